Source: an optimization exercise on an open RTL-to-GDS flow (aim: small area and a short achievable clock period). Production flows keep margins and buffers that such runs may drop. At most, simulation tests tie the RTL to the original design; equivalence was not proved. Order is by start time. A run may have started before the one above it ended, and the first run may already hold edits. Some runs may be left out. An edit can pass the tests and still lose a function that they never use. The RTL of runs 3 to 7, 9, 11 and 13 to 19 was laid out without a check of its function. The clock port is modelled as an ideal driver; clocking choices that lean on that would not hold on a real chip.

==> design/flow/config.mk <==
export PLATFORM = sky130hd
export DESIGN_NAME = fir_filter
export DESIGN_NICKNAME = fir_filter
export VERILOG_FILES = /design/flow/design.v
export SDC_FILE = /design/flow/constraint.sdc
export NUM_CORES = 4
export LEC_CHECK = 0
export CAP_MARGIN = 20
export CORE_MARGIN = 2
export CORE_UTILIZATION = 40
export SETUP_SLACK_MARGIN = 0.2
export SLEW_MARGIN = 20
export SYNTH_MEMORY_MAX_BITS = 65536
==> design/flow/filters_coeffs.mem <==
1111111111110110111111111110000111111111110010111111111110111000111111111010100111111111101001111111111110110111111111111110000100000000001001100000000010000011000000001110101100000001010010100000000110000111000000011000011100000001001100100000000001111101111111110110111111111110001000011111110011000101111110111001100111111010111010111111101100000101111111000010001111111110011010110000000111011101000001100101010100001011100001010001000011111111000101100100001000011010110010010001111000011011000111111101110000011111110111000001111000011011000110101100100100010110010000100001000011111111000010111000010100000110010101010000000111011101111111100110101111111100001000111111101100000101111110101110101111111011100110011111110011000101111111100010000111111111011011110000000001111101000000010011001000000001100001110000000110000111000000010100101000000000111010110000000010000011000000000010011011111111111000011111111110110111111111111010011111111111101010011111111110111000111111111100101111111111111000011111111111110110
1111111111110110111111111110101111111111111110100000000000101100000000000111100000000000101111000000000011000010000000000101110011111111100100001111111010100101111111100001000111111110001101101111111100010010000000000010101100000000110010100000000001111000111111110111010111111110110001001111111110100100000000101010110100000111000011000000101001111101000010100100001100000100101011011111101001111110111011110010111111100111110000001110100001101111111100100111011000000010111110000001001111101000000111101000111000011110100011100001001111101000000000101111100011110010011101101110100001101111111001111100000011101111001011111111101001111110000001001010110100001010010000110000101001111101000001110000110000000010101011011111111110100100111111101100010011111111011101010000000001111000000000001100101000000000001010111111111100010010111111100011011011111110000100011111111010100101111111111001000000000000010111000000000011000010000000001011110000000000011110000000000000101100111111111111101011111111111010111111111111110110
1111111111110111111111111111110100000000001011100000000001011001000000000010100011111111100010001111111100000111111111110110101000000000101101100000000110111111000000010011101111111111011010011111111000011101111111101010101100000000000111110000000001101111111111111000000011111111110011110000001011010011000001010110111100000010010100101111100101010000111100101100101011111000011010000000100011110001000101011010011000001111011101101111100000111110111001001000010011101000100101010000001100010011000111000010100100011100001010010000001100010011111010001001010111100100100001001111100000111110000011110111011000010101101001100000100011110001111110000110100011110010110010101111100101010000000000100101001000000101011011110000001011010011111111111100111111111111100000000000000001101111000000000001111111111110101010111111111000011101111111110110100100000001001110110000000110111111000000001011011011111111011010101111111100000111111111111000100000000000001010000000000001011001000000000010111011111111111111011111111111110111
1111111111111000000000000000111100000000001110011111111111110111111111110111100011111111110010010000000011011101000000001100101011111111000010111111111001110100000000001001000000000010000001010000000000110001111111100101100111111111011010100000000001100001111111111001000000000000111010110000001110000000111111110111001011111000000011011111110011110001000010111011010100001010001110011111001111110111111011001101000000000111000100110001101010011000000000101101000111100011000000111111000100110101000110001010111100011000101011111111000100110101111000110000001100000010110100010001101010011000000001110001001111101100110100001111001111110111000010100011100100001011101101011111110011110001111110000000110111111111011100100000001110000000000000001110101111111111100100000000000001100001111111110110101011111110010110010000000000110001000000100000010100000000100100001111111001110100111111110000101100000000110010100000000011011101111111111100100111111111011110001111111111110111000000000011100100000000000011111111111111111000
1111111111111001000000000001110100000000000100011111111110100011000000000000110100000000101101011111111110001010111111110000101000000001001010110000000011010100111111100010010011111111110011010000000111110110111111111000000011111110111001110000000001001111111111111010010000000001101110000000000100010000111110100101100100000000110010000000101000010110111110011011111011110011100011000000111010101010000010100100000111101000101011101111110101100010000111001001010111110111001101011110010001010100000101000100001000010100010000101110010001010100111101110011010100011100100101011111110101100010111010001010111000001010010000010000111010101010111100111000110011111001101111100000101000010110000000001100100011111010010110010000000100010000000000011011100011111111101001000000000001001111111111101110011111111111100000000000000111110110111111111100110111111110001001000000000011010100000000010010101111111111000010101111111110001010000000001011010100000000000011011111111110100011000000000001000100000000000111011111111111111001
1111111111111011000000000010000111111111110110101111111111100101000000001000001011111111011011101111111111100111000000010001100011111110101010110000000000101100000000011000000011111110000011110000000010010011000000010001100011111110110000110000000000111011111111111011101100000001111100001111110110101110111111100101101000000111101001011111011111011010111111101011001100001110001101101110111101000101000000100010001000010010110101101110011001101110000010000101011000010011001110001110000011000110000011110000110100001111000011011110000011000110000100110011100000001000010101101110011001101110000100101101011000000010001000101110111101000101000011100011011011111110101100111111011111011010000001111010010111111110010110101111110110101110000000011111000011111111101110110000000000111011111111101100001100000001000110000000000010010011111111100000111100000001100000000000000000101100111111101010101100000001000110001111111111100111111111110110111000000000100000101111111111100101111111111101101000000000001000011111111111111011
1111111111111101000000000001100111111111110001010000000001010010111111111100000011111111111011010000000010011111111111101101000000000001011100101111111011100011000000000011000100000000111101011111111001000011000000011011100011111111000010100000000000100100111111111101011000000001100000101111110001011101000001010000001011111100001111001111111011111000000010000110110011110000100101010001001000100111111100100011001100000010011000110000110010011001111001101010110000011110001001101110011110111111000010010100010100001001010001011110011110111111000111100010011011100110101011000000110010011001000000100110001111110010001100110001001000100111111100001001010100001000011011001111111011111000111111000011110000000101000000101111110001011101000000011000001011111111110101100000000000100100111111110000101000000001101110001111111001000011000000001111010100000000001100011111111011100011000000010111001011111110110100000000000010011111111111111110110111111111110000000000000001010010111111111100010100000000000110011111111111111101
1111111111110110000000000001111111111111110011000000000001001000111111111010101000000000010110011111111110110111000000000001111100000000001001101111111101111110000000001110101011111110101101110000000110000110111111100111101100000001001100011111111110000011111111110110111100000001110111011111110011000111000001000110010011111010111011110000010011111000111111000010011000000001100101000000000111011100111110011010111100001011011111011110111100001100000101100011010011100101010010010001111000000111111000000011100100011111110001111110000111111001000110101011011111101001110011000001000011110100111101001000001100000110010100011111111000100100111111100110110000000011110110101111101100001000000001010001000111111011100111000000001100111001111111100010001100000000100100010000000001111101111111101100111100000001100001011111111001111010000000010100100111111111000101100000000010000010111111111101101011111111111000010000000001001001111111111010011100000000010101101111111110111000000000000011010011111111111000010000000000001010
==> design/flow/design.v <==
module counter #(
    parameter NUMBER_OF_TAPS = 64
) (
    input clk,
    input rst,
    input clk_enable,   
    output reg [$clog2(NUMBER_OF_TAPS)-1:0] current_count,   
    output phase_min
);
  localparam COUNTER_BITS = $clog2(NUMBER_OF_TAPS);
  localparam COUNTER_MIN = 0;
  localparam COUNTER_MAX = NUMBER_OF_TAPS - 1;
  always @(posedge clk, posedge rst) begin : count_process
    if (rst) begin
      current_count <= COUNTER_MIN;
    end else begin
      if (clk_enable) begin
        if (current_count == COUNTER_MAX) begin
          current_count <= COUNTER_MIN;
        end else begin
          current_count <= current_count + 1;
        end
      end
    end
  end
  assign phase_min = (clk_enable && (current_count == COUNTER_MIN));
endmodule
module coeff_rom #(
    parameter NUMBER_OF_TAPS = 64,
    parameter COEFF_BITS     = 16,
    parameter NUMBER_OF_FILTERS = 8
) (
    input  [$clog2(NUMBER_OF_FILTERS)-1:0]  filter_sel,
    output [COEFF_BITS*NUMBER_OF_TAPS-1:0]  coeffs_all
);
  reg [COEFF_BITS*NUMBER_OF_TAPS-1:0] rom[0:NUMBER_OF_FILTERS-1];
  initial $readmemb("filters_coeffs.mem", rom);
  assign coeffs_all = rom[filter_sel];
endmodule
module coeffs #(
    parameter NUMBER_OF_TAPS = 64,   
    parameter COEFF_BITS     = 16    
) (
    input [$clog2(NUMBER_OF_TAPS)-1:0] current_count,   
    input [COEFF_BITS*NUMBER_OF_TAPS-1:0] coeffs_in,         
    output signed [COEFF_BITS-1:0] coeff   
);
  localparam COUNTER_BITS = $clog2(NUMBER_OF_TAPS);
  wire signed [COEFF_BITS-1:0] r_coeffs[0:NUMBER_OF_TAPS-1];
  genvar r_coeffs_index;
  generate
    for (
        r_coeffs_index = 0;  
        r_coeffs_index < NUMBER_OF_TAPS;  
        r_coeffs_index = r_coeffs_index + 1
    ) begin : gen_r_coeffs
      assign r_coeffs[r_coeffs_index] = coeffs_in[(r_coeffs_index+1)*COEFF_BITS-1:r_coeffs_index*COEFF_BITS];
    end
  endgenerate
  assign coeff = r_coeffs[current_count];
endmodule
module delay_pipeline #(
    parameter FILTER_IN_BITS  = 16,
    parameter FILTER_OUT_BITS = 16,
    parameter NUMBER_OF_TAPS  = 64
) (
    input clk,
    input rst,
    input phase_min,
    input [$clog2(NUMBER_OF_TAPS)-1:0] current_count,
    input  signed [ FILTER_IN_BITS-1:0] filter_in,
    output signed [FILTER_OUT_BITS-1:0] delay_filter_in
);
  localparam COUNTER_BITS = $clog2(NUMBER_OF_TAPS);
  integer pipe_index;
  reg signed [FILTER_IN_BITS-1:0] delay_line[0:NUMBER_OF_TAPS-1];
  always @(posedge clk, posedge rst) begin : delay_process
    if (rst) begin
      for (pipe_index = 0; pipe_index < NUMBER_OF_TAPS; pipe_index = pipe_index + 1) begin
        delay_line[pipe_index] <= 0;
      end
    end else begin
      if (phase_min) begin
        delay_line[0] <= filter_in;
        for (pipe_index = 1; pipe_index < NUMBER_OF_TAPS; pipe_index = pipe_index + 1) begin
          delay_line[pipe_index] <= delay_line[pipe_index-1];
        end
      end
    end
  end
  assign delay_filter_in = delay_line[current_count];
endmodule
module compute #(
    parameter FILTER_IN_BITS = 16,
    parameter FILTER_OUT_BITS = 16,
    parameter NUMBER_OF_TAPS = 64,
    parameter COEFF_BITS = 16,
    parameter COEFF_FRAC_BITS = 16
) (
    input clk,
    input rst,
    input clk_enable,
    input signed [FILTER_IN_BITS-1:0] delay_filter_in,   
    input signed [COEFF_BITS-1:0] coeff,   
    input phase_min,   
    output reg signed [FILTER_OUT_BITS-1:0] filter_out   
);
  localparam PRODUCT_BITS = FILTER_IN_BITS + FILTER_OUT_BITS;
  wire signed [PRODUCT_BITS-1:0] product = delay_filter_in * coeff;
  wire signed [PRODUCT_BITS-1+2:0] sign_extended_product = $signed(
      {
        {2{product[PRODUCT_BITS-1]}},   
        product
      }
  );
  reg signed [PRODUCT_BITS-1+2:0] acc_out;
  wire signed [PRODUCT_BITS-1+2:0] next_value_to_add = acc_out;
  wire signed [PRODUCT_BITS-1+3:0] add_temp = sign_extended_product + next_value_to_add;
  wire signed [PRODUCT_BITS-1+2:0] acc_sum = add_temp[PRODUCT_BITS-1+2:0];   
  wire signed [PRODUCT_BITS-1+2:0] acc_in = phase_min ? sign_extended_product : acc_sum;
  reg signed [PRODUCT_BITS-1+2:0] acc_final;
  always @(posedge clk, posedge rst) begin : update_acc_out
    if (rst) acc_out <= 0;
    else if (clk_enable) acc_out <= acc_in;
  end
  always @(posedge clk, posedge rst) begin
    if (rst) acc_final <= 0;
    else if (phase_min) acc_final <= acc_out;
  end
  localparam ACC_FINAL_BITS = PRODUCT_BITS + 2;   
  localparam ACC_FINAL_SIGN_BIT = ACC_FINAL_BITS - 1;   
  localparam ACC_FINAL_CHECK_BIT_HIGH = ACC_FINAL_SIGN_BIT - 1;  
  localparam ACC_FINAL_CHECK_BIT_LOW = COEFF_FRAC_BITS + FILTER_OUT_BITS;  
  localparam ACC_FINAL_CHECK_BITS = ACC_FINAL_CHECK_BIT_HIGH - ACC_FINAL_CHECK_BIT_LOW + 1;  
  localparam ACC_FINAL_CONVERTED_HIGH_BIT = COEFF_FRAC_BITS + FILTER_OUT_BITS - 1;
  localparam ACC_FINAL_CONVERTED_LOW_BIT = COEFF_FRAC_BITS;
  wire acc_final_sign_bit = acc_final[ACC_FINAL_SIGN_BIT];
  wire is_positive_overflow = (  
  (acc_final_sign_bit == 0) &&  
  (acc_final[ACC_FINAL_CHECK_BIT_HIGH:ACC_FINAL_CHECK_BIT_LOW] != {ACC_FINAL_CHECK_BITS{1'b0}})  
  );
  wire is_negative_overflow = (  
  (acc_final_sign_bit == 1) &&  
  (acc_final[ACC_FINAL_CHECK_BIT_HIGH:ACC_FINAL_CHECK_BIT_LOW] != {ACC_FINAL_CHECK_BITS{1'b1}})  
  );
  wire [FILTER_OUT_BITS-1:0] positive_overflow_filter_out = {1'b0, {(FILTER_OUT_BITS - 1) {1'b1}}};
  wire [FILTER_OUT_BITS-1:0] negative_overflow_filter_out = {1'b1, {(FILTER_OUT_BITS - 1) {1'b0}}};
  wire [FILTER_OUT_BITS-1:0] rounded_filter_out = acc_final[ACC_FINAL_CONVERTED_HIGH_BIT:ACC_FINAL_CONVERTED_LOW_BIT];
  always_comb begin : rounding_and_overflow_handling
    if (is_positive_overflow) filter_out = positive_overflow_filter_out;
    else if (is_negative_overflow) filter_out = negative_overflow_filter_out;
    else filter_out = rounded_filter_out;
  end
endmodule
module fir_filter (
    input clk,
    input rst,
    input clk_enable,
    input [2:0] filter_sel,
    input  signed [15:0] filter_in,
    output signed [15:0] filter_out
);
  localparam FILTER_IN_BITS  = 16;
  localparam FILTER_OUT_BITS = 16;
  localparam NUMBER_OF_TAPS  = 64;
  localparam COEFF_BITS      = 16;
  localparam COEFF_FRAC_BITS = 16;
  localparam COUNTER_BITS    = $clog2(NUMBER_OF_TAPS);
  wire [COUNTER_BITS-1:0] current_count;
  wire phase_min;
  wire [COEFF_BITS*NUMBER_OF_TAPS-1:0] coeffs_all;
  wire signed [COEFF_BITS-1:0] coeff;
  wire signed [FILTER_IN_BITS-1:0] delay_filter_in;
  counter #(
      .NUMBER_OF_TAPS(NUMBER_OF_TAPS)
  ) u_counter (
      .clk(clk),
      .rst(rst),
      .clk_enable(clk_enable),
      .current_count(current_count),
      .phase_min(phase_min)
  );
  coeff_rom #(
      .NUMBER_OF_TAPS(NUMBER_OF_TAPS),
      .COEFF_BITS(COEFF_BITS)
  ) u_coeff_rom (
      .filter_sel(filter_sel),
      .coeffs_all(coeffs_all)
  );
  coeffs #(
      .NUMBER_OF_TAPS(NUMBER_OF_TAPS),
      .COEFF_BITS(COEFF_BITS)
  ) u_coeffs (
      .current_count(current_count),
      .coeffs_in(coeffs_all),
      .coeff(coeff)
  );
  delay_pipeline #(
      .FILTER_IN_BITS(FILTER_IN_BITS),
      .FILTER_OUT_BITS(FILTER_OUT_BITS),
      .NUMBER_OF_TAPS(NUMBER_OF_TAPS)
  ) u_delay_pipeline (
      .clk(clk),
      .rst(rst),
      .phase_min(phase_min),
      .current_count(current_count),
      .filter_in(filter_in),
      .delay_filter_in(delay_filter_in)
  );
  compute #(
      .FILTER_IN_BITS(FILTER_IN_BITS),
      .FILTER_OUT_BITS(FILTER_OUT_BITS),
      .NUMBER_OF_TAPS(NUMBER_OF_TAPS),
      .COEFF_BITS(COEFF_BITS),
      .COEFF_FRAC_BITS(COEFF_FRAC_BITS)
  ) u_compute (
      .clk(clk),
      .rst(rst),
      .clk_enable(clk_enable),
      .delay_filter_in(delay_filter_in),
      .coeff(coeff),
      .phase_min(phase_min),
      .filter_out(filter_out)
  );
endmodule
==> design/flow/run.sh <==
#!/bin/bash
# synth_recipe.tcl (not shown) runs the flow's synth.tcl, then flattens the netlist and writes it again
# the make line also repeats each setting of config.mk as NAME=value (left out here)
make -C /OpenROAD-flow-scripts/flow DESIGN_CONFIG=/design/flow/config.mk WORK_HOME=/design/flow/orfs CLKGATE_MAP_FILE= SYNTH_SCRIPT=/design/flow/synth_recipe.tcl finish
==> design/flow/constraint.sdc <==
create_clock -name core_clock -period 13.5 [get_ports {clk}]
set_input_delay 2.7000 -clock core_clock [delete_from_list [all_inputs] [get_ports {clk}]]
set_output_delay 2.7000 -clock core_clock [all_outputs]
set_load 0.01 [all_outputs]
==> results of run 1 <==
-- sequential cells by signal, indices dropped and copies added, names as in the netlist --
signal,flops
u_delay_pipeline.delay_line,1024
u_compute.acc_out,34
u_compute.acc_final,18
u_counter.current_count,6
-- area by class of cell --
class | count | area [um2]
Fill cell | 15700 | 85000
Multi-Input combinational cell | 6075 | 34600
Sequential cell | 1082 | 27100
Timing Repair Buffer | 690 | 5590
Clock buffer | 164 | 3370
Tap cell | 2160 | 2700
Inverter | 315 | 1190
Clock inverter | 54 | 641
Antenna cell | 9 | 22.5
-- synthesized netlist by cell type, types with 15 or more instances --
cell type / instances
ha_1: 134
nor2_1: 369
xnor2_1: 39
or2_2: 109
nand2b_1: 23
o2111ai_1: 23
a221oi_1: 73
nand2_1: 3403
nor2b_1: 21
a21oi_1: 188
clkbuf_1: 466
fa_1: 261
o22ai_1: 78
buf_1: 34
buf_2: 21
and2_1: 16
o211ai_1: 28
nor3_1: 53
nor4_1: 47
a22oi_1: 444
a31oi_1: 25
xor2_1: 23
inv_1: 312
o221ai_1: 26
dfrtp_1: 1082
maj3_1: 15
a222oi_1: 17
nand4_1: 93
a21o_1: 23
o21ai_0: 198
a22o_1: 40
a211oi_1: 17
nand3_1: 87
and3_1: 18
-- per-layer routing --
layer	GRT usage [%]	share of wire, %
met1	52.4	41
met4	20.5	6.4
met3	10.2	11
met2	54.5	42
met5	0	0.095
-- worst paths after layout --
check	slack (ns)	start	depth (start not counted)	endpoint
setup / recovery	0.68	filter_sel[0]	49	u_compute.acc_out[33]
hold / removal	0.45	u_delay_pipeline.delay_line[6][11]	2	u_delay_pipeline.delay_line[7][11]
setup reg to reg	1.29	u_counter.current_count[0]	39	u_compute.acc_out[33]
hold reg to reg	0.45	u_delay_pipeline.delay_line[6][11]	2	u_delay_pipeline.delay_line[7][11]
max in group asynchronous	8.42	rst	5	u_delay_pipeline.delay_line[24][4]
min in group asynchronous	2.36	rst	2	u_delay_pipeline.delay_line[27][11]
-- through the flow --
| step | area (um2) | setup WS, ns | hold WS, ns | TNS, ns |
|---|---|---|---|---|
| floorplan | 64400 | -4.13 | 0.445 | -4463.48 |
| global placement | 71100 | -0.379 | 0.458 | -0.573 |
| detailed placement | 71100 | -0.405 | 0.466 | -0.705 |
| CTS | 75100 | 0.417 | 0.446 | 0 |
| global route | 75200 | 0.218 | 0.488 | 0 |
| finish | 75200 | 0.678 | 0.452 | 0 |
-- cell usage in the layout, fill, tap and decap left out, types with 17 or more instances in the layout --
cell type / count
o211ai_1: 28
a22oi_1: 444
clkbuf_1: 20
nand3_1: 86
ha_1: 134
xor2_1: 23
clkinv_2: 28
nand4_1: 93
a21o_1: 23
and3_1: 17
a31oi_1: 24
o21ai_0: 179
clkbuf_8: 27
o221ai_1: 26
nor4_1: 46
nor3_1: 48
nand2_1: 3403
nand2b_1: 23
xnor2_1: 39
nor2_4: 59
inv_1: 311
a221oi_1: 73
o21ai_1: 22
nor2_1: 310
dfrtp_1: 1082
fa_1: 261
or2_2: 109
buf_12: 25
nor2b_1: 21
o22ai_1: 77
clkbuf_16: 117
a222oi_1: 17
a21oi_1: 187
o2111ai_1: 23
a22o_1: 40
clkdlybuf4s50_1: 33
buf_4: 627
-- worst max-delay path: cells and delay by family --
family          cells  cell delay, ns
compound gates     18            3.98
fa+ha+maj           9            3.36
simple gates       10            1.76
buf+inv            11            1.48
xor+xnor            1            0.18
-- kinds of logic after synthesis --
| family | after synthesis | synth area share, % |
|---|---|---|
| muxes | 8 | 0.128 |
| adders and majority gates | 410 | 10.9 |
| DFF | 1082 | 42.0 |
| xor gates and xnor gates | 63 | 0.885 |
| AOI/OAI and AO/OA | 1297 | 14.0 |
| and+or+nand+nor | 4297 | 27.0 |
| buffers and inverters | 846 | 5.06 |
==> flow_summary.ini, run 1 <==
[clock_tree]
cts_tree = yes
clk_latency_ns = 0.81
clk_path_buf_depth = 3
clkSlewWorstSetupHoldPaths_ns = 0.06
cts.repair.resized = 0
post-cts-setup-buffers = 0
clock_sinks = 1082
h-tree-depth = 3
root_buffer = clkbuf_16
cts_buffers = 117
postCtsHoldBufs = 0

[setup_path]
path_max_fanout = 6
cp_slowest_stage_delay_ns = 0.51
critical_path_arrival_ns = 13.51
required_ns = 14.18
cp_slowest_cell = fa_1
startpoint_type = input pin
setup.worst_path.class = input pin to flip-flop
end_kind = flip-flop

[synth]
ys_ff_latch = 1082
yosysSeqAreaShare_pct = 42.0
yosys_warnings = 6
yosys.area.top_type = dfrtp_1
syn-mean-instance-area_um2 = 8.05
synth_top_area_share_pct = 42.0
netlist_area_um2 = 64400
synth.area.top_cells = dfrtp_1 42%, nand2_1 20%, fa_1 8.1%
synth_edf_count = 0
ys_types = 90
netlist_instances = 8003
syn-num-nets = 8420
synthFlopType = dfrtp_1
postSynth.asyncResetShare_pct = 100

[drt]
drtPass1Iterations = 7
wl_per_cell_um = 29.9
drc = 0
viasPerCell = 6.03
wl_um = 316000
drtIter0Drc = 9831
vias = 63600
drtAntennaViolNets = 0

[global_route]
grt_max_degree = 216
grt_pass1_vias = 60300
grt.total_usage_pct = 38.1
overflow = 0
antenna_found_initial = 43
grt_pass1_wl_um = 449000

[floorplan]
die_height_um = 405
rows = 147
core_um2 = 160000
die_x_um = 405
die_area_um2 = 164000
io_pins = 38
initial_core_util_pct = 40.2

[run]
cap_violations = 0

[layout]
drive_gt1_share_pct = 12.6
final-instance-count-excl-fill = 10500
area_growth_pct = 16.8
final_core_util_pct = 47.0
finalNetCount = 8698

[timing]
fin_crit_ns = 12.82
worst_pin_slew_ns = 1.31
relSlewSlack_pct = 12.7
max_freq_mhz = 78.0
setup_violations = 0
hold_violations = 0
fin_crit_sh_pct = 95.0
drv_slew = 0
rsz0062_at_grt = false
skew_ns = 0.0616

[place]
placedCellCount = 10300
io_buffers = 37
hpwl_um = 215000
place.gp.congestion = 1.10

[worst_hold_path]
hp-class = flip-flop to flip-flop

[outcome]
status = finished clean
Power of run 1 is left out: the tool's default activity adds up to more than one toggle a clock period on the data nets, which glitch-free logic cannot reach.
==> run 2: changes to the inputs <==
==> design/flow/design.v (replaced) <==
module counter (
    input clk,
    input rst,
    input clk_enable,
    output phase,
    output reg [5:0] age,
    output reg [6:0] since,
    output reg [5:0] filled
);
  reg [5:0] tap_count;
  assign phase = clk_enable && (tap_count == 6'd0);
  always @(posedge clk, posedge rst) begin
    if (rst) begin
      tap_count <= 6'd0;
      since     <= 7'd127;
      filled    <= 6'd0;
    end else begin
      if (clk_enable) tap_count <= tap_count + 6'd1;
      if (phase) since <= 7'd1;
      else if (since != 7'd127) since <= since + 7'd1;
      if (phase && filled != 6'd63) filled <= filled + 6'd1;
    end
  end
  always @(posedge clk) begin
    age <= phase ? age : age - 6'd1;
  end
endmodule
module coeff_rom (
    input  [2:0] filter_sel,
    input  [5:0] age,
    output reg signed [13:0] coeff
);
  always @(*) begin
    case ({filter_sel, age})
      9'd0: coeff = 14'sd0;
      9'd1: coeff = -14'sd41;
      9'd2: coeff = -14'sd53;
      9'd3: coeff = -14'sd72;
      9'd4: coeff = -14'sd87;
      9'd5: coeff = -14'sd89;
      9'd6: coeff = -14'sd73;
      9'd7: coeff = -14'sd31;
      9'd8: coeff = 14'sd38;
      9'd9: coeff = 14'sd131;
      9'd10: coeff = 14'sd235;
      9'd11: coeff = 14'sd330;
      9'd12: coeff = 14'sd391;
      9'd13: coeff = 14'sd391;
      9'd14: coeff = 14'sd306;
      9'd15: coeff = 14'sd125;
      9'd16: coeff = -14'sd145;
      9'd17: coeff = -14'sd479;
      9'd18: coeff = -14'sd827;
      9'd19: coeff = -14'sd1127;
      9'd20: coeff = -14'sd1301;
      9'd21: coeff = -14'sd1275;
      9'd22: coeff = -14'sd989;
      9'd23: coeff = -14'sd405;
      9'd24: coeff = 14'sd477;
      9'd25: coeff = 14'sd1621;
      9'd26: coeff = 14'sd2949;
      9'd27: coeff = 14'sd4351;
      9'd28: coeff = 14'sd5698;
      9'd29: coeff = 14'sd6857;
      9'd30: coeff = 14'sd7707;
      9'd31: coeff = 14'sd8156;
      9'd32: coeff = 14'sd8156;
      9'd33: coeff = 14'sd7707;
      9'd34: coeff = 14'sd6857;
      9'd35: coeff = 14'sd5698;
      9'd36: coeff = 14'sd4351;
      9'd37: coeff = 14'sd2949;
      9'd38: coeff = 14'sd1621;
      9'd39: coeff = 14'sd477;
      9'd40: coeff = -14'sd405;
      9'd41: coeff = -14'sd989;
      9'd42: coeff = -14'sd1275;
      9'd43: coeff = -14'sd1301;
      9'd44: coeff = -14'sd1127;
      9'd45: coeff = -14'sd827;
      9'd46: coeff = -14'sd479;
      9'd47: coeff = -14'sd145;
      9'd48: coeff = 14'sd125;
      9'd49: coeff = 14'sd306;
      9'd50: coeff = 14'sd391;
      9'd51: coeff = 14'sd391;
      9'd52: coeff = 14'sd330;
      9'd53: coeff = 14'sd235;
      9'd54: coeff = 14'sd131;
      9'd55: coeff = 14'sd38;
      9'd56: coeff = -14'sd31;
      9'd57: coeff = -14'sd73;
      9'd58: coeff = -14'sd89;
      9'd59: coeff = -14'sd87;
      9'd60: coeff = -14'sd72;
      9'd61: coeff = -14'sd53;
      9'd62: coeff = -14'sd31;
      9'd63: coeff = -14'sd10;
      9'd64: coeff = 14'sd0;
      9'd65: coeff = -14'sd31;
      9'd66: coeff = -14'sd6;
      9'd67: coeff = 14'sd44;
      9'd68: coeff = 14'sd120;
      9'd69: coeff = 14'sd188;
      9'd70: coeff = 14'sd194;
      9'd71: coeff = 14'sd92;
      9'd72: coeff = -14'sd112;
      9'd73: coeff = -14'sd347;
      9'd74: coeff = -14'sd495;
      9'd75: coeff = -14'sd458;
      9'd76: coeff = -14'sd238;
      9'd77: coeff = 14'sd43;
      9'd78: coeff = 14'sd202;
      9'd79: coeff = 14'sd120;
      9'd80: coeff = -14'sd139;
      9'd81: coeff = -14'sd316;
      9'd82: coeff = -14'sd92;
      9'd83: coeff = 14'sd685;
      9'd84: coeff = 14'sd1804;
      9'd85: coeff = 14'sd2685;
      9'd86: coeff = 14'sd2627;
      9'd87: coeff = 14'sd1197;
      9'd88: coeff = -14'sd1410;
      9'd89: coeff = -14'sd4305;
      9'd90: coeff = -14'sd6208;
      9'd91: coeff = -14'sd6033;
      9'd92: coeff = -14'sd3466;
      9'd93: coeff = 14'sd760;
      9'd94: coeff = 14'sd5096;
      9'd95: coeff = 14'sd7822;
      9'd96: coeff = 14'sd7822;
      9'd97: coeff = 14'sd5096;
      9'd98: coeff = 14'sd760;
      9'd99: coeff = -14'sd3466;
      9'd100: coeff = -14'sd6033;
      9'd101: coeff = -14'sd6208;
      9'd102: coeff = -14'sd4305;
      9'd103: coeff = -14'sd1410;
      9'd104: coeff = 14'sd1197;
      9'd105: coeff = 14'sd2627;
      9'd106: coeff = 14'sd2685;
      9'd107: coeff = 14'sd1804;
      9'd108: coeff = 14'sd685;
      9'd109: coeff = -14'sd92;
      9'd110: coeff = -14'sd316;
      9'd111: coeff = -14'sd139;
      9'd112: coeff = 14'sd120;
      9'd113: coeff = 14'sd202;
      9'd114: coeff = 14'sd43;
      9'd115: coeff = -14'sd238;
      9'd116: coeff = -14'sd458;
      9'd117: coeff = -14'sd495;
      9'd118: coeff = -14'sd347;
      9'd119: coeff = -14'sd112;
      9'd120: coeff = 14'sd92;
      9'd121: coeff = 14'sd194;
      9'd122: coeff = 14'sd188;
      9'd123: coeff = 14'sd120;
      9'd124: coeff = 14'sd44;
      9'd125: coeff = -14'sd6;
      9'd126: coeff = -14'sd21;
      9'd127: coeff = -14'sd10;
      9'd128: coeff = 14'sd0;
      9'd129: coeff = -14'sd12;
      9'd130: coeff = 14'sd46;
      9'd131: coeff = 14'sd89;
      9'd132: coeff = 14'sd40;
      9'd133: coeff = -14'sd120;
      9'd134: coeff = -14'sd249;
      9'd135: coeff = -14'sd150;
      9'd136: coeff = 14'sd182;
      9'd137: coeff = 14'sd447;
      9'd138: coeff = 14'sd315;
      9'd139: coeff = -14'sd151;
      9'd140: coeff = -14'sd483;
      9'd141: coeff = -14'sd341;
      9'd142: coeff = 14'sd31;
      9'd143: coeff = 14'sd111;
      9'd144: coeff = -14'sd128;
      9'd145: coeff = -14'sd49;
      9'd146: coeff = 14'sd723;
      9'd147: coeff = 14'sd1391;
      9'd148: coeff = 14'sd594;
      9'd149: coeff = -14'sd1712;
      9'd150: coeff = -14'sd3382;
      9'd151: coeff = -14'sd1944;
      9'd152: coeff = 14'sd2289;
      9'd153: coeff = 14'sd5542;
      9'd154: coeff = 14'sd3958;
      9'd155: coeff = -14'sd1986;
      9'd156: coeff = -14'sd7036;
      9'd157: coeff = -14'sd5995;
      9'd158: coeff = 14'sd787;
      9'd159: coeff = 14'sd7209;
      9'd160: coeff = 14'sd7209;
      9'd161: coeff = 14'sd787;
      9'd162: coeff = -14'sd5995;
      9'd163: coeff = -14'sd7036;
      9'd164: coeff = -14'sd1986;
      9'd165: coeff = 14'sd3958;
      9'd166: coeff = 14'sd5542;
      9'd167: coeff = 14'sd2289;
      9'd168: coeff = -14'sd1944;
      9'd169: coeff = -14'sd3382;
      9'd170: coeff = -14'sd1712;
      9'd171: coeff = 14'sd594;
      9'd172: coeff = 14'sd1391;
      9'd173: coeff = 14'sd723;
      9'd174: coeff = -14'sd49;
      9'd175: coeff = -14'sd128;
      9'd176: coeff = 14'sd111;
      9'd177: coeff = 14'sd31;
      9'd178: coeff = -14'sd341;
      9'd179: coeff = -14'sd483;
      9'd180: coeff = -14'sd151;
      9'd181: coeff = 14'sd315;
      9'd182: coeff = 14'sd447;
      9'd183: coeff = 14'sd182;
      9'd184: coeff = -14'sd150;
      9'd185: coeff = -14'sd249;
      9'd186: coeff = -14'sd120;
      9'd187: coeff = 14'sd40;
      9'd188: coeff = 14'sd89;
      9'd189: coeff = 14'sd46;
      9'd190: coeff = -14'sd3;
      9'd191: coeff = -14'sd9;
      9'd192: coeff = 14'sd0;
      9'd193: coeff = 14'sd7;
      9'd194: coeff = 14'sd57;
      9'd195: coeff = -14'sd9;
      9'd196: coeff = -14'sd136;
      9'd197: coeff = -14'sd55;
      9'd198: coeff = 14'sd221;
      9'd199: coeff = 14'sd202;
      9'd200: coeff = -14'sd245;
      9'd201: coeff = -14'sd396;
      9'd202: coeff = 14'sd144;
      9'd203: coeff = 14'sd517;
      9'd204: coeff = 14'sd49;
      9'd205: coeff = -14'sd423;
      9'd206: coeff = -14'sd150;
      9'd207: coeff = 14'sd97;
      9'd208: coeff = -14'sd112;
      9'd209: coeff = 14'sd235;
      9'd210: coeff = 14'sd896;
      9'd211: coeff = -14'sd142;
      9'd212: coeff = -14'sd2035;
      9'd213: coeff = -14'sd783;
      9'd214: coeff = 14'sd2997;
      9'd215: coeff = 14'sd2617;
      9'd216: coeff = -14'sd3081;
      9'd217: coeff = -14'sd4912;
      9'd218: coeff = 14'sd1811;
      9'd219: coeff = 14'sd6808;
      9'd220: coeff = 14'sd721;
      9'd221: coeff = -14'sd7421;
      9'd222: coeff = -14'sd3787;
      9'd223: coeff = 14'sd6319;
      9'd224: coeff = 14'sd6319;
      9'd225: coeff = -14'sd3787;
      9'd226: coeff = -14'sd7421;
      9'd227: coeff = 14'sd721;
      9'd228: coeff = 14'sd6808;
      9'd229: coeff = 14'sd1811;
      9'd230: coeff = -14'sd4912;
      9'd231: coeff = -14'sd3081;
      9'd232: coeff = 14'sd2617;
      9'd233: coeff = 14'sd2997;
      9'd234: coeff = -14'sd783;
      9'd235: coeff = -14'sd2035;
      9'd236: coeff = -14'sd142;
      9'd237: coeff = 14'sd896;
      9'd238: coeff = 14'sd235;
      9'd239: coeff = -14'sd112;
      9'd240: coeff = 14'sd97;
      9'd241: coeff = -14'sd150;
      9'd242: coeff = -14'sd423;
      9'd243: coeff = 14'sd49;
      9'd244: coeff = 14'sd517;
      9'd245: coeff = 14'sd144;
      9'd246: coeff = -14'sd396;
      9'd247: coeff = -14'sd245;
      9'd248: coeff = 14'sd202;
      9'd249: coeff = 14'sd221;
      9'd250: coeff = -14'sd55;
      9'd251: coeff = -14'sd136;
      9'd252: coeff = -14'sd9;
      9'd253: coeff = 14'sd57;
      9'd254: coeff = 14'sd15;
      9'd255: coeff = -14'sd8;
      9'd256: coeff = 14'sd0;
      9'd257: coeff = 14'sd22;
      9'd258: coeff = 14'sd17;
      9'd259: coeff = -14'sd93;
      9'd260: coeff = 14'sd13;
      9'd261: coeff = 14'sd181;
      9'd262: coeff = -14'sd118;
      9'd263: coeff = -14'sd246;
      9'd264: coeff = 14'sd299;
      9'd265: coeff = 14'sd212;
      9'd266: coeff = -14'sd476;
      9'd267: coeff = -14'sd51;
      9'd268: coeff = 14'sd502;
      9'd269: coeff = -14'sd128;
      9'd270: coeff = -14'sd281;
      9'd271: coeff = 14'sd79;
      9'd272: coeff = -14'sd92;
      9'd273: coeff = 14'sd440;
      9'd274: coeff = 14'sd272;
      9'd275: coeff = -14'sd1447;
      9'd276: coeff = 14'sd200;
      9'd277: coeff = 14'sd2582;
      9'd278: coeff = -14'sd1602;
      9'd279: coeff = -14'sd3188;
      9'd280: coeff = 14'sd3754;
      9'd281: coeff = 14'sd2625;
      9'd282: coeff = -14'sd5970;
      9'd283: coeff = -14'sd670;
      9'd284: coeff = 14'sd7317;
      9'd285: coeff = -14'sd2251;
      9'd286: coeff = -14'sd7084;
      9'd287: coeff = 14'sd5186;
      9'd288: coeff = 14'sd5186;
      9'd289: coeff = -14'sd7084;
      9'd290: coeff = -14'sd2251;
      9'd291: coeff = 14'sd7317;
      9'd292: coeff = -14'sd670;
      9'd293: coeff = -14'sd5970;
      9'd294: coeff = 14'sd2625;
      9'd295: coeff = 14'sd3754;
      9'd296: coeff = -14'sd3188;
      9'd297: coeff = -14'sd1602;
      9'd298: coeff = 14'sd2582;
      9'd299: coeff = 14'sd200;
      9'd300: coeff = -14'sd1447;
      9'd301: coeff = 14'sd272;
      9'd302: coeff = 14'sd440;
      9'd303: coeff = -14'sd92;
      9'd304: coeff = 14'sd79;
      9'd305: coeff = -14'sd281;
      9'd306: coeff = -14'sd128;
      9'd307: coeff = 14'sd502;
      9'd308: coeff = -14'sd51;
      9'd309: coeff = -14'sd476;
      9'd310: coeff = 14'sd212;
      9'd311: coeff = 14'sd299;
      9'd312: coeff = -14'sd246;
      9'd313: coeff = -14'sd118;
      9'd314: coeff = 14'sd181;
      9'd315: coeff = 14'sd13;
      9'd316: coeff = -14'sd93;
      9'd317: coeff = 14'sd17;
      9'd318: coeff = 14'sd29;
      9'd319: coeff = -14'sd7;
      9'd320: coeff = 14'sd0;
      9'd321: coeff = 14'sd28;
      9'd322: coeff = -14'sd38;
      9'd323: coeff = -14'sd27;
      9'd324: coeff = 14'sd130;
      9'd325: coeff = -14'sd146;
      9'd326: coeff = -14'sd25;
      9'd327: coeff = 14'sd280;
      9'd328: coeff = -14'sd341;
      9'd329: coeff = 14'sd44;
      9'd330: coeff = 14'sd384;
      9'd331: coeff = -14'sd497;
      9'd332: coeff = 14'sd147;
      9'd333: coeff = 14'sd280;
      9'd334: coeff = -14'sd317;
      9'd335: coeff = 14'sd59;
      9'd336: coeff = -14'sd69;
      9'd337: coeff = 14'sd496;
      9'd338: coeff = -14'sd594;
      9'd339: coeff = -14'sd422;
      9'd340: coeff = 14'sd1957;
      9'd341: coeff = -14'sd2086;
      9'd342: coeff = -14'sd333;
      9'd343: coeff = 14'sd3638;
      9'd344: coeff = -14'sd4283;
      9'd345: coeff = 14'sd546;
      9'd346: coeff = 14'sd4822;
      9'd347: coeff = -14'sd6546;
      9'd348: coeff = 14'sd2134;
      9'd349: coeff = 14'sd4920;
      9'd350: coeff = -14'sd7994;
      9'd351: coeff = 14'sd3853;
      9'd352: coeff = 14'sd3853;
      9'd353: coeff = -14'sd7994;
      9'd354: coeff = 14'sd4920;
      9'd355: coeff = 14'sd2134;
      9'd356: coeff = -14'sd6546;
      9'd357: coeff = 14'sd4822;
      9'd358: coeff = 14'sd546;
      9'd359: coeff = -14'sd4283;
      9'd360: coeff = 14'sd3638;
      9'd361: coeff = -14'sd333;
      9'd362: coeff = -14'sd2086;
      9'd363: coeff = 14'sd1957;
      9'd364: coeff = -14'sd422;
      9'd365: coeff = -14'sd594;
      9'd366: coeff = 14'sd496;
      9'd367: coeff = -14'sd69;
      9'd368: coeff = 14'sd59;
      9'd369: coeff = -14'sd317;
      9'd370: coeff = 14'sd280;
      9'd371: coeff = 14'sd147;
      9'd372: coeff = -14'sd497;
      9'd373: coeff = 14'sd384;
      9'd374: coeff = 14'sd44;
      9'd375: coeff = -14'sd341;
      9'd376: coeff = 14'sd280;
      9'd377: coeff = -14'sd25;
      9'd378: coeff = -14'sd146;
      9'd379: coeff = 14'sd130;
      9'd380: coeff = -14'sd27;
      9'd381: coeff = -14'sd38;
      9'd382: coeff = 14'sd33;
      9'd383: coeff = -14'sd5;
      9'd384: coeff = 14'sd0;
      9'd385: coeff = 14'sd22;
      9'd386: coeff = -14'sd59;
      9'd387: coeff = 14'sd82;
      9'd388: coeff = -14'sd64;
      9'd389: coeff = -14'sd19;
      9'd390: coeff = 14'sd159;
      9'd391: coeff = -14'sd304;
      9'd392: coeff = 14'sd370;
      9'd393: coeff = -14'sd285;
      9'd394: coeff = 14'sd49;
      9'd395: coeff = 14'sd245;
      9'd396: coeff = -14'sd445;
      9'd397: coeff = 14'sd440;
      9'd398: coeff = -14'sd246;
      9'd399: coeff = 14'sd36;
      9'd400: coeff = -14'sd42;
      9'd401: coeff = 14'sd386;
      9'd402: coeff = -14'sd931;
      9'd403: coeff = 14'sd1282;
      9'd404: coeff = -14'sd964;
      9'd405: coeff = -14'sd264;
      9'd406: coeff = 14'sd2156;
      9'd407: coeff = -14'sd3947;
      9'd408: coeff = 14'sd4647;
      9'd409: coeff = -14'sd3533;
      9'd410: coeff = 14'sd611;
      9'd411: coeff = 14'sd3225;
      9'd412: coeff = -14'sd6484;
      9'd413: coeff = 14'sd7718;
      9'd414: coeff = -14'sd6209;
      9'd415: coeff = 14'sd2373;
      9'd416: coeff = 14'sd2373;
      9'd417: coeff = -14'sd6209;
      9'd418: coeff = 14'sd7718;
      9'd419: coeff = -14'sd6484;
      9'd420: coeff = 14'sd3225;
      9'd421: coeff = 14'sd611;
      9'd422: coeff = -14'sd3533;
      9'd423: coeff = 14'sd4647;
      9'd424: coeff = -14'sd3947;
      9'd425: coeff = 14'sd2156;
      9'd426: coeff = -14'sd264;
      9'd427: coeff = -14'sd964;
      9'd428: coeff = 14'sd1282;
      9'd429: coeff = -14'sd931;
      9'd430: coeff = 14'sd386;
      9'd431: coeff = -14'sd42;
      9'd432: coeff = 14'sd36;
      9'd433: coeff = -14'sd246;
      9'd434: coeff = 14'sd440;
      9'd435: coeff = -14'sd445;
      9'd436: coeff = 14'sd245;
      9'd437: coeff = 14'sd49;
      9'd438: coeff = -14'sd285;
      9'd439: coeff = 14'sd370;
      9'd440: coeff = -14'sd304;
      9'd441: coeff = 14'sd159;
      9'd442: coeff = -14'sd19;
      9'd443: coeff = -14'sd64;
      9'd444: coeff = 14'sd82;
      9'd445: coeff = -14'sd59;
      9'd446: coeff = 14'sd25;
      9'd447: coeff = -14'sd3;
      9'd448: coeff = 14'sd0;
      9'd449: coeff = -14'sd21;
      9'd450: coeff = 14'sd52;
      9'd451: coeff = -14'sd72;
      9'd452: coeff = 14'sd86;
      9'd453: coeff = -14'sd89;
      9'd454: coeff = 14'sd73;
      9'd455: coeff = -14'sd31;
      9'd456: coeff = -14'sd38;
      9'd457: coeff = 14'sd130;
      9'd458: coeff = -14'sd234;
      9'd459: coeff = 14'sd329;
      9'd460: coeff = -14'sd390;
      9'd461: coeff = 14'sd389;
      9'd462: coeff = -14'sd305;
      9'd463: coeff = 14'sd125;
      9'd464: coeff = 14'sd145;
      9'd465: coeff = -14'sd477;
      9'd466: coeff = 14'sd825;
      9'd467: coeff = -14'sd1124;
      9'd468: coeff = 14'sd1297;
      9'd469: coeff = -14'sd1272;
      9'd470: coeff = 14'sd986;
      9'd471: coeff = -14'sd404;
      9'd472: coeff = -14'sd476;
      9'd473: coeff = 14'sd1617;
      9'd474: coeff = -14'sd2941;
      9'd475: coeff = 14'sd4340;
      9'd476: coeff = -14'sd5684;
      9'd477: coeff = 14'sd6839;
      9'd478: coeff = -14'sd7687;
      9'd479: coeff = 14'sd8135;
      9'd480: coeff = -14'sd8135;
      9'd481: coeff = 14'sd7687;
      9'd482: coeff = -14'sd6839;
      9'd483: coeff = 14'sd5684;
      9'd484: coeff = -14'sd4340;
      9'd485: coeff = 14'sd2941;
      9'd486: coeff = -14'sd1617;
      9'd487: coeff = 14'sd476;
      9'd488: coeff = 14'sd404;
      9'd489: coeff = -14'sd986;
      9'd490: coeff = 14'sd1272;
      9'd491: coeff = -14'sd1297;
      9'd492: coeff = 14'sd1124;
      9'd493: coeff = -14'sd825;
      9'd494: coeff = 14'sd477;
      9'd495: coeff = -14'sd145;
      9'd496: coeff = -14'sd125;
      9'd497: coeff = 14'sd305;
      9'd498: coeff = -14'sd389;
      9'd499: coeff = 14'sd390;
      9'd500: coeff = -14'sd329;
      9'd501: coeff = 14'sd234;
      9'd502: coeff = -14'sd130;
      9'd503: coeff = 14'sd38;
      9'd504: coeff = 14'sd31;
      9'd505: coeff = -14'sd73;
      9'd506: coeff = 14'sd89;
      9'd507: coeff = -14'sd86;
      9'd508: coeff = 14'sd72;
      9'd509: coeff = -14'sd52;
      9'd510: coeff = 14'sd31;
      9'd511: coeff = -14'sd10;
      default: coeff = 14'sd0;
    endcase
  end
endmodule
module coeffs (
    input clk,
    input rst,
    input [2:0] filter_sel,
    input [5:0] age,
    input [6:0] since,
    input [5:0] filled,
    output reg signed [13:0] coeff_q
);
  wire signed [13:0] rom_coeff;
  coeff_rom u_coeff_rom (
      .filter_sel(filter_sel),
      .age(age),
      .coeff(rom_coeff)
  );
  wire use_slot = (age <= filled) && (since != 7'd0) && (since <= 7'd64);
  always @(posedge clk, posedge rst) begin
    if (rst) coeff_q <= 14'sd0;
    else coeff_q <= use_slot ? rom_coeff : 14'sd0;
  end
endmodule
module delay_pipeline (
    input clk,
    input phase,
    input [5:0] age,
    input signed [15:0] filter_in,
    output signed [15:0] sample,
    output signed [15:0] sample_q    
);
  reg signed [15:0] newest;
  reg signed [15:0] ring[0:63];
  integer i;
  assign sample = (age == 6'd1) ? newest : ring[0];
  assign sample_q = ring[63];
  always @(posedge clk) begin
    if (phase) newest <= filter_in;
    for (i = 0; i < 63; i = i + 1) ring[i] <= ring[i+1];
    ring[63] <= sample;
  end
endmodule
module compute (
    input clk,
    input rst,
    input phase,
    input [6:0] since,
    input signed [15:0] sample_q,
    input signed [13:0] coeff_q,
    output reg signed [15:0] filter_out
);
  reg signed [29:0] product;
  reg signed [33:0] acc;
  reg signed [15:0] result;
  wire first = (since == 7'd3);
  wire sat_pos = ~acc[33] & acc[32];
  wire sat_neg = acc[33] & ~acc[32];
  wire [15:0] acc_sat = sat_pos ? 16'h7fff : sat_neg ? 16'h8000 : acc[31:16];
  always @(posedge clk, posedge rst) begin
    if (rst) begin
      product <= 30'sd0;
      acc <= 34'sd0;
      result <= 16'sd0;
      filter_out <= 16'sd0;
    end else begin
      product <= sample_q * coeff_q;
      acc <= (first ? 34'sd0 : acc) + {{4{product[29]}}, product};
      if (first) result <= acc_sat;
      if (phase) filter_out <= result;
    end
  end
endmodule
module fir_filter (
    input clk,
    input rst,
    input clk_enable,
    input [2:0] filter_sel,
    input  signed [15:0] filter_in,
    output signed [15:0] filter_out
);
  wire phase;
  wire [5:0] age;
  wire [6:0] since;
  wire [5:0] filled;
  wire signed [15:0] sample, sample_q;
  wire signed [13:0] coeff_q;
  counter u_counter (
      .clk(clk),
      .rst(rst),
      .clk_enable(clk_enable),
      .phase(phase),
      .age(age),
      .since(since),
      .filled(filled)
  );
  delay_pipeline u_delay_pipeline (
      .clk(clk),
      .phase(phase),
      .age(age),
      .filter_in(filter_in),
      .sample(sample),
      .sample_q(sample_q)
  );
  coeffs u_coeffs (
      .clk(clk),
      .rst(rst),
      .filter_sel(filter_sel),
      .age(age),
      .since(since),
      .filled(filled),
      .coeff_q(coeff_q)
  );
  compute u_compute (
      .clk(clk),
      .rst(rst),
      .phase(phase),
      .since(since),
      .sample_q(sample_q),
      .coeff_q(coeff_q),
      .filter_out(filter_out)
  );
endmodule
removed: design/flow/filters_coeffs.mem
==> run 2 against run 1 <==
  * Register-to-register slack improved by 5.8 ns
  * Die area fell by 30%
  * Via count fell by 52%
  * Design area fell by 34%
  * Wire length fell by 59%
  * Sequential cell count rose by 93
  * Setup slack improved by 6.4 ns
  * Critical path type is now flip-flop to flip-flop
  * Largest cell class is now flip-flops and latches
  * Highest routed layer unchanged
==> flow_summary.ini, run 2 <==
[outcome]
status = finished clean

[timing]
max_freq_mhz = 155
relSlewSlack_pct = 14.9
rsz0062_at_grt = false
skew_ns = 0.0453
worst_pin_slew_ns = 1.27
setup_tns_ns = 0
setup_slack_ns = 7.06
setup_violations = 0
fin_crit_sh_pct = 47.7
fin_crit_ns = 6.44
drv_slew = 0
hold_violations = 0

[drt]
drtPass1Iterations = 6
vias = 30700
wl_um = 128000
wl_per_cell_um = 22.9
viasPerCell = 5.47
drtAntennaViolNets = 0
drc = 0
drtIter0Drc = 3510

[synth]
yosysSeqAreaShare_pct = 54.5
syn-num-nets = 4452
postSynth.asyncResetShare_pct = 11.0
synth_most_common_cell = dfxtp_1
synthFlopType = dfxtp_1
synth_common_cells = 1024 x dfxtp_1, 362 x nand2_1, 285 x inv_1, 223 x o21ai_0, 220 x fa_1
yosys_warnings = 6
ys_types = 93
ys_ff_latch = 1175
synth_top_area_share_pct = 45.8
yosys.area.top_type = dfxtp_1
syn-mean-instance-area_um2 = 11.0
synth_edf_count = 22
synth.area.top_cells = dfxtp_1 46%, fa_1 9.8%, dfrtp_1 6.8%
netlist_instances = 4070
netlist_area_um2 = 44800

[global_route]
antenna_found_initial = 11
grt.total_usage_pct = 22.3
grt_pass1_vias = 30300
grt_max_degree = 150
grt_pass1_wl_um = 194000
overflow = 0

[layout]
largest-register = u_delay_pipeline.ring
layout_commonest_cell = dfxtp_1
largestRegisters = u_delay_pipeline.ring (1024), u_compute.acc (34), u_compute.product (30)
register_area_um2 = 24400
area_growth_pct = 11.3
drive_gt1_share_pct = 7.58
finalNetCount = 4410
layout.filler_cells = 10300
largest_reg_flops = 1024
mostFrequentLayoutCells = 1024 x dfxtp_1, 362 x nand2_1, 283 x inv_1
final-instance-count-excl-fill = 5608
multi_input_area_um2 = 18100

[clock_tree]
h-tree-depth = 3
cts.repair.resized = 0
cts_tree = yes
clkSlewWorstSetupHoldPaths_ns = 0.06
clk_path_buf_depth = 3
root_buffer = clkbuf_16
clk_latency_ns = 0.69
postCtsHoldBufs = 0
clock_sinks = 1175
post-cts-setup-buffers = 0
cts_buffers = 103

[setup_path]
crit_end = u_compute.product[26]
critical_path_arrival_ns = 7.03
required_ns = 14.09
end_kind = flip-flop
reg2regPathDepth = 22
cp_slowest_cell = dfrtp_1
reg2reg_slack_ns = 7.06
crit_path_start = u_coeffs.coeff_q[2]
rr_endpoint = u_compute.product[26]
path_buf_inv = 6
path_max_fanout = 16
r2r-start = u_coeffs.coeff_q[2]
path_delay_family = adder cells
cp_cell_sequence = and2_1 > fa_1 > inv_1 > fa_1 > inv_1 > fa_1 > inv_1 > fa_1 > inv_1 > fa_1 > inv_1 > fa_1 > inv_1 > ha_1 > a21o_1 > a21o_1 > o31a_1 > o21ai_1 > o21ai_0 > a41oi_1 > nor2b_1 > xnor2_1
cp_slowest_stage_delay_ns = 0.59
cp.depth = 22
setup.worst_path.class = flip-flop to flip-flop
startpoint_type = flip-flop

[floorplan]
die_height_um = 339
core_um2 = 111000
rows = 122
die_area_um2 = 115000
io_pins = 38
die_x_um = 339
initial_core_util_pct = 40.4

[place]
place.gp.congestion = 1.06
pre_cts_ws_ns = 7.10
io_buffers = 37
placedCellCount = 5411
hpwl_um = 86400

[run]
cap_violations = 0

[worst_hold_path]
hp-class = flip-flop to flip-flop
min-delay-start = u_delay_pipeline.ring[51][14]
## run 2: cell type report
class | instances | share of cell area (%)
multi-input cells | 2366 | 36.3
clock inverters | 47 | 1.25
well taps | 1488 | 3.74
diodes | 5 | 0.0251
inverters | 292 | 2.21
clock buffers | 145 | 5.91
repair buffers | 90 | 1.57
flip-flops and latches | 1175 | 49.0
## run 2: cell families (layout without fill, tap and decap cells)
logic type / Yosys count / in the layout / synth area share [%]
AOI/OAI and AO/OA: 887 / 887 / 13.0
xor gates and xnor gates: 77 / 77 / 1.51
adders and majority gates: 361 / 361 / 13.8
buffers and inverters: 529 / 574 / 5.07
DFF: 1175 / 1175 / 54.5
muxes: 43 / 43 / 1.52
other: 0 / 5 / 0
and+or+nand+nor: 998 / 998 / 10.7
## run 2: worst min-delay path by stage
stage / end / slack, ns / cells after the start
after detailed placement: u_delay_pipeline.ring[25][4] / 0.31 / 0
final: u_delay_pipeline.ring[50][14] / 0.28 / 0
after global placement: u_delay_pipeline.ring[26][14] / 0.31 / 0
after global routing: u_delay_pipeline.ring[50][14] / 0.30 / 0
after CTS: u_delay_pipeline.ring[50][14] / 0.28 / 0
after floorplan: u_delay_pipeline.ring[0][0] / 0.31 / 0
## run 2: per-layer routing
metal / share of wire [%] / up-vias / global-route usage, %
li1: - / 13700 / -
met1: 41 / 14800 / 29.1
met2: 42 / 1667 / 32.9
met3: 10 / 536 / 6.49
met4: 6.6 / 8 / 13.0
met5: 0.037 / - / 0
## run 2: through the flow
stage / utilization (%) / hold WS [ns] / instance area, um2
6_report: 45.0 / 0.282 / 49800
5_1_grt: 45.0 / 0.299 / 49800
4_1_cts: 45.0 / 0.284 / 49800
3_5_place_dp: 41.7 / 0.312 / 46300
3_3_place_gp: 41.7 / 0.310 / 46300
2_1_floorplan: - / 0.310 / 44800
## run 2: worst reg2reg max path, stage by stage (launching register included)
cell and delay [ns]:
dfrtp_1 0.59, and2_1 0.27, fa_1 0.53, inv_1 0.05
fa_1 0.47, inv_1 0.05, fa_1 0.50, inv_1 0.05
fa_1 0.53, inv_1 0.05, fa_1 0.47, inv_1 0.06
fa_1 0.47, inv_1 0.04, ha_1 0.37, a21o_1 0.21
a21o_1 0.17, o31a_1 0.26, o21ai_1 0.24, o21ai_0 0.29
a41oi_1 0.34, nor2b_1 0.21, xnor2_1 0.14
Power of run 2 is not shown: the default activity estimate is doubtful for this run.
==> run 3: changes to the inputs <==
==> design/flow/design.v (replaced) <==
module counter (
    input clk,
    input rst,
    input clk_enable,
    output phase,
    output reg [5:0] age,
    output reg [6:0] since,
    output reg [5:0] filled
);
  reg [5:0] tap_count;
  assign phase = clk_enable && (tap_count == 6'd0);
  always @(posedge clk, posedge rst) begin
    if (rst) begin
      tap_count <= 6'd0;
      since     <= 7'd127;
      filled    <= 6'd0;
    end else begin
      if (clk_enable) tap_count <= tap_count + 6'd1;
      if (phase) since <= 7'd1;
      else if (since != 7'd127) since <= since + 7'd1;
      if (phase && filled != 6'd63) filled <= filled + 6'd1;
    end
  end
  always @(posedge clk) begin
    age <= phase ? age : age - 6'd1;
  end
endmodule
module coeff_rom (
    input  [2:0] filter_sel,
    input  [4:0] tap,
    output reg signed [13:0] coeff
);
  always @(*) begin
    case ({filter_sel, tap})
      8'd0: coeff = -14'sd10;
      8'd1: coeff = -14'sd31;
      8'd2: coeff = -14'sd53;
      8'd3: coeff = -14'sd72;
      8'd4: coeff = -14'sd87;
      8'd5: coeff = -14'sd89;
      8'd6: coeff = -14'sd73;
      8'd7: coeff = -14'sd31;
      8'd8: coeff = 14'sd38;
      8'd9: coeff = 14'sd131;
      8'd10: coeff = 14'sd235;
      8'd11: coeff = 14'sd330;
      8'd12: coeff = 14'sd391;
      8'd13: coeff = 14'sd391;
      8'd14: coeff = 14'sd306;
      8'd15: coeff = 14'sd125;
      8'd16: coeff = -14'sd145;
      8'd17: coeff = -14'sd479;
      8'd18: coeff = -14'sd827;
      8'd19: coeff = -14'sd1127;
      8'd20: coeff = -14'sd1301;
      8'd21: coeff = -14'sd1275;
      8'd22: coeff = -14'sd989;
      8'd23: coeff = -14'sd405;
      8'd24: coeff = 14'sd477;
      8'd25: coeff = 14'sd1621;
      8'd26: coeff = 14'sd2949;
      8'd27: coeff = 14'sd4351;
      8'd28: coeff = 14'sd5698;
      8'd29: coeff = 14'sd6857;
      8'd30: coeff = 14'sd7707;
      8'd31: coeff = 14'sd8156;
      8'd32: coeff = -14'sd10;
      8'd33: coeff = -14'sd21;
      8'd34: coeff = -14'sd6;
      8'd35: coeff = 14'sd44;
      8'd36: coeff = 14'sd120;
      8'd37: coeff = 14'sd188;
      8'd38: coeff = 14'sd194;
      8'd39: coeff = 14'sd92;
      8'd40: coeff = -14'sd112;
      8'd41: coeff = -14'sd347;
      8'd42: coeff = -14'sd495;
      8'd43: coeff = -14'sd458;
      8'd44: coeff = -14'sd238;
      8'd45: coeff = 14'sd43;
      8'd46: coeff = 14'sd202;
      8'd47: coeff = 14'sd120;
      8'd48: coeff = -14'sd139;
      8'd49: coeff = -14'sd316;
      8'd50: coeff = -14'sd92;
      8'd51: coeff = 14'sd685;
      8'd52: coeff = 14'sd1804;
      8'd53: coeff = 14'sd2685;
      8'd54: coeff = 14'sd2627;
      8'd55: coeff = 14'sd1197;
      8'd56: coeff = -14'sd1410;
      8'd57: coeff = -14'sd4305;
      8'd58: coeff = -14'sd6208;
      8'd59: coeff = -14'sd6033;
      8'd60: coeff = -14'sd3466;
      8'd61: coeff = 14'sd760;
      8'd62: coeff = 14'sd5096;
      8'd63: coeff = 14'sd7822;
      8'd64: coeff = -14'sd9;
      8'd65: coeff = -14'sd3;
      8'd66: coeff = 14'sd46;
      8'd67: coeff = 14'sd89;
      8'd68: coeff = 14'sd40;
      8'd69: coeff = -14'sd120;
      8'd70: coeff = -14'sd249;
      8'd71: coeff = -14'sd150;
      8'd72: coeff = 14'sd182;
      8'd73: coeff = 14'sd447;
      8'd74: coeff = 14'sd315;
      8'd75: coeff = -14'sd151;
      8'd76: coeff = -14'sd483;
      8'd77: coeff = -14'sd341;
      8'd78: coeff = 14'sd31;
      8'd79: coeff = 14'sd111;
      8'd80: coeff = -14'sd128;
      8'd81: coeff = -14'sd49;
      8'd82: coeff = 14'sd723;
      8'd83: coeff = 14'sd1391;
      8'd84: coeff = 14'sd594;
      8'd85: coeff = -14'sd1712;
      8'd86: coeff = -14'sd3382;
      8'd87: coeff = -14'sd1944;
      8'd88: coeff = 14'sd2289;
      8'd89: coeff = 14'sd5542;
      8'd90: coeff = 14'sd3958;
      8'd91: coeff = -14'sd1986;
      8'd92: coeff = -14'sd7036;
      8'd93: coeff = -14'sd5995;
      8'd94: coeff = 14'sd787;
      8'd95: coeff = 14'sd7209;
      8'd96: coeff = -14'sd8;
      8'd97: coeff = 14'sd15;
      8'd98: coeff = 14'sd57;
      8'd99: coeff = -14'sd9;
      8'd100: coeff = -14'sd136;
      8'd101: coeff = -14'sd55;
      8'd102: coeff = 14'sd221;
      8'd103: coeff = 14'sd202;
      8'd104: coeff = -14'sd245;
      8'd105: coeff = -14'sd396;
      8'd106: coeff = 14'sd144;
      8'd107: coeff = 14'sd517;
      8'd108: coeff = 14'sd49;
      8'd109: coeff = -14'sd423;
      8'd110: coeff = -14'sd150;
      8'd111: coeff = 14'sd97;
      8'd112: coeff = -14'sd112;
      8'd113: coeff = 14'sd235;
      8'd114: coeff = 14'sd896;
      8'd115: coeff = -14'sd142;
      8'd116: coeff = -14'sd2035;
      8'd117: coeff = -14'sd783;
      8'd118: coeff = 14'sd2997;
      8'd119: coeff = 14'sd2617;
      8'd120: coeff = -14'sd3081;
      8'd121: coeff = -14'sd4912;
      8'd122: coeff = 14'sd1811;
      8'd123: coeff = 14'sd6808;
      8'd124: coeff = 14'sd721;
      8'd125: coeff = -14'sd7421;
      8'd126: coeff = -14'sd3787;
      8'd127: coeff = 14'sd6319;
      8'd128: coeff = -14'sd7;
      8'd129: coeff = 14'sd29;
      8'd130: coeff = 14'sd17;
      8'd131: coeff = -14'sd93;
      8'd132: coeff = 14'sd13;
      8'd133: coeff = 14'sd181;
      8'd134: coeff = -14'sd118;
      8'd135: coeff = -14'sd246;
      8'd136: coeff = 14'sd299;
      8'd137: coeff = 14'sd212;
      8'd138: coeff = -14'sd476;
      8'd139: coeff = -14'sd51;
      8'd140: coeff = 14'sd502;
      8'd141: coeff = -14'sd128;
      8'd142: coeff = -14'sd281;
      8'd143: coeff = 14'sd79;
      8'd144: coeff = -14'sd92;
      8'd145: coeff = 14'sd440;
      8'd146: coeff = 14'sd272;
      8'd147: coeff = -14'sd1447;
      8'd148: coeff = 14'sd200;
      8'd149: coeff = 14'sd2582;
      8'd150: coeff = -14'sd1602;
      8'd151: coeff = -14'sd3188;
      8'd152: coeff = 14'sd3754;
      8'd153: coeff = 14'sd2625;
      8'd154: coeff = -14'sd5970;
      8'd155: coeff = -14'sd670;
      8'd156: coeff = 14'sd7317;
      8'd157: coeff = -14'sd2251;
      8'd158: coeff = -14'sd7084;
      8'd159: coeff = 14'sd5186;
      8'd160: coeff = -14'sd5;
      8'd161: coeff = 14'sd33;
      8'd162: coeff = -14'sd38;
      8'd163: coeff = -14'sd27;
      8'd164: coeff = 14'sd130;
      8'd165: coeff = -14'sd146;
      8'd166: coeff = -14'sd25;
      8'd167: coeff = 14'sd280;
      8'd168: coeff = -14'sd341;
      8'd169: coeff = 14'sd44;
      8'd170: coeff = 14'sd384;
      8'd171: coeff = -14'sd497;
      8'd172: coeff = 14'sd147;
      8'd173: coeff = 14'sd280;
      8'd174: coeff = -14'sd317;
      8'd175: coeff = 14'sd59;
      8'd176: coeff = -14'sd69;
      8'd177: coeff = 14'sd496;
      8'd178: coeff = -14'sd594;
      8'd179: coeff = -14'sd422;
      8'd180: coeff = 14'sd1957;
      8'd181: coeff = -14'sd2086;
      8'd182: coeff = -14'sd333;
      8'd183: coeff = 14'sd3638;
      8'd184: coeff = -14'sd4283;
      8'd185: coeff = 14'sd546;
      8'd186: coeff = 14'sd4822;
      8'd187: coeff = -14'sd6546;
      8'd188: coeff = 14'sd2134;
      8'd189: coeff = 14'sd4920;
      8'd190: coeff = -14'sd7994;
      8'd191: coeff = 14'sd3853;
      8'd192: coeff = -14'sd3;
      8'd193: coeff = 14'sd25;
      8'd194: coeff = -14'sd59;
      8'd195: coeff = 14'sd82;
      8'd196: coeff = -14'sd64;
      8'd197: coeff = -14'sd19;
      8'd198: coeff = 14'sd159;
      8'd199: coeff = -14'sd304;
      8'd200: coeff = 14'sd370;
      8'd201: coeff = -14'sd285;
      8'd202: coeff = 14'sd49;
      8'd203: coeff = 14'sd245;
      8'd204: coeff = -14'sd445;
      8'd205: coeff = 14'sd440;
      8'd206: coeff = -14'sd246;
      8'd207: coeff = 14'sd36;
      8'd208: coeff = -14'sd42;
      8'd209: coeff = 14'sd386;
      8'd210: coeff = -14'sd931;
      8'd211: coeff = 14'sd1282;
      8'd212: coeff = -14'sd964;
      8'd213: coeff = -14'sd264;
      8'd214: coeff = 14'sd2156;
      8'd215: coeff = -14'sd3947;
      8'd216: coeff = 14'sd4647;
      8'd217: coeff = -14'sd3533;
      8'd218: coeff = 14'sd611;
      8'd219: coeff = 14'sd3225;
      8'd220: coeff = -14'sd6484;
      8'd221: coeff = 14'sd7718;
      8'd222: coeff = -14'sd6209;
      8'd223: coeff = 14'sd2373;
      8'd224: coeff = 14'sd10;
      8'd225: coeff = -14'sd31;
      8'd226: coeff = 14'sd52;
      8'd227: coeff = -14'sd72;
      8'd228: coeff = 14'sd86;
      8'd229: coeff = -14'sd89;
      8'd230: coeff = 14'sd73;
      8'd231: coeff = -14'sd31;
      8'd232: coeff = -14'sd38;
      8'd233: coeff = 14'sd130;
      8'd234: coeff = -14'sd234;
      8'd235: coeff = 14'sd329;
      8'd236: coeff = -14'sd390;
      8'd237: coeff = 14'sd389;
      8'd238: coeff = -14'sd305;
      8'd239: coeff = 14'sd125;
      8'd240: coeff = 14'sd145;
      8'd241: coeff = -14'sd477;
      8'd242: coeff = 14'sd825;
      8'd243: coeff = -14'sd1124;
      8'd244: coeff = 14'sd1297;
      8'd245: coeff = -14'sd1272;
      8'd246: coeff = 14'sd986;
      8'd247: coeff = -14'sd404;
      8'd248: coeff = -14'sd476;
      8'd249: coeff = 14'sd1617;
      8'd250: coeff = -14'sd2941;
      8'd251: coeff = 14'sd4340;
      8'd252: coeff = -14'sd5684;
      8'd253: coeff = 14'sd6839;
      8'd254: coeff = -14'sd7687;
      8'd255: coeff = 14'sd8135;
      default: coeff = 14'sd0;
    endcase
  end
endmodule
module coeffs (
    input clk,
    input [2:0] filter_sel,
    input [5:0] age,
    input [6:0] since,
    input [5:0] filled,
    output reg signed [13:0] coeff_q,
    output reg negate_q
);
  wire signed [13:0] rom_coeff;
  coeff_rom u_coeff_rom (
      .filter_sel(filter_sel),
      .tap(age[5] ? ~age[4:0] : age[4:0]),
      .coeff(rom_coeff)
  );
  wire use_slot = (age <= filled) && (filled != 6'd0) && (since <= 7'd64);
  always @(posedge clk) begin
    coeff_q  <= use_slot ? rom_coeff : 14'sd0;
    negate_q <= (filter_sel == 3'd7) && age[5];
  end
endmodule
module delay_pipeline (
    input clk,
    input phase,
    input [5:0] age,
    input signed [15:0] filter_in,
    output signed [15:0] sample_q
);
  reg signed [15:0] newest;
  reg signed [15:0] ring[0:63];
  integer i;
  wire signed [15:0] sample = (age[5:1] == 5'd0) ? newest : ring[0];
  assign sample_q = ring[63];
  always @(posedge clk) begin
    if (phase) newest <= filter_in;
    for (i = 0; i < 63; i = i + 1) ring[i] <= ring[i+1];
    ring[63] <= sample;
  end
endmodule
module compute (
    input clk,
    input rst,
    input phase,
    input [6:0] since,
    input [5:0] filled,
    input signed [15:0] sample_q,
    input signed [13:0] coeff_q,
    input negate_q,
    output reg signed [15:0] filter_out
);
  localparam W = 34;
  function automatic [2*W-1:0] csa(input [W-1:0] a, input [W-1:0] b, input [W-1:0] c);
    csa = {(a & b | a & c | b & c) << 1, a ^ b ^ c};
  endfunction
  wire [15:0] cx = {coeff_q[13], coeff_q, 1'b0};
  reg [W-1:0] rows[0:6];
  reg [W-1:0] negs;
  integer j;
  reg neg, one, two;
  reg [16:0] y;
  reg [17:0] r;
  always @(*) begin
    negs = {W{1'b0}};
    for (j = 0; j < 7; j = j + 1) begin
      neg = cx[2*j+2] ^ negate_q;
      one = cx[2*j+1] ^ cx[2*j];
      two = (cx[2*j+2] & ~cx[2*j+1] & ~cx[2*j]) | (~cx[2*j+2] & cx[2*j+1] & cx[2*j]);
      y = one ? {sample_q[15], sample_q} : two ? {sample_q, 1'b0} : 17'd0;
      r = {y[16], y} ^ {18{neg}};
      rows[j] = {{(W - 18) {1'b0}}, ~r[17], r[16:0]} << (2 * j);
      negs[2*j] = neg;
    end
  end
  localparam [W-1:0] CONST = -((34'd1 << 17) + (34'd1 << 19) + (34'd1 << 21) + (34'd1 << 23) +
                               (34'd1 << 25) + (34'd1 << 27) + (34'd1 << 29));
  reg [W-1:0] acc;
  reg signed [15:0] result;
  wire first = (since == 7'd2);
  wire [W-1:0] acc_in = first ? {W{1'b0}} : acc;
  wire [W-1:0] s1, c1, s2, c2, s3, c3, s4, c4, s5, c5, s6, c6, s7, c7;
  assign {c1, s1} = csa(rows[0], rows[1], rows[2]);
  assign {c2, s2} = csa(rows[3], rows[4], rows[5]);
  assign {c3, s3} = csa(rows[6], negs | CONST, acc_in);
  assign {c4, s4} = csa(s1, c1, s2);
  assign {c5, s5} = csa(c2, s3, c3);
  assign {c6, s6} = csa(s4, c4, s5);
  assign {c7, s7} = csa(s6, c6, c5);
  wire sat_pos = ~acc[33] & acc[32];
  wire sat_neg = acc[33] & ~acc[32];
  wire [15:0] acc_sat = sat_pos ? 16'h7fff : sat_neg ? 16'h8000 : acc[31:16];
  always @(posedge clk) begin
    acc <= s7 + c7;
  end
  always @(posedge clk, posedge rst) begin
    if (rst) begin
      result <= 16'sd0;
      filter_out <= 16'sd0;
    end else begin
      if (first) result <= (filled[5:1] != 5'd0) ? acc_sat : 16'd0;
      if (phase) filter_out <= result;
    end
  end
endmodule
module fir_filter (
    input clk,
    input rst,
    input clk_enable,
    input [2:0] filter_sel,
    input  signed [15:0] filter_in,
    output signed [15:0] filter_out
);
  wire phase;
  wire [5:0] age;
  wire [6:0] since;
  wire [5:0] filled;
  wire signed [15:0] sample_q;
  wire negate_q;
  wire signed [13:0] coeff_q;
  counter u_counter (
      .clk(clk),
      .rst(rst),
      .clk_enable(clk_enable),
      .phase(phase),
      .age(age),
      .since(since),
      .filled(filled)
  );
  delay_pipeline u_delay_pipeline (
      .clk(clk),
      .phase(phase),
      .age(age),
      .filter_in(filter_in),
      .sample_q(sample_q)
  );
  coeffs u_coeffs (
      .clk(clk),
      .filter_sel(filter_sel),
      .age(age),
      .since(since),
      .filled(filled),
      .coeff_q(coeff_q),
      .negate_q(negate_q)
  );
  compute u_compute (
      .clk(clk),
      .rst(rst),
      .phase(phase),
      .since(since),
      .filled(filled),
      .sample_q(sample_q),
      .coeff_q(coeff_q),
      .negate_q(negate_q),
      .filter_out(filter_out)
  );
endmodule
--- a/design/flow/config.mk
+++ b/design/flow/config.mk
@@ -5,6 +5,7 @@
 export SDC_FILE = /design/flow/constraint.sdc
 export NUM_CORES = 4
 export LEC_CHECK = 0
+export ABC_AREA = 1
 export CAP_MARGIN = 20
 export CORE_MARGIN = 2
 export CORE_UTILIZATION = 40
==> run 3 against run 2 <==
  * Still clean
  * Final cell count decreased by 14%
  * Setup slack improved by 0.81 ns
  * Critical path depth increased by 2
  * Global-route usage decreased by 3.8 points
  * Sequential cell count decreased by 29
  * Die area decreased by 17%
  * Wire length decreased by 32%
  * Critical path type unchanged
  * Highest routed layer is now met4
==> flow_summary.ini, run 3 <==
[clock_tree]
cts_tree = yes
cts.repair.resized = 0
cts_buffers = 103
root_buffer = clkbuf_16
post-cts-setup-buffers = 0
h-tree-depth = 3
clk_path_buf_depth = 3
clk_latency_ns = 0.68
clkSlewWorstSetupHoldPaths_ns = 0.06
postCtsHoldBufs = 0
clock_sinks = 1146

[global_route]
grt_pass1_vias = 23100
overflow = 0
grt_max_degree = 84
antenna_found_initial = 1
grt.total_usage_pct = 18.5
grt_pass1_wl_um = 135000

[setup_path]
required_ns = 14.05
r2r-start = u_coeffs.coeff_q[3]
path_delay_family = adder cells
crit_path_start = u_coeffs.coeff_q[3]
cp_slowest_cell = fa_1
setup.worst_path.class = flip-flop to flip-flop
cp_slowest_stage_delay_ns = 0.54
cp_cell_sequence = xor2_1 > nor2_1 > inv_1 > o22ai_1 > xor2_1 > fa_1 > inv_1 > fa_1 > inv_1 > fa_1 > inv_1 > fa_1 > inv_1 > ha_1 > nand2_1 > inv_1 > a21oi_1 > nand2_1 > a21oi_1 > o21ai_0 > nand3b_1 > nand2_1 > nand2_1 > nand2_1
startpoint_type = flip-flop
cp_common_cell = inv_1
path_max_fanout = 15
end_kind = flip-flop
critical_path_arrival_ns = 6.18
path_buf_inv = 6

[synth]
synth_edf_count = 22
synthFlopType = dfxtp_1
synth_common_cells = 1073 x dfxtp_1, 609 x nand2_1, 349 x inv_1, 231 x nand3_1, 156 x xor2_1
yosys.area.top_type = dfxtp_1
ys_types = 50
yosys_warnings = 7
synth_most_common_cell = dfxtp_1
synth.area.top_cells = dfxtp_1 58%, nand2_1 6.2%, fa_1 5.5%
synth_top_area_share_pct = 57.9
postSynth.asyncResetShare_pct = 4.45
synthAdderAreaFrac_pct = 9.69
yosysSeqAreaShare_pct = 63.2
netlist_instances = 3434
yosys.area_share.simple_pct = 11.8
syn-num-nets = 3682
ys_ff_latch = 1146
synth_compound_area_share_pct = 5.38
synth_top_family_by_area = simple AND/OR/NAND/NOR gates
netlist_area_um2 = 37100
synthMuxAreaShare_pct = 0.513
synth_xor_area_share_pct = 4.18
syn-mean-instance-area_um2 = 10.8

[drt]
vias = 23000
drtIter0Drc = 1797
drtAntennaViolNets = 0
drtPass1Iterations = 7
wl_per_cell_um = 18.1
drc = 0
viasPerCell = 4.78
wl_um = 87200

[timing]
max_freq_mhz = 178
fin_crit_ns = 5.63
skew_ns = 0.0662
relSlewSlack_pct = 31.9
setup_tns_ns = 0
fin_crit_sh_pct = 41.7
setup_violations = 0
drv_slew = 0
rsz0062_at_grt = false
worst_pin_slew_ns = 1.02
hold_violations = 0

[layout]
mostFrequentLayoutCells = 1073 x dfxtp_1, 608 x nand2_1, 348 x inv_1
antennaDiodeCount = 0
layout_commonest_cell = dfxtp_1
largest_reg_flops = 1024
area_growth_pct = 13.5
largest-register = u_delay_pipeline.ring
drive_gt1_share_pct = 7.04
layout.filler_cells = 8537
finalNetCount = 3734
largestRegisters = u_delay_pipeline.ring (1024), u_compute.acc (34)

[outcome]
status = finished clean

[worst_hold_path]
hp-class = flip-flop to flip-flop
min-delay-start = u_delay_pipeline.ring[49][8]

[floorplan]
die_x_um = 308
core_um2 = 91800
io_pins = 38
initial_core_util_pct = 40.4
die_height_um = 308
rows = 111
die_area_um2 = 95100

[place]
place.gp.congestion = 1.01
io_buffers = 37
hpwl_um = 59600

[run]
cap_violations = 0
## run 3: cell types whose count changed after synthesis, sizes merged, moves of 106 or more
| cell | previous run | this run |
|---|---|---|
| xor2 | 16 | 156 |
| nand2 | 364 | 633 |
| nand3 | 69 | 232 |
| and2 | 172 | 1 |
| fa | 220 | 102 |
| o21ai | 232 | 126 |
## run 3: area by class of cell
type	count	area [um2]	share of cell area (%)
clock inverters	39	581	1.38
flip-flops and latches	1146	23400	55.6
inverters	362	1360	3.23
clock buffers	147	2920	6.95
well taps	1243	1560	3.69
multi-input cells	1815	11700	27.9
repair buffers	58	523	1.24
## run 3: per-layer routing
layer | up-vias | global-route usage [%] | wire, um
li1 | 11000 | - | -
met1 | 10900 | 25.3 | 40100
met2 | 851 | 28.0 | 37100
met3 | 251 | 3.53 | 5550
met4 | 0 | 9.52 | 4450
met5 | - | 0 | 0
## run 3: per-stage QoR
| step | util [%] | worst slack (ns) | hold slack (ns) | cells | cell area [um2] |
|---|---|---|---|---|---|
| CTS | 45.9 | 7.93 | 0.258 | 4810 | 42100 |
| detailed placement | 42.0 | 7.93 | 0.312 | 4624 | 38600 |
| finish | 45.9 | 7.87 | 0.267 | 4810 | 42100 |
| floorplan | - | 8.64 | 0.310 | 3434 | 37100 |
| global route | 45.9 | 7.44 | 0.266 | 4810 | 42100 |
| global placement | 42.0 | 7.91 | 0.310 | 4624 | 38600 |
## run 3: cell families after synthesis
logic type      count (synthesis)
flops                        1146
simple gates                 1038
buf+inv                       473
compound gates                358
fa+ha+maj                     226
xor+xnor                      176
mux                            17
## run 3: path summary, 6_finish.rpt
check,endpoint,slack [ns],cells after the start
min reg2reg,u_delay_pipeline.ring[48][8],0.27,0
min,u_delay_pipeline.ring[48][8],0.27,0
max reg2reg,u_compute.acc[33],7.87,24
max,u_compute.acc[33],7.87,24
max in group asynchronous,u_compute.result[5],10.42,3
min in group asynchronous,u_counter.tap_count[3],2.57,3
Power of run 3 is not shown: default switching activity piles up to over one toggle a cycle in this logic, so the estimate is an artifact.
==> run 4: changes to the inputs <==
==> design/flow/design.v (replaced) <==
module counter (
    input clk,
    input rst,
    input clk_enable,
    output phase,
    output reg [5:0] age,
    output reg [6:0] since,
    output reg [5:0] filled
);
  reg [5:0] tap_count;
  assign phase = clk_enable && (tap_count == 6'd0);
  always @(posedge clk, posedge rst) begin
    if (rst) begin
      tap_count <= 6'd0;
      since     <= 7'd127;
      filled    <= 6'd0;
    end else begin
      if (clk_enable) tap_count <= tap_count + 6'd1;
      if (phase) since <= 7'd1;
      else if (since != 7'd127) since <= since + 7'd1;
      if (phase && filled != 6'd63) filled <= filled + 6'd1;
    end
  end
  always @(posedge clk) begin
    age <= phase ? age : age - 6'd1;
  end
endmodule
module coeff_rom (
    input  [2:0] filter_sel,
    input  [4:0] tap,
    output reg sign,
    output reg [12:0] magnitude
);
  always @(*) begin
    case ({filter_sel, tap})
      8'd0: {sign, magnitude} = {1'b1, 13'd10};
      8'd1: {sign, magnitude} = {1'b1, 13'd31};
      8'd2: {sign, magnitude} = {1'b1, 13'd53};
      8'd3: {sign, magnitude} = {1'b1, 13'd72};
      8'd4: {sign, magnitude} = {1'b1, 13'd87};
      8'd5: {sign, magnitude} = {1'b1, 13'd89};
      8'd6: {sign, magnitude} = {1'b1, 13'd73};
      8'd7: {sign, magnitude} = {1'b1, 13'd31};
      8'd8: {sign, magnitude} = {1'b0, 13'd38};
      8'd9: {sign, magnitude} = {1'b0, 13'd131};
      8'd10: {sign, magnitude} = {1'b0, 13'd235};
      8'd11: {sign, magnitude} = {1'b0, 13'd330};
      8'd12: {sign, magnitude} = {1'b0, 13'd391};
      8'd13: {sign, magnitude} = {1'b0, 13'd391};
      8'd14: {sign, magnitude} = {1'b0, 13'd306};
      8'd15: {sign, magnitude} = {1'b0, 13'd125};
      8'd16: {sign, magnitude} = {1'b1, 13'd145};
      8'd17: {sign, magnitude} = {1'b1, 13'd479};
      8'd18: {sign, magnitude} = {1'b1, 13'd827};
      8'd19: {sign, magnitude} = {1'b1, 13'd1127};
      8'd20: {sign, magnitude} = {1'b1, 13'd1301};
      8'd21: {sign, magnitude} = {1'b1, 13'd1275};
      8'd22: {sign, magnitude} = {1'b1, 13'd989};
      8'd23: {sign, magnitude} = {1'b1, 13'd405};
      8'd24: {sign, magnitude} = {1'b0, 13'd477};
      8'd25: {sign, magnitude} = {1'b0, 13'd1621};
      8'd26: {sign, magnitude} = {1'b0, 13'd2949};
      8'd27: {sign, magnitude} = {1'b0, 13'd4351};
      8'd28: {sign, magnitude} = {1'b0, 13'd5698};
      8'd29: {sign, magnitude} = {1'b0, 13'd6857};
      8'd30: {sign, magnitude} = {1'b0, 13'd7707};
      8'd31: {sign, magnitude} = {1'b0, 13'd8156};
      8'd32: {sign, magnitude} = {1'b1, 13'd10};
      8'd33: {sign, magnitude} = {1'b1, 13'd21};
      8'd34: {sign, magnitude} = {1'b1, 13'd6};
      8'd35: {sign, magnitude} = {1'b0, 13'd44};
      8'd36: {sign, magnitude} = {1'b0, 13'd120};
      8'd37: {sign, magnitude} = {1'b0, 13'd188};
      8'd38: {sign, magnitude} = {1'b0, 13'd194};
      8'd39: {sign, magnitude} = {1'b0, 13'd92};
      8'd40: {sign, magnitude} = {1'b1, 13'd112};
      8'd41: {sign, magnitude} = {1'b1, 13'd347};
      8'd42: {sign, magnitude} = {1'b1, 13'd495};
      8'd43: {sign, magnitude} = {1'b1, 13'd458};
      8'd44: {sign, magnitude} = {1'b1, 13'd238};
      8'd45: {sign, magnitude} = {1'b0, 13'd43};
      8'd46: {sign, magnitude} = {1'b0, 13'd202};
      8'd47: {sign, magnitude} = {1'b0, 13'd120};
      8'd48: {sign, magnitude} = {1'b1, 13'd139};
      8'd49: {sign, magnitude} = {1'b1, 13'd316};
      8'd50: {sign, magnitude} = {1'b1, 13'd92};
      8'd51: {sign, magnitude} = {1'b0, 13'd685};
      8'd52: {sign, magnitude} = {1'b0, 13'd1804};
      8'd53: {sign, magnitude} = {1'b0, 13'd2685};
      8'd54: {sign, magnitude} = {1'b0, 13'd2627};
      8'd55: {sign, magnitude} = {1'b0, 13'd1197};
      8'd56: {sign, magnitude} = {1'b1, 13'd1410};
      8'd57: {sign, magnitude} = {1'b1, 13'd4305};
      8'd58: {sign, magnitude} = {1'b1, 13'd6208};
      8'd59: {sign, magnitude} = {1'b1, 13'd6033};
      8'd60: {sign, magnitude} = {1'b1, 13'd3466};
      8'd61: {sign, magnitude} = {1'b0, 13'd760};
      8'd62: {sign, magnitude} = {1'b0, 13'd5096};
      8'd63: {sign, magnitude} = {1'b0, 13'd7822};
      8'd64: {sign, magnitude} = {1'b1, 13'd9};
      8'd65: {sign, magnitude} = {1'b1, 13'd3};
      8'd66: {sign, magnitude} = {1'b0, 13'd46};
      8'd67: {sign, magnitude} = {1'b0, 13'd89};
      8'd68: {sign, magnitude} = {1'b0, 13'd40};
      8'd69: {sign, magnitude} = {1'b1, 13'd120};
      8'd70: {sign, magnitude} = {1'b1, 13'd249};
      8'd71: {sign, magnitude} = {1'b1, 13'd150};
      8'd72: {sign, magnitude} = {1'b0, 13'd182};
      8'd73: {sign, magnitude} = {1'b0, 13'd447};
      8'd74: {sign, magnitude} = {1'b0, 13'd315};
      8'd75: {sign, magnitude} = {1'b1, 13'd151};
      8'd76: {sign, magnitude} = {1'b1, 13'd483};
      8'd77: {sign, magnitude} = {1'b1, 13'd341};
      8'd78: {sign, magnitude} = {1'b0, 13'd31};
      8'd79: {sign, magnitude} = {1'b0, 13'd111};
      8'd80: {sign, magnitude} = {1'b1, 13'd128};
      8'd81: {sign, magnitude} = {1'b1, 13'd49};
      8'd82: {sign, magnitude} = {1'b0, 13'd723};
      8'd83: {sign, magnitude} = {1'b0, 13'd1391};
      8'd84: {sign, magnitude} = {1'b0, 13'd594};
      8'd85: {sign, magnitude} = {1'b1, 13'd1712};
      8'd86: {sign, magnitude} = {1'b1, 13'd3382};
      8'd87: {sign, magnitude} = {1'b1, 13'd1944};
      8'd88: {sign, magnitude} = {1'b0, 13'd2289};
      8'd89: {sign, magnitude} = {1'b0, 13'd5542};
      8'd90: {sign, magnitude} = {1'b0, 13'd3958};
      8'd91: {sign, magnitude} = {1'b1, 13'd1986};
      8'd92: {sign, magnitude} = {1'b1, 13'd7036};
      8'd93: {sign, magnitude} = {1'b1, 13'd5995};
      8'd94: {sign, magnitude} = {1'b0, 13'd787};
      8'd95: {sign, magnitude} = {1'b0, 13'd7209};
      8'd96: {sign, magnitude} = {1'b1, 13'd8};
      8'd97: {sign, magnitude} = {1'b0, 13'd15};
      8'd98: {sign, magnitude} = {1'b0, 13'd57};
      8'd99: {sign, magnitude} = {1'b1, 13'd9};
      8'd100: {sign, magnitude} = {1'b1, 13'd136};
      8'd101: {sign, magnitude} = {1'b1, 13'd55};
      8'd102: {sign, magnitude} = {1'b0, 13'd221};
      8'd103: {sign, magnitude} = {1'b0, 13'd202};
      8'd104: {sign, magnitude} = {1'b1, 13'd245};
      8'd105: {sign, magnitude} = {1'b1, 13'd396};
      8'd106: {sign, magnitude} = {1'b0, 13'd144};
      8'd107: {sign, magnitude} = {1'b0, 13'd517};
      8'd108: {sign, magnitude} = {1'b0, 13'd49};
      8'd109: {sign, magnitude} = {1'b1, 13'd423};
      8'd110: {sign, magnitude} = {1'b1, 13'd150};
      8'd111: {sign, magnitude} = {1'b0, 13'd97};
      8'd112: {sign, magnitude} = {1'b1, 13'd112};
      8'd113: {sign, magnitude} = {1'b0, 13'd235};
      8'd114: {sign, magnitude} = {1'b0, 13'd896};
      8'd115: {sign, magnitude} = {1'b1, 13'd142};
      8'd116: {sign, magnitude} = {1'b1, 13'd2035};
      8'd117: {sign, magnitude} = {1'b1, 13'd783};
      8'd118: {sign, magnitude} = {1'b0, 13'd2997};
      8'd119: {sign, magnitude} = {1'b0, 13'd2617};
      8'd120: {sign, magnitude} = {1'b1, 13'd3081};
      8'd121: {sign, magnitude} = {1'b1, 13'd4912};
      8'd122: {sign, magnitude} = {1'b0, 13'd1811};
      8'd123: {sign, magnitude} = {1'b0, 13'd6808};
      8'd124: {sign, magnitude} = {1'b0, 13'd721};
      8'd125: {sign, magnitude} = {1'b1, 13'd7421};
      8'd126: {sign, magnitude} = {1'b1, 13'd3787};
      8'd127: {sign, magnitude} = {1'b0, 13'd6319};
      8'd128: {sign, magnitude} = {1'b1, 13'd7};
      8'd129: {sign, magnitude} = {1'b0, 13'd29};
      8'd130: {sign, magnitude} = {1'b0, 13'd17};
      8'd131: {sign, magnitude} = {1'b1, 13'd93};
      8'd132: {sign, magnitude} = {1'b0, 13'd13};
      8'd133: {sign, magnitude} = {1'b0, 13'd181};
      8'd134: {sign, magnitude} = {1'b1, 13'd118};
      8'd135: {sign, magnitude} = {1'b1, 13'd246};
      8'd136: {sign, magnitude} = {1'b0, 13'd299};
      8'd137: {sign, magnitude} = {1'b0, 13'd212};
      8'd138: {sign, magnitude} = {1'b1, 13'd476};
      8'd139: {sign, magnitude} = {1'b1, 13'd51};
      8'd140: {sign, magnitude} = {1'b0, 13'd502};
      8'd141: {sign, magnitude} = {1'b1, 13'd128};
      8'd142: {sign, magnitude} = {1'b1, 13'd281};
      8'd143: {sign, magnitude} = {1'b0, 13'd79};
      8'd144: {sign, magnitude} = {1'b1, 13'd92};
      8'd145: {sign, magnitude} = {1'b0, 13'd440};
      8'd146: {sign, magnitude} = {1'b0, 13'd272};
      8'd147: {sign, magnitude} = {1'b1, 13'd1447};
      8'd148: {sign, magnitude} = {1'b0, 13'd200};
      8'd149: {sign, magnitude} = {1'b0, 13'd2582};
      8'd150: {sign, magnitude} = {1'b1, 13'd1602};
      8'd151: {sign, magnitude} = {1'b1, 13'd3188};
      8'd152: {sign, magnitude} = {1'b0, 13'd3754};
      8'd153: {sign, magnitude} = {1'b0, 13'd2625};
      8'd154: {sign, magnitude} = {1'b1, 13'd5970};
      8'd155: {sign, magnitude} = {1'b1, 13'd670};
      8'd156: {sign, magnitude} = {1'b0, 13'd7317};
      8'd157: {sign, magnitude} = {1'b1, 13'd2251};
      8'd158: {sign, magnitude} = {1'b1, 13'd7084};
      8'd159: {sign, magnitude} = {1'b0, 13'd5186};
      8'd160: {sign, magnitude} = {1'b1, 13'd5};
      8'd161: {sign, magnitude} = {1'b0, 13'd33};
      8'd162: {sign, magnitude} = {1'b1, 13'd38};
      8'd163: {sign, magnitude} = {1'b1, 13'd27};
      8'd164: {sign, magnitude} = {1'b0, 13'd130};
      8'd165: {sign, magnitude} = {1'b1, 13'd146};
      8'd166: {sign, magnitude} = {1'b1, 13'd25};
      8'd167: {sign, magnitude} = {1'b0, 13'd280};
      8'd168: {sign, magnitude} = {1'b1, 13'd341};
      8'd169: {sign, magnitude} = {1'b0, 13'd44};
      8'd170: {sign, magnitude} = {1'b0, 13'd384};
      8'd171: {sign, magnitude} = {1'b1, 13'd497};
      8'd172: {sign, magnitude} = {1'b0, 13'd147};
      8'd173: {sign, magnitude} = {1'b0, 13'd280};
      8'd174: {sign, magnitude} = {1'b1, 13'd317};
      8'd175: {sign, magnitude} = {1'b0, 13'd59};
      8'd176: {sign, magnitude} = {1'b1, 13'd69};
      8'd177: {sign, magnitude} = {1'b0, 13'd496};
      8'd178: {sign, magnitude} = {1'b1, 13'd594};
      8'd179: {sign, magnitude} = {1'b1, 13'd422};
      8'd180: {sign, magnitude} = {1'b0, 13'd1957};
      8'd181: {sign, magnitude} = {1'b1, 13'd2086};
      8'd182: {sign, magnitude} = {1'b1, 13'd333};
      8'd183: {sign, magnitude} = {1'b0, 13'd3638};
      8'd184: {sign, magnitude} = {1'b1, 13'd4283};
      8'd185: {sign, magnitude} = {1'b0, 13'd546};
      8'd186: {sign, magnitude} = {1'b0, 13'd4822};
      8'd187: {sign, magnitude} = {1'b1, 13'd6546};
      8'd188: {sign, magnitude} = {1'b0, 13'd2134};
      8'd189: {sign, magnitude} = {1'b0, 13'd4920};
      8'd190: {sign, magnitude} = {1'b1, 13'd7994};
      8'd191: {sign, magnitude} = {1'b0, 13'd3853};
      8'd192: {sign, magnitude} = {1'b1, 13'd3};
      8'd193: {sign, magnitude} = {1'b0, 13'd25};
      8'd194: {sign, magnitude} = {1'b1, 13'd59};
      8'd195: {sign, magnitude} = {1'b0, 13'd82};
      8'd196: {sign, magnitude} = {1'b1, 13'd64};
      8'd197: {sign, magnitude} = {1'b1, 13'd19};
      8'd198: {sign, magnitude} = {1'b0, 13'd159};
      8'd199: {sign, magnitude} = {1'b1, 13'd304};
      8'd200: {sign, magnitude} = {1'b0, 13'd370};
      8'd201: {sign, magnitude} = {1'b1, 13'd285};
      8'd202: {sign, magnitude} = {1'b0, 13'd49};
      8'd203: {sign, magnitude} = {1'b0, 13'd245};
      8'd204: {sign, magnitude} = {1'b1, 13'd445};
      8'd205: {sign, magnitude} = {1'b0, 13'd440};
      8'd206: {sign, magnitude} = {1'b1, 13'd246};
      8'd207: {sign, magnitude} = {1'b0, 13'd36};
      8'd208: {sign, magnitude} = {1'b1, 13'd42};
      8'd209: {sign, magnitude} = {1'b0, 13'd386};
      8'd210: {sign, magnitude} = {1'b1, 13'd931};
      8'd211: {sign, magnitude} = {1'b0, 13'd1282};
      8'd212: {sign, magnitude} = {1'b1, 13'd964};
      8'd213: {sign, magnitude} = {1'b1, 13'd264};
      8'd214: {sign, magnitude} = {1'b0, 13'd2156};
      8'd215: {sign, magnitude} = {1'b1, 13'd3947};
      8'd216: {sign, magnitude} = {1'b0, 13'd4647};
      8'd217: {sign, magnitude} = {1'b1, 13'd3533};
      8'd218: {sign, magnitude} = {1'b0, 13'd611};
      8'd219: {sign, magnitude} = {1'b0, 13'd3225};
      8'd220: {sign, magnitude} = {1'b1, 13'd6484};
      8'd221: {sign, magnitude} = {1'b0, 13'd7718};
      8'd222: {sign, magnitude} = {1'b1, 13'd6209};
      8'd223: {sign, magnitude} = {1'b0, 13'd2373};
      8'd224: {sign, magnitude} = {1'b0, 13'd10};
      8'd225: {sign, magnitude} = {1'b1, 13'd31};
      8'd226: {sign, magnitude} = {1'b0, 13'd52};
      8'd227: {sign, magnitude} = {1'b1, 13'd72};
      8'd228: {sign, magnitude} = {1'b0, 13'd86};
      8'd229: {sign, magnitude} = {1'b1, 13'd89};
      8'd230: {sign, magnitude} = {1'b0, 13'd73};
      8'd231: {sign, magnitude} = {1'b1, 13'd31};
      8'd232: {sign, magnitude} = {1'b1, 13'd38};
      8'd233: {sign, magnitude} = {1'b0, 13'd130};
      8'd234: {sign, magnitude} = {1'b1, 13'd234};
      8'd235: {sign, magnitude} = {1'b0, 13'd329};
      8'd236: {sign, magnitude} = {1'b1, 13'd390};
      8'd237: {sign, magnitude} = {1'b0, 13'd389};
      8'd238: {sign, magnitude} = {1'b1, 13'd305};
      8'd239: {sign, magnitude} = {1'b0, 13'd125};
      8'd240: {sign, magnitude} = {1'b0, 13'd145};
      8'd241: {sign, magnitude} = {1'b1, 13'd477};
      8'd242: {sign, magnitude} = {1'b0, 13'd825};
      8'd243: {sign, magnitude} = {1'b1, 13'd1124};
      8'd244: {sign, magnitude} = {1'b0, 13'd1297};
      8'd245: {sign, magnitude} = {1'b1, 13'd1272};
      8'd246: {sign, magnitude} = {1'b0, 13'd986};
      8'd247: {sign, magnitude} = {1'b1, 13'd404};
      8'd248: {sign, magnitude} = {1'b1, 13'd476};
      8'd249: {sign, magnitude} = {1'b0, 13'd1617};
      8'd250: {sign, magnitude} = {1'b1, 13'd2941};
      8'd251: {sign, magnitude} = {1'b0, 13'd4340};
      8'd252: {sign, magnitude} = {1'b1, 13'd5684};
      8'd253: {sign, magnitude} = {1'b0, 13'd6839};
      8'd254: {sign, magnitude} = {1'b1, 13'd7687};
      8'd255: {sign, magnitude} = {1'b0, 13'd8135};
      default: {sign, magnitude} = 14'd0;
    endcase
  end
endmodule
module coeffs (
    input clk,
    input [2:0] filter_sel,
    input [5:0] age,
    input [6:0] since,
    input [5:0] filled,
    output reg [12:0] magnitude_q,
    output reg negative_q
);
  reg [2:0] sel_q;
  wire rom_sign;
  wire [12:0] rom_magnitude;
  coeff_rom u_coeff_rom (
      .filter_sel(sel_q),
      .tap(age[5] ? ~age[4:0] : age[4:0]),
      .sign(rom_sign),
      .magnitude(rom_magnitude)
  );
  wire use_slot = (age <= filled) && (filled != 6'd0) && (since <= 7'd64);
  always @(posedge clk) begin
    sel_q <= filter_sel;
    magnitude_q <= use_slot ? rom_magnitude : 13'd0;
    negative_q <= rom_sign ^ ((sel_q == 3'd7) && age[5]);
  end
endmodule
module delay_pipeline (
    input clk,
    input phase,
    input [5:0] age,
    input signed [15:0] filter_in,
    output signed [15:0] sample_q
);
  reg signed [15:0] newest;
  reg signed [15:0] ring[0:63];
  integer i;
  wire signed [15:0] sample = (age[5:1] == 5'd0) ? newest : ring[0];
  assign sample_q = ring[63];
  always @(posedge clk) begin
    if (phase) newest <= filter_in;
    for (i = 0; i < 63; i = i + 1) ring[i] <= ring[i+1];
    ring[63] <= sample;
  end
endmodule
module compute (
    input clk,
    input rst,
    input phase,
    input [6:0] since,
    input [5:0] filled,
    input signed [15:0] sample_q,
    input [12:0] magnitude_q,
    input negative_q,
    output reg signed [15:0] filter_out
);
  localparam W = 34;
  function automatic [2*W-1:0] csa(input [W-1:0] a, input [W-1:0] b, input [W-1:0] c);
    csa = {(a & b | a & c | b & c) << 1, a ^ b ^ c};
  endfunction
  wire [14:0] mx = {1'b0, magnitude_q, 1'b0};
  reg [W-1:0] rows[0:6];
  reg [W-1:0] negs;
  integer j;
  reg neg, one, two;
  reg [16:0] y;
  reg [17:0] r;
  always @(*) begin
    negs = {W{1'b0}};
    for (j = 0; j < 7; j = j + 1) begin
      neg = mx[2*j+2] ^ negative_q;
      one = mx[2*j+1] ^ mx[2*j];
      two = (mx[2*j+2] & ~mx[2*j+1] & ~mx[2*j]) | (~mx[2*j+2] & mx[2*j+1] & mx[2*j]);
      y = one ? {sample_q[15], sample_q} : two ? {sample_q, 1'b0} : 17'd0;
      r = {y[16], y} ^ {18{neg}};
      rows[j] = {{(W - 18) {1'b0}}, ~r[17], r[16:0]} << (2 * j);
      negs[2*j] = neg;
    end
  end
  localparam [W-1:0] CONST = -((34'd1 << 17) + (34'd1 << 19) + (34'd1 << 21) + (34'd1 << 23) +
                               (34'd1 << 25) + (34'd1 << 27) + (34'd1 << 29));
  reg [W-1:0] acc_s, acc_c;
  reg signed [15:0] result;
  wire first = (since == 7'd2);
  wire [W-1:0] s_in = first ? {W{1'b0}} : acc_s;
  wire [W-1:0] c_in = first ? {W{1'b0}} : acc_c;
  wire [W-1:0] s1, c1, s2, c2, s3, c3, s4, c4, s5, c5, s6, c6, s7, c7, s8, c8;
  assign {c1, s1} = csa(rows[0], rows[1], rows[2]);
  assign {c2, s2} = csa(rows[3], rows[4], rows[5]);
  assign {c3, s3} = csa(rows[6], negs | CONST, s_in);
  assign {c4, s4} = csa(s1, c1, s2);
  assign {c5, s5} = csa(c2, s3, c3);
  assign {c6, s6} = csa(s4, c4, s5);
  assign {c7, s7} = csa(s6, c6, c5);
  assign {c8, s8} = csa(s7, c7, c_in);
  wire [W-1:0] acc = acc_s + acc_c;
  wire sat_pos = ~acc[33] & acc[32];
  wire sat_neg = acc[33] & ~acc[32];
  wire [15:0] acc_sat = sat_pos ? 16'h7fff : sat_neg ? 16'h8000 : acc[31:16];
  always @(posedge clk) begin
    acc_s <= s8;
    acc_c <= c8;
  end
  always @(posedge clk, posedge rst) begin
    if (rst) begin
      result <= 16'sd0;
      filter_out <= 16'sd0;
    end else begin
      if (first) result <= (filled[5:1] != 5'd0) ? acc_sat : 16'd0;
      if (phase) filter_out <= result;
    end
  end
endmodule
module fir_filter (
    input clk,
    input rst,
    input clk_enable,
    input [2:0] filter_sel,
    input  signed [15:0] filter_in,
    output signed [15:0] filter_out
);
  wire phase;
  wire [5:0] age;
  wire [6:0] since;
  wire [5:0] filled;
  wire signed [15:0] sample_q;
  wire negative_q;
  wire [12:0] magnitude_q;
  counter u_counter (
      .clk(clk),
      .rst(rst),
      .clk_enable(clk_enable),
      .phase(phase),
      .age(age),
      .since(since),
      .filled(filled)
  );
  delay_pipeline u_delay_pipeline (
      .clk(clk),
      .phase(phase),
      .age(age),
      .filter_in(filter_in),
      .sample_q(sample_q)
  );
  coeffs u_coeffs (
      .clk(clk),
      .filter_sel(filter_sel),
      .age(age),
      .since(since),
      .filled(filled),
      .magnitude_q(magnitude_q),
      .negative_q(negative_q)
  );
  compute u_compute (
      .clk(clk),
      .rst(rst),
      .phase(phase),
      .since(since),
      .filled(filled),
      .sample_q(sample_q),
      .magnitude_q(magnitude_q),
      .negative_q(negative_q),
      .filter_out(filter_out)
  );
endmodule
--- a/design/flow/config.mk
+++ b/design/flow/config.mk
@@ -8,7 +8,9 @@
 export ABC_AREA = 1
 export CAP_MARGIN = 20
 export CORE_MARGIN = 2
-export CORE_UTILIZATION = 40
+export CORE_UTILIZATION = 60
+export CTS_BUF_LIST = sky130_fd_sc_hd__clkbuf_8
+export CTS_CLUSTER_SIZE = 30
 export SETUP_SLACK_MARGIN = 0.2
 export SLEW_MARGIN = 20
 export SYNTH_MEMORY_MAX_BITS = 65536
==> run 4 against run 3 <==
  * Register-to-register slack better by 0.75 ns
  * Highest routed layer is now met5
  * Final cell count down 5.2%
  * Clock skew up 0.014 ns
  * Die area down 31%
  * Via count up 4.6%
  * Worst hold slack better by 0.014 ns
==> flow_summary.ini, run 4 <==
[synth]
synth_common_cells = 1106 x dfxtp_1, 661 x nand2_1, 386 x inv_1, 143 x xor2_1, 139 x nand3_1
syn-num-nets = 3743
syn-mean-instance-area_um2 = 11.0
synth_top_family_by_area = adder cells
synth_most_common_cell = dfxtp_1
ys_ff_latch = 1179
yosys.area.top_type = dfxtp_1
postSynth.asyncResetShare_pct = 4.33
synth_edf_count = 22
synthAdderAreaFrac_pct = 11.1
netlist_area_um2 = 38000
yosys_warnings = 7
ys_types = 45
synthFlopType = dfxtp_1
netlist_instances = 3461
yosys.area_share.simple_pct = 10.4
synth_xor_area_share_pct = 3.86
yosysSeqAreaShare_pct = 63.5
synthMuxAreaShare_pct = 0.475
synth.area.top_cells = dfxtp_1 58%, fa_1 6.8%, nand2_1 6.5%
synth_top_area_share_pct = 58.3
synth_compound_area_share_pct = 5.53

[layout]
largestRegisters = u_delay_pipeline.ring (1024), u_compute.acc_s (34), u_compute.acc_c (31)
drive_gt1_share_pct = 8.40
largest-register = u_delay_pipeline.ring
multi_input_area_um2 = 12000
largest_reg_flops = 1024
finalNetCount = 3868
mostFrequentLayoutCells = 1106 x dfxtp_1, 661 x nand2_1, 438 x inv_1
register_area_um2 = 24100
layout_commonest_cell = dfxtp_1
layout.filler_cells = 4295
area_growth_pct = 12.2

[place]
place.gp.congestion = 0.947
pre_cts_ws_ns = 8.01
hpwl_um = 66100
io_buffers = 37

[timing]
drv_slew = 0
worst_pin_slew_ns = 0.961
fin_crit_sh_pct = 36.2
hold_violations = 0
fin_crit_ns = 4.88
skew_ns = 0.0804
relSlewSlack_pct = 35.8
setup_violations = 0
setup_slack_ns = 8.62
max_freq_mhz = 205
setup_tns_ns = 0
rsz0062_at_grt = false

[floorplan]
die_height_um = 256
core_um2 = 62900
io_pins = 38
rows = 92
initial_core_util_pct = 60.4
die_area_um2 = 65300
die_x_um = 256

[drt]
drtAntennaViolNets = 0
wl_um = 98600
drtPass1Iterations = 8
viasPerCell = 5.27
drtIter0Drc = 2134
wl_per_cell_um = 21.6
vias = 24000
drc = 0

[global_route]
grt.total_usage_pct = 30.6
antenna_found_initial = 5
grt_pass1_wl_um = 152000
busiest_layer = met2
grt.met1_usage_pct = 40.1
grt_max_degree = 58
overflow = 0
use_met2_pct = 50.0
use_met3_pct = 7.42
grt_pass1_vias = 25400

[clock_tree]
postCtsHoldBufs = 0
cts.repair.resized = 0
clk_latency_ns = 0.84
h-tree-depth = 4
clkSlewWorstSetupHoldPaths_ns = 0.07
clk_path_buf_depth = 3
root_buffer = clkbuf_8
post-cts-setup-buffers = 0
cts_tree = yes
cts_buffers = 160
clock_sinks = 1179

[setup_path]
end_kind = flip-flop
required_ns = 14.18
setup.worst_path.class = flip-flop to flip-flop
critical_path_arrival_ns = 5.56
path_max_fanout = 18
startpoint_type = flip-flop

[outcome]
status = finished clean

[run]
cap_violations = 0

[worst_hold_path]
hp-class = flip-flop to flip-flop
-- run 4: cell count changes after synthesis, sizes merged, moves of 27 or more --
cell   delta
inv      +35
fa       +27
dfxtp    +33
nand3    -93
nand2    +35
-- run 4: routing by layer --
metal	share of wire (%)	up-vias
met5	0.023	-
met4	2.8	2
met3	7.6	209
met2	47	990
met1	42	11700
li1	-	11200
-- run 4: layout make-up --
cell class / instances / share of cell area [%]
diodes: 2 / 0.0118
clock buffers: 203 / 6.56
clock inverters: 87 / 1.43
inverters: 395 / 3.49
multi-input cells: 1786 / 28.1
flip-flops and latches: 1179 / 56.6
well taps: 846 / 2.49
repair buffers: 64 / 1.35
-- run 4: logic make-up (layout without fill, tap and decap cells) --
logic type                 Yosys count  after routing
DFF                               1179           1179
and+or+nand+nor                    979            979
buffers and inverters              496            749
AOI/OAI and AO/OA                  367            367
adders and majority gates          260            260
xor gates and xnor gates           164            164
muxes                               16             16
other                                0              2
-- run 4: worst max-delay path, stage by stage, from the launching register on --
cell and delay (ns):
dfxtp_1 0.40, xnor2_2 0.75, nand2_1 0.54, o22ai_1 0.30, xor2_1 0.24, fa_1 0.44
inv_1 0.08, fa_1 0.42, fa_1 0.49, inv_1 0.05, fa_1 0.48, inv_1 0.05
fa_1 0.47, inv_1 0.04
-- run 4: final timing paths --
check | slack [ns] | depth (start not counted) | startpoint | to
min in group asynchronous | 2.37 | 2 | rst | u_counter.tap_count[1]
worst min-delay path | 0.28 | 0 | u_delay_pipeline.ring[24][2] | u_delay_pipeline.ring[23][2]
worst max-delay path | 8.62 | 13 | u_coeffs.magnitude_q[1] | u_compute.acc_s[13]
max in group asynchronous | 10.62 | 2 | rst | u_counter.filled[1]
worst min register to register | 0.28 | 0 | u_delay_pipeline.ring[24][2] | u_delay_pipeline.ring[23][2]
worst max register to register | 8.62 | 13 | u_coeffs.magnitude_q[1] | u_compute.acc_s[13]
-- run 4: metrics by stage --
stage | instances | instance area, um2 | hold slack [ns] | util (%)
after floorplan | 3461 | 38000 | 0.310 | -
after global placement | 4270 | 39200 | 0.310 | 62.3
after detailed placement | 4270 | 39200 | 0.312 | 62.3
after CTS | 4560 | 42600 | 0.279 | 67.7
after global routing | 4561 | 42600 | 0.282 | 67.7
final | 4562 | 42600 | 0.282 | 67.7
Power of run 4 is left out for the same reason.
==> run 5: changes to the inputs <==
--- a/design/flow/config.mk
+++ b/design/flow/config.mk
@@ -8,9 +8,7 @@
 export ABC_AREA = 1
 export CAP_MARGIN = 20
 export CORE_MARGIN = 2
-export CORE_UTILIZATION = 60
-export CTS_BUF_LIST = sky130_fd_sc_hd__clkbuf_8
-export CTS_CLUSTER_SIZE = 30
+export CORE_UTILIZATION = 40
 export SETUP_SLACK_MARGIN = 0.2
 export SLEW_MARGIN = 20
 export SYNTH_MEMORY_MAX_BITS = 65536
==> run 5 against run 4 <==
  * Critical path depth is the same
  * Register-to-register slack gained 0.09 ns
  * Utilization decreased by 21 points
  * Critical endpoint unchanged
  * Clock skew fell by 0.018 ns
  * First-iteration DRC count fell by 15%
  * Wire length shrank 14%
==> flow_summary.ini, run 5 <==
[outcome]
status = finished clean

[floorplan]
core_um2 = 93600
die_height_um = 312
io_pins = 38
rows = 112
die_x_um = 312
initial_core_util_pct = 40.5
die_area_um2 = 97400

[drt]
wl_um = 84800
drtIter0Drc = 1810
drc = 0
vias = 22800
drtAntennaViolNets = 0
drtPass1Iterations = 7
wl_per_cell_um = 17.4
viasPerCell = 4.67

[synth]
yosysSeqAreaShare_pct = 63.5
syn-mean-instance-area_um2 = 11.0
synth_top_area_share_pct = 58.3
synthFlopType = dfxtp_1
ys_types = 45
synth_edf_count = 22
postSynth.asyncResetShare_pct = 4.33
netlist_instances = 3461
synth_most_common_cell = dfxtp_1
ys_ff_latch = 1179
netlist_area_um2 = 38000
yosys_warnings = 7
synth_common_cells = 1106 x dfxtp_1, 661 x nand2_1, 386 x inv_1, 143 x xor2_1, 139 x nand3_1
yosys.area.top_type = dfxtp_1
synth.area.top_cells = dfxtp_1 58%, fa_1 6.8%, nand2_1 6.5%
syn-num-nets = 3743

[setup_path]
startpoint_type = flip-flop
cp_common_cell = fa_1
cp_slowest_cell = xnor2_2
setup.worst_path.class = flip-flop to flip-flop
cp_slowest_stage_delay_ns = 0.72
path_max_fanout = 18
required_ns = 14.03
critical_path_arrival_ns = 5.32
cp_cell_sequence = xnor2_2 > nand2_1 > o22ai_1 > xor2_1 > fa_1 > inv_1 > fa_1 > fa_1 > inv_1 > fa_1 > inv_1 > fa_1 > inv_1
end_kind = flip-flop

[global_route]
grt_pass1_vias = 22600
grt_max_degree = 58
use_met3_pct = 2.99
grt.met1_usage_pct = 24.8
antenna_found_initial = 1
use_met2_pct = 26.5
grt.total_usage_pct = 17.5
overflow = 0
grt_pass1_wl_um = 133000
busiest_layer = met2

[timing]
setup_tns_ns = 0
hold_violations = 0
relSlewSlack_pct = 18.0
drv_slew = 0
rsz0062_at_grt = false
skew_ns = 0.0623
fin_crit_ns = 4.79
worst_pin_slew_ns = 1.23
setup_violations = 0
max_freq_mhz = 209
fin_crit_sh_pct = 35.5

[clock_tree]
postCtsHoldBufs = 0
root_buffer = clkbuf_16
cts.repair.resized = 0
cts_tree = yes
clk_latency_ns = 0.68
h-tree-depth = 3
clk_path_buf_depth = 3
cts_buffers = 106
post-cts-setup-buffers = 0
clock_sinks = 1179
clkSlewWorstSetupHoldPaths_ns = 0.06

[layout]
mostFrequentLayoutCells = 1106 x dfxtp_1, 661 x nand2_1, 385 x inv_1
layout_commonest_cell = dfxtp_1
largestRegisters = u_delay_pipeline.ring (1024), u_compute.acc_s (34), u_compute.acc_c (31)
area_growth_pct = 14.5
final-instance-count-excl-fill = 4875
multi_input_area_um2 = 12000
register_area_um2 = 24100
drive_gt1_share_pct = 7.04
antennaDiodeCount = 0
finalNetCount = 3814
largest_reg_flops = 1024
layout.filler_cells = 8718
largest-register = u_delay_pipeline.ring

[place]
hpwl_um = 58000
placedCellCount = 4678
io_buffers = 37
place.gp.congestion = 0.986

[worst_hold_path]
hp-class = flip-flop to flip-flop

[run]
cap_violations = 0
[run 5: cell counts after synthesis]
No cell type changed its count.
[run 5: logic make-up after synthesis]
group           after synthesis  synth area share [%]
buf+inv                     496                  5.12
flops                      1179                  63.5
fa+ha+maj                   260                  11.1
mux                          16                 0.475
simple gates                979                  10.4
xor+xnor                    164                  3.86
compound gates              367                  5.53
[run 5: metal layers]
layer | up-vias | routed length, um
met5 | - | 0
met4 | 0 | 3380
met3 | 190 | 5320
met2 | 655 | 36500
met1 | 10900 | 39600
li1 | 11000 | -
[run 5: worst max-delay path: cells and delay by family, from the launching register on]
family / cells / cell delay [ns]
adder cells (fa/ha/maj): 5 / 2.28
XOR/XNOR: 2 / 0.94
AND/OR/NAND/NOR: 1 / 0.56
flip-flops: 1 / 0.37
AO/OA/AOI/OAI: 1 / 0.30
buffers and inverters: 4 / 0.21
[run 5: worst paths after layout]
path | from | endpoint | slack, ns | depth (start not counted)
max | u_coeffs.magnitude_q[1] | u_compute.acc_s[13] | 8.71 | 13
min | u_delay_pipeline.ring[5][0] | u_delay_pipeline.ring[4][0] | 0.29 | 0
max reg2reg | u_coeffs.magnitude_q[1] | u_compute.acc_s[13] | 8.71 | 13
min in group asynchronous | rst | u_counter.tap_count[5] | 2.51 | 3
min reg2reg | u_delay_pipeline.ring[5][0] | u_delay_pipeline.ring[4][0] | 0.29 | 0
max in group asynchronous | rst | u_counter.filled[0] | 10.53 | 3
[run 5: metrics by stage]
| step | worst slack (ns) | hold WS [ns] | utilization (%) | area, um2 |
|---|---|---|---|---|
| 2_1_floorplan | 9.28 | 0.310 | - | 38000 |
| 6_report | 8.71 | 0.290 | 46.4 | 43500 |
| 5_1_grt | 8.52 | 0.309 | 46.4 | 43500 |
| 3_3_place_gp | 8.60 | 0.310 | 42.4 | 39700 |
| 4_1_cts | 8.78 | 0.283 | 46.4 | 43500 |
| 3_5_place_dp | 8.58 | 0.312 | 42.4 | 39700 |
[run 5: final cells by class]
class | count | share of cell area, %
clock inverter | 46 | 1.57
sequential | 1179 | 55.4
clock buffer | 151 | 7.17
timing repair buffer | 64 | 1.32
tap | 1254 | 3.61
inverter | 395 | 3.41
multi-input combinational | 1786 | 27.5
Power of run 5 is left out for the same reason.
==> run 6: changes to the inputs <==
--- a/design/flow/design.v
+++ b/design/flow/design.v
@@ -299,8 +299,9 @@
     input [5:0] age,
     input [6:0] since,
     input [5:0] filled,
-    output reg [12:0] magnitude_q,
-    output reg negative_q
+    output reg [6:0] neg_q,
+    output reg [6:0] one_q,
+    output reg [6:0] two_q
 );
   reg [2:0] sel_q;
   wire rom_sign;
@@ -312,10 +313,16 @@
       .magnitude(rom_magnitude)
   );
   wire use_slot = (age <= filled) && (filled != 6'd0) && (since <= 7'd64);
+  wire negative = rom_sign ^ ((sel_q == 3'd7) && age[5]);
+  wire [14:0] mx = {1'b0, use_slot ? rom_magnitude : 13'd0, 1'b0};
+  integer j;
   always @(posedge clk) begin
     sel_q <= filter_sel;
-    magnitude_q <= use_slot ? rom_magnitude : 13'd0;
-    negative_q <= rom_sign ^ ((sel_q == 3'd7) && age[5]);
+    for (j = 0; j < 7; j = j + 1) begin
+      neg_q[j] <= mx[2*j+2] ^ negative;
+      one_q[j] <= mx[2*j+1] ^ mx[2*j];
+      two_q[j] <= (mx[2*j+2] & ~mx[2*j+1] & ~mx[2*j]) | (~mx[2*j+2] & mx[2*j+1] & mx[2*j]);
+    end
   end
 endmodule
 module delay_pipeline (
@@ -343,49 +350,44 @@
     input [6:0] since,
     input [5:0] filled,
     input signed [15:0] sample_q,
-    input [12:0] magnitude_q,
-    input negative_q,
+    input [6:0] neg_q,
+    input [6:0] one_q,
+    input [6:0] two_q,
     output reg signed [15:0] filter_out
 );
   localparam W = 34;
   function automatic [2*W-1:0] csa(input [W-1:0] a, input [W-1:0] b, input [W-1:0] c);
     csa = {(a & b | a & c | b & c) << 1, a ^ b ^ c};
   endfunction
-  wire [14:0] mx = {1'b0, magnitude_q, 1'b0};
   reg [W-1:0] rows[0:6];
-  reg [W-1:0] negs;
   integer j;
-  reg neg, one, two;
   reg [16:0] y;
   reg [17:0] r;
   always @(*) begin
-    negs = {W{1'b0}};
     for (j = 0; j < 7; j = j + 1) begin
-      neg = mx[2*j+2] ^ negative_q;
-      one = mx[2*j+1] ^ mx[2*j];
-      two = (mx[2*j+2] & ~mx[2*j+1] & ~mx[2*j]) | (~mx[2*j+2] & mx[2*j+1] & mx[2*j]);
-      y = one ? {sample_q[15], sample_q} : two ? {sample_q, 1'b0} : 17'd0;
-      r = {y[16], y} ^ {18{neg}};
+      y = one_q[j] ? {sample_q[15], sample_q} : two_q[j] ? {sample_q, 1'b0} : 17'd0;
+      r = {y[16], y} ^ {18{neg_q[j]}};
       rows[j] = {{(W - 18) {1'b0}}, ~r[17], r[16:0]} << (2 * j);
-      negs[2*j] = neg;
     end
   end
   localparam [W-1:0] CONST = -((34'd1 << 17) + (34'd1 << 19) + (34'd1 << 21) + (34'd1 << 23) +
                                (34'd1 << 25) + (34'd1 << 27) + (34'd1 << 29));
+  wire [W-1:0] negs = {{(W - 13) {1'b0}}, neg_q[6], 1'b0, neg_q[5], 1'b0, neg_q[4], 1'b0,
+                       neg_q[3], 1'b0, neg_q[2], 1'b0, neg_q[1], 1'b0, neg_q[0]};
   reg [W-1:0] acc_s, acc_c;
+  reg first;   
   reg signed [15:0] result;
-  wire first = (since == 7'd2);
   wire [W-1:0] s_in = first ? {W{1'b0}} : acc_s;
   wire [W-1:0] c_in = first ? {W{1'b0}} : acc_c;
   wire [W-1:0] s1, c1, s2, c2, s3, c3, s4, c4, s5, c5, s6, c6, s7, c7, s8, c8;
-  assign {c1, s1} = csa(rows[0], rows[1], rows[2]);
-  assign {c2, s2} = csa(rows[3], rows[4], rows[5]);
-  assign {c3, s3} = csa(rows[6], negs | CONST, s_in);
-  assign {c4, s4} = csa(s1, c1, s2);
-  assign {c5, s5} = csa(c2, s3, c3);
-  assign {c6, s6} = csa(s4, c4, s5);
-  assign {c7, s7} = csa(s6, c6, c5);
-  assign {c8, s8} = csa(s7, c7, c_in);
+  assign {c1, s1} = csa(s_in, c_in, negs | CONST);
+  assign {c2, s2} = csa(rows[0], rows[1], rows[2]);
+  assign {c3, s3} = csa(rows[3], rows[4], rows[5]);
+  assign {c4, s4} = csa(rows[6], s1, c1);
+  assign {c5, s5} = csa(s2, c2, s3);
+  assign {c6, s6} = csa(c3, s4, c4);
+  assign {c7, s7} = csa(s5, c5, s6);
+  assign {c8, s8} = csa(s7, c7, c6);
   wire [W-1:0] acc = acc_s + acc_c;
   wire sat_pos = ~acc[33] & acc[32];
   wire sat_neg = acc[33] & ~acc[32];
@@ -393,6 +395,7 @@
   always @(posedge clk) begin
     acc_s <= s8;
     acc_c <= c8;
+    first <= (since == 7'd1);
   end
   always @(posedge clk, posedge rst) begin
     if (rst) begin
@@ -417,8 +420,7 @@
   wire [6:0] since;
   wire [5:0] filled;
   wire signed [15:0] sample_q;
-  wire negative_q;
-  wire [12:0] magnitude_q;
+  wire [6:0] neg_q, one_q, two_q;
   counter u_counter (
       .clk(clk),
       .rst(rst),
@@ -441,8 +443,9 @@
       .age(age),
       .since(since),
       .filled(filled),
-      .magnitude_q(magnitude_q),
-      .negative_q(negative_q)
+      .neg_q(neg_q),
+      .one_q(one_q),
+      .two_q(two_q)
   );
   compute u_compute (
       .clk(clk),
@@ -451,8 +454,9 @@
       .since(since),
       .filled(filled),
       .sample_q(sample_q),
-      .magnitude_q(magnitude_q),
-      .negative_q(negative_q),
+      .neg_q(neg_q),
+      .one_q(one_q),
+      .two_q(two_q),
       .filter_out(filter_out)
   );
 endmodule
--- a/design/flow/config.mk
+++ b/design/flow/config.mk
@@ -8,7 +8,8 @@
 export ABC_AREA = 1
 export CAP_MARGIN = 20
 export CORE_MARGIN = 2
-export CORE_UTILIZATION = 40
+export CORE_UTILIZATION = 65
+export CTS_BUF_LIST = sky130_fd_sc_hd__clkbuf_4
 export SETUP_SLACK_MARGIN = 0.2
 export SLEW_MARGIN = 20
 export SYNTH_MEMORY_MAX_BITS = 65536
==> run 6 against run 5 <==
  * Register-to-register slack worse by 0.14 ns
  * Synthesized area rose by 3.1%
  * Design area hardly changed
  * Global-route usage rose by 20 points
  * Final cell count unchanged
  * Sequential cell count rose by 9
  * Critical path type unchanged
  * Highest routed layer is now met5
==> flow_summary.ini, run 6 <==
[timing]
drv_slew = 0
setup_violations = 0
hold_violations = 0
fin_crit_ns = 4.93
setup_tns_ns = 0
worst_pin_slew_ns = 1.24
rsz0062_at_grt = false
relSlewSlack_pct = 17.5
setup_slack_ns = 8.57
skew_ns = 0.115
max_freq_mhz = 203
fin_crit_sh_pct = 36.5

[clock_tree]
clock_sinks = 1188
cts_buffers = 285
clk_path_buf_depth = 4
post-cts-setup-buffers = 0
cts_tree = yes
h-tree-depth = 5
postCtsHoldBufs = 0
cts.repair.resized = 0
clk_latency_ns = 1.09
clkSlewWorstSetupHoldPaths_ns = 0.08
root_buffer = clkbuf_4

[layout]
final_core_util_pct = 73.4
finalNetCount = 4202
drive_gt1_share_pct = 12.9
mostFrequentLayoutCells = 1115 x dfxtp_1, 637 x nand2_1, 414 x clkbuf_4
largest_reg_flops = 1024
largest-register = u_delay_pipeline.ring
largestRegisters = u_delay_pipeline.ring (1024), u_compute.acc_s (34), u_compute.acc_c (32)
area_growth_pct = 11.2
layout_commonest_cell = dfxtp_1
final-instance-count-excl-fill = 4875

[setup_path]
r2r-start = u_delay_pipeline.ring[63][7]
reg2reg_slack_ns = 8.57
setup.worst_path.class = flip-flop to flip-flop
rr_endpoint = u_compute.acc_s[8]
crit_end = u_compute.acc_s[8]
startpoint_type = flip-flop
critical_path_arrival_ns = 5.83
crit_path_start = u_delay_pipeline.ring[63][7]
path_max_fanout = 9
end_kind = flip-flop
required_ns = 14.41
reg2regPathDepth = 10

[global_route]
overflow = 0
grt_pass1_vias = 29900
use_met2_pct = 60.3
grt.met1_usage_pct = 39.9
busiest_layer = met2
grt_max_degree = 75
grt.total_usage_pct = 37.2
use_met3_pct = 13.3
antenna_found_initial = 12
grt_pass1_wl_um = 173000

[place]
pre_cts_ws_ns = 8.10
hpwl_um = 69300
placedCellCount = 4396
place.gp.congestion = 0.987
io_buffers = 37

[synth]
postSynth.asyncResetShare_pct = 4.29
synthFlopType = dfxtp_1
netlist_instances = 3681
synth_edf_count = 22
yosys.area.top_type = dfxtp_1
ys_ff_latch = 1188
yosys_warnings = 7
synth_most_common_cell = dfxtp_1
synth_top_area_share_pct = 57.1
syn-num-nets = 3972
syn-mean-instance-area_um2 = 10.6
ys_types = 52
yosysSeqAreaShare_pct = 62.0
synth.area.top_cells = dfxtp_1 57%, fa_1 6.5%, nand2_1 6.1%
netlist_area_um2 = 39100
synth_common_cells = 1115 x dfxtp_1, 638 x nand2_1, 403 x inv_1, 273 x o21ai_0, 268 x nand3_1

[drt]
wl_um = 114000
drtPass1Iterations = 12
drtIter0Drc = 3148
viasPerCell = 5.70
drtAntennaViolNets = 0
wl_per_cell_um = 23.4
vias = 27800
drc = 0

[floorplan]
die_height_um = 249
io_pins = 38
initial_core_util_pct = 66.0
core_um2 = 59200
die_x_um = 249
rows = 89
die_area_um2 = 62200

[run]
cap_violations = 0

[outcome]
status = finished clean

[worst_hold_path]
hp-class = flip-flop to flip-flop
min-delay-start = u_delay_pipeline.ring[7][4]
run 6: cell types whose count changed after synthesis, moves of 13 or more:
cell	before	now
o211ai_1	18	4
inv_1	386	403
nand2_1	661	638
xnor2_1	17	4
nand3_1	139	268
clkbuf_1	51	64
nor2_1	129	168
a21oi_1	96	79
o21ai_0	110	273
o22ai_1	95	1
run 6: final cells by class:
cell class                      count  area, um2
Tap cell                          773        967
Inverter                          412       1550
Timing Repair Buffer               55        505
Multi-Input combinational cell   1969      12800
Clock inverter                     56        304
Fill cell                        3768      15700
Sequential cell                  1188      24300
Antenna cell                        8       20.0
Clock buffer                      414       3110
run 6: metrics by stage:
stage / hold slack (ns) / cell area, um2
6_report: 0.227 / 43500
5_1_grt: 0.234 / 43500
4_1_cts: 0.250 / 43500
3_5_place_dp: 0.312 / 40100
3_3_place_gp: 0.309 / 40100
2_1_floorplan: 0.310 / 39100
run 6: metal layers:
metal	share of wire, %	wire (um)
met3	9.9	11300
met1	35	39700
met4	8.0	9170
met2	47	53700
met5	0.17	198
run 6: worst min-delay path by stage:
stage,end,slack (ns),cells past startpoint
CTS,u_delay_pipeline.ring[54][14],0.25,0
floorplan,u_delay_pipeline.ring[0][0],0.31,0
detailed placement,u_delay_pipeline.ring[19][10],0.31,0
global placement,u_delay_pipeline.ring[18][2],0.31,0
global route,u_delay_pipeline.ring[6][4],0.23,0
finish,u_delay_pipeline.ring[6][4],0.23,0
run 6: cells by family after synthesis:
group	count (synthesis)	share of synthesized area [%]
multiplexers	16	0.460
AND/OR/NAND/NOR	1144	12.6
AO/OA/AOI/OAI	387	5.11
flip-flops	1188	62.0
adder cells (fa/ha/maj)	269	11.0
buffers and inverters	524	5.37
XOR/XNOR	153	3.42
run 6: critical path, stage by stage, from the launching register on:
cell and delay [ns]:
dfxtp_1 0.82, inv_1 0.34, o21ai_0 0.27, o21ai_0 0.17
xor2_1 0.84, fa_1 0.59, inv_1 0.20, fa_1 0.51
inv_1 0.12, fa_1 0.45, fa_1 0.46
Power of run 6 is left out for the same reason.
==> run 7: changes to the inputs <==
==> design/flow/flow/run.sh (new file) <==
#!/bin/bash
# Own layout flow: the standard layout (standard.sh: ORFS synthesis and
# place-and-route, same config and constraints), with these changes:
#  - ABC maps the logic with flow/abc.script in place of ORFS's script
#    (registers and their names are untouched: ABC sees only the
#    combinational logic),
#  - the port buffers that ORFS inserts are sky130_fd_sc_hd__buf_4,
#  - clock tree synthesis uses clkbuf_8 for the leaf (sink cluster) buffers and
#    clkbuf_16 above them.
# ORFS's scripts are copied into this folder and only the ABC scripts replaced.
# Every tool's output is in orfs/logs/ (one log per step) and flow_make.log.
set -euo pipefail
W="$(pwd)"
rm -rf "$W/scripts_own"
cp -r "$FLOW_HOME/scripts" "$W/scripts_own"
cp "$W/flow/abc.script" "$W/scripts_own/abc_area.script"
cp "$W/flow/abc.script" "$W/scripts_own/abc_speed.script"
export SCRIPTS_DIR="$W/scripts_own"
export BUFFER_PORTS_ARGS="-buffer_cell sky130_fd_sc_hd__buf_4"
export CTS_ARGS="-sink_clustering_enable -repair_clock_nets -root_buf sky130_fd_sc_hd__clkbuf_16 -tree_buf sky130_fd_sc_hd__clkbuf_16 -sink_clustering_buffer sky130_fd_sc_hd__clkbuf_8"
bash "$W/standard.sh" > "$W/flow_make.log" 2>&1
==> design/flow/flow/abc.script (new file) <==
strash
dc2
dch -f
map
topo
stime -c
buffer -c
upsize -c
dnsize -c
==> design/flow/standard.sh (new file) <==
#!/bin/bash
# synth_recipe.tcl (not shown) runs the flow's synth.tcl, then flattens the netlist and writes it again
# the make line also repeats each setting of config.mk as NAME=value (left out here)
make -C /OpenROAD-flow-scripts/flow DESIGN_CONFIG=/design/flow/config.mk WORK_HOME=/design/flow/orfs CLKGATE_MAP_FILE= SYNTH_SCRIPT=/design/flow/synth_recipe.tcl "${@:-finish}"
--- a/design/flow/config.mk
+++ b/design/flow/config.mk
@@ -8,8 +8,7 @@
 export ABC_AREA = 1
 export CAP_MARGIN = 20
 export CORE_MARGIN = 2
-export CORE_UTILIZATION = 65
-export CTS_BUF_LIST = sky130_fd_sc_hd__clkbuf_4
+export CORE_UTILIZATION = 60
 export SETUP_SLACK_MARGIN = 0.2
 export SLEW_MARGIN = 20
 export SYNTH_MEMORY_MAX_BITS = 65536
removed: design/flow/run.sh
==> run 7 against run 6 <==
  * Synthesized area down 4.5%
  * Design area down 3.4%
  * Still clean on timing, DRC and antenna
  * First-iteration DRC count down 29%
  * Critical path type is now input pin to flip-flop
  * Synthesized cell count down 14%
  * Die area up 3.4%
  * Sequential share of layout area up 2.0 points
  * Critical path depth up 1
  * Utilization down 5.2 points
  * Wire length down 23%
==> flow_summary.ini, run 7 <==
[clock_tree]
clk_latency_ns = 0.69
h-tree-depth = 4
clkSlewWorstSetupHoldPaths_ns = 0.07
cts_buffers = 163
cts.repair.resized = 0
root_buffer = clkbuf_16
clk_path_buf_depth = 3
postCtsHoldBufs = 0
cts_tree = yes
post-cts-setup-buffers = 0
clock_sinks = 1188

[layout]
layout.filler_cells = 4208
final-instance-count-excl-fill = 4244
area_growth_pct = 12.5
register_area_um2 = 24300
multi_input_area_um2 = 11300
largest_reg_flops = 1024
layout_commonest_cell = dfxtp_1
mostFrequentLayoutCells = 1110 x dfxtp_1, 346 x inv_1, 262 x a21oi_1
drive_gt1_share_pct = 10.7
largest-register = u_delay_pipeline.ring
finalNetCount = 3567
largestRegisters = u_delay_pipeline.ring (1024), u_compute.acc_s (34), u_compute.acc_c (32)

[synth]
synth_compound_area_share_pct = 8.47
postSynth.asyncResetShare_pct = 4.29
yosys.area_share.simple_pct = 5.96
synth_edf_count = 22
synthMuxAreaShare_pct = 0.509
synth_common_cells = 1115 x dfxtp_1, 348 x inv_1, 262 x a21oi_1, 227 x nand2_1, 199 x nor2_1
syn-num-nets = 3456
synthAdderAreaFrac_pct = 11.6
syn-mean-instance-area_um2 = 11.8
yosys.area.top_type = dfxtp_1
netlist_instances = 3165
synth_top_family_by_area = adder cells
yosysSeqAreaShare_pct = 64.9
synth_top_area_share_pct = 59.7
ys_ff_latch = 1188
yosys_warnings = 7
ys_types = 58
synthFlopType = dfxtp_1
netlist_area_um2 = 37400
synth_xor_area_share_pct = 3.77
synth.area.top_cells = dfxtp_1 60%, fa_1 6.8%, ha_1 4.8%
synth_most_common_cell = dfxtp_1

[floorplan]
die_height_um = 254
core_um2 = 61600
rows = 91
io_pins = 38
die_area_um2 = 64300
die_x_um = 254
initial_core_util_pct = 60.7

[drt]
drtPass1Iterations = 6
drtAntennaViolNets = 0
drtIter0Drc = 2239
wl_um = 87800
viasPerCell = 5.29
vias = 22500
drc = 0
wl_per_cell_um = 20.7

[timing]
worst_pin_slew_ns = 1.16
hold_violations = 0
drv_slew = 0
rsz0062_at_grt = false
relSlewSlack_pct = 22.6
skew_ns = 0.0379
setup_tns_ns = 0
fin_crit_ns = 4.72
fin_crit_sh_pct = 35.0
setup_violations = 0
max_freq_mhz = 212

[setup_path]
end_kind = flip-flop
startpoint_type = input pin
reg2reg_slack_ns = 8.84
rr_endpoint = u_coeffs.two_q[5]
critical_path_arrival_ns = 5.32
setup.worst_path.class = input pin to flip-flop
required_ns = 14.09
r2r-start = u_counter.age[5]
reg2regPathDepth = 17
path_max_fanout = 47

[worst_hold_path]
hold_depth = 0
hp-class = flip-flop to flip-flop
min-delay-start = u_delay_pipeline.ring[12][5]
hold_end = u_delay_pipeline.ring[11][5]

[place]
placedCellCount = 3948
hpwl_um = 57100
io_buffers = 37
place.gp.congestion = 0.988

[global_route]
grt_pass1_wl_um = 135000
overflow = 0
grt_pass1_vias = 23700
antenna_found_initial = 0
grt.total_usage_pct = 28.1
grt_max_degree = 70

[run]
cap_violations = 0

[outcome]
status = finished clean
## run 7: cell count changes after synthesis, sizes merged, moves of 26 or more
cell | previous run | this run
o211ai | 4 | 41
o21ai | 285 | 82
nor2 | 173 | 199
inv | 410 | 352
nand2 | 660 | 228
a21oi | 80 | 268
nand3 | 276 | 52
a31oi | 4 | 32
## run 7: worst max path at each step
| stage | start | endpoint | slack, ns | depth (start not counted) |
|---|---|---|---|---|
| floorplan | clk_enable | u_counter.filled[5] | 9.49 | 9 |
| CTS | clk_enable | u_counter.filled[5] | 8.86 | 11 |
| detailed placement | clk_enable | u_counter.filled[5] | 8.16 | 11 |
| finish | clk_enable | u_counter.filled[5] | 8.78 | 11 |
| global route | clk_enable | u_counter.filled[5] | 8.50 | 11 |
| global placement | clk_enable | u_counter.filled[5] | 8.23 | 11 |
## run 7: per-stage QoR
step / util (%) / hold WS, ns / worst slack [ns] / area [um2]
6_report: 68.2 / 0.302 / 8.78 / 42000
5_1_grt: 68.2 / 0.310 / 8.50 / 42000
4_1_cts: 68.2 / 0.303 / 8.86 / 42000
3_5_place_dp: 62.4 / 0.312 / 8.16 / 38500
3_3_place_gp: 62.4 / 0.310 / 8.23 / 38400
2_1_floorplan: - / 0.310 / 9.49 / 37400
## run 7: layer usage
metal / up-vias / global-route usage, % / routed length (um) / share of wire, %
li1: 10500 / - / - / -
met3: 258 / 6.94 / 6590 / 7.5
met1: 10800 / 34.5 / 35100 / 40
met5: - / 0 / 0 / 0
met2: 971 / 46.2 / 41900 / 48
met4: 0 / 14.3 / 4210 / 4.8
## run 7: final cells by class
cell class / instances / area share (%)
inverters: 360 / 3.22
well taps: 837 / 2.49
multi-input cells: 1505 / 27.0
flip-flops and latches: 1188 / 57.8
clock inverters: 39 / 0.968
diodes: 1 / 0.00595
repair buffers: 58 / 1.05
clock buffers: 256 / 7.51
## run 7: logic make-up (layout without fill, tap and decap cells)
family,after synthesis,count (layout)
AOI/OAI and AO/OA,523,523
DFF,1188,1188
buffers and inverters,472,713
adders and majority gates,269,269
xor gates and xnor gates,160,160
muxes,17,17
and+or+nand+nor,536,536
other,0,1
## run 7: worst max-delay path, cell delays in order
cell and delay, ns:
buf_4 0.11, nand2_1 0.10, nor2_4 0.12, buf_4 0.51, inv_1 0.49, a31oi_1 0.52, inv_1 0.10, nor2_1 0.15
nand3_1 0.12, nor3_1 0.22, xor2_1 0.16
Power of run 7 is left out for the same reason.
==> run 8: changes to the inputs <==
--- a/design/flow/design.v
+++ b/design/flow/design.v
@@ -8,21 +8,26 @@
     output reg [5:0] filled
 );
   reg [5:0] tap_count;
-  assign phase = clk_enable && (tap_count == 6'd0);
+  reg tap_zero;
+  assign phase = clk_enable && tap_zero;
   always @(posedge clk, posedge rst) begin
     if (rst) begin
       tap_count <= 6'd0;
+      tap_zero  <= 1'b1;
       since     <= 7'd127;
       filled    <= 6'd0;
     end else begin
-      if (clk_enable) tap_count <= tap_count + 6'd1;
+      if (clk_enable) begin
+        tap_count <= tap_count + 6'd1;
+        tap_zero  <= (tap_count == 6'd63);
+      end
       if (phase) since <= 7'd1;
       else if (since != 7'd127) since <= since + 7'd1;
       if (phase && filled != 6'd63) filled <= filled + 6'd1;
     end
   end
   always @(posedge clk) begin
-    age <= phase ? age : age - 6'd1;
+    age <= age + {6{~phase}};
   end
 endmodule
 module coeff_rom (
@@ -301,9 +306,10 @@
     input [5:0] filled,
     output reg [6:0] neg_q,
     output reg [6:0] one_q,
-    output reg [6:0] two_q
+    output reg [6:0] two_q,
+    output reg win_q,
+    output reg [2:0] sel_q
 );
-  reg [2:0] sel_q;
   wire rom_sign;
   wire [12:0] rom_magnitude;
   coeff_rom u_coeff_rom (
@@ -312,14 +318,21 @@
       .sign(rom_sign),
       .magnitude(rom_magnitude)
   );
-  wire use_slot = (age <= filled) && (filled != 6'd0) && (since <= 7'd64);
-  wire negative = rom_sign ^ ((sel_q == 3'd7) && age[5]);
-  wire [14:0] mx = {1'b0, use_slot ? rom_magnitude : 13'd0, 1'b0};
-  integer j;
+  reg [12:0] magnitude_q;
+  reg negative_q, use_q, win1;
   always @(posedge clk) begin
     sel_q <= filter_sel;
+    magnitude_q <= rom_magnitude;
+    negative_q <= rom_sign ^ ((sel_q == 3'd7) && age[5]);
+    use_q <= (age <= filled) && (filled != 6'd0) && (since <= 7'd64);
+    win1 <= (since <= 7'd64);
+  end
+  wire [14:0] mx = {1'b0, use_q ? magnitude_q : 13'd0, 1'b0};
+  integer j;
+  always @(posedge clk) begin
+    win_q <= win1;
     for (j = 0; j < 7; j = j + 1) begin
-      neg_q[j] <= mx[2*j+2] ^ negative;
+      neg_q[j] <= (mx[2*j+2] ^ negative_q) & win1;
       one_q[j] <= mx[2*j+1] ^ mx[2*j];
       two_q[j] <= (mx[2*j+2] & ~mx[2*j+1] & ~mx[2*j]) | (~mx[2*j+2] & mx[2*j+1] & mx[2*j]);
     end
@@ -336,7 +349,7 @@
   reg signed [15:0] ring[0:63];
   integer i;
   wire signed [15:0] sample = (age[5:1] == 5'd0) ? newest : ring[0];
-  assign sample_q = ring[63];
+  assign sample_q = ring[62];
   always @(posedge clk) begin
     if (phase) newest <= filter_in;
     for (i = 0; i < 63; i = i + 1) ring[i] <= ring[i+1];
@@ -349,53 +362,220 @@
     input phase,
     input [6:0] since,
     input [5:0] filled,
+    input [2:0] sel_q,
     input signed [15:0] sample_q,
     input [6:0] neg_q,
     input [6:0] one_q,
     input [6:0] two_q,
+    input win_q,
     output reg signed [15:0] filter_out
 );
-  localparam W = 34;
-  function automatic [2*W-1:0] csa(input [W-1:0] a, input [W-1:0] b, input [W-1:0] c);
-    csa = {(a & b | a & c | b & c) << 1, a ^ b ^ c};
-  endfunction
-  reg [W-1:0] rows[0:6];
-  integer j;
-  reg [16:0] y;
-  reg [17:0] r;
-  always @(*) begin
-    for (j = 0; j < 7; j = j + 1) begin
-      y = one_q[j] ? {sample_q[15], sample_q} : two_q[j] ? {sample_q, 1'b0} : 17'd0;
-      r = {y[16], y} ^ {18{neg_q[j]}};
-      rows[j] = {{(W - 18) {1'b0}}, ~r[17], r[16:0]} << (2 * j);
+  wire [15:0] x = sample_q;
+  wire [17:0] pp0;
+  wire [17:0] pp1;
+  wire [17:0] pp2;
+  wire [17:0] pp3;
+  wire [17:0] pp4;
+  wire [17:0] pp5;
+  wire [17:0] pp6;
+  genvar g;
+  generate
+    for (g = 0; g < 7; g = g + 1) begin : g_pp
+      wire [16:0] y = ({17{one_q[g]}} & {x[15], x}) | ({17{two_q[g]}} & {x, 1'b0});
+      wire [17:0] r = {~(y[16] ^ neg_q[g]) & win_q, y ^ {17{neg_q[g]}}};
     end
-  end
-  localparam [W-1:0] CONST = -((34'd1 << 17) + (34'd1 << 19) + (34'd1 << 21) + (34'd1 << 23) +
-                               (34'd1 << 25) + (34'd1 << 27) + (34'd1 << 29));
-  wire [W-1:0] negs = {{(W - 13) {1'b0}}, neg_q[6], 1'b0, neg_q[5], 1'b0, neg_q[4], 1'b0,
-                       neg_q[3], 1'b0, neg_q[2], 1'b0, neg_q[1], 1'b0, neg_q[0]};
-  reg [W-1:0] acc_s, acc_c;
+  endgenerate
+  assign pp0 = g_pp[0].r;
+  assign pp1 = g_pp[1].r;
+  assign pp2 = g_pp[2].r;
+  assign pp3 = g_pp[3].r;
+  assign pp4 = g_pp[4].r;
+  assign pp5 = g_pp[5].r;
+  assign pp6 = g_pp[6].r;
+  reg [33:0] acc_s, acc_c;
   reg first;   
   reg signed [15:0] result;
-  wire [W-1:0] s_in = first ? {W{1'b0}} : acc_s;
-  wire [W-1:0] c_in = first ? {W{1'b0}} : acc_c;
-  wire [W-1:0] s1, c1, s2, c2, s3, c3, s4, c4, s5, c5, s6, c6, s7, c7, s8, c8;
-  assign {c1, s1} = csa(s_in, c_in, negs | CONST);
-  assign {c2, s2} = csa(rows[0], rows[1], rows[2]);
-  assign {c3, s3} = csa(rows[3], rows[4], rows[5]);
-  assign {c4, s4} = csa(rows[6], s1, c1);
-  assign {c5, s5} = csa(s2, c2, s3);
-  assign {c6, s6} = csa(c3, s4, c4);
-  assign {c7, s7} = csa(s5, c5, s6);
-  assign {c8, s8} = csa(s7, c7, c6);
-  wire [W-1:0] acc = acc_s + acc_c;
+  reg [33:0] init;
+  always @(*) begin
+    case (sel_q)
+      3'd0: init = 34'd5729550336;
+      3'd1: init = 34'd5729550336;
+      3'd2: init = 34'd5729550336;
+      3'd3: init = 34'd5729550336;
+      3'd4: init = 34'd5729550336;
+      3'd5: init = 34'd5729550336;
+      3'd6: init = 34'd5729550336;
+      3'd7: init = 34'd5729550336;
+      default: init = 34'd0;
+    endcase
+  end
+  wire [33:0] s_in = first ? init : acc_s;
+  wire [33:0] c_in = first ? 34'd0 : acc_c;
+  wire [307:0] t;
+  csa_ha u0 (neg_q[3], c_in[6], t[0], t[1]);
+  csa_ha u1 (c_in[7], s_in[7], t[2], t[3]);
+  csa_fa u2 (neg_q[4], c_in[8], s_in[8], t[4], t[5]);
+  csa_ha u3 (pp0[8], pp1[6], t[6], t[7]);
+  csa_fa u4 (c_in[9], s_in[9], pp0[9], t[8], t[9]);
+  csa_ha u5 (pp1[7], pp2[5], t[10], t[11]);
+  csa_fa u6 (neg_q[5], c_in[10], s_in[10], t[12], t[13]);
+  csa_fa u7 (pp0[10], pp1[8], pp2[6], t[14], t[15]);
+  csa_ha u8 (pp3[4], pp4[2], t[16], t[17]);
+  csa_fa u9 (c_in[11], s_in[11], pp0[11], t[18], t[19]);
+  csa_fa u10 (pp1[9], pp2[7], pp3[5], t[20], t[21]);
+  csa_ha u11 (pp4[3], pp5[1], t[22], t[23]);
+  csa_fa u12 (c_in[12], s_in[12], pp0[12], t[24], t[25]);
+  csa_fa u13 (pp1[10], pp2[8], pp3[6], t[26], t[27]);
+  csa_fa u14 (pp4[4], pp5[2], pp6[0], t[28], t[29]);
+  csa_fa u15 (c_in[13], s_in[13], pp0[13], t[30], t[31]);
+  csa_fa u16 (pp1[11], pp2[9], pp3[7], t[32], t[33]);
+  csa_fa u17 (pp4[5], pp5[3], pp6[1], t[34], t[35]);
+  csa_fa u18 (c_in[14], s_in[14], pp0[14], t[36], t[37]);
+  csa_fa u19 (pp1[12], pp2[10], pp3[8], t[38], t[39]);
+  csa_fa u20 (pp4[6], pp5[4], pp6[2], t[40], t[41]);
+  csa_fa u21 (c_in[15], s_in[15], pp0[15], t[42], t[43]);
+  csa_fa u22 (pp1[13], pp2[11], pp3[9], t[44], t[45]);
+  csa_fa u23 (pp4[7], pp5[5], pp6[3], t[46], t[47]);
+  csa_fa u24 (c_in[16], s_in[16], pp0[16], t[48], t[49]);
+  csa_fa u25 (pp1[14], pp2[12], pp3[10], t[50], t[51]);
+  csa_fa u26 (pp4[8], pp5[6], pp6[4], t[52], t[53]);
+  csa_fa u27 (c_in[17], s_in[17], pp0[17], t[54], t[55]);
+  csa_fa u28 (pp1[15], pp2[13], pp3[11], t[56], t[57]);
+  csa_fa u29 (pp4[9], pp5[7], pp6[5], t[58], t[59]);
+  csa_fa u30 (c_in[18], s_in[18], pp1[16], t[60], t[61]);
+  csa_fa u31 (pp2[14], pp3[12], pp4[10], t[62], t[63]);
+  csa_ha u32 (pp5[8], pp6[6], t[64], t[65]);
+  csa_fa u33 (c_in[19], s_in[19], pp1[17], t[66], t[67]);
+  csa_fa u34 (pp2[15], pp3[13], pp4[11], t[68], t[69]);
+  csa_ha u35 (pp5[9], pp6[7], t[70], t[71]);
+  csa_fa u36 (c_in[20], s_in[20], pp2[16], t[72], t[73]);
+  csa_fa u37 (pp3[14], pp4[12], pp5[10], t[74], t[75]);
+  csa_fa u38 (c_in[21], s_in[21], pp2[17], t[76], t[77]);
+  csa_ha u39 (pp3[15], pp4[13], t[78], t[79]);
+  csa_fa u40 (c_in[22], s_in[22], pp3[16], t[80], t[81]);
+  csa_ha u41 (c_in[23], s_in[23], t[82], t[83]);
+  csa_ha u42 (neg_q[1], c_in[2], t[84], t[85]);
+  csa_ha u43 (c_in[3], s_in[3], t[86], t[87]);
+  csa_fa u44 (neg_q[2], c_in[4], s_in[4], t[88], t[89]);
+  csa_ha u45 (pp0[4], pp1[2], t[90], t[91]);
+  csa_fa u46 (c_in[5], s_in[5], pp0[5], t[92], t[93]);
+  csa_ha u47 (pp1[3], pp2[1], t[94], t[95]);
+  csa_fa u48 (s_in[6], t[0], pp0[6], t[96], t[97]);
+  csa_fa u49 (pp1[4], pp2[2], pp3[0], t[98], t[99]);
+  csa_fa u50 (t[1], t[2], pp0[7], t[100], t[101]);
+  csa_fa u51 (pp1[5], pp2[3], pp3[1], t[102], t[103]);
+  csa_fa u52 (t[3], pp2[4], pp3[2], t[104], t[105]);
+  csa_fa u53 (pp4[0], t[4], t[6], t[106], t[107]);
+  csa_fa u54 (pp3[3], pp4[1], t[5], t[108], t[109]);
+  csa_fa u55 (t[10], t[7], t[8], t[110], t[111]);
+  csa_fa u56 (pp5[0], t[12], t[11], t[112], t[113]);
+  csa_fa u57 (t[16], t[14], t[9], t[114], t[115]);
+  csa_fa u58 (t[13], t[17], t[22], t[116], t[117]);
+  csa_fa u59 (t[15], t[18], t[20], t[118], t[119]);
+  csa_fa u60 (t[23], t[19], t[21], t[120], t[121]);
+  csa_fa u61 (t[24], t[26], t[28], t[122], t[123]);
+  csa_fa u62 (t[25], t[27], t[29], t[124], t[125]);
+  csa_fa u63 (t[30], t[32], t[34], t[126], t[127]);
+  csa_fa u64 (t[31], t[33], t[35], t[128], t[129]);
+  csa_fa u65 (t[36], t[38], t[40], t[130], t[131]);
+  csa_fa u66 (t[37], t[39], t[41], t[132], t[133]);
+  csa_fa u67 (t[42], t[44], t[46], t[134], t[135]);
+  csa_fa u68 (t[43], t[45], t[47], t[136], t[137]);
+  csa_fa u69 (t[48], t[50], t[52], t[138], t[139]);
+  csa_fa u70 (t[49], t[51], t[53], t[140], t[141]);
+  csa_fa u71 (t[54], t[56], t[58], t[142], t[143]);
+  csa_fa u72 (t[64], t[55], t[57], t[144], t[145]);
+  csa_fa u73 (t[59], t[60], t[62], t[146], t[147]);
+  csa_fa u74 (t[65], t[70], t[61], t[148], t[149]);
+  csa_fa u75 (t[63], t[66], t[68], t[150], t[151]);
+  csa_fa u76 (pp6[8], t[71], t[67], t[152], t[153]);
+  csa_fa u77 (t[69], t[72], t[74], t[154], t[155]);
+  csa_fa u78 (pp5[11], pp6[9], t[78], t[156], t[157]);
+  csa_fa u79 (t[73], t[75], t[76], t[158], t[159]);
+  csa_fa u80 (pp4[14], pp5[12], pp6[10], t[160], t[161]);
+  csa_fa u81 (t[79], t[77], t[80], t[162], t[163]);
+  csa_fa u82 (t[82], pp3[17], pp4[15], t[164], t[165]);
+  csa_fa u83 (pp5[13], pp6[11], t[81], t[166], t[167]);
+  csa_fa u84 (c_in[24], s_in[24], t[83], t[168], t[169]);
+  csa_fa u85 (pp4[16], pp5[14], pp6[12], t[170], t[171]);
+  csa_fa u86 (c_in[25], s_in[25], pp4[17], t[172], t[173]);
+  csa_ha u87 (pp5[15], pp6[13], t[174], t[175]);
+  csa_fa u88 (c_in[26], s_in[26], pp5[16], t[176], t[177]);
+  csa_ha u89 (c_in[27], s_in[27], t[178], t[179]);
+  csa_ha u90 (neg_q[0], c_in[0], t[180], t[181]);
+  csa_ha u91 (c_in[1], s_in[1], t[182], t[183]);
+  csa_fa u92 (s_in[2], t[84], pp0[2], t[184], t[185]);
+  csa_fa u93 (t[85], t[86], pp0[3], t[186], t[187]);
+  csa_fa u94 (t[87], pp2[0], t[88], t[188], t[189]);
+  csa_fa u95 (t[89], t[91], t[94], t[190], t[191]);
+  csa_fa u96 (t[95], t[93], t[96], t[192], t[193]);
+  csa_fa u97 (t[100], t[102], t[97], t[194], t[195]);
+  csa_fa u98 (t[101], t[103], t[104], t[196], t[197]);
+  csa_fa u99 (t[105], t[108], t[107], t[198], t[199]);
+  csa_fa u100 (t[109], t[112], t[111], t[200], t[201]);
+  csa_fa u101 (t[113], t[116], t[115], t[202], t[203]);
+  csa_fa u102 (t[117], t[119], t[120], t[204], t[205]);
+  csa_fa u103 (t[121], t[123], t[124], t[206], t[207]);
+  csa_fa u104 (t[125], t[127], t[128], t[208], t[209]);
+  csa_fa u105 (t[129], t[131], t[132], t[210], t[211]);
+  csa_fa u106 (t[133], t[135], t[136], t[212], t[213]);
+  csa_fa u107 (t[137], t[139], t[140], t[214], t[215]);
+  csa_fa u108 (t[141], t[143], t[144], t[216], t[217]);
+  csa_fa u109 (t[145], t[147], t[148], t[218], t[219]);
+  csa_fa u110 (t[149], t[151], t[152], t[220], t[221]);
+  csa_fa u111 (t[156], t[153], t[155], t[222], t[223]);
+  csa_fa u112 (t[160], t[157], t[159], t[224], t[225]);
+  csa_fa u113 (t[161], t[164], t[163], t[226], t[227]);
+  csa_fa u114 (t[168], t[165], t[170], t[228], t[229]);
+  csa_fa u115 (t[169], t[174], t[171], t[230], t[231]);
+  csa_fa u116 (pp6[14], t[175], t[173], t[232], t[233]);
+  csa_fa u117 (t[178], pp5[17], pp6[15], t[234], t[235]);
+  csa_fa u118 (c_in[28], s_in[28], t[179], t[236], t[237]);
+  csa_ha u119 (c_in[29], s_in[29], t[238], t[239]);
+  csa_ha u120 (s_in[0], t[180], t[240], t[241]);
+  csa_fa u121 (t[181], t[182], pp0[1], t[242], t[243]);
+  csa_fa u122 (t[183], pp1[0], t[184], t[244], t[245]);
+  csa_fa u123 (pp1[1], t[185], t[186], t[246], t[247]);
+  csa_fa u124 (t[90], t[187], t[188], t[248], t[249]);
+  csa_fa u125 (t[189], t[92], t[190], t[250], t[251]);
+  csa_fa u126 (t[98], t[191], t[192], t[252], t[253]);
+  csa_fa u127 (t[99], t[193], t[194], t[254], t[255]);
+  csa_fa u128 (t[106], t[195], t[196], t[256], t[257]);
+  csa_fa u129 (t[110], t[197], t[198], t[258], t[259]);
+  csa_fa u130 (t[114], t[199], t[200], t[260], t[261]);
+  csa_fa u131 (t[118], t[201], t[202], t[262], t[263]);
+  csa_fa u132 (t[122], t[203], t[204], t[264], t[265]);
+  csa_fa u133 (t[126], t[205], t[206], t[266], t[267]);
+  csa_fa u134 (t[130], t[207], t[208], t[268], t[269]);
+  csa_fa u135 (t[134], t[209], t[210], t[270], t[271]);
+  csa_fa u136 (t[138], t[211], t[212], t[272], t[273]);
+  csa_fa u137 (t[142], t[213], t[214], t[274], t[275]);
+  csa_fa u138 (t[146], t[215], t[216], t[276], t[277]);
+  csa_fa u139 (t[150], t[217], t[218], t[278], t[279]);
+  csa_fa u140 (t[154], t[219], t[220], t[280], t[281]);
+  csa_fa u141 (t[158], t[221], t[222], t[282], t[283]);
+  csa_fa u142 (t[162], t[223], t[224], t[284], t[285]);
+  csa_fa u143 (t[166], t[225], t[226], t[286], t[287]);
+  csa_fa u144 (t[167], t[228], t[227], t[288], t[289]);
+  csa_fa u145 (t[172], t[229], t[230], t[290], t[291]);
+  csa_fa u146 (t[176], t[231], t[232], t[292], t[293]);
+  csa_fa u147 (t[177], t[234], t[233], t[294], t[295]);
+  csa_fa u148 (pp6[16], t[236], t[235], t[296], t[297]);
+  csa_fa u149 (t[238], pp6[17], t[237], t[298], t[299]);
+  csa_fa u150 (c_in[30], s_in[30], t[239], t[300], t[301]);
+  csa_ha u151 (c_in[31], s_in[31], t[302], t[303]);
+  csa_ha u152 (c_in[32], s_in[32], t[304], t[305]);
+  csa_ha u153 (c_in[33], s_in[33], t[306], t[307]);
+  wire [33:0] s_next = {t[306], t[304], t[302], t[300], t[298], t[296], t[294], t[292], t[290], t[288], t[286], t[284], t[282], t[280], t[278], t[276], t[274], t[272], t[270], t[268], t[266], t[264], t[262], t[260], t[258], t[256], t[254], t[252], t[250], t[248], t[246], t[244], t[242], t[240]};
+  wire [33:0] c_next = {t[305], t[303], t[301], t[299], t[297], t[295], t[293], t[291], t[289], t[287], t[285], t[283], t[281], t[279], t[277], t[275], t[273], t[271], t[269], t[267], t[265], t[263], t[261], t[259], t[257], t[255], t[253], t[251], t[249], t[247], t[245], t[243], t[241], pp0[0]};
+  wire [33:0] acc = acc_s + acc_c;
   wire sat_pos = ~acc[33] & acc[32];
   wire sat_neg = acc[33] & ~acc[32];
   wire [15:0] acc_sat = sat_pos ? 16'h7fff : sat_neg ? 16'h8000 : acc[31:16];
   always @(posedge clk) begin
-    acc_s <= s8;
-    acc_c <= c8;
-    first <= (since == 7'd1);
+    acc_s <= s_next;
+    acc_c <= c_next;
+    first <= (since == 7'd2);
   end
   always @(posedge clk, posedge rst) begin
     if (rst) begin
@@ -407,6 +587,23 @@
     end
   end
 endmodule
+module csa_fa (
+    input a,
+    input b,
+    input c,
+    output s,
+    output co
+);
+  assign {co, s} = {1'b0, a} + {1'b0, b} + {1'b0, c};
+endmodule
+module csa_ha (
+    input a,
+    input b,
+    output s,
+    output co
+);
+  assign {co, s} = {1'b0, a} + {1'b0, b};
+endmodule
 module fir_filter (
     input clk,
     input rst,
@@ -421,6 +618,8 @@
   wire [5:0] filled;
   wire signed [15:0] sample_q;
   wire [6:0] neg_q, one_q, two_q;
+  wire win_q;
+  wire [2:0] sel_q;
   counter u_counter (
       .clk(clk),
       .rst(rst),
@@ -445,7 +644,9 @@
       .filled(filled),
       .neg_q(neg_q),
       .one_q(one_q),
-      .two_q(two_q)
+      .two_q(two_q),
+      .win_q(win_q),
+      .sel_q(sel_q)
   );
   compute u_compute (
       .clk(clk),
@@ -453,10 +654,12 @@
       .phase(phase),
       .since(since),
       .filled(filled),
+      .sel_q(sel_q),
       .sample_q(sample_q),
       .neg_q(neg_q),
       .one_q(one_q),
       .two_q(two_q),
+      .win_q(win_q),
       .filter_out(filter_out)
   );
 endmodule
==> design/flow/flow/run.sh (replaced) <==
#!/bin/bash
# Own layout flow: the standard layout (standard.sh: ORFS synthesis and
# place-and-route with the standard flow's config and constraints), with these changes:
#  - synthesis: synth_recipe.tcl with Yosys's quick ABC pass inside 'synth'
#    skipped (-noabc), so the adders reach extract_fa as written; registers and
#    their names are the same as the standard synthesis's,
#  - ABC maps the logic with flow/abc.script in place of ORFS's script,
#  - the port buffers that ORFS inserts are sky130_fd_sc_hd__buf_4,
#  - clock tree synthesis: clusters of up to 26 sinks within 70 um, clkbuf_16
#    buffers, no dummy loads.
# ORFS's scripts are copied into this folder and only the ABC scripts replaced.
# Every tool's output is in orfs/logs/ (one log per step) and flow_make.log.
set -euo pipefail
W="$(pwd)"
rm -rf "$W/scripts_own"
cp -r "$FLOW_HOME/scripts" "$W/scripts_own"
cp "$W/flow/abc.script" "$W/scripts_own/abc_area.script"
cp "$W/flow/abc.script" "$W/scripts_own/abc_speed.script"
sed 's/yosys synth -nofsm -noshare {\*}\$args/yosys synth -nofsm -noshare -noabc {*}$args/' \
  "$W/synth_recipe.tcl" > "$W/own_synth.tcl"
grep -q -- '-noabc' "$W/own_synth.tcl"
sed "s#synth_recipe\.tcl#own_synth.tcl#g" "$W/standard.sh" > "$W/own_standard.sh"
grep -q own_synth.tcl "$W/own_standard.sh"
export SCRIPTS_DIR="$W/scripts_own"
export BUFFER_PORTS_ARGS="-buffer_cell sky130_fd_sc_hd__buf_4"
export CTS_ARGS="-sink_clustering_enable -repair_clock_nets -dont_use_dummy_load -sink_clustering_size 26 -sink_clustering_max_diameter 70 -buf_list sky130_fd_sc_hd__clkbuf_16"
bash "$W/own_standard.sh" > "$W/flow_make.log" 2>&1
==> run 8 against run 7 <==
  * Utilization down 3.1 points
  * Via count down 8.8%
  * Wire length down 0.35%
  * Synthesized area down 3.5%
  * Sequential cell count up 20
  * Final cell count down 13%
  * Largest cell class unchanged
  * Critical path depth up 14
  * Worst hold slack worse by 0.029 ns
  * Critical path type is now flip-flop to flip-flop
==> flow_summary.ini, run 8 <==
[outcome]
status = finished clean

[global_route]
use_met3_pct = 4.17
grt_max_degree = 85
grt_pass1_wl_um = 133000
grt_pass1_vias = 21700
antenna_found_initial = 4
grt.met1_usage_pct = 36.0
overflow = 0
use_met2_pct = 48.8
grt.total_usage_pct = 28.4
busiest_layer = met2

[setup_path]
cp_common_cell = a21oi_1
critical_path_arrival_ns = 4.98
cp_slowest_cell = o21bai_1
cp_slowest_stage_delay_ns = 0.60
path_buf_inv = 0
path_delay_family = compound AO/OA/AOI/OAI gates
required_ns = 13.93
end_kind = flip-flop
setup.worst_path.class = flip-flop to flip-flop
path_max_fanout = 12
startpoint_type = flip-flop

[clock_tree]
postCtsHoldBufs = 0
cts_tree = yes
clk_path_buf_depth = 3
cts.repair.resized = 0
root_buffer = clkbuf_16
clock_sinks = 1208
cts_buffers = 57
post-cts-setup-buffers = 0
clkSlewWorstSetupHoldPaths_ns = 0.10
clk_latency_ns = 0.66
h-tree-depth = 2

[floorplan]
die_area_um2 = 62100
core_um2 = 59200
die_x_um = 249
initial_core_util_pct = 60.9
die_height_um = 249
rows = 89
io_pins = 38

[timing]
skew_ns = 0.135
hold_violations = 0
fin_crit_ns = 4.56
setup_tns_ns = 0
relSlewSlack_pct = 24.0
worst_pin_slew_ns = 1.14
setup_violations = 0
rsz0062_at_grt = false
fin_crit_sh_pct = 33.8
drv_slew = 0
max_freq_mhz = 219

[drt]
drc = 0
vias = 20500
viasPerCell = 5.56
wl_um = 87500
drtPass1Iterations = 8
wl_per_cell_um = 23.8
drtAntennaViolNets = 0
drtIter0Drc = 2051

[synth]
synth_common_cells = 1140 x dfxtp_1, 264 x nor2_1, 256 x inv_1, 132 x fa_1, 128 x xor2_1
syn-mean-instance-area_um2 = 12.5
yosys.area_share.simple_pct = 5.42
synth_xor_area_share_pct = 3.64
synth_top_area_share_pct = 63.3
netlist_instances = 2882
yosys.area.top_type = dfxtp_1
synth_edf_count = 16
yosysSeqAreaShare_pct = 68.3
postSynth.asyncResetShare_pct = 4.30
netlist_area_um2 = 36100
synth_most_common_cell = dfxtp_1
synth_top_family_by_area = adder cells
synth_compound_area_share_pct = 8.48
synthMuxAreaShare_pct = 0.500
synthFlopType = dfxtp_1
yosys_warnings = 6
ys_types = 63
synthAdderAreaFrac_pct = 9.93
syn-num-nets = 3111
synth.area.top_cells = dfxtp_1 63%, fa_1 7.3%, xor2_1 3.1%
ys_ff_latch = 1208

[layout]
largest-register = u_delay_pipeline.ring
largest_reg_flops = 1024
multi_input_area_um2 = 10100
area_growth_pct = 7.04
mostFrequentLayoutCells = 1138 x dfxtp_1, 259 x nor2_1, 254 x inv_1
finalNetCount = 3140
layout_commonest_cell = dfxtp_1
register_area_um2 = 24600
drive_gt1_share_pct = 6.74
largestRegisters = u_delay_pipeline.ring (1024), u_compute.acc_c (34), u_compute.acc_s (34)
layout.filler_cells = 4195
antennaDiodeCount = 0

[run]
cap_violations = 0

[place]
io_buffers = 37
hpwl_um = 58500
place.gp.congestion = 0.986

[worst_hold_path]
hp-class = flip-flop to flip-flop
## run 8: cell types whose count changed in the layout (fill, tap and decap cells not counted), moves of 64 or more
cell / before / now
o22ai_1: 19 / 116
nor2_1: 195 / 259
inv_1: 346 / 254
nand2_1: 227 / 105
ha_1: 142 / 75
a21oi_1: 262 / 113
clkbuf_8: 181 / 0
## run 8: cells by family (layout without fill, tap and decap cells)
kind of cell,Yosys count,after routing
xor+xnor,150,150
flops,1208,1208
simple gates,473,473
fa+ha+maj,207,207
mux,16,16
compound gates,472,472
buf+inv,356,383
## run 8: path summary, 6_finish.rpt
| path | slack, ns | cells past startpoint | endpoint | from |
|---|---|---|---|---|
| max in group asynchronous | 10.64 | 2 | u_compute.result[1] | rst |
| setup reg to reg | 8.94 | 25 | u_compute.result[15] | u_compute.acc_c[1] |
| min in group asynchronous | 2.23 | 2 | u_counter.filled[1] | rst |
| setup / recovery | 8.94 | 25 | u_compute.result[15] | u_compute.acc_c[1] |
| hold / removal | 0.27 | 0 | u_delay_pipeline.ring[56][3] | u_delay_pipeline.ring[57][3] |
| hold reg to reg | 0.27 | 0 | u_delay_pipeline.ring[56][3] | u_delay_pipeline.ring[57][3] |
## run 8: metal layers
layer	share of wire, %	vias up
met2	49	858
met5	0.027	-
met4	4.9	4
li1	-	9373
met1	40	9989
met3	6.1	259
## run 8: final cells by class
type	instances	area share [%]
sequential	1208	63.8
timing repair buffer	64	1.24
tap	773	2.51
inverter	262	2.55
clock buffer	57	3.70
multi-input combinational	1318	26.2
## run 8: stage by stage
step / instance area (um2) / hold WS [ns] / util, % / setup WS [ns] / cells
after CTS: 38600 / 0.261 / 65.1 / 8.92 / 3682
after global routing: 38600 / 0.268 / 65.1 / 8.56 / 3682
after detailed placement: 37200 / 0.312 / 62.7 / 8.40 / 3625
final: 38600 / 0.273 / 65.1 / 8.94 / 3682
after floorplan: 36100 / 0.310 / - / 8.41 / 2882
after global placement: 37200 / 0.310 / 62.7 / 8.48 / 3625
## run 8: worst register-to-register path: cells and delay by family, from the launching register on
family / cells / cell delay [ns]
AND/OR/NAND/NOR: 5 / 0.71
flip-flops: 1 / 0.32
AO/OA/AOI/OAI: 19 / 3.06
adder cells (fa/ha/maj): 1 / 0.30
Power of run 8 is not shown: the default activity estimate is doubtful for this run.
==> run 9: changes to the inputs <==
--- a/design/flow/design.v
+++ b/design/flow/design.v
@@ -26,8 +26,16 @@
       if (phase && filled != 6'd63) filled <= filled + 6'd1;
     end
   end
+  wire [5:0] age_flip;
+  assign age_flip[0] = 1'b1;
+  genvar i;
+  generate
+    for (i = 1; i < 6; i = i + 1) begin : g_age
+      assign age_flip[i] = age_flip[i-1] & ~age[i-1];
+    end
+  endgenerate
   always @(posedge clk) begin
-    age <= age + {6{~phase}};
+    age <= age ^ (age_flip & {6{~phase}});
   end
 endmodule
 module coeff_rom (
@@ -394,7 +402,7 @@
   assign pp6 = g_pp[6].r;
   reg [33:0] acc_s, acc_c;
   reg first;   
-  reg signed [15:0] result;
+  reg [17:0] result;
   reg [33:0] init;
   always @(*) begin
     case (sel_q)
@@ -569,9 +577,10 @@
   wire [33:0] s_next = {t[306], t[304], t[302], t[300], t[298], t[296], t[294], t[292], t[290], t[288], t[286], t[284], t[282], t[280], t[278], t[276], t[274], t[272], t[270], t[268], t[266], t[264], t[262], t[260], t[258], t[256], t[254], t[252], t[250], t[248], t[246], t[244], t[242], t[240]};
   wire [33:0] c_next = {t[305], t[303], t[301], t[299], t[297], t[295], t[293], t[291], t[289], t[287], t[285], t[283], t[281], t[279], t[277], t[275], t[273], t[271], t[269], t[267], t[265], t[263], t[261], t[259], t[257], t[255], t[253], t[251], t[249], t[247], t[245], t[243], t[241], pp0[0]};
   wire [33:0] acc = acc_s + acc_c;
-  wire sat_pos = ~acc[33] & acc[32];
-  wire sat_neg = acc[33] & ~acc[32];
-  wire [15:0] acc_sat = sat_pos ? 16'h7fff : sat_neg ? 16'h8000 : acc[31:16];
+  wire [17:0] acc_hi = acc[33:16];
+  wire sat_pos = ~result[17] & result[16];
+  wire sat_neg = result[17] & ~result[16];
+  wire [15:0] result_sat = sat_pos ? 16'h7fff : sat_neg ? 16'h8000 : result[15:0];
   always @(posedge clk) begin
     acc_s <= s_next;
     acc_c <= c_next;
@@ -579,11 +588,11 @@
   end
   always @(posedge clk, posedge rst) begin
     if (rst) begin
-      result <= 16'sd0;
+      result <= 18'd0;
       filter_out <= 16'sd0;
     end else begin
-      if (first) result <= (filled[5:1] != 5'd0) ? acc_sat : 16'd0;
-      if (phase) filter_out <= result;
+      if (first) result <= (filled[5:1] != 5'd0) ? acc_hi : 18'd0;
+      if (phase) filter_out <= result_sat;
     end
   end
 endmodule
==> run 9 against run 8 <==
  * Still clean
  * Critical path depth decreased by 18
  * Clock skew decreased by 0.042 ns
  * Setup slack got worse by 0.12 ns
  * Final cell count increased by 0.22%
  * Sequential cell count increased by 2
  * Wire length decreased by 2.7%
  * Via count decreased by 0.40%
  * Worst hold slack improved by 0.0077 ns
  * Sequential share of layout area increased by 0.45 points
  * Register-to-register slack improved by 0.05 ns
  * Non-clock buffer count decreased by 1
  * Critical path type is now input pin to flip-flop
==> flow_summary.ini, run 9 <==
[worst_hold_path]
hp-class = flip-flop to flip-flop

[setup_path]
path_max_fanout = 36
cp_cell_sequence = buf_4 > inv_1 > nor2_4 > inv_1 > a21oi_2 > o21ai_0 > nand2_1
path_delay_family = simple AND/OR/NAND/NOR gates
path_buf_inv = 3
crit_path_start = clk_enable
rr_endpoint = u_coeffs.magnitude_q[4]
reg2reg_slack_ns = 8.99
cp.depth = 7
cp_common_cell = inv_1
cp_slowest_cell = nor2_4
required_ns = 14.06
cp_slowest_stage_delay_ns = 0.82
setup.worst_path.class = input pin to flip-flop
end_kind = flip-flop
startpoint_type = input pin
crit_end = u_compute.filter_out[15]
reg2regPathDepth = 13
r2r-start = u_counter.age[5]
critical_path_arrival_ns = 5.24

[run]
cap_violations = 0

[global_route]
grt.met1_usage_pct = 36.0
use_met3_pct = 3.84
grt_pass1_wl_um = 129000
grt.total_usage_pct = 28.1
use_met2_pct = 48.0
grt_max_degree = 70
busiest_layer = met2
grt_pass1_vias = 21500
antenna_found_initial = 1
overflow = 0

[synth]
postSynth.asyncResetShare_pct = 4.46
yosys.area.top_type = dfxtp_1
ys_ff_latch = 1210
synth.area.top_cells = dfxtp_1 64%, fa_1 7.3%, dfrtp_1 3.2%
synth_edf_count = 16
syn-num-nets = 3114
netlist_area_um2 = 35800
netlist_instances = 2890
synth_most_common_cell = dfxtp_1
yosys_warnings = 6
syn-mean-instance-area_um2 = 12.4
synth_top_area_share_pct = 63.7
ys_types = 54
synth_common_cells = 1140 x dfxtp_1, 272 x nor2_1, 250 x inv_1, 140 x nand2_1, 131 x fa_1
yosysSeqAreaShare_pct = 68.9
synthFlopType = dfxtp_1

[clock_tree]
cts_buffers = 58
clk_latency_ns = 0.63
post-cts-setup-buffers = 0
clock_sinks = 1210
postCtsHoldBufs = 0
cts.repair.resized = 0
root_buffer = clkbuf_16
cts_tree = yes
h-tree-depth = 2
clk_path_buf_depth = 3
clkSlewWorstSetupHoldPaths_ns = 0.10

[floorplan]
die_height_um = 248
die_area_um2 = 61700
initial_core_util_pct = 60.7
core_um2 = 59000
io_pins = 38
die_x_um = 248
rows = 89

[timing]
worst_pin_slew_ns = 1.22
max_freq_mhz = 214
relSlewSlack_pct = 18.4
rsz0062_at_grt = false
fin_crit_sh_pct = 34.6
hold_slack_ns = 0.281
fin_crit_ns = 4.68
skew_ns = 0.0924
hold_violations = 0
setup_violations = 0
setup_tns_ns = 0
drv_slew = 0

[drt]
wl_um = 85100
wl_per_cell_um = 23.1
vias = 20400
viasPerCell = 5.53
drtAntennaViolNets = 0
drtPass1Iterations = 6
drc = 0
drtIter0Drc = 1562

[place]
placed_cell_area_um2 = 36900
io_buffers = 37
hpwl_um = 56500
place.gp.congestion = 0.960

[layout]
postLayoutCellArea_um2 = 38400
largest-register = u_delay_pipeline.ring
antennaDiodeCount = 0
drive_gt1_share_pct = 6.24
register_area_um2 = 24700
layout.filler_cells = 4183
finalNetCount = 3143
mostFrequentLayoutCells = 1138 x dfxtp_1, 266 x nor2_1, 248 x inv_1
layout_commonest_cell = dfxtp_1
largestRegisters = u_delay_pipeline.ring (1024), u_compute.acc_c (34), u_compute.acc_s (34)
area_growth_pct = 7.23
largest_reg_flops = 1024
multi_input_area_um2 = 9870

[outcome]
status = finished clean
==> run 9: through the flow <==
stage	utilization, %	instances	worst slack, ns
finish	65.1	3690	8.82
global route	65.1	3690	8.65
CTS	65.0	3690	8.45
detailed placement	62.6	3632	7.88
global placement	62.6	3632	8.06
floorplan	-	2890	8.96
==> run 9: worst min-delay path by stage <==
stage                             startpoint                             to  cells after the start
2_1_floorplan    u_delay_pipeline.ring[1][0]    u_delay_pipeline.ring[0][0]                      0
3_5_place_dp   u_delay_pipeline.ring[40][15]  u_delay_pipeline.ring[39][15]                      0
4_1_cts          u_delay_pipeline.ring[8][1]    u_delay_pipeline.ring[7][1]                      0
5_1_grt         u_delay_pipeline.ring[38][1]   u_delay_pipeline.ring[37][1]                      0
6_report         u_delay_pipeline.ring[2][1]    u_delay_pipeline.ring[1][1]                      0
3_3_place_gp   u_delay_pipeline.ring[35][11]  u_delay_pipeline.ring[34][11]                      0
==> run 9: logic make-up (layout without fill, tap and decap cells) <==
logic type                 after synthesis  in the layout  synth area share [%]
AOI/OAI and AO/OA                      459            459                  7.88
xor gates and xnor gates               137            137                  3.37
adders and majority gates              202            202                  9.80
buffers and inverters                  351            378                  3.69
DFF                                   1210           1210                  68.9
muxes                                   16             16                 0.503
and+or+nand+nor                        515            515                  5.89
==> run 9: routing by layer <==
layer  routed length [um]  share of wire, %
met4                 3710               4.4
met2                41500                49
met3                 4870               5.7
met5                   10             0.012
met1                35000                41
==> run 9: layout make-up <==
cell class | instances | share of cell area [%]
Tap cell | 773 | 2.52
Timing Repair Buffer | 63 | 1.23
Sequential cell | 1210 | 64.2
Inverter | 257 | 2.52
Multi-Input combinational cell | 1329 | 25.7
Clock buffer | 58 | 3.78
Power of run 9 is not shown: the default activity estimate is doubtful for this run.
==> run 10: changes to the inputs <==
--- a/design/flow/design.v
+++ b/design/flow/design.v
@@ -26,16 +26,8 @@
       if (phase && filled != 6'd63) filled <= filled + 6'd1;
     end
   end
-  wire [5:0] age_flip;
-  assign age_flip[0] = 1'b1;
-  genvar i;
-  generate
-    for (i = 1; i < 6; i = i + 1) begin : g_age
-      assign age_flip[i] = age_flip[i-1] & ~age[i-1];
-    end
-  endgenerate
   always @(posedge clk) begin
-    age <= age ^ (age_flip & {6{~phase}});
+    age <= age + {6{~phase}};
   end
 endmodule
 module coeff_rom (
@@ -402,7 +394,7 @@
   assign pp6 = g_pp[6].r;
   reg [33:0] acc_s, acc_c;
   reg first;   
-  reg [17:0] result;
+  reg signed [15:0] result;
   reg [33:0] init;
   always @(*) begin
     case (sel_q)
@@ -577,10 +569,9 @@
   wire [33:0] s_next = {t[306], t[304], t[302], t[300], t[298], t[296], t[294], t[292], t[290], t[288], t[286], t[284], t[282], t[280], t[278], t[276], t[274], t[272], t[270], t[268], t[266], t[264], t[262], t[260], t[258], t[256], t[254], t[252], t[250], t[248], t[246], t[244], t[242], t[240]};
   wire [33:0] c_next = {t[305], t[303], t[301], t[299], t[297], t[295], t[293], t[291], t[289], t[287], t[285], t[283], t[281], t[279], t[277], t[275], t[273], t[271], t[269], t[267], t[265], t[263], t[261], t[259], t[257], t[255], t[253], t[251], t[249], t[247], t[245], t[243], t[241], pp0[0]};
   wire [33:0] acc = acc_s + acc_c;
-  wire [17:0] acc_hi = acc[33:16];
-  wire sat_pos = ~result[17] & result[16];
-  wire sat_neg = result[17] & ~result[16];
-  wire [15:0] result_sat = sat_pos ? 16'h7fff : sat_neg ? 16'h8000 : result[15:0];
+  wire sat_pos = ~acc[33] & acc[32];
+  wire sat_neg = acc[33] & ~acc[32];
+  wire [15:0] acc_sat = sat_pos ? 16'h7fff : sat_neg ? 16'h8000 : acc[31:16];
   always @(posedge clk) begin
     acc_s <= s_next;
     acc_c <= c_next;
@@ -588,11 +579,11 @@
   end
   always @(posedge clk, posedge rst) begin
     if (rst) begin
-      result <= 18'd0;
+      result <= 16'sd0;
       filter_out <= 16'sd0;
     end else begin
-      if (first) result <= (filled[5:1] != 5'd0) ? acc_hi : 18'd0;
-      if (phase) filter_out <= result_sat;
+      if (first) result <= (filled[5:1] != 5'd0) ? acc_sat : 16'd0;
+      if (phase) filter_out <= result;
     end
   end
 endmodule
==> design/flow/run.sh (new file) <==
#!/bin/bash
# synth_recipe.tcl (not shown) runs the flow's synth.tcl, then flattens the netlist and writes it again
# the make line also repeats each setting of config.mk as NAME=value (left out here)
make -C /OpenROAD-flow-scripts/flow DESIGN_CONFIG=/design/flow/config.mk WORK_HOME=/design/flow/orfs CLKGATE_MAP_FILE= SYNTH_SCRIPT=/design/flow/synth_recipe.tcl finish
--- a/design/flow/config.mk
+++ b/design/flow/config.mk
@@ -9,6 +9,9 @@
 export CAP_MARGIN = 20
 export CORE_MARGIN = 2
 export CORE_UTILIZATION = 60
+export CTS_BUF_LIST = sky130_fd_sc_hd__clkbuf_16
+export CTS_CLUSTER_DIAMETER = 70
+export CTS_CLUSTER_SIZE = 26
 export SETUP_SLACK_MARGIN = 0.2
 export SLEW_MARGIN = 20
 export SYNTH_MEMORY_MAX_BITS = 65536
removed: design/flow/flow/run.sh
removed: design/flow/flow/abc.script
removed: design/flow/standard.sh
==> run 10 against run 9 <==
  * Maximum frequency up 8.5%
  * Count of clock-buffer cells in the layout unchanged
  * Die area up 5.9%
  * Design area rose by 6.4%
  * Critical path depth up 4
  * Utilization hardly changed
  * Wire length increased by 6.3%
  * Sequential cell count down 2
  * Clock skew fell by 0.021 ns
  * Largest cell class unchanged
  * First-iteration DRC count grew 45%
==> flow_summary.ini, run 10 <==
[setup_path]
crit_path_start = clk_enable
end_kind = flip-flop
path_max_fanout = 30
cp_common_cell = nand2_1
setup.worst_path.class = input pin to flip-flop
path_buf_inv = 3
required_ns = 14.03
cp_cell_sequence = clkdlybuf4s50_1 > nand2_1 > buf_4 > ha_1 > a21oi_1 > inv_1 > a31oi_1 > nor2_1 > o21ai_0 > nand2_1 > xnor2_1
cp_slowest_cell = clkdlybuf4s50_1
r2r-start = u_compute.first
startpoint_type = input pin
path_delay_family = buffers and inverters
cp_slowest_stage_delay_ns = 0.58
critical_path_arrival_ns = 4.84

[floorplan]
core_um2 = 62900
die_x_um = 256
rows = 92
initial_core_util_pct = 60.4
die_area_um2 = 65300
io_pins = 38
die_height_um = 256

[synth]
yosys.area.top_type = dfxtp_1
netlist_area_um2 = 38000
synth_top_area_share_pct = 60.1
yosys_warnings = 6
syn-mean-instance-area_um2 = 11.2
synth_common_cells = 1140 x dfxtp_1, 499 x nand2_1, 359 x inv_1, 192 x nor2_1, 132 x fa_1
synthFlopType = dfxtp_1
yosysSeqAreaShare_pct = 64.8
syn-num-nets = 3640
synth_most_common_cell = dfxtp_1
postSynth.asyncResetShare_pct = 4.30
synth_edf_count = 16
netlist_instances = 3393
ys_types = 55
ys_ff_latch = 1208
synth.area.top_cells = dfxtp_1 60%, fa_1 7.0%, nand2_1 4.9%

[timing]
skew_ns = 0.0712
drv_slew = 0
max_freq_mhz = 232
worst_pin_slew_ns = 1.01
hold_violations = 0
relSlewSlack_pct = 32.6
fin_crit_sh_pct = 31.9
fin_crit_ns = 4.31
rsz0062_at_grt = false
setup_violations = 0
setup_tns_ns = 0

[clock_tree]
root_buffer = clkbuf_16
postCtsHoldBufs = 0
h-tree-depth = 2
clock_sinks = 1208
clkSlewWorstSetupHoldPaths_ns = 0.10
clk_path_buf_depth = 3
post-cts-setup-buffers = 0
cts_tree = yes
clk_latency_ns = 0.68
cts.repair.resized = 0
cts_buffers = 58

[worst_hold_path]
min-delay-start = u_delay_pipeline.ring[40][11]
hp-class = flip-flop to flip-flop

[place]
hpwl_um = 59500
io_buffers = 37
place.gp.congestion = 0.998

[drt]
viasPerCell = 5.45
drc = 0
wl_um = 90600
wl_per_cell_um = 21.2
drtPass1Iterations = 6
drtIter0Drc = 2271
drtAntennaViolNets = 0
vias = 23300

[layout]
mostFrequentLayoutCells = 1140 x dfxtp_1, 499 x nand2_1, 368 x inv_1
final_core_util_pct = 65.0
largestRegisters = u_delay_pipeline.ring (1024), u_compute.acc_c (34), u_compute.acc_s (34)
drive_gt1_share_pct = 4.38
largest_reg_flops = 1024
layout_commonest_cell = dfxtp_1
area_growth_pct = 7.65
antennaDiodeCount = 0
finalNetCount = 3651
largest-register = u_delay_pipeline.ring

[global_route]
grt_pass1_wl_um = 141000
overflow = 0
grt.total_usage_pct = 27.9
grt_max_degree = 67
grt_pass1_vias = 24000
antenna_found_initial = 0

[run]
cap_violations = 0

[outcome]
status = finished clean
run 10: final cells by class:
cell class | instances | area (um2)
Clock inverter | 26 | 335
Inverter | 372 | 1400
Tap cell | 846 | 1060
Clock buffer | 58 | 1450
Timing Repair Buffer | 58 | 528
Fill cell | 4641 | 22000
Sequential cell | 1208 | 24600
Multi-Input combinational cell | 1706 | 11500
run 10: cells by family (layout without fill, tap and decap cells):
| kind of cell | Yosys count | after routing | synth area share [%] |
|---|---|---|---|
| fa+ha+maj | 225 | 225 | 10.0 |
| simple gates | 879 | 879 | 9.49 |
| flops | 1208 | 1208 | 64.8 |
| mux | 16 | 16 | 0.475 |
| xor+xnor | 141 | 141 | 3.29 |
| buf+inv | 479 | 514 | 4.97 |
| compound gates | 445 | 445 | 6.92 |
run 10: path summary, 6_finish.rpt:
check,endpoint,slack [ns],cells past startpoint
worst max-delay path,u_counter.age[5],9.19,11
worst min-delay path,u_delay_pipeline.ring[39][11],0.29,0
worst max register to register,u_compute.acc_s[23],9.21,8
worst min register to register,u_delay_pipeline.ring[39][11],0.29,0
max in group asynchronous,u_compute.result[4],10.45,2
min in group asynchronous,u_counter.filled[2],2.53,2
run 10: stage by stage:
| stage | std cells | worst slack, ns | hold WS (ns) | area (um2) |
|---|---|---|---|---|
| after floorplan | 3393 | 8.86 | 0.310 | 38000 |
| after global placement | 4190 | 8.49 | 0.309 | 39100 |
| after detailed placement | 4190 | 8.52 | 0.312 | 39100 |
| after CTS | 4274 | 9.19 | 0.287 | 40900 |
| after global routing | 4274 | 8.95 | 0.290 | 40900 |
| final | 4274 | 9.19 | 0.285 | 40900 |
run 10: layer usage:
layer  vias up  GRT usage, %  wire, um
li1      10800             -         -
met1     11200          38.5     38800
met2      1037          44.2     41200
met3       276          3.90      6200
met4         0          12.6      4370
met5         -             0         0
Power of run 10 is not shown: the default activity estimate is doubtful for this run.
==> run 11: changes to the inputs <==
--- a/design/flow/design.v
+++ b/design/flow/design.v
@@ -26,8 +26,16 @@
       if (phase && filled != 6'd63) filled <= filled + 6'd1;
     end
   end
+  wire [5:0] age_flip;
+  assign age_flip[0] = 1'b1;
+  genvar i;
+  generate
+    for (i = 1; i < 6; i = i + 1) begin : g_age
+      assign age_flip[i] = age_flip[i-1] & ~age[i-1];
+    end
+  endgenerate
   always @(posedge clk) begin
-    age <= age + {6{~phase}};
+    age <= age ^ (age_flip & {6{~phase}});
   end
 endmodule
 module coeff_rom (
@@ -318,21 +326,16 @@
       .sign(rom_sign),
       .magnitude(rom_magnitude)
   );
-  reg [12:0] magnitude_q;
-  reg negative_q, use_q, win1;
-  always @(posedge clk) begin
-    sel_q <= filter_sel;
-    magnitude_q <= rom_magnitude;
-    negative_q <= rom_sign ^ ((sel_q == 3'd7) && age[5]);
-    use_q <= (age <= filled) && (filled != 6'd0) && (since <= 7'd64);
-    win1 <= (since <= 7'd64);
-  end
-  wire [14:0] mx = {1'b0, use_q ? magnitude_q : 13'd0, 1'b0};
+  wire win = (since <= 7'd64);
+  wire use_slot = (age <= filled) && (filled != 6'd0) && win;
+  wire negative = rom_sign ^ ((sel_q == 3'd7) && age[5]);
+  wire [14:0] mx = {1'b0, use_slot ? rom_magnitude : 13'd0, 1'b0};
   integer j;
   always @(posedge clk) begin
-    win_q <= win1;
+    sel_q <= filter_sel;
+    win_q <= win;
     for (j = 0; j < 7; j = j + 1) begin
-      neg_q[j] <= (mx[2*j+2] ^ negative_q) & win1;
+      neg_q[j] <= (mx[2*j+2] ^ negative) & win;
       one_q[j] <= mx[2*j+1] ^ mx[2*j];
       two_q[j] <= (mx[2*j+2] & ~mx[2*j+1] & ~mx[2*j]) | (~mx[2*j+2] & mx[2*j+1] & mx[2*j]);
     end
@@ -349,7 +352,7 @@
   reg signed [15:0] ring[0:63];
   integer i;
   wire signed [15:0] sample = (age[5:1] == 5'd0) ? newest : ring[0];
-  assign sample_q = ring[62];
+  assign sample_q = ring[63];
   always @(posedge clk) begin
     if (phase) newest <= filter_in;
     for (i = 0; i < 63; i = i + 1) ring[i] <= ring[i+1];
@@ -569,13 +572,14 @@
   wire [33:0] s_next = {t[306], t[304], t[302], t[300], t[298], t[296], t[294], t[292], t[290], t[288], t[286], t[284], t[282], t[280], t[278], t[276], t[274], t[272], t[270], t[268], t[266], t[264], t[262], t[260], t[258], t[256], t[254], t[252], t[250], t[248], t[246], t[244], t[242], t[240]};
   wire [33:0] c_next = {t[305], t[303], t[301], t[299], t[297], t[295], t[293], t[291], t[289], t[287], t[285], t[283], t[281], t[279], t[277], t[275], t[273], t[271], t[269], t[267], t[265], t[263], t[261], t[259], t[257], t[255], t[253], t[251], t[249], t[247], t[245], t[243], t[241], pp0[0]};
   wire [33:0] acc = acc_s + acc_c;
-  wire sat_pos = ~acc[33] & acc[32];
-  wire sat_neg = acc[33] & ~acc[32];
-  wire [15:0] acc_sat = sat_pos ? 16'h7fff : sat_neg ? 16'h8000 : acc[31:16];
+  wire [17:0] acc_hi = acc[33:16];
+  wire sat_pos = ~acc_hi[17] & acc_hi[16];
+  wire sat_neg = acc_hi[17] & ~acc_hi[16];
+  wire [15:0] acc_sat = sat_pos ? 16'h7fff : sat_neg ? 16'h8000 : acc_hi[15:0];
   always @(posedge clk) begin
     acc_s <= s_next;
     acc_c <= c_next;
-    first <= (since == 7'd2);
+    first <= (since == 7'd1);
   end
   always @(posedge clk, posedge rst) begin
     if (rst) begin
==> design/flow/flow/run.sh (new file) <==
#!/bin/bash
# Own layout flow: the standard layout (standard.sh: ORFS synthesis and
# place-and-route with the standard flow's config and constraints), with these changes:
#  - synthesis: synth_recipe.tcl with Yosys's quick ABC pass inside 'synth'
#    skipped (-noabc), so the adders reach extract_fa as written; registers and
#    their names are the same as the standard synthesis's,
#  - ABC maps the logic with flow/abc.script in place of ORFS's script,
#  - the port buffers that ORFS inserts are sky130_fd_sc_hd__buf_4,
#  - clock tree synthesis: clusters of up to 26 sinks within 70 um, clkbuf_16
#    buffers, no dummy loads.
# ORFS's scripts are copied into this folder and only the ABC scripts replaced.
# Every tool's output is in orfs/logs/ (one log per step) and flow_make.log.
set -euo pipefail
W="$(pwd)"
rm -rf "$W/scripts_own"
cp -r "$FLOW_HOME/scripts" "$W/scripts_own"
cp "$W/flow/abc.script" "$W/scripts_own/abc_area.script"
cp "$W/flow/abc.script" "$W/scripts_own/abc_speed.script"
sed 's/yosys synth -nofsm -noshare {\*}\$args/yosys synth -nofsm -noshare -noabc {*}$args/' \
  "$W/synth_recipe.tcl" > "$W/own_synth.tcl"
grep -q -- '-noabc' "$W/own_synth.tcl"
sed "s#synth_recipe\.tcl#own_synth.tcl#g" "$W/standard.sh" > "$W/own_standard.sh"
grep -q own_synth.tcl "$W/own_standard.sh"
export SCRIPTS_DIR="$W/scripts_own"
export BUFFER_PORTS_ARGS="-buffer_cell sky130_fd_sc_hd__buf_4"
export CTS_ARGS="-sink_clustering_enable -repair_clock_nets -dont_use_dummy_load -sink_clustering_size 26 -sink_clustering_max_diameter 70 -buf_list sky130_fd_sc_hd__clkbuf_16"
bash "$W/own_standard.sh" > "$W/flow_make.log" 2>&1
==> design/flow/flow/abc.script (new file) <==
strash
dc2
dch -f
map
topo
stime -c
buffer -c
upsize -c
dnsize -c
==> design/flow/standard.sh (new file) <==
#!/bin/bash
# synth_recipe.tcl (not shown) runs the flow's synth.tcl, then flattens the netlist and writes it again
# the make line also repeats each setting of config.mk as NAME=value (left out here)
make -C /OpenROAD-flow-scripts/flow DESIGN_CONFIG=/design/flow/config.mk WORK_HOME=/design/flow/orfs CLKGATE_MAP_FILE= SYNTH_SCRIPT=/design/flow/synth_recipe.tcl "${@:-finish}"
--- a/design/flow/config.mk
+++ b/design/flow/config.mk
@@ -9,9 +9,6 @@
 export CAP_MARGIN = 20
 export CORE_MARGIN = 2
 export CORE_UTILIZATION = 60
-export CTS_BUF_LIST = sky130_fd_sc_hd__clkbuf_16
-export CTS_CLUSTER_DIAMETER = 70
-export CTS_CLUSTER_SIZE = 26
 export SETUP_SLACK_MARGIN = 0.2
 export SLEW_MARGIN = 20
 export SYNTH_MEMORY_MAX_BITS = 65536
removed: design/flow/run.sh
==> run 11 against run 10 <==
  * Clock skew up 0.054 ns
  * Global-route usage down 1.2 points
  * Sequential share of layout area up 3.5 points
  * Die area down 6.3%
==> flow_summary.ini, run 11 <==
[outcome]
status = finished clean

[timing]
fin_crit_sh_pct = 32.2
setup_tns_ns = 0
worst_pin_slew_ns = 1.14
drv_slew = 0
max_freq_mhz = 230
relSlewSlack_pct = 23.8
fin_crit_ns = 4.35
skew_ns = 0.125
setup_slack_ns = 9.15
rsz0062_at_grt = false
hold_violations = 0
setup_violations = 0

[global_route]
antenna_found_initial = 1
overflow = 0
grt.total_usage_pct = 26.7
grt_pass1_vias = 20700
use_met2_pct = 44.5
grt.met1_usage_pct = 34.8
grt_max_degree = 85
busiest_layer = met2
use_met3_pct = 4.60
grt_pass1_wl_um = 123000

[floorplan]
die_height_um = 247
initial_core_util_pct = 60.4
core_um2 = 58800
rows = 89
die_x_um = 247
die_area_um2 = 61200
io_pins = 38

[synth]
synth_most_common_cell = dfxtp_1
yosysSeqAreaShare_pct = 68.4
netlist_instances = 2833
synth.area.top_cells = dfxtp_1 63%, fa_1 7.4%, xor2_1 3.1%
syn-mean-instance-area_um2 = 12.5
synth_common_cells = 1124 x dfxtp_1, 270 x nor2_1, 243 x inv_1, 131 x fa_1, 127 x xor2_1
yosys_warnings = 6
yosys.area.top_type = dfxtp_1
ys_types = 60
syn-num-nets = 3057
postSynth.asyncResetShare_pct = 4.36
synth_top_area_share_pct = 63.3
synthFlopType = dfxtp_1
ys_ff_latch = 1192
netlist_area_um2 = 35500
synth_edf_count = 16

[drt]
vias = 19700
wl_um = 80200
drtPass1Iterations = 7
drtIter0Drc = 1506
viasPerCell = 5.42
drtAntennaViolNets = 0
drc = 0
wl_per_cell_um = 22.0

[layout]
layout_commonest_cell = dfxtp_1
largestRegisters = u_delay_pipeline.ring (1024), u_compute.acc_c (34), u_compute.acc_s (34)
layout.filler_cells = 4179
largest-register = u_delay_pipeline.ring
area_growth_pct = 7.34
largest_reg_flops = 1024
final_core_util_pct = 64.8
finalNetCount = 3091
mostFrequentLayoutCells = 1123 x dfxtp_1, 266 x nor2_1, 242 x inv_1
final-instance-count-excl-fill = 3640
drive_gt1_share_pct = 6.63

[worst_hold_path]
hold_depth = 0
hp-class = flip-flop to flip-flop

[clock_tree]
cts.repair.resized = 0
cts_buffers = 58
clkSlewWorstSetupHoldPaths_ns = 0.09
post-cts-setup-buffers = 0
clk_path_buf_depth = 3
clock_sinks = 1192
clk_latency_ns = 0.65
cts_tree = yes
root_buffer = clkbuf_16
postCtsHoldBufs = 0
h-tree-depth = 2

[setup_path]
setup.worst_path.class = flip-flop to flip-flop
required_ns = 13.96
startpoint_type = flip-flop
critical_path_arrival_ns = 4.81
path_max_fanout = 47
reg2regPathDepth = 15
end_kind = flip-flop

[place]
pre_cts_ws_ns = 8.70
io_buffers = 37
place.gp.congestion = 0.956
placedCellCount = 3580
hpwl_um = 53700

[run]
cap_violations = 0
==> run 11: per-layer routing <==
| metal | wire (um) | part of all wire (%) |
|---|---|---|
| met1 | 34100 | 43 |
| met2 | 38100 | 48 |
| met3 | 4770 | 5.9 |
| met4 | 3220 | 4.0 |
| met5 | 0 | 0 |
==> run 11: critical path, cell delays in order (launching register included) <==
cell,delay (ns)
dfxtp_1,0.55
nor2_1,0.11
nor2_2,0.12
buf_4,0.54
clkinv_1,0.15
buf_4,0.32
nor2_1,0.42
inv_1,0.25
nor2_1,0.24
inv_1,0.09
a31oi_1,0.24
nand4_1,0.19
o21ai_0,0.59
nor2_1,0.16
nor2_1,0.15
a21oi_1,0.07
==> run 11: final timing paths <==
check | startpoint | to | slack, ns
worst max-delay path | u_counter.age[5] | u_coeffs.neg_q[1] | 9.15
worst min-delay path | u_delay_pipeline.ring[61][1] | u_delay_pipeline.ring[60][1] | 0.19
worst max register to register | u_counter.age[5] | u_coeffs.neg_q[1] | 9.15
worst min register to register | u_delay_pipeline.ring[61][1] | u_delay_pipeline.ring[60][1] | 0.19
max in group asynchronous | rst | u_counter.tap_count[0] | 10.76
min in group asynchronous | rst | u_compute.filter_out[4] | 2.26
==> run 11: logic make-up (layout without fill, tap and decap cells) <==
kind of cell | count (synthesis) | count (layout) | share of synthesized area, %
adder cells (fa/ha/maj) | 202 | 202 | 9.88
buffers and inverters | 345 | 377 | 3.65
other | 0 | 2 | 0
AO/OA/AOI/OAI | 435 | 435 | 8.00
flip-flops | 1192 | 1192 | 68.4
AND/OR/NAND/NOR | 489 | 489 | 5.77
XOR/XNOR | 154 | 154 | 3.80
multiplexers | 16 | 16 | 0.507
==> run 11: cell type report <==
| cell class | count | area, um2 | area share [%] |
|---|---|---|---|
| inverter | 253 | 950 | 2.49 |
| multi-input combinational | 1296 | 9960 | 26.1 |
| clock buffer | 58 | 1450 | 3.81 |
| tap | 773 | 967 | 2.54 |
| sequential | 1192 | 24300 | 63.7 |
| timing repair buffer | 66 | 495 | 1.30 |
| antenna | 2 | 5.00 | 0.0131 |
==> run 11: stage by stage <==
step           hold WS (ns)  area (um2)
4_1_cts               0.187       38100
3_5_place_dp          0.312       36700
5_1_grt               0.190       38100
6_report              0.192       38100
3_3_place_gp          0.310       36700
2_1_floorplan         0.310       35500
Power of run 11 is not shown: the default activity estimate is doubtful for this run.
==> run 12: changes to the inputs <==
--- a/design/flow/design.v
+++ b/design/flow/design.v
@@ -397,7 +397,9 @@
   assign pp6 = g_pp[6].r;
   reg [33:0] acc_s, acc_c;
   reg first;   
-  reg signed [15:0] result;
+  reg [17:0] result;
+  reg first2;   
+  reg signed [15:0] result_sat_q;
   reg [33:0] init;
   always @(*) begin
     case (sel_q)
@@ -573,21 +575,23 @@
   wire [33:0] c_next = {t[305], t[303], t[301], t[299], t[297], t[295], t[293], t[291], t[289], t[287], t[285], t[283], t[281], t[279], t[277], t[275], t[273], t[271], t[269], t[267], t[265], t[263], t[261], t[259], t[257], t[255], t[253], t[251], t[249], t[247], t[245], t[243], t[241], pp0[0]};
   wire [33:0] acc = acc_s + acc_c;
   wire [17:0] acc_hi = acc[33:16];
-  wire sat_pos = ~acc_hi[17] & acc_hi[16];
-  wire sat_neg = acc_hi[17] & ~acc_hi[16];
-  wire [15:0] acc_sat = sat_pos ? 16'h7fff : sat_neg ? 16'h8000 : acc_hi[15:0];
+  wire sat_pos = ~result[17] & result[16];
+  wire sat_neg = result[17] & ~result[16];
+  wire [15:0] result_sat = sat_pos ? 16'h7fff : sat_neg ? 16'h8000 : result[15:0];
   always @(posedge clk) begin
     acc_s <= s_next;
     acc_c <= c_next;
     first <= (since == 7'd1);
+    first2 <= first;
+    if (first) result <= acc_hi;
   end
   always @(posedge clk, posedge rst) begin
     if (rst) begin
-      result <= 16'sd0;
+      result_sat_q <= 16'sd0;
       filter_out <= 16'sd0;
     end else begin
-      if (first) result <= (filled[5:1] != 5'd0) ? acc_sat : 16'd0;
-      if (phase) filter_out <= result;
+      if (first2) result_sat_q <= (filled[5:1] != 5'd0) ? result_sat : 16'd0;
+      if (phase) filter_out <= result_sat_q;
     end
   end
 endmodule
==> run 12 against run 11 <==
  * Critical path type unchanged
  * Largest cell class unchanged
  * Maximum frequency rose by 10%
  * Count of clock-buffer cells in the layout down 1
  * Final cell count grew 1.3%
  * Sequential cell count rose by 19
  * Synthesized cell count grew 1.8%
  * Critical endpoint is now u_coeffs.two_q[4]
==> flow_summary.ini, run 12 <==
[floorplan]
die_x_um = 250
core_um2 = 60000
rows = 90
die_area_um2 = 62300
initial_core_util_pct = 60.3
die_height_um = 250
io_pins = 38

[drt]
vias = 19800
drtPass1Iterations = 6
viasPerCell = 5.38
wl_per_cell_um = 21.1
drtAntennaViolNets = 0
wl_um = 77900
drtIter0Drc = 1526
drc = 0

[setup_path]
startpoint_type = flip-flop
path_max_fanout = 13
r2r-start = u_counter.age[5]
reg2regPathDepth = 13
end_kind = flip-flop
setup.worst_path.class = flip-flop to flip-flop
required_ns = 14.01
cp_slowest_cell = dfxtp_1
cp_slowest_stage_delay_ns = 0.71
reg2reg_slack_ns = 9.56
rr_endpoint = u_coeffs.two_q[4]
critical_path_arrival_ns = 4.45
cp_cell_sequence = xnor2_2 > buf_4 > inv_2 > nor2_4 > nor2_2 > nor2_2 > nor2_1 > nand2_1 > nand2_1 > o22ai_1 > a32oi_1 > o2111ai_1 > a211oi_1

[global_route]
antenna_found_initial = 2
grt_pass1_wl_um = 122000
busiest_layer = met2
grt.total_usage_pct = 25.4
grt_max_degree = 63
grt_pass1_vias = 20800
use_met2_pct = 41.5
use_met3_pct = 3.99
grt.met1_usage_pct = 34.6
overflow = 0

[synth]
synth_common_cells = 1125 x dfxtp_1, 255 x nor2_1, 231 x inv_1, 132 x xor2_1, 131 x fa_1
synth.area.top_cells = dfxtp_1 62%, fa_1 7.2%, xor2_1 3.2%
synth_most_common_cell = dfxtp_1
yosys.area.top_type = dfxtp_1
synth_edf_count = 34
netlist_area_um2 = 36200
ys_ff_latch = 1211
syn-num-nets = 3108
synthFlopType = dfxtp_1
netlist_instances = 2884
ys_types = 64
postSynth.asyncResetShare_pct = 4.29
yosysSeqAreaShare_pct = 68.6
synth_top_area_share_pct = 62.2
yosys_warnings = 6
syn-mean-instance-area_um2 = 12.6

[run]
cap_violations = 0

[timing]
fin_crit_ns = 3.94
setup_violations = 0
skew_ns = 0.126
relSlewSlack_pct = 29.3
setup_slack_ns = 9.56
worst_pin_slew_ns = 1.06
drv_slew = 0
max_freq_mhz = 254
rsz0062_at_grt = false
hold_violations = 0
setup_tns_ns = 0
fin_crit_sh_pct = 29.2

[clock_tree]
cts_tree = yes
clock_sinks = 1211
clkSlewWorstSetupHoldPaths_ns = 0.10
h-tree-depth = 2
clk_path_buf_depth = 3
clk_latency_ns = 0.66
post-cts-setup-buffers = 0
cts.repair.resized = 0
cts_buffers = 57
postCtsHoldBufs = 0
root_buffer = clkbuf_16

[layout]
final-instance-count-excl-fill = 3687
layout_commonest_cell = dfxtp_1
layout.filler_cells = 4358
drive_gt1_share_pct = 7.20
finalNetCount = 3130
mostFrequentLayoutCells = 1124 x dfxtp_1, 252 x nor2_1, 230 x inv_1
largest_reg_flops = 1024
final_core_util_pct = 64.5
area_growth_pct = 6.84
largest-register = u_delay_pipeline.ring
largestRegisters = u_delay_pipeline.ring (1024), u_compute.acc_c (34), u_compute.acc_s (34)

[place]
hpwl_um = 52300
pre_cts_ws_ns = 9.01
io_buffers = 37
place.gp.congestion = 0.988
placedCellCount = 3629

[worst_hold_path]
hold_depth = 0
hold_end = u_delay_pipeline.ring[60][7]
min-delay-start = u_delay_pipeline.ring[61][7]
hp-class = flip-flop to flip-flop

[outcome]
status = finished clean
## run 12: logic make-up (layout without fill, tap and decap cells)
logic type	after synthesis	count (layout)	synth area share, %
buffers and inverters	348	368	3.72
AOI/OAI and AO/OA	449	449	7.46
and+or+nand+nor	504	504	6.15
muxes	16	16	0.498
DFF	1211	1211	68.6
xor gates and xnor gates	154	154	3.83
adders and majority gates	202	202	9.70
other	0	1	0
## run 12: worst max path at each step
stage | from | endpoint | slack, ns | cells after the start
after global routing | u_counter.age[5] | u_coeffs.two_q[2] | 9.30 | 16
final | u_counter.age[5] | u_coeffs.two_q[4] | 9.56 | 13
after CTS | u_compute.filter_out[0] | filter_out[0] | 9.57 | 1
after detailed placement | clk_enable | u_counter.age[5] | 9.01 | 9
after floorplan | clk_enable | u_delay_pipeline.newest[0] | 9.02 | 4
after global placement | clk_enable | u_counter.age[5] | 9.07 | 10
## run 12: area by class of cell
| cell class | instances | area [um2] | share of cell area, % |
|---|---|---|---|
| sequential | 1211 | 24900 | 64.3 |
| tap | 782 | 978 | 2.53 |
| timing repair buffer | 59 | 443 | 1.14 |
| inverter | 252 | 952 | 2.46 |
| multi-input combinational | 1325 | 10000 | 25.9 |
| antenna | 1 | 2.50 | 0.00647 |
| clock buffer | 57 | 1430 | 3.69 |
## run 12: worst max-delay path: cells and delay by family (launching register included)
kind | cells | cell delay [ns]
flip-flops | 1 | 0.71
AND/OR/NAND/NOR | 6 | 1.45
AO/OA/AOI/OAI | 4 | 0.97
XOR/XNOR | 1 | 0.12
buffers and inverters | 2 | 0.64
## run 12: metal layers
layer / vias up / wire (um)
li1: 9360 / -
met2: 566 / 36400
met4: 4 / 2860
met1: 9729 / 34700
met3: 163 / 3960
met5: - / 26
## run 12: through the flow
step	cell area [um2]	hold WS [ns]
after floorplan	36200	0.310
after global placement	37300	0.310
after detailed placement	37300	0.312
after CTS	38700	0.259
after global routing	38700	0.262
final	38700	0.260
Power of run 12 is not shown: the default activity estimate is doubtful for this run.
==> run 13: changes to the inputs <==
==> design/flow/design.v (replaced) <==
module counter (
    input clk,
    input rst,
    input clk_enable,
    output phase,
    output reg [4:0] tap,
    output reg upper,
    output [5:0] age,
    output reg [6:0] since,
    output reg [5:0] filled
);
  reg [5:0] tap_count;
  reg tap_zero;
  assign phase = clk_enable && tap_zero;
  assign age = upper ? ~{1'b0, tap} : {1'b0, tap};
  wire [5:0] tap_count_inc = tap_count + 6'd1;
  wire [6:0] since_inc = (since == 7'd127) ? since : since + 7'd1;
  wire [5:0] filled_inc = (filled == 6'd63) ? filled : filled + 6'd1;
  always @(posedge clk, posedge rst) begin
    if (rst) begin
      tap_count <= 6'd0;
      tap_zero  <= 1'b1;
      since     <= 7'd127;
      filled    <= 6'd0;
    end else begin
      tap_count <= tap_count ^ ((tap_count ^ tap_count_inc) & {6{clk_enable}});
      tap_zero  <= tap_zero ^ ((tap_zero ^ (tap_count == 6'd63)) & clk_enable);
      since     <= (since_inc & {7{~phase}}) | {6'd0, phase};
      filled    <= filled ^ ((filled ^ filled_inc) & {6{phase}});
    end
  end
  wire [4:0] tap_dec = upper ? ((tap == 5'd31) ? tap : tap + 5'd1) : ((tap == 5'd0) ? tap : tap - 5'd1);
  wire upper_dec = upper ? (tap != 5'd31) : (tap == 5'd0);
  always @(posedge clk) begin
    tap   <= tap ^ ((tap ^ tap_dec) & {5{~phase}});
    upper <= upper ^ ((upper ^ upper_dec) & ~phase);
  end
endmodule
module coeff_rom (
    input  [2:0] filter_sel,
    input  mirror,
    input  [4:0] tap,
    output reg sign,
    output reg [12:0] magnitude
);
  always @(*) begin
    case ({filter_sel, mirror, tap})
      9'd0: {sign, magnitude} = {1'b1, 13'd10};
      9'd1: {sign, magnitude} = {1'b1, 13'd31};
      9'd2: {sign, magnitude} = {1'b1, 13'd53};
      9'd3: {sign, magnitude} = {1'b1, 13'd72};
      9'd4: {sign, magnitude} = {1'b1, 13'd87};
      9'd5: {sign, magnitude} = {1'b1, 13'd89};
      9'd6: {sign, magnitude} = {1'b1, 13'd73};
      9'd7: {sign, magnitude} = {1'b1, 13'd31};
      9'd8: {sign, magnitude} = {1'b0, 13'd38};
      9'd9: {sign, magnitude} = {1'b0, 13'd131};
      9'd10: {sign, magnitude} = {1'b0, 13'd235};
      9'd11: {sign, magnitude} = {1'b0, 13'd330};
      9'd12: {sign, magnitude} = {1'b0, 13'd391};
      9'd13: {sign, magnitude} = {1'b0, 13'd391};
      9'd14: {sign, magnitude} = {1'b0, 13'd306};
      9'd15: {sign, magnitude} = {1'b0, 13'd125};
      9'd16: {sign, magnitude} = {1'b1, 13'd145};
      9'd17: {sign, magnitude} = {1'b1, 13'd479};
      9'd18: {sign, magnitude} = {1'b1, 13'd827};
      9'd19: {sign, magnitude} = {1'b1, 13'd1127};
      9'd20: {sign, magnitude} = {1'b1, 13'd1301};
      9'd21: {sign, magnitude} = {1'b1, 13'd1275};
      9'd22: {sign, magnitude} = {1'b1, 13'd989};
      9'd23: {sign, magnitude} = {1'b1, 13'd405};
      9'd24: {sign, magnitude} = {1'b0, 13'd477};
      9'd25: {sign, magnitude} = {1'b0, 13'd1621};
      9'd26: {sign, magnitude} = {1'b0, 13'd2949};
      9'd27: {sign, magnitude} = {1'b0, 13'd4351};
      9'd28: {sign, magnitude} = {1'b0, 13'd5698};
      9'd29: {sign, magnitude} = {1'b0, 13'd6857};
      9'd30: {sign, magnitude} = {1'b0, 13'd7707};
      9'd31: {sign, magnitude} = {1'b0, 13'd8156};
      9'd32: {sign, magnitude} = {1'b1, 13'd10};
      9'd33: {sign, magnitude} = {1'b1, 13'd31};
      9'd34: {sign, magnitude} = {1'b1, 13'd53};
      9'd35: {sign, magnitude} = {1'b1, 13'd72};
      9'd36: {sign, magnitude} = {1'b1, 13'd87};
      9'd37: {sign, magnitude} = {1'b1, 13'd89};
      9'd38: {sign, magnitude} = {1'b1, 13'd73};
      9'd39: {sign, magnitude} = {1'b1, 13'd31};
      9'd40: {sign, magnitude} = {1'b0, 13'd38};
      9'd41: {sign, magnitude} = {1'b0, 13'd131};
      9'd42: {sign, magnitude} = {1'b0, 13'd235};
      9'd43: {sign, magnitude} = {1'b0, 13'd330};
      9'd44: {sign, magnitude} = {1'b0, 13'd391};
      9'd45: {sign, magnitude} = {1'b0, 13'd391};
      9'd46: {sign, magnitude} = {1'b0, 13'd306};
      9'd47: {sign, magnitude} = {1'b0, 13'd125};
      9'd48: {sign, magnitude} = {1'b1, 13'd145};
      9'd49: {sign, magnitude} = {1'b1, 13'd479};
      9'd50: {sign, magnitude} = {1'b1, 13'd827};
      9'd51: {sign, magnitude} = {1'b1, 13'd1127};
      9'd52: {sign, magnitude} = {1'b1, 13'd1301};
      9'd53: {sign, magnitude} = {1'b1, 13'd1275};
      9'd54: {sign, magnitude} = {1'b1, 13'd989};
      9'd55: {sign, magnitude} = {1'b1, 13'd405};
      9'd56: {sign, magnitude} = {1'b0, 13'd477};
      9'd57: {sign, magnitude} = {1'b0, 13'd1621};
      9'd58: {sign, magnitude} = {1'b0, 13'd2949};
      9'd59: {sign, magnitude} = {1'b0, 13'd4351};
      9'd60: {sign, magnitude} = {1'b0, 13'd5698};
      9'd61: {sign, magnitude} = {1'b0, 13'd6857};
      9'd62: {sign, magnitude} = {1'b0, 13'd7707};
      9'd63: {sign, magnitude} = {1'b0, 13'd8156};
      9'd64: {sign, magnitude} = {1'b1, 13'd10};
      9'd65: {sign, magnitude} = {1'b1, 13'd21};
      9'd66: {sign, magnitude} = {1'b1, 13'd6};
      9'd67: {sign, magnitude} = {1'b0, 13'd44};
      9'd68: {sign, magnitude} = {1'b0, 13'd120};
      9'd69: {sign, magnitude} = {1'b0, 13'd188};
      9'd70: {sign, magnitude} = {1'b0, 13'd194};
      9'd71: {sign, magnitude} = {1'b0, 13'd92};
      9'd72: {sign, magnitude} = {1'b1, 13'd112};
      9'd73: {sign, magnitude} = {1'b1, 13'd347};
      9'd74: {sign, magnitude} = {1'b1, 13'd495};
      9'd75: {sign, magnitude} = {1'b1, 13'd458};
      9'd76: {sign, magnitude} = {1'b1, 13'd238};
      9'd77: {sign, magnitude} = {1'b0, 13'd43};
      9'd78: {sign, magnitude} = {1'b0, 13'd202};
      9'd79: {sign, magnitude} = {1'b0, 13'd120};
      9'd80: {sign, magnitude} = {1'b1, 13'd139};
      9'd81: {sign, magnitude} = {1'b1, 13'd316};
      9'd82: {sign, magnitude} = {1'b1, 13'd92};
      9'd83: {sign, magnitude} = {1'b0, 13'd685};
      9'd84: {sign, magnitude} = {1'b0, 13'd1804};
      9'd85: {sign, magnitude} = {1'b0, 13'd2685};
      9'd86: {sign, magnitude} = {1'b0, 13'd2627};
      9'd87: {sign, magnitude} = {1'b0, 13'd1197};
      9'd88: {sign, magnitude} = {1'b1, 13'd1410};
      9'd89: {sign, magnitude} = {1'b1, 13'd4305};
      9'd90: {sign, magnitude} = {1'b1, 13'd6208};
      9'd91: {sign, magnitude} = {1'b1, 13'd6033};
      9'd92: {sign, magnitude} = {1'b1, 13'd3466};
      9'd93: {sign, magnitude} = {1'b0, 13'd760};
      9'd94: {sign, magnitude} = {1'b0, 13'd5096};
      9'd95: {sign, magnitude} = {1'b0, 13'd7822};
      9'd96: {sign, magnitude} = {1'b1, 13'd10};
      9'd97: {sign, magnitude} = {1'b1, 13'd21};
      9'd98: {sign, magnitude} = {1'b1, 13'd6};
      9'd99: {sign, magnitude} = {1'b0, 13'd44};
      9'd100: {sign, magnitude} = {1'b0, 13'd120};
      9'd101: {sign, magnitude} = {1'b0, 13'd188};
      9'd102: {sign, magnitude} = {1'b0, 13'd194};
      9'd103: {sign, magnitude} = {1'b0, 13'd92};
      9'd104: {sign, magnitude} = {1'b1, 13'd112};
      9'd105: {sign, magnitude} = {1'b1, 13'd347};
      9'd106: {sign, magnitude} = {1'b1, 13'd495};
      9'd107: {sign, magnitude} = {1'b1, 13'd458};
      9'd108: {sign, magnitude} = {1'b1, 13'd238};
      9'd109: {sign, magnitude} = {1'b0, 13'd43};
      9'd110: {sign, magnitude} = {1'b0, 13'd202};
      9'd111: {sign, magnitude} = {1'b0, 13'd120};
      9'd112: {sign, magnitude} = {1'b1, 13'd139};
      9'd113: {sign, magnitude} = {1'b1, 13'd316};
      9'd114: {sign, magnitude} = {1'b1, 13'd92};
      9'd115: {sign, magnitude} = {1'b0, 13'd685};
      9'd116: {sign, magnitude} = {1'b0, 13'd1804};
      9'd117: {sign, magnitude} = {1'b0, 13'd2685};
      9'd118: {sign, magnitude} = {1'b0, 13'd2627};
      9'd119: {sign, magnitude} = {1'b0, 13'd1197};
      9'd120: {sign, magnitude} = {1'b1, 13'd1410};
      9'd121: {sign, magnitude} = {1'b1, 13'd4305};
      9'd122: {sign, magnitude} = {1'b1, 13'd6208};
      9'd123: {sign, magnitude} = {1'b1, 13'd6033};
      9'd124: {sign, magnitude} = {1'b1, 13'd3466};
      9'd125: {sign, magnitude} = {1'b0, 13'd760};
      9'd126: {sign, magnitude} = {1'b0, 13'd5096};
      9'd127: {sign, magnitude} = {1'b0, 13'd7822};
      9'd128: {sign, magnitude} = {1'b1, 13'd9};
      9'd129: {sign, magnitude} = {1'b1, 13'd3};
      9'd130: {sign, magnitude} = {1'b0, 13'd46};
      9'd131: {sign, magnitude} = {1'b0, 13'd89};
      9'd132: {sign, magnitude} = {1'b0, 13'd40};
      9'd133: {sign, magnitude} = {1'b1, 13'd120};
      9'd134: {sign, magnitude} = {1'b1, 13'd249};
      9'd135: {sign, magnitude} = {1'b1, 13'd150};
      9'd136: {sign, magnitude} = {1'b0, 13'd182};
      9'd137: {sign, magnitude} = {1'b0, 13'd447};
      9'd138: {sign, magnitude} = {1'b0, 13'd315};
      9'd139: {sign, magnitude} = {1'b1, 13'd151};
      9'd140: {sign, magnitude} = {1'b1, 13'd483};
      9'd141: {sign, magnitude} = {1'b1, 13'd341};
      9'd142: {sign, magnitude} = {1'b0, 13'd31};
      9'd143: {sign, magnitude} = {1'b0, 13'd111};
      9'd144: {sign, magnitude} = {1'b1, 13'd128};
      9'd145: {sign, magnitude} = {1'b1, 13'd49};
      9'd146: {sign, magnitude} = {1'b0, 13'd723};
      9'd147: {sign, magnitude} = {1'b0, 13'd1391};
      9'd148: {sign, magnitude} = {1'b0, 13'd594};
      9'd149: {sign, magnitude} = {1'b1, 13'd1712};
      9'd150: {sign, magnitude} = {1'b1, 13'd3382};
      9'd151: {sign, magnitude} = {1'b1, 13'd1944};
      9'd152: {sign, magnitude} = {1'b0, 13'd2289};
      9'd153: {sign, magnitude} = {1'b0, 13'd5542};
      9'd154: {sign, magnitude} = {1'b0, 13'd3958};
      9'd155: {sign, magnitude} = {1'b1, 13'd1986};
      9'd156: {sign, magnitude} = {1'b1, 13'd7036};
      9'd157: {sign, magnitude} = {1'b1, 13'd5995};
      9'd158: {sign, magnitude} = {1'b0, 13'd787};
      9'd159: {sign, magnitude} = {1'b0, 13'd7209};
      9'd160: {sign, magnitude} = {1'b1, 13'd9};
      9'd161: {sign, magnitude} = {1'b1, 13'd3};
      9'd162: {sign, magnitude} = {1'b0, 13'd46};
      9'd163: {sign, magnitude} = {1'b0, 13'd89};
      9'd164: {sign, magnitude} = {1'b0, 13'd40};
      9'd165: {sign, magnitude} = {1'b1, 13'd120};
      9'd166: {sign, magnitude} = {1'b1, 13'd249};
      9'd167: {sign, magnitude} = {1'b1, 13'd150};
      9'd168: {sign, magnitude} = {1'b0, 13'd182};
      9'd169: {sign, magnitude} = {1'b0, 13'd447};
      9'd170: {sign, magnitude} = {1'b0, 13'd315};
      9'd171: {sign, magnitude} = {1'b1, 13'd151};
      9'd172: {sign, magnitude} = {1'b1, 13'd483};
      9'd173: {sign, magnitude} = {1'b1, 13'd341};
      9'd174: {sign, magnitude} = {1'b0, 13'd31};
      9'd175: {sign, magnitude} = {1'b0, 13'd111};
      9'd176: {sign, magnitude} = {1'b1, 13'd128};
      9'd177: {sign, magnitude} = {1'b1, 13'd49};
      9'd178: {sign, magnitude} = {1'b0, 13'd723};
      9'd179: {sign, magnitude} = {1'b0, 13'd1391};
      9'd180: {sign, magnitude} = {1'b0, 13'd594};
      9'd181: {sign, magnitude} = {1'b1, 13'd1712};
      9'd182: {sign, magnitude} = {1'b1, 13'd3382};
      9'd183: {sign, magnitude} = {1'b1, 13'd1944};
      9'd184: {sign, magnitude} = {1'b0, 13'd2289};
      9'd185: {sign, magnitude} = {1'b0, 13'd5542};
      9'd186: {sign, magnitude} = {1'b0, 13'd3958};
      9'd187: {sign, magnitude} = {1'b1, 13'd1986};
      9'd188: {sign, magnitude} = {1'b1, 13'd7036};
      9'd189: {sign, magnitude} = {1'b1, 13'd5995};
      9'd190: {sign, magnitude} = {1'b0, 13'd787};
      9'd191: {sign, magnitude} = {1'b0, 13'd7209};
      9'd192: {sign, magnitude} = {1'b1, 13'd8};
      9'd193: {sign, magnitude} = {1'b0, 13'd15};
      9'd194: {sign, magnitude} = {1'b0, 13'd57};
      9'd195: {sign, magnitude} = {1'b1, 13'd9};
      9'd196: {sign, magnitude} = {1'b1, 13'd136};
      9'd197: {sign, magnitude} = {1'b1, 13'd55};
      9'd198: {sign, magnitude} = {1'b0, 13'd221};
      9'd199: {sign, magnitude} = {1'b0, 13'd202};
      9'd200: {sign, magnitude} = {1'b1, 13'd245};
      9'd201: {sign, magnitude} = {1'b1, 13'd396};
      9'd202: {sign, magnitude} = {1'b0, 13'd144};
      9'd203: {sign, magnitude} = {1'b0, 13'd517};
      9'd204: {sign, magnitude} = {1'b0, 13'd49};
      9'd205: {sign, magnitude} = {1'b1, 13'd423};
      9'd206: {sign, magnitude} = {1'b1, 13'd150};
      9'd207: {sign, magnitude} = {1'b0, 13'd97};
      9'd208: {sign, magnitude} = {1'b1, 13'd112};
      9'd209: {sign, magnitude} = {1'b0, 13'd235};
      9'd210: {sign, magnitude} = {1'b0, 13'd896};
      9'd211: {sign, magnitude} = {1'b1, 13'd142};
      9'd212: {sign, magnitude} = {1'b1, 13'd2035};
      9'd213: {sign, magnitude} = {1'b1, 13'd783};
      9'd214: {sign, magnitude} = {1'b0, 13'd2997};
      9'd215: {sign, magnitude} = {1'b0, 13'd2617};
      9'd216: {sign, magnitude} = {1'b1, 13'd3081};
      9'd217: {sign, magnitude} = {1'b1, 13'd4912};
      9'd218: {sign, magnitude} = {1'b0, 13'd1811};
      9'd219: {sign, magnitude} = {1'b0, 13'd6808};
      9'd220: {sign, magnitude} = {1'b0, 13'd721};
      9'd221: {sign, magnitude} = {1'b1, 13'd7421};
      9'd222: {sign, magnitude} = {1'b1, 13'd3787};
      9'd223: {sign, magnitude} = {1'b0, 13'd6319};
      9'd224: {sign, magnitude} = {1'b1, 13'd8};
      9'd225: {sign, magnitude} = {1'b0, 13'd15};
      9'd226: {sign, magnitude} = {1'b0, 13'd57};
      9'd227: {sign, magnitude} = {1'b1, 13'd9};
      9'd228: {sign, magnitude} = {1'b1, 13'd136};
      9'd229: {sign, magnitude} = {1'b1, 13'd55};
      9'd230: {sign, magnitude} = {1'b0, 13'd221};
      9'd231: {sign, magnitude} = {1'b0, 13'd202};
      9'd232: {sign, magnitude} = {1'b1, 13'd245};
      9'd233: {sign, magnitude} = {1'b1, 13'd396};
      9'd234: {sign, magnitude} = {1'b0, 13'd144};
      9'd235: {sign, magnitude} = {1'b0, 13'd517};
      9'd236: {sign, magnitude} = {1'b0, 13'd49};
      9'd237: {sign, magnitude} = {1'b1, 13'd423};
      9'd238: {sign, magnitude} = {1'b1, 13'd150};
      9'd239: {sign, magnitude} = {1'b0, 13'd97};
      9'd240: {sign, magnitude} = {1'b1, 13'd112};
      9'd241: {sign, magnitude} = {1'b0, 13'd235};
      9'd242: {sign, magnitude} = {1'b0, 13'd896};
      9'd243: {sign, magnitude} = {1'b1, 13'd142};
      9'd244: {sign, magnitude} = {1'b1, 13'd2035};
      9'd245: {sign, magnitude} = {1'b1, 13'd783};
      9'd246: {sign, magnitude} = {1'b0, 13'd2997};
      9'd247: {sign, magnitude} = {1'b0, 13'd2617};
      9'd248: {sign, magnitude} = {1'b1, 13'd3081};
      9'd249: {sign, magnitude} = {1'b1, 13'd4912};
      9'd250: {sign, magnitude} = {1'b0, 13'd1811};
      9'd251: {sign, magnitude} = {1'b0, 13'd6808};
      9'd252: {sign, magnitude} = {1'b0, 13'd721};
      9'd253: {sign, magnitude} = {1'b1, 13'd7421};
      9'd254: {sign, magnitude} = {1'b1, 13'd3787};
      9'd255: {sign, magnitude} = {1'b0, 13'd6319};
      9'd256: {sign, magnitude} = {1'b1, 13'd7};
      9'd257: {sign, magnitude} = {1'b0, 13'd29};
      9'd258: {sign, magnitude} = {1'b0, 13'd17};
      9'd259: {sign, magnitude} = {1'b1, 13'd93};
      9'd260: {sign, magnitude} = {1'b0, 13'd13};
      9'd261: {sign, magnitude} = {1'b0, 13'd181};
      9'd262: {sign, magnitude} = {1'b1, 13'd118};
      9'd263: {sign, magnitude} = {1'b1, 13'd246};
      9'd264: {sign, magnitude} = {1'b0, 13'd299};
      9'd265: {sign, magnitude} = {1'b0, 13'd212};
      9'd266: {sign, magnitude} = {1'b1, 13'd476};
      9'd267: {sign, magnitude} = {1'b1, 13'd51};
      9'd268: {sign, magnitude} = {1'b0, 13'd502};
      9'd269: {sign, magnitude} = {1'b1, 13'd128};
      9'd270: {sign, magnitude} = {1'b1, 13'd281};
      9'd271: {sign, magnitude} = {1'b0, 13'd79};
      9'd272: {sign, magnitude} = {1'b1, 13'd92};
      9'd273: {sign, magnitude} = {1'b0, 13'd440};
      9'd274: {sign, magnitude} = {1'b0, 13'd272};
      9'd275: {sign, magnitude} = {1'b1, 13'd1447};
      9'd276: {sign, magnitude} = {1'b0, 13'd200};
      9'd277: {sign, magnitude} = {1'b0, 13'd2582};
      9'd278: {sign, magnitude} = {1'b1, 13'd1602};
      9'd279: {sign, magnitude} = {1'b1, 13'd3188};
      9'd280: {sign, magnitude} = {1'b0, 13'd3754};
      9'd281: {sign, magnitude} = {1'b0, 13'd2625};
      9'd282: {sign, magnitude} = {1'b1, 13'd5970};
      9'd283: {sign, magnitude} = {1'b1, 13'd670};
      9'd284: {sign, magnitude} = {1'b0, 13'd7317};
      9'd285: {sign, magnitude} = {1'b1, 13'd2251};
      9'd286: {sign, magnitude} = {1'b1, 13'd7084};
      9'd287: {sign, magnitude} = {1'b0, 13'd5186};
      9'd288: {sign, magnitude} = {1'b1, 13'd7};
      9'd289: {sign, magnitude} = {1'b0, 13'd29};
      9'd290: {sign, magnitude} = {1'b0, 13'd17};
      9'd291: {sign, magnitude} = {1'b1, 13'd93};
      9'd292: {sign, magnitude} = {1'b0, 13'd13};
      9'd293: {sign, magnitude} = {1'b0, 13'd181};
      9'd294: {sign, magnitude} = {1'b1, 13'd118};
      9'd295: {sign, magnitude} = {1'b1, 13'd246};
      9'd296: {sign, magnitude} = {1'b0, 13'd299};
      9'd297: {sign, magnitude} = {1'b0, 13'd212};
      9'd298: {sign, magnitude} = {1'b1, 13'd476};
      9'd299: {sign, magnitude} = {1'b1, 13'd51};
      9'd300: {sign, magnitude} = {1'b0, 13'd502};
      9'd301: {sign, magnitude} = {1'b1, 13'd128};
      9'd302: {sign, magnitude} = {1'b1, 13'd281};
      9'd303: {sign, magnitude} = {1'b0, 13'd79};
      9'd304: {sign, magnitude} = {1'b1, 13'd92};
      9'd305: {sign, magnitude} = {1'b0, 13'd440};
      9'd306: {sign, magnitude} = {1'b0, 13'd272};
      9'd307: {sign, magnitude} = {1'b1, 13'd1447};
      9'd308: {sign, magnitude} = {1'b0, 13'd200};
      9'd309: {sign, magnitude} = {1'b0, 13'd2582};
      9'd310: {sign, magnitude} = {1'b1, 13'd1602};
      9'd311: {sign, magnitude} = {1'b1, 13'd3188};
      9'd312: {sign, magnitude} = {1'b0, 13'd3754};
      9'd313: {sign, magnitude} = {1'b0, 13'd2625};
      9'd314: {sign, magnitude} = {1'b1, 13'd5970};
      9'd315: {sign, magnitude} = {1'b1, 13'd670};
      9'd316: {sign, magnitude} = {1'b0, 13'd7317};
      9'd317: {sign, magnitude} = {1'b1, 13'd2251};
      9'd318: {sign, magnitude} = {1'b1, 13'd7084};
      9'd319: {sign, magnitude} = {1'b0, 13'd5186};
      9'd320: {sign, magnitude} = {1'b1, 13'd5};
      9'd321: {sign, magnitude} = {1'b0, 13'd33};
      9'd322: {sign, magnitude} = {1'b1, 13'd38};
      9'd323: {sign, magnitude} = {1'b1, 13'd27};
      9'd324: {sign, magnitude} = {1'b0, 13'd130};
      9'd325: {sign, magnitude} = {1'b1, 13'd146};
      9'd326: {sign, magnitude} = {1'b1, 13'd25};
      9'd327: {sign, magnitude} = {1'b0, 13'd280};
      9'd328: {sign, magnitude} = {1'b1, 13'd341};
      9'd329: {sign, magnitude} = {1'b0, 13'd44};
      9'd330: {sign, magnitude} = {1'b0, 13'd384};
      9'd331: {sign, magnitude} = {1'b1, 13'd497};
      9'd332: {sign, magnitude} = {1'b0, 13'd147};
      9'd333: {sign, magnitude} = {1'b0, 13'd280};
      9'd334: {sign, magnitude} = {1'b1, 13'd317};
      9'd335: {sign, magnitude} = {1'b0, 13'd59};
      9'd336: {sign, magnitude} = {1'b1, 13'd69};
      9'd337: {sign, magnitude} = {1'b0, 13'd496};
      9'd338: {sign, magnitude} = {1'b1, 13'd594};
      9'd339: {sign, magnitude} = {1'b1, 13'd422};
      9'd340: {sign, magnitude} = {1'b0, 13'd1957};
      9'd341: {sign, magnitude} = {1'b1, 13'd2086};
      9'd342: {sign, magnitude} = {1'b1, 13'd333};
      9'd343: {sign, magnitude} = {1'b0, 13'd3638};
      9'd344: {sign, magnitude} = {1'b1, 13'd4283};
      9'd345: {sign, magnitude} = {1'b0, 13'd546};
      9'd346: {sign, magnitude} = {1'b0, 13'd4822};
      9'd347: {sign, magnitude} = {1'b1, 13'd6546};
      9'd348: {sign, magnitude} = {1'b0, 13'd2134};
      9'd349: {sign, magnitude} = {1'b0, 13'd4920};
      9'd350: {sign, magnitude} = {1'b1, 13'd7994};
      9'd351: {sign, magnitude} = {1'b0, 13'd3853};
      9'd352: {sign, magnitude} = {1'b1, 13'd5};
      9'd353: {sign, magnitude} = {1'b0, 13'd33};
      9'd354: {sign, magnitude} = {1'b1, 13'd38};
      9'd355: {sign, magnitude} = {1'b1, 13'd27};
      9'd356: {sign, magnitude} = {1'b0, 13'd130};
      9'd357: {sign, magnitude} = {1'b1, 13'd146};
      9'd358: {sign, magnitude} = {1'b1, 13'd25};
      9'd359: {sign, magnitude} = {1'b0, 13'd280};
      9'd360: {sign, magnitude} = {1'b1, 13'd341};
      9'd361: {sign, magnitude} = {1'b0, 13'd44};
      9'd362: {sign, magnitude} = {1'b0, 13'd384};
      9'd363: {sign, magnitude} = {1'b1, 13'd497};
      9'd364: {sign, magnitude} = {1'b0, 13'd147};
      9'd365: {sign, magnitude} = {1'b0, 13'd280};
      9'd366: {sign, magnitude} = {1'b1, 13'd317};
      9'd367: {sign, magnitude} = {1'b0, 13'd59};
      9'd368: {sign, magnitude} = {1'b1, 13'd69};
      9'd369: {sign, magnitude} = {1'b0, 13'd496};
      9'd370: {sign, magnitude} = {1'b1, 13'd594};
      9'd371: {sign, magnitude} = {1'b1, 13'd422};
      9'd372: {sign, magnitude} = {1'b0, 13'd1957};
      9'd373: {sign, magnitude} = {1'b1, 13'd2086};
      9'd374: {sign, magnitude} = {1'b1, 13'd333};
      9'd375: {sign, magnitude} = {1'b0, 13'd3638};
      9'd376: {sign, magnitude} = {1'b1, 13'd4283};
      9'd377: {sign, magnitude} = {1'b0, 13'd546};
      9'd378: {sign, magnitude} = {1'b0, 13'd4822};
      9'd379: {sign, magnitude} = {1'b1, 13'd6546};
      9'd380: {sign, magnitude} = {1'b0, 13'd2134};
      9'd381: {sign, magnitude} = {1'b0, 13'd4920};
      9'd382: {sign, magnitude} = {1'b1, 13'd7994};
      9'd383: {sign, magnitude} = {1'b0, 13'd3853};
      9'd384: {sign, magnitude} = {1'b1, 13'd3};
      9'd385: {sign, magnitude} = {1'b0, 13'd25};
      9'd386: {sign, magnitude} = {1'b1, 13'd59};
      9'd387: {sign, magnitude} = {1'b0, 13'd82};
      9'd388: {sign, magnitude} = {1'b1, 13'd64};
      9'd389: {sign, magnitude} = {1'b1, 13'd19};
      9'd390: {sign, magnitude} = {1'b0, 13'd159};
      9'd391: {sign, magnitude} = {1'b1, 13'd304};
      9'd392: {sign, magnitude} = {1'b0, 13'd370};
      9'd393: {sign, magnitude} = {1'b1, 13'd285};
      9'd394: {sign, magnitude} = {1'b0, 13'd49};
      9'd395: {sign, magnitude} = {1'b0, 13'd245};
      9'd396: {sign, magnitude} = {1'b1, 13'd445};
      9'd397: {sign, magnitude} = {1'b0, 13'd440};
      9'd398: {sign, magnitude} = {1'b1, 13'd246};
      9'd399: {sign, magnitude} = {1'b0, 13'd36};
      9'd400: {sign, magnitude} = {1'b1, 13'd42};
      9'd401: {sign, magnitude} = {1'b0, 13'd386};
      9'd402: {sign, magnitude} = {1'b1, 13'd931};
      9'd403: {sign, magnitude} = {1'b0, 13'd1282};
      9'd404: {sign, magnitude} = {1'b1, 13'd964};
      9'd405: {sign, magnitude} = {1'b1, 13'd264};
      9'd406: {sign, magnitude} = {1'b0, 13'd2156};
      9'd407: {sign, magnitude} = {1'b1, 13'd3947};
      9'd408: {sign, magnitude} = {1'b0, 13'd4647};
      9'd409: {sign, magnitude} = {1'b1, 13'd3533};
      9'd410: {sign, magnitude} = {1'b0, 13'd611};
      9'd411: {sign, magnitude} = {1'b0, 13'd3225};
      9'd412: {sign, magnitude} = {1'b1, 13'd6484};
      9'd413: {sign, magnitude} = {1'b0, 13'd7718};
      9'd414: {sign, magnitude} = {1'b1, 13'd6209};
      9'd415: {sign, magnitude} = {1'b0, 13'd2373};
      9'd416: {sign, magnitude} = {1'b1, 13'd3};
      9'd417: {sign, magnitude} = {1'b0, 13'd25};
      9'd418: {sign, magnitude} = {1'b1, 13'd59};
      9'd419: {sign, magnitude} = {1'b0, 13'd82};
      9'd420: {sign, magnitude} = {1'b1, 13'd64};
      9'd421: {sign, magnitude} = {1'b1, 13'd19};
      9'd422: {sign, magnitude} = {1'b0, 13'd159};
      9'd423: {sign, magnitude} = {1'b1, 13'd304};
      9'd424: {sign, magnitude} = {1'b0, 13'd370};
      9'd425: {sign, magnitude} = {1'b1, 13'd285};
      9'd426: {sign, magnitude} = {1'b0, 13'd49};
      9'd427: {sign, magnitude} = {1'b0, 13'd245};
      9'd428: {sign, magnitude} = {1'b1, 13'd445};
      9'd429: {sign, magnitude} = {1'b0, 13'd440};
      9'd430: {sign, magnitude} = {1'b1, 13'd246};
      9'd431: {sign, magnitude} = {1'b0, 13'd36};
      9'd432: {sign, magnitude} = {1'b1, 13'd42};
      9'd433: {sign, magnitude} = {1'b0, 13'd386};
      9'd434: {sign, magnitude} = {1'b1, 13'd931};
      9'd435: {sign, magnitude} = {1'b0, 13'd1282};
      9'd436: {sign, magnitude} = {1'b1, 13'd964};
      9'd437: {sign, magnitude} = {1'b1, 13'd264};
      9'd438: {sign, magnitude} = {1'b0, 13'd2156};
      9'd439: {sign, magnitude} = {1'b1, 13'd3947};
      9'd440: {sign, magnitude} = {1'b0, 13'd4647};
      9'd441: {sign, magnitude} = {1'b1, 13'd3533};
      9'd442: {sign, magnitude} = {1'b0, 13'd611};
      9'd443: {sign, magnitude} = {1'b0, 13'd3225};
      9'd444: {sign, magnitude} = {1'b1, 13'd6484};
      9'd445: {sign, magnitude} = {1'b0, 13'd7718};
      9'd446: {sign, magnitude} = {1'b1, 13'd6209};
      9'd447: {sign, magnitude} = {1'b0, 13'd2373};
      9'd448: {sign, magnitude} = {1'b0, 13'd10};
      9'd449: {sign, magnitude} = {1'b1, 13'd31};
      9'd450: {sign, magnitude} = {1'b0, 13'd52};
      9'd451: {sign, magnitude} = {1'b1, 13'd72};
      9'd452: {sign, magnitude} = {1'b0, 13'd86};
      9'd453: {sign, magnitude} = {1'b1, 13'd89};
      9'd454: {sign, magnitude} = {1'b0, 13'd73};
      9'd455: {sign, magnitude} = {1'b1, 13'd31};
      9'd456: {sign, magnitude} = {1'b1, 13'd38};
      9'd457: {sign, magnitude} = {1'b0, 13'd130};
      9'd458: {sign, magnitude} = {1'b1, 13'd234};
      9'd459: {sign, magnitude} = {1'b0, 13'd329};
      9'd460: {sign, magnitude} = {1'b1, 13'd390};
      9'd461: {sign, magnitude} = {1'b0, 13'd389};
      9'd462: {sign, magnitude} = {1'b1, 13'd305};
      9'd463: {sign, magnitude} = {1'b0, 13'd125};
      9'd464: {sign, magnitude} = {1'b0, 13'd145};
      9'd465: {sign, magnitude} = {1'b1, 13'd477};
      9'd466: {sign, magnitude} = {1'b0, 13'd825};
      9'd467: {sign, magnitude} = {1'b1, 13'd1124};
      9'd468: {sign, magnitude} = {1'b0, 13'd1297};
      9'd469: {sign, magnitude} = {1'b1, 13'd1272};
      9'd470: {sign, magnitude} = {1'b0, 13'd986};
      9'd471: {sign, magnitude} = {1'b1, 13'd404};
      9'd472: {sign, magnitude} = {1'b1, 13'd476};
      9'd473: {sign, magnitude} = {1'b0, 13'd1617};
      9'd474: {sign, magnitude} = {1'b1, 13'd2941};
      9'd475: {sign, magnitude} = {1'b0, 13'd4340};
      9'd476: {sign, magnitude} = {1'b1, 13'd5684};
      9'd477: {sign, magnitude} = {1'b0, 13'd6839};
      9'd478: {sign, magnitude} = {1'b1, 13'd7687};
      9'd479: {sign, magnitude} = {1'b0, 13'd8135};
      9'd480: {sign, magnitude} = {1'b1, 13'd10};
      9'd481: {sign, magnitude} = {1'b0, 13'd31};
      9'd482: {sign, magnitude} = {1'b1, 13'd52};
      9'd483: {sign, magnitude} = {1'b0, 13'd72};
      9'd484: {sign, magnitude} = {1'b1, 13'd86};
      9'd485: {sign, magnitude} = {1'b0, 13'd89};
      9'd486: {sign, magnitude} = {1'b1, 13'd73};
      9'd487: {sign, magnitude} = {1'b0, 13'd31};
      9'd488: {sign, magnitude} = {1'b0, 13'd38};
      9'd489: {sign, magnitude} = {1'b1, 13'd130};
      9'd490: {sign, magnitude} = {1'b0, 13'd234};
      9'd491: {sign, magnitude} = {1'b1, 13'd329};
      9'd492: {sign, magnitude} = {1'b0, 13'd390};
      9'd493: {sign, magnitude} = {1'b1, 13'd389};
      9'd494: {sign, magnitude} = {1'b0, 13'd305};
      9'd495: {sign, magnitude} = {1'b1, 13'd125};
      9'd496: {sign, magnitude} = {1'b1, 13'd145};
      9'd497: {sign, magnitude} = {1'b0, 13'd477};
      9'd498: {sign, magnitude} = {1'b1, 13'd825};
      9'd499: {sign, magnitude} = {1'b0, 13'd1124};
      9'd500: {sign, magnitude} = {1'b1, 13'd1297};
      9'd501: {sign, magnitude} = {1'b0, 13'd1272};
      9'd502: {sign, magnitude} = {1'b1, 13'd986};
      9'd503: {sign, magnitude} = {1'b0, 13'd404};
      9'd504: {sign, magnitude} = {1'b0, 13'd476};
      9'd505: {sign, magnitude} = {1'b1, 13'd1617};
      9'd506: {sign, magnitude} = {1'b0, 13'd2941};
      9'd507: {sign, magnitude} = {1'b1, 13'd4340};
      9'd508: {sign, magnitude} = {1'b0, 13'd5684};
      9'd509: {sign, magnitude} = {1'b1, 13'd6839};
      9'd510: {sign, magnitude} = {1'b0, 13'd7687};
      9'd511: {sign, magnitude} = {1'b1, 13'd8135};
      default: {sign, magnitude} = 14'd0;
    endcase
  end
endmodule
module coeffs (
    input clk,
    input [2:0] filter_sel,
    input [5:0] age,
    input [4:0] tap,
    input upper,
    input [6:0] since,
    input [5:0] filled,
    output reg [6:0] neg_q,
    output reg [6:0] one_q,
    output reg [6:0] two_q,
    output reg win_q,
    output reg [2:0] sel_q
);
  wire rom_sign;
  wire [12:0] rom_magnitude;
  coeff_rom u_coeff_rom (
      .filter_sel(sel_q),
      .mirror(upper && (sel_q == 3'd7)),
      .tap(tap),
      .sign(rom_sign),
      .magnitude(rom_magnitude)
  );
  reg [12:0] magnitude_q;
  reg negative_q, use_q, win1;
  always @(posedge clk) begin
    sel_q <= filter_sel;
    magnitude_q <= rom_magnitude;
    negative_q <= rom_sign;
    win1 <= (since <= 7'd64);
    use_q <= (age <= filled) && (filled != 6'd0) && (since <= 7'd64);
  end
  wire [14:0] mx = {1'b0, use_q ? magnitude_q : 13'd0, 1'b0};
  integer j;
  always @(posedge clk) begin
    win_q <= win1;
    for (j = 0; j < 7; j = j + 1) begin
      neg_q[j] <= (mx[2*j+2] ^ negative_q) & win1;
      one_q[j] <= mx[2*j+1] ^ mx[2*j];
      two_q[j] <= (mx[2*j+2] & ~mx[2*j+1] & ~mx[2*j]) | (~mx[2*j+2] & mx[2*j+1] & mx[2*j]);
    end
  end
endmodule
module delay_pipeline (
    input clk,
    input phase,
    input [5:0] age,
    input signed [15:0] filter_in,
    output signed [15:0] sample_q
);
  reg signed [15:0] newest;
  reg signed [15:0] ring[0:63];
  integer i;
  wire signed [15:0] sample = (age[5:1] == 5'd0) ? newest : ring[0];
  assign sample_q = ring[62];
  always @(posedge clk) begin
    if (phase) newest <= filter_in;
    for (i = 0; i < 63; i = i + 1) ring[i] <= ring[i+1];
    ring[63] <= sample;
  end
endmodule
module compute (
    input clk,
    input rst,
    input phase,
    input [6:0] since,
    input [5:0] filled,
    input [2:0] sel_q,
    input signed [15:0] sample_q,
    input [6:0] neg_q,
    input [6:0] one_q,
    input [6:0] two_q,
    input win_q,
    output reg signed [15:0] filter_out
);
  wire [15:0] x = sample_q;
  wire [17:0] pp0;
  wire [17:0] pp1;
  wire [17:0] pp2;
  wire [17:0] pp3;
  wire [17:0] pp4;
  wire [17:0] pp5;
  wire [17:0] pp6;
  genvar g;
  generate
    for (g = 0; g < 7; g = g + 1) begin : g_pp
      wire [16:0] y = ({17{one_q[g]}} & {x[15], x}) | ({17{two_q[g]}} & {x, 1'b0});
      wire [17:0] r = {~(y[16] ^ neg_q[g]) & win_q, y ^ {17{neg_q[g]}}};
    end
  endgenerate
  assign pp0 = g_pp[0].r;
  assign pp1 = g_pp[1].r;
  assign pp2 = g_pp[2].r;
  assign pp3 = g_pp[3].r;
  assign pp4 = g_pp[4].r;
  assign pp5 = g_pp[5].r;
  assign pp6 = g_pp[6].r;
  reg [33:0] acc_s, acc_c;
  reg first;   
  reg signed [15:0] result;
  reg [33:0] init;
  always @(*) begin
    case (sel_q)
      3'd0: init = 34'd5729550336;
      3'd1: init = 34'd5729550336;
      3'd2: init = 34'd5729550336;
      3'd3: init = 34'd5729550336;
      3'd4: init = 34'd5729550336;
      3'd5: init = 34'd5729550336;
      3'd6: init = 34'd5729550336;
      3'd7: init = 34'd5729550336;
      default: init = 34'd0;
    endcase
  end
  wire [33:0] s_in = first ? init : acc_s;
  wire [33:0] c_in = first ? 34'd0 : acc_c;
  wire [307:0] t;
  csa_ha u0 (neg_q[3], c_in[6], t[0], t[1]);
  csa_ha u1 (c_in[7], s_in[7], t[2], t[3]);
  csa_fa u2 (neg_q[4], c_in[8], s_in[8], t[4], t[5]);
  csa_ha u3 (pp0[8], pp1[6], t[6], t[7]);
  csa_fa u4 (c_in[9], s_in[9], pp0[9], t[8], t[9]);
  csa_ha u5 (pp1[7], pp2[5], t[10], t[11]);
  csa_fa u6 (neg_q[5], c_in[10], s_in[10], t[12], t[13]);
  csa_fa u7 (pp0[10], pp1[8], pp2[6], t[14], t[15]);
  csa_ha u8 (pp3[4], pp4[2], t[16], t[17]);
  csa_fa u9 (c_in[11], s_in[11], pp0[11], t[18], t[19]);
  csa_fa u10 (pp1[9], pp2[7], pp3[5], t[20], t[21]);
  csa_ha u11 (pp4[3], pp5[1], t[22], t[23]);
  csa_fa u12 (c_in[12], s_in[12], pp0[12], t[24], t[25]);
  csa_fa u13 (pp1[10], pp2[8], pp3[6], t[26], t[27]);
  csa_fa u14 (pp4[4], pp5[2], pp6[0], t[28], t[29]);
  csa_fa u15 (c_in[13], s_in[13], pp0[13], t[30], t[31]);
  csa_fa u16 (pp1[11], pp2[9], pp3[7], t[32], t[33]);
  csa_fa u17 (pp4[5], pp5[3], pp6[1], t[34], t[35]);
  csa_fa u18 (c_in[14], s_in[14], pp0[14], t[36], t[37]);
  csa_fa u19 (pp1[12], pp2[10], pp3[8], t[38], t[39]);
  csa_fa u20 (pp4[6], pp5[4], pp6[2], t[40], t[41]);
  csa_fa u21 (c_in[15], s_in[15], pp0[15], t[42], t[43]);
  csa_fa u22 (pp1[13], pp2[11], pp3[9], t[44], t[45]);
  csa_fa u23 (pp4[7], pp5[5], pp6[3], t[46], t[47]);
  csa_fa u24 (c_in[16], s_in[16], pp0[16], t[48], t[49]);
  csa_fa u25 (pp1[14], pp2[12], pp3[10], t[50], t[51]);
  csa_fa u26 (pp4[8], pp5[6], pp6[4], t[52], t[53]);
  csa_fa u27 (c_in[17], s_in[17], pp0[17], t[54], t[55]);
  csa_fa u28 (pp1[15], pp2[13], pp3[11], t[56], t[57]);
  csa_fa u29 (pp4[9], pp5[7], pp6[5], t[58], t[59]);
  csa_fa u30 (c_in[18], s_in[18], pp1[16], t[60], t[61]);
  csa_fa u31 (pp2[14], pp3[12], pp4[10], t[62], t[63]);
  csa_ha u32 (pp5[8], pp6[6], t[64], t[65]);
  csa_fa u33 (c_in[19], s_in[19], pp1[17], t[66], t[67]);
  csa_fa u34 (pp2[15], pp3[13], pp4[11], t[68], t[69]);
  csa_ha u35 (pp5[9], pp6[7], t[70], t[71]);
  csa_fa u36 (c_in[20], s_in[20], pp2[16], t[72], t[73]);
  csa_fa u37 (pp3[14], pp4[12], pp5[10], t[74], t[75]);
  csa_fa u38 (c_in[21], s_in[21], pp2[17], t[76], t[77]);
  csa_ha u39 (pp3[15], pp4[13], t[78], t[79]);
  csa_fa u40 (c_in[22], s_in[22], pp3[16], t[80], t[81]);
  csa_ha u41 (c_in[23], s_in[23], t[82], t[83]);
  csa_ha u42 (neg_q[1], c_in[2], t[84], t[85]);
  csa_ha u43 (c_in[3], s_in[3], t[86], t[87]);
  csa_fa u44 (neg_q[2], c_in[4], s_in[4], t[88], t[89]);
  csa_ha u45 (pp0[4], pp1[2], t[90], t[91]);
  csa_fa u46 (c_in[5], s_in[5], pp0[5], t[92], t[93]);
  csa_ha u47 (pp1[3], pp2[1], t[94], t[95]);
  csa_fa u48 (s_in[6], t[0], pp0[6], t[96], t[97]);
  csa_fa u49 (pp1[4], pp2[2], pp3[0], t[98], t[99]);
  csa_fa u50 (t[1], t[2], pp0[7], t[100], t[101]);
  csa_fa u51 (pp1[5], pp2[3], pp3[1], t[102], t[103]);
  csa_fa u52 (t[3], pp2[4], pp3[2], t[104], t[105]);
  csa_fa u53 (pp4[0], t[4], t[6], t[106], t[107]);
  csa_fa u54 (pp3[3], pp4[1], t[5], t[108], t[109]);
  csa_fa u55 (t[10], t[7], t[8], t[110], t[111]);
  csa_fa u56 (pp5[0], t[12], t[11], t[112], t[113]);
  csa_fa u57 (t[16], t[14], t[9], t[114], t[115]);
  csa_fa u58 (t[13], t[17], t[22], t[116], t[117]);
  csa_fa u59 (t[15], t[18], t[20], t[118], t[119]);
  csa_fa u60 (t[23], t[19], t[21], t[120], t[121]);
  csa_fa u61 (t[24], t[26], t[28], t[122], t[123]);
  csa_fa u62 (t[25], t[27], t[29], t[124], t[125]);
  csa_fa u63 (t[30], t[32], t[34], t[126], t[127]);
  csa_fa u64 (t[31], t[33], t[35], t[128], t[129]);
  csa_fa u65 (t[36], t[38], t[40], t[130], t[131]);
  csa_fa u66 (t[37], t[39], t[41], t[132], t[133]);
  csa_fa u67 (t[42], t[44], t[46], t[134], t[135]);
  csa_fa u68 (t[43], t[45], t[47], t[136], t[137]);
  csa_fa u69 (t[48], t[50], t[52], t[138], t[139]);
  csa_fa u70 (t[49], t[51], t[53], t[140], t[141]);
  csa_fa u71 (t[54], t[56], t[58], t[142], t[143]);
  csa_fa u72 (t[64], t[55], t[57], t[144], t[145]);
  csa_fa u73 (t[59], t[60], t[62], t[146], t[147]);
  csa_fa u74 (t[65], t[70], t[61], t[148], t[149]);
  csa_fa u75 (t[63], t[66], t[68], t[150], t[151]);
  csa_fa u76 (pp6[8], t[71], t[67], t[152], t[153]);
  csa_fa u77 (t[69], t[72], t[74], t[154], t[155]);
  csa_fa u78 (pp5[11], pp6[9], t[78], t[156], t[157]);
  csa_fa u79 (t[73], t[75], t[76], t[158], t[159]);
  csa_fa u80 (pp4[14], pp5[12], pp6[10], t[160], t[161]);
  csa_fa u81 (t[79], t[77], t[80], t[162], t[163]);
  csa_fa u82 (t[82], pp3[17], pp4[15], t[164], t[165]);
  csa_fa u83 (pp5[13], pp6[11], t[81], t[166], t[167]);
  csa_fa u84 (c_in[24], s_in[24], t[83], t[168], t[169]);
  csa_fa u85 (pp4[16], pp5[14], pp6[12], t[170], t[171]);
  csa_fa u86 (c_in[25], s_in[25], pp4[17], t[172], t[173]);
  csa_ha u87 (pp5[15], pp6[13], t[174], t[175]);
  csa_fa u88 (c_in[26], s_in[26], pp5[16], t[176], t[177]);
  csa_ha u89 (c_in[27], s_in[27], t[178], t[179]);
  csa_ha u90 (neg_q[0], c_in[0], t[180], t[181]);
  csa_ha u91 (c_in[1], s_in[1], t[182], t[183]);
  csa_fa u92 (s_in[2], t[84], pp0[2], t[184], t[185]);
  csa_fa u93 (t[85], t[86], pp0[3], t[186], t[187]);
  csa_fa u94 (t[87], pp2[0], t[88], t[188], t[189]);
  csa_fa u95 (t[89], t[91], t[94], t[190], t[191]);
  csa_fa u96 (t[95], t[93], t[96], t[192], t[193]);
  csa_fa u97 (t[100], t[102], t[97], t[194], t[195]);
  csa_fa u98 (t[101], t[103], t[104], t[196], t[197]);
  csa_fa u99 (t[105], t[108], t[107], t[198], t[199]);
  csa_fa u100 (t[109], t[112], t[111], t[200], t[201]);
  csa_fa u101 (t[113], t[116], t[115], t[202], t[203]);
  csa_fa u102 (t[117], t[119], t[120], t[204], t[205]);
  csa_fa u103 (t[121], t[123], t[124], t[206], t[207]);
  csa_fa u104 (t[125], t[127], t[128], t[208], t[209]);
  csa_fa u105 (t[129], t[131], t[132], t[210], t[211]);
  csa_fa u106 (t[133], t[135], t[136], t[212], t[213]);
  csa_fa u107 (t[137], t[139], t[140], t[214], t[215]);
  csa_fa u108 (t[141], t[143], t[144], t[216], t[217]);
  csa_fa u109 (t[145], t[147], t[148], t[218], t[219]);
  csa_fa u110 (t[149], t[151], t[152], t[220], t[221]);
  csa_fa u111 (t[156], t[153], t[155], t[222], t[223]);
  csa_fa u112 (t[160], t[157], t[159], t[224], t[225]);
  csa_fa u113 (t[161], t[164], t[163], t[226], t[227]);
  csa_fa u114 (t[168], t[165], t[170], t[228], t[229]);
  csa_fa u115 (t[169], t[174], t[171], t[230], t[231]);
  csa_fa u116 (pp6[14], t[175], t[173], t[232], t[233]);
  csa_fa u117 (t[178], pp5[17], pp6[15], t[234], t[235]);
  csa_fa u118 (c_in[28], s_in[28], t[179], t[236], t[237]);
  csa_ha u119 (c_in[29], s_in[29], t[238], t[239]);
  csa_ha u120 (s_in[0], t[180], t[240], t[241]);
  csa_fa u121 (t[181], t[182], pp0[1], t[242], t[243]);
  csa_fa u122 (t[183], pp1[0], t[184], t[244], t[245]);
  csa_fa u123 (pp1[1], t[185], t[186], t[246], t[247]);
  csa_fa u124 (t[90], t[187], t[188], t[248], t[249]);
  csa_fa u125 (t[189], t[92], t[190], t[250], t[251]);
  csa_fa u126 (t[98], t[191], t[192], t[252], t[253]);
  csa_fa u127 (t[99], t[193], t[194], t[254], t[255]);
  csa_fa u128 (t[106], t[195], t[196], t[256], t[257]);
  csa_fa u129 (t[110], t[197], t[198], t[258], t[259]);
  csa_fa u130 (t[114], t[199], t[200], t[260], t[261]);
  csa_fa u131 (t[118], t[201], t[202], t[262], t[263]);
  csa_fa u132 (t[122], t[203], t[204], t[264], t[265]);
  csa_fa u133 (t[126], t[205], t[206], t[266], t[267]);
  csa_fa u134 (t[130], t[207], t[208], t[268], t[269]);
  csa_fa u135 (t[134], t[209], t[210], t[270], t[271]);
  csa_fa u136 (t[138], t[211], t[212], t[272], t[273]);
  csa_fa u137 (t[142], t[213], t[214], t[274], t[275]);
  csa_fa u138 (t[146], t[215], t[216], t[276], t[277]);
  csa_fa u139 (t[150], t[217], t[218], t[278], t[279]);
  csa_fa u140 (t[154], t[219], t[220], t[280], t[281]);
  csa_fa u141 (t[158], t[221], t[222], t[282], t[283]);
  csa_fa u142 (t[162], t[223], t[224], t[284], t[285]);
  csa_fa u143 (t[166], t[225], t[226], t[286], t[287]);
  csa_fa u144 (t[167], t[228], t[227], t[288], t[289]);
  csa_fa u145 (t[172], t[229], t[230], t[290], t[291]);
  csa_fa u146 (t[176], t[231], t[232], t[292], t[293]);
  csa_fa u147 (t[177], t[234], t[233], t[294], t[295]);
  csa_fa u148 (pp6[16], t[236], t[235], t[296], t[297]);
  csa_fa u149 (t[238], pp6[17], t[237], t[298], t[299]);
  csa_fa u150 (c_in[30], s_in[30], t[239], t[300], t[301]);
  csa_ha u151 (c_in[31], s_in[31], t[302], t[303]);
  csa_ha u152 (c_in[32], s_in[32], t[304], t[305]);
  csa_ha u153 (c_in[33], s_in[33], t[306], t[307]);
  wire [33:0] s_next = {t[306], t[304], t[302], t[300], t[298], t[296], t[294], t[292], t[290], t[288], t[286], t[284], t[282], t[280], t[278], t[276], t[274], t[272], t[270], t[268], t[266], t[264], t[262], t[260], t[258], t[256], t[254], t[252], t[250], t[248], t[246], t[244], t[242], t[240]};
  wire [33:0] c_next = {t[305], t[303], t[301], t[299], t[297], t[295], t[293], t[291], t[289], t[287], t[285], t[283], t[281], t[279], t[277], t[275], t[273], t[271], t[269], t[267], t[265], t[263], t[261], t[259], t[257], t[255], t[253], t[251], t[249], t[247], t[245], t[243], t[241], pp0[0]};
  wire [33:0] acc = acc_s + acc_c;
  wire [17:0] acc_hi = acc[33:16];
  wire sat_pos = ~acc_hi[17] & acc_hi[16];
  wire sat_neg = acc_hi[17] & ~acc_hi[16];
  wire [15:0] acc_sat = sat_pos ? 16'h7fff : sat_neg ? 16'h8000 : acc_hi[15:0];
  always @(posedge clk) begin
    acc_s <= s_next;
    acc_c <= c_next;
    first <= (since == 7'd2);
  end
  always @(posedge clk, posedge rst) begin
    if (rst) begin
      result <= 16'sd0;
      filter_out <= 16'sd0;
    end else begin
      if (first) result <= (filled[5:1] != 5'd0) ? acc_sat : 16'd0;
      if (phase) filter_out <= result;
    end
  end
endmodule
module csa_fa (
    input a,
    input b,
    input c,
    output s,
    output co
);
  assign {co, s} = {1'b0, a} + {1'b0, b} + {1'b0, c};
endmodule
module csa_ha (
    input a,
    input b,
    output s,
    output co
);
  assign {co, s} = {1'b0, a} + {1'b0, b};
endmodule
module fir_filter (
    input clk,
    input rst,
    input clk_enable,
    input [2:0] filter_sel,
    input  signed [15:0] filter_in,
    output signed [15:0] filter_out
);
  wire phase;
  wire [5:0] age;
  wire [4:0] tap;
  wire upper;
  wire [6:0] since;
  wire [5:0] filled;
  wire signed [15:0] sample_q;
  wire [6:0] neg_q, one_q, two_q;
  wire win_q;
  wire [2:0] sel_q;
  counter u_counter (
      .clk(clk),
      .rst(rst),
      .clk_enable(clk_enable),
      .phase(phase),
      .tap(tap),
      .upper(upper),
      .age(age),
      .since(since),
      .filled(filled)
  );
  delay_pipeline u_delay_pipeline (
      .clk(clk),
      .phase(phase),
      .age(age),
      .filter_in(filter_in),
      .sample_q(sample_q)
  );
  coeffs u_coeffs (
      .clk(clk),
      .filter_sel(filter_sel),
      .age(age),
      .tap(tap),
      .upper(upper),
      .since(since),
      .filled(filled),
      .neg_q(neg_q),
      .one_q(one_q),
      .two_q(two_q),
      .win_q(win_q),
      .sel_q(sel_q)
  );
  compute u_compute (
      .clk(clk),
      .rst(rst),
      .phase(phase),
      .since(since),
      .filled(filled),
      .sel_q(sel_q),
      .sample_q(sample_q),
      .neg_q(neg_q),
      .one_q(one_q),
      .two_q(two_q),
      .win_q(win_q),
      .filter_out(filter_out)
  );
endmodule
==> run 13 against run 12 <==
  * Highest routed layer is now met4
  * Die area increased by 0.59%
  * Critical path type is now input pin to flip-flop
  * Synthesized area rose by 0.59%
  * Wire length is 10% higher
  * Design area rose by 0.86%
  * Global-route usage is 2.4 points higher
  * Final cell count increased by 1.8%
  * Via count grew 4.8%
  * Clock skew decreased by 0.030 ns
  * Non-clock buffer count up 10
  * Critical endpoint is now u_counter.filled[4]
  * First-iteration DRC count rose by 11%
  * Setup slack lost 0.26 ns
==> flow_summary.ini, run 13 <==
[global_route]
grt_max_degree = 85
grt.total_usage_pct = 27.8
grt_pass1_vias = 21900
antenna_found_initial = 0
grt_pass1_wl_um = 133000
overflow = 0

[setup_path]
cp_slowest_stage_delay_ns = 0.64
setup.worst_path.class = input pin to flip-flop
cp_common_cell = inv_1
cp_cell_sequence = buf_4 > inv_1 > nor2_4 > buf_4 > inv_1 > nor2_1 > inv_1 > nor2_1 > nand3_1 > xor2_1
path_delay_family = buffers and inverters
critical_path_arrival_ns = 4.73
cp_slowest_cell = buf_4
path_max_fanout = 65
path_buf_inv = 5
required_ns = 14.03
end_kind = flip-flop
cp.depth = 10
startpoint_type = input pin
reg2regPathDepth = 25

[synth]
netlist_instances = 2941
synth_top_area_share_pct = 62.7
ys_types = 67
syn-num-nets = 3167
synth.area.top_cells = dfxtp_1 63%, fa_1 7.2%, xor2_1 3.2%
synth_common_cells = 1140 x dfxtp_1, 291 x nor2_1, 261 x inv_1, 131 x fa_1, 131 x xor2_1
synth_most_common_cell = dfxtp_1
netlist_area_um2 = 36400
synthFlopType = dfxtp_1
postSynth.asyncResetShare_pct = 4.30
synth_edf_count = 16
ys_ff_latch = 1208
yosys_warnings = 6
yosys.area.top_type = dfxtp_1
syn-mean-instance-area_um2 = 12.4
yosysSeqAreaShare_pct = 67.6

[timing]
setup_tns_ns = 0
hold_violations = 0
fin_crit_ns = 4.20
max_freq_mhz = 238
setup_violations = 0
skew_ns = 0.0956
relSlewSlack_pct = 24.8
rsz0062_at_grt = false
worst_pin_slew_ns = 1.13
fin_crit_sh_pct = 31.1
drv_slew = 0

[clock_tree]
root_buffer = clkbuf_16
post-cts-setup-buffers = 0
h-tree-depth = 2
cts_buffers = 59
clkSlewWorstSetupHoldPaths_ns = 0.10
clk_latency_ns = 0.65
clk_path_buf_depth = 3
cts_tree = yes
postCtsHoldBufs = 0
cts.repair.resized = 0
clock_sinks = 1208

[layout]
largestRegisters = u_delay_pipeline.ring (1024), u_compute.acc_c (34), u_compute.acc_s (34)
mostFrequentLayoutCells = 1139 x dfxtp_1, 288 x nor2_1, 260 x inv_1
drive_gt1_share_pct = 7.34
layout_commonest_cell = dfxtp_1
largest-register = u_delay_pipeline.ring
antennaDiodeCount = 0
largest_reg_flops = 1024
layout.filler_cells = 4387
area_growth_pct = 7.12
finalNetCount = 3199

[place]
hpwl_um = 57000
io_buffers = 37
place.gp.congestion = 0.990

[worst_hold_path]
hp-class = flip-flop to flip-flop
hold_depth = 0

[run]
cap_violations = 0

[drt]
drtPass1Iterations = 6
drc = 0
vias = 20800
wl_um = 86000
wl_per_cell_um = 22.9
drtAntennaViolNets = 0
drtIter0Drc = 1700
viasPerCell = 5.54

[floorplan]
core_um2 = 60100
rows = 90
io_pins = 38
initial_core_util_pct = 60.6
die_area_um2 = 62700
die_height_um = 250
die_x_um = 250

[outcome]
status = finished clean
-- run 13: final timing paths --
check / from / slack, ns / end
max reg2reg: u_compute.acc_c[1] / 9.56 / u_compute.result[2]
min reg2reg: u_delay_pipeline.ring[2][13] / 0.26 / u_delay_pipeline.ring[1][13]
min: u_delay_pipeline.ring[2][13] / 0.26 / u_delay_pipeline.ring[1][13]
max: clk_enable / 9.30 / u_counter.filled[4]
max in group asynchronous: rst / 10.67 / u_counter.filled[0]
min in group asynchronous: rst / 2.23 / u_compute.filter_out[10]
-- run 13: metal layers --
| metal | vias up | wire, um | global-route usage [%] |
|---|---|---|---|
| met2 | 761 | 41300 | 46.6 |
| met3 | 219 | 4700 | 3.86 |
| met5 | - | 0 | 0 |
| li1 | 9616 | - | - |
| met4 | 0 | 3900 | 11.5 |
| met1 | 10200 | 36100 | 36.6 |
-- run 13: cells by family after synthesis --
| kind of cell | after synthesis | synth area share [%] |
|---|---|---|
| AOI/OAI and AO/OA | 468 | 8.51 |
| xor gates and xnor gates | 148 | 3.56 |
| adders and majority gates | 204 | 9.71 |
| buffers and inverters | 366 | 3.85 |
| DFF | 1208 | 67.6 |
| muxes | 16 | 0.495 |
| and+or+nand+nor | 531 | 6.31 |
-- run 13: final cells by class --
class | instances | area, um2 | share of cell area, %
repair buffers | 69 | 518 | 1.33
inverters | 268 | 1010 | 2.59
flip-flops and latches | 1208 | 24600 | 63.1
well taps | 782 | 978 | 2.51
multi-input cells | 1367 | 10400 | 26.7
clock buffers | 59 | 1480 | 3.78
-- run 13: metrics by stage --
| step | setup WS [ns] | instance area (um2) | utilization [%] | instances | hold slack, ns |
|---|---|---|---|---|---|
| 6_report | 9.30 | 39000 | 64.9 | 3753 | 0.265 |
| 5_1_grt | 9.07 | 39000 | 64.9 | 3753 | 0.257 |
| 4_1_cts | 9.31 | 39000 | 64.9 | 3753 | 0.250 |
| 3_5_place_dp | 8.63 | 37500 | 62.4 | 3694 | 0.312 |
| 3_3_place_gp | 8.71 | 37500 | 62.4 | 3694 | 0.310 |
| 2_1_floorplan | 9.21 | 36400 | - | 2941 | 0.310 |
Power of run 13 is not shown: the default activity estimate is doubtful for this run.
==> run 14: changes to the inputs <==
--- a/design/flow/design.v
+++ b/design/flow/design.v
@@ -6,6 +6,7 @@
     output reg [4:0] tap,
     output reg upper,
     output [5:0] age,
+    output reg phase_q,
     output reg [6:0] since,
     output reg [5:0] filled
 );
@@ -20,13 +21,15 @@
     if (rst) begin
       tap_count <= 6'd0;
       tap_zero  <= 1'b1;
+      phase_q   <= 1'b0;
       since     <= 7'd127;
       filled    <= 6'd0;
     end else begin
       tap_count <= tap_count ^ ((tap_count ^ tap_count_inc) & {6{clk_enable}});
       tap_zero  <= tap_zero ^ ((tap_zero ^ (tap_count == 6'd63)) & clk_enable);
-      since     <= (since_inc & {7{~phase}}) | {6'd0, phase};
-      filled    <= filled ^ ((filled ^ filled_inc) & {6{phase}});
+      phase_q   <= phase;
+      since     <= phase_q ? 7'd1 : since_inc;
+      if (phase_q) filled <= filled_inc;
     end
   end
   wire [4:0] tap_dec = upper ? ((tap == 5'd31) ? tap : tap + 5'd1) : ((tap == 5'd0) ? tap : tap - 5'd1);
@@ -567,6 +570,7 @@
     input [5:0] age,
     input [4:0] tap,
     input upper,
+    input phase_q,
     input [6:0] since,
     input [5:0] filled,
     output reg [6:0] neg_q,
@@ -584,14 +588,16 @@
       .sign(rom_sign),
       .magnitude(rom_magnitude)
   );
+  wire win = phase_q || (since != 7'd0 && since <= 7'd63);
+  wire age_ok = (age <= filled) && (filled != 6'd0 || phase_q);
   reg [12:0] magnitude_q;
   reg negative_q, use_q, win1;
   always @(posedge clk) begin
     sel_q <= filter_sel;
     magnitude_q <= rom_magnitude;
     negative_q <= rom_sign;
-    win1 <= (since <= 7'd64);
-    use_q <= (age <= filled) && (filled != 6'd0) && (since <= 7'd64);
+    win1 <= win;
+    use_q <= (age_ok || phase_q && age == filled + 6'd1) && win;
   end
   wire [14:0] mx = {1'b0, use_q ? magnitude_q : 13'd0, 1'b0};
   integer j;
@@ -842,7 +848,7 @@
   always @(posedge clk) begin
     acc_s <= s_next;
     acc_c <= c_next;
-    first <= (since == 7'd2);
+    first <= (since == 7'd1);
   end
   always @(posedge clk, posedge rst) begin
     if (rst) begin
@@ -883,6 +889,7 @@
   wire [5:0] age;
   wire [4:0] tap;
   wire upper;
+  wire phase_q;
   wire [6:0] since;
   wire [5:0] filled;
   wire signed [15:0] sample_q;
@@ -897,6 +904,7 @@
       .tap(tap),
       .upper(upper),
       .age(age),
+      .phase_q(phase_q),
       .since(since),
       .filled(filled)
   );
@@ -913,6 +921,7 @@
       .age(age),
       .tap(tap),
       .upper(upper),
+      .phase_q(phase_q),
       .since(since),
       .filled(filled),
       .neg_q(neg_q),
==> run 14 against run 13 <==
  * Still clean
  * Critical path depth rose by 13
  * Final cell count up 0.27%
  * Non-clock buffer count grew 4
  * Die area down 0.33%
  * Sequential cell count is 1 higher
  * Synthesized area is 0.33% lower
  * First-iteration DRC count rose by 2.8%
  * Highest routed layer is now met5
==> flow_summary.ini, run 14 <==
[outcome]
status = finished clean

[setup_path]
crit_end = u_compute.result[6]
cp.depth = 23
end_kind = flip-flop
critical_path_arrival_ns = 4.36
path_delay_family = compound AO/OA/AOI/OAI gates
setup.worst_path.class = flip-flop to flip-flop
cp_slowest_stage_delay_ns = 0.33
path_buf_inv = 0
r2r-start = u_compute.acc_c[1]
crit_path_start = u_compute.acc_c[1]
cp_slowest_cell = dfxtp_1
reg2reg_slack_ns = 9.57
cp_common_cell = o21bai_1
required_ns = 13.93
reg2regPathDepth = 23
startpoint_type = flip-flop
rr_endpoint = u_compute.result[6]
cp_cell_sequence = ha_1 > a31oi_1 > o21bai_1 > a21oi_1 > o21bai_1 > a21oi_1 > o21bai_1 > a21oi_1 > o21bai_1 > a31oi_1 > o21bai_2 > nand3_2 > nand2_2 > nand3_2 > nand2_4 > a31oi_4 > o21ai_4 > a21boi_4 > nand2_1 > nand2_1 > nand3_4 > nand2_4 > o22ai_2
path_max_fanout = 8

[drt]
drtAntennaViolNets = 0
drtPass1Iterations = 6
wl_um = 85700
viasPerCell = 5.53
vias = 20800
drtIter0Drc = 1747
drc = 0
wl_per_cell_um = 22.8

[global_route]
antenna_found_initial = 2
grt_pass1_wl_um = 132000
overflow = 0
grt_pass1_vias = 21900
grt.total_usage_pct = 27.8
grt_max_degree = 84

[timing]
max_freq_mhz = 254
setup_tns_ns = 0
rsz0062_at_grt = false
hold_violations = 0
relSlewSlack_pct = 24.8
fin_crit_sh_pct = 29.1
fin_crit_ns = 3.93
setup_violations = 0
skew_ns = 0.113
worst_pin_slew_ns = 1.13
drv_slew = 0

[layout]
drive_gt1_share_pct = 6.57
area_growth_pct = 7.38
largestRegisters = u_delay_pipeline.ring (1024), u_compute.acc_c (34), u_compute.acc_s (34)
layout_commonest_cell = dfxtp_1
largest-register = u_delay_pipeline.ring
layout.filler_cells = 4298
multi_input_area_um2 = 10300
antennaDiodeCount = 0
largest_reg_flops = 1024
finalNetCount = 3209
mostFrequentLayoutCells = 1139 x dfxtp_1, 275 x nor2_1, 269 x inv_1
register_area_um2 = 24600

[clock_tree]
root_buffer = clkbuf_16
cts.repair.resized = 0
clk_latency_ns = 0.66
cts_tree = yes
h-tree-depth = 2
post-cts-setup-buffers = 0
clkSlewWorstSetupHoldPaths_ns = 0.09
postCtsHoldBufs = 0
cts_buffers = 60
clk_path_buf_depth = 3
clock_sinks = 1209

[floorplan]
die_area_um2 = 62500
die_x_um = 250
core_um2 = 60100
rows = 90
initial_core_util_pct = 60.4
die_height_um = 250
io_pins = 38

[synth]
postSynth.asyncResetShare_pct = 4.38
synth_edf_count = 16
syn-mean-instance-area_um2 = 12.3
syn-num-nets = 3174
synth.area.top_cells = dfxtp_1 63%, fa_1 7.2%, dfrtp_1 3.1%
synth_top_area_share_pct = 62.9
netlist_area_um2 = 36300
yosys.area.top_type = dfxtp_1
yosys_warnings = 6
ys_types = 59
synth_most_common_cell = dfxtp_1
synth_common_cells = 1140 x dfxtp_1, 278 x nor2_1, 271 x inv_1, 131 x fa_1, 129 x nand2_1
ys_ff_latch = 1209
synthFlopType = dfxtp_1
netlist_instances = 2948
yosysSeqAreaShare_pct = 67.9

[place]
io_buffers = 37
place.gp.congestion = 0.986
hpwl_um = 55000

[run]
cap_violations = 0

[worst_hold_path]
hp-class = flip-flop to flip-flop
## run 14: cell type report
| type | count | share of cell area (%) |
|---|---|---|
| Clock buffer | 60 | 3.85 |
| Tap cell | 782 | 2.51 |
| Sequential cell | 1209 | 63.2 |
| Multi-Input combinational cell | 1367 | 26.4 |
| Inverter | 272 | 2.62 |
| Timing Repair Buffer | 73 | 1.43 |
## run 14: worst reg2reg max path, cell delays in order, from the launching register on
cell and delay (ns):
dfxtp_1 0.33, ha_1 0.30, a31oi_1 0.19, o21bai_1 0.09, a21oi_1 0.17, o21bai_1 0.10, a21oi_1 0.19, o21bai_1 0.11
a21oi_1 0.18, o21bai_1 0.11, a31oi_1 0.22, o21bai_2 0.16, nand3_2 0.09, nand2_2 0.09, nand3_2 0.10, nand2_4 0.08
a31oi_4 0.23, o21ai_4 0.11, a21boi_4 0.24, nand2_1 0.09, nand2_1 0.13, nand3_4 0.15, nand2_4 0.19, o22ai_2 0.09
## run 14: how the worst min path moves through the flow
stage                                   from                            end  slack (ns)  depth (start not counted)
5_1_grt        u_delay_pipeline.ring[59][11]  u_delay_pipeline.ring[58][11]        0.26                          0
4_1_cts        u_delay_pipeline.ring[63][10]  u_delay_pipeline.ring[62][10]        0.25                          0
2_1_floorplan    u_delay_pipeline.ring[1][0]    u_delay_pipeline.ring[0][0]        0.31                          0
3_3_place_gp    u_delay_pipeline.ring[32][0]   u_delay_pipeline.ring[31][0]        0.31                          0
3_5_place_dp    u_delay_pipeline.ring[25][3]   u_delay_pipeline.ring[24][3]        0.31                          0
6_report       u_delay_pipeline.ring[63][10]  u_delay_pipeline.ring[62][10]        0.26                          0
## run 14: through the flow
step | util (%) | worst slack (ns) | cells | area, um2 | hold WS (ns)
after floorplan | - | 9.18 | 2948 | 36300 | 0.310
after global placement | 62.3 | 9.29 | 3702 | 37500 | 0.310
after detailed placement | 62.3 | 9.22 | 3702 | 37500 | 0.312
after CTS | 64.8 | 9.59 | 3762 | 39000 | 0.254
after global routing | 64.8 | 9.30 | 3763 | 39000 | 0.265
final | 64.8 | 9.57 | 3763 | 39000 | 0.263
## run 14: cell families after synthesis
kind of cell / share of synthesized area [%]
DFF: 67.9
muxes: 0.496
and+or+nand+nor: 6.00
buffers and inverters: 3.85
xor gates and xnor gates: 3.57
adders and majority gates: 9.74
AOI/OAI and AO/OA: 8.47
## run 14: routing by layer
| metal | GRT usage (%) | vias to the layer above | wire (um) | share of wire, % |
|---|---|---|---|---|
| li1 | - | 9608 | - | - |
| met1 | 37.9 | 10200 | 37100 | 43 |
| met2 | 44.8 | 777 | 39500 | 46 |
| met3 | 4.33 | 203 | 5260 | 6.1 |
| met4 | 11.0 | 2 | 3780 | 4.4 |
| met5 | 0 | - | 11 | 0.013 |
Power of run 14 is not shown: the default activity estimate is doubtful for this run.
==> run 15: changes to the inputs <==
--- a/design/flow/design.v
+++ b/design/flow/design.v
@@ -589,22 +589,15 @@
       .magnitude(rom_magnitude)
   );
   wire win = phase_q || (since != 7'd0 && since <= 7'd63);
-  wire age_ok = (age <= filled) && (filled != 6'd0 || phase_q);
-  reg [12:0] magnitude_q;
-  reg negative_q, use_q, win1;
-  always @(posedge clk) begin
-    sel_q <= filter_sel;
-    magnitude_q <= rom_magnitude;
-    negative_q <= rom_sign;
-    win1 <= win;
-    use_q <= (age_ok || phase_q && age == filled + 6'd1) && win;
-  end
-  wire [14:0] mx = {1'b0, use_q ? magnitude_q : 13'd0, 1'b0};
+  wire use_slot = ((age <= filled) || phase_q && age == filled + 6'd1) && (filled != 6'd0 || phase_q) && win;
+  wire negative = rom_sign;
+  wire [14:0] mx = {1'b0, use_slot ? rom_magnitude : 13'd0, 1'b0};
   integer j;
   always @(posedge clk) begin
-    win_q <= win1;
+    sel_q <= filter_sel;
+    win_q <= win;
     for (j = 0; j < 7; j = j + 1) begin
-      neg_q[j] <= (mx[2*j+2] ^ negative_q) & win1;
+      neg_q[j] <= (mx[2*j+2] ^ negative) & win;
       one_q[j] <= mx[2*j+1] ^ mx[2*j];
       two_q[j] <= (mx[2*j+2] & ~mx[2*j+1] & ~mx[2*j]) | (~mx[2*j+2] & mx[2*j+1] & mx[2*j]);
     end
@@ -621,7 +614,7 @@
   reg signed [15:0] ring[0:63];
   integer i;
   wire signed [15:0] sample = (age[5:1] == 5'd0) ? newest : ring[0];
-  assign sample_q = ring[62];
+  assign sample_q = ring[63];
   always @(posedge clk) begin
     if (phase) newest <= filter_in;
     for (i = 0; i < 63; i = i + 1) ring[i] <= ring[i+1];
@@ -632,7 +625,7 @@
     input clk,
     input rst,
     input phase,
-    input [6:0] since,
+    input phase_q,
     input [5:0] filled,
     input [2:0] sel_q,
     input signed [15:0] sample_q,
@@ -848,7 +841,7 @@
   always @(posedge clk) begin
     acc_s <= s_next;
     acc_c <= c_next;
-    first <= (since == 7'd1);
+    first <= phase_q;
   end
   always @(posedge clk, posedge rst) begin
     if (rst) begin
@@ -934,7 +927,7 @@
       .clk(clk),
       .rst(rst),
       .phase(phase),
-      .since(since),
+      .phase_q(phase_q),
       .filled(filled),
       .sel_q(sel_q),
       .sample_q(sample_q),
==> run 15 against run 14 <==
  * Utilization rose by 0.29 points
  * Maximum frequency decreased by 15%
  * Critical path depth fell by 12
  * Sequential share of layout area hardly changed
==> flow_summary.ini, run 15 <==
[synth]
yosys_warnings = 6
synthFlopType = dfxtp_1
yosysSeqAreaShare_pct = 67.7
ys_ff_latch = 1193
postSynth.asyncResetShare_pct = 4.44
synth_edf_count = 16
synth_most_common_cell = dfxtp_1
netlist_area_um2 = 35900
netlist_instances = 2938
synth.area.top_cells = dfxtp_1 63%, fa_1 7.3%, xor2_1 3.2%
synth_common_cells = 1124 x dfxtp_1, 283 x nor2_1, 260 x inv_1, 137 x nand2_1, 132 x xor2_1
ys_types = 56
syn-mean-instance-area_um2 = 12.2
syn-num-nets = 3163
yosys.area.top_type = dfxtp_1
synth_top_area_share_pct = 62.7

[timing]
worst_pin_slew_ns = 1.23
relSlewSlack_pct = 17.1
setup_tns_ns = 0
setup_violations = 0
fin_crit_ns = 4.65
hold_violations = 0
fin_crit_sh_pct = 34.4
skew_ns = 0.119
rsz0062_at_grt = false
max_freq_mhz = 215
drv_slew = 0

[global_route]
grt_pass1_vias = 22000
grt_max_degree = 85
grt_pass1_wl_um = 139000
overflow = 0
grt.total_usage_pct = 29.9
antenna_found_initial = 2

[layout]
largestRegisters = u_delay_pipeline.ring (1024), u_compute.acc_c (34), u_compute.acc_s (34)
layout.filler_cells = 4143
mostFrequentLayoutCells = 1119 x dfxtp_1, 281 x nor2_1, 259 x inv_1
antennaDiodeCount = 0
drive_gt1_share_pct = 6.33
finalNetCount = 3195
largest_reg_flops = 1024
multi_input_area_um2 = 10200
register_area_um2 = 24300
area_growth_pct = 7.24
layout_commonest_cell = dfxtp_1
largest-register = u_delay_pipeline.ring

[drt]
drtPass1Iterations = 16
drtAntennaViolNets = 0
drc = 0
drtIter0Drc = 1899
wl_um = 91800
vias = 21100
viasPerCell = 5.64
wl_per_cell_um = 24.6

[floorplan]
rows = 89
die_height_um = 249
die_x_um = 249
initial_core_util_pct = 60.7
core_um2 = 59100
die_area_um2 = 61800
io_pins = 38

[place]
hpwl_um = 63000
place.gp.congestion = 1.01
io_buffers = 37

[setup_path]
cp_cell_sequence = buf_4 > clkinv_1 > nor2_1 > clkinv_1 > nor2_1 > nor3_1 > o31ai_1 > a21oi_1 > o21ai_0 > nor3_1 > o22a_1
critical_path_arrival_ns = 5.09
r2r-start = u_counter.tap[3]
startpoint_type = flip-flop
end_kind = flip-flop
cp_slowest_cell = nor2_1
setup.worst_path.class = flip-flop to flip-flop
cp_slowest_stage_delay_ns = 0.66
path_max_fanout = 24
required_ns = 13.95
crit_path_start = u_counter.tap[3]
path_delay_family = simple AND/OR/NAND/NOR gates
path_buf_inv = 3

[worst_hold_path]
hp-class = flip-flop to flip-flop
min-delay-start = u_delay_pipeline.ring[19][0]

[clock_tree]
clk_path_buf_depth = 3
cts_buffers = 58
cts.repair.resized = 0
clk_latency_ns = 0.67
cts_tree = yes
clock_sinks = 1193
clkSlewWorstSetupHoldPaths_ns = 0.09
root_buffer = clkbuf_16
postCtsHoldBufs = 0
h-tree-depth = 2
post-cts-setup-buffers = 0

[run]
cap_violations = 0

[outcome]
status = finished clean
==> run 15: routing by layer <==
layer | vias up | share of wire [%] | track usage, %
li1 | 9556 | - | -
met5 | - | 0.032 | 0
met1 | 10500 | 42 | 39.8
met3 | 215 | 6.0 | 4.17
met4 | 4 | 4.2 | 11.3
met2 | 841 | 48 | 50.1
==> run 15: final cells by class <==
class / instances / area share, %
Multi-Input combinational cell: 1380 / 26.6
Sequential cell: 1193 / 63.2
Clock buffer: 58 / 3.77
Tap cell: 773 / 2.51
Inverter: 265 / 2.58
Timing Repair Buffer: 72 / 1.40
==> run 15: metrics by stage <==
stage	cells	utilization, %	hold WS (ns)	cell area, um2	setup slack, ns
after global routing	3741	65.1	0.275	38500	8.66
final	3741	65.1	0.269	38500	8.85
after global placement	3683	62.7	0.310	37100	9.12
after floorplan	2938	-	0.310	35900	8.89
after CTS	3741	65.1	0.274	38500	9.06
after detailed placement	3683	62.7	0.312	37100	9.14
==> run 15: cell families (layout without fill, tap and decap cells) <==
family,count (synthesis),after routing,synth area share (%)
compound gates,457,457,7.97
xor+xnor,151,151,3.68
fa+ha+maj,203,203,9.81
buf+inv,365,395,3.82
flops,1193,1193,67.7
mux,16,16,0.502
simple gates,553,553,6.49
==> run 15: final timing paths <==
| path | to | slack, ns | cells after the start |
|---|---|---|---|
| setup / recovery | u_coeffs.two_q[1] | 8.85 | 11 |
| hold / removal | u_delay_pipeline.ring[18][0] | 0.27 | 0 |
| setup reg to reg | u_coeffs.two_q[1] | 8.85 | 11 |
| hold reg to reg | u_delay_pipeline.ring[18][0] | 0.27 | 0 |
| max in group asynchronous | u_counter.phase_q | 10.59 | 3 |
| min in group asynchronous | u_counter.tap_count[5] | 2.29 | 3 |
Power of run 15 is not shown: the default activity estimate is doubtful for this run.
==> run 16: changes to the inputs <==
--- a/design/flow/design.v
+++ b/design/flow/design.v
@@ -32,8 +32,8 @@
       if (phase_q) filled <= filled_inc;
     end
   end
-  wire [4:0] tap_dec = upper ? ((tap == 5'd31) ? tap : tap + 5'd1) : ((tap == 5'd0) ? tap : tap - 5'd1);
-  wire upper_dec = upper ? (tap != 5'd31) : (tap == 5'd0);
+  wire [4:0] tap_dec = upper ? ((tap == 5'd31) ? tap : tap + 5'd1) : ((tap == 5'd1) ? 5'd0 : tap - 5'd1);
+  wire upper_dec = upper ? (tap != 5'd31) : (tap == 5'd1);
   always @(posedge clk) begin
     tap   <= tap ^ ((tap ^ tap_dec) & {5{~phase}});
     upper <= upper ^ ((upper ^ upper_dec) & ~phase);
@@ -49,7 +49,7 @@
   always @(*) begin
     case ({filter_sel, mirror, tap})
       9'd0: {sign, magnitude} = {1'b1, 13'd10};
-      9'd1: {sign, magnitude} = {1'b1, 13'd31};
+      9'd1: {sign, magnitude} = {1'b1, 13'd41};
       9'd2: {sign, magnitude} = {1'b1, 13'd53};
       9'd3: {sign, magnitude} = {1'b1, 13'd72};
       9'd4: {sign, magnitude} = {1'b1, 13'd87};
@@ -113,7 +113,7 @@
       9'd62: {sign, magnitude} = {1'b0, 13'd7707};
       9'd63: {sign, magnitude} = {1'b0, 13'd8156};
       9'd64: {sign, magnitude} = {1'b1, 13'd10};
-      9'd65: {sign, magnitude} = {1'b1, 13'd21};
+      9'd65: {sign, magnitude} = {1'b1, 13'd31};
       9'd66: {sign, magnitude} = {1'b1, 13'd6};
       9'd67: {sign, magnitude} = {1'b0, 13'd44};
       9'd68: {sign, magnitude} = {1'b0, 13'd120};
@@ -177,7 +177,7 @@
       9'd126: {sign, magnitude} = {1'b0, 13'd5096};
       9'd127: {sign, magnitude} = {1'b0, 13'd7822};
       9'd128: {sign, magnitude} = {1'b1, 13'd9};
-      9'd129: {sign, magnitude} = {1'b1, 13'd3};
+      9'd129: {sign, magnitude} = {1'b1, 13'd12};
       9'd130: {sign, magnitude} = {1'b0, 13'd46};
       9'd131: {sign, magnitude} = {1'b0, 13'd89};
       9'd132: {sign, magnitude} = {1'b0, 13'd40};
@@ -241,7 +241,7 @@
       9'd190: {sign, magnitude} = {1'b0, 13'd787};
       9'd191: {sign, magnitude} = {1'b0, 13'd7209};
       9'd192: {sign, magnitude} = {1'b1, 13'd8};
-      9'd193: {sign, magnitude} = {1'b0, 13'd15};
+      9'd193: {sign, magnitude} = {1'b0, 13'd7};
       9'd194: {sign, magnitude} = {1'b0, 13'd57};
       9'd195: {sign, magnitude} = {1'b1, 13'd9};
       9'd196: {sign, magnitude} = {1'b1, 13'd136};
@@ -305,7 +305,7 @@
       9'd254: {sign, magnitude} = {1'b1, 13'd3787};
       9'd255: {sign, magnitude} = {1'b0, 13'd6319};
       9'd256: {sign, magnitude} = {1'b1, 13'd7};
-      9'd257: {sign, magnitude} = {1'b0, 13'd29};
+      9'd257: {sign, magnitude} = {1'b0, 13'd22};
       9'd258: {sign, magnitude} = {1'b0, 13'd17};
       9'd259: {sign, magnitude} = {1'b1, 13'd93};
       9'd260: {sign, magnitude} = {1'b0, 13'd13};
@@ -369,7 +369,7 @@
       9'd318: {sign, magnitude} = {1'b1, 13'd7084};
       9'd319: {sign, magnitude} = {1'b0, 13'd5186};
       9'd320: {sign, magnitude} = {1'b1, 13'd5};
-      9'd321: {sign, magnitude} = {1'b0, 13'd33};
+      9'd321: {sign, magnitude} = {1'b0, 13'd28};
       9'd322: {sign, magnitude} = {1'b1, 13'd38};
       9'd323: {sign, magnitude} = {1'b1, 13'd27};
       9'd324: {sign, magnitude} = {1'b0, 13'd130};
@@ -433,7 +433,7 @@
       9'd382: {sign, magnitude} = {1'b1, 13'd7994};
       9'd383: {sign, magnitude} = {1'b0, 13'd3853};
       9'd384: {sign, magnitude} = {1'b1, 13'd3};
-      9'd385: {sign, magnitude} = {1'b0, 13'd25};
+      9'd385: {sign, magnitude} = {1'b0, 13'd22};
       9'd386: {sign, magnitude} = {1'b1, 13'd59};
       9'd387: {sign, magnitude} = {1'b0, 13'd82};
       9'd388: {sign, magnitude} = {1'b1, 13'd64};
@@ -496,8 +496,8 @@
       9'd445: {sign, magnitude} = {1'b0, 13'd7718};
       9'd446: {sign, magnitude} = {1'b1, 13'd6209};
       9'd447: {sign, magnitude} = {1'b0, 13'd2373};
-      9'd448: {sign, magnitude} = {1'b0, 13'd10};
-      9'd449: {sign, magnitude} = {1'b1, 13'd31};
+      9'd448: {sign, magnitude} = {1'b1, 13'd10};
+      9'd449: {sign, magnitude} = {1'b1, 13'd21};
       9'd450: {sign, magnitude} = {1'b0, 13'd52};
       9'd451: {sign, magnitude} = {1'b1, 13'd72};
       9'd452: {sign, magnitude} = {1'b0, 13'd86};
@@ -583,21 +583,28 @@
   wire [12:0] rom_magnitude;
   coeff_rom u_coeff_rom (
       .filter_sel(sel_q),
-      .mirror(upper && (sel_q == 3'd7)),
+      .mirror(upper),
       .tap(tap),
       .sign(rom_sign),
       .magnitude(rom_magnitude)
   );
-  wire win = phase_q || (since != 7'd0 && since <= 7'd63);
-  wire use_slot = ((age <= filled) || phase_q && age == filled + 6'd1) && (filled != 6'd0 || phase_q) && win;
-  wire negative = rom_sign;
-  wire [14:0] mx = {1'b0, use_slot ? rom_magnitude : 13'd0, 1'b0};
-  integer j;
+  wire win = phase_q || (since != 7'd0 && since <= 7'd62);
+  wire age_ok = (age <= filled);
+  reg [12:0] magnitude_q;
+  reg negative_q, use_q, win1;
   always @(posedge clk) begin
     sel_q <= filter_sel;
-    win_q <= win;
+    magnitude_q <= rom_magnitude;
+    negative_q <= rom_sign;
+    win1 <= win;
+    use_q <= (age_ok || phase_q && age == filled + 6'd1) && win;
+  end
+  wire [14:0] mx = {1'b0, use_q ? magnitude_q : 13'd0, 1'b0};
+  integer j;
+  always @(posedge clk) begin
+    win_q <= win1;
     for (j = 0; j < 7; j = j + 1) begin
-      neg_q[j] <= (mx[2*j+2] ^ negative) & win;
+      neg_q[j] <= (mx[2*j+2] ^ negative_q) & win1;
       one_q[j] <= mx[2*j+1] ^ mx[2*j];
       two_q[j] <= (mx[2*j+2] & ~mx[2*j+1] & ~mx[2*j]) | (~mx[2*j+2] & mx[2*j+1] & mx[2*j]);
     end
@@ -611,21 +618,21 @@
     output signed [15:0] sample_q
 );
   reg signed [15:0] newest;
-  reg signed [15:0] ring[0:63];
+  reg signed [15:0] ring[0:62];
   integer i;
-  wire signed [15:0] sample = (age[5:1] == 5'd0) ? newest : ring[0];
-  assign sample_q = ring[63];
+  wire signed [15:0] sample = (age == 6'd1) ? newest : ring[0];
+  assign sample_q = ring[61];
   always @(posedge clk) begin
     if (phase) newest <= filter_in;
-    for (i = 0; i < 63; i = i + 1) ring[i] <= ring[i+1];
-    ring[63] <= sample;
+    for (i = 0; i < 62; i = i + 1) ring[i] <= ring[i+1];
+    ring[62] <= sample;
   end
 endmodule
 module compute (
     input clk,
     input rst,
     input phase,
-    input phase_q,
+    input [6:0] since,
     input [5:0] filled,
     input [2:0] sel_q,
     input signed [15:0] sample_q,
@@ -663,14 +670,14 @@
   reg [33:0] init;
   always @(*) begin
     case (sel_q)
-      3'd0: init = 34'd5729550336;
-      3'd1: init = 34'd5729550336;
-      3'd2: init = 34'd5729550336;
-      3'd3: init = 34'd5729550336;
-      3'd4: init = 34'd5729550336;
-      3'd5: init = 34'd5729550336;
-      3'd6: init = 34'd5729550336;
-      3'd7: init = 34'd5729550336;
+      3'd0: init = 34'd6445330432;
+      3'd1: init = 34'd6445330432;
+      3'd2: init = 34'd6445330432;
+      3'd3: init = 34'd6445330432;
+      3'd4: init = 34'd6445330432;
+      3'd5: init = 34'd6445330432;
+      3'd6: init = 34'd6445330432;
+      3'd7: init = 34'd6445334528;
       default: init = 34'd0;
     endcase
   end
@@ -841,7 +848,7 @@
   always @(posedge clk) begin
     acc_s <= s_next;
     acc_c <= c_next;
-    first <= phase_q;
+    first <= (since == 7'd1);
   end
   always @(posedge clk, posedge rst) begin
     if (rst) begin
@@ -927,7 +934,7 @@
       .clk(clk),
       .rst(rst),
       .phase(phase),
-      .phase_q(phase_q),
+      .since(since),
       .filled(filled),
       .sel_q(sel_q),
       .sample_q(sample_q),
==> run 16 against run 15 <==
  * Still clean on timing, DRC and antenna
  * Die area grew 1.1%
  * Maximum frequency rose by 11%
  * Wire length grew 1.7%
==> flow_summary.ini, run 16 <==
[setup_path]
path_delay_family = compound AO/OA/AOI/OAI gates
path_max_fanout = 9
r2r-start = u_compute.acc_c[1]
cp_common_cell = o21bai_1
path_buf_inv = 0
startpoint_type = flip-flop
cp_slowest_cell = dfxtp_1
critical_path_arrival_ns = 4.63
cp_slowest_stage_delay_ns = 0.32
end_kind = flip-flop
cp_cell_sequence = ha_1 > a31oi_1 > o21bai_1 > a21oi_1 > o21bai_1 > a21oi_1 > o21bai_1 > a21oi_2 > o211ai_2 > nand3_2 > a21oi_1 > o21ai_0 > a211oi_1 > o21bai_1 > a21oi_1 > o21bai_1 > a21oi_1 > o21bai_1 > nand2_4 > a31oi_1 > o22ai_2
required_ns = 13.96
crit_path_start = u_compute.acc_c[1]
setup.worst_path.class = flip-flop to flip-flop

[drt]
drtAntennaViolNets = 0
vias = 21900
drtIter0Drc = 2224
viasPerCell = 5.69
wl_per_cell_um = 24.3
drtPass1Iterations = 7
drc = 0
wl_um = 93400

[layout]
mostFrequentLayoutCells = 1124 x dfxtp_1, 297 x nor2_1, 257 x inv_1
area_growth_pct = 7.16
largest_reg_flops = 1008
largestRegisters = u_delay_pipeline.ring (1008), u_compute.acc_c (34), u_compute.acc_s (34)
antennaDiodeCount = 0
largest-register = u_delay_pipeline.ring
finalNetCount = 3287
layout_commonest_cell = dfxtp_1
drive_gt1_share_pct = 5.76

[synth]
syn-mean-instance-area_um2 = 12.0
syn-num-nets = 3258
yosys.area.top_type = dfxtp_1
yosysSeqAreaShare_pct = 67.1
synth.area.top_cells = dfxtp_1 62%, fa_1 7.2%, dfrtp_1 3.1%
netlist_instances = 3031
ys_ff_latch = 1195
synth_edf_count = 16
ys_types = 57
synthFlopType = dfxtp_1
synth_most_common_cell = dfxtp_1
synth_common_cells = 1126 x dfxtp_1, 300 x nor2_1, 258 x inv_1, 193 x nand2_1, 131 x fa_1
netlist_area_um2 = 36300
yosys_warnings = 6
synth_top_area_share_pct = 62.1
postSynth.asyncResetShare_pct = 4.44

[global_route]
antenna_found_initial = 3
grt_max_degree = 79
grt.total_usage_pct = 30.0
grt_pass1_wl_um = 141000
overflow = 0
grt_pass1_vias = 22800

[floorplan]
die_area_um2 = 62500
io_pins = 38
die_x_um = 250
rows = 90
initial_core_util_pct = 60.4
core_um2 = 60100
die_height_um = 250

[timing]
setup_violations = 0
relSlewSlack_pct = 24.6
worst_pin_slew_ns = 1.13
hold_violations = 0
fin_crit_sh_pct = 30.9
fin_crit_ns = 4.17
max_freq_mhz = 240
setup_tns_ns = 0
drv_slew = 0
rsz0062_at_grt = false
skew_ns = 0.0695

[worst_hold_path]
min-delay-start = u_delay_pipeline.ring[58][5]
hp-class = flip-flop to flip-flop

[run]
cap_violations = 0

[clock_tree]
clock_sinks = 1195
root_buffer = clkbuf_16
post-cts-setup-buffers = 0
clkSlewWorstSetupHoldPaths_ns = 0.09
clk_path_buf_depth = 3
clk_latency_ns = 0.64
cts_tree = yes
cts.repair.resized = 0
postCtsHoldBufs = 0
cts_buffers = 58
h-tree-depth = 2

[outcome]
status = finished clean

[place]
place.gp.congestion = 1.02
io_buffers = 37
hpwl_um = 60700
-- run 16: worst register-to-register path: cells and delay by family (launching register included) --
kind,cells,cell delay (ns)
AOI/OAI and AO/OA,18,3.17
DFF,1,0.32
adders and majority gates,1,0.28
and+or+nand+nor,2,0.26
-- run 16: path summary, 6_finish.rpt --
path                       slack, ns  cells after the start                            to
max                             9.33                     21           u_compute.result[5]
min                             0.29                      0  u_delay_pipeline.ring[57][5]
max reg2reg                     9.33                     21           u_compute.result[5]
min reg2reg                     0.29                      0  u_delay_pipeline.ring[57][5]
max in group asynchronous      10.65                      2       u_compute.filter_out[9]
min in group asynchronous       2.26                      2           u_counter.filled[3]
-- run 16: layout make-up --
class / instances / area, um2
clock buffers: 58 / 1450
repair buffers: 70 / 533
flip-flops and latches: 1195 / 24400
fillers: 4295 / 21200
multi-input cells: 1471 / 10600
well taps: 782 / 978
inverters: 264 / 992
-- run 16: metal layers --
layer | part of all wire [%] | track usage, %
met1 | 42 | 39.6
met2 | 46 | 47.8
met3 | 6.8 | 5.51
met4 | 5.7 | 15.3
met5 | 0.012 | 0
-- run 16: through the flow --
| stage | area [um2] | instances | setup slack (ns) | hold WS [ns] | util, % |
|---|---|---|---|---|---|
| finish | 38900 | 3840 | 9.33 | 0.286 | 64.7 |
| global route | 38900 | 3840 | 9.08 | 0.287 | 64.7 |
| CTS | 38900 | 3839 | 9.42 | 0.285 | 64.7 |
| detailed placement | 37500 | 3781 | 9.15 | 0.312 | 62.3 |
| global placement | 37500 | 3781 | 9.18 | 0.310 | 62.3 |
| floorplan | 36300 | 3031 | 8.99 | 0.310 | - |
-- run 16: cells by family after synthesis --
logic type / Yosys count / share of synthesized area, %
DFF: 1195 / 67.1
and+or+nand+nor: 618 / 7.07
AOI/OAI and AO/OA: 505 / 8.88
buffers and inverters: 365 / 3.77
adders and majority gates: 205 / 9.77
xor gates and xnor gates: 143 / 3.45
Power of run 16 is not shown: the default activity estimate is doubtful for this run.
==> run 17: changes to the inputs <==
--- a/design/flow/design.v
+++ b/design/flow/design.v
@@ -25,18 +25,22 @@
       since     <= 7'd127;
       filled    <= 6'd0;
     end else begin
-      tap_count <= tap_count ^ ((tap_count ^ tap_count_inc) & {6{clk_enable}});
-      tap_zero  <= tap_zero ^ ((tap_zero ^ (tap_count == 6'd63)) & clk_enable);
+      if (clk_enable) begin
+        tap_count <= tap_count_inc;
+        tap_zero  <= (tap_count == 6'd63);
+      end
       phase_q   <= phase;
       since     <= phase_q ? 7'd1 : since_inc;
       if (phase_q) filled <= filled_inc;
     end
   end
-  wire [4:0] tap_dec = upper ? ((tap == 5'd31) ? tap : tap + 5'd1) : ((tap == 5'd1) ? 5'd0 : tap - 5'd1);
-  wire upper_dec = upper ? (tap != 5'd31) : (tap == 5'd1);
+  wire [4:0] tap_dec = upper ? ((tap == 5'd31) ? tap : tap + 5'd1) : ((tap == 5'd0) ? tap : tap - 5'd1);
+  wire upper_dec = upper ? (tap != 5'd31) : (tap == 5'd0);
   always @(posedge clk) begin
-    tap   <= tap ^ ((tap ^ tap_dec) & {5{~phase}});
-    upper <= upper ^ ((upper ^ upper_dec) & ~phase);
+    if (!phase) begin
+      tap   <= tap_dec;
+      upper <= upper_dec;
+    end
   end
 endmodule
 module coeff_rom (
@@ -49,7 +53,7 @@
   always @(*) begin
     case ({filter_sel, mirror, tap})
       9'd0: {sign, magnitude} = {1'b1, 13'd10};
-      9'd1: {sign, magnitude} = {1'b1, 13'd41};
+      9'd1: {sign, magnitude} = {1'b1, 13'd31};
       9'd2: {sign, magnitude} = {1'b1, 13'd53};
       9'd3: {sign, magnitude} = {1'b1, 13'd72};
       9'd4: {sign, magnitude} = {1'b1, 13'd87};
@@ -113,7 +117,7 @@
       9'd62: {sign, magnitude} = {1'b0, 13'd7707};
       9'd63: {sign, magnitude} = {1'b0, 13'd8156};
       9'd64: {sign, magnitude} = {1'b1, 13'd10};
-      9'd65: {sign, magnitude} = {1'b1, 13'd31};
+      9'd65: {sign, magnitude} = {1'b1, 13'd21};
       9'd66: {sign, magnitude} = {1'b1, 13'd6};
       9'd67: {sign, magnitude} = {1'b0, 13'd44};
       9'd68: {sign, magnitude} = {1'b0, 13'd120};
@@ -177,7 +181,7 @@
       9'd126: {sign, magnitude} = {1'b0, 13'd5096};
       9'd127: {sign, magnitude} = {1'b0, 13'd7822};
       9'd128: {sign, magnitude} = {1'b1, 13'd9};
-      9'd129: {sign, magnitude} = {1'b1, 13'd12};
+      9'd129: {sign, magnitude} = {1'b1, 13'd3};
       9'd130: {sign, magnitude} = {1'b0, 13'd46};
       9'd131: {sign, magnitude} = {1'b0, 13'd89};
       9'd132: {sign, magnitude} = {1'b0, 13'd40};
@@ -241,7 +245,7 @@
       9'd190: {sign, magnitude} = {1'b0, 13'd787};
       9'd191: {sign, magnitude} = {1'b0, 13'd7209};
       9'd192: {sign, magnitude} = {1'b1, 13'd8};
-      9'd193: {sign, magnitude} = {1'b0, 13'd7};
+      9'd193: {sign, magnitude} = {1'b0, 13'd15};
       9'd194: {sign, magnitude} = {1'b0, 13'd57};
       9'd195: {sign, magnitude} = {1'b1, 13'd9};
       9'd196: {sign, magnitude} = {1'b1, 13'd136};
@@ -305,7 +309,7 @@
       9'd254: {sign, magnitude} = {1'b1, 13'd3787};
       9'd255: {sign, magnitude} = {1'b0, 13'd6319};
       9'd256: {sign, magnitude} = {1'b1, 13'd7};
-      9'd257: {sign, magnitude} = {1'b0, 13'd22};
+      9'd257: {sign, magnitude} = {1'b0, 13'd29};
       9'd258: {sign, magnitude} = {1'b0, 13'd17};
       9'd259: {sign, magnitude} = {1'b1, 13'd93};
       9'd260: {sign, magnitude} = {1'b0, 13'd13};
@@ -369,7 +373,7 @@
       9'd318: {sign, magnitude} = {1'b1, 13'd7084};
       9'd319: {sign, magnitude} = {1'b0, 13'd5186};
       9'd320: {sign, magnitude} = {1'b1, 13'd5};
-      9'd321: {sign, magnitude} = {1'b0, 13'd28};
+      9'd321: {sign, magnitude} = {1'b0, 13'd33};
       9'd322: {sign, magnitude} = {1'b1, 13'd38};
       9'd323: {sign, magnitude} = {1'b1, 13'd27};
       9'd324: {sign, magnitude} = {1'b0, 13'd130};
@@ -433,7 +437,7 @@
       9'd382: {sign, magnitude} = {1'b1, 13'd7994};
       9'd383: {sign, magnitude} = {1'b0, 13'd3853};
       9'd384: {sign, magnitude} = {1'b1, 13'd3};
-      9'd385: {sign, magnitude} = {1'b0, 13'd22};
+      9'd385: {sign, magnitude} = {1'b0, 13'd25};
       9'd386: {sign, magnitude} = {1'b1, 13'd59};
       9'd387: {sign, magnitude} = {1'b0, 13'd82};
       9'd388: {sign, magnitude} = {1'b1, 13'd64};
@@ -496,8 +500,8 @@
       9'd445: {sign, magnitude} = {1'b0, 13'd7718};
       9'd446: {sign, magnitude} = {1'b1, 13'd6209};
       9'd447: {sign, magnitude} = {1'b0, 13'd2373};
-      9'd448: {sign, magnitude} = {1'b1, 13'd10};
-      9'd449: {sign, magnitude} = {1'b1, 13'd21};
+      9'd448: {sign, magnitude} = {1'b0, 13'd10};
+      9'd449: {sign, magnitude} = {1'b1, 13'd31};
       9'd450: {sign, magnitude} = {1'b0, 13'd52};
       9'd451: {sign, magnitude} = {1'b1, 13'd72};
       9'd452: {sign, magnitude} = {1'b0, 13'd86};
@@ -583,13 +587,13 @@
   wire [12:0] rom_magnitude;
   coeff_rom u_coeff_rom (
       .filter_sel(sel_q),
-      .mirror(upper),
+      .mirror(upper && (sel_q == 3'd7)),
       .tap(tap),
       .sign(rom_sign),
       .magnitude(rom_magnitude)
   );
-  wire win = phase_q || (since != 7'd0 && since <= 7'd62);
-  wire age_ok = (age <= filled);
+  wire win = phase_q || (since != 7'd0 && since <= 7'd63);
+  wire age_ok = (age <= filled) && (filled != 6'd0 || phase_q);
   reg [12:0] magnitude_q;
   reg negative_q, use_q, win1;
   always @(posedge clk) begin
@@ -618,14 +622,14 @@
     output signed [15:0] sample_q
 );
   reg signed [15:0] newest;
-  reg signed [15:0] ring[0:62];
+  reg signed [15:0] ring[0:63];
   integer i;
-  wire signed [15:0] sample = (age == 6'd1) ? newest : ring[0];
-  assign sample_q = ring[61];
+  wire signed [15:0] sample = (age[5:1] == 5'd0) ? newest : ring[0];
+  assign sample_q = ring[62];
   always @(posedge clk) begin
     if (phase) newest <= filter_in;
-    for (i = 0; i < 62; i = i + 1) ring[i] <= ring[i+1];
-    ring[62] <= sample;
+    for (i = 0; i < 63; i = i + 1) ring[i] <= ring[i+1];
+    ring[63] <= sample;
   end
 endmodule
 module compute (
@@ -670,14 +674,14 @@
   reg [33:0] init;
   always @(*) begin
     case (sel_q)
-      3'd0: init = 34'd6445330432;
-      3'd1: init = 34'd6445330432;
-      3'd2: init = 34'd6445330432;
-      3'd3: init = 34'd6445330432;
-      3'd4: init = 34'd6445330432;
-      3'd5: init = 34'd6445330432;
-      3'd6: init = 34'd6445330432;
-      3'd7: init = 34'd6445334528;
+      3'd0: init = 34'd5729550336;
+      3'd1: init = 34'd5729550336;
+      3'd2: init = 34'd5729550336;
+      3'd3: init = 34'd5729550336;
+      3'd4: init = 34'd5729550336;
+      3'd5: init = 34'd5729550336;
+      3'd6: init = 34'd5729550336;
+      3'd7: init = 34'd5729550336;
       default: init = 34'd0;
     endcase
   end
@@ -855,7 +859,7 @@
       result <= 16'sd0;
       filter_out <= 16'sd0;
     end else begin
-      if (first) result <= (filled[5:1] != 5'd0) ? acc_sat : 16'd0;
+      if (first && filled[5:1] != 5'd0) result <= acc_sat;
       if (phase) filter_out <= result;
     end
   end
--- a/design/flow/flow/run.sh
+++ b/design/flow/flow/run.sh
@@ -7,7 +7,10 @@
 #  - ABC maps the logic with flow/abc.script in place of ORFS's script,
 #  - the port buffers that ORFS inserts are sky130_fd_sc_hd__buf_4,
 #  - clock tree synthesis: clusters of up to 26 sinks within 70 um, clkbuf_16
-#    buffers, no dummy loads.
+#    buffers, no dummy loads,
+#  - timing repair (ORFS's repair_timing after CTS and global routing) aims for
+#    a setup slack of 9.5 ns against the design's 13.5 ns clock (the SDC is
+#    unchanged), so it also mends paths slower than 4 ns.
 # ORFS's scripts are copied into this folder and only the ABC scripts replaced.
 # Every tool's output is in orfs/logs/ (one log per step) and flow_make.log.
 set -euo pipefail
@@ -22,6 +25,7 @@
 sed "s#synth_recipe\.tcl#own_synth.tcl#g" "$W/standard.sh" > "$W/own_standard.sh"
 grep -q own_synth.tcl "$W/own_standard.sh"
 export SCRIPTS_DIR="$W/scripts_own"
+export SETUP_SLACK_MARGIN=9.5
 export BUFFER_PORTS_ARGS="-buffer_cell sky130_fd_sc_hd__buf_4"
 export CTS_ARGS="-sink_clustering_enable -repair_clock_nets -dont_use_dummy_load -sink_clustering_size 26 -sink_clustering_max_diameter 70 -buf_list sky130_fd_sc_hd__clkbuf_16"
 bash "$W/own_standard.sh" > "$W/flow_make.log" 2>&1
--- a/design/flow/config.mk
+++ b/design/flow/config.mk
@@ -9,6 +9,5 @@
 export CAP_MARGIN = 20
 export CORE_MARGIN = 2
 export CORE_UTILIZATION = 60
-export SETUP_SLACK_MARGIN = 0.2
 export SLEW_MARGIN = 20
 export SYNTH_MEMORY_MAX_BITS = 65536
==> run 17 against run 16 <==
  * Still clean on timing, DRC and antenna
  * Count of clock-buffer cells in the layout increased by 2
  * Maximum frequency increased by 3.3%
  * Synthesized cell count decreased by 3.4%
  * Design area decreased by 0.21%
  * Critical path type unchanged
==> flow_summary.ini, run 17 <==
[layout]
largest_reg_flops = 1024
layout_commonest_cell = dfxtp_1
register_area_um2 = 24700
postLayoutCellArea_um2 = 38800
largest-register = u_delay_pipeline.ring
multi_input_area_um2 = 10200
finalNetCount = 3189
drive_gt1_share_pct = 6.52
area_growth_pct = 7.33
layout.filler_cells = 4279
mostFrequentLayoutCells = 1132 x dfxtp_1, 277 x nor2_1, 239 x inv_1
largestRegisters = u_delay_pipeline.ring (1024), u_compute.acc_c (34), u_compute.acc_s (34)

[global_route]
grt_pass1_vias = 21400
grt.met1_usage_pct = 36.7
grt.total_usage_pct = 26.9
use_met2_pct = 43.7
antenna_found_initial = 3
use_met3_pct = 4.09
grt_max_degree = 69
overflow = 0
grt_pass1_wl_um = 129000
busiest_layer = met2

[place]
placed_cell_area_um2 = 37300
place.gp.congestion = 0.964
io_buffers = 37
hpwl_um = 54000

[synth]
yosys.area.top_type = dfxtp_1
yosys.area_share.simple_pct = 6.30
synth_top_area_share_pct = 62.7
ys_types = 58
yosys_warnings = 6
postSynth.asyncResetShare_pct = 4.38
synthFlopType = dfxtp_1
ys_ff_latch = 1209
synth_most_common_cell = dfxtp_1
synth.area.top_cells = dfxtp_1 63%, fa_1 7.3%, dfrtp_1 3.1%
synthMuxAreaShare_pct = 0.498
synth_edf_count = 22
netlist_area_um2 = 36200
synth_common_cells = 1134 x dfxtp_1, 279 x nor2_1, 241 x inv_1, 176 x nand2_1, 132 x fa_1
synth_xor_area_share_pct = 3.73
synth_top_family_by_area = adder cells
synth_compound_area_share_pct = 7.82
synthAdderAreaFrac_pct = 9.83
netlist_instances = 2927
syn-mean-instance-area_um2 = 12.4
yosysSeqAreaShare_pct = 68.3
syn-num-nets = 3154

[setup_path]
path_delay_family = simple AND/OR/NAND/NOR gates
cp_cell_sequence = nor2_1 > inv_1 > nand2_1 > inv_1 > nor2_1 > nor2_1 > o32ai_1 > nand2_1 > a21oi_1
reg2regPathDepth = 9
critical_path_arrival_ns = 4.55
path_max_fanout = 15
required_ns = 14.01
cp.depth = 9
end_kind = flip-flop
cp_slowest_stage_delay_ns = 0.83
startpoint_type = flip-flop
setup.worst_path.class = flip-flop to flip-flop
cp_slowest_cell = nor2_1
path_buf_inv = 2
cp_common_cell = nor2_1

[drt]
drtIter0Drc = 1811
viasPerCell = 5.45
drtPass1Iterations = 8
vias = 20400
wl_per_cell_um = 21.9
drtAntennaViolNets = 0
drc = 0
wl_um = 82100

[worst_hold_path]
hold_depth = 0
hp-class = flip-flop to flip-flop

[outcome]
status = finished clean

[floorplan]
io_pins = 38
die_area_um2 = 62300
rows = 90
die_height_um = 250
die_x_um = 250
core_um2 = 60000
initial_core_util_pct = 60.3

[timing]
hold_violations = 0
skew_ns = 0.101
relSlewSlack_pct = 25.3
drv_slew = 0
setup_tns_ns = 0
fin_crit_sh_pct = 29.9
worst_pin_slew_ns = 1.12
rsz0062_at_grt = false
fin_crit_ns = 4.04
setup_violations = 0
max_freq_mhz = 248

[clock_tree]
h-tree-depth = 2
cts_tree = yes
cts_buffers = 60
clock_sinks = 1209
clkSlewWorstSetupHoldPaths_ns = 0.09
clk_path_buf_depth = 3
postCtsHoldBufs = 0
root_buffer = clkbuf_16
clk_latency_ns = 0.69

[run]
cap_violations = 0
[run 17: cell count changes after synthesis, moves of 8 or more]
cell      before   now
nor2_1       300   279
a31oi_1       37    19
nand3_1       54    36
inv_1        258   241
nand2_1      193   176
o21ai_0      115    98
mux2_2         0    16
a21oi_2        1    10
a211oi_1       9    17
dfxtp_1     1126  1134
[run 17: worst reg2reg max path: stages, from the launching register on]
cell and delay (ns):
edfxtp_1 0.69, nor2_1 0.84, inv_1 0.36, nand2_1 0.40
inv_1 0.11, nor2_1 0.50, nor2_1 0.23, o32ai_1 0.55
nand2_1 0.10, a21oi_1 0.18
[run 17: layout make-up]
cell class | instances | area share [%]
antenna | 1 | 0.00644
clock buffer | 60 | 3.87
tap | 782 | 2.52
inverter | 244 | 2.36
timing repair buffer | 67 | 1.33
multi-input combinational | 1380 | 26.3
sequential | 1209 | 63.6
[run 17: worst paths after layout]
kind,start,slack [ns],to
max,u_counter.tap[2],9.46,u_coeffs.negative_q
min,u_delay_pipeline.ring[17][2],0.23,u_delay_pipeline.ring[16][2]
max reg2reg,u_counter.tap[2],9.46,u_coeffs.negative_q
min reg2reg,u_delay_pipeline.ring[17][2],0.23,u_delay_pipeline.ring[16][2]
max in group asynchronous,rst,10.67,u_counter.filled[0]
min in group asynchronous,rst,2.24,u_compute.filter_out[5]
[run 17: what timing repair did]
item	CTS	global route
setup endpoints to repair	0	20
setup buffers	0	2
gates resized for setup	0	4
[run 17: per-stage QoR]
step	instances	hold WS [ns]	worst slack, ns	util (%)
after global placement	3680	0.310	9.04	62.1
after detailed placement	3680	0.312	8.97	62.1
final	3743	0.231	9.46	64.7
after floorplan	2927	0.310	9.50	-
after global routing	3742	0.229	9.50	64.7
after CTS	3740	0.219	9.60	64.6
[run 17: cells by family (layout without fill, tap and decap cells)]
| group | count (synthesis) | count (layout) |
|---|---|---|
| other | 0 | 1 |
| AND/OR/NAND/NOR | 558 | 558 |
| buffers and inverters | 338 | 371 |
| multiplexers | 16 | 16 |
| XOR/XNOR | 154 | 154 |
| adder cells (fa/ha/maj) | 205 | 205 |
| AO/OA/AOI/OAI | 447 | 447 |
| flip-flops | 1209 | 1209 |
[run 17: per-layer routing]
| metal | up-vias | share of wire [%] |
|---|---|---|
| met3 | 224 | 6.0 |
| met1 | 9915 | 43 |
| li1 | 9506 | - |
| met5 | - | 0.016 |
| met4 | 2 | 4.4 |
| met2 | 768 | 46 |
Power of run 17 is not shown: the default activity estimate is doubtful for this run.
==> run 18: changes to the inputs <==
--- a/design/flow/design.v
+++ b/design/flow/design.v
@@ -593,22 +593,15 @@
       .magnitude(rom_magnitude)
   );
   wire win = phase_q || (since != 7'd0 && since <= 7'd63);
-  wire age_ok = (age <= filled) && (filled != 6'd0 || phase_q);
-  reg [12:0] magnitude_q;
-  reg negative_q, use_q, win1;
-  always @(posedge clk) begin
-    sel_q <= filter_sel;
-    magnitude_q <= rom_magnitude;
-    negative_q <= rom_sign;
-    win1 <= win;
-    use_q <= (age_ok || phase_q && age == filled + 6'd1) && win;
-  end
-  wire [14:0] mx = {1'b0, use_q ? magnitude_q : 13'd0, 1'b0};
+  wire use_slot = ((age <= filled) || phase_q && age == filled + 6'd1) && (filled != 6'd0 || phase_q) && win;
+  wire negative = rom_sign;
+  wire [14:0] mx = {1'b0, use_slot ? rom_magnitude : 13'd0, 1'b0};
   integer j;
   always @(posedge clk) begin
-    win_q <= win1;
+    sel_q <= filter_sel;
+    win_q <= win;
     for (j = 0; j < 7; j = j + 1) begin
-      neg_q[j] <= (mx[2*j+2] ^ negative_q) & win1;
+      neg_q[j] <= (mx[2*j+2] ^ negative) & win;
       one_q[j] <= mx[2*j+1] ^ mx[2*j];
       two_q[j] <= (mx[2*j+2] & ~mx[2*j+1] & ~mx[2*j]) | (~mx[2*j+2] & mx[2*j+1] & mx[2*j]);
     end
@@ -625,7 +618,7 @@
   reg signed [15:0] ring[0:63];
   integer i;
   wire signed [15:0] sample = (age[5:1] == 5'd0) ? newest : ring[0];
-  assign sample_q = ring[62];
+  assign sample_q = ring[63];
   always @(posedge clk) begin
     if (phase) newest <= filter_in;
     for (i = 0; i < 63; i = i + 1) ring[i] <= ring[i+1];
@@ -636,7 +629,7 @@
     input clk,
     input rst,
     input phase,
-    input [6:0] since,
+    input phase_q,
     input [5:0] filled,
     input [2:0] sel_q,
     input signed [15:0] sample_q,
@@ -852,7 +845,7 @@
   always @(posedge clk) begin
     acc_s <= s_next;
     acc_c <= c_next;
-    first <= (since == 7'd1);
+    first <= phase_q;
   end
   always @(posedge clk, posedge rst) begin
     if (rst) begin
@@ -938,7 +931,7 @@
       .clk(clk),
       .rst(rst),
       .phase(phase),
-      .since(since),
+      .phase_q(phase_q),
       .filled(filled),
       .sel_q(sel_q),
       .sample_q(sample_q),
==> run 18 against run 17 <==
  * Setup slack better by 0.11 ns
  * Synthesized area down 0.79%
  * Worst hold slack better by 0.021 ns
  * Die area fell by 0.78%
  * Via count increased by 0.90%
  * Still clean on timing, DRC and antenna
  * First-iteration DRC count rose by 1.2%
  * Non-clock buffer count increased by 13
  * Wire length increased by 6.2%
  * Sequential share of layout area decreased by 0.51 points
  * Critical path depth is 7 higher
==> flow_summary.ini, run 18 <==
[outcome]
status = finished clean

[floorplan]
die_x_um = 249
io_pins = 38
initial_core_util_pct = 60.7
die_height_um = 249
core_um2 = 59100
rows = 89
die_area_um2 = 61800

[layout]
drive_gt1_share_pct = 7.85
mostFrequentLayoutCells = 1115 x dfxtp_1, 252 x nor2_1, 234 x inv_1
final-instance-count-excl-fill = 3705
register_area_um2 = 24400
finalNetCount = 3159
layout_commonest_cell = dfxtp_1
largest-register = u_delay_pipeline.ring
area_growth_pct = 7.65
largest_reg_flops = 1024
largestRegisters = u_delay_pipeline.ring (1024), u_compute.acc_c (34), u_compute.acc_s (34)
layout.filler_cells = 4152
multi_input_area_um2 = 10400

[drt]
vias = 20600
drtIter0Drc = 1832
drtPass1Iterations = 27
drtAntennaViolNets = 0
wl_um = 87200
drc = 0
viasPerCell = 5.56
wl_per_cell_um = 23.5

[setup_path]
cp_common_cell = nor2_1
startpoint_type = flip-flop
critical_path_arrival_ns = 4.35
cp_slowest_cell = a311oi_1
required_ns = 13.91
path_max_fanout = 16
cp_slowest_stage_delay_ns = 0.44
setup.worst_path.class = flip-flop to flip-flop
end_kind = flip-flop
cp_cell_sequence = buf_4 > nor2_1 > buf_4 > inv_2 > nand2_1 > inv_1 > nor2_4 > nor2_1 > a21oi_2 > a21oi_1 > a311oi_1 > o2111ai_1 > o21ai_1 > nor2_1 > a22oi_1 > a21oi_1

[worst_hold_path]
hp-class = flip-flop to flip-flop

[timing]
hold_violations = 0
skew_ns = 0.155
relSlewSlack_pct = 25.6
setup_violations = 0
setup_tns_ns = 0
fin_crit_sh_pct = 29.1
rsz0062_at_grt = false
fin_crit_ns = 3.93
max_freq_mhz = 254
drv_slew = 0
setup_slack_ns = 9.57
worst_pin_slew_ns = 1.12

[clock_tree]
cts_buffers = 55
h-tree-depth = 2
clock_sinks = 1193
cts_tree = yes
postCtsHoldBufs = 0
clk_latency_ns = 0.67
clk_path_buf_depth = 3
root_buffer = clkbuf_16
clkSlewWorstSetupHoldPaths_ns = 0.10

[synth]
synthFlopType = dfxtp_1
yosys_warnings = 6
synth_common_cells = 1118 x dfxtp_1, 259 x nor2_1, 236 x inv_1, 158 x nand2_1, 132 x fa_1
netlist_area_um2 = 35900
synth_most_common_cell = dfxtp_1
synth.area.top_cells = dfxtp_1 62%, fa_1 7.4%, xor2_1 3.2%
syn-mean-instance-area_um2 = 12.4
postSynth.asyncResetShare_pct = 4.44
yosys.area.top_type = dfxtp_1
syn-num-nets = 3115
synth_top_area_share_pct = 62.3
netlist_instances = 2889
ys_types = 68
ys_ff_latch = 1193
yosysSeqAreaShare_pct = 67.9
synth_edf_count = 22

[place]
placedCellCount = 3635
hpwl_um = 58100
pre_cts_ws_ns = 8.89
place.gp.congestion = 0.974
io_buffers = 37

[global_route]
grt_pass1_wl_um = 132000
grt_max_degree = 68
overflow = 0
grt.total_usage_pct = 28.2
grt_pass1_vias = 21500
antenna_found_initial = 2

[run]
cap_violations = 0
run 18: cell count changes in the layout (fill, tap and decap cells not counted), sizes merged, moves of 11 or more:
| cell | previous run | this run |
|---|---|---|
| dfxtp | 1134 | 1118 |
| buf | 67 | 79 |
| nand2 | 178 | 158 |
| nand3 | 40 | 51 |
| nor2 | 279 | 259 |
| a2bb2oi | 0 | 15 |
run 18: worst paths after layout:
path | start | endpoint | slack (ns) | depth (start not counted)
setup / recovery | u_counter.tap[0] | u_coeffs.two_q[1] | 9.57 | 16
hold / removal | u_delay_pipeline.ring[61][1] | u_delay_pipeline.ring[60][1] | 0.25 | 0
setup reg to reg | u_counter.tap[0] | u_coeffs.two_q[1] | 9.57 | 16
hold reg to reg | u_delay_pipeline.ring[61][1] | u_delay_pipeline.ring[60][1] | 0.25 | 0
max in group asynchronous | rst | u_counter.phase_q | 10.68 | 2
min in group asynchronous | rst | u_compute.result[6] | 2.27 | 2
run 18: worst max-delay path: cells and delay by family (launching register included):
kind	cells	cell delay, ns
AO/OA/AOI/OAI	7	1.53
AND/OR/NAND/NOR	5	1.00
buffers and inverters	4	0.86
flip-flops	1	0.40
run 18: per-layer routing:
| metal | routed length [um] | vias to the layer above | track usage [%] |
|---|---|---|---|
| met3 | 5460 | 167 | 3.89 |
| met5 | 13 | - | 0 |
| li1 | - | 9456 | - |
| met2 | 42000 | 794 | 47.6 |
| met4 | 2660 | 2 | 8.29 |
| met1 | 37000 | 10200 | 38.1 |
run 18: logic make-up after synthesis:
kind of cell,Yosys count,synth area share [%]
compound gates,465,8.52
xor+xnor,154,3.76
fa+ha+maj,204,9.87
buf+inv,337,3.57
flops,1193,67.9
mux,16,0.502
simple gates,520,5.89
run 18: what timing repair did:
item / CTS / global route
setup endpoints to repair: 19 / 33
pin swaps: 1 / 16
setup buffers: 5 / 7
gates resized for setup: 2 / 32
cloned: 0 / 2
run 18: final cells by class:
cell class	instances	share of cell area, %
inverters	243	2.37
clock buffers	55	3.56
well taps	773	2.50
flip-flops and latches	1193	63.1
multi-input cells	1360	26.8
diodes	1	0.00648
repair buffers	80	1.64
run 18: stage by stage:
| step | utilization [%] | hold WS [ns] | area [um2] |
|---|---|---|---|
| 5_1_grt | 65.4 | 0.265 | 38600 |
| 4_1_cts | 65.0 | 0.244 | 38500 |
| 6_report | 65.4 | 0.252 | 38600 |
| 2_1_floorplan | - | 0.310 | 35900 |
| 3_5_place_dp | 62.6 | 0.312 | 37000 |
| 3_3_place_gp | 62.6 | 0.310 | 37000 |
Power of run 18 is not shown: the default activity estimate is doubtful for this run.
==> run 19: changes to the inputs <==
--- a/design/flow/design.v
+++ b/design/flow/design.v
@@ -583,25 +583,32 @@
     output reg win_q,
     output reg [2:0] sel_q
 );
+  wire win = phase_q || (since != 7'd0 && since <= 7'd63);
+  wire use_slot = ((age <= filled) || phase_q && age == filled + 6'd1) && (filled != 6'd0 || phase_q) && win;
+  reg [4:0] tap_d;
+  reg upper_d, use_d, win_d;
+  always @(posedge clk) begin
+    sel_q <= filter_sel;
+    tap_d <= tap;
+    upper_d <= upper;
+    use_d <= use_slot;
+    win_d <= win;
+  end
   wire rom_sign;
   wire [12:0] rom_magnitude;
   coeff_rom u_coeff_rom (
       .filter_sel(sel_q),
-      .mirror(upper && (sel_q == 3'd7)),
-      .tap(tap),
+      .mirror(upper_d && (sel_q == 3'd7)),
+      .tap(tap_d),
       .sign(rom_sign),
       .magnitude(rom_magnitude)
   );
-  wire win = phase_q || (since != 7'd0 && since <= 7'd63);
-  wire use_slot = ((age <= filled) || phase_q && age == filled + 6'd1) && (filled != 6'd0 || phase_q) && win;
-  wire negative = rom_sign;
-  wire [14:0] mx = {1'b0, use_slot ? rom_magnitude : 13'd0, 1'b0};
+  wire [14:0] mx = {1'b0, use_d ? rom_magnitude : 13'd0, 1'b0};
   integer j;
   always @(posedge clk) begin
-    sel_q <= filter_sel;
-    win_q <= win;
+    win_q <= win_d;
     for (j = 0; j < 7; j = j + 1) begin
-      neg_q[j] <= (mx[2*j+2] ^ negative) & win;
+      neg_q[j] <= (mx[2*j+2] ^ rom_sign) & win_d;
       one_q[j] <= mx[2*j+1] ^ mx[2*j];
       two_q[j] <= (mx[2*j+2] & ~mx[2*j+1] & ~mx[2*j]) | (~mx[2*j+2] & mx[2*j+1] & mx[2*j]);
     end
@@ -618,7 +625,7 @@
   reg signed [15:0] ring[0:63];
   integer i;
   wire signed [15:0] sample = (age[5:1] == 5'd0) ? newest : ring[0];
-  assign sample_q = ring[63];
+  assign sample_q = ring[62];
   always @(posedge clk) begin
     if (phase) newest <= filter_in;
     for (i = 0; i < 63; i = i + 1) ring[i] <= ring[i+1];
@@ -629,7 +636,7 @@
     input clk,
     input rst,
     input phase,
-    input phase_q,
+    input [6:0] since,
     input [5:0] filled,
     input [2:0] sel_q,
     input signed [15:0] sample_q,
@@ -845,7 +852,7 @@
   always @(posedge clk) begin
     acc_s <= s_next;
     acc_c <= c_next;
-    first <= phase_q;
+    first <= (since == 7'd1);
   end
   always @(posedge clk, posedge rst) begin
     if (rst) begin
@@ -931,7 +938,7 @@
       .clk(clk),
       .rst(rst),
       .phase(phase),
-      .phase_q(phase_q),
+      .since(since),
       .filled(filled),
       .sel_q(sel_q),
       .sample_q(sample_q),
==> run 19 against run 18 <==
  * Critical path type unchanged
  * Via count decreased by 1.5%
  * Die area is 0.34% higher
  * First-iteration DRC count down 15%
  * Critical path depth down 4
  * Design area fell by 0.25%
  * Non-clock buffer count is 18 lower
  * Synthesized cell count is 0.31% higher
  * Clock skew fell by 0.052 ns
  * Utilization fell by 0.29 points
==> flow_summary.ini, run 19 <==
[floorplan]
initial_core_util_pct = 60.8
io_pins = 38
core_um2 = 59200
die_height_um = 249
rows = 89
die_area_um2 = 62000
die_x_um = 249

[synth]
postSynth.asyncResetShare_pct = 4.41
syn-mean-instance-area_um2 = 12.4
synth.area.top_cells = dfxtp_1 63%, fa_1 7.3%, xor2_1 3.2%
syn-num-nets = 3125
yosysSeqAreaShare_pct = 68.1
synthFlopType = dfxtp_1
ys_ff_latch = 1201
synth_top_area_share_pct = 62.6
synth_edf_count = 22
synth_most_common_cell = dfxtp_1
yosys.area.top_type = dfxtp_1
netlist_instances = 2898
synth_common_cells = 1126 x dfxtp_1, 235 x nor2_1, 231 x inv_1, 199 x nand2_1, 132 x fa_1
ys_types = 59
netlist_area_um2 = 36000
yosys_warnings = 6

[setup_path]
cp_slowest_cell = nor2_1
cp_cell_sequence = buf_4 > inv_1 > buf_4 > nor2_1 > inv_2 > nor2_2 > a21oi_1 > o2111ai_1 > nand2_1 > inv_1 > o21ai_0 > a21oi_1
startpoint_type = flip-flop
setup.worst_path.class = flip-flop to flip-flop
path_delay_family = simple AND/OR/NAND/NOR gates
required_ns = 13.99
cp.depth = 12
cp_slowest_stage_delay_ns = 0.76
end_kind = flip-flop
path_buf_inv = 5
path_max_fanout = 29
critical_path_arrival_ns = 4.49
reg2regPathDepth = 12

[layout]
layout.filler_cells = 4264
drive_gt1_share_pct = 6.57
area_growth_pct = 7.01
largestRegisters = u_delay_pipeline.ring (1024), u_compute.acc_c (34), u_compute.acc_s (34)
largest_reg_flops = 1024
mostFrequentLayoutCells = 1125 x dfxtp_1, 230 x inv_1, 230 x nor2_1
antennaDiodeCount = 0
finalNetCount = 3152
layout_commonest_cell = dfxtp_1
largest-register = u_delay_pipeline.ring
final_core_util_pct = 65.1

[drt]
routed.top_layer = met5
viasPerCell = 5.49
drt-met1-wl_um = 35400
drtPass1Iterations = 5
drtIter0Drc = 1555
drtAntennaViolNets = 0
met3_length_um = 5380
vias = 20300
wl_um = 82300
wl_met2_um = 38400
drc = 0
wl_per_cell_um = 22.3

[global_route]
overflow = 0
grt_max_degree = 69
grt.total_usage_pct = 26.7
antenna_found_initial = 3
grt_pass1_wl_um = 127000
grt_pass1_vias = 21100

[clock_tree]
clk_path_buf_depth = 3
h-tree-depth = 2
root_buffer = clkbuf_16
clkSlewWorstSetupHoldPaths_ns = 0.10
clk_latency_ns = 0.65
clock_sinks = 1201
cts_buffers = 56
cts_tree = yes
postCtsHoldBufs = 0

[timing]
worst_pin_slew_ns = 1.17
fin_crit_ns = 3.99
skew_ns = 0.103
rsz0062_at_grt = true
hold_violations = 0
drv_slew = 0
max_freq_mhz = 250
setup_tns_ns = 0
fin_crit_sh_pct = 29.6
setup_violations = 0
relSlewSlack_pct = 21.7

[run]
cap_violations = 0

[place]
place.gp.congestion = 0.967
hpwl_um = 55700
io_buffers = 37

[outcome]
status = finished clean

[worst_hold_path]
hold_depth = 0
hp-class = flip-flop to flip-flop
[run 19: cell types whose count changed after synthesis, sizes merged, moves of 6 or more]
cell    before   now
nand2      158   199
nor2       259   236
a21oi      122   105
nor3        31    18
nand4        9    20
dfxtp     1118  1126
inv        239   232
nand3       50    57
o21ai       90    97
a311oi       6     0
[run 19: repair_timing]
| item | in CTS | in global routing |
|---|---|---|
| endpoints found under the setup margin | 0 | 25 |
| setup buffers | 0 | 1 |
| gates resized for setup | 0 | 6 |
[run 19: logic make-up after synthesis]
kind of cell | synth area share [%]
AO/OA/AOI/OAI | 7.96
XOR/XNOR | 3.82
adder cells (fa/ha/maj) | 9.87
buffers and inverters | 3.49
flip-flops | 68.1
multiplexers | 0.500
AND/OR/NAND/NOR | 6.25
[run 19: path summary, 6_finish.rpt]
check,endpoint,slack [ns],start
setup / recovery,u_coeffs.two_q[4],9.51,u_coeffs.tap_d[3]
hold / removal,u_delay_pipeline.ring[62][14],0.27,u_delay_pipeline.ring[63][14]
setup reg to reg,u_coeffs.two_q[4],9.51,u_coeffs.tap_d[3]
hold reg to reg,u_delay_pipeline.ring[62][14],0.27,u_delay_pipeline.ring[63][14]
max in group asynchronous,u_compute.filter_out[9],10.68,rst
min in group asynchronous,u_compute.result[2],2.23,rst
[run 19: per-stage QoR]
step	hold WS, ns	cell area (um2)	setup slack, ns	std cells
finish	0.275	38500	9.51	3696
global route	0.271	38500	9.46	3696
floorplan	0.310	36000	9.53	2898
detailed placement	0.312	37100	9.30	3639
CTS	0.271	38500	9.58	3695
global placement	0.310	37100	9.30	3639
[run 19: final cells by class]
type                       instances  area, um2  share of cell area, %
inverter                         237        895                   2.32
clock buffer                      56       1400                   3.64
multi-input combinational       1367      10300                   26.6
timing repair buffer              62        478                   1.24
tap                              773        967                   2.51
sequential                      1201      24500                   63.7
[run 19: worst reg2reg max path, delay by kind of cell (launching register included)]
family	cells	cell delay [ns]
AOI/OAI and AO/OA	4	0.60
buffers and inverters	5	1.31
DFF	1	0.32
and+or+nand+nor	3	1.69
[run 19: layer usage]
layer / vias up / GRT usage, %
li1: 9438 / -
met5: - / 0
met2: 760 / 44.1
met4: 2 / 9.60
met3: 194 / 4.17
met1: 9890 / 36.1
Power of run 19 is not shown: the default activity estimate is doubtful for this run.
==> run 20: changes to the inputs <==
--- a/design/flow/design.v
+++ b/design/flow/design.v
@@ -583,19 +583,10 @@
     output reg win_q,
     output reg [2:0] sel_q
 );
-  wire win = phase_q || (since != 7'd0 && since <= 7'd63);
-  wire use_slot = ((age <= filled) || phase_q && age == filled + 6'd1) && (filled != 6'd0 || phase_q) && win;
-  reg [4:0] tap_d;
-  reg upper_d, use_d, win_d;
-  always @(posedge clk) begin
-    sel_q <= filter_sel;
-    tap_d <= tap;
-    upper_d <= upper;
-    use_d <= use_slot;
-    win_d <= win;
-  end
   wire rom_sign;
   wire [12:0] rom_magnitude;
+  reg [4:0] tap_d;
+  reg upper_d, use_d, win_d;
   coeff_rom u_coeff_rom (
       .filter_sel(sel_q),
       .mirror(upper_d && (sel_q == 3'd7)),
@@ -603,12 +594,27 @@
       .sign(rom_sign),
       .magnitude(rom_magnitude)
   );
-  wire [14:0] mx = {1'b0, use_d ? rom_magnitude : 13'd0, 1'b0};
+  wire win = phase_q || (since != 7'd0 && since <= 7'd63);
+  wire age_ok = (age <= filled) && (filled != 6'd0 || phase_q);
+  reg [12:0] magnitude_q;
+  reg negative_q, use_q, win1;
+  always @(posedge clk) begin
+    sel_q <= filter_sel;
+    tap_d <= tap;
+    upper_d <= upper;
+    win_d <= win;
+    use_d <= (age_ok || phase_q && age == filled + 6'd1) && win;
+    magnitude_q <= rom_magnitude;
+    negative_q <= rom_sign;
+    win1 <= win_d;
+    use_q <= use_d;
+  end
+  wire [14:0] mx = {1'b0, use_q ? magnitude_q : 13'd0, 1'b0};
   integer j;
   always @(posedge clk) begin
-    win_q <= win_d;
+    win_q <= win1;
     for (j = 0; j < 7; j = j + 1) begin
-      neg_q[j] <= (mx[2*j+2] ^ rom_sign) & win_d;
+      neg_q[j] <= (mx[2*j+2] ^ negative_q) & win1;
       one_q[j] <= mx[2*j+1] ^ mx[2*j];
       two_q[j] <= (mx[2*j+2] & ~mx[2*j+1] & ~mx[2*j]) | (~mx[2*j+2] & mx[2*j+1] & mx[2*j]);
     end
@@ -625,7 +631,7 @@
   reg signed [15:0] ring[0:63];
   integer i;
   wire signed [15:0] sample = (age[5:1] == 5'd0) ? newest : ring[0];
-  assign sample_q = ring[62];
+  assign sample_q = ring[61];
   always @(posedge clk) begin
     if (phase) newest <= filter_in;
     for (i = 0; i < 63; i = i + 1) ring[i] <= ring[i+1];
@@ -852,7 +858,7 @@
   always @(posedge clk) begin
     acc_s <= s_next;
     acc_c <= c_next;
-    first <= (since == 7'd1);
+    first <= (since == 7'd2);
   end
   always @(posedge clk, posedge rst) begin
     if (rst) begin
==> run 20 against run 19 <==
  * Non-clock buffer count increased by 8
  * Utilization is 0.20 points lower
  * Maximum frequency rose by 2.4%
  * Worst hold slack improved by 0.018 ns
  * Sequential cell count rose by 16
  * Count of clock-buffer cells in the layout increased by 1
  * Sequential share of layout area hardly changed
  * Setup slack improved by 0.094 ns
  * Critical path depth fell by 11
  * First-iteration DRC count is 4.2% higher
  * Die area rose by 1.3%
  * Largest cell class unchanged
==> flow_summary.ini, run 20 <==
[outcome]
status = finished clean

[clock_tree]
root_buffer = clkbuf_16
cts.repair.resized = 0
cts_buffers = 57
clock_sinks = 1217
h-tree-depth = 2
postCtsHoldBufs = 0
cts_tree = yes
post-cts-setup-buffers = 0
clk_path_buf_depth = 3
clk_latency_ns = 0.67
clkSlewWorstSetupHoldPaths_ns = 0.09

[drt]
vias = 20800
drtPass1Iterations = 6
drtAntennaViolNets = 0
viasPerCell = 5.48
wl_um = 83500
drtIter0Drc = 1621
wl_per_cell_um = 22.1
drc = 0

[timing]
hold_violations = 0
relSlewSlack_pct = 27.7
setup_violations = 0
max_freq_mhz = 256
skew_ns = 0.140
worst_pin_slew_ns = 1.08
setup_tns_ns = 0
fin_crit_sh_pct = 28.9
rsz0062_at_grt = false
fin_crit_ns = 3.90
drv_slew = 0

[setup_path]
cp_cell_sequence = buf_4
cp_slowest_stage_delay_ns = 0.42
path_buf_inv = 1
path_max_fanout = 2
r2r-start = u_delay_pipeline.ring[61][15]
cp_slowest_cell = dfrtp_1
startpoint_type = flip-flop
setup.worst_path.class = flip-flop to output pin
required_ns = 10.80
reg2regPathDepth = 7
path_delay_family = flip-flops
end_kind = output pin
rr_endpoint = u_compute.acc_s[20]
reg2reg_slack_ns = 9.83
critical_path_arrival_ns = 1.20

[worst_hold_path]
min-delay-start = u_delay_pipeline.ring[59][14]
hp-class = flip-flop to flip-flop
hold_end = u_delay_pipeline.ring[58][14]
hold_depth = 0

[synth]
synth_edf_count = 22
ys_ff_latch = 1217
synth_common_cells = 1142 x dfxtp_1, 284 x nor2_1, 257 x inv_1, 167 x nand2_1, 132 x fa_1
netlist_area_um2 = 36500
synth_most_common_cell = dfxtp_1
yosysSeqAreaShare_pct = 68.1
postSynth.asyncResetShare_pct = 4.35
synth.area.top_cells = dfxtp_1 63%, fa_1 7.2%, dfrtp_1 3.1%
synthFlopType = dfxtp_1
ys_types = 61
syn-num-nets = 3201
yosys.area.top_type = dfxtp_1
netlist_instances = 2974
synth_top_area_share_pct = 62.6
syn-mean-instance-area_um2 = 12.3
yosys_warnings = 6

[layout]
largestRegisters = u_delay_pipeline.ring (1024), u_compute.acc_c (34), u_compute.acc_s (34)
finalNetCount = 3235
layout_commonest_cell = dfxtp_1
layout.filler_cells = 4309
area_growth_pct = 7.10
largest_reg_flops = 1024
drive_gt1_share_pct = 6.45
largest-register = u_delay_pipeline.ring
mostFrequentLayoutCells = 1139 x dfxtp_1, 282 x nor2_1, 256 x inv_1
antennaDiodeCount = 0

[global_route]
overflow = 0
grt_pass1_vias = 21800
grt_max_degree = 69
antenna_found_initial = 2
grt_pass1_wl_um = 129000
grt.total_usage_pct = 26.9

[floorplan]
die_height_um = 251
rows = 90
core_um2 = 60200
die_x_um = 251
initial_core_util_pct = 60.6
io_pins = 38
die_area_um2 = 62800

[place]
hpwl_um = 55100
io_buffers = 37
place.gp.congestion = 1.03

[run]
cap_violations = 0
[run 20: worst max-delay path by stage]
stage / to / start / cells after the start
floorplan: u_compute.filter_out[0] / rst / 1
global placement: u_counter.upper / clk_enable / 5
detailed placement: u_counter.upper / clk_enable / 5
CTS: filter_out[6] / u_compute.filter_out[6] / 1
global route: u_compute.result[14] / u_compute.acc_c[1] / 20
finish: filter_out[6] / u_compute.filter_out[6] / 1
[run 20: layout make-up]
cell class	instances	area, um2	area share, %
Clock buffer	57	1430	3.65
Multi-Input combinational cell	1399	10300	26.3
Inverter	263	988	2.53
Tap cell	782	978	2.50
Sequential cell	1217	24900	63.6
Timing Repair Buffer	70	538	1.38
[run 20: kinds of logic after synthesis]
| family | after synthesis | synth area share, % |
|---|---|---|
| flops | 1217 | 68.1 |
| simple gates | 565 | 6.36 |
| compound gates | 466 | 8.03 |
| buf+inv | 358 | 3.73 |
| fa+ha+maj | 205 | 9.74 |
| xor+xnor | 147 | 3.53 |
| mux | 16 | 0.494 |
[run 20: through the flow]
step | cell area, um2 | setup WS (ns) | hold WS [ns] | cells | utilization [%]
floorplan | 36500 | 9.53 | 0.310 | 2974 | -
global placement | 37600 | 9.37 | 0.310 | 3730 | 62.5
detailed placement | 37600 | 9.30 | 0.312 | 3730 | 62.5
CTS | 39100 | 9.57 | 0.279 | 3787 | 64.8
global route | 39100 | 9.52 | 0.275 | 3788 | 64.9
finish | 39100 | 9.60 | 0.293 | 3788 | 64.9
[run 20: routing by layer]
metal / global-route usage, % / wire length [um] / up-vias / part of all wire [%]
li1: - / - / 9637 / -
met1: 36.2 / 35700 / 10100 / 43
met2: 44.2 / 39100 / 797 / 47
met3: 4.23 / 5430 / 197 / 6.5
met4: 10.3 / 3310 / 2 / 4.0
met5: 0 / 13 / - / 0.016
Power of run 20 is not shown: the default activity estimate is doubtful for this run.
==> run 21: changes to the inputs <==
--- a/design/flow/flow/run.sh
+++ b/design/flow/flow/run.sh
@@ -6,7 +6,7 @@
 #    their names are the same as the standard synthesis's,
 #  - ABC maps the logic with flow/abc.script in place of ORFS's script,
 #  - the port buffers that ORFS inserts are sky130_fd_sc_hd__buf_4,
-#  - clock tree synthesis: clusters of up to 26 sinks within 70 um, clkbuf_16
+#  - clock tree synthesis: clusters of up to 30 sinks within 90 um, clkbuf_16
 #    buffers, no dummy loads,
 #  - timing repair (ORFS's repair_timing after CTS and global routing) aims for
 #    a setup slack of 9.5 ns against the design's 13.5 ns clock (the SDC is
@@ -27,5 +27,5 @@
 export SCRIPTS_DIR="$W/scripts_own"
 export SETUP_SLACK_MARGIN=9.5
 export BUFFER_PORTS_ARGS="-buffer_cell sky130_fd_sc_hd__buf_4"
-export CTS_ARGS="-sink_clustering_enable -repair_clock_nets -dont_use_dummy_load -sink_clustering_size 26 -sink_clustering_max_diameter 70 -buf_list sky130_fd_sc_hd__clkbuf_16"
+export CTS_ARGS="-sink_clustering_enable -repair_clock_nets -dont_use_dummy_load -sink_clustering_size 30 -sink_clustering_max_diameter 90 -buf_list sky130_fd_sc_hd__clkbuf_16"
 bash "$W/own_standard.sh" > "$W/flow_make.log" 2>&1
==> run 21 against run 20 <==
  * Count of clock-buffer cells in the layout is 6 lower
  * Register-to-register slack improved by 0.03 ns
  * Sequential share of layout area increased by 0.24 points
  * Largest cell class unchanged
==> flow_summary.ini, run 21 <==
[outcome]
status = finished clean

[synth]
synth_common_cells = 1142 x dfxtp_1, 284 x nor2_1, 257 x inv_1, 167 x nand2_1, 132 x fa_1
synthFlopType = dfxtp_1
yosys.area.top_type = dfxtp_1
netlist_instances = 2974
postSynth.asyncResetShare_pct = 4.35
ys_ff_latch = 1217
synth_top_area_share_pct = 62.6
netlist_area_um2 = 36500
synth.area.top_cells = dfxtp_1 63%, fa_1 7.2%, dfrtp_1 3.1%
synth_edf_count = 22
yosys_warnings = 6
syn-mean-instance-area_um2 = 12.3
syn-num-nets = 3201
synth_most_common_cell = dfxtp_1
yosysSeqAreaShare_pct = 68.1
ys_types = 61

[place]
io_buffers = 37
hpwl_um = 55100
place.gp.congestion = 1.03
placed_cell_area_um2 = 37600

[clock_tree]
h-tree-depth = 2
clock_sinks = 1217
clkSlewWorstSetupHoldPaths_ns = 0.11
cts_buffers = 51
clk_latency_ns = 0.64
postCtsHoldBufs = 0
root_buffer = clkbuf_16
clk_path_buf_depth = 3
cts_tree = yes

[worst_hold_path]
hp-class = flip-flop to flip-flop
hold_depth = 0

[layout]
postLayoutCellArea_um2 = 38900
layout.filler_cells = 4334
mostFrequentLayoutCells = 1139 x dfxtp_1, 282 x nor2_1, 256 x inv_1
largest-register = u_delay_pipeline.ring
largest_reg_flops = 1024
finalNetCount = 3229
drive_gt1_share_pct = 6.27
area_growth_pct = 6.70
final_core_util_pct = 64.6
register_area_um2 = 24900
layout_commonest_cell = dfxtp_1
multi_input_area_um2 = 10300
largestRegisters = u_delay_pipeline.ring (1024), u_compute.acc_c (34), u_compute.acc_s (34)

[setup_path]
setup.worst_path.class = flip-flop to output pin
end_kind = output pin
cp_slowest_cell = dfrtp_1
cp.depth = 1
path_max_fanout = 2
startpoint_type = flip-flop
required_ns = 10.80
cp_cell_sequence = buf_4
path_buf_inv = 1
path_delay_family = flip-flops
reg2regPathDepth = 7
critical_path_arrival_ns = 1.15
cp_slowest_stage_delay_ns = 0.42

[timing]
hold_violations = 0
skew_ns = 0.112
fin_crit_ns = 3.85
drv_slew = 0
hold_slack_ns = 0.301
setup_tns_ns = 0
rsz0062_at_grt = false
fin_crit_sh_pct = 28.5
worst_pin_slew_ns = 1.09
max_freq_mhz = 260
setup_violations = 0
relSlewSlack_pct = 27.4

[global_route]
grt_pass1_wl_um = 127000
overflow = 0
grt_max_degree = 69
grt.total_usage_pct = 26.4
grt_pass1_vias = 21500
antenna_found_initial = 4

[drt]
wl_um = 82000
wl_per_cell_um = 21.7
drtPass1Iterations = 5
drc = 0
viasPerCell = 5.45
drtAntennaViolNets = 0
vias = 20600
drtIter0Drc = 1665

[floorplan]
io_pins = 38
die_height_um = 251
core_um2 = 60200
initial_core_util_pct = 60.6
die_area_um2 = 62800
die_x_um = 251
rows = 90

[run]
cap_violations = 0
[run 21: cell count changes in the layout (fill, tap and decap cells not counted), sizes merged]
| cell | change |
|---|---|
| clkbuf | -6 |
| diode | +1 |
[run 21: path summary, 6_finish.rpt]
check	startpoint	endpoint	slack, ns
setup / recovery	u_compute.filter_out[6]	filter_out[6]	9.65
hold reg to reg	u_delay_pipeline.ring[51][13]	u_delay_pipeline.ring[50][13]	0.30
setup reg to reg	u_delay_pipeline.ring[61][15]	u_compute.acc_s[20]	9.86
hold / removal	u_delay_pipeline.ring[51][13]	u_delay_pipeline.ring[50][13]	0.30
max in group asynchronous	rst	u_compute.result[3]	10.71
min in group asynchronous	rst	u_counter.filled[3]	2.26
[run 21: timing repair]
item                                    CTS  global route
buffers inserted                          0             1
gates resized for setup                   0             0
endpoints found under the hold margin     0             0
endpoints found under the setup margin    0             7
[run 21: area by class of cell]
class | instances | share of cell area [%]
antenna | 1 | 0.00643
inverter | 263 | 2.54
timing repair buffer | 70 | 1.38
multi-input combinational | 1399 | 26.4
clock buffer | 51 | 3.28
sequential | 1217 | 63.9
tap | 782 | 2.51
[run 21: worst reg2reg max path, cell delays in order (launching register included)]
cell	delay, ns
dfxtp_1	0.72
inv_1	0.32
o22ai_1	0.23
xor2_1	0.28
fa_1	0.49
fa_1	0.47
fa_1	0.54
fa_1	0.41
[run 21: per-stage QoR]
| step | std cells | worst slack, ns |
|---|---|---|
| 3_3_place_gp | 3730 | 9.37 |
| 6_report | 3783 | 9.65 |
| 5_1_grt | 3782 | 9.60 |
| 2_1_floorplan | 2974 | 9.53 |
| 4_1_cts | 3781 | 9.63 |
| 3_5_place_dp | 3730 | 9.30 |
[run 21: cells by family after synthesis]
kind of cell / share of synthesized area [%]
and+or+nand+nor: 6.36
AOI/OAI and AO/OA: 8.03
buffers and inverters: 3.73
muxes: 0.494
adders and majority gates: 9.74
xor gates and xnor gates: 3.53
DFF: 68.1
[run 21: per-layer routing]
| layer | GRT usage [%] | vias to the layer above | share of wire (%) |
|---|---|---|---|
| met3 | 3.75 | 182 | 6.1 |
| li1 | - | 9613 | - |
| met1 | 36.2 | 10000 | 44 |
| met4 | 9.91 | 2 | 4.0 |
| met2 | 43.1 | 777 | 46 |
| met5 | 0 | - | 0.016 |
Power of run 21 is not shown: the default activity estimate is doubtful for this run.
==> run 22: changes to the inputs <==
==> design/flow/flow/abc.script (replaced) <==
strash
dc2
dch -f
map
==> run 22 against run 21 <==
  * Still clean on timing, DRC and antenna
  * Critical endpoint is now u_coeffs.negative_q
  * Global-route usage grew 0.88 points
  * Sequential cell count is the same
  * Synthesized area shrank 1.4%
  * Die area shrank 1.4%
  * Highest routed layer unchanged
  * Wire length grew 2.2%
  * Sequential share of layout area grew 0.30 points
  * Critical path type is now flip-flop to flip-flop
  * Non-clock buffer count shrank 2
  * Setup slack lost 0.13 ns
==> flow_summary.ini, run 22 <==
[layout]
antennaDiodeCount = 0
postLayoutCellArea_um2 = 38800
mostFrequentLayoutCells = 1139 x dfxtp_1, 284 x nor2_1, 260 x clkinv_1
layout_commonest_cell = dfxtp_1
largest_reg_flops = 1024
largestRegisters = u_delay_pipeline.ring (1024), u_compute.acc_c (34), u_compute.acc_s (34)
drive_gt1_share_pct = 5.57
final-instance-count-excl-fill = 3770
finalNetCount = 3226
area_growth_pct = 7.68
layout.filler_cells = 4147
largest-register = u_delay_pipeline.ring

[timing]
fin_crit_sh_pct = 29.5
setup_tns_ns = 0
max_freq_mhz = 251
relSlewSlack_pct = 23.3
setup_violations = 0
drv_slew = 0
fin_crit_ns = 3.98
skew_ns = 0.0702
worst_pin_slew_ns = 1.15
hold_violations = 0
rsz0062_at_grt = false

[synth]
netlist_instances = 2879
synth_most_common_cell = dfxtp_1
yosys.area.top_type = dfxtp_1
ys_ff_latch = 1217
ys_types = 44
postSynth.asyncResetShare_pct = 4.35
yosys_warnings = 6
synth_top_area_share_pct = 63.5
synth_edf_count = 22
yosysSeqAreaShare_pct = 69.1
netlist_area_um2 = 36000
syn-mean-instance-area_um2 = 12.5
synth_common_cells = 1142 x dfxtp_1, 285 x nor2_1, 263 x clkinv_1, 168 x nand2_1, 132 x fa_1
synth.area.top_cells = dfxtp_1 64%, fa_1 7.3%, dfrtp_1 3.1%
synthFlopType = dfxtp_1
syn-num-nets = 3106

[run]
cap_violations = 0

[global_route]
grt_pass1_wl_um = 130000
grt_pass1_vias = 21800
grt.met1_usage_pct = 36.1
use_met2_pct = 45.5
grt.total_usage_pct = 27.3
overflow = 0
grt_max_degree = 69
busiest_layer = met2
use_met3_pct = 4.63
antenna_found_initial = 9

[setup_path]
crit_path_start = u_coeffs.sel_q[1]
cp_cell_sequence = clkinv_1 > nor2_1 > buf_4 > clkinv_1 > nor2_1 > nand2_1 > a21oi_1 > o21ai_0 > nand2_1 > a21oi_1 > o31ai_1
cp_slowest_cell = dfxtp_1
end_kind = flip-flop
cp_slowest_stage_delay_ns = 0.81
setup.worst_path.class = flip-flop to flip-flop
r2r-start = u_coeffs.sel_q[1]
path_max_fanout = 15
required_ns = 13.97
startpoint_type = flip-flop
critical_path_arrival_ns = 4.45

[drt]
vias = 20800
drtIter0Drc = 1771
viasPerCell = 5.52
wl_um = 83700
wl_per_cell_um = 22.2
drtPass1Iterations = 7
drtAntennaViolNets = 0
drc = 0

[place]
io_buffers = 37
hpwl_um = 55800
place.gp.congestion = 1.01
placedCellCount = 3720
placed_cell_area_um2 = 37500

[clock_tree]
clk_path_buf_depth = 3
clock_sinks = 1217
root_buffer = clkbuf_16
clkSlewWorstSetupHoldPaths_ns = 0.10
cts_tree = yes
h-tree-depth = 2
cts_buffers = 50
clk_latency_ns = 0.61

[floorplan]
die_x_um = 249
die_height_um = 249
die_area_um2 = 62000
rows = 89
io_pins = 38
core_um2 = 59100
initial_core_util_pct = 60.9

[outcome]
status = finished clean

[worst_hold_path]
min-delay-start = u_delay_pipeline.ring[36][3]
hp-class = flip-flop to flip-flop
==> run 22: worst max-delay path, delay by kind of cell (launching register included) <==
kind	cells	cell delay [ns]
buf+inv	3	1.44
simple gates	4	0.89
compound gates	4	0.74
flops	1	0.81
==> run 22: logic make-up after synthesis <==
family	synth area share (%)
AOI/OAI and AO/OA	7.80
xor gates and xnor gates	3.58
adders and majority gates	9.88
buffers and inverters	2.74
DFF	69.1
muxes	0.501
and+or+nand+nor	6.42
==> run 22: area by class of cell <==
type / count / area, um2 / share of cell area (%)
clock buffers: 50 / 1250 / 3.23
inverters: 263 / 990 / 2.55
multi-input cells: 1399 / 10200 / 26.2
flip-flops and latches: 1217 / 24900 / 64.2
well taps: 773 / 967 / 2.50
repair buffers: 68 / 510 / 1.32
==> run 22: stage by stage <==
step	utilization [%]	worst slack [ns]	hold slack, ns
global placement	63.4	9.26	0.310
finish	65.5	9.52	0.277
floorplan	-	9.57	0.310
CTS	65.5	9.60	0.284
detailed placement	63.4	9.11	0.312
global route	65.5	9.50	0.279
==> run 22: timing repair <==
action,4_1_cts,5_1_grt
endpoints found under the hold margin,0,0
setup endpoints to repair,15,16
hold buffers,0,0
setup buffers,0,0
pin swaps,0,0
gates resized for setup,1,3
==> run 22: final timing paths <==
path                       slack (ns)                            to  cells past startpoint
min in group asynchronous        2.27       u_compute.filter_out[9]                      2
hold / removal                   0.28  u_delay_pipeline.ring[35][3]                      0
setup reg to reg                 9.52           u_coeffs.negative_q                     11
hold reg to reg                  0.28  u_delay_pipeline.ring[35][3]                      0
setup / recovery                 9.52           u_coeffs.negative_q                     11
max in group asynchronous       10.71        u_counter.tap_count[0]                      2
==> run 22: per-layer routing <==
layer | vias to the layer above | wire length, um
li1 | 9652 | -
met1 | 10100 | 35100
met2 | 830 | 39800
met3 | 222 | 5550
met4 | 10 | 3270
met5 | - | 58
Power of run 22 is not shown: the default activity estimate is doubtful for this run.
==> run 23: changes to the inputs <==
--- a/design/flow/flow/run.sh
+++ b/design/flow/flow/run.sh
@@ -27,5 +27,5 @@
 export SCRIPTS_DIR="$W/scripts_own"
 export SETUP_SLACK_MARGIN=9.5
 export BUFFER_PORTS_ARGS="-buffer_cell sky130_fd_sc_hd__buf_4"
-export CTS_ARGS="-sink_clustering_enable -repair_clock_nets -dont_use_dummy_load -sink_clustering_size 30 -sink_clustering_max_diameter 90 -buf_list sky130_fd_sc_hd__clkbuf_16"
+export CTS_ARGS="-sink_clustering_enable -repair_clock_nets -dont_use_dummy_load -sink_clustering_size 34 -sink_clustering_max_diameter 90 -buf_list sky130_fd_sc_hd__clkbuf_16"
 bash "$W/own_standard.sh" > "$W/flow_make.log" 2>&1
==> design/flow/flow/abc.script (replaced) <==
strash
dc2
dch -f
map
topo
stime -c
buffer -c
upsize -c
dnsize -c
==> run 23 against run 22 <==
  * Maximum frequency grew 2.9%
  * Sequential cell count unchanged
  * Non-clock buffer count up 2
  * First-iteration DRC count down 5.3%
  * Sequential share of layout area fell by 0.097 points
  * Final cell count grew 0.21%
==> flow_summary.ini, run 23 <==
[clock_tree]
cts_buffers = 46
clock_sinks = 1217
clk_latency_ns = 0.64
clkSlewWorstSetupHoldPaths_ns = 0.11
clk_path_buf_depth = 3
root_buffer = clkbuf_16
cts_tree = yes
h-tree-depth = 2
postCtsHoldBufs = 0

[timing]
hold_violations = 0
skew_ns = 0.129
fin_crit_ns = 3.87
setup_tns_ns = 0
rsz0062_at_grt = false
fin_crit_sh_pct = 28.6
worst_pin_slew_ns = 1.11
setup_violations = 0
drv_slew = 0
relSlewSlack_pct = 25.8
max_freq_mhz = 259

[layout]
mostFrequentLayoutCells = 1139 x dfxtp_1, 282 x nor2_1, 256 x inv_1
area_growth_pct = 6.36
drive_gt1_share_pct = 6.11
largest_reg_flops = 1024
finalNetCount = 3224
largestRegisters = u_delay_pipeline.ring (1024), u_compute.acc_c (34), u_compute.acc_s (34)
largest-register = u_delay_pipeline.ring
layout_commonest_cell = dfxtp_1

[synth]
syn-num-nets = 3201
synth_edf_count = 22
netlist_instances = 2974
syn-mean-instance-area_um2 = 12.3
postSynth.asyncResetShare_pct = 4.35
netlist_area_um2 = 36500
synth.area.top_cells = dfxtp_1 63%, fa_1 7.2%, dfrtp_1 3.1%
yosysSeqAreaShare_pct = 68.1
ys_ff_latch = 1217
synthFlopType = dfxtp_1
yosys_warnings = 6
synth_top_area_share_pct = 62.6
ys_types = 61
yosys.area.top_type = dfxtp_1
synth_most_common_cell = dfxtp_1
synth_common_cells = 1142 x dfxtp_1, 284 x nor2_1, 257 x inv_1, 167 x nand2_1, 132 x fa_1

[worst_hold_path]
min-delay-start = u_delay_pipeline.ring[5][0]
hp-class = flip-flop to flip-flop

[drt]
viasPerCell = 5.43
drtIter0Drc = 1677
vias = 20500
wl_per_cell_um = 21.6
drc = 0
wl_um = 81400
drtAntennaViolNets = 0
drtPass1Iterations = 6

[setup_path]
crit_path_start = u_compute.filter_out[6]
end_kind = output pin
setup.worst_path.class = flip-flop to output pin
cp_cell_sequence = buf_4
r2r-start = u_delay_pipeline.ring[61][15]
required_ns = 10.80
path_delay_family = flip-flops
path_buf_inv = 1
reg2reg_slack_ns = 9.86
cp_slowest_stage_delay_ns = 0.42
critical_path_arrival_ns = 1.17
startpoint_type = flip-flop
path_max_fanout = 2
cp_slowest_cell = dfrtp_1

[floorplan]
io_pins = 38
core_um2 = 60200
rows = 90
die_area_um2 = 62800
initial_core_util_pct = 60.6
die_x_um = 251
die_height_um = 251

[outcome]
status = finished clean

[run]
cap_violations = 0

[place]
io_buffers = 37
place.gp.congestion = 1.03
hpwl_um = 55100

[global_route]
grt_pass1_vias = 21300
grt_pass1_wl_um = 126000
grt.total_usage_pct = 26.3
grt_max_degree = 69
antenna_found_initial = 4
overflow = 0
[run 23: changes by cell type after synthesis, sizes merged]
cell	before	now
clkinv	263	5
clkbuf	0	85
inv	0	258
buf	0	10
[run 23: cells by family after synthesis]
family / Yosys count / synth area share [%]
xor gates and xnor gates: 147 / 3.53
muxes: 16 / 0.494
adders and majority gates: 205 / 9.74
DFF: 1217 / 68.1
and+or+nand+nor: 565 / 6.36
AOI/OAI and AO/OA: 466 / 8.03
buffers and inverters: 358 / 3.73
[run 23: final timing paths]
check	endpoint	depth (start not counted)
min in group asynchronous	u_compute.filter_out[9]	2
max in group asynchronous	u_compute.result[3]	2
hold / removal	u_delay_pipeline.ring[4][0]	0
setup reg to reg	u_compute.acc_s[20]	7
hold reg to reg	u_delay_pipeline.ring[4][0]	0
setup / recovery	filter_out[6]	1
[run 23: repair_timing]
action | CTS | global route
setup endpoints to repair | 0 | 8
gates resized for setup | 0 | 0
setup buffers | 0 | 1
[run 23: per-layer routing]
layer	up-vias	global-route usage [%]	wire [um]
li1	9622	-	-
met1	9994	36.2	35600
met2	736	42.8	38000
met3	162	3.46	4800
met4	2	9.72	3080
met5	-	0	13
[run 23: cell type report]
type	instances	area, um2
repair buffers	70	538
diodes	1	2.50
fillers	4359	21400
clock buffers	46	1150
flip-flops and latches	1217	24900
multi-input cells	1399	10300
well taps	782	978
inverters	263	988
[run 23: through the flow]
step,hold WS [ns],setup WS [ns],instance area [um2],util (%),cells
after floorplan,0.310,9.53,36500,-,2974
after global placement,0.310,9.37,37600,62.5,3730
after detailed placement,0.312,9.30,37600,62.5,3730
after CTS,0.288,9.61,38800,64.4,3776
after global routing,0.282,9.58,38800,64.4,3777
final,0.286,9.63,38800,64.4,3778
Power of run 23 is not shown: the default activity estimate is doubtful for this run.
==> run 24: changes to the inputs <==
--- a/design/flow/flow/run.sh
+++ b/design/flow/flow/run.sh
@@ -27,5 +27,5 @@
 export SCRIPTS_DIR="$W/scripts_own"
 export SETUP_SLACK_MARGIN=9.5
 export BUFFER_PORTS_ARGS="-buffer_cell sky130_fd_sc_hd__buf_4"
-export CTS_ARGS="-sink_clustering_enable -repair_clock_nets -dont_use_dummy_load -sink_clustering_size 34 -sink_clustering_max_diameter 90 -buf_list sky130_fd_sc_hd__clkbuf_16"
+export CTS_ARGS="-sink_clustering_enable -repair_clock_nets -dont_use_dummy_load -sink_clustering_size 30 -sink_clustering_max_diameter 90 -buf_list sky130_fd_sc_hd__clkbuf_16"
 bash "$W/own_standard.sh" > "$W/flow_make.log" 2>&1
--- a/design/flow/config.mk
+++ b/design/flow/config.mk
@@ -8,6 +8,6 @@
 export ABC_AREA = 1
 export CAP_MARGIN = 20
 export CORE_MARGIN = 2
-export CORE_UTILIZATION = 60
+export CORE_UTILIZATION = 64
 export SLEW_MARGIN = 20
 export SYNTH_MEMORY_MAX_BITS = 65536
==> run 24 against run 23 <==
  * Still clean on timing, DRC and antenna
  * Non-clock buffer count is the same
  * Sequential share of layout area shrank 0.15 points
  * Count of clock-buffer cells in the layout grew 5
  * Design area grew 0.24%
  * Critical path depth is the same
  * Critical path type unchanged
  * Largest cell class unchanged
==> flow_summary.ini, run 24 <==
[outcome]
status = finished clean

[synth]
postSynth.asyncResetShare_pct = 4.35
synthMuxAreaShare_pct = 0.494
yosys.area_share.simple_pct = 6.36
synth_compound_area_share_pct = 8.03
yosys.area.top_type = dfxtp_1
synth_edf_count = 22
netlist_instances = 2974
synth.area.top_cells = dfxtp_1 63%, fa_1 7.2%, dfrtp_1 3.1%
ys_ff_latch = 1217
syn-mean-instance-area_um2 = 12.3
synthAdderAreaFrac_pct = 9.74
synth_common_cells = 1142 x dfxtp_1, 284 x nor2_1, 257 x inv_1, 167 x nand2_1, 132 x fa_1
synthFlopType = dfxtp_1
syn-num-nets = 3201
netlist_area_um2 = 36500
yosys_warnings = 6
synth_xor_area_share_pct = 3.53
ys_types = 61
synth_most_common_cell = dfxtp_1
synth_top_family_by_area = adder cells
yosysSeqAreaShare_pct = 68.1
synth_top_area_share_pct = 62.6

[clock_tree]
clk_latency_ns = 0.64
h-tree-depth = 2
clkSlewWorstSetupHoldPaths_ns = 0.11
clk_path_buf_depth = 3
cts_tree = yes
clock_sinks = 1217
cts_buffers = 51
root_buffer = clkbuf_16

[global_route]
grt_max_degree = 69
grt_pass1_vias = 22500
grt_pass1_wl_um = 136000
overflow = 0
grt.total_usage_pct = 30.6
antenna_found_initial = 6

[timing]
rsz0062_at_grt = false
setup_violations = 0
drv_slew = 0
setup_tns_ns = 0
fin_crit_sh_pct = 29.0
worst_pin_slew_ns = 1.10
hold_violations = 0
relSlewSlack_pct = 26.7
fin_crit_ns = 3.91
max_freq_mhz = 255
skew_ns = 0.120

[drt]
drtPass1Iterations = 6
wl_per_cell_um = 23.9
drtAntennaViolNets = 0
drtIter0Drc = 1865
vias = 21400
drc = 0
viasPerCell = 5.69
wl_um = 89800

[setup_path]
path_delay_family = flip-flops
startpoint_type = flip-flop
cp_slowest_cell = dfrtp_1
cp_cell_sequence = buf_4
cp_slowest_stage_delay_ns = 0.42
critical_path_arrival_ns = 1.21
setup.worst_path.class = flip-flop to output pin
required_ns = 10.80
path_max_fanout = 2
path_buf_inv = 1
end_kind = output pin

[place]
placed_cell_area_um2 = 37600
hpwl_um = 59600
place.gp.congestion = 1.02
placedCellCount = 3704
io_buffers = 37

[layout]
largest_reg_flops = 1024
drive_gt1_share_pct = 6.27
mostFrequentLayoutCells = 1139 x dfxtp_1, 282 x nor2_1, 256 x inv_1
layout_commonest_cell = dfxtp_1
area_growth_pct = 6.61
largestRegisters = u_delay_pipeline.ring (1024), u_compute.acc_c (34), u_compute.acc_s (34)
postLayoutCellArea_um2 = 38900
finalNetCount = 3229
largest-register = u_delay_pipeline.ring
final-instance-count-excl-fill = 3758
final_core_util_pct = 69.0

[floorplan]
rows = 87
die_x_um = 243
core_um2 = 56400
die_area_um2 = 58900
initial_core_util_pct = 64.7
die_height_um = 243
io_pins = 38

[run]
cap_violations = 0

[worst_hold_path]
hp-class = flip-flop to flip-flop
## run 24: cell counts after synthesis
No cell type changed its count.
## run 24: through the flow
| stage | setup WS [ns] | hold WS [ns] |
|---|---|---|
| 2_1_floorplan | 9.53 | 0.310 |
| 3_3_place_gp | 9.33 | 0.310 |
| 3_5_place_dp | 9.21 | 0.312 |
| 4_1_cts | 9.56 | 0.291 |
| 5_1_grt | 9.51 | 0.294 |
| 6_report | 9.59 | 0.285 |
## run 24: cells by family after synthesis
family,Yosys count
buffers and inverters,358
XOR/XNOR,147
multiplexers,16
AND/OR/NAND/NOR,565
flip-flops,1217
AO/OA/AOI/OAI,466
adder cells (fa/ha/maj),205
## run 24: path summary, 6_finish.rpt
kind | startpoint | to | slack (ns) | cells past startpoint
worst min-delay path | u_delay_pipeline.ring[29][9] | u_delay_pipeline.ring[28][9] | 0.28 | 0
min in group asynchronous | rst | u_compute.filter_out[9] | 2.21 | 2
worst max-delay path | u_compute.filter_out[6] | filter_out[6] | 9.59 | 1
worst min register to register | u_delay_pipeline.ring[29][9] | u_delay_pipeline.ring[28][9] | 0.28 | 0
max in group asynchronous | rst | u_counter.filled[4] | 10.68 | 2
worst max register to register | u_compute.acc_c[1] | u_compute.result[4] | 9.70 | 20
## run 24: layout make-up
| type | count | area, um2 |
|---|---|---|
| tap | 756 | 946 |
| antenna | 2 | 5.00 |
| timing repair buffer | 70 | 538 |
| inverter | 263 | 988 |
| clock buffer | 51 | 1280 |
| multi-input combinational | 1399 | 10300 |
| fill | 3797 | 17500 |
| sequential | 1217 | 24900 |
## run 24: repair_timing
item	CTS	global route
setup endpoints to repair	1	0
buffers inserted	1	0
gates resized for setup	0	0
hold buffers	0	0
## run 24: per-layer routing
layer,global-route usage [%],vias up,share of wire [%]
met1,39.5,10400,40
met3,5.42,309,7.4
li1,-,9627,-
met5,0,-,0.027
met2,50.8,1063,48
met4,13.6,4,5.1
Power of run 24 is not shown: the default activity estimate is doubtful for this run.
==> run 25: changes to the inputs <==
==> design/flow/flow/abc.script (replaced) <==
strash
dc2
drw
dch -f
map
topo
stime -c
buffer -c
upsize -c
dnsize -c
--- a/design/flow/config.mk
+++ b/design/flow/config.mk
@@ -8,6 +8,6 @@
 export ABC_AREA = 1
 export CAP_MARGIN = 20
 export CORE_MARGIN = 2
-export CORE_UTILIZATION = 64
+export CORE_UTILIZATION = 60
 export SLEW_MARGIN = 20
 export SYNTH_MEMORY_MAX_BITS = 65536
==> run 25 against run 24 <==
  * Die area up 6.2%
  * Highest routed layer unchanged
  * Critical path depth is the same
  * First-iteration DRC count decreased by 8.0%
  * Wire length is 9.9% lower
  * Critical path type unchanged
  * Register-to-register slack about the same
  * Global-route usage decreased by 4.6 points
  * Via count is 4.5% lower
  * Count of clock-buffer cells in the layout shrank 2
  * Worst hold slack gained 0.018 ns
  * Maximum frequency rose by 0.76%
  * Still clean
  * Synthesized area is 0.36% lower
  * Final cell count shrank 0.53%
==> flow_summary.ini, run 25 <==
[outcome]
status = finished clean

[clock_tree]
clock_sinks = 1217
cts_buffers = 49
postCtsHoldBufs = 0
root_buffer = clkbuf_16
clk_path_buf_depth = 3
clk_latency_ns = 0.61
cts_tree = yes
clkSlewWorstSetupHoldPaths_ns = 0.11
h-tree-depth = 2

[timing]
setup_violations = 0
drv_slew = 0
worst_pin_slew_ns = 0.894
hold_slack_ns = 0.302
setup_tns_ns = 0
fin_crit_ns = 3.88
hold_violations = 0
max_freq_mhz = 257
fin_crit_sh_pct = 28.8
skew_ns = 0.0657
rsz0062_at_grt = false
relSlewSlack_pct = 39.7

[place]
hpwl_um = 54800
io_buffers = 37
place.gp.congestion = 1.00

[synth]
syn-mean-instance-area_um2 = 12.4
synthFlopType = dfxtp_1
yosys_warnings = 6
synth.area.top_cells = dfxtp_1 63%, fa_1 7.3%, dfrtp_1 3.1%
synth_top_area_share_pct = 62.9
postSynth.asyncResetShare_pct = 4.35
ys_ff_latch = 1217
yosysSeqAreaShare_pct = 68.4
synth_most_common_cell = dfxtp_1
syn-num-nets = 3152
yosys.area.top_type = dfxtp_1
netlist_area_um2 = 36400
synth_common_cells = 1142 x dfxtp_1, 259 x nor2_1, 254 x inv_1, 172 x nand2_1, 132 x fa_1
synth_edf_count = 22
ys_types = 64
netlist_instances = 2925

[run]
cap_violations = 0

[setup_path]
path_max_fanout = 2
cp_slowest_cell = dfrtp_1
cp_cell_sequence = buf_4
reg2regPathDepth = 13
cp_slowest_stage_delay_ns = 0.41
end_kind = output pin
startpoint_type = flip-flop
path_delay_family = flip-flops
cp.depth = 1
required_ns = 10.80
critical_path_arrival_ns = 1.18
path_buf_inv = 1
setup.worst_path.class = flip-flop to output pin

[worst_hold_path]
hp-class = flip-flop to flip-flop
hold_depth = 0

[layout]
drive_gt1_share_pct = 6.53
largestRegisters = u_delay_pipeline.ring (1024), u_compute.acc_c (34), u_compute.acc_s (34)
layout_commonest_cell = dfxtp_1
mostFrequentLayoutCells = 1141 x dfxtp_1, 258 x nor2_1, 252 x inv_1
finalNetCount = 3184
largest-register = u_delay_pipeline.ring
largest_reg_flops = 1024
layout.filler_cells = 4422
area_growth_pct = 6.95

[drt]
viasPerCell = 5.46
wl_um = 81000
drtIter0Drc = 1715
drtAntennaViolNets = 0
drc = 0
wl_per_cell_um = 21.7
drtPass1Iterations = 12
vias = 20400

[floorplan]
initial_core_util_pct = 60.5
die_x_um = 250
die_area_um2 = 62600
io_pins = 38
die_height_um = 250
rows = 90
core_um2 = 60100

[global_route]
overflow = 0
antenna_found_initial = 1
grt_pass1_wl_um = 124000
grt.total_usage_pct = 26.0
grt_pass1_vias = 20800
grt_max_degree = 69
==> run 25: changes by cell type after synthesis, sizes merged, moves of 5 or more <==
| cell | delta |
|---|---|
| a21oi | -14 |
| a2bb2oi | +15 |
| a31oi | -5 |
| nand3 | -6 |
| nor2 | -26 |
| nor3 | -7 |
| o21ai | -8 |
| o221ai | +5 |
==> run 25: path summary, 6_finish.rpt <==
path | slack [ns] | endpoint | startpoint
setup / recovery | 9.62 | filter_out[4] | u_compute.filter_out[4]
hold / removal | 0.30 | u_delay_pipeline.ring[29][12] | u_delay_pipeline.ring[30][12]
setup reg to reg | 9.69 | u_coeffs.magnitude_q[6] | u_coeffs.tap_d[2]
hold reg to reg | 0.30 | u_delay_pipeline.ring[29][12] | u_delay_pipeline.ring[30][12]
max in group asynchronous | 10.77 | u_compute.result[7] | rst
min in group asynchronous | 2.24 | u_compute.filter_out[7] | rst
==> run 25: cells by family after synthesis <==
kind of cell / after synthesis / synth area share (%)
compound gates: 455 / 8.06
xor+xnor: 151 / 3.64
fa+ha+maj: 205 / 9.78
buf+inv: 353 / 3.68
flops: 1217 / 68.4
mux: 16 / 0.496
simple gates: 528 / 5.99
==> run 25: timing repair <==
item                       CTS  global route
setup endpoints to repair   15            16
gates resized for setup      1            14
pin swaps                    1            12
cloned                       0             1
hold endpoints to repair     0             0
buffers inserted             1             7
==> run 25: layout make-up <==
cell class / count / area, um2 / area share (%)
multi-input cells: 1356 / 10300 / 26.4
inverters: 256 / 961 / 2.47
repair buffers: 77 / 591 / 1.52
flip-flops and latches: 1217 / 24900 / 63.9
clock buffers: 49 / 1230 / 3.15
diodes: 1 / 2.50 / 0.00644
well taps: 782 / 978 / 2.52
==> run 25: metrics by stage <==
| step | utilization [%] | setup WS [ns] | std cells | cell area, um2 |
|---|---|---|---|---|
| global placement | 62.4 | 9.31 | 3679 | 37500 |
| CTS | 64.4 | 9.53 | 3729 | 38800 |
| detailed placement | 62.4 | 9.24 | 3679 | 37500 |
| finish | 64.7 | 9.62 | 3738 | 38900 |
| floorplan | - | 9.53 | 2925 | 36400 |
| global route | 64.7 | 9.47 | 3737 | 38900 |
==> run 25: layer usage <==
layer	share of wire, %	global-route usage, %	up-vias
li1	-	-	9512
met1	44	36.1	9881
met2	46	41.9	781
met3	6.2	3.91	225
met4	3.7	9.29	2
met5	0.016	0	-
Power of run 25 is not shown: the default activity estimate is doubtful for this run.

re-timing with driven ports:
The results above use ideal ports. As a check the final layouts listed here were re-extracted and re-timed, cells and wires unchanged.
Step 1 sets driving cells, clkbuf_16 on the clock port and buf_2 on the other inputs (assumed; they add their load-dependent delay and slew).
Step 2 also shifts input and output timing later by t, the mid clock arrival at the registers, as if the neighbouring blocks saw the same clock.
Slacks: ideal ports / drivers / drivers and shift; pairs: ideal ports / drivers.
run	shift t [ns]	slack for setup (ns)	latest minus earliest clock arrival (ns)	worst data-port slew with drivers (ns)
run 1	0.861	0.678 / 0.714 / -0.146	0.061 / 0.061	0.04
run 2	0.726	7.059 / 7.059 / 7.059	0.051 / 0.052	0.11
run 3	0.712	7.870 / 7.870 / 7.870	0.074 / 0.074	0.06
run 4	0.861	8.619 / 8.619 / 7.920	0.085 / 0.085	0.05
run 5	0.724	8.713 / 8.713 / 8.573	0.069 / 0.069	0.06
run 6	1.106	8.572 / 8.572 / 7.813	0.127 / 0.127	0.05
run 7	0.726	8.775 / 8.806 / 8.081	0.045 / 0.045	0.06
run 8	0.661	8.943 / 8.943 / 8.429	0.135 / 0.135	0.05
run 9	0.645	8.824 / 8.838 / 8.193	0.112 / 0.112	0.07
run 10	0.708	9.190 / 9.153 / 8.524	0.075 / 0.075	0.06
run 11	0.657	9.150 / 9.150 / 8.712	0.135 / 0.135	0.05
run 12	0.662	9.562 / 9.535 / 8.921	0.132 / 0.132	0.13
run 13	0.660	9.303 / 9.333 / 8.673	0.109 / 0.110	0.06
run 14	0.672	9.568 / 9.568 / 9.206	0.132 / 0.133	0.06
run 15	0.672	8.852 / 8.852 / 8.852	0.127 / 0.127	0.05
run 16	0.660	9.326 / 9.326 / 9.133	0.081 / 0.080	0.08
run 17	0.685	9.460 / 9.460 / 9.084	0.140 / 0.141	0.07
run 18	0.661	9.567 / 9.567 / 9.047	0.156 / 0.157	0.07
run 19	0.658	9.506 / 9.506 / 9.285	0.107 / 0.107	0.06
run 20	0.665	9.601 / 9.539 / 9.266	0.155 / 0.154	0.05
run 21	0.654	9.650 / 9.587 / 9.240	0.125 / 0.125	0.05
run 22	0.652	9.520 / 9.520 / 9.139	0.089 / 0.089	0.05
run 23	0.636	9.633 / 9.570 / 9.236	0.137 / 0.137	0.05
run 24	0.640	9.586 / 9.522 / 9.095	0.121 / 0.121	0.05
run 25	0.661	9.615 / 9.551 / 9.228	0.097 / 0.097	0.06
With both steps, setup timing fails in run 1, where it was met with ideal ports. The setup slack of run 1, which loses most, moves by +0.036 ns with the drivers and by -0.824 ns with both steps.
